Context: an optimization exercise on an open-source flow, tuned for small area. The choices shown serve that exercise and are no tape-out recipe.
Where RTL was checked, it was by simulation tests only, not by an equivalence proof against the original.
The runs stand in the order in which they began. Some may have run side by side, so a run need not build on the results above it, and the first need not be the original design.
Some runs may be left out. An edit can pass the tests and still lose a function that they never use.
The RTL of runs 2, 3, 13, 16 and 17 was laid out without a check of its function.
Power and IR drop assume default switching activity. The flow treats the clock pin as an ideal source, which a real chip does not have.

**design.v**
```verilog
module Hough(
	input wire			nReset,
	input wire			Clk,
	input wire 	[7:0]	PixelIn,
	input wire			FrameIn,
	input wire			LineIn,
	output reg	[7:0]	PixelOut,
	output reg			FrameOut,
	output reg			LineOut
);
	localparam N = 105;
	reg [6*N-1:0] line;
	always @(posedge Clk)
		line <= {line[6*N-7:0], PixelIn[7:2]};
	reg [5:0] ci;		 
	reg [5:0] Wm1;		 
	reg [7:0] ri;		 
	reg [7:0] Hm1;		 
	always @(posedge Clk) begin
		if (LineIn) begin
			ci  <= 6'd0;
			Wm1 <= ci;
		end else
			ci  <= ci + 6'd1;
	end
	always @(posedge Clk or negedge nReset) begin
		if (!nReset)
			ri <= 8'd254;
		else if (FrameIn)
			ri <= 8'd0;
		else if (LineIn)
			ri <= ri + 8'd1;
	end
	always @(posedge Clk)
		if (FrameIn) Hm1 <= ri;
	reg [5:0] m1, m2;
	integer i;
	always @* begin
		m1 = 6'd0;
		m2 = 6'd0;
		for (i = 2; i <= 48; i = i + 1) begin
			if (Wm1 == i) begin
				m1 = m1 | line[6*(101-i) +: 6];
				m2 = m2 | line[6*(100-2*i) +: 6];
			end
		end
	end
	reg [5:0] T1, T2, U1, U2;
	always @(posedge Clk) begin
		T1 <= m1;
		T2 <= T1;
		U1 <= m2;
		U2 <= U1;
	end
	wire [5:0] p0 = line[6*104 +: 6];
	wire [5:0] p1 = line[6*103 +: 6];
	wire [5:0] p2 = line[6*102 +: 6];
	function [5:0] absd(input [5:0] a, input [5:0] b);
		absd = (a > b) ? a - b : b - a;
	endfunction
	wire [5:0] ha = absd(p0, p2);
	wire [5:0] hb = absd(T2, m1);
	wire [5:0] hc = absd(U2, m2);
	wire [5:0] vd = absd(p0, U2);
	wire [5:0] ve = absd(p1, U1);
	wire [5:0] vf = absd(p2, m2);
	wire [7:0] sum = ha[5:1] + hb + hc[5:1] + vd[5:1] + ve + vf[5:1];
	reg [6:0] s;
	reg [5:0] co;
	reg [7:0] ro;
	reg       q;
	always @(posedge Clk or negedge nReset) begin
		if (!nReset)
			s <= 7'd0;
		else if (s != 7'd105)
			s <= s + 7'd1;
	end
	always @(posedge Clk) begin
		if (s == 7'd104) begin
			co <= 6'd0;
			ro <= 8'd0;
		end else if (co == Wm1) begin
			co <= 6'd0;
			ro <= (ro == Hm1) ? 8'd0 : ro + 8'd1;
		end else
			co <= co + 6'd1;
	end
	wire mask = ({1'b0, co} + 7'd1 >= {1'b0, Wm1}) | ({1'b0, ro} + 9'd1 >= {1'b0, Hm1});
	always @(posedge Clk) begin
		q        <= (ro == {2'b0, co} + 8'd1);
		FrameOut <= (co == 6'd0) && (ro == 8'd0);
		LineOut  <= (co == 6'd0);
		PixelOut <= q ? 8'hFF : (mask ? 8'h00 : sum);
	end
endmodule
```
**run.sh**
```bash
#!/bin/bash
# synth_recipe.tcl (not shown) runs the flow's synth.tcl, then flattens the netlist and writes it again
# the make line also repeats each setting of config.mk as NAME=value (left out here)
make -C /OpenROAD-flow-scripts/flow DESIGN_CONFIG=/design/flow/config.mk WORK_HOME=/design/flow/orfs CLKGATE_MAP_FILE= SYNTH_SCRIPT=/design/flow/synth_recipe.tcl finish
```
**config.mk**
```make
export PLATFORM = sky130hd
export DESIGN_NAME = Hough
export DESIGN_NICKNAME = Hough
export VERILOG_FILES = /design/flow/design.v
export SDC_FILE = /design/flow/constraint.sdc
export NUM_CORES = 8
export LEC_CHECK = 0
export CAP_MARGIN = 40
export CORE_MARGIN = 2
export CORE_UTILIZATION = 30
export SLEW_MARGIN = 40
```
**constraint.sdc**
```tcl
create_clock -name core_clock -period 10.0 [get_ports {Clk}]
set_input_delay 2.0000 -clock core_clock [delete_from_list [all_inputs] [get_ports {Clk}]]
set_output_delay 2.0000 -clock core_clock [all_outputs]
set_load 0.01 [all_outputs]
```
==> impl_metrics.json, run 1 <==
{
  "status": "no timing/DRC/antenna violations",
  "grt_use_total": 0.161,
  "post_cts_buffers": 0,
  "synth_top_area_share": 0.596,
  "drc": 0,
  "setup_viol": 0,
  "synth_area_leaders": "dfxtp_1 60%, a22oi_1 9.1%, ha_1 5.3%, fa_1 2.9%, nand2_1 1.9%",
  "n_fill_cell": 7342,
  "slew_violations": 0,
  "vias_per_cell": 5.05,
  "synth_top_family_by_area": "compound AO/OA/AOI/OAI gates",
  "synthArstFlopShare": 0.0210,
  "nets": 2123,
  "grt_pass1_vias": 15700,
  "fin_crit_sh": 0.802,
  "synth_compound_area_frac": 0.131,
  "grt_setup_unrepaired": "false",
  "crit_start": "Wm1[1]$_DFFE_PP_",
  "wl_per_cell_um": 20.9,
  "cp_max_fo": 12,
  "cp-end-kind": "register",
  "ys_seq_area_frac": 0.631,
  "worstSetupPathType": "reg2reg",
  "r2r-start": "Wm1[1]$_DFFE_PP_",
  "syn-num-nets": 2066,
  "synth_edf_count": 14,
  "die_area_um2": 79000,
  "p_total_mw": 6.81,
  "synthAdderAreaFrac": 0.0820,
  "synth_cell_type_count": 68,
  "p_leak_nw": 11.1,
  "stdcell_area_um2": 27000,
  "max_freq_mhz": 125,
  "drt_first_pass_iters": 6,
  "hold_class": "reg2reg",
  "min_from": "line[94]$_DFF_P_",
  "grt_max_degree": 19,
  "core.rowCount": 101,
  "die_height_um": 281,
  "fin_skew_ns": 0.0287,
  "coreArea_um2": 75900,
  "place_congestion": 0.927,
  "slew_headroom": 0.470,
  "cts_root_buffer": "clkbuf_16",
  "worstMarginPinSlew_ns": 0.795,
  "post-dp-hpwl_um": 43600,
  "power_density_nw_per_um2": 252,
  "yosys_warnings": 1,
  "die_w_um": 281,
  "grt_antenna_before_repair": 1,
  "holdWs_ns": 0.312,
  "maxCapViolations": 0,
  "cts.clk_slew.worst_paths_ns": 0.06,
  "initial_core_util": 0.303,
  "clock-sinks": 714,
  "syn_area_per_cell_um2": 12.0,
  "vias": 15500,
  "wl_um": 64100,
  "numPortBuffers": 19,
  "peakVddDrop_mv": 0.134,
  "period_needed_ns": 8.02,
  "worstPathRequired_ns": 10.49,
  "area_growth_pct": 17.4,
  "synthFlopType": "dfxtp_1",
  "synth_area_leader_cell": "dfxtp_1",
  "ioPinCount": 22,
  "ant_nets": 0,
  "clockBufferDepth": 3,
  "synth-xor-area-share": 0.0266,
  "synthMuxAreaShare": 0.0120,
  "layout-drive-gt1-share": 0.100,
  "placement.cell_area_um2": 24600,
  "cts_tree": "built",
  "setup_tns_ns": 0,
  "arrival_ns": 8.50,
  "synthSimpleGateAreaFrac": 0.0862,
  "ctsHoldBuffers": 0,
  "synthCells": 1923,
  "cts.htree.levels": 3,
  "yosys_register_bits": 714,
  "drt_iter0_markers": 1581,
  "yosys-top-cells-count": "685 x dfxtp_1, 278 x a22oi_1, 116 x nand2_1",
  "yosysMostFrequentCell": "dfxtp_1",
  "cp-start-kind": "register",
  "overflow": 0,
  "grt_pass1_wl_um": 96300,
  "cts_resized": 0,
  "synth.cell_area_um2": 23000,
  "cts_buffers": 69,
  "hold_viol": 0,
  "clkLatencyLatePin_ns": 0.62
}
per-stage QoR:
| step | setup slack [ns] | instances | utilization |
|---|---|---|---|
| after floorplan | 3.56 | 1923 | - |
| after global placement | 2.18 | 2939 | 0.323 |
| after detailed placement | 2.17 | 2939 | 0.324 |
| after CTS | 2.14 | 3064 | 0.356 |
| after global routing | 1.72 | 3064 | 0.356 |
| final | 1.98 | 3065 | 0.356 |
critical path: stages (launching register included):
cell	delay [ns]
edfxtp_1	0.47
nand2b_1	0.59
nor2_1	0.35
buf_4	0.31
a22oi_1	0.15
nand2_1	0.08
nor4_1	0.48
nand3_1	0.42
ha_1	0.38
fa_1	0.39
nand2b_1	0.21
a21oi_1	0.19
o311ai_2	0.21
mux2i_1	0.21
a221oi_1	0.32
nand4_1	0.25
fa_1	0.58
inv_1	0.06
fa_1	0.54
inv_1	0.06
fa_1	0.54
inv_1	0.05
ha_1	0.33
a21oi_1	0.22
o21bai_1	0.08
a21oi_1	0.17
xnor2_1	0.09
a21o_1	0.18
kinds of logic (layout without fill, tap and decap cells):
group,count (synthesis),in the layout
xor gates and xnor gates,70,70
other,0,1
adders and majority gates,131,131
buffers and inverters,178,289
AOI/OAI and AO/OA,410,410
and+or+nand+nor,393,393
muxes,27,27
DFF,714,714
path summary, 6_finish.rpt:
check	cells past startpoint	slack, ns	end
setup / recovery	27	1.98	PixelOut[7]$_SDFF_PP1_
hold / removal	0	0.31	line[100]$_DFF_P_
setup reg to reg	27	1.98	PixelOut[7]$_SDFF_PP1_
hold reg to reg	0	0.31	line[100]$_DFF_P_
max in group asynchronous	1	7.76	ri[0]$_DFFE_PN0P_
min in group asynchronous	1	1.81	s[0]$_DFFE_PN0P_
per-layer routing:
| layer | vias up | global-route usage | wire (um) | part of all wire |
|---|---|---|---|---|
| li1 | 6934 | - | - | - |
| met1 | 7545 | 0.209 | 26900 | 0.42 |
| met2 | 775 | 0.256 | 28600 | 0.45 |
| met3 | 216 | 0.0397 | 5780 | 0.090 |
| met4 | 0 | 0.0681 | 2830 | 0.044 |
| met5 | - | 0 | 0 | 0 |
cells in the final DEF (no fill, tap or decap), types with 24 or more instances in the layout:
cell	instances
a21o_1	24
a21oi_1	36
a22oi_1	278
buf_4	34
clkbuf_16	71
dfxtp_1	685
fa_1	33
ha_1	98
inv_1	111
mux2i_1	25
nand2_1	116
nand3_1	32
nand4_1	43
nor2_1	61
xnor2_1	45
xor2_1	25
area by class of cell:
| class | count | area [um^2] | area share |
|---|---|---|---|
| clock inverters | 30 | 455 | 0.0168 |
| inverters | 111 | 417 | 0.0154 |
| diodes | 1 | 2.50 | 0.0000926 |
| well taps | 1030 | 1290 | 0.0477 |
| multi-input cells | 1031 | 7920 | 0.293 |
| repair buffers | 53 | 445 | 0.0165 |
| clock buffers | 95 | 1990 | 0.0735 |
| flip-flops and latches | 714 | 14500 | 0.537 |
registers in the layout, summed over array words and instances, names as in the netlist, 7 cells and up:
| register | cells |
|---|---|
| ri | 8 |
| line | 630 |
| s | 7 |
| Hm1 | 8 |
| ro | 8 |
| PixelOut | 8 |
power by group:
| group | internal (mW) | switching (mW) |
|---|---|---|
| combinational | 0.469 | 0.539 |
| clock | 1.62 | 1.13 |
| sequential | 2.97 | 0.0818 |
==> inputs of run 2 (changes only) <==
--- a/design.v
+++ b/design.v
@@ -56,14 +56,18 @@
 	wire [5:0] p1 = line[6*103 +: 6];
 	wire [5:0] p2 = line[6*102 +: 6];
-	function [5:0] absd(input [5:0] a, input [5:0] b);
-		absd = (a > b) ? a - b : b - a;
-	endfunction
-	wire [5:0] ha = absd(p0, p2);
-	wire [5:0] hb = absd(T2, m1);
-	wire [5:0] hc = absd(U2, m2);
-	wire [5:0] vd = absd(p0, U2);
-	wire [5:0] ve = absd(p1, U1);
-	wire [5:0] vf = absd(p2, m2);
-	wire [7:0] sum = ha[5:1] + hb + hc[5:1] + vd[5:1] + ve + vf[5:1];
+	wire [6:0] ta = {1'b0, p0} + {1'b0, ~p2};
+	wire [6:0] tb = {1'b0, T2} + {1'b0, ~m1};
+	wire [6:0] tc = {1'b0, U2} + {1'b0, ~m2};
+	wire [6:0] td = {1'b0, p0} + {1'b0, ~U2};
+	wire [6:0] te = {1'b0, p1} + {1'b0, ~U1};
+	wire [6:0] tf = {1'b0, p2} + {1'b0, ~m2};
+	wire [4:0] xa = ta[5:1] ^ {5{~ta[6]}};
+	wire [5:0] xb = tb[5:0] ^ {6{~tb[6]}};
+	wire [4:0] xc = tc[5:1] ^ {5{~tc[6]}};
+	wire [4:0] xd = td[5:1] ^ {5{~td[6]}};
+	wire [5:0] xe = te[5:0] ^ {6{~te[6]}};
+	wire [4:0] xf = tf[5:1] ^ {5{~tf[6]}};
+	wire [5:0] cin = {ta[6] & ta[0], tb[6], tc[6] & tc[0], td[6] & td[0], te[6], tf[6] & tf[0]};
+	wire [7:0] sum = xa + xb + xc + xd + xe + xf + cin[0] + cin[1] + cin[2] + cin[3] + cin[4] + cin[5];
 	reg [6:0] s;
 	reg [5:0] co;
--- a/config.mk
+++ b/config.mk
@@ -9,3 +9,5 @@
 export CORE_MARGIN = 2
 export CORE_UTILIZATION = 30
+export CTS_BUF_LIST = sky130_fd_sc_hd__clkbuf_4
+export CTS_CLUSTER_SIZE = 20
 export SLEW_MARGIN = 40
==> run 2 against run 1 <==
  * Still clean on timing, DRC and antenna
  * Sequential share of layout area grew 1.5 points
  * Wire length increased by 2.6%
  * Worst setup slack got worse by 0.61 ns
  * Sequential power is essentially flat
  * Design area decreased by 2.7%
  * Non-clock buffer count rose by 25
==> impl_metrics.json, run 2 <==
{
  "cp_common_cell": "fa_1",
  "cts.htree.levels": 4,
  "clock-sinks": 714,
  "grt_pass1_vias": 16200,
  "worstSetupPathType": "reg2reg",
  "ant_nets": 0,
  "cp_max_fo": 19,
  "slowest_stage": "or4b_2",
  "post-dp-hpwl_um": 46300,
  "power_density_nw_per_um2": 266,
  "finalWorstSetupSlack_ns": 1.37,
  "numPortBuffers": 19,
  "fin_skew_ns": 0.104,
  "synth_cell_type_count": 68,
  "hold_viol": 0,
  "ctsHoldBuffers": 0,
  "max_freq_mhz": 116,
  "cts_resized": 0,
  "synth_edf_count": 14,
  "die_area_um2": 77300,
  "area_growth_pct": 16.7,
  "wl_um": 65700,
  "core.rowCount": 100,
  "synth_area_leader_cell": "dfxtp_1",
  "slew_headroom": 0.397,
  "synthArstFlopShare": 0.0210,
  "worstMarginPinSlew_ns": 0.901,
  "yosysMostFrequentCell": "dfxtp_1",
  "die_w_um": 278,
  "coreArea_um2": 74400,
  "period_needed_ns": 8.63,
  "cts_root_buffer": "clkbuf_4",
  "layout-drive-gt1-share": 0.171,
  "overflow": 0,
  "initial_core_util": 0.303,
  "status": "no timing/DRC/antenna violations",
  "worstPathRequired_ns": 10.88,
  "yosys_register_bits": 714,
  "grt_max_degree": 20,
  "cp-end-kind": "register",
  "grt_pass1_wl_um": 98800,
  "syn-num-nets": 1976,
  "peakVddDrop_mv": 0.326,
  "layout_common_cells": "685 x dfxtp_1, 250 x a22oi_1, 241 x clkbuf_4",
  "wl_per_cell_um": 20.9,
  "max_stage_delay_ns": 0.90,
  "cts_tree": "built",
  "synth.cell_area_um2": 22500,
  "crit_family": "adder cells",
  "drt_first_pass_iters": 5,
  "grt_antenna_before_repair": 1,
  "grt_setup_unrepaired": "false",
  "setup_viol": 0,
  "rrSetupSlack_ns": 1.37,
  "grt_use_total": 0.172,
  "ioPinCount": 22,
  "cp_num_buf_inv": 2,
  "arrival_ns": 9.51,
  "hold_class": "reg2reg",
  "synth_area_leaders": "dfxtp_1 61%, a22oi_1 8.3%, ha_1 4.1%, fa_1 2.7%, xnor2_1 2.3%",
  "clkLatencyLatePin_ns": 1.08,
  "synth_top_area_share": 0.609,
  "vias": 15400,
  "syn_area_per_cell_um2": 12.1,
  "drc": 0,
  "post_cts_buffers": 0,
  "p_leak_nw": 10.9,
  "synthCells": 1861,
  "cp-start-kind": "register",
  "drt_iter0_markers": 1173,
  "layout_commonest_cell": "dfxtp_1",
  "slew_violations": 0,
  "yosys_warnings": 1,
  "synthFlopType": "dfxtp_1",
  "maxCapViolations": 0,
  "clockBufferDepth": 3,
  "cts_buffers": 179,
  "vias_per_cell": 4.89,
  "yosys-top-cells-count": "685 x dfxtp_1, 250 x a22oi_1, 97 x nor2_1",
  "nets": 2164,
  "largest_register_ff_count": 630,
  "regMostFlops": "line",
  "die_height_um": 278,
  "dp_slack_ns": 1.50,
  "place_congestion": 0.931,
  "setup_tns_ns": 0,
  "ys_seq_area_frac": 0.644,
  "fin_crit_sh": 0.863,
  "cts.clk_slew.worst_paths_ns": 0.07
}
## run 2: cell types whose count changed after synthesis, moves of 13 or more
cell	change
buf_2	-29
a22oi_1	-28
and3_1	+14
nor3_1	+15
nor2_1	+13
inv_1	-32
mux2i_1	-16
clkbuf_1	+29
xnor2_1	+15
nand2_1	-36
ha_1	-25
## run 2: cells by family after synthesis
group           after synthesis  share of synthesized area
fa+ha+maj                   103                     0.0672
buf+inv                     150                     0.0274
compound gates              372                      0.121
flops                       714                      0.644
xor+xnor                     97                     0.0377
mux                          15                    0.00700
simple gates                410                     0.0957
## run 2: where the power goes
part | total, mW | switching, mW | internal, mW
sequential | 3.06 | 0.0823 | 2.98
combinational | 1.61 | 0.840 | 0.771
clock | 2.33 | 1.17 | 1.16
## run 2: layout make-up
type | instances | area, um^2
fillers | 7325 | 48200
well taps | 969 | 1210
flip-flops and latches | 714 | 14500
repair buffers | 78 | 633
inverters | 79 | 297
clock inverters | 62 | 357
multi-input cells | 997 | 7460
diodes | 1 | 2.50
clock buffers | 241 | 1810
## run 2: worst register-to-register path, cell delays in order, from the launching register on
cell and delay [ns]:
edfxtp_1 0.72, or4b_2 0.91, nor2_1 0.70, buf_4 0.33
a22oi_1 0.11, nand2_1 0.11, nor3_1 0.06, and3_1 0.23
ha_1 0.25, fa_1 0.41, a21o_1 0.20, a21oi_1 0.35
o21bai_1 0.10, a21oi_1 0.56, xnor2_1 0.18, fa_1 0.52
inv_1 0.06, fa_1 0.50, fa_1 0.49, ha_1 0.34
fa_1 0.46, a21o_1 0.19, a21oi_1 0.21, o21bai_1 0.10
a21oi_1 0.18, xnor2_1 0.09, a21o_1 0.17
## run 2: final timing paths
| path | startpoint | endpoint | cells after the start |
|---|---|---|---|
| max | Wm1[2]$_DFFE_PP_ | PixelOut[6]$_SDFF_PP1_ | 26 |
| min | line[166]$_DFF_P_ | line[172]$_DFF_P_ | 0 |
| max reg2reg | Wm1[2]$_DFFE_PP_ | PixelOut[6]$_SDFF_PP1_ | 26 |
| min reg2reg | line[166]$_DFF_P_ | line[172]$_DFF_P_ | 0 |
| max in group asynchronous | nReset | s[1]$_DFFE_PN0P_ | 1 |
| min in group asynchronous | nReset | s[4]$_DFFE_PN0P_ | 1 |
## run 2: layer usage
layer / track usage / share of wire / vias to the layer above
met3: 0.0535 / 0.096 / 201
met2: 0.262 / 0.44 / 750
met1: 0.212 / 0.41 / 7306
li1: - / - / 7094
met5: 0 / 0 / -
met4: 0.108 / 0.056 / 0
## run 2: per-stage QoR
stage                     hold WS (ns)  instances  power, mW   util  instance area [um^2]
after floorplan                  0.310       1861       4.38      -                 22500
after detailed placement         0.312       2837       4.73  0.324                 24100
after global placement           0.310       2837       4.69  0.323                 24100
after global routing             0.294       3141       7.52  0.353                 26300
after CTS                        0.275       3140       7.10  0.353                 26300
final                            0.275       3141       7.00  0.353                 26300
==> inputs of run 3 (changes only) <==
--- a/config.mk
+++ b/config.mk
@@ -9,5 +9,5 @@
 export CORE_MARGIN = 2
 export CORE_UTILIZATION = 30
-export CTS_BUF_LIST = sky130_fd_sc_hd__clkbuf_4
-export CTS_CLUSTER_SIZE = 20
+export CTS_BUF_LIST = sky130_fd_sc_hd__clkbuf_8
+export CTS_CLUSTER_SIZE = 30
 export SLEW_MARGIN = 40
==> run 3 against run 2 <==
  * Maximum frequency increased by 0.47%
  * Register-to-register slack gained 0.04 ns
  * Clock skew shrank 0.043 ns
  * Area after synthesis unchanged
  * Via count down 2.0%
  * Critical path type unchanged
  * Largest cell class unchanged
==> impl_metrics.json, run 3 <==
{
  "largest_register_ff_count": 630,
  "slew_headroom": 0.383,
  "layout-drive-gt1-share": 0.140,
  "clkLatencyLatePin_ns": 0.75,
  "cts_tree": "built",
  "regMostFlops": "line",
  "grt_pass1_wl_um": 97800,
  "yosysMostFrequentCell": "dfxtp_1",
  "ys_seq_area_frac": 0.644,
  "rrSetupSlack_ns": 1.41,
  "layout_commonest_cell": "dfxtp_1",
  "cp_max_fo": 16,
  "wl_um": 65500,
  "grt_antenna_before_repair": 1,
  "die_height_um": 278,
  "drt_iter0_markers": 1225,
  "initial_core_util": 0.303,
  "crit_start": "Wm1[5]$_DFFE_PP_",
  "syn_area_per_cell_um2": 12.1,
  "ioPinCount": 22,
  "grt_use_total": 0.169,
  "p_leak_nw": 11.1,
  "final_util": 0.358,
  "die_w_um": 278,
  "worstPathRequired_ns": 10.59,
  "post_cts_buffers": 0,
  "synth.cell_area_um2": 22500,
  "ant_nets": 0,
  "synth_cell_type_count": 68,
  "rr_endpoint": "PixelOut[6]$_SDFF_PP1_",
  "synth_top_area_share": 0.609,
  "hold_class": "reg2reg",
  "place_congestion": 0.931,
  "grt_pass1_vias": 15600,
  "cts_buffers": 112,
  "power_density_nw_per_um2": 276,
  "vias": 15100,
  "hold_path_depth": 0,
  "yosys-top-cells-count": "685 x dfxtp_1, 250 x a22oi_1, 97 x nor2_1",
  "status": "no timing/DRC/antenna violations",
  "numPortBuffers": 19,
  "yosys_register_bits": 714,
  "cp-start-kind": "register",
  "seq_area_um2": 14500,
  "synth_area_leaders": "dfxtp_1 61%, a22oi_1 8.3%, ha_1 4.1%, fa_1 2.7%, xnor2_1 2.3%",
  "period_needed_ns": 8.59,
  "min_from": "line[284]$_DFF_P_",
  "grt_setup_unrepaired": "false",
  "cts.htree.levels": 3,
  "p_total_mw": 7.34,
  "n_fill_cell": 7215,
  "clock-sinks": 714,
  "cp-end-kind": "register",
  "cts_root_buffer": "clkbuf_8",
  "max_freq_mhz": 116,
  "fin_skew_ns": 0.0612,
  "synth_edf_count": 14,
  "peakVddDrop_mv": 0.340,
  "overflow": 0,
  "final_cells": 3045,
  "drt_first_pass_iters": 7,
  "area_growth_pct": 18.3,
  "cts_resized": 0,
  "post-dp-hpwl_um": 46300,
  "synthArstFlopShare": 0.0210,
  "clockBufferDepth": 3,
  "grt_max_degree": 20,
  "synthFlopType": "dfxtp_1",
  "vias_per_cell": 4.94,
  "layout_common_cells": "685 x dfxtp_1, 250 x a22oi_1, 142 x clkbuf_8",
  "worstSetupPathType": "reg2reg",
  "setup_viol": 0,
  "multi_input_area_um2": 7460,
  "ctsHoldBuffers": 0,
  "hold_viol": 0,
  "synth_area_leader_cell": "dfxtp_1",
  "cts.clk_slew.worst_paths_ns": 0.06,
  "r2r-start": "Wm1[5]$_DFFE_PP_",
  "maxCapViolations": 0,
  "r2r_cells": 26,
  "yosys_warnings": 1,
  "fin_crit_sh": 0.859,
  "syn-num-nets": 1976,
  "min_to": "line[290]$_DFF_P_",
  "core.rowCount": 100,
  "slew_violations": 0,
  "drc": 0,
  "worstMarginPinSlew_ns": 0.923,
  "synthCells": 1861,
  "die_area_um2": 77300,
  "wl_per_cell_um": 21.5,
  "coreArea_um2": 74400,
  "nets": 2097,
  "setup_tns_ns": 0,
  "arrival_ns": 9.18,
  "post-place-cells": 2837
}
-- run 3: changes by cell type in the layout (fill, tap and decap cells not counted), moves of 2 or more --
cell / change
clkbuf_4: -241
clkbuf_8: +142
clkinv_1: -39
inv_1: +24
clkinv_2: +16
bufinv_16: +7
inv_6: -5
clkinv_8: -2
inv_12: +2
-- run 3: how the worst max path moves through the flow --
stage / to / slack [ns] / depth (start not counted)
2_1_floorplan: PixelOut[6]$_SDFF_PP1_ / 2.63 / 28
3_3_place_gp: PixelOut[6]$_SDFF_PP1_ / 1.45 / 25
3_5_place_dp: PixelOut[6]$_SDFF_PP1_ / 1.50 / 26
4_1_cts: PixelOut[7]$_SDFF_PP1_ / 1.44 / 26
5_1_grt: PixelOut[6]$_SDFF_PP1_ / 0.95 / 26
6_report: PixelOut[6]$_SDFF_PP1_ / 1.41 / 26
-- run 3: final cells by class --
class                           instances  area share
Sequential cell                       714       0.545
Multi-Input combinational cell        997       0.280
Clock buffer                          142      0.0733
Tap cell                              969      0.0455
Timing Repair Buffer                   78      0.0238
Clock inverter                         65      0.0212
Inverter                               79      0.0111
Antenna cell                            1   0.0000939
-- run 3: where the power goes --
part           total (mW)  switching [mW]  internal [mW]
Combinational        1.61           0.839          0.771
Clock                2.67            1.17           1.50
Sequential           3.06          0.0827           2.98
Total                7.34            2.09           5.25
-- run 3: stage by stage --
step / hold slack, ns / cell area, um^2 / setup WS, ns
2_1_floorplan: 0.310 / 22500 / 2.63
3_3_place_gp: 0.310 / 24100 / 1.45
3_5_place_dp: 0.312 / 24100 / 1.50
4_1_cts: 0.295 / 26600 / 1.44
5_1_grt: 0.293 / 26600 / 0.948
6_report: 0.293 / 26600 / 1.41
-- run 3: cell families (layout without fill, tap and decap cells) --
kind of cell,after synthesis,in the layout,share of synthesized area
flip-flops,714,714,0.644
AND/OR/NAND/NOR,410,410,0.0957
AO/OA/AOI/OAI,372,372,0.121
buffers and inverters,150,364,0.0274
adder cells (fa/ha/maj),103,103,0.0672
XOR/XNOR,97,97,0.0377
multiplexers,15,15,0.00700
other,0,1,0
-- run 3: critical path, stage by stage, from the launching register on --
cell and delay, ns:
edfxtp_1 0.65, buf_4 0.30, or4b_2 0.71, nor2_1 0.58, buf_4 0.40, a22oi_1 0.13
nand2_1 0.09, nor4_1 0.06, and3_1 0.30, fa_1 0.50, a21o_1 0.20, a21oi_1 0.35
o21bai_1 0.10, a21oi_1 0.56, xnor2_1 0.18, fa_1 0.52, inv_1 0.06, fa_1 0.50
fa_1 0.49, ha_1 0.34, fa_1 0.46, a21o_1 0.19, a21oi_1 0.21, o21bai_1 0.10
a21oi_1 0.18, xnor2_1 0.09, a21o_1 0.17
-- run 3: layer usage --
metal	share of wire	up-vias	GRT usage	routed length, um
met4	0.052	0	0.0973	3440
li1	-	6862	-	-
met2	0.44	679	0.262	28800
met5	0	-	0	0
met1	0.42	7317	0.213	27600
met3	0.086	193	0.0442	5660
==> inputs of run 4 (changes only) <==
==> design.v (replaced) <==
module Hough(
	input wire			nReset,
	input wire			Clk,
	input wire 	[7:0]	PixelIn,
	input wire			FrameIn,
	input wire			LineIn,
	output reg	[7:0]	PixelOut,
	output reg			FrameOut,
	output reg			LineOut
);
	localparam N = 105;
	reg [6*N-1:0] line;
	always @(posedge Clk)
		line <= {line[6*N-7:0], PixelIn[7:2]};
	reg [5:0] Wm1;
	reg [7:0] ri;
	reg [7:0] Hm1;
	always @(posedge Clk or negedge nReset) begin
		if (!nReset)
			ri <= 8'd254;
		else if (FrameIn)
			ri <= 8'd0;
		else if (LineIn)
			ri <= ri + 8'd1;
	end
	always @(posedge Clk)
		if (FrameIn) Hm1 <= ri;
	wire [4:0] a = Wm1[5:1];
	wire       b = Wm1[0];
	wire [24:1] sel;
	wire [5:0]  M1, M2;
	genvar g, k;
	generate
		for (g = 1; g <= 24; g = g + 1) begin : dec
			assign sel[g] = (a == g);
		end
		for (k = 0; k < 6; k = k + 1) begin : tap
			wire [24:1] d1, d2;
			for (g = 1; g <= 24; g = g + 1) begin : pos
				assign d1[g] = line[6*(100-2*g) + k];
				assign d2[g] = line[6*(98-4*g) + k];
			end
			Select24 s1 (.d(d1), .s(sel), .y(M1[k]));
			Select24 s2 (.d(d2), .s(sel), .y(M2[k]));
		end
	endgenerate
	reg  [5:0] Q1, P1, P2, Q2a, Q2b, S1, S2;
	wire [5:0] X1 = b ? M1 : Q1;	 
	wire [5:0] X2 = b ? M2 : Q2b;	 
	always @(posedge Clk) begin
		Q1  <= M1;
		P1  <= X1;
		P2  <= P1;	 
		Q2a <= M2;
		Q2b <= Q2a;
		S1  <= X2;	 
		S2  <= S1;	 
	end
	wire [5:0] p0 = line[6*104 +: 6];	 
	wire [5:0] p1 = line[6*103 +: 6];	 
	wire [5:0] p2 = line[6*102 +: 6];	 
	wire [7:0] sum;
	EdgeSum es (.p0(p0), .p1(p1), .p2(p2), .X1(X1), .P2(P2), .X2(X2), .S1(S1), .S2(S2), .sum(sum));
	reg       run;
	reg [5:0] co;
	reg [7:0] ro;
	reg       q;
	wire start = !run && (ro == 8'd104);
	wire rowend = !run || (co == Wm1);
	wire [7:0] rolast = run ? Hm1 : 8'd104;
	always @(posedge Clk or negedge nReset) begin
		if (!nReset) begin
			run <= 1'b0;
			ro  <= 8'd0;
		end else begin
			if (start) run <= 1'b1;
			if (rowend) ro <= (ro == rolast) ? 8'd0 : ro + 8'd1;
		end
	end
	always @(posedge Clk) begin
		if (run ? (co == Wm1) : (LineIn || start))
			co <= 6'd0;
		else
			co <= co + 6'd1;
		if (!run && LineIn)
			Wm1 <= co;
	end
	wire mask = ({1'b0, co} + 7'd1 >= {1'b0, Wm1}) | ({1'b0, ro} + 9'd1 >= {1'b0, Hm1});
	always @(posedge Clk) begin
		q        <= (ro == {2'b0, co} + 8'd1);
		FrameOut <= (co == 6'd0) && (ro == 8'd0);
		LineOut  <= (co == 6'd0);
		PixelOut <= q ? 8'hFF : (mask ? 8'h00 : sum);
	end
endmodule
module Select24(
	input wire [24:1] d,
	input wire [24:1] s,
	output wire y
);
	assign y = |(d & s);
endmodule
module EdgeSum(
	input wire [5:0] p0, p1, p2,	 
	input wire [5:0] X1, P2,	 
	input wire [5:0] X2, S1, S2,	 
	output wire [7:0] sum
);
	wire s0, c1, s2, c3, s4, c5, s6, c7, s8, c9, s10, c11, x12, x13, x14, x15, x16, k17, s18, c19, s20, c21, s22, c23, s24, c25, s26, c27, s28, c29, x30, x31, x32, x33, x34, x35, s36, c37, s38, c39, s40, c41, s42, c43, s44, c45, s46, c47, x48, x49, x50, x51, x52, k53, s54, c55, s56, c57, s58, c59, s60, c61, s62, c63, s64, c65, x66, x67, x68, x69, x70, k71, s72, c73, s74, c75, s76, c77, s78, c79, s80, c81, s82, c83, x84, x85, x86, x87, x88, x89, s90, c91, s92, c93, s94, c95, s96, c97, s98, c99, s100, c101, x102, x103, x104, x105, x106, k107, s108, c109, s110, c111, s112, c113, s114, c115, s116, c117, s118, c119, s120, c121, s122, c123, s124, c125, s126, c127, s128, c129, s130, c131, s132, c133, s134, c135, s136, c137, s138, c139, s140, c141, s142, c143, s144, c145, s146, c147, s148, c149, s150, c151, s152, c153, s154, c155, s156, c157, s158, c159, s160, c161, s162, c163, s164, c165, s166, c167, s168, c169, s170, c171, s172, c173, s174, c175, s176, c177, s178, c179, s180, c181, s182, c183, s184, c185, x186;
	HA ha1 (.a(p0[0]), .b(~p2[0]), .s(s0), .co(c1));
	FA fa1 (.a(p0[1]), .b(~p2[1]), .c(c1), .s(s2), .co(c3));
	FA fa2 (.a(p0[2]), .b(~p2[2]), .c(c3), .s(s4), .co(c5));
	FA fa3 (.a(p0[3]), .b(~p2[3]), .c(c5), .s(s6), .co(c7));
	FA fa4 (.a(p0[4]), .b(~p2[4]), .c(c7), .s(s8), .co(c9));
	FA fa5 (.a(p0[5]), .b(~p2[5]), .c(c9), .s(s10), .co(c11));
	assign x12 = ~(s2 ^ c11);
	assign x13 = ~(s4 ^ c11);
	assign x14 = ~(s6 ^ c11);
	assign x15 = ~(s8 ^ c11);
	assign x16 = ~(s10 ^ c11);
	assign k17 = c11 & s0;
	HA ha2 (.a(P2[0]), .b(~X1[0]), .s(s18), .co(c19));
	FA fa6 (.a(P2[1]), .b(~X1[1]), .c(c19), .s(s20), .co(c21));
	FA fa7 (.a(P2[2]), .b(~X1[2]), .c(c21), .s(s22), .co(c23));
	FA fa8 (.a(P2[3]), .b(~X1[3]), .c(c23), .s(s24), .co(c25));
	FA fa9 (.a(P2[4]), .b(~X1[4]), .c(c25), .s(s26), .co(c27));
	FA fa10 (.a(P2[5]), .b(~X1[5]), .c(c27), .s(s28), .co(c29));
	assign x30 = ~(s18 ^ c29);
	assign x31 = ~(s20 ^ c29);
	assign x32 = ~(s22 ^ c29);
	assign x33 = ~(s24 ^ c29);
	assign x34 = ~(s26 ^ c29);
	assign x35 = ~(s28 ^ c29);
	HA ha3 (.a(S2[0]), .b(~X2[0]), .s(s36), .co(c37));
	FA fa11 (.a(S2[1]), .b(~X2[1]), .c(c37), .s(s38), .co(c39));
	FA fa12 (.a(S2[2]), .b(~X2[2]), .c(c39), .s(s40), .co(c41));
	FA fa13 (.a(S2[3]), .b(~X2[3]), .c(c41), .s(s42), .co(c43));
	FA fa14 (.a(S2[4]), .b(~X2[4]), .c(c43), .s(s44), .co(c45));
	FA fa15 (.a(S2[5]), .b(~X2[5]), .c(c45), .s(s46), .co(c47));
	assign x48 = ~(s38 ^ c47);
	assign x49 = ~(s40 ^ c47);
	assign x50 = ~(s42 ^ c47);
	assign x51 = ~(s44 ^ c47);
	assign x52 = ~(s46 ^ c47);
	assign k53 = c47 & s36;
	HA ha4 (.a(p0[0]), .b(~S2[0]), .s(s54), .co(c55));
	FA fa16 (.a(p0[1]), .b(~S2[1]), .c(c55), .s(s56), .co(c57));
	FA fa17 (.a(p0[2]), .b(~S2[2]), .c(c57), .s(s58), .co(c59));
	FA fa18 (.a(p0[3]), .b(~S2[3]), .c(c59), .s(s60), .co(c61));
	FA fa19 (.a(p0[4]), .b(~S2[4]), .c(c61), .s(s62), .co(c63));
	FA fa20 (.a(p0[5]), .b(~S2[5]), .c(c63), .s(s64), .co(c65));
	assign x66 = ~(s56 ^ c65);
	assign x67 = ~(s58 ^ c65);
	assign x68 = ~(s60 ^ c65);
	assign x69 = ~(s62 ^ c65);
	assign x70 = ~(s64 ^ c65);
	assign k71 = c65 & s54;
	HA ha5 (.a(p1[0]), .b(~S1[0]), .s(s72), .co(c73));
	FA fa21 (.a(p1[1]), .b(~S1[1]), .c(c73), .s(s74), .co(c75));
	FA fa22 (.a(p1[2]), .b(~S1[2]), .c(c75), .s(s76), .co(c77));
	FA fa23 (.a(p1[3]), .b(~S1[3]), .c(c77), .s(s78), .co(c79));
	FA fa24 (.a(p1[4]), .b(~S1[4]), .c(c79), .s(s80), .co(c81));
	FA fa25 (.a(p1[5]), .b(~S1[5]), .c(c81), .s(s82), .co(c83));
	assign x84 = ~(s72 ^ c83);
	assign x85 = ~(s74 ^ c83);
	assign x86 = ~(s76 ^ c83);
	assign x87 = ~(s78 ^ c83);
	assign x88 = ~(s80 ^ c83);
	assign x89 = ~(s82 ^ c83);
	HA ha6 (.a(p2[0]), .b(~X2[0]), .s(s90), .co(c91));
	FA fa26 (.a(p2[1]), .b(~X2[1]), .c(c91), .s(s92), .co(c93));
	FA fa27 (.a(p2[2]), .b(~X2[2]), .c(c93), .s(s94), .co(c95));
	FA fa28 (.a(p2[3]), .b(~X2[3]), .c(c95), .s(s96), .co(c97));
	FA fa29 (.a(p2[4]), .b(~X2[4]), .c(c97), .s(s98), .co(c99));
	FA fa30 (.a(p2[5]), .b(~X2[5]), .c(c99), .s(s100), .co(c101));
	assign x102 = ~(s92 ^ c101);
	assign x103 = ~(s94 ^ c101);
	assign x104 = ~(s96 ^ c101);
	assign x105 = ~(s98 ^ c101);
	assign x106 = ~(s100 ^ c101);
	assign k107 = c101 & s90;
	FA fa31 (.a(x12), .b(k17), .c(x30), .s(s108), .co(c109));
	HA ha7 (.a(c29), .b(x48), .s(s110), .co(c111));
	FA fa32 (.a(k53), .b(x66), .c(k71), .s(s112), .co(c113));
	HA ha8 (.a(x84), .b(c83), .s(s114), .co(c115));
	FA fa33 (.a(x13), .b(x31), .c(x49), .s(s116), .co(c117));
	FA fa34 (.a(x67), .b(x85), .c(x103), .s(s118), .co(c119));
	FA fa35 (.a(x14), .b(x32), .c(x50), .s(s120), .co(c121));
	HA ha9 (.a(x15), .b(x33), .s(s122), .co(c123));
	HA ha10 (.a(x16), .b(x34), .s(s124), .co(c125));
	FA fa36 (.a(x102), .b(k107), .c(s108), .s(s126), .co(c127));
	FA fa37 (.a(c109), .b(c111), .c(c113), .s(s128), .co(c129));
	HA ha11 (.a(c115), .b(s116), .s(s130), .co(c131));
	FA fa38 (.a(x68), .b(x86), .c(x104), .s(s132), .co(c133));
	FA fa39 (.a(c117), .b(c119), .c(s120), .s(s134), .co(c135));
	FA fa40 (.a(x51), .b(x69), .c(x87), .s(s136), .co(c137));
	FA fa41 (.a(x105), .b(c121), .c(s122), .s(s138), .co(c139));
	FA fa42 (.a(x52), .b(x70), .c(x88), .s(s140), .co(c141));
	FA fa43 (.a(x106), .b(c123), .c(s124), .s(s142), .co(c143));
	HA ha12 (.a(x35), .b(x89), .s(s144), .co(c145));
	HA ha13 (.a(s110), .b(s112), .s(s146), .co(c147));
	FA fa44 (.a(s118), .b(c127), .c(s128), .s(s148), .co(c149));
	FA fa45 (.a(c129), .b(c131), .c(s132), .s(s150), .co(c151));
	FA fa46 (.a(c133), .b(c135), .c(s136), .s(s152), .co(c153));
	FA fa47 (.a(c137), .b(c139), .c(s140), .s(s154), .co(c155));
	FA fa48 (.a(c125), .b(c141), .c(c143), .s(s156), .co(c157));
	HA ha14 (.a(s114), .b(s126), .s(s158), .co(c159));
	FA fa49 (.a(s130), .b(c147), .c(s148), .s(s160), .co(c161));
	FA fa50 (.a(s134), .b(c149), .c(s150), .s(s162), .co(c163));
	FA fa51 (.a(s138), .b(c151), .c(s152), .s(s164), .co(c165));
	FA fa52 (.a(s142), .b(c153), .c(s154), .s(s166), .co(c167));
	FA fa53 (.a(s144), .b(c155), .c(s156), .s(s168), .co(c169));
	HA ha15 (.a(c145), .b(c157), .s(s170), .co(c171));
	HA ha16 (.a(s146), .b(s158), .s(s172), .co(c173));
	FA fa54 (.a(c159), .b(s160), .c(c173), .s(s174), .co(c175));
	FA fa55 (.a(c161), .b(s162), .c(c175), .s(s176), .co(c177));
	FA fa56 (.a(c163), .b(s164), .c(c177), .s(s178), .co(c179));
	FA fa57 (.a(c165), .b(s166), .c(c179), .s(s180), .co(c181));
	FA fa58 (.a(c167), .b(s168), .c(c181), .s(s182), .co(c183));
	FA fa59 (.a(c169), .b(s170), .c(c183), .s(s184), .co(c185));
	assign x186 = c171 ^ c185;
	assign sum = {x186, s184, s182, s180, s178, s176, s174, s172};
endmodule
module FA(input wire a, input wire b, input wire c, output wire s, output wire co);
	assign s = a ^ b ^ c;
	assign co = (a & b) | (a & c) | (b & c);
endmodule
module HA(input wire a, input wire b, output wire s, output wire co);
	assign s = a ^ b;
	assign co = a & b;
endmodule
==> config.mk (replaced) <==
export PLATFORM = sky130hd
export DESIGN_NAME = Hough
export DESIGN_NICKNAME = Hough
export VERILOG_FILES = /design/flow/design.v
export SDC_FILE = /design/flow/constraint.sdc
export NUM_CORES = 8
export LEC_CHECK = 0
export CAP_MARGIN = 20
export CORE_MARGIN = 2
export CORE_UTILIZATION = 30
export CTS_BUF_LIST = sky130_fd_sc_hd__clkbuf_16
export CTS_CLUSTER_DIAMETER = 80
export CTS_CLUSTER_SIZE = 25
export GPL_TIMING_DRIVEN = 0
export SLEW_MARGIN = 20
export SYNTH_HIERARCHICAL = 1
==> run 4 against run 3 <==
  * Critical path depth is 4 higher
  * Highest routed layer unchanged
  * First-iteration DRC count fell by 49%
  * Clock power fell by about 40%
  * Sequential power shrank 2%
  * Sequential cell count rose by 6
  * Synthesized cell count shrank 29%
  * Wire length is 41% lower
  * Clock skew shrank 0.039 ns
  * Power is 32% lower
  * Via count decreased by 33%
==> impl_metrics.json, run 4 <==
{
  "max_freq_mhz": 103,
  "cp-end-kind": "register",
  "vias_per_cell": 4.37,
  "area_growth_pct": 15.5,
  "stdcell_area_um2": 22700,
  "hold_class": "reg2reg",
  "core.rowCount": 93,
  "wl_um": 38400,
  "grt_use_total": 0.113,
  "fin_crit_sh": 0.968,
  "cts.clk_slew.worst_paths_ns": 0.09,
  "p_leak_nw": 9.01,
  "hold_viol": 0,
  "drt_first_pass_iters": 5,
  "antennaDiodeCount": 0,
  "cts_buffers": 37,
  "drt_iter0_markers": 619,
  "synthArstFlopShare": 0.0236,
  "synth_area_leader_cell": "dfxtp_1",
  "ys_seq_area_frac": 0.744,
  "post-dp-hpwl_um": 26500,
  "finalWorstSetupSlack_ns": 0.324,
  "initial_core_util": 0.304,
  "layout_common_cells": "689 x dfxtp_1, 133 x a22oi_1, 59 x fa_1",
  "cp-start-kind": "register",
  "die_height_um": 260,
  "syn_area_per_cell_um2": 14.8,
  "ioPinCount": 22,
  "grt_pass1_vias": 10300,
  "layout-drive-gt1-share": 0.125,
  "wl_per_cell_um": 16.7,
  "setup_viol": 0,
  "clkLatencyLatePin_ns": 0.59,
  "nets": 1539,
  "peakVddDrop_mv": 0.106,
  "n_fill_cell": 6244,
  "yosys_warnings": 7,
  "fin_skew_ns": 0.0226,
  "drc": 0,
  "max_stage_delay_ns": 0.54,
  "arrival_ns": 10.14,
  "numPortBuffers": 18,
  "coreArea_um2": 64700,
  "overflow": 0,
  "cts_tree": "built",
  "layout_commonest_cell": "dfxtp_1",
  "syn-num-nets": 1434,
  "yosys_register_bits": 720,
  "power_density_nw_per_um2": 220,
  "slew_headroom": 0.465,
  "synth.cell_area_um2": 19700,
  "clock-sinks": 720,
  "slew_violations": 0,
  "period_needed_ns": 9.68,
  "worstSetupPathType": "reg2reg",
  "ant_nets": 0,
  "cts_root_buffer": "clkbuf_16",
  "slowest_stage": "fa_1",
  "regMostFlops": "line",
  "vias": 10000,
  "worstMarginPinSlew_ns": 0.800,
  "synthCells": 1328,
  "synth_cell_type_count": 51,
  "yosysMostFrequentCell": "dfxtp_1",
  "die_area_um2": 67700,
  "synth_top_area_share": 0.700,
  "status": "no timing/DRC/antenna violations",
  "synthFlopType": "dfxtp_1",
  "grt_antenna_before_repair": 0,
  "holdWs_ns": 0.322,
  "maxCapViolations": 0,
  "yosys-top-cells-count": "689 x dfxtp_1, 133 x a22oi_1, 59 x fa_1",
  "clockBufferDepth": 3,
  "placement.cell_area_um2": 21200,
  "die_w_um": 260,
  "place_congestion": 0.814,
  "final_util": 0.352,
  "cp_common_cell": "fa_1",
  "cp_max_fo": 7,
  "worstPathRequired_ns": 10.47,
  "synth_edf_count": 14,
  "synth_area_leaders": "dfxtp_1 70%, fa_1 6.0%, a22oi_1 5.1%, ha_1 2.2%, edfxtp_1 2.1%",
  "rrSetupSlack_ns": 0.32,
  "dp_slack_ns": 0.125,
  "cts.htree.levels": 2,
  "grt_pass1_wl_um": 59000,
  "largest_register_ff_count": 630,
  "ctsHoldBuffers": 0,
  "grt_max_degree": 27
}
## run 4: cell types whose count changed after synthesis, sizes merged, moves of 16 or more
| cell | previous run | this run |
|---|---|---|
| nand2 | 80 | 21 |
| a21oi | 34 | 11 |
| a21o | 30 | 13 |
| clkbuf | 56 | 6 |
| ha | 73 | 35 |
| nor2 | 97 | 41 |
| inv | 79 | 53 |
| a22oi | 250 | 145 |
| nor3 | 34 | 4 |
| xor2 | 37 | 21 |
| and3 | 36 | 4 |
| xnor2 | 60 | 43 |
| fa | 30 | 59 |
| nand3 | 42 | 18 |
## run 4: timing repair
| action | CTS | global route |
|---|---|---|
| endpoints found under the setup margin | 0 | 2 |
| setup buffers | 0 | 28 |
| gates resized for setup | 0 | 30 |
## run 4: layout make-up
class | instances | area [um^2] | area share
plain buffers | 28 | 209 | 0.00919
clock buffers | 38 | 951 | 0.0418
clock inverters | 13 | 139 | 0.00611
inverters | 53 | 199 | 0.00875
multi-input cells | 527 | 4840 | 0.213
flip-flops and latches | 720 | 14600 | 0.644
well taps | 855 | 1070 | 0.0470
repair buffers | 66 | 694 | 0.0305
## run 4: worst paths after layout
| kind | start | endpoint | cells past startpoint |
|---|---|---|---|
| min reg2reg | line[5]$_DFF_P_ | line[11]$_DFF_P_ | 0 |
| min in group asynchronous | nReset | ri[0]$_DFFE_PN0P_ | 1 |
| max in group asynchronous | nReset | ro[0]$_DFFE_PN0P_ | 1 |
| max | Wm1[2]$_DFFE_PP_ | PixelOut[7]$_SDFF_PP1_ | 30 |
| max reg2reg | Wm1[2]$_DFFE_PP_ | PixelOut[7]$_SDFF_PP1_ | 30 |
| min | line[5]$_DFF_P_ | line[11]$_DFF_P_ | 0 |
## run 4: layer usage
| metal | global-route usage | vias to the layer above | wire (um) |
|---|---|---|---|
| met4 | 0.0375 | 0 | 1130 |
| met1 | 0.148 | 4938 | 17300 |
| li1 | - | 4732 | - |
| met5 | 0 | - | 0 |
| met3 | 0.0264 | 79 | 2200 |
| met2 | 0.184 | 296 | 17800 |
## run 4: modules after synthesis, one instance, submodules excluded
module / cells inside / times used
Hough: 980 / 1
FA: 1 / 59
Select24: 16 / 12
HA: 1 / 16
EdgeSum: 81 / 1
## run 4: logic make-up (layout without fill, tap and decap cells)
kind of cell | after synthesis | count (layout) | share of synthesized area
adder cells (fa/ha/maj) | 94 | 94 | 0.0822
XOR/XNOR | 64 | 64 | 0.0285
AO/OA/AOI/OAI | 193 | 193 | 0.0741
buffers and inverters | 81 | 198 | 0.0207
multiplexers | 13 | 13 | 0.00737
AND/OR/NAND/NOR | 163 | 163 | 0.0433
flip-flops | 720 | 720 | 0.744
## run 4: where the power goes
group | switching (mW) | internal, mW | leakage (nW)
sequential | 0.0353 | 2.97 | 6.01
clock | 0.901 | 0.713 | 0.544
combinational | 0.171 | 0.214 | 2.45
total | 1.11 | 3.89 | 9.01
## run 4: critical path, delay by kind of cell (launching register included)
family                     cells  cell delay (ns)
and+or+nand+nor                4             1.00
buffers and inverters          5             0.72
xor gates and xnor gates       2             0.48
adders and majority gates     16             6.47
DFF                            1             0.47
muxes                          1             0.17
AOI/OAI and AO/OA              2             0.24
## run 4: per-stage QoR
stage	instances	TNS [ns]	total power, mW
after global routing	2300	-0.00826	5.22
after floorplan	1328	0	3.34
after global placement	2201	-5.18	3.44
final	2300	0	5.00
after CTS	2272	0	5.06
after detailed placement	2221	0	3.45
==> inputs of run 5 (changes only) <==
--- a/config.mk
+++ b/config.mk
@@ -10,7 +10,6 @@
 export CORE_UTILIZATION = 30
 export CTS_BUF_LIST = sky130_fd_sc_hd__clkbuf_16
-export CTS_CLUSTER_DIAMETER = 80
-export CTS_CLUSTER_SIZE = 25
-export GPL_TIMING_DRIVEN = 0
+export CTS_CLUSTER_DIAMETER = 100
+export CTS_CLUSTER_SIZE = 30
 export SLEW_MARGIN = 20
 export SYNTH_HIERARCHICAL = 1
==> run 5 against run 4 <==
  * Critical path type unchanged
  * Still clean on timing, DRC and antenna
  * Non-clock buffer count is 44 lower
  * Sequential share of layout area is 2.9 points higher
  * Highest routed layer unchanged
  * Hold slack worse by 0.0033 ns
==> impl_metrics.json, run 5 <==
{
  "status": "no timing/DRC/antenna violations",
  "wl_um": 36100,
  "largest_register_ff_count": 630,
  "period_needed_ns": 9.41,
  "rr_endpoint": "PixelOut[7]$_SDFF_PP1_",
  "p_leak_nw": 8.62,
  "peakVddDrop_mv": 0.128,
  "drt_first_pass_iters": 5,
  "switchingPower_mw": 1.01,
  "rrSetupSlack_ns": 0.59,
  "cp-start-kind": "register",
  "cts_resized": 0,
  "cts.htree.levels": 1,
  "clkLatencyLatePin_ns": 0.61,
  "worstPathRequired_ns": 10.50,
  "slew_headroom": 0.450,
  "coreArea_um2": 64700,
  "ys_seq_area_frac": 0.744,
  "cp_max_fo": 8,
  "hold_class": "reg2reg",
  "hold_viol": 0,
  "hold_path_depth": 0,
  "maxCapViolations": 0,
  "drt_iter0_markers": 862,
  "grt_setup_unrepaired": "false",
  "yosysMostFrequentCell": "dfxtp_1",
  "wl_met1_um": 17300,
  "regMostFlops": "line",
  "ctsHoldBuffers": 0,
  "max_freq_mhz": 106,
  "die_area_um2": 67700,
  "final_util": 0.337,
  "synthCells": 1328,
  "ioPinCount": 22,
  "setup_viol": 0,
  "synth_area_leaders": "dfxtp_1 70%, fa_1 6.0%, a22oi_1 5.1%, ha_1 2.2%, edfxtp_1 2.1%",
  "core.rowCount": 93,
  "die_height_um": 260,
  "fin_skew_ns": 0.0257,
  "die_w_um": 260,
  "min_from": "line[558]$_DFF_P_",
  "cts_buffers": 28,
  "initial_core_util": 0.304,
  "comb_power_share": 0.065,
  "ant_nets": 0,
  "clockBufferDepth": 3,
  "synth.cell_area_um2": 19700,
  "post-dp-hpwl_um": 25100,
  "synth_cell_type_count": 51,
  "synth_top_area_share": 0.700,
  "max_stage_delay_ns": 0.61,
  "worstSetupPathType": "reg2reg",
  "grt_pass1_wl_um": 55600,
  "wl_met3_um": 1710,
  "synthArstFlopShare": 0.0236,
  "min_to": "line[564]$_DFF_P_",
  "grt_use_total": 0.106,
  "crit_cells": 27,
  "synthFlopType": "dfxtp_1",
  "layout_commonest_cell": "dfxtp_1",
  "synthMuxAreaShare": 0.00737,
  "fin_crit_sh": 0.941,
  "synth_compound_area_frac": 0.0741,
  "switching_share": 0.215,
  "vias": 9663,
  "worstMarginPinSlew_ns": 0.823,
  "numPortBuffers": 19,
  "post_cts_buffers": 0,
  "holdWs_ns": 0.319,
  "stdcell_area_um2": 21800,
  "wl_per_cell_um": 16.1,
  "r2r_cells": 27,
  "slowest_stage": "nor2_1",
  "drc": 0,
  "yosys_register_bits": 720,
  "grt_max_degree": 32,
  "cp_common_cell": "fa_1",
  "r2r-start": "Wm1[5]$_DFFE_PP_",
  "crit_family": "adder cells",
  "vias_per_cell": 4.31,
  "synthSimpleGateAreaFrac": 0.0433,
  "arrival_ns": 9.91,
  "place_congestion": 0.831,
  "synthAdderAreaFrac": 0.0822,
  "synth_area_leader_cell": "dfxtp_1",
  "p_int_mw": 3.67,
  "grt_pass1_vias": 9678,
  "clock-sinks": 720,
  "setup_tns_ns": 0,
  "p_total_mw": 4.67,
  "p_clk_frac": 0.292,
  "cp_num_buf_inv": 3,
  "power_density_nw_per_um2": 215,
  "top_layer": "met4",
  "placement.cell_area_um2": 21000,
  "syn-num-nets": 1434,
  "yosys-top-cells-count": "689 x dfxtp_1, 133 x a22oi_1, 59 x fa_1",
  "synth_edf_count": 14,
  "yosys_warnings": 7,
  "area_growth_pct": 10.6,
  "layout-drive-gt1-share": 0.0700,
  "wl_met2_um": 16100,
  "cp-end-kind": "register",
  "synth_top_family_by_area": "adder cells",
  "slew_violations": 0,
  "syn_area_per_cell_um2": 14.8,
  "layout_common_cells": "689 x dfxtp_1, 133 x a22oi_1, 59 x fa_1",
  "overflow": 0,
  "cts_tree": "built",
  "pwr-share-seq": 0.643,
  "cts_root_buffer": "clkbuf_16",
  "grt_antenna_before_repair": 0,
  "nets": 1486,
  "synth-xor-area-share": 0.0285,
  "cts.clk_slew.worst_paths_ns": 0.12
}
## run 5: cell counts after synthesis
No cell type changed its count.
## run 5: Yosys stat by module (local to each module, per instance)
module	area [um^2]	cells inside	copies in the design	flip-flops and latches
Hough	16300	980	1	720
EdgeSum	554	81	1	0
Select24	120	16	12	0
FA	20.0	1	59	0
HA	12.5	1	16	0
## run 5: metrics by stage
stage          setup WS [ns]  std cells
2_1_floorplan          0.859       1328
3_3_place_gp           0.682       2205
3_5_place_dp           0.661       2205
4_1_cts                0.627       2240
5_1_grt                0.290       2240
6_report               0.588       2241
## run 5: area by class of cell
type | count | area [um^2]
well taps | 855 | 1070
diodes | 1 | 2.50
inverters | 53 | 199
repair buffers | 50 | 423
fillers | 6294 | 42900
flip-flops and latches | 720 | 14600
clock buffers | 30 | 751
multi-input cells | 527 | 4640
clock inverters | 5 | 38.8
## run 5: power groups by stage
| stage | logic (mW) | registers (mW) | clock network (mW) |
|---|---|---|---|
| finish | 0.302 | 3.01 | 1.36 |
| global route | 0.348 | 3.02 | 1.50 |
| CTS | 0.312 | 3.01 | 1.40 |
| detailed placement | 0.310 | 3.07 | 0 |
| global placement | 0.304 | 3.07 | 0 |
| floorplan | 0.281 | 3.06 | 0 |
## run 5: how the worst max path moves through the flow
stage	slack (ns)	startpoint	to
3_3_place_gp	0.68	Wm1[4]$_DFFE_PP_	PixelOut[7]$_SDFF_PP1_
6_report	0.59	Wm1[5]$_DFFE_PP_	PixelOut[7]$_SDFF_PP1_
4_1_cts	0.63	Wm1[5]$_DFFE_PP_	PixelOut[7]$_SDFF_PP1_
2_1_floorplan	0.86	Wm1[3]$_DFFE_PP_	PixelOut[7]$_SDFF_PP1_
3_5_place_dp	0.66	Wm1[5]$_DFFE_PP_	PixelOut[7]$_SDFF_PP1_
5_1_grt	0.29	Wm1[5]$_DFFE_PP_	PixelOut[7]$_SDFF_PP1_
## run 5: cell families (layout without fill, tap and decap cells)
logic type	Yosys count	after routing
compound gates	193	193
xor+xnor	64	64
fa+ha+maj	94	94
buf+inv	81	138
flops	720	720
mux	13	13
other cells	0	1
simple gates	163	163
## run 5: metal layers
metal,track usage,vias to the layer above
li1,-,4609
met5,0,-
met4,0.0321,0
met3,0.0142,59
met2,0.167,264
met1,0.150,4731
==> inputs of run 6 (changes only) <==
--- a/config.mk
+++ b/config.mk
@@ -8,5 +8,5 @@
 export CAP_MARGIN = 20
 export CORE_MARGIN = 2
-export CORE_UTILIZATION = 30
+export CORE_UTILIZATION = 50
 export CTS_BUF_LIST = sky130_fd_sc_hd__clkbuf_16
 export CTS_CLUSTER_DIAMETER = 100
==> run 6 against run 5 <==
  * Still clean on timing, DRC and antenna
  * Maximum frequency grew 1.4%
  * Design area shrank 2.0%
  * Power shrank 0.61%
  * Non-clock buffer count grew 1
==> impl_metrics.json, run 6 <==
{
  "ctsHoldBuffers": 0,
  "comb_power_share": 0.065,
  "die_area_um2": 41000,
  "yosys-top-cells-count": "689 x dfxtp_1, 133 x a22oi_1, 59 x fa_1",
  "crit_start": "Wm1[4]$_DFFE_PP_",
  "ant_nets": 0,
  "peakVddDrop_mv": 0.165,
  "cts.htree.levels": 1,
  "cp-start-kind": "register",
  "post-place-cells": 1869,
  "synthFlopType": "dfxtp_1",
  "area_growth_pct": 8.36,
  "grt_use_total": 0.175,
  "nets": 1487,
  "cts_root_buffer": "clkbuf_16",
  "worstPathRequired_ns": 10.51,
  "synth_edf_count": 14,
  "clock-sinks": 720,
  "vias": 9576,
  "arrival_ns": 9.79,
  "wl_per_cell_um": 18.8,
  "p_clk_frac": 0.288,
  "status": "no timing/DRC/antenna violations",
  "slowest_stage": "fa_1",
  "clockBufferDepth": 3,
  "crit_end": "PixelOut[7]$_SDFF_PP1_",
  "n_fill_cell": 3250,
  "synth_top_area_share": 0.700,
  "rrSetupSlack_ns": 0.72,
  "post-dp-hpwl_um": 24100,
  "slew_headroom": 0.456,
  "drt_first_pass_iters": 6,
  "numPortBuffers": 19,
  "synth_area_leader_cell": "dfxtp_1",
  "drt_iter0_markers": 758,
  "drc": 0,
  "yosys_warnings": 7,
  "die_w_um": 202,
  "synth_area_leaders": "dfxtp_1 70%, fa_1 6.0%, a22oi_1 5.1%, ha_1 2.2%, edfxtp_1 2.1%",
  "core.rowCount": 72,
  "post_cts_buffers": 0,
  "p_leak_nw": 8.62,
  "layout-drive-gt1-share": 0.0700,
  "antennaDiodeCount": 0,
  "yosysMostFrequentCell": "dfxtp_1",
  "place_congestion": 0.824,
  "holdWs_ns": 0.319,
  "yosys_register_bits": 720,
  "synthCells": 1328,
  "synth_cell_type_count": 51,
  "cts_resized": 0,
  "switchingPower_mw": 0.993,
  "pwr-share-seq": 0.647,
  "largest_register_ff_count": 630,
  "synthArstFlopShare": 0.0236,
  "vias_per_cell": 5.03,
  "r2r_cells": 28,
  "initial_core_util": 0.508,
  "overflow": 0,
  "synth.cell_area_um2": 19700,
  "grt_setup_unrepaired": "false",
  "cp_max_fo": 10,
  "ioPinCount": 22,
  "worstMarginPinSlew_ns": 0.814,
  "clkLatencyLatePin_ns": 0.60,
  "cp-end-kind": "register",
  "p_int_mw": 3.65,
  "setup_viol": 0,
  "fin_crit_sh": 0.928,
  "die_height_um": 202,
  "ys_seq_area_frac": 0.744,
  "grt_pass1_wl_um": 55100,
  "cts_buffers": 28,
  "worstSetupPathType": "reg2reg",
  "cts.clk_slew.worst_paths_ns": 0.12,
  "switching_share": 0.214,
  "cp_common_cell": "fa_1",
  "rr_endpoint": "PixelOut[7]$_SDFF_PP1_",
  "cts_tree": "built",
  "layout_common_cells": "689 x dfxtp_1, 133 x a22oi_1, 59 x fa_1",
  "grt_pass1_vias": 9602,
  "grt_max_degree": 32,
  "regMostFlops": "line",
  "hold_viol": 0,
  "slew_violations": 0,
  "hold_class": "reg2reg",
  "maxCapViolations": 0,
  "wl_um": 35900,
  "max_freq_mhz": 108,
  "period_needed_ns": 9.28,
  "finalWorstSetupSlack_ns": 0.718,
  "final_cells": 1903,
  "power_density_nw_per_um2": 218,
  "max_stage_delay_ns": 0.54,
  "syn-num-nets": 1434,
  "dp_slack_ns": 0.740,
  "fin_skew_ns": 0.0381,
  "syn_area_per_cell_um2": 14.8,
  "layout_commonest_cell": "dfxtp_1",
  "grt_antenna_before_repair": 0,
  "final_util": 0.551,
  "coreArea_um2": 38700,
  "r2r-start": "Wm1[4]$_DFFE_PP_",
  "setup_tns_ns": 0
}
==> run 6: cells by family after synthesis <==
| logic type | synth area share |
|---|---|
| xor+xnor | 0.0285 |
| fa+ha+maj | 0.0822 |
| flops | 0.744 |
| simple gates | 0.0433 |
| buf+inv | 0.0207 |
| mux | 0.00737 |
| compound gates | 0.0741 |
==> run 6: how the worst min path moves through the flow <==
stage,from,end,slack [ns],depth (start not counted)
3_3_place_gp,line[82]$_DFF_P_,line[88]$_DFF_P_,0.31,0
3_5_place_dp,line[500]$_DFF_P_,line[506]$_DFF_P_,0.31,0
2_1_floorplan,P1[0]$_DFF_P_,P2[0]$_DFF_P_,0.31,0
6_report,line[415]$_DFF_P_,line[421]$_DFF_P_,0.32,0
5_1_grt,line[415]$_DFF_P_,line[421]$_DFF_P_,0.32,0
4_1_cts,line[415]$_DFF_P_,line[421]$_DFF_P_,0.31,0
==> run 6: cell type report <==
class	instances	area, um^2	area share
clock buffer	29	726	0.0340
tap	518	648	0.0304
timing repair buffer	51	430	0.0202
inverter	53	199	0.00932
clock inverter	5	43.8	0.00205
multi-input combinational	527	4640	0.218
sequential	720	14600	0.686
==> run 6: metrics by stage <==
stage	area, um^2	power (mW)
3_3_place_gp	20600	3.37
5_1_grt	21300	4.84
2_1_floorplan	19700	3.34
3_5_place_dp	20600	3.38
6_report	21300	4.64
4_1_cts	21300	4.69
==> run 6: power by group through the flow <==
stage / Combinational, mW / Clock (mW) / Sequential, mW
after floorplan: 0.281 / 0 / 3.06
after global placement: 0.305 / 0 / 3.07
after detailed placement: 0.306 / 0 / 3.07
after CTS: 0.308 / 1.38 / 3.00
after global routing: 0.345 / 1.48 / 3.01
final: 0.301 / 1.34 / 3.00
==> run 6: worst max-delay path, delay by kind of cell, from the launching register on <==
family	cells	cell delay, ns
AND/OR/NAND/NOR	5	0.92
AO/OA/AOI/OAI	2	0.27
multiplexers	1	0.19
buffers and inverters	3	0.62
flip-flops	1	0.47
adder cells (fa/ha/maj)	16	6.51
XOR/XNOR	1	0.17
==> run 6: metal layers <==
layer / up-vias / global-route usage / share of wire
li1: 4604 / - / -
met1: 4616 / 0.252 / 0.47
met2: 296 / 0.278 / 0.44
met3: 60 / 0.0270 / 0.064
met4: 0 / 0.0487 / 0.026
met5: - / 0 / 0
==> run 6: per-module statistics from Yosys, one instance, submodules excluded <==
module    copies in the design  cell area (um^2)  flip-flops and latches  cells inside
EdgeSum                      1               554                       0            81
HA                          16              12.5                       0             1
FA                          59              20.0                       0             1
Hough                        1             16300                     720           980
Select24                    12               120                       0            16
==> inputs of run 7 (changes only) <==
--- a/config.mk
+++ b/config.mk
@@ -8,5 +8,5 @@
 export CAP_MARGIN = 20
 export CORE_MARGIN = 2
-export CORE_UTILIZATION = 50
+export CORE_UTILIZATION = 65
 export CTS_BUF_LIST = sky130_fd_sc_hd__clkbuf_16
 export CTS_CLUSTER_DIAMETER = 100
==> run 7 against run 6 <==
  * Sequential cell count is the same
  * Design area is 0.78% lower
  * Critical endpoint unchanged
  * Sequential power about the same
  * Maximum frequency shrank 0.25%
  * Critical path type unchanged
  * Largest cell class unchanged
  * Largest power group unchanged
==> impl_metrics.json, run 7 <==
{
  "layout-drive-gt1-share": 0.0686,
  "r2r-start": "Wm1[5]$_DFFE_PP_",
  "cts.htree.levels": 1,
  "synth.cell_area_um2": 19700,
  "hold_viol": 0,
  "cts_tree": "built",
  "power_density_nw_per_um2": 219,
  "crit_family": "adder cells",
  "vias_per_cell": 5.44,
  "cp-end-kind": "register",
  "slowest_stage": "fa_1",
  "maxCapViolations": 0,
  "yosysMostFrequentCell": "dfxtp_1",
  "rrSetupSlack_ns": 0.69,
  "drt_iter0_markers": 710,
  "wl_met2_um": 17000,
  "arrival_ns": 9.80,
  "worstPathRequired_ns": 10.50,
  "grt_pass1_vias": 9868,
  "synth_cell_type_count": 51,
  "synthFlopType": "dfxtp_1",
  "largest_register_ff_count": 630,
  "antennaDiodeCount": 0,
  "place_congestion": 0.822,
  "wl_met1_um": 15700,
  "synth_area_leaders": "dfxtp_1 70%, fa_1 6.0%, a22oi_1 5.1%, ha_1 2.2%, edfxtp_1 2.1%",
  "wl_um": 35800,
  "die_height_um": 178,
  "fin_skew_ns": 0.0267,
  "initial_core_util": 0.663,
  "slew_headroom": 0.460,
  "clockBufferDepth": 3,
  "post-dp-hpwl_um": 24000,
  "numPortBuffers": 19,
  "fin_crit_sh": 0.931,
  "grt_setup_unrepaired": "false",
  "status": "no timing/DRC/antenna violations",
  "worstSetupPathType": "reg2reg",
  "vias": 9656,
  "cts_buffers": 28,
  "post-place-cells": 1740,
  "cp_num_buf_inv": 3,
  "grt_use_total": 0.234,
  "synth_top_area_share": 0.700,
  "setup_viol": 0,
  "hold_class": "reg2reg",
  "crit_cells": 27,
  "r2r_cells": 27,
  "layout_commonest_cell": "dfxtp_1",
  "crit_end": "PixelOut[7]$_SDFF_PP1_",
  "syn-num-nets": 1434,
  "regMostFlops": "line",
  "ctsHoldBuffers": 0,
  "cp_common_cell": "fa_1",
  "period_needed_ns": 9.31,
  "post_cts_buffers": 0,
  "n_fill_cell": 1989,
  "grt_pass1_wl_um": 55600,
  "cts_root_buffer": "clkbuf_16",
  "final_util": 0.712,
  "coreArea_um2": 29700,
  "worstMarginPinSlew_ns": 0.808,
  "final_cells": 1774,
  "crit_start": "Wm1[5]$_DFFE_PP_",
  "cts.clk_slew.worst_paths_ns": 0.11,
  "core.rowCount": 63,
  "ioPinCount": 22,
  "ant_nets": 0,
  "syn_area_per_cell_um2": 14.8,
  "clock-sinks": 720,
  "layout_common_cells": "689 x dfxtp_1, 133 x a22oi_1, 59 x fa_1",
  "area_growth_pct": 7.51,
  "grt_antenna_before_repair": 0,
  "synth_area_leader_cell": "dfxtp_1",
  "p_leak_nw": 8.62,
  "max_freq_mhz": 107,
  "setup_tns_ns": 0,
  "drc": 0,
  "slew_violations": 0,
  "clkLatencyLatePin_ns": 0.59,
  "ys_seq_area_frac": 0.744,
  "rr_endpoint": "PixelOut[7]$_SDFF_PP1_",
  "top_layer": "met4",
  "yosys_register_bits": 720,
  "stdcell_area_um2": 21200,
  "wl_per_cell_um": 20.2,
  "wl_met3_um": 2170,
  "peakVddDrop_mv": 0.177,
  "placement.cell_area_um2": 20400,
  "drt_first_pass_iters": 6,
  "nets": 1486,
  "die_w_um": 178,
  "synthArstFlopShare": 0.0236,
  "synthCells": 1328,
  "die_area_um2": 31700,
  "cts_resized": 0,
  "yosys-top-cells-count": "689 x dfxtp_1, 133 x a22oi_1, 59 x fa_1",
  "synth_edf_count": 14,
  "holdWs_ns": 0.314,
  "yosys_warnings": 7,
  "grt_max_degree": 32,
  "overflow": 0,
  "max_stage_delay_ns": 0.55,
  "cp-start-kind": "register",
  "cp_max_fo": 9
}
==> run 7: Yosys stat by module, one instance, submodules excluded <==
module    cells inside  copies in the design  flops+latches
EdgeSum             81                     1              0
Select24            16                    12              0
Hough              980                     1            720
HA                   1                    16              0
FA                   1                    59              0
==> run 7: worst min-delay path by stage <==
stage | startpoint | to | slack, ns | cells after the start
2_1_floorplan | P1[0]$_DFF_P_ | P2[0]$_DFF_P_ | 0.31 | 0
3_3_place_gp | line[177]$_DFF_P_ | line[183]$_DFF_P_ | 0.31 | 0
3_5_place_dp | line[20]$_DFF_P_ | line[26]$_DFF_P_ | 0.31 | 0
4_1_cts | line[122]$_DFF_P_ | line[128]$_DFF_P_ | 0.32 | 0
5_1_grt | line[224]$_DFF_P_ | line[230]$_DFF_P_ | 0.31 | 0
6_report | line[122]$_DFF_P_ | line[128]$_DFF_P_ | 0.31 | 0
==> run 7: kinds of logic after synthesis <==
family | share of synthesized area
DFF | 0.744
AOI/OAI and AO/OA | 0.0741
and+or+nand+nor | 0.0433
adders and majority gates | 0.0822
buffers and inverters | 0.0207
xor gates and xnor gates | 0.0285
muxes | 0.00737
==> run 7: worst reg2reg max path: stages, from the launching register on <==
cell	delay, ns
edfxtp_1	0.46
inv_1	0.22
nand3_1	0.21
nor2_1	0.22
buf_4	0.30
a22oi_1	0.16
nand4_1	0.14
or3_1	0.19
mux2_2	0.25
inv_1	0.11
fa_1	0.42
fa_1	0.40
fa_1	0.42
fa_1	0.40
fa_1	0.55
and2_1	0.23
fa_1	0.45
fa_1	0.51
fa_1	0.43
fa_1	0.47
fa_1	0.42
fa_1	0.39
fa_1	0.39
fa_1	0.39
fa_1	0.39
fa_1	0.38
xor2_1	0.18
a21o_1	0.15
==> run 7: per-layer routing <==
metal,up-vias,track usage
li1,4591,-
met1,4733,0.319
met2,267,0.392
met3,65,0.0377
met4,0,0.0615
met5,-,0
==> run 7: area by class of cell <==
| class | instances | area (um^2) | share of cell area |
|---|---|---|---|
| Timing Repair Buffer | 50 | 423 | 0.0200 |
| Sequential cell | 720 | 14600 | 0.692 |
| Inverter | 53 | 199 | 0.00940 |
| Tap cell | 390 | 488 | 0.0230 |
| Multi-Input combinational cell | 527 | 4640 | 0.219 |
| Clock inverter | 5 | 45.0 | 0.00213 |
| Clock buffer | 29 | 726 | 0.0343 |
==> run 7: metrics by stage <==
step	power, mW	worst slack (ns)
6_report	4.64	0.695
5_1_grt	4.82	0.284
4_1_cts	4.67	0.669
3_5_place_dp	3.38	0.705
3_3_place_gp	3.37	0.814
2_1_floorplan	3.34	0.859
==> run 7: report_power, final <==
part	internal, mW	leakage (nW)	switching (mW)
Combinational	0.151	2.21	0.151
Clock	0.528	0.389	0.801
Sequential	2.97	6.01	0.0375
Total	3.65	8.62	0.989
==> inputs of run 8 (changes only) <==
==> design.v (replaced) <==
module Hough(
	input wire			nReset,
	input wire			Clk,
	input wire 	[7:0]	PixelIn,
	input wire			FrameIn,
	input wire			LineIn,
	output reg	[7:0]	PixelOut,
	output reg			FrameOut,
	output reg			LineOut
);
	localparam N = 105;
	reg [6*N-1:0] line;
	always @(posedge Clk)
		line <= {line[6*N-7:0], PixelIn[7:2]};
	reg [5:0] Wm1;
	reg [7:0] ri;
	reg [7:0] Hm1;
	always @(posedge Clk or negedge nReset) begin
		if (!nReset)
			ri <= 8'd254;
		else if (FrameIn)
			ri <= 8'd0;
		else if (LineIn)
			ri <= ri + 8'd1;
	end
	always @(posedge Clk)
		if (FrameIn) Hm1 <= ri;
	wire [4:0] a = Wm1[5:1];
	wire       b = Wm1[0];
	wire [24:1] sel;
	wire [5:0]  M1, M2;
	genvar g, k;
	generate
		for (g = 1; g <= 24; g = g + 1) begin : dec
			assign sel[g] = (a == g);
		end
		for (k = 0; k < 6; k = k + 1) begin : tap
			wire [24:1] d1, d2;
			for (g = 1; g <= 24; g = g + 1) begin : pos
				assign d1[g] = line[6*(100-2*g) + k];
				assign d2[g] = line[6*(98-4*g) + k];
			end
			Select24 s1 (.d(d1), .s(sel), .y(M1[k]));
			Select24 s2 (.d(d2), .s(sel), .y(M2[k]));
		end
	endgenerate
	reg  [5:0] Q1, P1, P2, Q2a, Q2b, S1, S2;
	wire [5:0] X1 = b ? M1 : Q1;	 
	wire [5:0] X2 = b ? M2 : Q2b;	 
	always @(posedge Clk) begin
		Q1  <= M1;
		P1  <= X1;
		P2  <= P1;	 
		Q2a <= M2;
		Q2b <= Q2a;
		S1  <= X2;	 
		S2  <= S1;	 
	end
	wire [5:0] p0 = line[6*104 +: 6];	 
	wire [5:0] p2 = line[6*102 +: 6];	 
	wire [5:0] dv;
	reg  [5:0] ve;
	reg  [4:0] vd;
	always @(posedge Clk) begin
		ve <= dv;
		vd <= ve[5:1];
	end
	wire [7:0] sum;
	EdgeSum es (.p0(p0), .p2(p2), .X1(X1), .P2(P2), .X2(X2), .S2(S2),
		.ve(ve), .vd(vd), .dv(dv), .sum(sum));
	reg       run;
	reg [5:0] co;
	reg [7:0] ro;
	reg       Lc;		 
	reg       Lr;		 
	reg       q;
	wire [5:0] co1 = co + 6'd1;
	wire [7:0] ro1 = ro + 8'd1;
	wire       E = (co1 == Wm1);	 
	wire       F = (ro1 == Hm1);	 
	wire start = !run && (ro == 8'd104);
	always @(posedge Clk or negedge nReset) begin
		if (!nReset) begin
			run <= 1'b0;
			ro  <= 8'd0;
		end else if (!run) begin
			run <= start;
			ro  <= start ? 8'd0 : ro1;
		end else if (Lc)
			ro  <= Lr ? 8'd0 : ro1;
	end
	always @(posedge Clk) begin
		if (!run) begin
			co <= (LineIn || start) ? 6'd0 : co1;
			if (LineIn) Wm1 <= co;
			Lc <= 1'b0;
			Lr <= 1'b0;
		end else begin
			co <= Lc ? 6'd0 : co1;
			Lc <= !Lc && E;
			if (Lc) Lr <= !Lr && F;
		end
	end
	wire mask = Lc | E | Lr | F;
	always @(posedge Clk) begin
		q        <= (ro == {2'b0, co1});
		FrameOut <= (co == 6'd0) && (ro == 8'd0);
		LineOut  <= (co == 6'd0);
		PixelOut <= q ? 8'hFF : (mask ? 8'h00 : sum);
	end
endmodule
module Select24(
	input wire [24:1] d,
	input wire [24:1] s,
	output wire y
);
	assign y = |(d & s);
endmodule
module EdgeSum(
	input wire [5:0] p0, p2,	 
	input wire [5:0] X1, P2,	 
	input wire [5:0] X2, S2,	 
	input wire [5:0] ve,		 
	input wire [4:0] vd,		 
	output wire [5:0] dv,		 
	output wire [7:0] sum
);
	wire n0, s1, c2, n3, s4, c5, n6, s7, c8, n9, s10, c11, n12, s13, c14, n15, s16, c17, x18, x19, x20, x21, x22, k23, n24, s25, c26, n27, s28, c29, n30, s31, c32, n33, s34, c35, n36, s37, c38, n39, s40, c41, x42, x43, x44, x45, x46, x47, n48, s49, c50, n51, s52, c53, n54, s55, c56, n57, s58, c59, n60, s61, c62, n63, s64, c65, x66, x67, x68, x69, x70, k71, n72, s73, c74, n75, s76, c77, n78, s79, c80, n81, s82, c83, n84, s85, c86, n87, s88, c89, x90, x91, x92, x93, x94, x95, s96, c97, s98, c99, s100, c101, s102, c103, s104, c105, s106, s107, c108, s109, c110, s111, c112, s113, c114, s115, c116, s117, c118, s119, c120, s121, c122, s123, c124, s125, c126, s127, c128, s129, c130, s131, c132, s133, c134, s135, c136, s137, c138, s139, c140, s141, c142, s143, c144, s145, c146, s147, c148, s149, c150, s151, c152, s153, c154, s155, c156, s157, c158, s159, c160, s161, c162, s163, c164, s165, c166, s167, c168, s169, c170, s171, c172, s173, c174, s175, c176, s177, c178, x179;
	assign n0 = ~p2[0];
	HA ha1 (.a(p0[0]), .b(n0), .s(s1), .co(c2));
	assign n3 = ~p2[1];
	FA fa1 (.a(p0[1]), .b(n3), .c(c2), .s(s4), .co(c5));
	assign n6 = ~p2[2];
	FA fa2 (.a(p0[2]), .b(n6), .c(c5), .s(s7), .co(c8));
	assign n9 = ~p2[3];
	FA fa3 (.a(p0[3]), .b(n9), .c(c8), .s(s10), .co(c11));
	assign n12 = ~p2[4];
	FA fa4 (.a(p0[4]), .b(n12), .c(c11), .s(s13), .co(c14));
	assign n15 = ~p2[5];
	FA fa5 (.a(p0[5]), .b(n15), .c(c14), .s(s16), .co(c17));
	assign x18 = ~(s4 ^ c17);
	assign x19 = ~(s7 ^ c17);
	assign x20 = ~(s10 ^ c17);
	assign x21 = ~(s13 ^ c17);
	assign x22 = ~(s16 ^ c17);
	assign k23 = c17 & s1;
	assign n24 = ~X1[0];
	HA ha2 (.a(P2[0]), .b(n24), .s(s25), .co(c26));
	assign n27 = ~X1[1];
	FA fa6 (.a(P2[1]), .b(n27), .c(c26), .s(s28), .co(c29));
	assign n30 = ~X1[2];
	FA fa7 (.a(P2[2]), .b(n30), .c(c29), .s(s31), .co(c32));
	assign n33 = ~X1[3];
	FA fa8 (.a(P2[3]), .b(n33), .c(c32), .s(s34), .co(c35));
	assign n36 = ~X1[4];
	FA fa9 (.a(P2[4]), .b(n36), .c(c35), .s(s37), .co(c38));
	assign n39 = ~X1[5];
	FA fa10 (.a(P2[5]), .b(n39), .c(c38), .s(s40), .co(c41));
	assign x42 = ~(s25 ^ c41);
	assign x43 = ~(s28 ^ c41);
	assign x44 = ~(s31 ^ c41);
	assign x45 = ~(s34 ^ c41);
	assign x46 = ~(s37 ^ c41);
	assign x47 = ~(s40 ^ c41);
	assign n48 = ~X2[0];
	HA ha3 (.a(S2[0]), .b(n48), .s(s49), .co(c50));
	assign n51 = ~X2[1];
	FA fa11 (.a(S2[1]), .b(n51), .c(c50), .s(s52), .co(c53));
	assign n54 = ~X2[2];
	FA fa12 (.a(S2[2]), .b(n54), .c(c53), .s(s55), .co(c56));
	assign n57 = ~X2[3];
	FA fa13 (.a(S2[3]), .b(n57), .c(c56), .s(s58), .co(c59));
	assign n60 = ~X2[4];
	FA fa14 (.a(S2[4]), .b(n60), .c(c59), .s(s61), .co(c62));
	assign n63 = ~X2[5];
	FA fa15 (.a(S2[5]), .b(n63), .c(c62), .s(s64), .co(c65));
	assign x66 = ~(s52 ^ c65);
	assign x67 = ~(s55 ^ c65);
	assign x68 = ~(s58 ^ c65);
	assign x69 = ~(s61 ^ c65);
	assign x70 = ~(s64 ^ c65);
	assign k71 = c65 & s49;
	assign n72 = ~X2[0];
	HA ha4 (.a(p2[0]), .b(n72), .s(s73), .co(c74));
	assign n75 = ~X2[1];
	FA fa16 (.a(p2[1]), .b(n75), .c(c74), .s(s76), .co(c77));
	assign n78 = ~X2[2];
	FA fa17 (.a(p2[2]), .b(n78), .c(c77), .s(s79), .co(c80));
	assign n81 = ~X2[3];
	FA fa18 (.a(p2[3]), .b(n81), .c(c80), .s(s82), .co(c83));
	assign n84 = ~X2[4];
	FA fa19 (.a(p2[4]), .b(n84), .c(c83), .s(s85), .co(c86));
	assign n87 = ~X2[5];
	FA fa20 (.a(p2[5]), .b(n87), .c(c86), .s(s88), .co(c89));
	assign x90 = ~(s73 ^ c89);
	assign x91 = ~(s76 ^ c89);
	assign x92 = ~(s79 ^ c89);
	assign x93 = ~(s82 ^ c89);
	assign x94 = ~(s85 ^ c89);
	assign x95 = ~(s88 ^ c89);
	HA ha5 (.a(x90), .b(c89), .s(s96), .co(c97));
	HA ha6 (.a(x91), .b(c97), .s(s98), .co(c99));
	HA ha7 (.a(x92), .b(c99), .s(s100), .co(c101));
	HA ha8 (.a(x93), .b(c101), .s(s102), .co(c103));
	HA ha9 (.a(x94), .b(c103), .s(s104), .co(c105));
	assign s106 = x95 ^ c105;
	FA fa21 (.a(x18), .b(k23), .c(x42), .s(s107), .co(c108));
	HA ha10 (.a(c41), .b(x66), .s(s109), .co(c110));
	FA fa22 (.a(x19), .b(x43), .c(x67), .s(s111), .co(c112));
	HA ha11 (.a(x20), .b(x44), .s(s113), .co(c114));
	HA ha12 (.a(x21), .b(x45), .s(s115), .co(c116));
	HA ha13 (.a(x22), .b(x46), .s(s117), .co(c118));
	FA fa23 (.a(k71), .b(s98), .c(ve[0]), .s(s119), .co(c120));
	FA fa24 (.a(s100), .b(ve[1]), .c(vd[1]), .s(s121), .co(c122));
	HA ha14 (.a(c108), .b(c110), .s(s123), .co(c124));
	FA fa25 (.a(x68), .b(s102), .c(ve[2]), .s(s125), .co(c126));
	FA fa26 (.a(vd[2]), .b(c112), .c(s113), .s(s127), .co(c128));
	FA fa27 (.a(x69), .b(s104), .c(ve[3]), .s(s129), .co(c130));
	FA fa28 (.a(vd[3]), .b(c114), .c(s115), .s(s131), .co(c132));
	FA fa29 (.a(x70), .b(s106), .c(ve[4]), .s(s133), .co(c134));
	FA fa30 (.a(vd[4]), .b(c116), .c(s117), .s(s135), .co(c136));
	HA ha15 (.a(x47), .b(ve[5]), .s(s137), .co(c138));
	HA ha16 (.a(vd[0]), .b(s107), .s(s139), .co(c140));
	FA fa31 (.a(s111), .b(c120), .c(s121), .s(s141), .co(c142));
	FA fa32 (.a(c122), .b(c124), .c(s125), .s(s143), .co(c144));
	FA fa33 (.a(c126), .b(c128), .c(s129), .s(s145), .co(c146));
	FA fa34 (.a(c130), .b(c132), .c(s133), .s(s147), .co(c148));
	FA fa35 (.a(c118), .b(c134), .c(c136), .s(s149), .co(c150));
	HA ha17 (.a(s109), .b(s119), .s(s151), .co(c152));
	FA fa36 (.a(s123), .b(c140), .c(s141), .s(s153), .co(c154));
	FA fa37 (.a(s127), .b(c142), .c(s143), .s(s155), .co(c156));
	FA fa38 (.a(s131), .b(c144), .c(s145), .s(s157), .co(c158));
	FA fa39 (.a(s135), .b(c146), .c(s147), .s(s159), .co(c160));
	FA fa40 (.a(s137), .b(c148), .c(s149), .s(s161), .co(c162));
	HA ha18 (.a(c138), .b(c150), .s(s163), .co(c164));
	HA ha19 (.a(s139), .b(s151), .s(s165), .co(c166));
	FA fa41 (.a(c152), .b(s153), .c(c166), .s(s167), .co(c168));
	FA fa42 (.a(c154), .b(s155), .c(c168), .s(s169), .co(c170));
	FA fa43 (.a(c156), .b(s157), .c(c170), .s(s171), .co(c172));
	FA fa44 (.a(c158), .b(s159), .c(c172), .s(s173), .co(c174));
	FA fa45 (.a(c160), .b(s161), .c(c174), .s(s175), .co(c176));
	FA fa46 (.a(c162), .b(s163), .c(c176), .s(s177), .co(c178));
	assign x179 = c164 ^ c178;
	assign dv = {s106, s104, s102, s100, s98, s96};
	assign sum = {x179, s177, s175, s173, s171, s169, s167, s165};
endmodule
module FA(input wire a, input wire b, input wire c, output wire s, output wire co);
	assign s = a ^ b ^ c;
	assign co = (a & b) | (a & c) | (b & c);
endmodule
module HA(input wire a, input wire b, output wire s, output wire co);
	assign s = a ^ b;
	assign co = a & b;
endmodule
--- a/config.mk
+++ b/config.mk
@@ -8,5 +8,5 @@
 export CAP_MARGIN = 20
 export CORE_MARGIN = 2
-export CORE_UTILIZATION = 65
+export CORE_UTILIZATION = 30
 export CTS_BUF_LIST = sky130_fd_sc_hd__clkbuf_16
 export CTS_CLUSTER_DIAMETER = 100
==> run 8 against run 7 <==
  * Cell count rose by 24%
  * Sequential share of layout area about the same
  * Register-to-register slack got worse by 0.18 ns
  * Area after synthesis decreased by 1.4%
  * Design area rose by 1.8%
  * Clock skew fell by 0.013 ns
  * Count of clock-buffer cells in the layout decreased by 1
  * Critical endpoint unchanged
  * Worst setup slack got worse by 0.18 ns
==> impl_metrics.json, run 8 <==
{
  "cp-end-kind": "register",
  "yosys-top-cells-count": "702 x dfxtp_1, 132 x a22oi_1, 46 x fa_1",
  "slowest_stage": "or3b_2",
  "vias_per_cell": 4.24,
  "overflow": 0,
  "cp_common_cell": "fa_1",
  "clock-sinks": 733,
  "setup_tns_ns": 0,
  "final_cells": 2199,
  "synth_cell_type_count": 57,
  "max_freq_mhz": 105,
  "worstPathRequired_ns": 10.51,
  "layout_common_cells": "702 x dfxtp_1, 132 x a22oi_1, 46 x fa_1",
  "comb_power_share": 0.067,
  "rr_endpoint": "PixelOut[7]$_SDFF_PP1_",
  "drt_first_pass_iters": 5,
  "cp_max_fo": 7,
  "ioPinCount": 22,
  "yosys_register_bits": 733,
  "period_needed_ns": 9.48,
  "wl_per_cell_um": 15.7,
  "initial_core_util": 0.302,
  "grt_pass1_vias": 9547,
  "n_fill_cell": 6203,
  "rrSetupSlack_ns": 0.52,
  "final_util": 0.336,
  "grt_max_degree": 32,
  "clockBufferDepth": 3,
  "maxCapViolations": 0,
  "drc": 0,
  "dp_slack_ns": 0.533,
  "die_height_um": 258,
  "pwr-share-seq": 0.650,
  "r2r-start": "Wm1[4]$_DFFE_PP_",
  "synth_top_area_share": 0.724,
  "cts_tree": "built",
  "drt_iter0_markers": 765,
  "switching_share": 0.216,
  "cts_buffers": 28,
  "nets": 1422,
  "antennaDiodeCount": 0,
  "grt_antenna_before_repair": 1,
  "coreArea_um2": 64200,
  "status": "no timing/DRC/antenna violations",
  "vias": 9324,
  "grt_setup_unrepaired": "false",
  "synthCells": 1274,
  "setup_viol": 0,
  "grt_use_total": 0.102,
  "cp-start-kind": "register",
  "cts_resized": 0,
  "layout_commonest_cell": "dfxtp_1",
  "post-place-cells": 2165,
  "worstMarginPinSlew_ns": 0.808,
  "die_w_um": 258,
  "hold_class": "reg2reg",
  "r2r_cells": 29,
  "syn_area_per_cell_um2": 15.2,
  "fin_crit_sh": 0.948,
  "ctsHoldBuffers": 0,
  "cts.clk_slew.worst_paths_ns": 0.11,
  "place_congestion": 0.820,
  "syn-num-nets": 1356,
  "cts.htree.levels": 1,
  "yosys_warnings": 7,
  "ys_seq_area_frac": 0.768,
  "ant_nets": 0,
  "power_density_nw_per_um2": 219,
  "finalWorstSetupSlack_ns": 0.516,
  "switchingPower_mw": 1.02,
  "regMostFlops": "line",
  "slew_headroom": 0.460,
  "largest_register_ff_count": 630,
  "crit_end": "PixelOut[7]$_SDFF_PP1_",
  "p_clk_frac": 0.283,
  "cts_root_buffer": "clkbuf_16",
  "layout-drive-gt1-share": 0.0856,
  "grt_pass1_wl_um": 53700,
  "worstSetupPathType": "reg2reg",
  "synth_edf_count": 14,
  "hold_viol": 0,
  "post_cts_buffers": 0,
  "clkLatencyLatePin_ns": 0.59,
  "area_growth_pct": 11.0,
  "yosysMostFrequentCell": "dfxtp_1",
  "synth_area_leader_cell": "dfxtp_1",
  "synth.cell_area_um2": 19400,
  "holdWs_ns": 0.329,
  "p_int_mw": 3.70,
  "core.rowCount": 93,
  "p_leak_nw": 8.42,
  "numPortBuffers": 19,
  "wl_um": 34600,
  "synthFlopType": "dfxtp_1",
  "crit_start": "Wm1[4]$_DFFE_PP_",
  "arrival_ns": 10.00,
  "synth_area_leaders": "dfxtp_1 72%, a22oi_1 5.1%, fa_1 4.7%, edfxtp_1 2.2%, xnor2_1 1.8%",
  "max_stage_delay_ns": 0.56,
  "slew_violations": 0,
  "peakVddDrop_mv": 0.120,
  "fin_skew_ns": 0.0134,
  "die_area_um2": 66800,
  "synthArstFlopShare": 0.0232,
  "post-dp-hpwl_um": 24000
}
==> run 8: cell count changes after synthesis, moves of 7 or more <==
cell | before | now
o31ai_1 | 1 | 8
fa_1 | 59 | 46
dfxtp_1 | 689 | 702
ha_1 | 35 | 24
xor2_1 | 21 | 10
a21o_1 | 13 | 0
inv_1 | 53 | 28
nand3_1 | 18 | 3
==> run 8: power groups by stage <==
| stage | Combinational, mW | Clock, mW | Sequential [mW] |
|---|---|---|---|
| 6_report | 0.317 | 1.33 | 3.07 |
| 4_1_cts | 0.327 | 1.37 | 3.07 |
| 3_5_place_dp | 0.326 | 0 | 3.14 |
| 5_1_grt | 0.368 | 1.48 | 3.08 |
| 2_1_floorplan | 0.294 | 0 | 3.13 |
| 3_3_place_gp | 0.329 | 0 | 3.13 |
==> run 8: Yosys stat by module, one instance, submodules excluded <==
module | area (um^2) | copies in the design | flip-flops and latches
EdgeSum | 427 | 1 | 0
Hough | 16400 | 1 | 733
FA | 20.0 | 46 | 0
Select24 | 120 | 12 | 0
HA | 12.5 | 19 | 0
==> run 8: logic make-up after synthesis <==
logic type	count (synthesis)	share of synthesized area
DFF	733	0.768
buffers and inverters	57	0.0162
and+or+nand+nor	162	0.0451
adders and majority gates	70	0.0629
xor gates and xnor gates	53	0.0253
AOI/OAI and AO/OA	185	0.0746
muxes	14	0.00806
==> run 8: routing by layer <==
| metal | GRT usage | share of wire | vias to the layer above |
|---|---|---|---|
| met5 | 0 | 0 | - |
| met2 | 0.162 | 0.45 | 242 |
| met4 | 0.0329 | 0.028 | 0 |
| met1 | 0.144 | 0.48 | 4547 |
| met3 | 0.0154 | 0.049 | 63 |
| li1 | - | - | 4472 |
==> run 8: stage by stage <==
stage          cell area (um^2)  power [mW]
3_3_place_gp              20800        3.46
5_1_grt                   21600        4.92
6_report                  21600        4.72
4_1_cts                   21600        4.77
3_5_place_dp              20800        3.46
2_1_floorplan             19400        3.42
==> run 8: worst min-delay path by stage <==
stage	cells after the start	slack, ns	startpoint	end
after CTS	0	0.33	line[167]$_DFF_P_	line[173]$_DFF_P_
final	0	0.33	line[525]$_DFF_P_	line[531]$_DFF_P_
after floorplan	0	0.31	P1[0]$_DFF_P_	P2[0]$_DFF_P_
after detailed placement	0	0.31	line[322]$_DFF_P_	line[328]$_DFF_P_
after global placement	0	0.31	P1[1]$_DFF_P_	P2[1]$_DFF_P_
after global routing	0	0.33	line[251]$_DFF_P_	line[257]$_DFF_P_
==> run 8: area by class of cell <==
class	count	area, um^2	share of cell area
clock inverter	6	51.3	0.00238
multi-input combinational	484	4190	0.194
sequential	733	14900	0.691
clock buffer	28	701	0.0325
timing repair buffer	64	528	0.0245
inverter	29	109	0.00505
tap	855	1070	0.0496
==> run 8: worst max-delay path, delay by kind of cell, from the launching register on <==
family | cells | cell delay [ns]
AO/OA/AOI/OAI | 2 | 0.35
XOR/XNOR | 1 | 0.16
adder cells (fa/ha/maj) | 18 | 6.68
buffers and inverters | 2 | 0.25
flip-flops | 1 | 0.51
multiplexers | 1 | 0.17
AND/OR/NAND/NOR | 5 | 1.27
==> inputs of run 9 (changes only) <==
==> flow/run.sh (new file) <==
#!/bin/bash
# Own layout flow: the standard flow (standard.sh) with a clock tree
# built without dummy loads, small port buffers and power recovery
# (down-sizing of gates off the critical paths) after global routing.
set -euo pipefail
export CTS_ARGS="-sink_clustering_enable -repair_clock_nets -dont_use_dummy_load -sink_clustering_size 30 -sink_clustering_max_diameter 100 -buf_list sky130_fd_sc_hd__clkbuf_16"
export BUFFER_PORTS_ARGS="-buffer_cell sky130_fd_sc_hd__buf_1"
export RECOVER_POWER=100
bash standard.sh > standard.log 2>&1
==> standard.sh (new file) <==
#!/bin/bash
# synth_recipe.tcl (not shown) runs the flow's synth.tcl, then flattens the netlist and writes it again
# the make line also repeats each setting of config.mk as NAME=value (left out here)
make -C /OpenROAD-flow-scripts/flow DESIGN_CONFIG=/design/flow/config.mk WORK_HOME=/design/flow/orfs CLKGATE_MAP_FILE= SYNTH_SCRIPT=/design/flow/synth_recipe.tcl "${@:-finish}"
removed: run.sh
==> run 9 against run 8 <==
  * Now fails the layout checks on capacitance limit, slew limit
  * Hold slack worse by 0.023 ns
  * Utilization decreased by 0.32 points
  * Combinational power fell by 6%
  * Synthesized cell count stayed put
  * Highest routed layer unchanged
  * Wire length about the same
  * Critical path type unchanged
  * Via count up 0.76%
  * Area after synthesis stayed put
  * Maximum frequency decreased by 1.1%
  * Count of clock-buffer cells in the layout unchanged
==> impl_metrics.json, run 9 <==
{
  "status": "complete, but fails checks",
  "so.violations": "capacitance limit, slew limit",
  "synthFlopType": "dfxtp_1",
  "yosys-top-cells-count": "702 x dfxtp_1, 132 x a22oi_1, 46 x fa_1",
  "drt_first_pass_iters": 5,
  "post-place-cells": 2165,
  "initial_core_util": 0.302,
  "seq_area_um2": 14900,
  "power_density_nw_per_um2": 219,
  "yosys_warnings": 7,
  "synthCells": 1274,
  "hold_viol": 0,
  "ioPinCount": 22,
  "worstSetupPathType": "reg2reg",
  "clock-sinks": 733,
  "layout-drive-gt1-share": 0.0658,
  "cts_resized": 0,
  "max_freq_mhz": 104,
  "die_area_um2": 66800,
  "ctsHoldBuffers": 0,
  "rrSetupSlack_ns": 0.41,
  "synth.cell_area_um2": 19400,
  "cp_max_fo": 7,
  "min_to": "line[533]$_DFF_P_",
  "setup_viol": 0,
  "die_w_um": 258,
  "vias_per_cell": 4.28,
  "core.rowCount": 93,
  "place_congestion": 0.856,
  "layout_common_cells": "702 x dfxtp_1, 132 x a22oi_1, 46 x fa_1",
  "wl_per_cell_um": 15.8,
  "grt_setup_unrepaired": "false",
  "synth_area_leader_cell": "dfxtp_1",
  "clkLatencyLatePin_ns": 0.59,
  "r2r-start": "Wm1[4]$_DFFE_PP_",
  "slew_violations": 10,
  "ant_nets": 0,
  "cts.htree.levels": 1,
  "syn_area_per_cell_um2": 15.2,
  "layout_commonest_cell": "dfxtp_1",
  "antennaDiodeCount": 0,
  "p_leak_nw": 8.33,
  "post-dp-hpwl_um": 24100,
  "grt_use_total": 0.103,
  "grt_max_degree": 31,
  "grt_antenna_before_repair": 0,
  "worstPathRequired_ns": 10.50,
  "switchingPower_mw": 0.996,
  "p_int_mw": 3.67,
  "peakVddDrop_mv": 0.128,
  "switching_share": 0.213,
  "die_height_um": 258,
  "area_growth_pct": 9.98,
  "cts_root_buffer": "clkbuf_16",
  "stdcell_area_um2": 21400,
  "p_clk_frac": 0.279,
  "cts.clk_slew.worst_paths_ns": 0.11,
  "grt_pass1_vias": 9609,
  "hold_path_depth": 0,
  "grt_pass1_wl_um": 53600,
  "drc": 0,
  "cp-end-kind": "register",
  "yosys_register_bits": 733,
  "vias": 9395,
  "largest_register_ff_count": 630,
  "numPortBuffers": 19,
  "min_from": "line[527]$_DFF_P_",
  "multi_input_area_um2": 4170,
  "fin_skew_ns": 0.0483,
  "slew_headroom": -0.650,
  "fin_crit_sh": 0.959,
  "r2r_cells": 28,
  "cts_tree": "built",
  "overflow": 0,
  "synth_edf_count": 14,
  "wl_um": 34600,
  "cp_common_cell": "fa_1",
  "ys_seq_area_frac": 0.768,
  "n_fill_cell": 6239,
  "comb_power_share": 0.064,
  "max_stage_delay_ns": 0.56,
  "syn-num-nets": 1356,
  "worstMarginPinSlew_ns": 2.41,
  "maxCapViolations": 1,
  "synthArstFlopShare": 0.0232,
  "synth_area_leaders": "dfxtp_1 72%, a22oi_1 5.1%, fa_1 4.7%, edfxtp_1 2.2%, xnor2_1 1.8%",
  "cts_buffers": 28,
  "period_needed_ns": 9.59,
  "clockBufferDepth": 3,
  "hold_class": "reg2reg",
  "coreArea_um2": 64200,
  "drt_iter0_markers": 681,
  "regMostFlops": "line",
  "post_cts_buffers": 0,
  "synth_top_area_share": 0.724,
  "placement.cell_area_um2": 20700,
  "pwr-share-seq": 0.657,
  "setup_tns_ns": 0,
  "cp-start-kind": "register",
  "yosysMostFrequentCell": "dfxtp_1",
  "slowest_stage": "or3b_2",
  "synth_cell_type_count": 57,
  "final_cells": 2193,
  "rr_endpoint": "PixelOut[7]$_SDFF_PP1_",
  "p_total_mw": 4.67,
  "nets": 1422,
  "arrival_ns": 10.08
}
run 9: Yosys stat by module, one instance, submodules excluded:
module | flip-flops and latches | cells inside | times used | area, um^2
EdgeSum | 0 | 61 | 1 | 427
FA | 0 | 1 | 46 | 20.0
HA | 0 | 1 | 19 | 12.5
Hough | 733 | 956 | 1 | 16400
Select24 | 0 | 16 | 12 | 120
run 9: cell type report:
type,instances,share of cell area
Sequential cell,733,0.698
Multi-Input combinational cell,484,0.195
Tap cell,855,0.0501
Clock buffer,28,0.0328
Timing Repair Buffer,64,0.0183
Inverter,29,0.00510
run 9: worst max path at each step:
stage / start / cells after the start / to
after floorplan: Wm1[3]$_DFFE_PP_ / 31 / PixelOut[7]$_SDFF_PP1_
after global placement: Wm1[4]$_DFFE_PP_ / 29 / PixelOut[7]$_SDFF_PP1_
after detailed placement: Wm1[4]$_DFFE_PP_ / 29 / PixelOut[7]$_SDFF_PP1_
after CTS: Wm1[4]$_DFFE_PP_ / 29 / PixelOut[7]$_SDFF_PP1_
after global routing: Wm1[4]$_DFFE_PP_ / 29 / PixelOut[7]$_SDFF_PP1_
final: Wm1[4]$_DFFE_PP_ / 28 / PixelOut[7]$_SDFF_PP1_
run 9: power groups by stage:
stage | Clock [mW] | Sequential [mW] | Combinational (mW)
final | 1.30 | 3.07 | 0.298
after global routing | 1.45 | 3.08 | 0.350
after CTS | 1.35 | 3.07 | 0.313
after detailed placement | 0 | 3.14 | 0.311
after global placement | 0 | 3.13 | 0.309
after floorplan | 0 | 3.13 | 0.294
run 9: logic make-up after synthesis:
kind of cell             Yosys count  synth area share
AO/OA/AOI/OAI                    185            0.0746
XOR/XNOR                          53            0.0253
adder cells (fa/ha/maj)           70            0.0629
buffers and inverters             57            0.0162
flip-flops                       733             0.768
multiplexers                      14           0.00806
AND/OR/NAND/NOR                  162            0.0451
run 9: worst max-delay path: cells and delay by family (launching register included):
kind | cells | cell delay (ns)
xor gates and xnor gates | 1 | 0.17
AOI/OAI and AO/OA | 2 | 0.37
buffers and inverters | 3 | 0.74
and+or+nand+nor | 5 | 1.40
adders and majority gates | 16 | 6.11
DFF | 1 | 0.50
muxes | 1 | 0.19
run 9: metal layers:
layer,vias to the layer above,wire (um),track usage
li1,4479,-,-
met1,4543,16000,0.143
met2,286,15100,0.159
met3,87,2130,0.0162
met4,0,1360,0.0400
met5,-,0,0
run 9: per-stage QoR:
| step | hold WS (ns) | util | worst slack (ns) |
|---|---|---|---|
| 2_1_floorplan | 0.310 | - | 0.570 |
| 3_3_place_gp | 0.310 | 0.322 | 0.495 |
| 3_5_place_dp | 0.312 | 0.322 | 0.489 |
| 4_1_cts | 0.306 | 0.333 | 0.431 |
| 5_1_grt | 0.317 | 0.332 | 0.0963 |
| 6_report | 0.306 | 0.332 | 0.415 |
==> inputs of run 10 (changes only) <==
==> flow/run.sh (replaced) <==
#!/bin/bash
# Own layout flow: the standard flow (standard.sh) with a clock tree
# built without dummy loads and small port buffers

set -euo pipefail
export CTS_ARGS="-sink_clustering_enable -repair_clock_nets -dont_use_dummy_load -sink_clustering_size 30 -sink_clustering_max_diameter 100 -buf_list sky130_fd_sc_hd__clkbuf_16"
export BUFFER_PORTS_ARGS="-buffer_cell sky130_fd_sc_hd__buf_1"
bash standard.sh > standard.log 2>&1
==> run 10 against run 9 <==
  * The run now finishes clean
  * Design area is 0.19% higher
  * Critical path depth is 1 higher
  * First-iteration DRC count is 6.0% higher
==> impl_metrics.json, run 10 <==
{
  "status": "no timing/DRC/antenna violations",
  "crit_family": "adder cells",
  "initial_core_util": 0.302,
  "syn-num-nets": 1356,
  "grt_pass1_vias": 9609,
  "power_density_nw_per_um2": 218,
  "layout_commonest_cell": "dfxtp_1",
  "ctsHoldBuffers": 0,
  "yosys_warnings": 7,
  "worstPathRequired_ns": 10.50,
  "pwr-share-seq": 0.657,
  "multi_input_area_um2": 4190,
  "synth_cell_type_count": 57,
  "largest_register_ff_count": 630,
  "cp_num_buf_inv": 2,
  "n_fill_cell": 6230,
  "setup_tns_ns": 0,
  "grt_max_degree": 31,
  "numPortBuffers": 19,
  "fin_crit_sh": 0.955,
  "max_stage_delay_ns": 0.56,
  "clock-sinks": 733,
  "worstSetupPathType": "reg2reg",
  "top_layer": "met4",
  "regMostFlops": "line",
  "cp-start-kind": "register",
  "layout_common_cells": "702 x dfxtp_1, 132 x a22oi_1, 46 x fa_1",
  "coreArea_um2": 64200,
  "setup_viol": 0,
  "drc": 0,
  "clkLatencyLatePin_ns": 0.59,
  "clockBufferDepth": 3,
  "fin_skew_ns": 0.0481,
  "ant_nets": 0,
  "die_w_um": 258,
  "slew_headroom": 0.366,
  "switching_share": 0.214,
  "synthCells": 1274,
  "cts_resized": 0,
  "peakVddDrop_mv": 0.129,
  "wl_met2_um": 15200,
  "max_freq_mhz": 105,
  "comb_power_share": 0.064,
  "maxCapViolations": 0,
  "cp_max_fo": 7,
  "nets": 1422,
  "cts_root_buffer": "clkbuf_16",
  "wl_per_cell_um": 15.8,
  "yosysMostFrequentCell": "dfxtp_1",
  "seq_area_um2": 14900,
  "p_clk_frac": 0.279,
  "synth.cell_area_um2": 19400,
  "synth_top_area_share": 0.724,
  "cp-end-kind": "register",
  "core.rowCount": 93,
  "grt_antenna_before_repair": 0,
  "wl_um": 34600,
  "worstMarginPinSlew_ns": 0.950,
  "grt_use_total": 0.103,
  "place_congestion": 0.856,
  "vias_per_cell": 4.28,
  "post_cts_buffers": 0,
  "slowest_stage": "or3b_2",
  "synth_edf_count": 14,
  "slew_violations": 0,
  "area_growth_pct": 10.2,
  "holdWs_ns": 0.308,
  "period_needed_ns": 9.55,
  "cts_buffers": 28,
  "overflow": 0,
  "synth_area_leaders": "dfxtp_1 72%, a22oi_1 5.1%, fa_1 4.7%, edfxtp_1 2.2%, xnor2_1 1.8%",
  "wl_met1_um": 16100,
  "cts.htree.levels": 1,
  "hold_class": "reg2reg",
  "arrival_ns": 10.05,
  "layout-drive-gt1-share": 0.0837,
  "ioPinCount": 22,
  "ys_seq_area_frac": 0.768,
  "post-dp-hpwl_um": 24100,
  "cts_tree": "built",
  "die_area_um2": 66800,
  "cts.clk_slew.worst_paths_ns": 0.12,
  "vias": 9381,
  "syn_area_per_cell_um2": 15.2,
  "die_height_um": 258,
  "wl_met3_um": 1950,
  "switchingPower_mw": 0.998,
  "yosys_register_bits": 733,
  "hold_viol": 0,
  "yosys-top-cells-count": "702 x dfxtp_1, 132 x a22oi_1, 46 x fa_1",
  "synthArstFlopShare": 0.0232,
  "drt_iter0_markers": 722,
  "p_leak_nw": 8.34,
  "synthFlopType": "dfxtp_1",
  "cp_common_cell": "fa_1",
  "p_int_mw": 3.67,
  "synth_area_leader_cell": "dfxtp_1",
  "grt_pass1_wl_um": 53600,
  "drt_first_pass_iters": 5,
  "grt_setup_unrepaired": "false"
}
-- run 10: cell count changes in the layout (fill, tap and decap cells not counted), moves of 2 or more --
cell      change
dfstp_2       +7
mux2_1       -10
dfstp_1       -7
clkbuf_1      -8
buf_4         +5
and2_0        -2
mux2_2       +10
buf_1         +3
and2_1        +2
-- run 10: final timing paths --
check                           depth (start not counted)                     end         startpoint  slack [ns]
worst max-delay path                                   29  PixelOut[7]$_SDFF_PP1_   Wm1[4]$_DFFE_PP_        0.45
worst min-delay path                                    0       line[606]$_DFF_P_  line[600]$_DFF_P_        0.31
worst max register to register                         29  PixelOut[7]$_SDFF_PP1_   Wm1[4]$_DFFE_PP_        0.45
worst min register to register                          0       line[606]$_DFF_P_  line[600]$_DFF_P_        0.31
max in group asynchronous                               1       ro[6]$_DFFE_PN0P_             nReset        7.88
min in group asynchronous                               1       ro[4]$_DFFE_PN0P_             nReset        1.54
-- run 10: layer usage --
| metal | vias to the layer above | track usage |
|---|---|---|
| li1 | 4476 | - |
| met1 | 4548 | 0.143 |
| met2 | 271 | 0.159 |
| met3 | 86 | 0.0162 |
| met4 | 0 | 0.0400 |
| met5 | - | 0 |
-- run 10: final cells by class --
class / count / area share
flip-flops and latches: 733 / 0.697
clock buffers: 28 / 0.0328
diodes: 1 / 0.000117
multi-input cells: 484 / 0.196
inverters: 29 / 0.00509
repair buffers: 64 / 0.0191
well taps: 855 / 0.0500
-- run 10: Yosys stat by module, one instance, submodules excluded --
module / cell area, um^2 / cells inside / copies in the design / flops+latches
FA: 20.0 / 1 / 46 / 0
HA: 12.5 / 1 / 19 / 0
Select24: 120 / 16 / 12 / 0
EdgeSum: 427 / 61 / 1 / 0
Hough: 16400 / 956 / 1 / 733
-- run 10: cells by family after synthesis --
kind of cell             count (synthesis)  share of synthesized area
flip-flops                             733                      0.768
AO/OA/AOI/OAI                          185                     0.0746
AND/OR/NAND/NOR                        162                     0.0451
adder cells (fa/ha/maj)                 70                     0.0629
buffers and inverters                   57                     0.0162
XOR/XNOR                                53                     0.0253
multiplexers                            14                    0.00806
-- run 10: through the flow --
step                      instances  worst slack (ns)  utilization  total power [mW]  area (um^2)
after floorplan                1274             0.570            -              3.42        19400
after global placement         2165             0.495        0.322              3.44        20700
after detailed placement       2165             0.489        0.322              3.45        20700
after CTS                      2193             0.431        0.333              4.73        21400
after global routing           2193             0.100        0.333              4.88        21400
final                          2194             0.455        0.333              4.67        21400
-- run 10: power by group through the flow --
stage               clock, mW  combinational (mW)  sequential (mW)
CTS                      1.35               0.313             3.07
global placement            0               0.309             3.13
finish                   1.30               0.300             3.07
detailed placement          0               0.311             3.14
floorplan                   0               0.294             3.13
global route             1.45               0.352             3.08
==> inputs of run 11 (changes only) <==
==> run.sh (new file) <==
#!/bin/bash
# synth_recipe.tcl (not shown) runs the flow's synth.tcl, then flattens the netlist and writes it again
# the make line also repeats each setting of config.mk as NAME=value (left out here)
make -C /OpenROAD-flow-scripts/flow DESIGN_CONFIG=/design/flow/config.mk WORK_HOME=/design/flow/orfs CLKGATE_MAP_FILE= SYNTH_SCRIPT=/design/flow/synth_recipe.tcl finish
--- a/config.mk
+++ b/config.mk
@@ -6,5 +6,5 @@
 export NUM_CORES = 8
 export LEC_CHECK = 0
-export CAP_MARGIN = 20
+export CAP_MARGIN = 10
 export CORE_MARGIN = 2
 export CORE_UTILIZATION = 30
@@ -12,4 +12,4 @@
 export CTS_CLUSTER_DIAMETER = 100
 export CTS_CLUSTER_SIZE = 30
-export SLEW_MARGIN = 20
+export SLEW_MARGIN = 10
 export SYNTH_HIERARCHICAL = 1
removed: flow/run.sh
removed: standard.sh
==> run 11 against run 10 <==
  * Maximum frequency is 0.64% higher
  * Design area is 0.78% higher
  * Still clean
  * Cell count is 0.23% higher
  * Clock power hardly changed
  * Count of clock-buffer cells in the layout stayed put
  * Register-to-register slack better by 0.06 ns
  * Utilization is 0.26 points higher
  * Sequential share of layout area is 0.54 points lower
  * Worst setup slack better by 0.061 ns
==> impl_metrics.json, run 11 <==
{
  "worstSetupPathType": "reg2reg",
  "grt_setup_unrepaired": "false",
  "hold_class": "reg2reg",
  "synth.cell_area_um2": 19400,
  "final_util": 0.336,
  "synth_area_leader_cell": "dfxtp_1",
  "clock-sinks": 733,
  "post_cts_buffers": 0,
  "layout_common_cells": "702 x dfxtp_1, 132 x a22oi_1, 46 x fa_1",
  "status": "no timing/DRC/antenna violations",
  "layout_commonest_cell": "dfxtp_1",
  "cts_buffers": 28,
  "place_congestion": 0.820,
  "cts_tree": "built",
  "die_area_um2": 66800,
  "cts_root_buffer": "clkbuf_16",
  "slew_headroom": 0.460,
  "pwr-share-seq": 0.650,
  "cts.htree.levels": 1,
  "initial_core_util": 0.302,
  "synth_area_leaders": "dfxtp_1 72%, a22oi_1 5.1%, fa_1 4.7%, edfxtp_1 2.2%, xnor2_1 1.8%",
  "drc": 0,
  "grt_max_degree": 32,
  "p_total_mw": 4.72,
  "vias": 9324,
  "synth_edf_count": 14,
  "fin_crit_sh": 0.948,
  "yosysMostFrequentCell": "dfxtp_1",
  "cp_common_cell": "fa_1",
  "grt_pass1_wl_um": 53700,
  "cp-end-kind": "register",
  "cts_resized": 0,
  "synth_top_area_share": 0.724,
  "worstPathRequired_ns": 10.51,
  "yosys-top-cells-count": "702 x dfxtp_1, 132 x a22oi_1, 46 x fa_1",
  "wl_um": 34600,
  "core.rowCount": 93,
  "worstMarginPinSlew_ns": 0.808,
  "cp_max_fo": 7,
  "post-dp-hpwl_um": 24000,
  "numPortBuffers": 19,
  "area_growth_pct": 11.0,
  "switchingPower_mw": 1.02,
  "cp-start-kind": "register",
  "switching_share": 0.216,
  "overflow": 0,
  "hold_viol": 0,
  "ant_nets": 0,
  "n_fill_cell": 6203,
  "p_clk_frac": 0.283,
  "nets": 1422,
  "synth_cell_type_count": 57,
  "slew_violations": 0,
  "yosys_warnings": 7,
  "max_freq_mhz": 105,
  "ioPinCount": 22,
  "peakVddDrop_mv": 0.120,
  "comb_power_share": 0.067,
  "coreArea_um2": 64200,
  "slowest_stage": "or3b_2",
  "setup_tns_ns": 0,
  "regMostFlops": "line",
  "clockBufferDepth": 3,
  "clkLatencyLatePin_ns": 0.59,
  "maxCapViolations": 0,
  "die_w_um": 258,
  "drt_first_pass_iters": 5,
  "drt_iter0_markers": 765,
  "grt_pass1_vias": 9547,
  "period_needed_ns": 9.48,
  "largest_register_ff_count": 630,
  "vias_per_cell": 4.24,
  "setup_viol": 0,
  "fin_skew_ns": 0.0134,
  "yosys_register_bits": 733,
  "power_density_nw_per_um2": 219,
  "wl_per_cell_um": 15.7,
  "synthArstFlopShare": 0.0232,
  "grt_antenna_before_repair": 1,
  "die_height_um": 258,
  "layout-drive-gt1-share": 0.0856,
  "p_int_mw": 3.70,
  "max_stage_delay_ns": 0.56,
  "grt_use_total": 0.102,
  "ys_seq_area_frac": 0.768,
  "arrival_ns": 10.00,
  "synthFlopType": "dfxtp_1",
  "antennaDiodeCount": 0,
  "synthCells": 1274,
  "p_leak_nw": 8.42,
  "syn-num-nets": 1356,
  "ctsHoldBuffers": 0,
  "syn_area_per_cell_um2": 15.2,
  "cts.clk_slew.worst_paths_ns": 0.11
}
==> run 11: cell counts after synthesis <==
Identical to the previous run, type by type.
==> run 11: final timing paths <==
check / depth (start not counted) / endpoint / slack, ns / start
max: 29 / PixelOut[7]$_SDFF_PP1_ / 0.52 / Wm1[4]$_DFFE_PP_
min: 0 / line[531]$_DFF_P_ / 0.33 / line[525]$_DFF_P_
max reg2reg: 29 / PixelOut[7]$_SDFF_PP1_ / 0.52 / Wm1[4]$_DFFE_PP_
min reg2reg: 0 / line[531]$_DFF_P_ / 0.33 / line[525]$_DFF_P_
max in group asynchronous: 1 / ro[2]$_DFFE_PN0P_ / 7.64 / nReset
min in group asynchronous: 1 / ro[0]$_DFFE_PN0P_ / 1.86 / nReset
==> run 11: worst max-delay path: cells and delay by family (launching register included) <==
family	cells	cell delay, ns
adder cells (fa/ha/maj)	18	6.68
AND/OR/NAND/NOR	5	1.27
flip-flops	1	0.51
AO/OA/AOI/OAI	2	0.35
buffers and inverters	2	0.25
multiplexers	1	0.17
XOR/XNOR	1	0.16
==> run 11: logic make-up after synthesis <==
group / after synthesis / synth area share
flops: 733 / 0.768
compound gates: 185 / 0.0746
simple gates: 162 / 0.0451
fa+ha+maj: 70 / 0.0629
buf+inv: 57 / 0.0162
xor+xnor: 53 / 0.0253
mux: 14 / 0.00806
==> run 11: routing by layer <==
layer  track usage  share of wire  up-vias  wire, um
met1         0.144           0.48     4547     16500
met2         0.162           0.45      242     15400
met5             0              0        -         0
met4        0.0329          0.028        0       983
met3        0.0154          0.049       63      1690
li1              -              -     4472         -
==> run 11: power by group through the flow <==
stage / clock, mW / combinational, mW / sequential (mW)
detailed placement: 0 / 0.326 / 3.14
global route: 1.48 / 0.368 / 3.08
floorplan: 0 / 0.294 / 3.13
global placement: 0 / 0.329 / 3.13
CTS: 1.37 / 0.327 / 3.07
finish: 1.33 / 0.317 / 3.07
==> run 11: through the flow <==
stage / hold WS [ns] / cells / setup slack [ns] / area, um^2
floorplan: 0.310 / 1274 / 0.570 / 19400
global placement: 0.310 / 2165 / 0.511 / 20800
detailed placement: 0.312 / 2165 / 0.533 / 20800
CTS: 0.325 / 2199 / 0.460 / 21600
global route: 0.331 / 2199 / 0.0703 / 21600
finish: 0.329 / 2199 / 0.516 / 21600
==> run 11: layout make-up <==
cell class	instances	area [um^2]	share of cell area
inverters	29	109	0.00505
well taps	855	1070	0.0496
multi-input cells	484	4190	0.194
flip-flops and latches	733	14900	0.691
clock buffers	28	701	0.0325
clock inverters	6	51.3	0.00238
repair buffers	64	528	0.0245
==> run 11: per-module statistics from Yosys (local to each module, per instance) <==
module / cells inside / flip-flops and latches / area [um^2]
EdgeSum: 61 / 0 / 427
FA: 1 / 0 / 20.0
HA: 1 / 0 / 12.5
Hough: 956 / 733 / 16400
Select24: 16 / 0 / 120
==> inputs of run 12 (changes only) <==
--- a/config.mk
+++ b/config.mk
@@ -6,5 +6,5 @@
 export NUM_CORES = 8
 export LEC_CHECK = 0
-export CAP_MARGIN = 10
+export CAP_MARGIN = 0
 export CORE_MARGIN = 2
 export CORE_UTILIZATION = 30
@@ -12,4 +12,4 @@
 export CTS_CLUSTER_DIAMETER = 100
 export CTS_CLUSTER_SIZE = 30
-export SLEW_MARGIN = 10
+export SLEW_MARGIN = 0
 export SYNTH_HIERARCHICAL = 1
==> run 12 against run 11 <==
  * Still clean on timing, DRC and antenna
  * Count of clock-buffer cells in the layout did not move
  * Cell count did not move
  * Via count did not move
  * Worst setup slack did not move
==> impl_metrics.json, run 12 <==
{
  "layout-drive-gt1-share": 0.0856,
  "maxCapViolations": 0,
  "cts_resized": 0,
  "hold_class": "reg2reg",
  "die_height_um": 258,
  "grt_antenna_before_repair": 1,
  "synth.cell_area_um2": 19400,
  "cts.clk_slew.worst_paths_ns": 0.11,
  "drt_iter0_markers": 765,
  "synthCells": 1274,
  "status": "no timing/DRC/antenna violations",
  "synth_top_area_share": 0.724,
  "post_cts_buffers": 0,
  "slowest_stage": "or3b_2",
  "cp-end-kind": "register",
  "placement.cell_area_um2": 20800,
  "ant_nets": 0,
  "slew_headroom": 0.460,
  "p_clk_frac": 0.283,
  "ioPinCount": 22,
  "fin_crit_sh": 0.948,
  "grt_max_degree": 32,
  "synth_area_leader_cell": "dfxtp_1",
  "vias_per_cell": 4.24,
  "clockBufferDepth": 3,
  "period_needed_ns": 9.48,
  "coreArea_um2": 64200,
  "syn-num-nets": 1356,
  "ys_seq_area_frac": 0.768,
  "drt_first_pass_iters": 5,
  "nets": 1422,
  "p_int_mw": 3.70,
  "switchingPower_mw": 1.02,
  "clkLatencyLatePin_ns": 0.59,
  "yosys_register_bits": 733,
  "grt_pass1_vias": 9547,
  "ctsHoldBuffers": 0,
  "synthFlopType": "dfxtp_1",
  "arrival_ns": 10.00,
  "slew_violations": 0,
  "cts_root_buffer": "clkbuf_16",
  "power_density_nw_per_um2": 219,
  "layout_commonest_cell": "dfxtp_1",
  "max_stage_delay_ns": 0.56,
  "regMostFlops": "line",
  "wl_per_cell_um": 15.7,
  "peakVddDrop_mv": 0.120,
  "cts.htree.levels": 1,
  "grt_pass1_wl_um": 53700,
  "stdcell_area_um2": 21600,
  "comb_power_share": 0.067,
  "worstSetupPathType": "reg2reg",
  "synth_cell_type_count": 57,
  "synth_edf_count": 14,
  "post-dp-hpwl_um": 24000,
  "synth_area_leaders": "dfxtp_1 72%, a22oi_1 5.1%, fa_1 4.7%, edfxtp_1 2.2%, xnor2_1 1.8%",
  "pwr-share-seq": 0.650,
  "grt_use_total": 0.102,
  "fin_skew_ns": 0.0134,
  "setup_viol": 0,
  "layout_common_cells": "702 x dfxtp_1, 132 x a22oi_1, 46 x fa_1",
  "hold_viol": 0,
  "area_growth_pct": 11.0,
  "cp_max_fo": 7,
  "drc": 0,
  "die_area_um2": 66800,
  "max_freq_mhz": 105,
  "die_w_um": 258,
  "yosysMostFrequentCell": "dfxtp_1",
  "final_util": 0.336,
  "worstMarginPinSlew_ns": 0.808,
  "syn_area_per_cell_um2": 15.2,
  "cp_common_cell": "fa_1",
  "switching_share": 0.216,
  "largest_register_ff_count": 630,
  "p_leak_nw": 8.42,
  "numPortBuffers": 19,
  "antennaDiodeCount": 0,
  "cts_tree": "built",
  "initial_core_util": 0.302,
  "core.rowCount": 93,
  "n_fill_cell": 6203,
  "p_total_mw": 4.72,
  "seq_area_um2": 14900,
  "yosys-top-cells-count": "702 x dfxtp_1, 132 x a22oi_1, 46 x fa_1",
  "cp-start-kind": "register",
  "synthArstFlopShare": 0.0232,
  "vias": 9324,
  "yosys_warnings": 7,
  "place_congestion": 0.820,
  "wl_um": 34600,
  "worstPathRequired_ns": 10.51,
  "clock-sinks": 733,
  "grt_setup_unrepaired": "false",
  "overflow": 0,
  "setup_tns_ns": 0,
  "cts_buffers": 28,
  "multi_input_area_um2": 4190
}
run 12: logic make-up (layout without fill, tap and decap cells):
logic type | count (synthesis) | in the layout | synth area share
XOR/XNOR | 53 | 53 | 0.0253
flip-flops | 733 | 733 | 0.768
AO/OA/AOI/OAI | 185 | 185 | 0.0746
adder cells (fa/ha/maj) | 70 | 70 | 0.0629
multiplexers | 14 | 14 | 0.00806
buffers and inverters | 57 | 127 | 0.0162
AND/OR/NAND/NOR | 162 | 162 | 0.0451
run 12: power groups by stage:
stage	Sequential (mW)	Combinational (mW)	Clock [mW]
2_1_floorplan	3.13	0.294	0
3_3_place_gp	3.13	0.329	0
3_5_place_dp	3.14	0.326	0
4_1_cts	3.07	0.327	1.37
5_1_grt	3.08	0.368	1.48
6_report	3.07	0.317	1.33
run 12: worst max-delay path, delay by kind of cell (launching register included):
| family | cells | cell delay [ns] |
|---|---|---|
| fa+ha+maj | 18 | 6.68 |
| compound gates | 2 | 0.35 |
| flops | 1 | 0.51 |
| mux | 1 | 0.17 |
| simple gates | 5 | 1.27 |
| xor+xnor | 1 | 0.16 |
| buf+inv | 2 | 0.25 |
run 12: layout make-up:
cell class | count | area share
Timing Repair Buffer | 64 | 0.0245
Multi-Input combinational cell | 484 | 0.194
Inverter | 29 | 0.00505
Tap cell | 855 | 0.0496
Clock buffer | 28 | 0.0325
Clock inverter | 6 | 0.00238
Sequential cell | 733 | 0.691
run 12: final timing paths:
| path | startpoint | endpoint | slack [ns] | depth (start not counted) |
|---|---|---|---|---|
| min in group asynchronous | nReset | ro[0]$_DFFE_PN0P_ | 1.86 | 1 |
| setup reg to reg | Wm1[4]$_DFFE_PP_ | PixelOut[7]$_SDFF_PP1_ | 0.52 | 29 |
| max in group asynchronous | nReset | ro[2]$_DFFE_PN0P_ | 7.64 | 1 |
| hold reg to reg | line[525]$_DFF_P_ | line[531]$_DFF_P_ | 0.33 | 0 |
| hold / removal | line[525]$_DFF_P_ | line[531]$_DFF_P_ | 0.33 | 0 |
| setup / recovery | Wm1[4]$_DFFE_PP_ | PixelOut[7]$_SDFF_PP1_ | 0.52 | 29 |
run 12: metrics by stage:
stage,worst slack [ns],cells,hold slack (ns)
floorplan,0.570,1274,0.310
global placement,0.511,2165,0.310
detailed placement,0.533,2165,0.312
CTS,0.460,2199,0.325
global route,0.0703,2199,0.331
finish,0.516,2199,0.329
run 12: metal layers:
metal / up-vias / global-route usage / part of all wire
li1: 4472 / - / -
met1: 4547 / 0.144 / 0.48
met2: 242 / 0.162 / 0.45
met3: 63 / 0.0154 / 0.049
met4: 0 / 0.0329 / 0.028
met5: - / 0 / 0
run 12: per-module statistics from Yosys (local to each module, per instance):
module | flops+latches | cell area [um^2] | cells inside | times used
EdgeSum | 0 | 427 | 61 | 1
FA | 0 | 20.0 | 1 | 46
HA | 0 | 12.5 | 1 | 19
Select24 | 0 | 120 | 16 | 12
Hough | 733 | 16400 | 956 | 1
==> inputs of run 13 (changes only) <==
--- a/design.v
+++ b/design.v
@@ -28,11 +28,10 @@
 	wire [4:0] a = Wm1[5:1];
 	wire       b = Wm1[0];
-	wire [24:1] sel;
+	wire [24:1] sel1, sel2;
 	wire [5:0]  M1, M2;
+	Decode24 dec1 (.a(a), .s(sel1));
+	Decode24 dec2 (.a(a), .s(sel2));
 	genvar g, k;
 	generate
-		for (g = 1; g <= 24; g = g + 1) begin : dec
-			assign sel[g] = (a == g);
-		end
 		for (k = 0; k < 6; k = k + 1) begin : tap
 			wire [24:1] d1, d2;
@@ -41,6 +40,6 @@
 				assign d2[g] = line[6*(98-4*g) + k];
 			end
-			Select24 s1 (.d(d1), .s(sel), .y(M1[k]));
-			Select24 s2 (.d(d2), .s(sel), .y(M2[k]));
+			Select24 s1 (.d(d1), .s(sel1), .y(M1[k]));
+			Select24 s2 (.d(d2), .s(sel2), .y(M2[k]));
 		end
 	endgenerate
@@ -109,4 +108,15 @@
 		PixelOut <= q ? 8'hFF : (mask ? 8'h00 : sum);
 	end
+endmodule
+module Decode24(
+	input wire [4:0] a,
+	output wire [24:1] s
+);
+	genvar g;
+	generate
+		for (g = 1; g <= 24; g = g + 1) begin : dec
+			assign s[g] = (a == g);
+		end
+	endgenerate
 endmodule
 module Select24(
--- a/config.mk
+++ b/config.mk
@@ -6,5 +6,5 @@
 export NUM_CORES = 8
 export LEC_CHECK = 0
-export CAP_MARGIN = 0
+export CAP_MARGIN = 20
 export CORE_MARGIN = 2
 export CORE_UTILIZATION = 30
@@ -12,4 +12,4 @@
 export CTS_CLUSTER_DIAMETER = 100
 export CTS_CLUSTER_SIZE = 30
-export SLEW_MARGIN = 0
+export SLEW_MARGIN = 20
 export SYNTH_HIERARCHICAL = 1
==> run 13 against run 12 <==
  * Utilization is 0.20 points higher
  * Critical path depth is 1 lower
  * Maximum frequency is 0.63% lower
  * Sequential power hardly changed
  * Still clean
==> impl_metrics.json, run 13 <==
{
  "place_congestion": 0.918,
  "cts.clk_slew.worst_paths_ns": 0.12,
  "initial_core_util": 0.304,
  "maxCapViolations": 0,
  "grt_pass1_wl_um": 58700,
  "die_w_um": 260,
  "vias": 9751,
  "cp-end-kind": "register",
  "p_int_mw": 3.71,
  "p_total_mw": 4.73,
  "synth_cell_type_count": 59,
  "layout-drive-gt1-share": 0.0914,
  "max_stage_delay_ns": 0.56,
  "regMostFlops": "line",
  "comb_power_share": 0.067,
  "fin_skew_ns": 0.0586,
  "coreArea_um2": 64700,
  "worstSetupPathType": "reg2reg",
  "peakVddDrop_mv": 0.151,
  "clkLatencyLatePin_ns": 0.63,
  "rrSetupSlack_ns": 0.46,
  "die_area_um2": 67700,
  "wl_um": 38500,
  "slew_violations": 0,
  "setup_viol": 0,
  "p_clk_frac": 0.284,
  "post-dp-hpwl_um": 27400,
  "layout_commonest_cell": "dfxtp_1",
  "core.rowCount": 93,
  "grt_max_degree": 32,
  "finalWorstSetupSlack_ns": 0.455,
  "drt_iter0_markers": 973,
  "post_cts_buffers": 0,
  "slowest_stage": "edfxtp_1",
  "cp_max_fo": 10,
  "synthFlopType": "dfxtp_1",
  "fin_crit_sh": 0.954,
  "drc": 0,
  "cts_root_buffer": "clkbuf_16",
  "worstMarginPinSlew_ns": 0.813,
  "largest_register_ff_count": 630,
  "r2r-start": "Wm1[2]$_DFFE_PP_",
  "yosys_warnings": 7,
  "hold_class": "reg2reg",
  "dp_slack_ns": 0.520,
  "synth_area_leader_cell": "dfxtp_1",
  "syn_area_per_cell_um2": 15.0,
  "nets": 1456,
  "yosys-top-cells-count": "702 x dfxtp_1, 133 x a22oi_1, 62 x nor2_1",
  "ys_seq_area_frac": 0.757,
  "area_growth_pct": 10.9,
  "layout_common_cells": "702 x dfxtp_1, 133 x a22oi_1, 62 x nor2_1",
  "cp_common_cell": "fa_1",
  "switchingPower_mw": 1.02,
  "grt_antenna_before_repair": 1,
  "r2r_cells": 28,
  "cts_tree": "built",
  "synth_edf_count": 14,
  "cts_buffers": 28,
  "overflow": 0,
  "hold_path_depth": 0,
  "die_height_um": 260,
  "synthArstFlopShare": 0.0232,
  "pwr-share-seq": 0.649,
  "grt_use_total": 0.114,
  "cts.htree.levels": 1,
  "numPortBuffers": 19,
  "min_to": "line[425]$_DFF_P_",
  "worstPathRequired_ns": 10.50,
  "n_fill_cell": 6284,
  "slew_headroom": 0.456,
  "drt_first_pass_iters": 5,
  "synth_area_leaders": "dfxtp_1 71%, a22oi_1 5.1%, fa_1 4.7%, edfxtp_1 2.1%, xnor2_1 1.9%",
  "ioPinCount": 22,
  "grt_pass1_vias": 9775,
  "clock-sinks": 733,
  "p_leak_nw": 8.56,
  "setup_tns_ns": 0,
  "synth_top_area_share": 0.714,
  "cp-start-kind": "register",
  "cts_resized": 0,
  "holdWs_ns": 0.292,
  "yosys_register_bits": 733,
  "syn-num-nets": 1393,
  "synthCells": 1311,
  "max_freq_mhz": 105,
  "power_density_nw_per_um2": 217,
  "rr_endpoint": "PixelOut[7]$_SDFF_PP1_",
  "synth.cell_area_um2": 19700,
  "ctsHoldBuffers": 0,
  "wl_per_cell_um": 17.2,
  "yosysMostFrequentCell": "dfxtp_1",
  "period_needed_ns": 9.54,
  "arrival_ns": 10.05,
  "hold_viol": 0,
  "vias_per_cell": 4.36,
  "switching_share": 0.216,
  "ant_nets": 0,
  "min_from": "line[419]$_DFF_P_",
  "status": "no timing/DRC/antenna violations",
  "clockBufferDepth": 3,
  "grt_setup_unrepaired": "false"
}
## run 13: changes by cell type in the layout (fill, tap and decap cells not counted), moves of 3 or more
| cell | previous run | this run |
|---|---|---|
| a21o_1 | 0 | 8 |
| a22o_1 | 3 | 0 |
| buf_4 | 45 | 56 |
| nand2_1 | 22 | 13 |
| nand3_1 | 3 | 7 |
| nand3b_1 | 4 | 7 |
| nor2_1 | 43 | 62 |
| nor3_1 | 5 | 2 |
| nor4_1 | 4 | 9 |
| o21ai_0 | 9 | 4 |
| o21ai_1 | 0 | 7 |
| o31ai_1 | 8 | 2 |
| or3b_1 | 0 | 6 |
| xor2_1 | 10 | 13 |
## run 13: worst max path at each step
stage	from	slack (ns)	end	depth (start not counted)
after floorplan	Wm1[3]$_DFFE_PP_	0.75	PixelOut[7]$_SDFF_PP1_	31
after global placement	Wm1[2]$_DFFE_PP_	0.60	PixelOut[7]$_SDFF_PP1_	28
after detailed placement	Wm1[2]$_DFFE_PP_	0.52	PixelOut[7]$_SDFF_PP1_	28
after CTS	Wm1[3]$_DFFE_PP_	0.50	PixelOut[7]$_SDFF_PP1_	28
after global routing	Wm1[2]$_DFFE_PP_	0.13	PixelOut[7]$_SDFF_PP1_	28
final	Wm1[2]$_DFFE_PP_	0.46	PixelOut[7]$_SDFF_PP1_	28
## run 13: power by group through the flow
stage                     sequential [mW]  clock, mW  combinational (mW)
final                                3.07       1.35               0.318
after global routing                 3.08       1.49               0.360
after CTS                            3.07       1.39               0.324
after detailed placement             3.14          0               0.322
after global placement               3.14          0               0.317
after floorplan                      3.13          0               0.300
## run 13: logic make-up (layout without fill, tap and decap cells)
kind of cell,Yosys count,in the layout,share of synthesized area
flip-flops,733,733,0.757
AND/OR/NAND/NOR,190,190,0.0551
AO/OA/AOI/OAI,180,180,0.0698
other,0,2,0
buffers and inverters,66,134,0.0203
multiplexers,13,13,0.00737
XOR/XNOR,59,59,0.0286
adder cells (fa/ha/maj),70,70,0.0620
## run 13: metrics by stage
stage          area (um^2)   util  cells
2_1_floorplan        19700      -   1311
3_3_place_gp         21100  0.326   2199
3_5_place_dp         21100  0.326   2199
4_1_cts              21800  0.338   2234
5_1_grt              21800  0.338   2234
6_report             21800  0.338   2236
## run 13: critical path: cells and delay by family, from the launching register on
| family | cells | cell delay [ns] |
|---|---|---|
| compound gates | 2 | 0.33 |
| xor+xnor | 2 | 0.35 |
| fa+ha+maj | 18 | 6.79 |
| buf+inv | 1 | 0.06 |
| flops | 1 | 0.56 |
| mux | 1 | 0.19 |
| simple gates | 4 | 1.20 |
## run 13: Yosys stat by module, one instance, submodules excluded
module / flip-flops and latches / copies in the design
Hough: 733 / 1
Decode24: 0 / 2
Select24: 0 / 12
HA: 0 / 19
FA: 0 / 46
EdgeSum: 0 / 1
## run 13: layer usage
metal	share of wire	GRT usage	wire (um)
met1	0.46	0.158	17700
met2	0.43	0.174	16600
met3	0.074	0.0253	2870
met4	0.035	0.0384	1340
met5	0	0	0
## run 13: area by class of cell
type                            instances  area [um^2]  share of cell area
Sequential cell                       733        14900               0.683
Multi-Input combinational cell        512         4390               0.201
Tap cell                              855         1070              0.0490
Clock buffer                           28          701              0.0321
Timing Repair Buffer                   75          611              0.0280
Inverter                               24         90.1             0.00412
Clock inverter                          7         68.8             0.00315
Antenna cell                            2         5.00            0.000229
==> inputs of run 14 (changes only) <==
--- a/design.v
+++ b/design.v
@@ -28,10 +28,11 @@
 	wire [4:0] a = Wm1[5:1];
 	wire       b = Wm1[0];
-	wire [24:1] sel1, sel2;
+	wire [24:1] sel;
 	wire [5:0]  M1, M2;
-	Decode24 dec1 (.a(a), .s(sel1));
-	Decode24 dec2 (.a(a), .s(sel2));
 	genvar g, k;
 	generate
+		for (g = 1; g <= 24; g = g + 1) begin : dec
+			assign sel[g] = (a == g);
+		end
 		for (k = 0; k < 6; k = k + 1) begin : tap
 			wire [24:1] d1, d2;
@@ -40,6 +41,6 @@
 				assign d2[g] = line[6*(98-4*g) + k];
 			end
-			Select24 s1 (.d(d1), .s(sel1), .y(M1[k]));
-			Select24 s2 (.d(d2), .s(sel2), .y(M2[k]));
+			Select24 s1 (.d(d1), .s(sel), .y(M1[k]));
+			Select24 s2 (.d(d2), .s(sel), .y(M2[k]));
 		end
 	endgenerate
@@ -108,15 +109,4 @@
 		PixelOut <= q ? 8'hFF : (mask ? 8'h00 : sum);
 	end
-endmodule
-module Decode24(
-	input wire [4:0] a,
-	output wire [24:1] s
-);
-	genvar g;
-	generate
-		for (g = 1; g <= 24; g = g + 1) begin : dec
-			assign s[g] = (a == g);
-		end
-	endgenerate
 endmodule
 module Select24(
--- a/config.mk
+++ b/config.mk
@@ -6,5 +6,5 @@
 export NUM_CORES = 8
 export LEC_CHECK = 0
-export CAP_MARGIN = 20
+export CAP_MARGIN = 0
 export CORE_MARGIN = 2
 export CORE_UTILIZATION = 30
@@ -12,4 +12,5 @@
 export CTS_CLUSTER_DIAMETER = 100
 export CTS_CLUSTER_SIZE = 30
-export SLEW_MARGIN = 20
+export GPL_TIMING_DRIVEN = 0
+export SLEW_MARGIN = 0
 export SYNTH_HIERARCHICAL = 1
==> run 14 against run 13 <==
  * Still clean
  * Area after synthesis down 1.4%
  * Clock power about the same
  * Via count down 1.5%
  * Wire length down 4.3%
  * Global-route usage down 0.50 points
  * Largest cell class unchanged
==> impl_metrics.json, run 14 <==
{
  "numPortBuffers": 18,
  "die_height_um": 258,
  "cts_buffers": 28,
  "grt_use_total": 0.109,
  "n_fill_cell": 6168,
  "cp-start-kind": "register",
  "hold_viol": 0,
  "layout_commonest_cell": "dfxtp_1",
  "wl_per_cell_um": 16.6,
  "ant_nets": 0,
  "grt_max_degree": 32,
  "period_needed_ns": 9.65,
  "cts_tree": "built",
  "clkLatencyLatePin_ns": 0.61,
  "syn-num-nets": 1356,
  "finalWorstSetupSlack_ns": 0.353,
  "fin_skew_ns": 0.0167,
  "nets": 1448,
  "max_freq_mhz": 104,
  "synth_top_area_share": 0.724,
  "antennaDiodeCount": 0,
  "core.rowCount": 93,
  "slew_headroom": 0.468,
  "overflow": 0,
  "layout-drive-gt1-share": 0.121,
  "max_stage_delay_ns": 0.57,
  "synthCells": 1274,
  "yosysMostFrequentCell": "dfxtp_1",
  "synth.cell_area_um2": 19400,
  "cts_root_buffer": "clkbuf_16",
  "coreArea_um2": 64200,
  "maxCapViolations": 0,
  "syn_area_per_cell_um2": 15.2,
  "cts.clk_slew.worst_paths_ns": 0.11,
  "yosys_register_bits": 733,
  "peakVddDrop_mv": 0.130,
  "cp_common_cell": "fa_1",
  "drc": 0,
  "place_congestion": 0.814,
  "seq_area_um2": 14900,
  "crit_family": "adder cells",
  "slew_violations": 0,
  "yosys-top-cells-count": "702 x dfxtp_1, 132 x a22oi_1, 46 x fa_1",
  "die_area_um2": 66800,
  "p_leak_nw": 8.58,
  "worstPathRequired_ns": 10.53,
  "cp-end-kind": "register",
  "vias": 9609,
  "power_density_nw_per_um2": 218,
  "fin_crit_sh": 0.965,
  "synth_area_leaders": "dfxtp_1 72%, a22oi_1 5.1%, fa_1 4.7%, edfxtp_1 2.2%, xnor2_1 1.8%",
  "post-dp-hpwl_um": 23700,
  "drt_first_pass_iters": 5,
  "initial_core_util": 0.302,
  "arrival_ns": 10.17,
  "worstMarginPinSlew_ns": 0.795,
  "area_growth_pct": 13.9,
  "grt_pass1_wl_um": 56100,
  "synth_area_leader_cell": "dfxtp_1",
  "slowest_stage": "edfxtp_1",
  "status": "no timing/DRC/antenna violations",
  "cp_max_fo": 8,
  "clockBufferDepth": 3,
  "layout_common_cells": "702 x dfxtp_1, 132 x a22oi_1, 45 x fa_1",
  "synthArstFlopShare": 0.0232,
  "synth_edf_count": 14,
  "cp_num_buf_inv": 5,
  "ioPinCount": 22,
  "grt_pass1_vias": 9707,
  "drt_iter0_markers": 689,
  "worstSetupPathType": "reg2reg",
  "vias_per_cell": 4.32,
  "dp_slack_ns": -0.706,
  "post-place-cells": 2161,
  "wl_um": 36900,
  "cts.htree.levels": 1,
  "synthFlopType": "dfxtp_1",
  "final_cells": 2223,
  "synth_cell_type_count": 57,
  "regMostFlops": "line",
  "yosys_warnings": 7,
  "grt_antenna_before_repair": 3,
  "clock-sinks": 733,
  "largest_register_ff_count": 630,
  "die_w_um": 258,
  "setup_viol": 0,
  "multi_input_area_um2": 4380,
  "hold_class": "reg2reg",
  "ys_seq_area_frac": 0.768
}
==> run 14: changes by cell type after synthesis, sizes merged, moves of 5 or more <==
cell   before  now
a21o        8    0
nor2       62   43
nand2      14   22
nand3       8    3
buf        32   21
nor4       11    4
o31ai       2    8
==> run 14: worst reg2reg max path: cells and delay by family (launching register included) <==
family,cells,cell delay (ns)
mux,1,0.17
buf+inv,5,0.77
fa+ha+maj,18,6.66
simple gates,5,0.85
compound gates,2,0.26
flops,1,0.57
xor+xnor,2,0.30
==> run 14: routing by layer <==
metal,track usage,vias up,wire [um]
li1,-,4530,-
met1,0.142,4759,16600
met2,0.175,250,16900
met3,0.0230,66,2050
met4,0.0440,4,1250
met5,0,-,25
==> run 14: cell type report <==
class                           count  area share
Clock buffer                       28      0.0317
Inverter                           29     0.00492
Tap cell                          855      0.0484
Multi-Input combinational cell    484       0.198
Clock inverter                      4     0.00198
Buffer                             27     0.00911
Sequential cell                   733       0.674
Timing Repair Buffer               63      0.0314
==> run 14: kinds of logic after synthesis <==
logic type,after synthesis,synth area share
buffers and inverters,57,0.0162
adder cells (fa/ha/maj),70,0.0629
flip-flops,733,0.768
AND/OR/NAND/NOR,162,0.0451
multiplexers,14,0.00806
AO/OA/AOI/OAI,185,0.0746
XOR/XNOR,53,0.0253
==> run 14: stage by stage <==
stage | total power [mW] | util | TNS, ns | hold WS, ns | cell area (um^2)
floorplan | 3.42 | - | 0 | 0.310 | 19400
finish | 4.81 | 0.344 | 0 | 0.315 | 22100
detailed placement | 3.54 | 0.326 | -1.54 | 0.312 | 20900
CTS | 4.86 | 0.340 | 0 | 0.313 | 21900
global route | 5.02 | 0.344 | -0.00439 | 0.325 | 22100
global placement | 3.53 | 0.322 | -1.83 | 0.310 | 20700
==> run 14: final timing paths <==
kind                                    from                endpoint  slack [ns]  cells after the start
max                         Wm1[4]$_DFFE_PP_  PixelOut[7]$_SDFF_PP1_        0.35                     33
min                        line[199]$_DFF_P_       line[205]$_DFF_P_        0.31                      0
max reg2reg                 Wm1[4]$_DFFE_PP_  PixelOut[7]$_SDFF_PP1_        0.35                     33
min reg2reg                line[199]$_DFF_P_       line[205]$_DFF_P_        0.31                      0
max in group asynchronous             nReset       ro[7]$_DFFE_PN0P_        7.67                      1
min in group asynchronous             nReset       ri[0]$_DFFE_PN0P_        1.84                      1
==> run 14: what timing repair did <==
item	in CTS	in global routing
gates resized for setup	18	14
pin swaps	6	7
setup buffers	13	18
hold buffers	0	0
endpoints found under the setup margin	3	2
==> run 14: per-module statistics from Yosys, one instance, submodules excluded <==
| module | area [um^2] | times used | cells inside |
|---|---|---|---|
| Hough | 16400 | 1 | 956 |
| FA | 20.0 | 46 | 1 |
| EdgeSum | 427 | 1 | 61 |
| HA | 12.5 | 19 | 1 |
| Select24 | 120 | 12 | 16 |
==> run 14: where the power goes <==
group / total (mW) / internal [mW] / switching (mW)
registers: 3.07 / 3.03 / 0.0357
logic: 0.404 / 0.221 / 0.182
clock network: 1.34 / 0.514 / 0.827
==> inputs of run 15 (changes only) <==
==> flow/run.sh (new file) <==
#!/bin/bash
# Own layout flow: the standard flow (standard.sh) with its own clock
# tree settings (no dummy loads) and small port buffers.
set -euo pipefail
export CTS_ARGS="-sink_clustering_enable -repair_clock_nets -dont_use_dummy_load -sink_clustering_size 20 -sink_clustering_max_diameter 60 -buf_list sky130_fd_sc_hd__clkbuf_8 -root_buf sky130_fd_sc_hd__clkbuf_16"
export BUFFER_PORTS_ARGS="-buffer_cell sky130_fd_sc_hd__buf_1"
bash standard.sh > standard.log 2>&1
==> standard.sh (new file) <==
#!/bin/bash
# synth_recipe.tcl (not shown) runs the flow's synth.tcl, then flattens the netlist and writes it again
# the make line also repeats each setting of config.mk as NAME=value (left out here)
make -C /OpenROAD-flow-scripts/flow DESIGN_CONFIG=/design/flow/config.mk WORK_HOME=/design/flow/orfs CLKGATE_MAP_FILE= SYNTH_SCRIPT=/design/flow/synth_recipe.tcl "${@:-finish}"
--- a/config.mk
+++ b/config.mk
@@ -6,5 +6,5 @@
 export NUM_CORES = 8
 export LEC_CHECK = 0
-export CAP_MARGIN = 0
+export CAP_MARGIN = 20
 export CORE_MARGIN = 2
 export CORE_UTILIZATION = 30
@@ -12,5 +12,4 @@
 export CTS_CLUSTER_DIAMETER = 100
 export CTS_CLUSTER_SIZE = 30
-export GPL_TIMING_DRIVEN = 0
-export SLEW_MARGIN = 0
+export SLEW_MARGIN = 20
 export SYNTH_HIERARCHICAL = 1
removed: run.sh
==> run 15 against run 14 <==
  * Combinational power shrank 26%
  * Non-clock buffer count fell by 26
  * Largest cell class unchanged
  * Die area stayed put
  * Highest routed layer is now met4
  * Still clean
  * Synthesized cell count unchanged
  * Critical path type unchanged
  * Global-route usage shrank 0.37 points
  * Critical path depth shrank 4
==> impl_metrics.json, run 15 <==
{
  "status": "no timing/DRC/antenna violations",
  "r2r_cells": 29,
  "nets": 1441,
  "cp-start-kind": "register",
  "layout-drive-gt1-share": 0.0965,
  "die_w_um": 258,
  "yosys_warnings": 7,
  "hold_path_depth": 0,
  "drc": 0,
  "vias": 9488,
  "die_area_um2": 66800,
  "overflow": 0,
  "period_needed_ns": 9.51,
  "numPortBuffers": 19,
  "slew_headroom": 0.352,
  "max_freq_mhz": 105,
  "min_to": "line[87]$_DFF_P_",
  "worstMarginPinSlew_ns": 0.972,
  "grt_setup_unrepaired": "false",
  "coreArea_um2": 64200,
  "switchingPower_mw": 1.01,
  "n_fill_cell": 6237,
  "area_growth_pct": 10.2,
  "pwr-share-seq": 0.659,
  "grt_pass1_wl_um": 54200,
  "yosysMostFrequentCell": "dfxtp_1",
  "synthFlopType": "dfxtp_1",
  "synth_top_area_share": 0.724,
  "min_from": "line[81]$_DFF_P_",
  "vias_per_cell": 4.29,
  "final_cells": 2212,
  "layout_common_cells": "702 x dfxtp_1, 132 x a22oi_1, 46 x fa_1",
  "crit_family": "adder cells",
  "cts_resized": 0,
  "holdWs_ns": 0.278,
  "setup_tns_ns": 0,
  "synthArstFlopShare": 0.0232,
  "cp_common_cell": "fa_1",
  "p_int_mw": 3.64,
  "grt_max_degree": 21,
  "synth_area_leader_cell": "dfxtp_1",
  "p_clk_frac": 0.277,
  "clkLatencyLatePin_ns": 0.57,
  "grt_use_total": 0.105,
  "core.rowCount": 93,
  "clock-sinks": 733,
  "synth_edf_count": 14,
  "slowest_stage": "or3b_2",
  "layout_commonest_cell": "dfxtp_1",
  "slew_violations": 0,
  "switching_share": 0.218,
  "largest_register_ff_count": 630,
  "post-place-cells": 2165,
  "wl_um": 35200,
  "die_height_um": 258,
  "p_total_mw": 4.65,
  "ant_nets": 0,
  "grt_antenna_before_repair": 0,
  "cp-end-kind": "register",
  "grt_pass1_vias": 9817,
  "yosys-top-cells-count": "702 x dfxtp_1, 132 x a22oi_1, 46 x fa_1",
  "synth_area_leaders": "dfxtp_1 72%, a22oi_1 5.1%, fa_1 4.7%, edfxtp_1 2.2%, xnor2_1 1.8%",
  "initial_core_util": 0.302,
  "maxCapViolations": 0,
  "cp_num_buf_inv": 2,
  "drt_first_pass_iters": 5,
  "post-dp-hpwl_um": 24100,
  "p_leak_nw": 8.36,
  "regMostFlops": "line",
  "rr_endpoint": "PixelOut[7]$_SDFF_PP1_",
  "peakVddDrop_mv": 0.0826,
  "ys_seq_area_frac": 0.768,
  "cts_root_buffer": "clkbuf_16",
  "ctsHoldBuffers": 0,
  "cts_tree": "built",
  "post_cts_buffers": 0,
  "place_congestion": 0.856,
  "synth_cell_type_count": 57,
  "syn-num-nets": 1356,
  "antennaDiodeCount": 0,
  "cp_max_fo": 7,
  "cts_buffers": 47,
  "wl_per_cell_um": 15.9,
  "hold_viol": 0,
  "setup_viol": 0,
  "comb_power_share": 0.064,
  "syn_area_per_cell_um2": 15.2,
  "power_density_nw_per_um2": 218,
  "cts.htree.levels": 2,
  "max_stage_delay_ns": 0.56,
  "hold_class": "reg2reg",
  "synthCells": 1274,
  "drt_iter0_markers": 652,
  "fin_skew_ns": 0.0671,
  "yosys_register_bits": 733,
  "cts.clk_slew.worst_paths_ns": 0.11,
  "r2r-start": "Wm1[4]$_DFFE_PP_",
  "clockBufferDepth": 3,
  "worstSetupPathType": "reg2reg",
  "arrival_ns": 9.97,
  "worstPathRequired_ns": 10.46,
  "ioPinCount": 22,
  "fin_crit_sh": 0.951,
  "synth.cell_area_um2": 19400,
  "rrSetupSlack_ns": 0.49
}
==> run 15: changes by cell type in the layout (fill, tap and decap cells not counted), moves of 4 or more <==
cell	before	now
nor2_4	21	0
buf_8	13	0
buf_12	6	0
buf_1	1	19
clkdlybuf4s50_1	18	0
clkbuf_16	28	5
buf_4	39	45
clkbuf_8	2	42
nor2_1	19	43
buf_6	4	0
==> run 15: cell type report <==
| class | instances | area, um^2 | share of cell area |
|---|---|---|---|
| multi-input cells | 484 | 4190 | 0.196 |
| inverters | 29 | 109 | 0.00509 |
| well taps | 855 | 1070 | 0.0500 |
| repair buffers | 64 | 409 | 0.0191 |
| clock buffers | 47 | 703 | 0.0329 |
| flip-flops and latches | 733 | 14900 | 0.697 |
==> run 15: worst max-delay path by stage <==
stage                     cells past startpoint        startpoint                endpoint  slack [ns]
after CTS                                    29  Wm1[4]$_DFFE_PP_  PixelOut[7]$_SDFF_PP1_        0.44
after global placement                       29  Wm1[4]$_DFFE_PP_  PixelOut[7]$_SDFF_PP1_        0.50
after detailed placement                     29  Wm1[4]$_DFFE_PP_  PixelOut[7]$_SDFF_PP1_        0.49
final                                        29  Wm1[4]$_DFFE_PP_  PixelOut[7]$_SDFF_PP1_        0.49
after floorplan                              31  Wm1[3]$_DFFE_PP_  PixelOut[7]$_SDFF_PP1_        0.57
after global routing                         29  Wm1[4]$_DFFE_PP_  PixelOut[7]$_SDFF_PP1_         0.1
==> run 15: cell families (layout without fill, tap and decap cells) <==
logic type / after synthesis / in the layout / synth area share
AO/OA/AOI/OAI: 185 / 185 / 0.0746
XOR/XNOR: 53 / 53 / 0.0253
adder cells (fa/ha/maj): 70 / 70 / 0.0629
buffers and inverters: 57 / 140 / 0.0162
flip-flops: 733 / 733 / 0.768
multiplexers: 14 / 14 / 0.00806
AND/OR/NAND/NOR: 162 / 162 / 0.0451
==> run 15: stage by stage <==
step	area, um^2	worst slack [ns]	utilization
floorplan	19400	0.570	-
global placement	20700	0.495	0.322
detailed placement	20700	0.489	0.322
CTS	21400	0.444	0.333
global route	21400	0.0979	0.333
finish	21400	0.487	0.333
==> run 15: power by group through the flow <==
stage                     logic, mW  registers, mW  clock network (mW)
after global placement        0.309           3.13                   0
after floorplan               0.294           3.13                   0
after detailed placement      0.311           3.14                   0
after global routing          0.352           3.08                1.45
after CTS                     0.313           3.07                1.35
final                         0.299           3.07                1.29
==> run 15: modules after synthesis (local to each module, per instance) <==
module | cells inside | area [um^2]
HA | 1 | 12.5
Hough | 956 | 16400
Select24 | 16 | 120
EdgeSum | 61 | 427
FA | 1 | 20.0
==> run 15: per-layer routing <==
metal / up-vias / GRT usage / wire, um
li1: 4508 / - / -
met1: 4607 / 0.141 / 16400
met2: 263 / 0.160 / 15500
met3: 110 / 0.0230 / 1870
met4: 0 / 0.0496 / 1450
met5: - / 0 / 0
==> run 15: worst reg2reg max path, delay by kind of cell (launching register included) <==
kind,cells,cell delay [ns]
simple gates,5,1.31
flops,1,0.50
xor+xnor,1,0.17
compound gates,2,0.35
fa+ha+maj,18,6.65
mux,1,0.18
buf+inv,2,0.26
==> inputs of run 16 (changes only) <==
--- a/design.v
+++ b/design.v
@@ -115,5 +115,18 @@
 	output wire y
 );
-	assign y = |(d & s);
+	wire [7:0] n;
+	genvar g;
+	generate
+		for (g = 0; g < 8; g = g + 1) begin : grp
+			AOI222 u (.d(d[3*g+3:3*g+1]), .s(s[3*g+3:3*g+1]), .y(n[g]));
+		end
+	endgenerate
+	Nand8 o (.a(n), .y(y));
+endmodule
+module AOI222(input wire [2:0] d, input wire [2:0] s, output wire y);
+	assign y = ~((d[0] & s[0]) | (d[1] & s[1]) | (d[2] & s[2]));
+endmodule
+module Nand8(input wire [7:0] a, output wire y);
+	assign y = ~&a;
 endmodule
 module EdgeSum(
==> run.sh (new file) <==
#!/bin/bash
# synth_recipe.tcl (not shown) runs the flow's synth.tcl, then flattens the netlist and writes it again
# the make line also repeats each setting of config.mk as NAME=value (left out here)
make -C /OpenROAD-flow-scripts/flow DESIGN_CONFIG=/design/flow/config.mk WORK_HOME=/design/flow/orfs CLKGATE_MAP_FILE= SYNTH_SCRIPT=/design/flow/synth_recipe.tcl finish
removed: flow/run.sh
removed: standard.sh
==> run 16 against run 15 <==
  * Still clean
  * Global-route usage decreased by 0.55 points
  * Utilization is 0.51 points higher
  * Sequential power barely moved
  * Clock skew is 0.046 ns lower
  * Worst setup slack got worse by 0.051 ns
  * Combinational power increased by 6.7%
  * Clock power increased by 4%
  * Wire length decreased by 5.3%
  * Area after synthesis is 1.3% lower
==> impl_metrics.json, run 16 <==
{
  "slew_violations": 0,
  "p_leak_nw": 8.38,
  "slew_headroom": 0.451,
  "post-place-cells": 2098,
  "final_util": 0.338,
  "cp_common_cell": "fa_1",
  "post-dp-hpwl_um": 23600,
  "cts.clk_slew.worst_paths_ns": 0.11,
  "stdcell_area_um2": 21300,
  "fin_crit_sh": 0.956,
  "n_fill_cell": 6134,
  "syn-num-nets": 1296,
  "synth_top_area_share": 0.733,
  "ctsHoldBuffers": 0,
  "hold_viol": 0,
  "worstMarginPinSlew_ns": 0.821,
  "synth_area_leaders": "dfxtp_1 73%, a222oi_1 5.0%, fa_1 4.8%, edfxtp_1 2.2%, xnor2_1 1.9%",
  "rrSetupSlack_ns": 0.44,
  "grt_pass1_wl_um": 51900,
  "vias_per_cell": 4.28,
  "yosysMostFrequentCell": "dfxtp_1",
  "layout-drive-gt1-share": 0.0846,
  "clock-sinks": 733,
  "overflow": 0,
  "cp-start-kind": "register",
  "grt_antenna_before_repair": 0,
  "yosys_warnings": 7,
  "synth_edf_count": 14,
  "synthCells": 1214,
  "multi_input_area_um2": 3940,
  "wl_um": 33300,
  "coreArea_um2": 63100,
  "setup_tns_ns": 0,
  "drt_iter0_markers": 966,
  "numPortBuffers": 19,
  "area_growth_pct": 11.3,
  "place_congestion": 0.869,
  "layout_commonest_cell": "dfxtp_1",
  "die_height_um": 257,
  "worstSetupPathType": "reg2reg",
  "cts_root_buffer": "clkbuf_16",
  "cts_buffers": 28,
  "synth.cell_area_um2": 19200,
  "layout_common_cells": "702 x dfxtp_1, 96 x a222oi_1, 50 x buf_4",
  "drc": 0,
  "die_area_um2": 65900,
  "cts_tree": "built",
  "synthArstFlopShare": 0.0232,
  "clkLatencyLatePin_ns": 0.61,
  "period_needed_ns": 9.56,
  "peakVddDrop_mv": 0.137,
  "placement.cell_area_um2": 20600,
  "status": "no timing/DRC/antenna violations",
  "initial_core_util": 0.304,
  "drt_first_pass_iters": 8,
  "final_cells": 2136,
  "seq_area_um2": 14900,
  "p_total_mw": 4.72,
  "power_density_nw_per_um2": 221,
  "arrival_ns": 10.09,
  "ys_seq_area_frac": 0.778,
  "grt_use_total": 0.0994,
  "nets": 1367,
  "wl_per_cell_um": 15.6,
  "yosys-top-cells-count": "702 x dfxtp_1, 96 x a222oi_1, 46 x fa_1",
  "setup_viol": 0,
  "cp_max_fo": 7,
  "core.rowCount": 92,
  "grt_max_degree": 32,
  "vias": 9138,
  "hold_class": "reg2reg",
  "cp-end-kind": "register",
  "max_freq_mhz": 105,
  "grt_setup_unrepaired": "false",
  "clockBufferDepth": 3,
  "ioPinCount": 22,
  "max_stage_delay_ns": 0.59,
  "syn_area_per_cell_um2": 15.8,
  "synth_area_leader_cell": "dfxtp_1",
  "largest_register_ff_count": 630,
  "ant_nets": 0,
  "slowest_stage": "or3b_2",
  "yosys_register_bits": 733,
  "die_w_um": 257,
  "holdWs_ns": 0.317,
  "worstPathRequired_ns": 10.52,
  "maxCapViolations": 0,
  "cts.htree.levels": 1,
  "grt_pass1_vias": 9192,
  "regMostFlops": "line",
  "finalWorstSetupSlack_ns": 0.436,
  "synth_cell_type_count": 57,
  "dp_slack_ns": 0.364,
  "synthFlopType": "dfxtp_1",
  "fin_skew_ns": 0.0210
}
==> run 16: worst paths after layout <==
| check | start | endpoint | cells after the start |
|---|---|---|---|
| worst max-delay path | Wm1[4]$_DFFE_PP_ | PixelOut[7]$_SDFF_PP1_ | 29 |
| worst min-delay path | line[83]$_DFF_P_ | line[89]$_DFF_P_ | 0 |
| worst max register to register | Wm1[4]$_DFFE_PP_ | PixelOut[7]$_SDFF_PP1_ | 29 |
| worst min register to register | line[83]$_DFF_P_ | line[89]$_DFF_P_ | 0 |
| max in group asynchronous | nReset | ro[7]$_DFFE_PN0P_ | 1 |
| min in group asynchronous | nReset | ro[2]$_DFFE_PN0P_ | 1 |
==> run 16: per-layer routing <==
layer,track usage,part of all wire,up-vias
li1,-,-,4369
met1,0.137,0.47,4519
met2,0.158,0.45,208
met3,0.0197,0.050,42
met4,0.0304,0.025,0
met5,0,0,-
==> run 16: repair_timing <==
action	4_1_cts	5_1_grt
setup endpoints to repair	0	1
setup buffers	0	3
gates resized for setup	0	1
==> run 16: worst max-delay path: cells and delay by family (launching register included) <==
kind,cells,cell delay (ns)
compound gates,2,0.29
xor+xnor,2,0.34
fa+ha+maj,17,6.63
buf+inv,2,0.26
flops,1,0.55
mux,1,0.19
simple gates,5,1.25
==> run 16: area by class of cell <==
| cell class | count | share of cell area |
|---|---|---|
| multi-input cells | 424 | 0.185 |
| well taps | 846 | 0.0496 |
| diodes | 1 | 0.000117 |
| clock buffers | 28 | 0.0328 |
| inverters | 29 | 0.00510 |
| flip-flops and latches | 733 | 0.699 |
| repair buffers | 69 | 0.0265 |
| clock inverters | 6 | 0.00223 |
==> run 16: per-module statistics from Yosys, one instance, submodules excluded, excerpt <==
module,times used,flops+latches
EdgeSum,1,0
Nand8,12,0
Hough,1,733
HA,19,0
FA,46,0
AOI222,96,0
==> run 16: report_power, final <==
part	switching, mW	internal [mW]	total (mW)
clock	0.822	0.514	1.34
sequential	0.0351	3.03	3.06
combinational	0.161	0.158	0.319
==> run 16: logic make-up after synthesis <==
| kind of cell | count (synthesis) | share of synthesized area |
|---|---|---|
| simple gates | 150 | 0.0418 |
| buf+inv | 57 | 0.0164 |
| xor+xnor | 53 | 0.0257 |
| mux | 14 | 0.00816 |
| compound gates | 137 | 0.0662 |
| flops | 733 | 0.778 |
| fa+ha+maj | 70 | 0.0637 |
==> inputs of run 17 (changes only) <==
==> design.v (replaced) <==
module Hough(
	input wire			nReset,
	input wire			Clk,
	input wire 	[7:0]	PixelIn,
	input wire			FrameIn,
	input wire			LineIn,
	output reg	[7:0]	PixelOut,
	output reg			FrameOut,
	output reg			LineOut
);
	localparam N = 105;
	reg [6*N-1:0] line;
	always @(posedge Clk)
		line <= {line[6*N-7:0], PixelIn[7:2]};
	reg [5:0] Wm1;
	reg [7:0] ri;
	reg [7:0] Hm1;
	always @(posedge Clk or negedge nReset) begin
		if (!nReset)
			ri <= 8'd254;
		else if (FrameIn)
			ri <= 8'd0;
		else if (LineIn)
			ri <= ri + 8'd1;
	end
	always @(posedge Clk)
		if (FrameIn) Hm1 <= ri;
	wire [4:0] a = Wm1[5:1];
	wire       b = Wm1[0];
	wire [24:1] sel;
	wire [5:0]  M1, M2;
	genvar g, k;
	generate
		for (g = 1; g <= 24; g = g + 1) begin : dec
			assign sel[g] = (a == g);
		end
		for (k = 0; k < 6; k = k + 1) begin : tap
			wire [24:1] d1, d2;
			for (g = 1; g <= 24; g = g + 1) begin : pos
				assign d1[g] = line[6*(100-2*g) + k];
				assign d2[g] = line[6*(98-4*g) + k];
			end
			Select24 s1 (.d(d1), .s(sel), .y(M1[k]));
			Select24 s2 (.d(d2), .s(sel), .y(M2[k]));
		end
	endgenerate
	reg  [5:0] Q1, P1, P2, Q2a, Q2b, S1, S2;
	wire [5:0] X1 = b ? M1 : Q1;	 
	wire [5:0] X2 = b ? M2 : Q2b;	 
	always @(posedge Clk) begin
		Q1  <= M1;
		P1  <= X1;
		P2  <= P1;	 
		Q2a <= M2;
		Q2b <= Q2a;
		S1  <= X2;	 
		S2  <= S1;	 
	end
	wire [5:0] p0 = line[6*104 +: 6];	 
	wire [5:0] p2 = line[6*102 +: 6];	 
	wire [5:0] dv;
	reg  [5:0] ve;
	reg  [4:0] vd;
	always @(posedge Clk) begin
		ve <= dv;
		vd <= ve[5:1];
	end
	wire [7:0] sum;
	EdgeSum es (.p0(p0), .p2(p2), .X1(X1), .P2(P2), .X2(X2), .S2(S2),
		.ve(ve), .vd(vd), .dv(dv), .sum(sum));
	reg       run;
	reg [5:0] co;
	reg [7:0] ro;
	reg       Lc;		 
	reg       Lr;		 
	reg       q;
	wire [5:0] co1 = co + 6'd1;
	wire [7:0] ro1 = ro + 8'd1;
	wire       E = (co1 == Wm1);	 
	wire       F = (ro1 == Hm1);	 
	wire start = !run && (ro == 8'd104);
	always @(posedge Clk or negedge nReset) begin
		if (!nReset) begin
			run <= 1'b0;
			ro  <= 8'd0;
		end else if (!run) begin
			run <= start;
			ro  <= start ? 8'd0 : ro1;
		end else if (Lc)
			ro  <= Lr ? 8'd0 : ro1;
	end
	always @(posedge Clk) begin
		if (!run) begin
			co <= (LineIn || start) ? 6'd0 : co1;
			if (LineIn) Wm1 <= co;
			Lc <= 1'b0;
			Lr <= 1'b0;
		end else begin
			co <= Lc ? 6'd0 : co1;
			Lc <= !Lc && E;
			if (Lc) Lr <= !Lr && F;
		end
	end
	wire mask = Lc | E | Lr | F;
	always @(posedge Clk) begin
		q        <= (ro == {2'b0, co1});
		FrameOut <= (co == 6'd0) && (ro == 8'd0);
		LineOut  <= (co == 6'd0);
		PixelOut <= q ? 8'hFF : (mask ? 8'h00 : sum);
	end
endmodule
module Select24(
	input wire [24:1] d,
	input wire [24:1] s,
	output wire y
);
	wire [7:0] n;
	genvar g;
	generate
		for (g = 0; g < 8; g = g + 1) begin : grp
			AOI222 u (.d(d[3*g+3:3*g+1]), .s(s[3*g+3:3*g+1]), .y(n[g]));
		end
	endgenerate
	Nand8 o (.a(n), .y(y));
endmodule
module AOI222(input wire [2:0] d, input wire [2:0] s, output wire y);
	assign y = ~((d[0] & s[0]) | (d[1] & s[1]) | (d[2] & s[2]));
endmodule
module Nand8(input wire [7:0] a, output wire y);
	assign y = ~&a;
endmodule
module EdgeSum(
	input wire [5:0] p0, p2,	 
	input wire [5:0] X1, P2,	 
	input wire [5:0] X2, S2,	 
	input wire [5:0] ve,		 
	input wire [4:0] vd,		 
	output wire [5:0] dv,		 
	output wire [7:0] sum
);
	wire x0, s1, c2, x3, s4, c5, x6, s7, c8, x9, s10, c11, x12, s13, c14, x15, s16, c17, x18, x19, x20, x21, x22, x23, x24, s25, c26, x27, s28, c29, x30, s31, c32, x33, s34, c35, x36, s37, c38, x39, s40, c41, x42, x43, x44, x45, x46, x47, x48, s49, c50, x51, s52, c53, x54, s55, c56, x57, s58, c59, x60, s61, c62, x63, s64, c65, x66, x67, x68, x69, x70, x71, x72, s73, c74, x75, s76, c77, x78, s79, c80, x81, s82, c83, x84, s85, c86, x87, s88, c89, x90, x91, x92, x93, x94, x95, x96, s97, c98, s99, c100, s101, c102, s103, c104, s105, c106, x107, s108, c109, s110, c111, s112, c113, s114, c115, s116, c117, s118, c119, s120, c121, s122, c123, s124, c125, s126, c127, s128, c129, s130, c131, s132, c133, s134, c135, s136, c137, s138, c139, s140, c141, s142, c143, s144, c145, s146, c147, s148, c149, s150, c151, s152, c153, s154, c155, s156, c157, s158, c159, s160, c161, s162, c163, s164, c165;
	assign x0 = ~p2[0];
	HA ha1 (.a(p0[0]), .b(x0), .s(s1), .co(c2));
	assign x3 = ~p2[1];
	FA fa1 (.a(p0[1]), .b(x3), .c(c2), .s(s4), .co(c5));
	assign x6 = ~p2[2];
	FA fa2 (.a(p0[2]), .b(x6), .c(c5), .s(s7), .co(c8));
	assign x9 = ~p2[3];
	FA fa3 (.a(p0[3]), .b(x9), .c(c8), .s(s10), .co(c11));
	assign x12 = ~p2[4];
	FA fa4 (.a(p0[4]), .b(x12), .c(c11), .s(s13), .co(c14));
	assign x15 = ~p2[5];
	FA fa5 (.a(p0[5]), .b(x15), .c(c14), .s(s16), .co(c17));
	assign x18 = ~(s4 ^ c17);
	assign x19 = ~(s7 ^ c17);
	assign x20 = ~(s10 ^ c17);
	assign x21 = ~(s13 ^ c17);
	assign x22 = ~(s16 ^ c17);
	assign x23 = c17 & s1;
	assign x24 = ~X1[0];
	HA ha2 (.a(P2[0]), .b(x24), .s(s25), .co(c26));
	assign x27 = ~X1[1];
	FA fa6 (.a(P2[1]), .b(x27), .c(c26), .s(s28), .co(c29));
	assign x30 = ~X1[2];
	FA fa7 (.a(P2[2]), .b(x30), .c(c29), .s(s31), .co(c32));
	assign x33 = ~X1[3];
	FA fa8 (.a(P2[3]), .b(x33), .c(c32), .s(s34), .co(c35));
	assign x36 = ~X1[4];
	FA fa9 (.a(P2[4]), .b(x36), .c(c35), .s(s37), .co(c38));
	assign x39 = ~X1[5];
	FA fa10 (.a(P2[5]), .b(x39), .c(c38), .s(s40), .co(c41));
	assign x42 = ~(s25 ^ c41);
	assign x43 = ~(s28 ^ c41);
	assign x44 = ~(s31 ^ c41);
	assign x45 = ~(s34 ^ c41);
	assign x46 = ~(s37 ^ c41);
	assign x47 = ~(s40 ^ c41);
	assign x48 = ~X2[0];
	HA ha3 (.a(S2[0]), .b(x48), .s(s49), .co(c50));
	assign x51 = ~X2[1];
	FA fa11 (.a(S2[1]), .b(x51), .c(c50), .s(s52), .co(c53));
	assign x54 = ~X2[2];
	FA fa12 (.a(S2[2]), .b(x54), .c(c53), .s(s55), .co(c56));
	assign x57 = ~X2[3];
	FA fa13 (.a(S2[3]), .b(x57), .c(c56), .s(s58), .co(c59));
	assign x60 = ~X2[4];
	FA fa14 (.a(S2[4]), .b(x60), .c(c59), .s(s61), .co(c62));
	assign x63 = ~X2[5];
	FA fa15 (.a(S2[5]), .b(x63), .c(c62), .s(s64), .co(c65));
	assign x66 = ~(s52 ^ c65);
	assign x67 = ~(s55 ^ c65);
	assign x68 = ~(s58 ^ c65);
	assign x69 = ~(s61 ^ c65);
	assign x70 = ~(s64 ^ c65);
	assign x71 = c65 & s49;
	assign x72 = ~X2[0];
	HA ha4 (.a(p2[0]), .b(x72), .s(s73), .co(c74));
	assign x75 = ~X2[1];
	FA fa16 (.a(p2[1]), .b(x75), .c(c74), .s(s76), .co(c77));
	assign x78 = ~X2[2];
	FA fa17 (.a(p2[2]), .b(x78), .c(c77), .s(s79), .co(c80));
	assign x81 = ~X2[3];
	FA fa18 (.a(p2[3]), .b(x81), .c(c80), .s(s82), .co(c83));
	assign x84 = ~X2[4];
	FA fa19 (.a(p2[4]), .b(x84), .c(c83), .s(s85), .co(c86));
	assign x87 = ~X2[5];
	FA fa20 (.a(p2[5]), .b(x87), .c(c86), .s(s88), .co(c89));
	assign x90 = ~(s73 ^ c89);
	assign x91 = ~(s76 ^ c89);
	assign x92 = ~(s79 ^ c89);
	assign x93 = ~(s82 ^ c89);
	assign x94 = ~(s85 ^ c89);
	assign x95 = ~(s88 ^ c89);
	assign x96 = c89 & x90;
	HA ha5 (.a(c89), .b(x90), .s(s97), .co(c98));
	HA ha6 (.a(x91), .b(c98), .s(s99), .co(c100));
	HA ha7 (.a(x92), .b(c100), .s(s101), .co(c102));
	HA ha8 (.a(x93), .b(c102), .s(s103), .co(c104));
	HA ha9 (.a(x94), .b(c104), .s(s105), .co(c106));
	assign x107 = x95 ^ c106;
	FA fa21 (.a(vd[0]), .b(ve[0]), .c(x23), .s(s108), .co(c109));
	FA fa22 (.a(x18), .b(s108), .c(c41), .s(s110), .co(c111));
	FA fa23 (.a(x71), .b(x42), .c(x66), .s(s112), .co(c113));
	FA fa24 (.a(x91), .b(x96), .c(s110), .s(s114), .co(c115));
	HA ha10 (.a(s112), .b(s114), .s(s116), .co(c117));
	FA fa25 (.a(vd[1]), .b(ve[1]), .c(x19), .s(s118), .co(c119));
	FA fa26 (.a(c109), .b(s118), .c(x43), .s(s120), .co(c121));
	FA fa27 (.a(x67), .b(x92), .c(c111), .s(s122), .co(c123));
	FA fa28 (.a(c113), .b(s120), .c(c115), .s(s124), .co(c125));
	FA fa29 (.a(s122), .b(c117), .c(s124), .s(s126), .co(c127));
	FA fa30 (.a(vd[2]), .b(ve[2]), .c(x20), .s(s128), .co(c129));
	FA fa31 (.a(c119), .b(s128), .c(x44), .s(s130), .co(c131));
	FA fa32 (.a(x68), .b(x93), .c(c121), .s(s132), .co(c133));
	FA fa33 (.a(s130), .b(c123), .c(s132), .s(s134), .co(c135));
	FA fa34 (.a(c125), .b(s134), .c(c127), .s(s136), .co(c137));
	FA fa35 (.a(vd[3]), .b(ve[3]), .c(x21), .s(s138), .co(c139));
	FA fa36 (.a(c129), .b(s138), .c(x45), .s(s140), .co(c141));
	FA fa37 (.a(x69), .b(x94), .c(c131), .s(s142), .co(c143));
	FA fa38 (.a(s140), .b(c133), .c(s142), .s(s144), .co(c145));
	FA fa39 (.a(c135), .b(s144), .c(c137), .s(s146), .co(c147));
	FA fa40 (.a(vd[4]), .b(ve[4]), .c(x22), .s(s148), .co(c149));
	FA fa41 (.a(c139), .b(s148), .c(x46), .s(s150), .co(c151));
	FA fa42 (.a(x70), .b(x95), .c(c141), .s(s152), .co(c153));
	FA fa43 (.a(s150), .b(c143), .c(s152), .s(s154), .co(c155));
	FA fa44 (.a(c145), .b(s154), .c(c147), .s(s156), .co(c157));
	FA fa45 (.a(ve[5]), .b(c149), .c(x47), .s(s158), .co(c159));
	FA fa46 (.a(c151), .b(s158), .c(c153), .s(s160), .co(c161));
	FA fa47 (.a(c155), .b(s160), .c(c157), .s(s162), .co(c163));
	FA fa48 (.a(c159), .b(c161), .c(c163), .s(s164), .co(c165));
	assign dv = {x107, s105, s103, s101, s99, s97};
	assign sum = {c165, s164, s162, s156, s146, s136, s126, s116};
endmodule
module FA(input wire a, input wire b, input wire c, output wire s, output wire co);
	assign s = a ^ b ^ c;
	assign co = (a & b) | (a & c) | (b & c);
endmodule
module HA(input wire a, input wire b, output wire s, output wire co);
	assign s = a ^ b;
	assign co = a & b;
endmodule
==> run 17 against run 16 <==
  * Critical endpoint is now PixelOut[6]$_SDFF_PP1_
  * Non-clock buffer count shrank 22
  * Hold slack improved by 0.012 ns
  * Sequential cell count did not move
  * Via count down 1.9%
  * Synthesized cell count is 0.49% lower
  * Worst setup slack improved by 0.49 ns
  * Die area shrank 0.33%
  * Combinational power fell by 8.2%
  * Highest routed layer unchanged
  * Design area shrank 0.86%
  * Critical path depth is 5 lower
  * Critical path type unchanged
  * Register-to-register slack better by 0.49 ns
==> impl_metrics.json, run 17 <==
{
  "status": "no timing/DRC/antenna violations",
  "yosysMostFrequentCell": "dfxtp_1",
  "layout-drive-gt1-share": 0.0690,
  "largest_register_ff_count": 630,
  "cts.htree.levels": 1,
  "syn-num-nets": 1284,
  "maxCapViolations": 0,
  "slowest_stage": "fa_1",
  "grt_antenna_before_repair": 0,
  "synth_area_leader_cell": "dfxtp_1",
  "grt_pass1_vias": 9161,
  "wl_um": 32300,
  "worstMarginPinSlew_ns": 0.804,
  "ioPinCount": 22,
  "fin_crit_sh": 0.907,
  "cts.clk_slew.worst_paths_ns": 0.11,
  "worstSetupPathType": "reg2reg",
  "numPortBuffers": 19,
  "place_congestion": 0.821,
  "clkLatencyLatePin_ns": 0.62,
  "cp-start-kind": "register",
  "placement.cell_area_um2": 20400,
  "synth_cell_type_count": 57,
  "cp_cell_sequence": "or3b_2, nor2_1, a222oi_1, nand4_1, or2_1, mux2_2, inv_1, ha_1, fa_1, fa_1, fa_1, fa_1, fa_1, fa_1, fa_1, fa_1, fa_1, fa_1, fa_1, fa_1, fa_1, fa_1, nand2_1, o31ai_1",
  "ys_seq_area_frac": 0.781,
  "r2r_cells": 24,
  "synthFlopType": "dfxtp_1",
  "vias_per_cell": 4.26,
  "layout_commonest_cell": "dfxtp_1",
  "n_fill_cell": 6102,
  "crit_cells": 24,
  "grt_use_total": 0.0978,
  "cp-end-kind": "register",
  "grt_max_degree": 32,
  "synth_edf_count": 14,
  "post-dp-hpwl_um": 22100,
  "die_height_um": 256,
  "max_stage_delay_ns": 0.59,
  "dp_slack_ns": 1.01,
  "crit_family": "adder cells",
  "drc": 0,
  "cp_max_fo": 8,
  "die_w_um": 256,
  "slew_headroom": 0.463,
  "coreArea_um2": 63000,
  "hold_viol": 0,
  "yosys_register_bits": 733,
  "hold_path_depth": 0,
  "nets": 1333,
  "max_freq_mhz": 110,
  "area_growth_pct": 10.8,
  "hold_class": "reg2reg",
  "synthArstFlopShare": 0.0232,
  "setup_tns_ns": 0,
  "core.rowCount": 92,
  "overflow": 0,
  "synth_area_leaders": "dfxtp_1 74%, a222oi_1 5.0%, fa_1 5.0%, edfxtp_1 2.2%, xnor2_1 1.9%",
  "cts_tree": "built",
  "syn_area_per_cell_um2": 15.8,
  "grt_pass1_wl_um": 51500,
  "die_area_um2": 65700,
  "yosys_warnings": 7,
  "arrival_ns": 9.59,
  "synth_top_area_share": 0.736,
  "post_cts_buffers": 0,
  "peakVddDrop_mv": 0.152,
  "synthCells": 1208,
  "slew_violations": 0,
  "clockBufferDepth": 3,
  "initial_core_util": 0.303,
  "layout_common_cells": "702 x dfxtp_1, 96 x a222oi_1, 48 x fa_1",
  "synth.cell_area_um2": 19100,
  "cts_resized": 0,
  "cp_num_buf_inv": 1,
  "finalWorstSetupSlack_ns": 0.926,
  "ant_nets": 0,
  "drt_first_pass_iters": 5,
  "period_needed_ns": 9.07,
  "clock-sinks": 733,
  "power_density_nw_per_um2": 222,
  "wl_per_cell_um": 15.3,
  "vias": 8967,
  "worstPathRequired_ns": 10.52,
  "cp_common_cell": "fa_1",
  "yosys-top-cells-count": "702 x dfxtp_1, 96 x a222oi_1, 48 x fa_1",
  "antennaDiodeCount": 0,
  "stdcell_area_um2": 21100,
  "regMostFlops": "line",
  "grt_setup_unrepaired": "false",
  "cts_buffers": 28,
  "fin_skew_ns": 0.0297,
  "setup_viol": 0,
  "drt_iter0_markers": 774,
  "cts_root_buffer": "clkbuf_16",
  "p_leak_nw": 8.20,
  "ctsHoldBuffers": 0
}
-- run 17: cell types whose count changed after synthesis, sizes merged --
| cell | previous run | this run |
|---|---|---|
| ha | 24 | 16 |
| xor2 | 10 | 9 |
| inv | 28 | 29 |
| fa | 46 | 48 |
-- run 17: final timing paths --
kind,start,endpoint,slack (ns)
worst max-delay path,Wm1[3]$_DFFE_PP_,PixelOut[6]$_SDFF_PP1_,0.93
worst max register to register,Wm1[3]$_DFFE_PP_,PixelOut[6]$_SDFF_PP1_,0.93
min in group asynchronous,nReset,ro[2]$_DFFE_PN0P_,1.86
max in group asynchronous,nReset,ro[1]$_DFFE_PN0P_,7.65
worst min register to register,line[220]$_DFF_P_,line[226]$_DFF_P_,0.33
worst min-delay path,line[220]$_DFF_P_,line[226]$_DFF_P_,0.33
-- run 17: worst reg2reg max path, stage by stage, from the launching register on --
cell,delay [ns]
edfxtp_1,0.55
or3b_2,0.58
nor2_1,0.58
a222oi_1,0.25
nand4_1,0.18
or2_1,0.18
mux2_2,0.18
inv_1,0.04
ha_1,0.18
fa_1,0.38
fa_1,0.41
fa_1,0.41
fa_1,0.39
fa_1,0.59
fa_1,0.53
fa_1,0.42
fa_1,0.46
fa_1,0.39
fa_1,0.39
fa_1,0.39
fa_1,0.38
fa_1,0.39
fa_1,0.50
nand2_1,0.05
o31ai_1,0.21
-- run 17: logic make-up after synthesis --
group,after synthesis,synth area share
AOI/OAI and AO/OA,137,0.0664
xor gates and xnor gates,52,0.0253
adders and majority gates,64,0.0608
buffers and inverters,58,0.0166
DFF,733,0.781
muxes,14,0.00819
and+or+nand+nor,150,0.0419
-- run 17: metrics by stage --
| stage | hold slack (ns) | utilization | cells | power (mW) |
|---|---|---|---|---|
| 6_report | 0.328 | 0.336 | 2107 | 4.69 |
| 5_1_grt | 0.333 | 0.336 | 2107 | 4.90 |
| 4_1_cts | 0.329 | 0.336 | 2107 | 4.75 |
| 3_5_place_dp | 0.312 | 0.324 | 2073 | 3.43 |
| 3_3_place_gp | 0.310 | 0.324 | 2073 | 3.43 |
| 2_1_floorplan | 0.310 | - | 1208 | 3.40 |
-- run 17: metal layers --
metal | up-vias | part of all wire | wire length [um] | track usage
li1 | 4301 | - | - | -
met1 | 4448 | 0.48 | 15600 | 0.140
met2 | 174 | 0.45 | 14500 | 0.153
met3 | 44 | 0.044 | 1430 | 0.0162
met4 | 0 | 0.024 | 764 | 0.0273
met5 | - | 0 | 0 | 0
-- run 17: where the power goes --
| part | internal, mW | total, mW | leakage [nW] | switching, mW |
|---|---|---|---|---|
| logic | 0.145 | 0.293 | 1.70 | 0.148 |
| registers | 3.03 | 3.07 | 6.12 | 0.0349 |
| clock network | 0.515 | 1.33 | 0.375 | 0.819 |
-- run 17: area by class of cell --
class	count	area, um^2	area share
tap	846	1060	0.0501
clock buffer	28	701	0.0331
sequential	733	14900	0.705
multi-input combinational	417	3870	0.183
timing repair buffer	47	438	0.0207
inverter	30	113	0.00532
clock inverter	6	62.6	0.00296
-- run 17: per-module statistics from Yosys, one instance, submodules excluded, a selection --
module	area, um^2	cells inside	flip-flops and latches
FA	20.0	1	0
AOI222	10.0	1	0
HA	12.5	1	0
EdgeSum	434	62	0
Hough	16400	956	733
Nand8	18.8	3	0
==> inputs of run 18 (changes only) <==
--- a/design.v
+++ b/design.v
@@ -14,16 +14,15 @@
 		line <= {line[6*N-7:0], PixelIn[7:2]};
 	reg [5:0] Wm1;
-	reg [7:0] ri;
 	reg [7:0] Hm1;
+	reg       Hdone;
 	always @(posedge Clk or negedge nReset) begin
-		if (!nReset)
-			ri <= 8'd254;
-		else if (FrameIn)
-			ri <= 8'd0;
-		else if (LineIn)
-			ri <= ri + 8'd1;
-	end
-	always @(posedge Clk)
-		if (FrameIn) Hm1 <= ri;
+		if (!nReset) begin
+			Hm1   <= 8'd0;
+			Hdone <= 1'b0;
+		end else if (FrameIn) begin
+			if (Hm1 != 8'd0) Hdone <= 1'b1;
+		end else if (LineIn && !Hdone)
+			Hm1 <= Hm1 + 8'd1;
+	end
 	wire [4:0] a = Wm1[5:1];
 	wire       b = Wm1[0];
==> run 18 against run 17 <==
  * Still clean on timing, DRC and antenna
  * Utilization is 0.090 points higher
  * Clock power hardly changed
  * Wire length is 4.3% lower
  * Count of clock-buffer cells in the layout stayed put
  * Global-route usage is 0.21 points lower
  * Register-to-register slack better by 0.22 ns
==> impl_metrics.json, run 18 <==
{
  "status": "no timing/DRC/antenna violations",
  "cts_root_buffer": "clkbuf_16",
  "final_util": 0.337,
  "die_w_um": 255,
  "cts_tree": "built",
  "wl_met1_um": 15100,
  "die_area_um2": 64900,
  "rrSetupSlack_ns": 1.14,
  "ioPinCount": 22,
  "grt_antenna_before_repair": 1,
  "cp_max_fo": 8,
  "setup_tns_ns": 0,
  "dp_slack_ns": 1.15,
  "synth_top_area_share": 0.746,
  "vias_per_cell": 4.19,
  "grt_pass1_vias": 8694,
  "syn-num-nets": 1270,
  "clock-sinks": 726,
  "regMostFlops": "line",
  "coreArea_um2": 61900,
  "yosysMostFrequentCell": "dfxtp_1",
  "ys_seq_area_frac": 0.779,
  "hold_class": "reg2reg",
  "post-dp-hpwl_um": 21200,
  "maxCapViolations": 0,
  "yosys_warnings": 7,
  "placement.cell_area_um2": 20100,
  "cp-start-kind": "register",
  "drt_iter0_markers": 801,
  "r2r-start": "Wm1[3]$_DFFE_PP_",
  "slew_headroom": 0.339,
  "wl_um": 30900,
  "nets": 1317,
  "fin_crit_sh": 0.886,
  "wl_per_cell_um": 14.9,
  "largest_register_ff_count": 630,
  "wl_met2_um": 13700,
  "top_layer": "met4",
  "overflow": 0,
  "cp-end-kind": "register",
  "post_cts_buffers": 0,
  "synthArstFlopShare": 0.0248,
  "min_to": "line[458]$_DFF_P_",
  "clkLatencyLatePin_ns": 0.62,
  "stdcell_area_um2": 20900,
  "setup_viol": 0,
  "core.rowCount": 91,
  "hold_viol": 0,
  "layout-drive-gt1-share": 0.0659,
  "layout_common_cells": "702 x dfxtp_1, 96 x a222oi_1, 48 x xnor2_1, 48 x fa_1, 37 x nor2_1",
  "cts.htree.levels": 1,
  "power_density_nw_per_um2": 223,
  "min_from": "line[452]$_DFF_P_",
  "finalWorstSetupSlack_ns": 1.14,
  "hold_path_depth": 0,
  "ctsHoldBuffers": 0,
  "synth_cell_type_count": 49,
  "worstPathRequired_ns": 10.51,
  "synth_edf_count": 6,
  "rr_endpoint": "PixelOut[6]$_SDFF_PP1_",
  "wl_met3_um": 1420,
  "p_leak_nw": 8.11,
  "synthFlopType": "dfxtp_1",
  "area_growth_pct": 10.7,
  "cts_resized": 0,
  "synth.cell_area_um2": 18900,
  "cts_buffers": 28,
  "drc": 0,
  "initial_core_util": 0.304,
  "fin_skew_ns": 0.0268,
  "layout_commonest_cell": "dfxtp_1",
  "synthCells": 1193,
  "slew_violations": 0,
  "r2r_cells": 25,
  "grt_use_total": 0.0958,
  "period_needed_ns": 8.86,
  "synth_area_leader_cell": "dfxtp_1",
  "p_total_mw": 4.66,
  "syn_area_per_cell_um2": 15.8,
  "grt_pass1_wl_um": 48900,
  "synth_area_leaders": "dfxtp_1 75%, a222oi_1 5.1%, fa_1 5.1%, dfrtp_1 2.4%, xnor2_1 2.2%",
  "peakVddDrop_mv": 0.133,
  "cts.clk_slew.worst_paths_ns": 0.11,
  "grt_setup_unrepaired": "false",
  "ant_nets": 0,
  "antennaDiodeCount": 0,
  "clockBufferDepth": 3,
  "die_height_um": 255,
  "grt_max_degree": 32,
  "worstSetupPathType": "reg2reg",
  "worstMarginPinSlew_ns": 0.989,
  "arrival_ns": 9.37,
  "place_congestion": 0.801,
  "max_freq_mhz": 113,
  "yosys-top-cells-count": "702 x dfxtp_1, 96 x a222oi_1, 48 x fa_1, 48 x xnor2_1, 37 x nor2_1",
  "vias": 8723,
  "numPortBuffers": 19,
  "yosys_register_bits": 726,
  "drt_first_pass_iters": 9
}
[run 18: worst max-delay path by stage]
stage	cells past startpoint	to	start	slack, ns
final	25	PixelOut[6]$_SDFF_PP1_	Wm1[3]$_DFFE_PP_	1.14
after global routing	25	PixelOut[6]$_SDFF_PP1_	Wm1[3]$_DFFE_PP_	0.71
after CTS	25	PixelOut[6]$_SDFF_PP1_	Wm1[3]$_DFFE_PP_	1.11
after detailed placement	25	PixelOut[6]$_SDFF_PP1_	Wm1[3]$_DFFE_PP_	1.15
after global placement	25	PixelOut[6]$_SDFF_PP1_	Wm1[3]$_DFFE_PP_	1.18
after floorplan	27	PixelOut[6]$_SDFF_PP1_	Wm1[4]$_DFFE_PP_	1.88
[run 18: layout make-up]
cell class,instances,area [um^2]
clock buffer,28,701
clock inverter,6,71.3
fill,5996,41100
inverter,27,101
multi-input combinational,411,3860
sequential,726,14700
tap,837,1050
timing repair buffer,46,393
[run 18: critical path, stage by stage (launching register included)]
cell      delay [ns]
edfxtp_1        0.55
or3b_2          0.56
nor2_1          0.38
buf_4           0.27
a222oi_1        0.12
nand4_1         0.11
or2_1           0.15
mux2_2          0.17
inv_1           0.04
ha_1            0.18
fa_1            0.38
fa_1            0.39
fa_1            0.40
fa_1            0.39
fa_1            0.60
fa_1            0.52
fa_1            0.39
fa_1            0.46
fa_1            0.39
fa_1            0.39
fa_1            0.39
fa_1            0.39
fa_1            0.39
fa_1            0.50
nand2_1         0.05
o31ai_1         0.20
[run 18: power by group]
| group | leakage [nW] | switching [mW] | internal (mW) | total, mW |
|---|---|---|---|---|
| clock | 0.383 | 0.818 | 0.517 | 1.34 |
| combinational | 1.66 | 0.146 | 0.146 | 0.292 |
| sequential | 6.06 | 0.0365 | 3.00 | 3.03 |
| total | 8.11 | 1.00 | 3.66 | 4.66 |
[run 18: per-layer routing]
metal	track usage	vias up
li1	-	4227
met1	0.137	4281
met2	0.151	173
met3	0.0155	42
met4	0.0231	0
met5	0	-
[run 18: modules after synthesis (local to each module, per instance), excerpt]
module / cells / cell area [um^2] / flops+latches
HA: 1 / 12.5 / 0
AOI222: 1 / 10.0 / 0
Hough: 941 / 16100 / 726
FA: 1 / 20.0 / 0
EdgeSum: 62 / 434 / 0
Nand8: 3 / 18.8 / 0
[run 18: cells by family (layout without fill, tap and decap cells)]
group | Yosys count | count (layout) | synth area share
buf+inv | 56 | 107 | 0.0161
mux | 13 | 13 | 0.00770
compound gates | 126 | 126 | 0.0631
fa+ha+maj | 65 | 65 | 0.0623
flops | 726 | 726 | 0.779
simple gates | 148 | 148 | 0.0430
xor+xnor | 59 | 59 | 0.0289
[run 18: stage by stage]
step	hold WS [ns]	instances
6_report	0.320	2081
3_5_place_dp	0.312	2047
2_1_floorplan	0.310	1193
3_3_place_gp	0.310	2047
4_1_cts	0.327	2081
5_1_grt	0.334	2081
==> inputs of run 19 (changes only) <==
==> flow/run.sh (new file) <==
#!/bin/bash
# Own layout flow: the standard flow (standard.sh) with a clock tree
# built without dummy loads and small port buffers

set -euo pipefail
export CTS_ARGS="-sink_clustering_enable -repair_clock_nets -dont_use_dummy_load -sink_clustering_size 30 -sink_clustering_max_diameter 100 -buf_list sky130_fd_sc_hd__clkbuf_16"
export BUFFER_PORTS_ARGS="-buffer_cell sky130_fd_sc_hd__buf_1"
bash standard.sh > standard.log 2>&1
==> standard.sh (new file) <==
#!/bin/bash
# synth_recipe.tcl (not shown) runs the flow's synth.tcl, then flattens the netlist and writes it again
# the make line also repeats each setting of config.mk as NAME=value (left out here)
make -C /OpenROAD-flow-scripts/flow DESIGN_CONFIG=/design/flow/config.mk WORK_HOME=/design/flow/orfs CLKGATE_MAP_FILE= SYNTH_SCRIPT=/design/flow/synth_recipe.tcl "${@:-finish}"
removed: run.sh
==> run 19 against run 18 <==
  * Clock skew grew 0.030 ns
  * Critical endpoint unchanged
  * Utilization is 0.32 points lower
  * Critical path type unchanged
  * Maximum frequency fell by 0.99%
  * Area after synthesis is the same
  * Critical path depth did not move
  * Sequential power is essentially flat
  * Design area is 0.94% lower
  * Wire length increased by 1.0%
==> impl_metrics.json, run 19 <==
{
  "fin_crit_sh": 0.894,
  "fin_skew_ns": 0.0567,
  "yosys_register_bits": 726,
  "ioPinCount": 22,
  "wl_um": 31200,
  "die_w_um": 255,
  "yosys-top-cells-count": "702 x dfxtp_1, 96 x a222oi_1, 48 x fa_1, 48 x xnor2_1, 37 x nor2_1",
  "clock-sinks": 726,
  "setup_viol": 0,
  "cts_resized": 0,
  "synthArstFlopShare": 0.0248,
  "antennaDiodeCount": 0,
  "max_freq_mhz": 112,
  "post-place-cells": 2046,
  "synthFlopType": "dfxtp_1",
  "cts_buffers": 28,
  "cts_root_buffer": "clkbuf_16",
  "synth_area_leader_cell": "dfxtp_1",
  "layout_common_cells": "702 x dfxtp_1, 96 x a222oi_1, 48 x xnor2_1, 48 x fa_1, 37 x nor2_1",
  "worstMarginPinSlew_ns": 0.942,
  "grt_pass1_vias": 8870,
  "clkLatencyLatePin_ns": 0.60,
  "core.rowCount": 91,
  "regMostFlops": "line",
  "yosys_warnings": 7,
  "numPortBuffers": 19,
  "hold_path_depth": 0,
  "syn_area_per_cell_um2": 15.8,
  "arrival_ns": 9.44,
  "n_fill_cell": 6009,
  "cts.htree.levels": 1,
  "yosysMostFrequentCell": "dfxtp_1",
  "vias": 8773,
  "drt_iter0_markers": 772,
  "layout_commonest_cell": "dfxtp_1",
  "synth_cell_type_count": 49,
  "period_needed_ns": 8.94,
  "largest_register_ff_count": 630,
  "grt_pass1_wl_um": 49100,
  "hold_class": "reg2reg",
  "r2r_cells": 25,
  "grt_setup_unrepaired": "false",
  "ctsHoldBuffers": 0,
  "hold_viol": 0,
  "cp-end-kind": "register",
  "grt_max_degree": 31,
  "synth_top_area_share": 0.746,
  "initial_core_util": 0.304,
  "vias_per_cell": 4.23,
  "peakVddDrop_mv": 0.137,
  "cts.clk_slew.worst_paths_ns": 0.11,
  "drc": 0,
  "overflow": 0,
  "status": "no timing/DRC/antenna violations",
  "nets": 1316,
  "final_cells": 2074,
  "cp-start-kind": "register",
  "synthCells": 1193,
  "worstPathRequired_ns": 10.49,
  "wl_per_cell_um": 15.1,
  "drt_first_pass_iters": 7,
  "cp_max_fo": 8,
  "setup_tns_ns": 0,
  "worstSetupPathType": "reg2reg",
  "post-dp-hpwl_um": 21700,
  "synth_area_leaders": "dfxtp_1 75%, a222oi_1 5.1%, fa_1 5.1%, dfrtp_1 2.4%, xnor2_1 2.2%",
  "slew_violations": 0,
  "die_height_um": 255,
  "layout-drive-gt1-share": 0.0631,
  "place_congestion": 0.801,
  "ant_nets": 0,
  "grt_use_total": 0.0962,
  "synth_edf_count": 6,
  "die_area_um2": 64900,
  "area_growth_pct": 9.62,
  "p_leak_nw": 8.01,
  "maxCapViolations": 0,
  "grt_antenna_before_repair": 1,
  "cts_tree": "built",
  "coreArea_um2": 61900,
  "power_density_nw_per_um2": 223,
  "ys_seq_area_frac": 0.779,
  "slew_headroom": 0.370,
  "post_cts_buffers": 0,
  "syn-num-nets": 1270,
  "synth.cell_area_um2": 18900,
  "clockBufferDepth": 3
}
==> run 19: metrics by stage <==
stage               power [mW]  instance area [um^2]  setup slack (ns)  utilization  hold WS (ns)
CTS                       4.66                 20700              1.04        0.334         0.293
detailed placement        3.38                 20000              1.07        0.322         0.312
finish                    4.60                 20700              1.06        0.334         0.289
global placement          3.37                 20000              1.14        0.322         0.310
floorplan                 3.37                 18900              1.88            -         0.310
global route              4.81                 20700             0.718        0.334         0.313
==> run 19: worst paths after layout <==
check / from / endpoint / slack [ns]
worst max-delay path: Wm1[3]$_DFFE_PP_ / PixelOut[6]$_SDFF_PP1_ / 1.06
max in group asynchronous: nReset / Hm1[2]$_DFFE_PN0P_ / 8.29
min in group asynchronous: nReset / Hm1[3]$_DFFE_PN0P_ / 1.37
worst min register to register: line[245]$_DFF_P_ / line[251]$_DFF_P_ / 0.29
worst max register to register: Wm1[3]$_DFFE_PP_ / PixelOut[6]$_SDFF_PP1_ / 1.06
worst min-delay path: line[245]$_DFF_P_ / line[251]$_DFF_P_ / 0.29
==> run 19: kinds of logic after synthesis <==
| group | count (synthesis) | share of synthesized area |
|---|---|---|
| flops | 726 | 0.779 |
| simple gates | 148 | 0.0430 |
| compound gates | 126 | 0.0631 |
| fa+ha+maj | 65 | 0.0623 |
| xor+xnor | 59 | 0.0289 |
| buf+inv | 56 | 0.0161 |
| mux | 13 | 0.00770 |
==> run 19: worst max-delay path, stage by stage, from the launching register on <==
cell	delay, ns
edfxtp_1	0.54
or3b_2	0.56
nor2_1	0.49
buf_4	0.28
a222oi_1	0.12
nand4_1	0.16
or2_1	0.19
mux2_2	0.18
inv_1	0.07
ha_1	0.19
fa_1	0.38
fa_1	0.42
fa_1	0.40
fa_1	0.42
fa_1	0.53
and2_1	0.22
fa_1	0.49
fa_1	0.51
fa_1	0.39
fa_1	0.39
fa_1	0.39
fa_1	0.40
fa_1	0.40
fa_1	0.50
nand2_1	0.05
o31ai_1	0.18
==> run 19: where the power goes <==
group / internal, mW / total (mW) / leakage [nW] / switching, mW
logic: 0.126 / 0.274 / 1.61 / 0.147
registers: 3.00 / 3.03 / 6.06 / 0.0368
clock network: 0.504 / 1.29 / 0.345 / 0.790
total: 3.63 / 4.60 / 8.01 / 0.974
==> run 19: metal layers <==
| metal | vias to the layer above | wire, um | track usage |
|---|---|---|---|
| met2 | 164 | 13700 | 0.150 |
| met3 | 48 | 1470 | 0.0184 |
| li1 | 4214 | - | - |
| met4 | 0 | 673 | 0.0256 |
| met5 | - | 0 | 0 |
| met1 | 4347 | 15400 | 0.136 |
==> run 19: layout make-up <==
type | count | area (um^2) | area share
Timing Repair Buffer | 45 | 268 | 0.0130
Inverter | 27 | 101 | 0.00490
Clock buffer | 28 | 701 | 0.0339
Tap cell | 837 | 1050 | 0.0507
Sequential cell | 726 | 14700 | 0.711
Multi-Input combinational cell | 411 | 3860 | 0.187
==> run 19: per-module statistics from Yosys (local to each module, per instance), excerpt <==
module,area (um^2),copies in the design
EdgeSum,434,1
Hough,16100,1
AOI222,10.0,96
HA,12.5,10
Nand8,18.8,12
FA,20.0,48
==> inputs of run 20 (changes only) <==
==> flow/run.sh (replaced) <==
#!/bin/bash
# Own layout flow: the standard flow (standard.sh) with a clock tree
# built without dummy loads, small port buffers, and timing-driven
# placement that does not keep its trial buffering.

set -euo pipefail
export CTS_ARGS="-sink_clustering_enable -repair_clock_nets -dont_use_dummy_load -sink_clustering_size 30 -sink_clustering_max_diameter 100 -buf_list sky130_fd_sc_hd__clkbuf_16"
export GPL_KEEP_OVERFLOW=0
export BUFFER_PORTS_ARGS="-buffer_cell sky130_fd_sc_hd__buf_1"
bash standard.sh > standard.log 2>&1
--- a/config.mk
+++ b/config.mk
@@ -8,5 +8,5 @@
 export CAP_MARGIN = 20
 export CORE_MARGIN = 2
-export CORE_UTILIZATION = 30
+export CORE_UTILIZATION = 45
 export CTS_BUF_LIST = sky130_fd_sc_hd__clkbuf_16
 export CTS_CLUSTER_DIAMETER = 100
==> run 20 against run 19 <==
  * Still clean
  * Non-clock buffer count shrank 22
  * Global-route usage grew 4.5 points
  * Clock power is essentially flat
  * Critical path depth down 1
  * Critical endpoint unchanged
==> impl_metrics.json, run 20 <==
{
  "wl_um": 30300,
  "coreArea_um2": 41100,
  "syn_area_per_cell_um2": 15.8,
  "grt_setup_unrepaired": "false",
  "dp_slack_ns": 0.619,
  "grt_pass1_wl_um": 48300,
  "slew_headroom": 0.179,
  "place_congestion": 0.840,
  "fin_crit_sh": 0.941,
  "hold_class": "reg2reg",
  "worstMarginPinSlew_ns": 1.23,
  "finalWorstSetupSlack_ns": 0.588,
  "synth.cell_area_um2": 18900,
  "worstPathRequired_ns": 10.47,
  "layout_common_cells": "702 x dfxtp_1, 96 x a222oi_1, 48 x xnor2_1, 48 x fa_1, 28 x clkbuf_16",
  "stdcell_area_um2": 20200,
  "yosys-top-cells-count": "702 x dfxtp_1, 96 x a222oi_1, 48 x fa_1, 48 x xnor2_1, 37 x nor2_1",
  "die_height_um": 209,
  "grt_max_degree": 31,
  "synthFlopType": "dfxtp_1",
  "drt_first_pass_iters": 6,
  "slowest_stage": "nor2_1",
  "overflow": 0,
  "regMostFlops": "line",
  "maxCapViolations": 0,
  "cp_max_fo": 12,
  "hold_viol": 0,
  "clockBufferDepth": 3,
  "arrival_ns": 9.88,
  "core.rowCount": 74,
  "cp-end-kind": "register",
  "setup_tns_ns": 0,
  "synthArstFlopShare": 0.0248,
  "numPortBuffers": 19,
  "cts_root_buffer": "clkbuf_16",
  "vias_per_cell": 4.90,
  "synthCells": 1193,
  "cts_resized": 0,
  "multi_input_area_um2": 3890,
  "clkLatencyLatePin_ns": 0.61,
  "nets": 1294,
  "syn-num-nets": 1270,
  "slew_violations": 0,
  "cp-start-kind": "register",
  "die_area_um2": 43500,
  "setup_viol": 0,
  "post_cts_buffers": 0,
  "peakVddDrop_mv": 0.126,
  "yosys_register_bits": 726,
  "yosysMostFrequentCell": "dfxtp_1",
  "seq_area_um2": 14700,
  "synth_top_area_share": 0.746,
  "cts_buffers": 28,
  "status": "no timing/DRC/antenna violations",
  "power_density_nw_per_um2": 228,
  "wl_per_cell_um": 17.4,
  "drc": 0,
  "final_util": 0.490,
  "layout_commonest_cell": "dfxtp_1",
  "grt_antenna_before_repair": 0,
  "grt_pass1_vias": 8546,
  "synth_edf_count": 6,
  "ant_nets": 0,
  "synth_area_leader_cell": "dfxtp_1",
  "cts.htree.levels": 1,
  "ctsHoldBuffers": 0,
  "n_fill_cell": 3507,
  "worstSetupPathType": "reg2reg",
  "clock-sinks": 726,
  "drt_iter0_markers": 824,
  "vias": 8563,
  "max_freq_mhz": 106,
  "area_growth_pct": 6.92,
  "synth_cell_type_count": 49,
  "post-dp-hpwl_um": 20400,
  "ioPinCount": 22,
  "die_w_um": 209,
  "cp_cell_sequence": "or3b_2, nor2_1, a222oi_1, nand4_1, or2_1, mux2_2, inv_1, ha_1, fa_1, fa_1, fa_1, fa_1, fa_1, fa_1, fa_1, fa_1, fa_1, fa_1, fa_1, fa_1, fa_1, fa_1, nand2_1, o31ai_1",
  "max_stage_delay_ns": 0.94,
  "fin_skew_ns": 0.0706,
  "synth_area_leaders": "dfxtp_1 75%, a222oi_1 5.1%, fa_1 5.1%, dfrtp_1 2.4%, xnor2_1 2.2%",
  "yosys_warnings": 7,
  "period_needed_ns": 9.41,
  "cp_common_cell": "fa_1",
  "grt_use_total": 0.141,
  "antennaDiodeCount": 0,
  "initial_core_util": 0.459,
  "p_leak_nw": 7.90,
  "p_total_mw": 4.59,
  "cts_tree": "built",
  "layout-drive-gt1-share": 0.0560,
  "largest_register_ff_count": 630,
  "ys_seq_area_frac": 0.779,
  "cts.clk_slew.worst_paths_ns": 0.11,
  "placement.cell_area_um2": 19400
}
[run 20: worst paths after layout]
| kind | startpoint | endpoint | slack, ns | depth (start not counted) |
|---|---|---|---|---|
| max | Wm1[3]$_DFFE_PP_ | PixelOut[6]$_SDFF_PP1_ | 0.59 | 24 |
| min in group asynchronous | nReset | ro[6]$_DFFE_PN0P_ | 1.37 | 1 |
| min reg2reg | line[487]$_DFF_P_ | line[493]$_DFF_P_ | 0.29 | 0 |
| min | line[487]$_DFF_P_ | line[493]$_DFF_P_ | 0.29 | 0 |
| max in group asynchronous | nReset | Hm1[3]$_DFFE_PN0P_ | 8.29 | 1 |
| max reg2reg | Wm1[3]$_DFFE_PP_ | PixelOut[6]$_SDFF_PP1_ | 0.59 | 24 |
[run 20: where the power goes]
part           switching [mW]  internal (mW)
clock network           0.779          0.503
logic                   0.147          0.123
registers              0.0363           3.00
[run 20: worst max-delay path: cells and delay by family, from the launching register on]
family | cells | cell delay, ns
compound gates | 2 | 0.45
fa+ha+maj | 15 | 6.14
buf+inv | 1 | 0.04
flops | 1 | 0.54
mux | 1 | 0.17
simple gates | 5 | 1.94
[run 20: cell families (layout without fill, tap and decap cells)]
family	Yosys count	after routing	synth area share
XOR/XNOR	59	59	0.0289
AO/OA/AOI/OAI	126	126	0.0631
adder cells (fa/ha/maj)	65	65	0.0623
buffers and inverters	56	78	0.0161
flip-flops	726	726	0.779
AND/OR/NAND/NOR	148	148	0.0430
multiplexers	13	13	0.00770
[run 20: Yosys stat by module (local to each module, per instance), excerpt]
module,flip-flops and latches,cells inside,copies in the design
FA,0,1,48
AOI222,0,1,96
EdgeSum,0,62,1
HA,0,1,10
Nand8,0,3,12
Hough,726,941,1
[run 20: layer usage]
layer  GRT usage  part of all wire  vias to the layer above
li1            -                 -                     4160
met1       0.202              0.49                     4221
met2       0.223              0.44                      141
met3      0.0261             0.044                       41
met4      0.0347             0.021                        0
met5           0                 0                        -
[run 20: per-stage QoR]
| stage | hold slack [ns] | cells |
|---|---|---|
| 6_report | 0.287 | 1747 |
| 3_3_place_gp | 0.310 | 1715 |
| 3_5_place_dp | 0.312 | 1717 |
| 2_1_floorplan | 0.310 | 1193 |
| 5_1_grt | 0.305 | 1747 |
| 4_1_cts | 0.281 | 1745 |
[run 20: area by class of cell]
class / count / share of cell area
Multi-Input combinational cell: 411 / 0.193
Inverter: 27 / 0.00503
Timing Repair Buffer: 23 / 0.00546
Tap cell: 532 / 0.0330
Clock buffer: 28 / 0.0348
Sequential cell: 726 / 0.729
==> inputs of run 21 (changes only) <==
--- a/config.mk
+++ b/config.mk
@@ -8,8 +8,9 @@
 export CAP_MARGIN = 20
 export CORE_MARGIN = 2
-export CORE_UTILIZATION = 45
+export CORE_UTILIZATION = 30
 export CTS_BUF_LIST = sky130_fd_sc_hd__clkbuf_16
 export CTS_CLUSTER_DIAMETER = 100
 export CTS_CLUSTER_SIZE = 30
+export PLACE_DENSITY = 0.75
 export SLEW_MARGIN = 20
 export SYNTH_HIERARCHICAL = 1
==> run 21 against run 20 <==
  * Wire length grew 1.7%
  * Maximum frequency grew 4.9%
  * Combinational power is essentially flat
  * Non-clock buffer count is the same
  * Count of clock-buffer cells in the layout is the same
  * Register-to-register slack gained 0.44 ns
  * Die area grew 49%
  * Clock skew shrank 0.028 ns
  * Power grew 0.14%
  * Area after synthesis is the same
  * Global-route usage shrank 4.6 points
  * Cell count grew 17%
  * Highest routed layer unchanged
==> impl_metrics.json, run 21 <==
{
  "synth_edf_count": 6,
  "initial_core_util": 0.304,
  "synthCells": 1193,
  "hold_viol": 0,
  "hold_path_depth": 0,
  "cp-start-kind": "register",
  "cts.htree.levels": 1,
  "largest_register_ff_count": 630,
  "syn-num-nets": 1270,
  "die_height_um": 255,
  "synth_cell_type_count": 49,
  "yosysMostFrequentCell": "dfxtp_1",
  "fin_crit_sh": 0.897,
  "period_needed_ns": 8.97,
  "dp_slack_ns": 0.673,
  "cp-end-kind": "register",
  "vias_per_cell": 4.27,
  "post_cts_buffers": 0,
  "grt_antenna_before_repair": 0,
  "clkLatencyLatePin_ns": 0.59,
  "cts_buffers": 28,
  "drt_iter0_markers": 890,
  "clock-sinks": 726,
  "antennaDiodeCount": 0,
  "synth_top_area_share": 0.746,
  "wl_per_cell_um": 15.0,
  "grt_use_total": 0.0947,
  "synth_area_leader_cell": "dfxtp_1",
  "worstMarginPinSlew_ns": 1.13,
  "coreArea_um2": 61900,
  "cts.clk_slew.worst_paths_ns": 0.11,
  "synthFlopType": "dfxtp_1",
  "yosys_register_bits": 726,
  "hold_class": "reg2reg",
  "grt_max_degree": 31,
  "ant_nets": 0,
  "nets": 1294,
  "cp_max_fo": 8,
  "power_density_nw_per_um2": 224,
  "drc": 0,
  "drt_first_pass_iters": 6,
  "setup_tns_ns": 0,
  "grt_pass1_vias": 8761,
  "finalWorstSetupSlack_ns": 1.03,
  "yosys-top-cells-count": "702 x dfxtp_1, 96 x a222oi_1, 48 x fa_1, 48 x xnor2_1, 37 x nor2_1",
  "status": "no timing/DRC/antenna violations",
  "final_cells": 2052,
  "fin_skew_ns": 0.0423,
  "setup_viol": 0,
  "maxCapViolations": 0,
  "place_congestion": 0.789,
  "synthArstFlopShare": 0.0248,
  "die_w_um": 255,
  "wl_um": 30900,
  "arrival_ns": 9.46,
  "grt_setup_unrepaired": "false",
  "slew_violations": 0,
  "synth_area_leaders": "dfxtp_1 75%, a222oi_1 5.1%, fa_1 5.1%, dfrtp_1 2.4%, xnor2_1 2.2%",
  "layout-drive-gt1-share": 0.0568,
  "regMostFlops": "line",
  "overflow": 0,
  "ys_seq_area_frac": 0.779,
  "layout_commonest_cell": "dfxtp_1",
  "core.rowCount": 91,
  "p_leak_nw": 7.89,
  "yosys_warnings": 7,
  "vias": 8770,
  "synth.cell_area_um2": 18900,
  "max_freq_mhz": 111,
  "cts_tree": "built",
  "worstPathRequired_ns": 10.49,
  "ctsHoldBuffers": 0,
  "slew_headroom": 0.241,
  "die_area_um2": 64900,
  "syn_area_per_cell_um2": 15.8,
  "numPortBuffers": 19,
  "worstSetupPathType": "reg2reg",
  "post-dp-hpwl_um": 20500,
  "layout_common_cells": "702 x dfxtp_1, 96 x a222oi_1, 48 x xnor2_1, 48 x fa_1, 28 x clkbuf_16",
  "r2r_cells": 25,
  "post-place-cells": 2022,
  "area_growth_pct": 8.93,
  "ioPinCount": 22,
  "peakVddDrop_mv": 0.141,
  "cts_root_buffer": "clkbuf_16",
  "clockBufferDepth": 3,
  "grt_pass1_wl_um": 48600,
  "cts_resized": 0
}
[run 21: worst max-delay path: stages (launching register included)]
cell and delay, ns:
edfxtp_1 0.55, or3b_2 0.59, nor2_1 0.54, buf_6 0.23
a222oi_1 0.13, nand4_1 0.15, or2_1 0.13, mux2_2 0.16
inv_1 0.04, ha_1 0.18, fa_1 0.38, fa_1 0.40
fa_1 0.39, fa_1 0.39, fa_1 0.59, fa_1 0.51
fa_1 0.39, fa_1 0.45, fa_1 0.39, fa_1 0.39
fa_1 0.39, fa_1 0.39, fa_1 0.39, fa_1 0.49
nand2_1 0.05, o31ai_1 0.20
[run 21: worst paths after layout]
check	startpoint	end	slack, ns
setup / recovery	Wm1[3]$_DFFE_PP_	PixelOut[6]$_SDFF_PP1_	1.03
hold / removal	line[31]$_DFF_P_	line[37]$_DFF_P_	0.30
setup reg to reg	Wm1[3]$_DFFE_PP_	PixelOut[6]$_SDFF_PP1_	1.03
hold reg to reg	line[31]$_DFF_P_	line[37]$_DFF_P_	0.30
max in group asynchronous	nReset	ro[2]$_DFFE_PN0P_	8.30
min in group asynchronous	nReset	Hm1[2]$_DFFE_PN0P_	1.37
[run 21: through the flow]
stage          hold WS, ns   util  total power [mW]  instance area [um^2]
6_report             0.299  0.332              4.59                 20500
5_1_grt              0.299  0.332              4.78                 20500
4_1_cts              0.303  0.331              4.63                 20500
3_3_place_gp         0.310  0.319              3.37                 19800
2_1_floorplan        0.310      -              3.37                 18900
3_5_place_dp         0.312  0.320              3.38                 19800
[run 21: area by class of cell]
cell class	count	area [um^2]
Multi-Input combinational cell	411	3890
Clock buffer	28	701
Inverter	27	101
Timing Repair Buffer	23	106
Fill cell	5934	41400
Tap cell	837	1050
Sequential cell	726	14700
[run 21: kinds of logic (layout without fill, tap and decap cells)]
family	count (synthesis)	after routing	share of synthesized area
flops	726	726	0.779
xor+xnor	59	59	0.0289
compound gates	126	126	0.0631
fa+ha+maj	65	65	0.0623
buf+inv	56	78	0.0161
mux	13	13	0.00770
simple gates	148	148	0.0430
[run 21: report_power, final]
group | internal (mW) | switching, mW
logic | 0.124 | 0.148
clock network | 0.504 | 0.783
registers | 3.00 | 0.0360
total | 3.62 | 0.968
[run 21: metal layers]
| metal | global-route usage | wire, um |
|---|---|---|
| met1 | 0.130 | 14200 |
| met2 | 0.154 | 14000 |
| met3 | 0.0182 | 2080 |
| met4 | 0.0224 | 586 |
| met5 | 0 | 0 |
[run 21: modules after synthesis (local to each module, per instance), excerpt]
module | area (um^2) | flip-flops and latches
Hough | 16100 | 726
HA | 12.5 | 0
EdgeSum | 434 | 0
AOI222 | 10.0 | 0
Nand8 | 18.8 | 0
FA | 20.0 | 0
==> inputs of run 22 (changes only) <==
--- a/flow/run.sh
+++ b/flow/run.sh
@@ -2,5 +2,6 @@
 # Own layout flow: the standard flow (standard.sh) with a clock tree
 # built without dummy loads, small port buffers, and timing-driven
-# placement that does not keep its trial buffering.
+# placement that does not keep its trial buffering, and gates off the
+# critical paths down-sized after global routing (flow/post_grt.tcl).
 
 set -euo pipefail
@@ -8,3 +9,4 @@
 export GPL_KEEP_OVERFLOW=0
 export BUFFER_PORTS_ARGS="-buffer_cell sky130_fd_sc_hd__buf_1"
+export POST_GLOBAL_ROUTE_TCL="$PWD/flow/post_grt.tcl"
 bash standard.sh > standard.log 2>&1
==> flow/post_grt.tcl (new file) <==
# After global routing: down-size gates that are off the critical paths,
# then repair slew and capacitance again and route the changed nets.
global_route -start_incremental
repair_timing -recover_power 100 -verbose
repair_design -slew_margin 20 -cap_margin 20 -verbose
detailed_placement
global_route -end_incremental
estimate_parasitics -global_routing
report_worst_slack
report_check_types -max_slew -max_capacitance -violators
--- a/config.mk
+++ b/config.mk
@@ -12,5 +12,4 @@
 export CTS_CLUSTER_DIAMETER = 100
 export CTS_CLUSTER_SIZE = 30
-export PLACE_DENSITY = 0.75
 export SLEW_MARGIN = 20
 export SYNTH_HIERARCHICAL = 1
==> run 22 against run 21 <==
  * Clock power is essentially flat
  * Power up 0.12%
  * Sequential cell count unchanged
  * Combinational power about the same
==> impl_metrics.json, run 22 <==
{
  "status": "no timing/DRC/antenna violations",
  "hold_class": "reg2reg",
  "period_needed_ns": 9.20,
  "grt_max_degree": 31,
  "synth.cell_area_um2": 18900,
  "final_cells": 2051,
  "worstPathRequired_ns": 10.49,
  "n_fill_cell": 6076,
  "crit_family": "adder cells",
  "pwr-share-seq": 0.660,
  "grt_use_total": 0.0980,
  "switching_share": 0.212,
  "ctsHoldBuffers": 0,
  "p_leak_nw": 7.87,
  "antennaDiodeCount": 0,
  "final_util": 0.331,
  "grtUsageMet3": 0.0167,
  "clkLatencyLatePin_ns": 0.59,
  "peakVddDrop_mv": 0.137,
  "arrival_ns": 9.69,
  "die_w_um": 255,
  "max_stage_delay_ns": 0.68,
  "cts.clk_slew.worst_paths_ns": 0.11,
  "post-place-cells": 2021,
  "ioPinCount": 22,
  "yosysMostFrequentCell": "dfxtp_1",
  "synthArstFlopShare": 0.0248,
  "drt_iter0_markers": 751,
  "top_usage_layer": "met2",
  "initial_core_util": 0.304,
  "overflow": 0,
  "setup_viol": 0,
  "ant_nets": 0,
  "coreArea_um2": 61900,
  "slowest_stage": "nor2_2",
  "clockBufferDepth": 3,
  "post-dp-hpwl_um": 20900,
  "cp_common_cell": "fa_1",
  "cts_resized": 0,
  "power_density_nw_per_um2": 224,
  "placement.cell_area_um2": 19800,
  "worstSetupPathType": "reg2reg",
  "numPortBuffers": 19,
  "syn_area_per_cell_um2": 15.8,
  "grt_pass1_wl_um": 49900,
  "p_int_mw": 3.62,
  "yosys-top-cells-count": "702 x dfxtp_1, 96 x a222oi_1, 48 x fa_1, 48 x xnor2_1, 37 x nor2_1",
  "area_growth_pct": 8.91,
  "fin_crit_sh": 0.920,
  "vias_per_cell": 4.23,
  "die_area_um2": 64900,
  "synthFlopType": "dfxtp_1",
  "layout_common_cells": "702 x dfxtp_1, 96 x a222oi_1, 48 x xnor2_1, 48 x fa_1, 28 x clkbuf_16",
  "cts_tree": "built",
  "p_clk_frac": 0.281,
  "post_cts_buffers": 0,
  "drt_first_pass_iters": 9,
  "hold_viol": 0,
  "met2_usage": 0.153,
  "slew_headroom": 0.361,
  "place_congestion": 0.771,
  "synth_area_leader_cell": "dfxtp_1",
  "layout_commonest_cell": "dfxtp_1",
  "maxCapViolations": 0,
  "core.rowCount": 91,
  "stdcell_area_um2": 20500,
  "synth_area_leaders": "dfxtp_1 75%, a222oi_1 5.1%, fa_1 5.1%, dfrtp_1 2.4%, xnor2_1 2.2%",
  "slew_violations": 0,
  "setup_tns_ns": 0,
  "wl_um": 31800,
  "synth_top_area_share": 0.746,
  "max_freq_mhz": 109,
  "grt_pass1_vias": 8693,
  "synth_edf_count": 6,
  "die_height_um": 255,
  "rrSetupSlack_ns": 0.80,
  "cp_cell_sequence": "or3b_2, nor2_2, a222oi_1, nand4_1, or2_0, mux2_1, inv_1, ha_1, fa_1, fa_1, fa_1, fa_1, fa_1, fa_1, fa_1, fa_1, fa_1, fa_1, fa_1, fa_1, fa_1, fa_1, nand2_1, o31ai_1",
  "fin_skew_ns": 0.0364,
  "nets": 1293,
  "yosys_warnings": 7,
  "cp-start-kind": "register",
  "synthCells": 1193,
  "cp_max_fo": 12,
  "ys_seq_area_frac": 0.779,
  "largest_register_ff_count": 630,
  "switchingPower_mw": 0.975,
  "layout-drive-gt1-share": 0.0527,
  "syn-num-nets": 1270,
  "cts_root_buffer": "clkbuf_16",
  "regMostFlops": "line",
  "wl_per_cell_um": 15.5,
  "cp_num_buf_inv": 1,
  "vias": 8681,
  "yosys_register_bits": 726,
  "clock-sinks": 726,
  "finalWorstSetupSlack_ns": 0.800,
  "dp_slack_ns": 0.848,
  "worstMarginPinSlew_ns": 0.956,
  "synth_cell_type_count": 49,
  "cts_buffers": 28,
  "drc": 0,
  "cp-end-kind": "register",
  "comb_power_share": 0.059,
  "cts.htree.levels": 1,
  "grt_antenna_before_repair": 0,
  "use_met1": 0.143
}
## run 22: cell counts after synthesis
Identical to the previous run, type by type.
## run 22: path summary, 6_finish.rpt
kind                                    from                endpoint  cells past startpoint
max                         Wm1[3]$_DFFE_PP_  PixelOut[6]$_SDFF_PP1_                     24
min                        line[620]$_DFF_P_       line[626]$_DFF_P_                      0
max reg2reg                 Wm1[3]$_DFFE_PP_  PixelOut[6]$_SDFF_PP1_                     24
min reg2reg                line[620]$_DFF_P_       line[626]$_DFF_P_                      0
max in group asynchronous             nReset       ro[2]$_DFFE_PN0P_                      1
min in group asynchronous             nReset       Hdone$_DFFE_PN0P_                      1
## run 22: through the flow
stage	hold slack [ns]	power [mW]
2_1_floorplan	0.310	3.37
3_3_place_gp	0.310	3.37
3_5_place_dp	0.312	3.38
4_1_cts	0.308	4.65
6_report	0.301	4.60
## run 22: worst register-to-register path, cell delays in order, from the launching register on
cell,delay (ns)
edfxtp_1,0.53
or3b_2,0.59
nor2_2,0.68
a222oi_1,0.33
nand4_1,0.20
or2_0,0.17
mux2_1,0.16
inv_1,0.05
ha_1,0.18
fa_1,0.38
fa_1,0.40
fa_1,0.40
fa_1,0.40
fa_1,0.58
fa_1,0.51
fa_1,0.39
fa_1,0.45
fa_1,0.39
fa_1,0.39
fa_1,0.39
fa_1,0.39
fa_1,0.39
fa_1,0.50
nand2_1,0.05
o31ai_1,0.21
## run 22: per-module statistics from Yosys, one instance, submodules excluded, excerpt
module   copies in the design  flops+latches  area [um^2]
Hough                       1            726        16100
EdgeSum                     1              0          434
FA                         48              0         20.0
Nand8                      12              0         18.8
HA                         10              0         12.5
AOI222                     96              0         10.0
## run 22: area by class of cell
class                           instances  area [um^2]  area share
Clock buffer                           28          701      0.0341
Sequential cell                       726        14700       0.715
Multi-Input combinational cell        411         3900       0.190
Inverter                               27          101     0.00494
Tap cell                              837         1050      0.0510
Timing Repair Buffer                   22         96.3     0.00469
## run 22: power groups by stage
stage / combinational (mW) / sequential [mW] / clock (mW)
2_1_floorplan: 0.272 / 3.10 / 0
3_3_place_gp: 0.272 / 3.10 / 0
3_5_place_dp: 0.277 / 3.10 / 0
4_1_cts: 0.278 / 3.04 / 1.34
6_report: 0.271 / 3.03 / 1.29
## run 22: cell families after synthesis
group,after synthesis,share of synthesized area
AO/OA/AOI/OAI,126,0.0631
AND/OR/NAND/NOR,148,0.0430
buffers and inverters,56,0.0161
multiplexers,13,0.00770
adder cells (fa/ha/maj),65,0.0623
XOR/XNOR,59,0.0289
flip-flops,726,0.779
## run 22: routing by layer
metal	vias up	part of all wire
met1	4290	0.49
met2	193	0.44
met4	0	0.015
met5	-	0
li1	4164	-
met3	34	0.056
==> inputs of run 23 (changes only) <==
==> flow/run.sh (replaced) <==
#!/bin/bash
# Own layout flow: the standard flow (standard.sh) with a clock tree
# built without dummy loads, small port buffers, and timing-driven
# placement that does not keep its trial buffering.

set -euo pipefail
export CTS_ARGS="-sink_clustering_enable -repair_clock_nets -dont_use_dummy_load -sink_clustering_size 30 -sink_clustering_max_diameter 100 -buf_list sky130_fd_sc_hd__clkbuf_16"
export GPL_KEEP_OVERFLOW=0
export BUFFER_PORTS_ARGS="-buffer_cell sky130_fd_sc_hd__buf_1"
bash standard.sh > standard.log 2>&1
removed: flow/post_grt.tcl
==> run 23 against run 22 <==
  * Power about the same
  * Sequential power about the same
  * Wire length up 0.16%
  * Global-route usage unchanged
  * First-iteration DRC count up 12%
  * Synthesized cell count unchanged
  * Clock power about the same
  * Area after synthesis unchanged
  * Largest cell class unchanged
==> impl_metrics.json, run 23 <==
{
  "wl_um": 31900,
  "r2r_cells": 24,
  "arrival_ns": 9.67,
  "status": "no timing/DRC/antenna violations",
  "core.rowCount": 91,
  "cts.htree.levels": 1,
  "syn-num-nets": 1270,
  "grt_pass1_vias": 8693,
  "min_to": "line[626]$_DFF_P_",
  "slew_violations": 0,
  "nets": 1291,
  "drc": 0,
  "peakVddDrop_mv": 0.137,
  "maxCapViolations": 0,
  "synth_edf_count": 6,
  "synth.cell_area_um2": 18900,
  "grt_use_total": 0.0980,
  "coreArea_um2": 61900,
  "synthCells": 1193,
  "drt_first_pass_iters": 7,
  "yosys_register_bits": 726,
  "syn_area_per_cell_um2": 15.8,
  "worstSetupPathType": "reg2reg",
  "wl_per_cell_um": 15.6,
  "r2r-start": "Wm1[3]$_DFFE_PP_",
  "cts_root_buffer": "clkbuf_16",
  "dp_slack_ns": 0.848,
  "drt_iter0_markers": 838,
  "overflow": 0,
  "grt_setup_unrepaired": "false",
  "finalWorstSetupSlack_ns": 0.811,
  "vias_per_cell": 4.24,
  "switching_share": 0.213,
  "period_needed_ns": 9.19,
  "numPortBuffers": 19,
  "worstMarginPinSlew_ns": 0.992,
  "synth_cell_type_count": 49,
  "setup_tns_ns": 0,
  "min_from": "line[620]$_DFF_P_",
  "hold_viol": 0,
  "post_cts_buffers": 0,
  "fin_crit_sh": 0.919,
  "cts_resized": 0,
  "grt_max_degree": 31,
  "post-place-cells": 2021,
  "setup_viol": 0,
  "final_util": 0.331,
  "max_freq_mhz": 109,
  "cp-start-kind": "register",
  "ys_seq_area_frac": 0.779,
  "hold_class": "reg2reg",
  "clockBufferDepth": 3,
  "ioPinCount": 22,
  "die_area_um2": 64900,
  "layout_common_cells": "702 x dfxtp_1, 96 x a222oi_1, 48 x xnor2_1, 48 x fa_1, 28 x clkbuf_16",
  "initial_core_util": 0.304,
  "ctsHoldBuffers": 0,
  "largest_register_ff_count": 630,
  "vias": 8690,
  "synthArstFlopShare": 0.0248,
  "place_congestion": 0.771,
  "synth_area_leader_cell": "dfxtp_1",
  "cp_max_fo": 12,
  "die_height_um": 255,
  "layout-drive-gt1-share": 0.0602,
  "cts.clk_slew.worst_paths_ns": 0.11,
  "cts_buffers": 28,
  "switchingPower_mw": 0.978,
  "grt_pass1_wl_um": 49900,
  "layout_commonest_cell": "dfxtp_1",
  "regMostFlops": "line",
  "synth_area_leaders": "dfxtp_1 75%, a222oi_1 5.1%, fa_1 5.1%, dfrtp_1 2.4%, xnor2_1 2.2%",
  "clkLatencyLatePin_ns": 0.60,
  "cts_tree": "built",
  "slew_headroom": 0.337,
  "cp-end-kind": "register",
  "clock-sinks": 726,
  "yosysMostFrequentCell": "dfxtp_1",
  "synthFlopType": "dfxtp_1",
  "final_cells": 2049,
  "hold_path_depth": 0,
  "p_total_mw": 4.60,
  "rrSetupSlack_ns": 0.81,
  "fin_skew_ns": 0.0377,
  "comb_power_share": 0.059,
  "area_growth_pct": 8.91,
  "post-dp-hpwl_um": 20900,
  "yosys_warnings": 7,
  "p_clk_frac": 0.282,
  "synth_top_area_share": 0.746,
  "antennaDiodeCount": 0,
  "worstPathRequired_ns": 10.49,
  "grt_antenna_before_repair": 0,
  "n_fill_cell": 6074,
  "rr_endpoint": "PixelOut[6]$_SDFF_PP1_",
  "pwr-share-seq": 0.659,
  "p_int_mw": 3.62,
  "die_w_um": 255,
  "power_density_nw_per_um2": 224,
  "yosys-top-cells-count": "702 x dfxtp_1, 96 x a222oi_1, 48 x fa_1, 48 x xnor2_1, 37 x nor2_1",
  "ant_nets": 0,
  "p_leak_nw": 7.88
}
[run 23: cell types whose count changed in the layout (fill, tap and decap cells not counted), moves of 11 or more]
cell / previous run / this run
or2_0: 11 / 0
mux2_2: 1 / 12
mux2_1: 11 / 0
or2_1: 1 / 12
[run 23: cell type report]
cell class | count | area (um^2) | share of cell area
Sequential cell | 726 | 14700 | 0.715
Multi-Input combinational cell | 411 | 3910 | 0.191
Tap cell | 837 | 1050 | 0.0510
Clock buffer | 28 | 701 | 0.0341
Inverter | 27 | 101 | 0.00494
Timing Repair Buffer | 20 | 83.8 | 0.00408
[run 23: critical path, stage by stage, from the launching register on]
cell and delay (ns):
edfxtp_1 0.54, or3b_2 0.58, nor2_2 0.69, a222oi_1 0.32, nand4_1 0.20, or2_1 0.15
mux2_2 0.16, inv_1 0.04, ha_1 0.18, fa_1 0.38, fa_1 0.40, fa_1 0.40
fa_1 0.40, fa_1 0.58, fa_1 0.51, fa_1 0.39, fa_1 0.45, fa_1 0.39
fa_1 0.39, fa_1 0.39, fa_1 0.39, fa_1 0.39, fa_1 0.50, nand2_1 0.05
o31ai_1 0.21
[run 23: power groups by stage]
stage | logic, mW | registers [mW] | clock network [mW]
finish | 0.271 | 3.03 | 1.30
global route | 0.319 | 3.05 | 1.44
CTS | 0.278 | 3.04 | 1.34
detailed placement | 0.277 | 3.10 | 0
global placement | 0.272 | 3.10 | 0
floorplan | 0.272 | 3.10 | 0
[run 23: Yosys stat by module, one instance, submodules excluded, a selection]
| module | cells | flops+latches | cell area, um^2 |
|---|---|---|---|
| AOI222 | 1 | 0 | 10.0 |
| Nand8 | 3 | 0 | 18.8 |
| HA | 1 | 0 | 12.5 |
| EdgeSum | 62 | 0 | 434 |
| FA | 1 | 0 | 20.0 |
| Hough | 941 | 726 | 16100 |
[run 23: logic make-up after synthesis]
group           count (synthesis)  synth area share
xor+xnor                       59            0.0289
buf+inv                        56            0.0161
compound gates                126            0.0631
flops                         726             0.779
mux                            13           0.00770
fa+ha+maj                      65            0.0623
simple gates                  148            0.0430
[run 23: worst max-delay path by stage]
stage	startpoint	endpoint	slack, ns	depth (start not counted)
3_3_place_gp	Wm1[3]$_DFFE_PP_	PixelOut[6]$_SDFF_PP1_	0.50	24
4_1_cts	Wm1[3]$_DFFE_PP_	PixelOut[6]$_SDFF_PP1_	0.81	24
2_1_floorplan	Wm1[4]$_DFFE_PP_	PixelOut[6]$_SDFF_PP1_	1.88	27
6_report	Wm1[3]$_DFFE_PP_	PixelOut[6]$_SDFF_PP1_	0.81	24
5_1_grt	Wm1[3]$_DFFE_PP_	PixelOut[6]$_SDFF_PP1_	0.49	24
3_5_place_dp	Wm1[3]$_DFFE_PP_	PixelOut[6]$_SDFF_PP1_	0.85	24
[run 23: per-layer routing]
metal	part of all wire	GRT usage	routed length, um	up-vias
li1	-	-	-	4157
met1	0.49	0.143	15800	4324
met2	0.44	0.153	13900	171
met3	0.054	0.0167	1720	38
met4	0.016	0.0202	509	0
met5	0	0	0	-
[run 23: metrics by stage]
stage	hold WS, ns	area [um^2]
final	0.300	20500
after global routing	0.308	20500
after CTS	0.308	20500
after detailed placement	0.312	19800
after global placement	0.310	19800
after floorplan	0.310	18900
==> inputs of run 24 (changes only) <==
--- a/flow/run.sh
+++ b/flow/run.sh
@@ -5,5 +5,5 @@
 
 set -euo pipefail
-export CTS_ARGS="-sink_clustering_enable -repair_clock_nets -dont_use_dummy_load -sink_clustering_size 30 -sink_clustering_max_diameter 100 -buf_list sky130_fd_sc_hd__clkbuf_16"
+export CTS_ARGS="-sink_clustering_enable -repair_clock_nets -dont_use_dummy_load -sink_clustering_size 34 -sink_clustering_max_diameter 100 -buf_list sky130_fd_sc_hd__clkbuf_16"
 export GPL_KEEP_OVERFLOW=0
 export BUFFER_PORTS_ARGS="-buffer_cell sky130_fd_sc_hd__buf_1"
==> run 24 against run 23 <==
  * Still clean on timing, DRC and antenna
  * Synthesized cell count unchanged
  * Power shrank 0.94%
  * Maximum frequency is 0.35% lower
  * Global-route usage hardly changed
  * Die area stayed put
  * Utilization is 0.081 points lower
  * Count of clock-buffer cells in the layout shrank 2
  * Critical endpoint unchanged
  * Highest routed layer unchanged
==> impl_metrics.json, run 24 <==
{
  "finalWorstSetupSlack_ns": 0.779,
  "placement.cell_area_um2": 19800,
  "final_cells": 2047,
  "stdcell_area_um2": 20500,
  "synthArstFlopShare": 0.0248,
  "synthFlopType": "dfxtp_1",
  "final_util": 0.331,
  "nets": 1289,
  "layout-drive-gt1-share": 0.0587,
  "fin_crit_sh": 0.922,
  "cts_tree": "built",
  "die_height_um": 255,
  "cp_max_fo": 12,
  "clkLatencyLatePin_ns": 0.61,
  "antennaDiodeCount": 0,
  "post-dp-hpwl_um": 20900,
  "status": "no timing/DRC/antenna violations",
  "largest_register_ff_count": 630,
  "grt_pass1_vias": 8662,
  "synth_cell_type_count": 49,
  "synthSimpleGateAreaFrac": 0.0430,
  "clock-sinks": 726,
  "yosysMostFrequentCell": "dfxtp_1",
  "syn_area_per_cell_um2": 15.8,
  "ioPinCount": 22,
  "holdWs_ns": 0.296,
  "die_area_um2": 64900,
  "syn-num-nets": 1270,
  "cts.clk_slew.worst_paths_ns": 0.11,
  "cts.htree.levels": 1,
  "die_w_um": 255,
  "slew_headroom": 0.340,
  "yosys-top-cells-count": "702 x dfxtp_1, 96 x a222oi_1, 48 x fa_1, 48 x xnor2_1, 37 x nor2_1",
  "regMostFlops": "line",
  "yosys_warnings": 7,
  "power_density_nw_per_um2": 223,
  "wl_um": 31800,
  "max_freq_mhz": 108,
  "synth-xor-area-share": 0.0289,
  "synthMuxAreaShare": 0.00770,
  "drc": 0,
  "p_total_mw": 4.56,
  "grt_max_degree": 35,
  "synth_top_area_share": 0.746,
  "wl_per_cell_um": 15.5,
  "worstPathRequired_ns": 10.45,
  "hold_viol": 0,
  "multi_input_area_um2": 3910,
  "clockBufferDepth": 3,
  "synth_area_leader_cell": "dfxtp_1",
  "initial_core_util": 0.304,
  "setup_tns_ns": 0,
  "seq_area_um2": 14700,
  "grt_antenna_before_repair": 0,
  "overflow": 0,
  "grt_setup_unrepaired": "false",
  "min_from": "line[193]$_DFF_P_",
  "arrival_ns": 9.67,
  "cts_resized": 0,
  "synth_compound_area_frac": 0.0631,
  "r2r_cells": 24,
  "synth_edf_count": 6,
  "grt_pass1_wl_um": 49800,
  "p_leak_nw": 7.85,
  "cp-end-kind": "register",
  "post-place-cells": 2021,
  "synth_area_leaders": "dfxtp_1 75%, a222oi_1 5.1%, fa_1 5.1%, dfrtp_1 2.4%, xnor2_1 2.2%",
  "layout_commonest_cell": "dfxtp_1",
  "period_needed_ns": 9.22,
  "cts_buffers": 26,
  "drt_first_pass_iters": 7,
  "vias_per_cell": 4.25,
  "cp-start-kind": "register",
  "post_cts_buffers": 0,
  "yosys_register_bits": 726,
  "drt_iter0_markers": 761,
  "ant_nets": 0,
  "hold_path_depth": 0,
  "setup_viol": 0,
  "numPortBuffers": 19,
  "cts_root_buffer": "clkbuf_16",
  "rr_endpoint": "PixelOut[6]$_SDFF_PP1_",
  "worstMarginPinSlew_ns": 0.988,
  "min_to": "line[199]$_DFF_P_",
  "r2r-start": "Wm1[3]$_DFFE_PP_",
  "n_fill_cell": 6080,
  "synthAdderAreaFrac": 0.0623,
  "ys_seq_area_frac": 0.779,
  "synth_top_family_by_area": "compound AO/OA/AOI/OAI gates",
  "grt_use_total": 0.0978,
  "vias": 8706,
  "coreArea_um2": 61900,
  "slew_violations": 0,
  "rrSetupSlack_ns": 0.78,
  "maxCapViolations": 0,
  "synth.cell_area_um2": 18900,
  "peakVddDrop_mv": 0.117,
  "layout_common_cells": "702 x dfxtp_1, 96 x a222oi_1, 48 x xnor2_1, 48 x fa_1, 27 x inv_1",
  "fin_skew_ns": 0.0869,
  "core.rowCount": 91,
  "place_congestion": 0.771,
  "synthCells": 1193,
  "hold_class": "reg2reg",
  "dp_slack_ns": 0.848,
  "ctsHoldBuffers": 0,
  "worstSetupPathType": "reg2reg",
  "area_growth_pct": 8.64
}
[run 24: power by group]
group / leakage [nW] / internal [mW] / switching, mW
Combinational: 1.47 / 0.122 / 0.149
Sequential: 6.06 / 3.00 / 0.0354
Clock: 0.320 / 0.470 / 0.784
[run 24: Yosys stat by module (local to each module, per instance), excerpt]
module,cells inside,times used
AOI222,1,96
FA,1,48
EdgeSum,62,1
Hough,941,1
Nand8,3,12
HA,1,10
[run 24: final cells by class]
class,count,area share
clock buffers,26,0.0318
well taps,837,0.0511
flip-flops and latches,726,0.717
repair buffers,20,0.00409
multi-input cells,411,0.191
inverters,27,0.00495
[run 24: kinds of logic (layout without fill, tap and decap cells)]
logic type                 count (synthesis)  count (layout)
and+or+nand+nor                          148             148
adders and majority gates                 65              65
buffers and inverters                     56              73
DFF                                      726             726
muxes                                     13              13
xor gates and xnor gates                  59              59
AOI/OAI and AO/OA                        126             126
[run 24: worst max-delay path by stage]
stage,from,end,depth (start not counted)
finish,Wm1[3]$_DFFE_PP_,PixelOut[6]$_SDFF_PP1_,24
floorplan,Wm1[4]$_DFFE_PP_,PixelOut[6]$_SDFF_PP1_,27
global route,Wm1[3]$_DFFE_PP_,PixelOut[6]$_SDFF_PP1_,24
detailed placement,Wm1[3]$_DFFE_PP_,PixelOut[6]$_SDFF_PP1_,24
CTS,Wm1[3]$_DFFE_PP_,PixelOut[6]$_SDFF_PP1_,24
global placement,Wm1[3]$_DFFE_PP_,PixelOut[6]$_SDFF_PP1_,24
[run 24: worst max-delay path: stages, from the launching register on]
cell,delay [ns]
edfxtp_1,0.54
or3b_2,0.59
nor2_2,0.70
a222oi_1,0.33
nand4_1,0.20
or2_1,0.14
mux2_2,0.16
inv_1,0.04
ha_1,0.18
fa_1,0.38
fa_1,0.41
fa_1,0.40
fa_1,0.40
fa_1,0.59
fa_1,0.51
fa_1,0.39
fa_1,0.45
fa_1,0.39
fa_1,0.39
fa_1,0.39
fa_1,0.39
fa_1,0.39
fa_1,0.50
nand2_1,0.05
o31ai_1,0.20
[run 24: layer usage]
layer,vias up,wire length (um),GRT usage
met5,-,0,0
met4,0,584,0.0222
met3,35,1440,0.0157
met2,167,13900,0.153
met1,4357,15800,0.142
li1,4147,-,-
==> inputs of run 25 (changes only) <==
--- a/design.v
+++ b/design.v
@@ -16,12 +16,13 @@
 	reg [7:0] Hm1;
 	reg       Hdone;
+	wire Hcount = LineIn && !FrameIn && !Hdone;
 	always @(posedge Clk or negedge nReset) begin
 		if (!nReset) begin
 			Hm1   <= 8'd0;
 			Hdone <= 1'b0;
-		end else if (FrameIn) begin
-			if (Hm1 != 8'd0) Hdone <= 1'b1;
-		end else if (LineIn && !Hdone)
-			Hm1 <= Hm1 + 8'd1;
+		end else begin
+			Hm1 <= Hm1 + {7'd0, Hcount};
+			if (FrameIn && Hm1 != 8'd0) Hdone <= 1'b1;
+		end
 	end
 	wire [4:0] a = Wm1[5:1];
@@ -79,13 +80,14 @@
 	wire       F = (ro1 == Hm1);	 
 	wire start = !run && (ro == 8'd104);
+	wire roinc = !run || Lc;
+	wire roclr = run ? (Lc && Lr) : start;
 	always @(posedge Clk or negedge nReset) begin
 		if (!nReset) begin
 			run <= 1'b0;
 			ro  <= 8'd0;
-		end else if (!run) begin
-			run <= start;
-			ro  <= start ? 8'd0 : ro1;
-		end else if (Lc)
-			ro  <= Lr ? 8'd0 : ro1;
+		end else begin
+			if (start) run <= 1'b1;
+			ro <= roclr ? 8'd0 : ro + {7'd0, roinc};
+		end
 	end
 	always @(posedge Clk) begin
--- a/flow/run.sh
+++ b/flow/run.sh
@@ -5,5 +5,5 @@
 
 set -euo pipefail
-export CTS_ARGS="-sink_clustering_enable -repair_clock_nets -dont_use_dummy_load -sink_clustering_size 34 -sink_clustering_max_diameter 100 -buf_list sky130_fd_sc_hd__clkbuf_16"
+export CTS_ARGS="-sink_clustering_enable -repair_clock_nets -dont_use_dummy_load -sink_clustering_size 30 -sink_clustering_max_diameter 100 -buf_list sky130_fd_sc_hd__clkbuf_16"
 export GPL_KEEP_OVERFLOW=0
 export BUFFER_PORTS_ARGS="-buffer_cell sky130_fd_sc_hd__buf_1"
==> run 25 against run 24 <==
  * Maximum frequency rose by 0.49%
  * Cell count barely moved
  * Still clean on timing, DRC and antenna
  * Largest power group unchanged
  * Synthesized cell count decreased by 0.84%
  * Combinational power is 3% lower
  * Via count is 1.6% lower
  * Critical path depth unchanged
  * Sequential cell count is the same
  * Sequential share of layout area shrank 0.16 points
  * Clock skew fell by 0.041 ns
==> impl_metrics.json, run 25 <==
{
  "cp-start-kind": "register",
  "post-place-cells": 2013,
  "wl_per_cell_um": 14.8,
  "hold_path_depth": 0,
  "peakVddDrop_mv": 0.143,
  "largest_register_ff_count": 630,
  "cts.clk_slew.worst_paths_ns": 0.11,
  "synth_cell_type_count": 53,
  "holdWs_ns": 0.308,
  "grt_antenna_before_repair": 0,
  "switching_share": 0.211,
  "ioPinCount": 22,
  "place_congestion": 0.791,
  "switchingPower_mw": 0.968,
  "rrSetupSlack_ns": 0.82,
  "die_area_um2": 64800,
  "slew_violations": 0,
  "yosys-top-cells-count": "702 x dfxtp_1, 96 x a222oi_1, 48 x fa_1",
  "cp_common_cell": "fa_1",
  "maxCapViolations": 0,
  "setup_tns_ns": 0,
  "wl_met1_um": 14800,
  "clkLatencyLatePin_ns": 0.59,
  "syn-num-nets": 1262,
  "nets": 1288,
  "ys_seq_area_frac": 0.780,
  "layout_commonest_cell": "dfxtp_1",
  "numPortBuffers": 19,
  "p_total_mw": 4.59,
  "wl_met3_um": 1590,
  "area_growth_pct": 8.98,
  "hold_class": "reg2reg",
  "cp_max_fo": 12,
  "die_w_um": 255,
  "vias": 8570,
  "arrival_ns": 9.69,
  "ctsHoldBuffers": 0,
  "cts_root_buffer": "clkbuf_16",
  "grt_pass1_vias": 8704,
  "ant_nets": 0,
  "yosys_warnings": 7,
  "die_height_um": 255,
  "synth_top_area_share": 0.746,
  "clock-sinks": 726,
  "grt_max_degree": 31,
  "crit_family": "adder cells",
  "power_density_nw_per_um2": 224,
  "synth_area_leader_cell": "dfxtp_1",
  "grt_use_total": 0.0939,
  "synthCells": 1183,
  "post-dp-hpwl_um": 20600,
  "worstPathRequired_ns": 10.51,
  "coreArea_um2": 61900,
  "drt_first_pass_iters": 9,
  "syn_area_per_cell_um2": 15.9,
  "period_needed_ns": 9.18,
  "pwr-share-seq": 0.662,
  "drc": 0,
  "synth.cell_area_um2": 18800,
  "yosysMostFrequentCell": "dfxtp_1",
  "clockBufferDepth": 3,
  "cp_num_buf_inv": 1,
  "regMostFlops": "line",
  "comb_power_share": 0.058,
  "core.rowCount": 91,
  "cp-end-kind": "register",
  "max_freq_mhz": 109,
  "r2r-start": "Wm1[5]$_DFFE_PP_",
  "worstSetupPathType": "reg2reg",
  "initial_core_util": 0.304,
  "min_from": "line[274]$_DFF_P_",
  "layout_common_cells": "702 x dfxtp_1, 96 x a222oi_1, 48 x fa_1",
  "cts_tree": "built",
  "synthArstFlopShare": 0.0248,
  "post_cts_buffers": 0,
  "vias_per_cell": 4.19,
  "synthFlopType": "dfxtp_1",
  "synth_area_leaders": "dfxtp_1 75%, a222oi_1 5.1%, fa_1 5.1%, dfrtp_1 2.4%, xnor2_1 1.9%",
  "p_int_mw": 3.62,
  "crit_start": "Wm1[5]$_DFFE_PP_",
  "wl_met2_um": 13200,
  "cts.htree.levels": 1,
  "p_clk_frac": 0.281,
  "rr_endpoint": "PixelOut[6]$_SDFF_PP1_",
  "slowest_stage": "nor2_1",
  "r2r_cells": 24,
  "worstMarginPinSlew_ns": 1.21,
  "layout-drive-gt1-share": 0.0547,
  "status": "no timing/DRC/antenna violations",
  "yosys_register_bits": 726,
  "min_to": "line[280]$_DFF_P_",
  "top_layer": "met4",
  "cp_cell_sequence": "or3b_2, nor2_1, a222oi_1, nand4_1, or2_1, mux2_2, inv_1, ha_1, fa_1, fa_1, fa_1, fa_1, fa_1, xnor2_1, fa_1, fa_1, fa_1, fa_1, fa_1, fa_1, fa_1, fa_1, nand2_1, o21bai_1",
  "cts_resized": 0,
  "max_stage_delay_ns": 0.93,
  "setup_viol": 0,
  "finalWorstSetupSlack_ns": 0.823,
  "dp_slack_ns": 0.678,
  "wl_um": 30200,
  "slew_headroom": 0.188,
  "overflow": 0,
  "grt_pass1_wl_um": 48200,
  "drt_iter0_markers": 672,
  "p_leak_nw": 7.91,
  "hold_viol": 0,
  "final_cells": 2045,
  "grt_setup_unrepaired": "false",
  "fin_skew_ns": 0.0461,
  "synth_edf_count": 6,
  "cts_buffers": 28,
  "fin_crit_sh": 0.918
}
-- run 25: worst max path at each step --
stage	slack [ns]	cells after the start	endpoint
floorplan	1.94	27	PixelOut[6]$_SDFF_PP1_
global placement	0.66	24	PixelOut[6]$_SDFF_PP1_
detailed placement	0.68	24	PixelOut[6]$_SDFF_PP1_
CTS	0.65	24	PixelOut[6]$_SDFF_PP1_
global route	0.50	24	PixelOut[6]$_SDFF_PP1_
finish	0.82	24	PixelOut[6]$_SDFF_PP1_
-- run 25: worst reg2reg max path, delay by kind of cell, from the launching register on --
kind / cells / cell delay [ns]
fa+ha+maj: 14 / 5.74
simple gates: 5 / 1.98
flops: 1 / 0.54
compound gates: 2 / 0.36
xor+xnor: 1 / 0.25
mux: 1 / 0.18
buf+inv: 1 / 0.06
-- run 25: kinds of logic (layout without fill, tap and decap cells) --
logic type,count (synthesis),in the layout,synth area share
flip-flops,726,726,0.780
AND/OR/NAND/NOR,148,148,0.0423
AO/OA/AOI/OAI,117,117,0.0611
adder cells (fa/ha/maj),67,67,0.0636
XOR/XNOR,59,59,0.0302
buffers and inverters,54,78,0.0158
multiplexers,12,12,0.00718
other,0,1,0
-- run 25: per-module statistics from Yosys, one instance, submodules excluded, excerpt --
module,flip-flops and latches,area [um^2]
AOI222,0,10.0
EdgeSum,0,434
FA,0,20.0
HA,0,12.5
Hough,726,16100
Nand8,0,18.8
-- run 25: through the flow --
stage	utilization	cell area [um^2]
after floorplan	-	18800
after global placement	0.319	19700
after detailed placement	0.319	19800
after CTS	0.331	20500
after global routing	0.331	20500
final	0.331	20500
-- run 25: routing by layer --
metal	vias to the layer above	track usage
met5	-	0
met4	0	0.0217
met3	43	0.0161
met2	177	0.148
met1	4212	0.135
li1	4138	-
-- run 25: power by group through the flow --
stage	clock [mW]	combinational, mW	sequential, mW
after floorplan	0	0.272	3.10
after global placement	0	0.266	3.10
after detailed placement	0	0.272	3.11
after CTS	1.34	0.272	3.04
after global routing	1.44	0.309	3.05
final	1.29	0.264	3.04
-- run 25: cell type report --
cell class	instances	area, um^2
Timing Repair Buffer	25	128
Tap cell	837	1050
Clock buffer	28	701
Fill cell	6051	41400
Sequential cell	726	14700
Multi-Input combinational cell	403	3870
Inverter	25	93.8
Antenna cell	1	2.50
==> inputs of run 26 (changes only) <==
--- a/flow/run.sh
+++ b/flow/run.sh
@@ -5,5 +5,5 @@
 
 set -euo pipefail
-export CTS_ARGS="-sink_clustering_enable -repair_clock_nets -dont_use_dummy_load -sink_clustering_size 30 -sink_clustering_max_diameter 100 -buf_list sky130_fd_sc_hd__clkbuf_16"
+export CTS_ARGS="-sink_clustering_enable -repair_clock_nets -dont_use_dummy_load -sink_clustering_size 32 -sink_clustering_max_diameter 100 -buf_list sky130_fd_sc_hd__clkbuf_16"
 export GPL_KEEP_OVERFLOW=0
 export BUFFER_PORTS_ARGS="-buffer_cell sky130_fd_sc_hd__buf_1"
==> run 26 against run 25 <==
  * Register-to-register slack barely moved
  * Global-route usage hardly changed
  * Cell count about the same
  * Clock power is essentially flat
  * Non-clock buffer count is the same
  * Area after synthesis did not move
  * Count of clock-buffer cells in the layout decreased by 1
  * Power shrank 0.37%
  * Still clean
  * Utilization about the same
  * Worst setup slack improved by 0.0061 ns
==> impl_metrics.json, run 26 <==
{
  "yosysMostFrequentCell": "dfxtp_1",
  "setup_viol": 0,
  "cts.htree.levels": 1,
  "dp_slack_ns": 0.678,
  "cp_cell_sequence": "or3b_2, nor2_1, a222oi_1, nand4_1, or2_1, mux2_2, inv_1, ha_1, fa_1, fa_1, fa_1, fa_1, fa_1, xnor2_1, fa_1, fa_1, fa_1, fa_1, fa_1, fa_1, fa_1, fa_1, nand2_1, o21bai_1",
  "grt_setup_unrepaired": "false",
  "synth_cell_type_count": 53,
  "cts.clk_slew.worst_paths_ns": 0.12,
  "die_height_um": 255,
  "worstSetupPathType": "reg2reg",
  "yosys_register_bits": 726,
  "synth_area_leader_cell": "dfxtp_1",
  "max_stage_delay_ns": 0.93,
  "worstMarginPinSlew_ns": 1.21,
  "area_growth_pct": 8.84,
  "cts_resized": 0,
  "core.rowCount": 91,
  "post_cts_buffers": 0,
  "ctsHoldBuffers": 0,
  "slew_headroom": 0.193,
  "syn_area_per_cell_um2": 15.9,
  "drt_first_pass_iters": 6,
  "hold_viol": 0,
  "place_congestion": 0.791,
  "clkLatencyLatePin_ns": 0.59,
  "nets": 1287,
  "yosys_warnings": 7,
  "ioPinCount": 22,
  "finalWorstSetupSlack_ns": 0.829,
  "drt_iter0_markers": 685,
  "grt_pass1_wl_um": 48100,
  "layout-drive-gt1-share": 0.0539,
  "clock-sinks": 726,
  "antennaDiodeCount": 0,
  "maxCapViolations": 0,
  "grt_max_degree": 33,
  "fin_crit_sh": 0.917,
  "cp-end-kind": "register",
  "status": "no timing/DRC/antenna violations",
  "cp_common_cell": "fa_1",
  "final_util": 0.331,
  "synthFlopType": "dfxtp_1",
  "layout_commonest_cell": "dfxtp_1",
  "synth_edf_count": 6,
  "syn-num-nets": 1262,
  "top_usage_layer": "met2",
  "die_area_um2": 64800,
  "synth.cell_area_um2": 18800,
  "overflow": 0,
  "n_fill_cell": 6063,
  "fin_skew_ns": 0.0397,
  "largest_register_ff_count": 630,
  "synth_top_area_share": 0.746,
  "cts_tree": "built",
  "peakVddDrop_mv": 0.119,
  "slew_violations": 0,
  "p_total_mw": 4.58,
  "arrival_ns": 9.69,
  "cp-start-kind": "register",
  "wl_um": 30300,
  "coreArea_um2": 61900,
  "synthCells": 1183,
  "ant_nets": 0,
  "vias": 8609,
  "cts_buffers": 27,
  "grt_use_total": 0.0935,
  "holdWs_ns": 0.281,
  "grtUsageMet3": 0.0179,
  "clockBufferDepth": 3,
  "wl_per_cell_um": 14.8,
  "period_needed_ns": 9.17,
  "post-dp-hpwl_um": 20600,
  "drc": 0,
  "slowest_stage": "nor2_1",
  "yosys-top-cells-count": "702 x dfxtp_1, 96 x a222oi_1, 48 x fa_1",
  "cp_max_fo": 12,
  "vias_per_cell": 4.21,
  "ys_seq_area_frac": 0.780,
  "die_w_um": 255,
  "layout_common_cells": "702 x dfxtp_1, 96 x a222oi_1, 48 x fa_1",
  "max_freq_mhz": 109,
  "cts_root_buffer": "clkbuf_16",
  "initial_core_util": 0.304,
  "worstPathRequired_ns": 10.52,
  "hold_class": "reg2reg",
  "setup_tns_ns": 0,
  "numPortBuffers": 19,
  "synth_area_leaders": "dfxtp_1 75%, a222oi_1 5.1%, fa_1 5.1%, dfrtp_1 2.4%, xnor2_1 1.9%",
  "power_density_nw_per_um2": 223,
  "synthArstFlopShare": 0.0248,
  "grt_pass1_vias": 8665,
  "p_leak_nw": 7.89,
  "met2_usage": 0.148,
  "regMostFlops": "line",
  "grt_antenna_before_repair": 0,
  "use_met1": 0.133
}
## run 26: kinds of logic (layout without fill, tap and decap cells)
logic type	Yosys count	count (layout)	synth area share
xor+xnor	59	59	0.0302
flops	726	726	0.780
compound gates	117	117	0.0611
mux	12	12	0.00718
simple gates	148	148	0.0423
fa+ha+maj	67	67	0.0636
buf+inv	54	77	0.0158
## run 26: worst paths after layout
path / slack [ns] / end / startpoint / cells after the start
worst min-delay path: 0.28 / line[7]$_DFF_P_ / line[1]$_DFF_P_ / 0
worst max-delay path: 0.83 / PixelOut[6]$_SDFF_PP1_ / Wm1[5]$_DFFE_PP_ / 24
max in group asynchronous: 8.16 / Hm1[0]$_DFF_PN0_ / nReset / 2
min in group asynchronous: 1.33 / ro[2]$_DFF_PN0_ / nReset / 1
worst max register to register: 0.83 / PixelOut[6]$_SDFF_PP1_ / Wm1[5]$_DFFE_PP_ / 24
worst min register to register: 0.28 / line[7]$_DFF_P_ / line[1]$_DFF_P_ / 0
## run 26: cell type report
type | count | area, um^2 | share of cell area
multi-input cells | 403 | 3870 | 0.189
well taps | 837 | 1050 | 0.0511
clock buffers | 27 | 676 | 0.0330
repair buffers | 25 | 128 | 0.00623
inverters | 25 | 93.8 | 0.00458
flip-flops and latches | 726 | 14700 | 0.716
## run 26: per-stage QoR
step,area (um^2),cells
after floorplan,18800,1183
after global placement,19700,2010
after detailed placement,19800,2013
after CTS,20500,2040
after global routing,20500,2043
final,20500,2043
## run 26: per-module statistics from Yosys, one instance, submodules excluded, a selection
module / flip-flops and latches / times used / cells
Hough: 726 / 1 / 931
EdgeSum: 0 / 1 / 62
AOI222: 0 / 96 / 1
FA: 0 / 48 / 1
HA: 0 / 10 / 1
Nand8: 0 / 12 / 3
## run 26: layer usage
metal  up-vias  wire length (um)
met5         -                 0
met2       169             13300
met1      4256             14800
li1       4137                 -
met3        47              1640
met4         0               629
## run 26: where the power goes
part,internal [mW],switching [mW]
sequential,3.00,0.0404
clock,0.487,0.783
combinational,0.122,0.143
total,3.61,0.967
## run 26: critical path: cells and delay by family (launching register included)
kind	cells	cell delay (ns)
AO/OA/AOI/OAI	2	0.35
AND/OR/NAND/NOR	5	1.99
flip-flops	1	0.54
XOR/XNOR	1	0.25
adder cells (fa/ha/maj)	14	5.73
multiplexers	1	0.18
buffers and inverters	1	0.06
==> inputs of run 27 (changes only) <==
--- a/flow/run.sh
+++ b/flow/run.sh
@@ -5,5 +5,5 @@
 
 set -euo pipefail
-export CTS_ARGS="-sink_clustering_enable -repair_clock_nets -dont_use_dummy_load -sink_clustering_size 32 -sink_clustering_max_diameter 100 -buf_list sky130_fd_sc_hd__clkbuf_16"
+export CTS_ARGS="-sink_clustering_enable -repair_clock_nets -dont_use_dummy_load -sink_clustering_size 34 -sink_clustering_max_diameter 100 -buf_list sky130_fd_sc_hd__clkbuf_16"
 export GPL_KEEP_OVERFLOW=0
 export BUFFER_PORTS_ARGS="-buffer_cell sky130_fd_sc_hd__buf_1"
--- a/config.mk
+++ b/config.mk
@@ -8,5 +8,5 @@
 export CAP_MARGIN = 20
 export CORE_MARGIN = 2
-export CORE_UTILIZATION = 30
+export CORE_UTILIZATION = 55
 export CTS_BUF_LIST = sky130_fd_sc_hd__clkbuf_16
 export CTS_CLUSTER_DIAMETER = 100
==> run 27 against run 26 <==
  * Still clean on timing, DRC and antenna
  * Synthesized cell count unchanged
  * Area after synthesis unchanged
  * Worst setup slack worse by 0.0065 ns
  * Global-route usage up 8.4 points
  * First-iteration DRC count up 13%
  * Non-clock buffer count up 2
  * Sequential cell count unchanged
  * Sequential power about the same
  * Critical path depth unchanged
  * Register-to-register slack about the same
  * Critical path type unchanged
==> impl_metrics.json, run 27 <==
{
  "synthCells": 1183,
  "grt_pass1_wl_um": 49000,
  "cts.clk_slew.worst_paths_ns": 0.12,
  "synth_compound_area_frac": 0.0611,
  "final_util": 0.597,
  "vias_per_cell": 5.20,
  "area_growth_pct": 6.48,
  "hold_class": "reg2reg",
  "cp-start-kind": "register",
  "cp_max_fo": 12,
  "wl_per_cell_um": 18.8,
  "fin_crit_sh": 0.918,
  "layout_common_cells": "702 x dfxtp_1, 96 x a222oi_1, 48 x fa_1",
  "grt_setup_unrepaired": "false",
  "worstSetupPathType": "reg2reg",
  "cp_cell_sequence": "or3b_2, nor2_2, a222oi_1, nand4_1, or2_1, mux2_2, inv_1, ha_1, fa_1, fa_1, fa_1, fa_1, fa_1, fa_1, fa_1, fa_1, fa_1, fa_1, fa_1, fa_1, fa_1, fa_1, nand2_1, o21bai_1",
  "rrSetupSlack_ns": 0.82,
  "core.rowCount": 67,
  "post_cts_buffers": 0,
  "grt_pass1_vias": 8617,
  "synthMuxAreaShare": 0.00718,
  "cts_resized": 0,
  "yosys_warnings": 7,
  "slew_violations": 0,
  "cp-end-kind": "register",
  "clkLatencyLatePin_ns": 0.58,
  "drc": 0,
  "final_cells": 1654,
  "status": "no timing/DRC/antenna violations",
  "maxCapViolations": 0,
  "synth.cell_area_um2": 18800,
  "syn_area_per_cell_um2": 15.9,
  "syn-num-nets": 1262,
  "ioPinCount": 22,
  "overflow": 0,
  "pwr-share-seq": 0.670,
  "grt_antenna_before_repair": 1,
  "synth-xor-area-share": 0.0302,
  "nets": 1287,
  "grt_max_degree": 35,
  "post-place-cells": 1629,
  "synthFlopType": "dfxtp_1",
  "yosys-top-cells-count": "702 x dfxtp_1, 96 x a222oi_1, 48 x fa_1",
  "cp_common_cell": "fa_1",
  "synth_top_family_by_area": "adder cells",
  "peakVddDrop_mv": 0.143,
  "clock-sinks": 726,
  "synthArstFlopShare": 0.0248,
  "slowest_stage": "nor2_2",
  "max_stage_delay_ns": 0.75,
  "arrival_ns": 9.67,
  "layout_commonest_cell": "dfxtp_1",
  "p_clk_frac": 0.270,
  "setup_tns_ns": 0,
  "synthSimpleGateAreaFrac": 0.0423,
  "die_area_um2": 35700,
  "yosys_register_bits": 726,
  "worstPathRequired_ns": 10.50,
  "yosysMostFrequentCell": "dfxtp_1",
  "layout-drive-gt1-share": 0.0663,
  "ant_nets": 0,
  "setup_viol": 0,
  "ctsHoldBuffers": 0,
  "drt_first_pass_iters": 6,
  "synth_top_area_share": 0.746,
  "max_freq_mhz": 109,
  "switchingPower_mw": 0.959,
  "regMostFlops": "line",
  "cts.htree.levels": 1,
  "fin_skew_ns": 0.0600,
  "period_needed_ns": 9.18,
  "die_height_um": 189,
  "coreArea_um2": 33600,
  "p_leak_nw": 7.89,
  "slew_headroom": 0.312,
  "p_total_mw": 4.54,
  "vias": 8600,
  "synthAdderAreaFrac": 0.0636,
  "cts_root_buffer": "clkbuf_16",
  "p_int_mw": 3.58,
  "place_congestion": 0.753,
  "wl_um": 31200,
  "clockBufferDepth": 3,
  "antennaDiodeCount": 0,
  "hold_viol": 0,
  "switching_share": 0.211,
  "grt_use_total": 0.178,
  "synth_area_leader_cell": "dfxtp_1",
  "worstMarginPinSlew_ns": 1.03,
  "cts_buffers": 25,
  "die_w_um": 189,
  "synth_cell_type_count": 53,
  "synth_area_leaders": "dfxtp_1 75%, a222oi_1 5.1%, fa_1 5.1%, dfrtp_1 2.4%, xnor2_1 1.9%",
  "comb_power_share": 0.060,
  "power_density_nw_per_um2": 226,
  "numPortBuffers": 19,
  "largest_register_ff_count": 630,
  "post-dp-hpwl_um": 21000,
  "n_fill_cell": 2636,
  "ys_seq_area_frac": 0.780,
  "initial_core_util": 0.560,
  "drt_iter0_markers": 777,
  "synth_edf_count": 6,
  "cts_tree": "built"
}
## run 27: per-stage QoR
stage / area (um^2) / hold WS, ns / worst slack, ns
after floorplan: 18800 / 0.310 / 1.94
after global placement: 19300 / 0.310 / 0.367
after detailed placement: 19400 / 0.312 / 0.867
after CTS: 20100 / 0.274 / 0.836
after global routing: 20100 / 0.270 / 0.500
final: 20100 / 0.267 / 0.823
## run 27: worst paths after layout
path                            cells past startpoint                      to        startpoint
worst max-delay path                               24  PixelOut[6]$_SDFF_PP1_  Wm1[3]$_DFFE_PP_
worst min-delay path                                0       line[103]$_DFF_P_  line[97]$_DFF_P_
worst max register to register                     24  PixelOut[6]$_SDFF_PP1_  Wm1[3]$_DFFE_PP_
worst min register to register                      0       line[103]$_DFF_P_  line[97]$_DFF_P_
max in group asynchronous                           1         run$_DFFE_PN0P_            nReset
min in group asynchronous                           1        Hm1[2]$_DFF_PN0_            nReset
## run 27: power groups by stage
stage	Clock, mW	Combinational, mW	Sequential [mW]
2_1_floorplan	0	0.272	3.10
3_3_place_gp	0	0.271	3.10
3_5_place_dp	0	0.280	3.11
4_1_cts	1.26	0.281	3.04
5_1_grt	1.36	0.328	3.05
6_report	1.22	0.273	3.04
## run 27: logic make-up (layout without fill, tap and decap cells)
logic type | after synthesis | count (layout)
adder cells (fa/ha/maj) | 67 | 67
AO/OA/AOI/OAI | 117 | 117
multiplexers | 12 | 12
buffers and inverters | 54 | 77
AND/OR/NAND/NOR | 148 | 148
flip-flops | 726 | 726
XOR/XNOR | 59 | 59
## run 27: per-layer routing
metal / GRT usage / up-vias / part of all wire / wire (um)
met2: 0.292 / 199 / 0.46 / 14400
met4: 0.0505 / 0 / 0.024 / 752
met1: 0.252 / 4214 / 0.47 / 14500
met3: 0.0184 / 46 / 0.050 / 1540
li1: - / 4141 / - / -
met5: 0 / - / 0 / 0
## run 27: per-module statistics from Yosys, one instance, submodules excluded, a selection
module / flops+latches / times used / cells
AOI222: 0 / 96 / 1
EdgeSum: 0 / 1 / 62
FA: 0 / 48 / 1
HA: 0 / 10 / 1
Hough: 726 / 1 / 931
Nand8: 0 / 12 / 3
## run 27: final cells by class
type	count	area, um^2	area share
inverter	25	93.8	0.00468
multi-input combinational	403	3900	0.195
timing repair buffer	27	185	0.00923
tap	448	561	0.0280
sequential	726	14700	0.732
clock buffer	25	626	0.0312
## run 27: worst max-delay path: cells and delay by family (launching register included)
family	cells	cell delay [ns]
compound gates	2	0.39
fa+ha+maj	15	6.25
buf+inv	1	0.04
flops	1	0.53
mux	1	0.18
simple gates	5	1.73
==> inputs of run 28 (changes only) <==
--- a/flow/run.sh
+++ b/flow/run.sh
@@ -5,5 +5,5 @@
 
 set -euo pipefail
-export CTS_ARGS="-sink_clustering_enable -repair_clock_nets -dont_use_dummy_load -sink_clustering_size 34 -sink_clustering_max_diameter 100 -buf_list sky130_fd_sc_hd__clkbuf_16"
+export CTS_ARGS="-sink_clustering_enable -repair_clock_nets -dont_use_dummy_load -sink_clustering_size 36 -sink_clustering_max_diameter 100 -buf_list sky130_fd_sc_hd__clkbuf_16"
 export GPL_KEEP_OVERFLOW=0
 export BUFFER_PORTS_ARGS="-buffer_cell sky130_fd_sc_hd__buf_1"
--- a/config.mk
+++ b/config.mk
@@ -8,5 +8,5 @@
 export CAP_MARGIN = 20
 export CORE_MARGIN = 2
-export CORE_UTILIZATION = 55
+export CORE_UTILIZATION = 45
 export CTS_BUF_LIST = sky130_fd_sc_hd__clkbuf_16
 export CTS_CLUSTER_DIAMETER = 100
==> run 28 against run 27 <==
  * Synthesized cell count did not move
  * Clock power barely moved
  * Hold slack improved by 0.022 ns
  * Die area rose by 22%
  * Wire length fell by 4.6%
  * Clock skew rose by 0.036 ns
==> impl_metrics.json, run 28 <==
{
  "max_freq_mhz": 106,
  "hold_viol": 0,
  "fin_skew_ns": 0.0960,
  "layout_common_cells": "702 x dfxtp_1, 96 x a222oi_1, 48 x fa_1",
  "cp_cell_sequence": "or3b_2, nor2_1, a222oi_1, nand4_1, or2_1, mux2_2, inv_1, ha_1, fa_1, fa_1, fa_1, fa_1, fa_1, fa_1, fa_1, fa_1, fa_1, fa_1, fa_1, fa_1, fa_1, fa_1, nand2_1, o21bai_1",
  "ant_nets": 0,
  "cts_tree": "built",
  "clock-sinks": 726,
  "stdcell_area_um2": 20000,
  "grt_setup_unrepaired": "false",
  "largest_register_ff_count": 630,
  "cts_resized": 0,
  "yosysMostFrequentCell": "dfxtp_1",
  "cts.clk_slew.worst_paths_ns": 0.12,
  "r2r-start": "Wm1[3]$_DFFE_PP_",
  "post-dp-hpwl_um": 19900,
  "die_w_um": 209,
  "setup_viol": 0,
  "drc": 0,
  "layout_commonest_cell": "dfxtp_1",
  "vias": 8524,
  "placement.cell_area_um2": 19400,
  "layout-drive-gt1-share": 0.0550,
  "initial_core_util": 0.458,
  "period_needed_ns": 9.40,
  "cts_buffers": 24,
  "grt_pass1_wl_um": 47500,
  "maxCapViolations": 0,
  "fin_crit_sh": 0.940,
  "clockBufferDepth": 3,
  "crit_end": "PixelOut[6]$_SDFF_PP1_",
  "synth.cell_area_um2": 18800,
  "synth_cell_type_count": 53,
  "yosys_register_bits": 726,
  "yosys_warnings": 7,
  "clkLatencyLatePin_ns": 0.60,
  "slowest_stage": "nor2_1",
  "worstSetupPathType": "reg2reg",
  "overflow": 0,
  "nets": 1280,
  "final_util": 0.487,
  "synth_area_leaders": "dfxtp_1 75%, a222oi_1 5.1%, fa_1 5.1%, dfrtp_1 2.4%, xnor2_1 1.9%",
  "synth_area_leader_cell": "dfxtp_1",
  "area_growth_pct": 6.29,
  "worstMarginPinSlew_ns": 1.24,
  "synthArstFlopShare": 0.0248,
  "core.rowCount": 74,
  "switching_share": 0.210,
  "cts.htree.levels": 1,
  "die_area_um2": 43500,
  "synthFlopType": "dfxtp_1",
  "pwr-share-seq": 0.675,
  "power_density_nw_per_um2": 225,
  "grt_max_degree": 37,
  "wl_per_cell_um": 17.2,
  "worstPathRequired_ns": 10.46,
  "ys_seq_area_frac": 0.780,
  "ioPinCount": 22,
  "r2r_cells": 24,
  "hold_class": "reg2reg",
  "slew_headroom": 0.171,
  "grt_pass1_vias": 8469,
  "syn_area_per_cell_um2": 15.9,
  "switchingPower_mw": 0.946,
  "regMostFlops": "line",
  "vias_per_cell": 4.92,
  "synth_top_area_share": 0.746,
  "p_clk_frac": 0.266,
  "synthCells": 1183,
  "synth_edf_count": 6,
  "cp_max_fo": 12,
  "setup_tns_ns": 0,
  "comb_power_share": 0.060,
  "syn-num-nets": 1262,
  "grt_antenna_before_repair": 0,
  "cts_root_buffer": "clkbuf_16",
  "cp_common_cell": "fa_1",
  "rrSetupSlack_ns": 0.60,
  "rr_endpoint": "PixelOut[6]$_SDFF_PP1_",
  "slew_violations": 0,
  "drt_first_pass_iters": 6,
  "wl_um": 29700,
  "die_height_um": 209,
  "cp-end-kind": "register",
  "arrival_ns": 9.85,
  "coreArea_um2": 41100,
  "p_int_mw": 3.56,
  "p_leak_nw": 7.83,
  "post_cts_buffers": 0,
  "holdWs_ns": 0.289,
  "grt_use_total": 0.139,
  "peakVddDrop_mv": 0.164,
  "drt_iter0_markers": 760,
  "yosys-top-cells-count": "702 x dfxtp_1, 96 x a222oi_1, 48 x fa_1",
  "place_congestion": 0.799,
  "ctsHoldBuffers": 0,
  "status": "no timing/DRC/antenna violations",
  "numPortBuffers": 19,
  "antennaDiodeCount": 0,
  "crit_start": "Wm1[3]$_DFFE_PP_",
  "max_stage_delay_ns": 0.95,
  "cp-start-kind": "register"
}
==> run 28: cell count changes in the layout (fill, tap and decap cells not counted) <==
cell	before	now
clkbuf_16	25	24
buf_4	0	2
buf_8	6	0
buf_6	2	0
nor2_1	22	29
nor2_2	21	14
==> run 28: how the worst min path moves through the flow <==
stage	startpoint	endpoint	slack, ns	depth (start not counted)
2_1_floorplan	P1[0]$_DFF_P_	P2[0]$_DFF_P_	0.31	0
4_1_cts	line[192]$_DFF_P_	line[198]$_DFF_P_	0.28	0
5_1_grt	line[192]$_DFF_P_	line[198]$_DFF_P_	0.31	0
6_report	line[192]$_DFF_P_	line[198]$_DFF_P_	0.29	0
3_3_place_gp	line[513]$_DFF_P_	line[519]$_DFF_P_	0.31	0
3_5_place_dp	Q2a[2]$_DFF_P_	Q2b[2]$_DFF_P_	0.31	0
==> run 28: layout make-up <==
class	instances	area [um^2]
sequential	726	14700
inverter	25	93.8
multi-input combinational	403	3890
timing repair buffer	21	87.6
clock buffer	24	601
fill	3571	21100
tap	532	666
==> run 28: layer usage <==
| metal | wire length [um] | GRT usage | vias to the layer above |
|---|---|---|---|
| met5 | 0 | 0 | - |
| li1 | - | - | 4132 |
| met4 | 680 | 0.0330 | 0 |
| met3 | 1250 | 0.0173 | 45 |
| met2 | 13100 | 0.220 | 155 |
| met1 | 14700 | 0.204 | 4192 |
==> run 28: critical path, delay by kind of cell (launching register included) <==
| family | cells | cell delay, ns |
|---|---|---|
| flops | 1 | 0.53 |
| fa+ha+maj | 15 | 6.24 |
| mux | 1 | 0.17 |
| buf+inv | 1 | 0.04 |
| compound gates | 2 | 0.40 |
| simple gates | 5 | 1.94 |
==> run 28: cells by family (layout without fill, tap and decap cells) <==
kind of cell | Yosys count | count (layout) | share of synthesized area
flip-flops | 726 | 726 | 0.780
AND/OR/NAND/NOR | 148 | 148 | 0.0423
AO/OA/AOI/OAI | 117 | 117 | 0.0611
adder cells (fa/ha/maj) | 67 | 67 | 0.0636
XOR/XNOR | 59 | 59 | 0.0302
buffers and inverters | 54 | 70 | 0.0158
multiplexers | 12 | 12 | 0.00718
==> run 28: per-stage QoR <==
step | setup WS [ns] | power [mW] | cells
2_1_floorplan | 1.94 | 3.37 | 1183
3_3_place_gp | 0.687 | 3.37 | 1705
3_5_place_dp | 0.683 | 3.38 | 1706
4_1_cts | 0.574 | 4.57 | 1730
5_1_grt | 0.233 | 4.71 | 1731
6_report | 0.604 | 4.50 | 1731
==> run 28: per-module statistics from Yosys, one instance, submodules excluded, a selection <==
| module | flip-flops and latches | times used |
|---|---|---|
| AOI222 | 0 | 96 |
| EdgeSum | 0 | 1 |
| FA | 0 | 48 |
| HA | 0 | 10 |
| Hough | 726 | 1 |
| Nand8 | 0 | 12 |
==> run 28: power groups by stage <==
| stage | clock, mW | combinational [mW] | sequential (mW) |
|---|---|---|---|
| 6_report | 1.20 | 0.268 | 3.04 |
| 5_1_grt | 1.35 | 0.314 | 3.05 |
| 4_1_cts | 1.25 | 0.277 | 3.04 |
| 3_5_place_dp | 0 | 0.277 | 3.11 |
| 3_3_place_gp | 0 | 0.264 | 3.10 |
| 2_1_floorplan | 0 | 0.272 | 3.10 |
==> inputs of run 29 (changes only) <==
--- a/config.mk
+++ b/config.mk
@@ -9,7 +9,4 @@
 export CORE_MARGIN = 2
 export CORE_UTILIZATION = 45
-export CTS_BUF_LIST = sky130_fd_sc_hd__clkbuf_16
-export CTS_CLUSTER_DIAMETER = 100
-export CTS_CLUSTER_SIZE = 30
 export SLEW_MARGIN = 20
 export SYNTH_HIERARCHICAL = 1
==> run 29 against run 28 <==
  * Register-to-register slack is essentially flat
  * Critical path type unchanged
  * Largest power group unchanged
  * Hold slack is the same
  * Sequential cell count is the same
  * Still clean
  * Critical endpoint unchanged
  * Power is the same
==> impl_metrics.json, run 29 <==
{
  "hold_viol": 0,
  "slew_headroom": 0.171,
  "worstSetupPathType": "reg2reg",
  "maxCapViolations": 0,
  "clkLatencyLatePin_ns": 0.60,
  "wl_um": 29700,
  "synth_edf_count": 6,
  "power_density_nw_per_um2": 225,
  "syn-num-nets": 1262,
  "grt_pass1_wl_um": 47500,
  "synth_cell_type_count": 53,
  "die_w_um": 209,
  "final_util": 0.487,
  "pwr-share-seq": 0.675,
  "place_congestion": 0.799,
  "clock-sinks": 726,
  "overflow": 0,
  "yosys-top-cells-count": "702 x dfxtp_1, 96 x a222oi_1, 48 x fa_1",
  "coreArea_um2": 41100,
  "area_growth_pct": 6.29,
  "cts_resized": 0,
  "largest_register_ff_count": 630,
  "post-dp-hpwl_um": 19900,
  "p_int_mw": 3.56,
  "antennaDiodeCount": 0,
  "worstPathRequired_ns": 10.46,
  "synth_top_area_share": 0.746,
  "arrival_ns": 9.85,
  "clockBufferDepth": 3,
  "syn_area_per_cell_um2": 15.9,
  "drc": 0,
  "cts_tree": "built",
  "nets": 1280,
  "die_area_um2": 43500,
  "final_cells": 1731,
  "status": "no timing/DRC/antenna violations",
  "regMostFlops": "line",
  "layout-drive-gt1-share": 0.0550,
  "numPortBuffers": 19,
  "dp_slack_ns": 0.683,
  "hold_class": "reg2reg",
  "synthArstFlopShare": 0.0248,
  "setup_tns_ns": 0,
  "synthFlopType": "dfxtp_1",
  "p_leak_nw": 7.83,
  "post-place-cells": 1706,
  "synth_area_leaders": "dfxtp_1 75%, a222oi_1 5.1%, fa_1 5.1%, dfrtp_1 2.4%, xnor2_1 1.9%",
  "comb_power_share": 0.060,
  "ctsHoldBuffers": 0,
  "yosys_warnings": 7,
  "grt_antenna_before_repair": 0,
  "fin_crit_sh": 0.940,
  "grt_pass1_vias": 8469,
  "cts_buffers": 24,
  "cts_root_buffer": "clkbuf_16",
  "cts.clk_slew.worst_paths_ns": 0.12,
  "cp_max_fo": 12,
  "yosysMostFrequentCell": "dfxtp_1",
  "cp-end-kind": "register",
  "vias_per_cell": 4.92,
  "peakVddDrop_mv": 0.164,
  "switchingPower_mw": 0.946,
  "worstMarginPinSlew_ns": 1.24,
  "max_freq_mhz": 106,
  "finalWorstSetupSlack_ns": 0.604,
  "synth_area_leader_cell": "dfxtp_1",
  "grt_setup_unrepaired": "false",
  "grt_use_total": 0.139,
  "cp-start-kind": "register",
  "slew_violations": 0,
  "layout_common_cells": "702 x dfxtp_1, 96 x a222oi_1, 48 x fa_1",
  "fin_skew_ns": 0.0960,
  "switching_share": 0.210,
  "drt_first_pass_iters": 6,
  "synth.cell_area_um2": 18800,
  "initial_core_util": 0.458,
  "grt_max_degree": 37,
  "ioPinCount": 22,
  "layout_commonest_cell": "dfxtp_1",
  "drt_iter0_markers": 760,
  "wl_per_cell_um": 17.2,
  "period_needed_ns": 9.40,
  "post_cts_buffers": 0,
  "core.rowCount": 74,
  "ys_seq_area_frac": 0.780,
  "synthCells": 1183,
  "vias": 8524,
  "yosys_register_bits": 726,
  "p_clk_frac": 0.266,
  "setup_viol": 0,
  "ant_nets": 0,
  "cts.htree.levels": 1,
  "die_height_um": 209
}
## run 29: cell counts in the layout (fill, tap and decap cells not counted)
No cell type changed its count.
## run 29: cell families after synthesis
group | Yosys count | synth area share
adder cells (fa/ha/maj) | 67 | 0.0636
XOR/XNOR | 59 | 0.0302
buffers and inverters | 54 | 0.0158
AO/OA/AOI/OAI | 117 | 0.0611
multiplexers | 12 | 0.00718
flip-flops | 726 | 0.780
AND/OR/NAND/NOR | 148 | 0.0423
## run 29: cell type report
cell class / count / area (um^2)
clock buffer: 24 / 601
timing repair buffer: 21 / 87.6
sequential: 726 / 14700
tap: 532 / 666
inverter: 25 / 93.8
fill: 3571 / 21100
multi-input combinational: 403 / 3890
## run 29: stage by stage
stage               hold WS [ns]  cell area [um^2]  power, mW
floorplan                  0.310             18800       3.37
detailed placement         0.312             19400       3.38
finish                     0.289             20000       4.50
CTS                        0.284             20000       4.57
global route               0.307             20000       4.71
global placement           0.310             19400       3.37
## run 29: routing by layer
layer | vias up | GRT usage | part of all wire
li1 | 4132 | - | -
met1 | 4192 | 0.204 | 0.49
met2 | 155 | 0.220 | 0.44
met3 | 45 | 0.0173 | 0.042
met4 | 0 | 0.0330 | 0.023
met5 | - | 0 | 0
## run 29: worst paths after layout
check	startpoint	endpoint	slack, ns	cells after the start
worst max-delay path	Wm1[3]$_DFFE_PP_	PixelOut[6]$_SDFF_PP1_	0.60	24
worst min-delay path	line[192]$_DFF_P_	line[198]$_DFF_P_	0.29	0
worst max register to register	Wm1[3]$_DFFE_PP_	PixelOut[6]$_SDFF_PP1_	0.60	24
worst min register to register	line[192]$_DFF_P_	line[198]$_DFF_P_	0.29	0
max in group asynchronous	nReset	Hm1[7]$_DFF_PN0_	8.27	1
min in group asynchronous	nReset	ro[4]$_DFF_PN0_	1.39	1
## run 29: power groups by stage
stage | clock [mW] | sequential [mW] | combinational (mW)
after global placement | 0 | 3.10 | 0.264
after floorplan | 0 | 3.10 | 0.272
after detailed placement | 0 | 3.11 | 0.277
after global routing | 1.35 | 3.05 | 0.314
final | 1.20 | 3.04 | 0.268
after CTS | 1.25 | 3.04 | 0.277
## run 29: modules after synthesis, one instance, submodules excluded, excerpt
| module | flops+latches | times used | cell area (um^2) |
|---|---|---|---|
| EdgeSum | 0 | 1 | 434 |
| AOI222 | 0 | 96 | 10.0 |
| Nand8 | 0 | 12 | 18.8 |
| HA | 0 | 10 | 12.5 |
| FA | 0 | 48 | 20.0 |
| Hough | 726 | 1 | 16100 |
## run 29: critical path: stages, from the launching register on
cell and delay [ns]:
edfxtp_1 0.53, or3b_2 0.58, nor2_1 0.95, a222oi_1 0.25
nand4_1 0.20, or2_1 0.16, mux2_2 0.17, inv_1 0.04
ha_1 0.18, fa_1 0.39, fa_1 0.40, fa_1 0.40
fa_1 0.41, fa_1 0.60, fa_1 0.52, fa_1 0.39
fa_1 0.46, fa_1 0.41, fa_1 0.40, fa_1 0.40
fa_1 0.39, fa_1 0.40, fa_1 0.49, nand2_1 0.05
o21bai_1 0.15
==> inputs of run 30 (changes only) <==
--- a/flow/run.sh
+++ b/flow/run.sh
@@ -5,5 +5,5 @@
 
 set -euo pipefail
-export CTS_ARGS="-sink_clustering_enable -repair_clock_nets -dont_use_dummy_load -sink_clustering_size 36 -sink_clustering_max_diameter 100 -buf_list sky130_fd_sc_hd__clkbuf_16"
+export CTS_ARGS="-sink_clustering_enable -repair_clock_nets -dont_use_dummy_load -sink_clustering_size 32 -sink_clustering_max_diameter 100 -buf_list sky130_fd_sc_hd__clkbuf_16"
 export GPL_KEEP_OVERFLOW=0
 export BUFFER_PORTS_ARGS="-buffer_cell sky130_fd_sc_hd__buf_1"
==> run 30 against run 29 <==
  * Critical path type unchanged
  * Combinational power about the same
  * Worst setup slack better by 0.019 ns
  * Synthesized cell count unchanged
  * Highest routed layer unchanged
==> impl_metrics.json, run 30 <==
{
  "status": "no timing/DRC/antenna violations",
  "p_leak_nw": 7.86,
  "clockBufferDepth": 3,
  "yosys_warnings": 7,
  "cp_max_fo": 12,
  "cts_tree": "built",
  "layout_common_cells": "702 x dfxtp_1, 96 x a222oi_1, 48 x fa_1",
  "ant_nets": 0,
  "finalWorstSetupSlack_ns": 0.623,
  "drt_first_pass_iters": 7,
  "drt_iter0_markers": 755,
  "antennaDiodeCount": 0,
  "wl_per_cell_um": 17.3,
  "r2r_cells": 24,
  "vias_per_cell": 4.92,
  "drc": 0,
  "grt_setup_unrepaired": "false",
  "area_growth_pct": 6.56,
  "cp-end-kind": "register",
  "switching_share": 0.211,
  "ctsHoldBuffers": 0,
  "grt_pass1_vias": 8580,
  "die_area_um2": 43500,
  "synth_cell_type_count": 53,
  "place_congestion": 0.799,
  "regMostFlops": "line",
  "pwr-share-seq": 0.668,
  "cts_buffers": 26,
  "synthCells": 1183,
  "hold_path_depth": 0,
  "switchingPower_mw": 0.960,
  "final_util": 0.488,
  "layout-drive-gt1-share": 0.0566,
  "power_density_nw_per_um2": 227,
  "comb_power_share": 0.059,
  "wl_um": 29900,
  "yosysMostFrequentCell": "dfxtp_1",
  "numPortBuffers": 19,
  "synth_area_leaders": "dfxtp_1 75%, a222oi_1 5.1%, fa_1 5.1%, dfrtp_1 2.4%, xnor2_1 1.9%",
  "syn_area_per_cell_um2": 15.9,
  "vias": 8528,
  "clock-sinks": 726,
  "cts.htree.levels": 1,
  "grt_pass1_wl_um": 47700,
  "peakVddDrop_mv": 0.178,
  "post_cts_buffers": 0,
  "cts_resized": 0,
  "cts_root_buffer": "clkbuf_16",
  "grt_use_total": 0.140,
  "setup_viol": 0,
  "period_needed_ns": 9.38,
  "synth.cell_area_um2": 18800,
  "hold_class": "reg2reg",
  "r2r-start": "Wm1[5]$_DFFE_PP_",
  "dp_slack_ns": 0.683,
  "p_int_mw": 3.59,
  "die_height_um": 209,
  "synthFlopType": "dfxtp_1",
  "layout_commonest_cell": "dfxtp_1",
  "nets": 1282,
  "slew_headroom": 0.170,
  "synth_top_area_share": 0.746,
  "grt_max_degree": 33,
  "holdWs_ns": 0.309,
  "yosys-top-cells-count": "702 x dfxtp_1, 96 x a222oi_1, 48 x fa_1",
  "setup_tns_ns": 0,
  "overflow": 0,
  "synthArstFlopShare": 0.0248,
  "core.rowCount": 74,
  "coreArea_um2": 41100,
  "syn-num-nets": 1262,
  "grt_antenna_before_repair": 0,
  "max_freq_mhz": 107,
  "synth_area_leader_cell": "dfxtp_1",
  "p_total_mw": 4.55,
  "hold_viol": 0,
  "min_from": "line[176]$_DFF_P_",
  "clkLatencyLatePin_ns": 0.58,
  "worstSetupPathType": "reg2reg",
  "ys_seq_area_frac": 0.780,
  "arrival_ns": 9.89,
  "initial_core_util": 0.458,
  "die_w_um": 209,
  "min_to": "line[182]$_DFF_P_",
  "p_clk_frac": 0.273,
  "rrSetupSlack_ns": 0.62,
  "fin_crit_sh": 0.938,
  "yosys_register_bits": 726,
  "worstPathRequired_ns": 10.51,
  "maxCapViolations": 0,
  "fin_skew_ns": 0.0251,
  "rr_endpoint": "PixelOut[6]$_SDFF_PP1_",
  "ioPinCount": 22,
  "largest_register_ff_count": 630,
  "worstMarginPinSlew_ns": 1.24,
  "slew_violations": 0,
  "post-dp-hpwl_um": 19900,
  "cts.clk_slew.worst_paths_ns": 0.12,
  "synth_edf_count": 6,
  "cp-start-kind": "register"
}
## run 30: changes by cell type in the layout (fill, tap and decap cells not counted), sizes merged
| cell | change |
|---|---|
| clkbuf | +2 |
## run 30: modules after synthesis, one instance, submodules excluded, a selection
module / flip-flops and latches / area [um^2]
AOI222: 0 / 10.0
HA: 0 / 12.5
FA: 0 / 20.0
Nand8: 0 / 18.8
Hough: 726 / 16100
EdgeSum: 0 / 434
## run 30: critical path, cell delays in order, from the launching register on
cell and delay (ns):
edfxtp_1 0.54, or3b_2 0.56, nor2_1 0.95, a222oi_1 0.25
nand4_1 0.20, or2_1 0.16, mux2_2 0.17, inv_1 0.04
ha_1 0.18, fa_1 0.39, fa_1 0.40, fa_1 0.40
fa_1 0.41, fa_1 0.60, fa_1 0.52, fa_1 0.39
fa_1 0.46, fa_1 0.41, fa_1 0.40, fa_1 0.40
fa_1 0.39, fa_1 0.40, fa_1 0.49, nand2_1 0.05
o21bai_1 0.15
## run 30: cell families (layout without fill, tap and decap cells)
logic type,Yosys count,count (layout),share of synthesized area
XOR/XNOR,59,59,0.0302
AO/OA/AOI/OAI,117,117,0.0611
flip-flops,726,726,0.780
adder cells (fa/ha/maj),67,67,0.0636
AND/OR/NAND/NOR,148,148,0.0423
multiplexers,12,12,0.00718
buffers and inverters,54,72,0.0158
## run 30: cell type report
type / instances / area [um^2]
clock buffer: 26 / 651
timing repair buffer: 21 / 87.6
sequential: 726 / 14700
fill: 3578 / 21000
multi-input combinational: 403 / 3890
inverter: 25 / 93.8
tap: 532 / 666
## run 30: per-stage QoR
step | std cells | cell area [um^2]
after floorplan | 1183 | 18800
after global placement | 1705 | 19400
after detailed placement | 1706 | 19400
after CTS | 1732 | 20000
after global routing | 1733 | 20100
final | 1733 | 20100
## run 30: power by group through the flow
stage / Sequential (mW) / Combinational [mW] / Clock, mW
after floorplan: 3.10 / 0.272 / 0
after global placement: 3.10 / 0.264 / 0
after detailed placement: 3.11 / 0.277 / 0
after CTS: 3.04 / 0.277 / 1.30
after global routing: 3.05 / 0.314 / 1.39
final: 3.04 / 0.268 / 1.24
## run 30: how the worst max path moves through the flow
| stage | startpoint | to |
|---|---|---|
| floorplan | Wm1[4]$_DFFE_PP_ | PixelOut[6]$_SDFF_PP1_ |
| detailed placement | Wm1[4]$_DFFE_PP_ | PixelOut[6]$_SDFF_PP1_ |
| global placement | Wm1[3]$_DFFE_PP_ | PixelOut[6]$_SDFF_PP1_ |
| finish | Wm1[5]$_DFFE_PP_ | PixelOut[6]$_SDFF_PP1_ |
| global route | Wm1[3]$_DFFE_PP_ | PixelOut[6]$_SDFF_PP1_ |
| CTS | Wm1[4]$_DFFE_PP_ | PixelOut[6]$_SDFF_PP1_ |
## run 30: metal layers
metal | wire length, um | GRT usage | part of all wire | vias up
met5 | 0 | 0 | 0 | -
met1 | 14700 | 0.201 | 0.49 | 4178
met4 | 592 | 0.0394 | 0.020 | 0
met2 | 13300 | 0.223 | 0.44 | 182
li1 | - | - | - | 4130
met3 | 1360 | 0.0168 | 0.046 | 38
==> inputs of run 31 (changes only) <==
--- a/flow/run.sh
+++ b/flow/run.sh
@@ -5,5 +5,5 @@
 
 set -euo pipefail
-export CTS_ARGS="-sink_clustering_enable -repair_clock_nets -dont_use_dummy_load -sink_clustering_size 32 -sink_clustering_max_diameter 100 -buf_list sky130_fd_sc_hd__clkbuf_16"
+export CTS_ARGS="-sink_clustering_enable -repair_clock_nets -dont_use_dummy_load -sink_clustering_size 34 -sink_clustering_max_diameter 100 -buf_list sky130_fd_sc_hd__clkbuf_16"
 export GPL_KEEP_OVERFLOW=0
 export BUFFER_PORTS_ARGS="-buffer_cell sky130_fd_sc_hd__buf_1"
==> run 31 against run 30 <==
  * Wire length fell by 0.10%
  * Non-clock buffer count did not move
  * Largest cell class unchanged
  * Power fell by 0.40%
  * Utilization fell by 0.061 points
  * Highest routed layer unchanged
  * Global-route usage barely moved
  * Synthesized cell count did not move
  * Die area did not move
==> impl_metrics.json, run 31 <==
{
  "final_cells": 1732,
  "vias_per_cell": 4.94,
  "power_density_nw_per_um2": 226,
  "yosys-top-cells-count": "702 x dfxtp_1, 96 x a222oi_1, 48 x fa_1",
  "place_congestion": 0.799,
  "yosys_warnings": 7,
  "drt_first_pass_iters": 6,
  "yosysMostFrequentCell": "dfxtp_1",
  "p_leak_nw": 7.85,
  "initial_core_util": 0.458,
  "grt_max_degree": 35,
  "worstSetupPathType": "reg2reg",
  "die_w_um": 209,
  "r2r-start": "Wm1[3]$_DFFE_PP_",
  "slew_headroom": 0.165,
  "grt_pass1_wl_um": 47700,
  "grt_pass1_vias": 8508,
  "drc": 0,
  "synth_area_leader_cell": "dfxtp_1",
  "placement.cell_area_um2": 19400,
  "layout_common_cells": "702 x dfxtp_1, 96 x a222oi_1, 48 x fa_1",
  "grt_antenna_before_repair": 0,
  "holdWs_ns": 0.314,
  "numPortBuffers": 19,
  "drt_iter0_markers": 820,
  "hold_class": "reg2reg",
  "post_cts_buffers": 0,
  "multi_input_area_um2": 3890,
  "clockBufferDepth": 3,
  "post-dp-hpwl_um": 19900,
  "syn_area_per_cell_um2": 15.9,
  "status": "no timing/DRC/antenna violations",
  "regMostFlops": "line",
  "n_fill_cell": 3580,
  "maxCapViolations": 0,
  "hold_viol": 0,
  "grt_use_total": 0.140,
  "post-place-cells": 1706,
  "vias": 8562,
  "die_height_um": 209,
  "clock-sinks": 726,
  "antennaDiodeCount": 0,
  "ctsHoldBuffers": 0,
  "cp-end-kind": "register",
  "cts.htree.levels": 1,
  "synth_top_area_share": 0.746,
  "die_area_um2": 43500,
  "slew_violations": 0,
  "hold_path_depth": 0,
  "clkLatencyLatePin_ns": 0.58,
  "cts_resized": 0,
  "cp-start-kind": "register",
  "period_needed_ns": 9.39,
  "layout_commonest_cell": "dfxtp_1",
  "cts_tree": "built",
  "coreArea_um2": 41100,
  "max_freq_mhz": 106,
  "seq_area_um2": 14700,
  "nets": 1281,
  "setup_tns_ns": 0,
  "synth_edf_count": 6,
  "ioPinCount": 22,
  "stdcell_area_um2": 20000,
  "min_from": "S1[3]$_DFF_P_",
  "synthCells": 1183,
  "finalWorstSetupSlack_ns": 0.609,
  "fin_skew_ns": 0.0354,
  "largest_register_ff_count": 630,
  "overflow": 0,
  "cts_root_buffer": "clkbuf_16",
  "rrSetupSlack_ns": 0.61,
  "worstMarginPinSlew_ns": 1.25,
  "r2r_cells": 24,
  "p_total_mw": 4.53,
  "arrival_ns": 9.91,
  "synthArstFlopShare": 0.0248,
  "cp_max_fo": 12,
  "fin_crit_sh": 0.939,
  "ys_seq_area_frac": 0.780,
  "area_growth_pct": 6.42,
  "dp_slack_ns": 0.683,
  "cts_buffers": 25,
  "ant_nets": 0,
  "synth.cell_area_um2": 18800,
  "synthFlopType": "dfxtp_1",
  "rr_endpoint": "PixelOut[6]$_SDFF_PP1_",
  "grt_setup_unrepaired": "false",
  "layout-drive-gt1-share": 0.0558,
  "worstPathRequired_ns": 10.52,
  "synth_cell_type_count": 53,
  "final_util": 0.488,
  "yosys_register_bits": 726,
  "synth_area_leaders": "dfxtp_1 75%, a222oi_1 5.1%, fa_1 5.1%, dfrtp_1 2.4%, xnor2_1 1.9%",
  "cts.clk_slew.worst_paths_ns": 0.12,
  "syn-num-nets": 1262,
  "min_to": "S2[3]$_DFF_P_",
  "wl_um": 29900,
  "peakVddDrop_mv": 0.160,
  "setup_viol": 0,
  "core.rowCount": 74,
  "wl_per_cell_um": 17.2
}
## run 31: cell families after synthesis
logic type                 after synthesis  synth area share
DFF                                    726             0.780
muxes                                   12           0.00718
AOI/OAI and AO/OA                      117            0.0611
xor gates and xnor gates                59            0.0302
and+or+nand+nor                        148            0.0423
buffers and inverters                   54            0.0158
adders and majority gates               67            0.0636
## run 31: worst max path at each step
stage | start | depth (start not counted) | slack, ns | end
after floorplan | Wm1[4]$_DFFE_PP_ | 27 | 1.94 | PixelOut[6]$_SDFF_PP1_
after global placement | Wm1[3]$_DFFE_PP_ | 24 | 0.69 | PixelOut[6]$_SDFF_PP1_
after detailed placement | Wm1[4]$_DFFE_PP_ | 24 | 0.68 | PixelOut[6]$_SDFF_PP1_
after CTS | Wm1[4]$_DFFE_PP_ | 24 | 0.59 | PixelOut[6]$_SDFF_PP1_
after global routing | Wm1[4]$_DFFE_PP_ | 24 | 0.23 | PixelOut[6]$_SDFF_PP1_
final | Wm1[3]$_DFFE_PP_ | 24 | 0.61 | PixelOut[6]$_SDFF_PP1_
## run 31: modules after synthesis, one instance, submodules excluded, excerpt
module	flops+latches	cell area, um^2	cells	times used
FA	0	20.0	1	48
HA	0	12.5	1	10
Nand8	0	18.8	3	12
AOI222	0	10.0	1	96
EdgeSum	0	434	62	1
Hough	726	16100	931	1
## run 31: report_power, final
part           switching (mW)  internal (mW)
clock                   0.771          0.454
combinational           0.146          0.122
sequential             0.0398           3.00
## run 31: cell type report
class / count / area share
flip-flops and latches: 726 / 0.733
multi-input cells: 403 / 0.194
well taps: 532 / 0.0332
clock buffers: 25 / 0.0312
inverters: 25 / 0.00468
repair buffers: 21 / 0.00437
## run 31: routing by layer
metal,up-vias,GRT usage,part of all wire
met5,-,0,0
met4,0,0.0345,0.016
met3,31,0.0188,0.043
met2,152,0.221,0.44
met1,4246,0.205,0.50
li1,4133,-,-
## run 31: worst max-delay path, stage by stage, from the launching register on
cell	delay, ns
edfxtp_1	0.53
or3b_2	0.58
nor2_1	0.96
a222oi_1	0.25
nand4_1	0.20
or2_1	0.16
mux2_2	0.17
inv_1	0.04
ha_1	0.18
fa_1	0.39
fa_1	0.40
fa_1	0.40
fa_1	0.42
fa_1	0.60
fa_1	0.52
fa_1	0.39
fa_1	0.46
fa_1	0.41
fa_1	0.40
fa_1	0.40
fa_1	0.39
fa_1	0.40
fa_1	0.49
nand2_1	0.05
o21bai_1	0.15
==> inputs of run 32 (changes only) <==
--- a/design.v
+++ b/design.v
@@ -75,6 +75,19 @@
 	reg       Lr;		 
 	reg       q;
-	wire [5:0] co1 = co + 6'd1;
-	wire [7:0] ro1 = ro + 8'd1;
+	wire [6:0] cc;
+	wire [8:0] rc;
+	assign cc[0] = 1'b1;
+	assign rc[0] = 1'b1;
+	genvar i;
+	generate
+		for (i = 0; i < 6; i = i + 1) begin : cch
+			assign cc[i+1] = cc[i] & co[i];
+		end
+		for (i = 0; i < 8; i = i + 1) begin : rch
+			assign rc[i+1] = rc[i] & ro[i];
+		end
+	endgenerate
+	wire [5:0] co1 = co ^ cc[5:0];
+	wire [7:0] ro1 = ro ^ rc[7:0];
 	wire       E = (co1 == Wm1);	 
 	wire       F = (ro1 == Hm1);	 
@@ -88,18 +101,13 @@
 		end else begin
 			if (start) run <= 1'b1;
-			ro <= roclr ? 8'd0 : ro + {7'd0, roinc};
-		end
-	end
-	always @(posedge Clk) begin
-		if (!run) begin
-			co <= (LineIn || start) ? 6'd0 : co1;
-			if (LineIn) Wm1 <= co;
-			Lc <= 1'b0;
-			Lr <= 1'b0;
-		end else begin
-			co <= Lc ? 6'd0 : co1;
-			Lc <= !Lc && E;
-			if (Lc) Lr <= !Lr && F;
-		end
+			ro <= {8{!roclr}} & (ro ^ ({8{roinc}} & rc[7:0]));
+		end
+	end
+	wire coclr = run ? Lc : (LineIn || start);
+	always @(posedge Clk) begin
+		co <= {6{!coclr}} & co1;
+		if (!run && LineIn) Wm1 <= co;
+		Lc <= run && !Lc && E;
+		Lr <= run && (Lc ? (!Lr && F) : Lr);
 	end
 	wire mask = Lc | E | Lr | F;
--- a/flow/run.sh
+++ b/flow/run.sh
@@ -5,5 +5,5 @@
 
 set -euo pipefail
-export CTS_ARGS="-sink_clustering_enable -repair_clock_nets -dont_use_dummy_load -sink_clustering_size 34 -sink_clustering_max_diameter 100 -buf_list sky130_fd_sc_hd__clkbuf_16"
+export CTS_ARGS="-sink_clustering_enable -repair_clock_nets -dont_use_dummy_load -sink_clustering_size 32 -sink_clustering_max_diameter 100 -buf_list sky130_fd_sc_hd__clkbuf_16"
 export GPL_KEEP_OVERFLOW=0
 export BUFFER_PORTS_ARGS="-buffer_cell sky130_fd_sc_hd__buf_1"
==> run 32 against run 31 <==
  * Cell count is 0.69% lower
  * Hold slack lost 0.038 ns
  * Design area down 0.46%
  * Wire length shrank 1.3%
  * First-iteration DRC count decreased by 5.4%
  * Maximum frequency rose by 1.1%
  * Critical endpoint unchanged
  * Largest power group unchanged
==> impl_metrics.json, run 32 <==
{
  "status": "no timing/DRC/antenna violations",
  "cts.htree.levels": 1,
  "grt_max_degree": 33,
  "initial_core_util": 0.457,
  "synth_area_leader_cell": "dfxtp_1",
  "regMostFlops": "line",
  "cp-end-kind": "register",
  "period_needed_ns": 9.29,
  "numPortBuffers": 19,
  "layout-drive-gt1-share": 0.0522,
  "largest_register_ff_count": 630,
  "worstPathRequired_ns": 10.46,
  "core.rowCount": 74,
  "slowest_stage": "nor2_1",
  "vias_per_cell": 4.88,
  "drt_iter0_markers": 776,
  "fin_crit_sh": 0.929,
  "grt_setup_unrepaired": "false",
  "yosysMostFrequentCell": "dfxtp_1",
  "cts_resized": 0,
  "die_w_um": 208,
  "ys_seq_area_frac": 0.787,
  "yosys_register_bits": 726,
  "synth_top_area_share": 0.753,
  "cts_buffers": 26,
  "yosys-top-cells-count": "702 x dfxtp_1, 96 x a222oi_1, 48 x fa_1",
  "layout_common_cells": "702 x dfxtp_1, 96 x a222oi_1, 48 x fa_1",
  "power_density_nw_per_um2": 228,
  "arrival_ns": 9.75,
  "post_cts_buffers": 0,
  "maxCapViolations": 0,
  "synth.cell_area_um2": 18700,
  "hold_class": "reg2reg",
  "grt_antenna_before_repair": 1,
  "wl_per_cell_um": 17.1,
  "syn-num-nets": 1248,
  "post-place-cells": 1693,
  "wl_um": 29500,
  "final_cells": 1720,
  "slew_violations": 0,
  "grt_use_total": 0.136,
  "ioPinCount": 22,
  "nets": 1276,
  "coreArea_um2": 40800,
  "area_growth_pct": 6.96,
  "synth_cell_type_count": 41,
  "max_stage_delay_ns": 0.88,
  "max_freq_mhz": 108,
  "cp_cell_sequence": "or3b_2, nor2_1, a222oi_1, nand4_1, or2_1, mux2_2, inv_1, ha_1, fa_1, fa_1, fa_1, fa_1, fa_1, fa_1, fa_1, fa_1, fa_1, fa_1, fa_1, fa_1, fa_1, fa_1, nand2_1, o31ai_1",
  "cts_root_buffer": "clkbuf_16",
  "synthFlopType": "dfxtp_1",
  "synthArstFlopShare": 0.0248,
  "layout_commonest_cell": "dfxtp_1",
  "ctsHoldBuffers": 0,
  "slew_headroom": 0.195,
  "holdWs_ns": 0.276,
  "drc": 0,
  "fin_skew_ns": 0.0890,
  "hold_viol": 0,
  "syn_area_per_cell_um2": 16.1,
  "cp_max_fo": 12,
  "post-dp-hpwl_um": 19700,
  "die_area_um2": 43100,
  "cts_tree": "built",
  "p_leak_nw": 7.89,
  "peakVddDrop_mv": 0.198,
  "synthCells": 1162,
  "grt_pass1_wl_um": 46400,
  "setup_viol": 0,
  "antennaDiodeCount": 0,
  "cts.clk_slew.worst_paths_ns": 0.11,
  "cp-start-kind": "register",
  "drt_first_pass_iters": 5,
  "worstSetupPathType": "reg2reg",
  "dp_slack_ns": 0.673,
  "ant_nets": 0,
  "synth_area_leaders": "dfxtp_1 75%, a222oi_1 5.2%, fa_1 5.2%, dfrtp_1 2.4%, xnor2_1 1.9%",
  "worstMarginPinSlew_ns": 1.20,
  "finalWorstSetupSlack_ns": 0.715,
  "clock-sinks": 726,
  "cp_common_cell": "fa_1",
  "overflow": 0,
  "setup_tns_ns": 0,
  "clkLatencyLatePin_ns": 0.60,
  "synth_edf_count": 6,
  "grt_pass1_vias": 8195,
  "die_height_um": 208,
  "vias": 8391,
  "place_congestion": 0.818,
  "clockBufferDepth": 3,
  "yosys_warnings": 7
}
[run 32: layout make-up]
class | count | area (um^2)
clock buffer | 26 | 651
sequential | 726 | 14700
fill | 3480 | 20900
inverter | 28 | 105
tap | 532 | 666
multi-input combinational | 387 | 3760
timing repair buffer | 21 | 87.6
[run 32: through the flow]
stage	power, mW	cell area, um^2	utilization
after floorplan	3.37	18700	-
after global placement	3.38	19200	0.471
after detailed placement	3.39	19300	0.472
after CTS	4.62	19900	0.488
after global routing	4.76	20000	0.489
final	4.55	20000	0.489
[run 32: worst paths after layout]
check                                   from  slack (ns)  cells past startpoint                endpoint
setup / recovery            Wm1[4]$_DFFE_PP_        0.71                     24  PixelOut[6]$_SDFF_PP1_
hold / removal             line[391]$_DFF_P_        0.28                      0       line[397]$_DFF_P_
setup reg to reg            Wm1[4]$_DFFE_PP_        0.71                     24  PixelOut[6]$_SDFF_PP1_
hold reg to reg            line[391]$_DFF_P_        0.28                      0       line[397]$_DFF_P_
max in group asynchronous             nReset        8.30                      1         ro[3]$_DFF_PN0_
min in group asynchronous             nReset        1.38                      1        Hm1[4]$_DFF_PN0_
[run 32: routing by layer]
metal	global-route usage	vias up	wire length, um
met2	0.217	163	13300
met3	0.0172	28	1320
met1	0.200	4141	14400
li1	-	4059	-
met5	0	-	0
met4	0.0271	0	487
[run 32: worst max-delay path: cells and delay by family (launching register included)]
| family | cells | cell delay (ns) |
|---|---|---|
| AO/OA/AOI/OAI | 2 | 0.46 |
| adder cells (fa/ha/maj) | 15 | 6.20 |
| buffers and inverters | 1 | 0.04 |
| flip-flops | 1 | 0.52 |
| multiplexers | 1 | 0.16 |
| AND/OR/NAND/NOR | 5 | 1.79 |
[run 32: cells by family after synthesis]
logic type | count (synthesis) | share of synthesized area
flops | 726 | 0.787
fa+ha+maj | 74 | 0.0690
xor+xnor | 57 | 0.0279
compound gates | 108 | 0.0561
buf+inv | 49 | 0.0133
mux | 12 | 0.00724
simple gates | 136 | 0.0392
[run 32: power breakdown]
group          total, mW  leakage (nW)  internal, mW  switching [mW]
clock network       1.24         0.320         0.470           0.771
registers           3.04          6.07          3.00          0.0387
logic              0.274          1.50         0.123           0.150
[run 32: per-module statistics from Yosys, one instance, submodules excluded, excerpt]
module / flops+latches / times used / cells inside
EdgeSum: 0 / 1 / 62
FA: 0 / 48 / 1
Hough: 726 / 1 / 910
AOI222: 0 / 96 / 1
Nand8: 0 / 12 / 3
HA: 0 / 10 / 1
==> inputs of run 33 (changes only) <==
--- a/flow/run.sh
+++ b/flow/run.sh
@@ -5,5 +5,5 @@
 
 set -euo pipefail
-export CTS_ARGS="-sink_clustering_enable -repair_clock_nets -dont_use_dummy_load -sink_clustering_size 32 -sink_clustering_max_diameter 100 -buf_list sky130_fd_sc_hd__clkbuf_16"
+export CTS_ARGS="-sink_clustering_enable -repair_clock_nets -dont_use_dummy_load -sink_clustering_size 34 -sink_clustering_max_diameter 70 -buf_list sky130_fd_sc_hd__clkbuf_16"
 export GPL_KEEP_OVERFLOW=0
 export BUFFER_PORTS_ARGS="-buffer_cell sky130_fd_sc_hd__buf_1"
==> run 33 against run 32 <==
  * Sequential cell count stayed put
  * Largest cell class unchanged
  * Hold slack better by 0.0082 ns
  * Utilization is 0.31 points higher
  * Cell count is 0.29% higher
  * Power is 2.3% higher
  * Non-clock buffer count stayed put
  * Critical path depth stayed put
  * Maximum frequency hardly changed
  * Die area stayed put
  * Critical endpoint unchanged
  * Critical path type unchanged
  * Worst setup slack worse by 0.0055 ns
  * Combinational power hardly changed
  * Design area is 0.63% higher
==> impl_metrics.json, run 33 <==
{
  "worstSetupPathType": "reg2reg",
  "ctsHoldBuffers": 0,
  "synthArstFlopShare": 0.0248,
  "syn-num-nets": 1248,
  "holdWs_ns": 0.284,
  "slew_headroom": 0.202,
  "grt_max_degree": 35,
  "wl_um": 29500,
  "clock-sinks": 726,
  "slew_violations": 0,
  "synth_cell_type_count": 41,
  "yosys_warnings": 7,
  "switchingPower_mw": 0.982,
  "status": "no timing/DRC/antenna violations",
  "p_int_mw": 3.68,
  "regMostFlops": "line",
  "drt_iter0_markers": 815,
  "vias_per_cell": 4.85,
  "overflow": 0,
  "finalWorstSetupSlack_ns": 0.709,
  "max_freq_mhz": 108,
  "cts.clk_slew.worst_paths_ns": 0.10,
  "power_density_nw_per_um2": 232,
  "post_cts_buffers": 0,
  "switching_share": 0.211,
  "yosys_register_bits": 726,
  "cp_cell_sequence": "or3b_2, nor2_1, a222oi_1, nand4_1, or2_1, mux2_2, inv_1, ha_1, fa_1, fa_1, fa_1, fa_1, fa_1, fa_1, fa_1, fa_1, fa_1, fa_1, fa_1, fa_1, fa_1, fa_1, nand2_1, o31ai_1",
  "yosys-top-cells-count": "702 x dfxtp_1, 96 x a222oi_1, 48 x fa_1",
  "wl_per_cell_um": 17.1,
  "slowest_stage": "nor2_1",
  "layout_commonest_cell": "dfxtp_1",
  "synth_edf_count": 6,
  "grt_use_total": 0.136,
  "area_growth_pct": 7.63,
  "nets": 1281,
  "synth_area_leaders": "dfxtp_1 75%, a222oi_1 5.2%, fa_1 5.2%, dfrtp_1 2.4%, xnor2_1 1.9%",
  "fin_crit_sh": 0.929,
  "coreArea_um2": 40800,
  "grt_antenna_before_repair": 1,
  "die_height_um": 208,
  "grt_pass1_vias": 8242,
  "arrival_ns": 9.75,
  "antennaDiodeCount": 0,
  "cts_tree": "built",
  "synthCells": 1162,
  "cts_root_buffer": "clkbuf_16",
  "grt_setup_unrepaired": "false",
  "initial_core_util": 0.457,
  "synthFlopType": "dfxtp_1",
  "die_w_um": 208,
  "yosysMostFrequentCell": "dfxtp_1",
  "layout_common_cells": "702 x dfxtp_1, 96 x a222oi_1, 48 x fa_1",
  "place_congestion": 0.818,
  "cp_common_cell": "fa_1",
  "cts.htree.levels": 1,
  "drt_first_pass_iters": 7,
  "p_leak_nw": 7.95,
  "layout-drive-gt1-share": 0.0562,
  "setup_viol": 0,
  "ant_nets": 0,
  "rrSetupSlack_ns": 0.71,
  "cp_max_fo": 12,
  "hold_viol": 0,
  "dp_slack_ns": 0.673,
  "worstMarginPinSlew_ns": 1.19,
  "fin_skew_ns": 0.0898,
  "cts_buffers": 31,
  "core.rowCount": 74,
  "period_needed_ns": 9.29,
  "post-dp-hpwl_um": 19700,
  "clkLatencyLatePin_ns": 0.62,
  "comb_power_share": 0.059,
  "die_area_um2": 43100,
  "setup_tns_ns": 0,
  "cts_resized": 0,
  "worstPathRequired_ns": 10.46,
  "drc": 0,
  "synth_area_leader_cell": "dfxtp_1",
  "maxCapViolations": 0,
  "numPortBuffers": 19,
  "peakVddDrop_mv": 0.190,
  "syn_area_per_cell_um2": 16.1,
  "cp-start-kind": "register",
  "max_stage_delay_ns": 0.88,
  "pwr-share-seq": 0.652,
  "ioPinCount": 22,
  "cp-end-kind": "register",
  "synth_top_area_share": 0.753,
  "vias": 8368,
  "p_clk_frac": 0.289,
  "grt_pass1_wl_um": 46400,
  "ys_seq_area_frac": 0.787,
  "largest_register_ff_count": 630,
  "synth.cell_area_um2": 18700,
  "hold_class": "reg2reg",
  "clockBufferDepth": 3
}
[run 33: changes by cell type in the layout (fill, tap and decap cells not counted), sizes merged]
cell / before / now
clkbuf: 27 / 32
[run 33: path summary, 6_finish.rpt]
check,from,end,cells after the start
setup / recovery,Wm1[4]$_DFFE_PP_,PixelOut[6]$_SDFF_PP1_,24
hold / removal,P1[3]$_DFF_P_,P2[3]$_DFF_P_,0
setup reg to reg,Wm1[4]$_DFFE_PP_,PixelOut[6]$_SDFF_PP1_,24
hold reg to reg,P1[3]$_DFF_P_,P2[3]$_DFF_P_,0
max in group asynchronous,nReset,ro[7]$_DFF_PN0_,1
min in group asynchronous,nReset,Hm1[4]$_DFF_PN0_,1
[run 33: stage by stage]
stage,total power [mW],utilization,instance area (um^2),cells
floorplan,3.37,-,18700,1162
global placement,3.38,0.471,19200,1692
detailed placement,3.39,0.472,19300,1693
CTS,4.72,0.491,20100,1724
global route,4.86,0.492,20100,1725
finish,4.66,0.492,20100,1725
[run 33: power groups by stage]
stage | Combinational [mW] | Clock (mW) | Sequential [mW]
after CTS | 0.286 | 1.39 | 3.04
final | 0.273 | 1.35 | 3.04
after detailed placement | 0.284 | 0 | 3.11
after global routing | 0.319 | 1.49 | 3.05
after floorplan | 0.271 | 0 | 3.10
after global placement | 0.276 | 0 | 3.10
[run 33: per-module statistics from Yosys (local to each module, per instance), a selection]
module | cells inside | cell area (um^2)
AOI222 | 1 | 10.0
EdgeSum | 62 | 434
FA | 1 | 20.0
HA | 1 | 12.5
Hough | 910 | 15900
Nand8 | 3 | 18.8
[run 33: layer usage]
| metal | global-route usage | vias to the layer above | share of wire |
|---|---|---|---|
| met5 | 0 | - | 0 |
| met4 | 0.0310 | 0 | 0.019 |
| met3 | 0.0207 | 37 | 0.046 |
| met2 | 0.217 | 169 | 0.45 |
| met1 | 0.198 | 4074 | 0.49 |
| li1 | - | 4088 | - |
[run 33: area by class of cell]
type	count	area, um^2
clock buffers	31	776
fillers	3463	20800
inverters	28	105
multi-input cells	387	3760
flip-flops and latches	726	14700
well taps	532	666
repair buffers	21	87.6
[run 33: cell families (layout without fill, tap and decap cells)]
logic type / after synthesis / in the layout / synth area share
compound gates: 108 / 108 / 0.0561
xor+xnor: 57 / 57 / 0.0279
fa+ha+maj: 74 / 74 / 0.0690
buf+inv: 49 / 80 / 0.0133
flops: 726 / 726 / 0.787
mux: 12 / 12 / 0.00724
simple gates: 136 / 136 / 0.0392
[run 33: worst max-delay path, delay by kind of cell (launching register included)]
family / cells / cell delay (ns)
DFF: 1 / 0.51
adders and majority gates: 15 / 6.21
and+or+nand+nor: 5 / 1.79
AOI/OAI and AO/OA: 2 / 0.46
buffers and inverters: 1 / 0.04
muxes: 1 / 0.16

-- what the ideal ports hide --
How much do the figures lean on ideal ports? The routed layouts below were timed once more, with nothing changed but the port constraints.
Step 1: set_driving_cell puts a clkbuf_16 on Clk and a buf_2 on each other input, an assumption about the parent block.
Step 2, shift: input delay + t, output delay - t, t = (earliest + latest rising clock arrival at the registers) / 2. This alone moves slack from input paths to output paths.
a / b / c = no drivers / after step 1 / after step 2; a / b = the first two.
run | shift t [ns] | setup WS [ns] | worst slew at a driven data input, ns | pins driven straight from the clock port
run 1 | 0.661 | 1.985 / 1.985 / 1.985 | 0.03 | 1
run 2 | 1.071 | 1.371 / 1.371 / 1.371 | 0.04 | 1
run 3 | 0.772 | 1.411 / 1.411 / 1.411 | 0.04 | 1
run 4 | 0.630 | 0.324 / 0.324 / 0.324 | 0.04 | 1
run 5 | 0.649 | 0.588 / 0.588 / 0.588 | 0.04 | 1
run 6 | 0.633 | 0.718 / 0.718 / 0.718 | 0.04 | 1
run 7 | 0.627 | 0.695 / 0.695 / 0.695 | 0.03 | 1
run 8 | 0.643 | 0.516 / 0.516 / 0.516 | 0.04 | 1
run 9 | 0.629 | 0.415 / 0.415 / 0.415 | 0.04 | 1
run 10 | 0.629 | 0.455 / 0.455 / 0.455 | 0.04 | 1
run 11 | 0.643 | 0.516 / 0.516 / 0.516 | 0.04 | 1
run 12 | 0.643 | 0.516 / 0.516 / 0.516 | 0.04 | 1
run 13 | 0.661 | 0.455 / 0.455 / 0.455 | 0.07 | 1
run 14 | 0.661 | 0.353 / 0.353 / 0.353 | 0.04 | 1
run 15 | 0.593 | 0.487 / 0.487 / 0.487 | 0.04 | 1
run 16 | 0.653 | 0.436 / 0.436 / 0.436 | 0.03 | 1
run 17 | 0.663 | 0.926 / 0.926 / 0.926 | 0.03 | 1
run 18 | 0.655 | 1.144 / 1.144 / 1.144 | 0.03 | 1
run 19 | 0.629 | 1.055 / 1.055 / 1.055 | 0.03 | 1
run 20 | 0.623 | 0.588 / 0.588 / 0.588 | 0.03 | 1
run 21 | 0.626 | 1.031 / 1.031 / 1.031 | 0.04 | 1
run 22 | 0.621 | 0.800 / 0.800 / 0.800 | 0.03 | 1
run 23 | 0.620 | 0.811 / 0.811 / 0.811 | 0.03 | 1
run 24 | 0.623 | 0.779 / 0.779 / 0.779 | 0.03 | 1
run 25 | 0.615 | 0.823 / 0.823 / 0.823 | 0.04 | 1
run 26 | 0.614 | 0.829 / 0.829 / 0.829 | 0.04 | 1
run 27 | 0.607 | 0.823 / 0.823 / 0.823 | 0.03 | 1
run 28 | 0.603 | 0.604 / 0.604 / 0.604 | 0.03 | 1
run 29 | 0.603 | 0.604 / 0.604 / 0.604 | 0.03 | 1
run 30 | 0.622 | 0.623 / 0.623 / 0.623 | 0.03 | 1
run 31 | 0.619 | 0.609 / 0.609 / 0.609 | 0.03 | 1
run 32 | 0.609 | 0.715 / 0.715 / 0.715 | 0.03 | 1
run 33 | 0.625 | 0.709 / 0.709 / 0.709 | 0.03 | 1
